From an optimization exercise on the open Yosys and OpenROAD flow, aimed at small area, a short achievable clock period and few clock cycles per item; shortcuts taken in it are not production practice. Only simulation tests tie the RTL to the original design; equivalence was not proved. Runs are listed by start time; runs that overlapped did not see each other's results, and the first one shown may already differ from the original design. Some runs may be left out. An edit can pass the tests and still lose a function that they never use.

File: design/flow/run.sh
#!/bin/bash
# synth_recipe.tcl (not shown) runs the flow's synth.tcl, then flattens the netlist and writes it again
# the make line also repeats each setting of config.mk as NAME=value (left out here)
make -C /OpenROAD-flow-scripts/flow DESIGN_CONFIG=/design/flow/config.mk WORK_HOME=/design/flow/orfs CLKGATE_MAP_FILE= SYNTH_SCRIPT=/design/flow/synth_recipe.tcl finish
File: design/flow/design.v
module geofence ( clk,reset,X,Y,R,valid,is_inside);
input clk;
input reset;
input [9:0] X;
input [9:0] Y;
input [10:0] R;
output reg valid;
output reg is_inside;
reg [5:0]  state,next_state;
reg [9:0]  X_buffer [5:0];
reg [9:0]  Y_buffer [5:0];
reg [10:0] R_buffer [5:0];
reg signed [20:0] mul_reg;
reg  [9:0] temp0,temp3;
reg  [10:0] temp1,temp2;
wire signed [10:0] mul_a,mul_b;
wire signed [20:0] mul;
wire [9:0] S;
reg [9:0] S_reg;
assign mul_a = temp0 - temp1;
assign mul_b = temp2 - temp3;
wire bigger_flag;
assign mul = mul_a * mul_b;
assign bigger_flag = (mul_reg < mul)?1'b1:0;
assign S = (temp0+temp1+temp2)>>1;
wire [19:0] sqrt_in;
wire [9:0] sqrt_out;
reg [21:0] area_reg,area_all_reg,next_area_all,next_area_reg;
assign sqrt_in = mul + mul_reg;
DW_sqrt_inst m_sqrt_inst_1(sqrt_in, sqrt_out);
always@(*) begin
	if(state == 8 || state == 10 || state == 12 || state == 14) begin
		if (bigger_flag) next_state = 6;
		else next_state = state + 1;
	end
	else begin
		next_state = state + 1;
	end
	if (&state) begin
		valid = 1;
	end
	else valid = 0;
	if(area_all_reg < area_reg) begin
		is_inside = 0;
	end
	else begin
		is_inside = 1;
	end
	next_area_all = (state > 56)? area_all_reg - mul : area_all_reg + mul;
	next_area_reg = area_reg + mul;
end
always@(posedge clk or posedge reset) begin
	if(reset) begin
		state <= 0;
	end
	else begin
		state <= next_state;
	end
end
always@(posedge clk or posedge reset) begin
	if(reset) begin
		area_reg <= 0;
		area_all_reg <= 0;
	end
	else begin
		case(state)
			0:begin
				X_buffer[0] <= X;
				Y_buffer[0] <= Y;
				R_buffer[0] <= R;
			end
			1:begin
				X_buffer[1] <= X;
				Y_buffer[1] <= Y;
				R_buffer[1] <= R;
			end
			2:begin
				X_buffer[2] <= X;
				Y_buffer[2] <= Y;
				R_buffer[2] <= R;
			end
			3:begin
				X_buffer[3] <= X;
				Y_buffer[3] <= Y;
				R_buffer[3] <= R;
			end
			4:begin
				X_buffer[4] <= X;
				Y_buffer[4] <= Y;
				R_buffer[4] <= R;
			end
			5:begin
				X_buffer[5] <= X;
				Y_buffer[5] <= Y;
				R_buffer[5] <= R;
			end
			6: begin
				temp0 <= X_buffer[1];
				temp1 <= X_buffer[0];
				temp2 <= Y_buffer[2];
				temp3 <= Y_buffer[0];
			end
			7:begin
				mul_reg <= mul;
				temp0 <= Y_buffer[1];
				temp1 <= Y_buffer[0];
				temp2 <= X_buffer[2];
				temp3 <= X_buffer[0];
			end
			8: begin
				if(bigger_flag) begin
					X_buffer[1] <= X_buffer[2];
					X_buffer[2] <= X_buffer[1];
					Y_buffer[1] <= Y_buffer[2];
					Y_buffer[2] <= Y_buffer[1];
					R_buffer[1] <= R_buffer[2];
					R_buffer[2] <= R_buffer[1];
				end
				temp0 <= X_buffer[2];
				temp1 <= X_buffer[0];
				temp2 <= Y_buffer[3];
				temp3 <= Y_buffer[0];
			end
			9: begin
				mul_reg <= mul;
				temp0 <= Y_buffer[2];
				temp1 <= Y_buffer[0];
				temp2 <= X_buffer[3];
				temp3 <= X_buffer[0];				
			end
			10: begin
				if(bigger_flag) begin
					X_buffer[2] <= X_buffer[3];
					X_buffer[3] <= X_buffer[2];
					Y_buffer[2] <= Y_buffer[3];
					Y_buffer[3] <= Y_buffer[2];
					R_buffer[2] <= R_buffer[3];
					R_buffer[3] <= R_buffer[2];
				end
				temp0 <= X_buffer[3];
				temp1 <= X_buffer[0];
				temp2 <= Y_buffer[4];
				temp3 <= Y_buffer[0];
			end
			11: begin
				mul_reg <= mul;
				temp0 <= Y_buffer[3];
				temp1 <= Y_buffer[0];
				temp2 <= X_buffer[4];
				temp3 <= X_buffer[0];					
			end
			12: begin
				if(bigger_flag) begin
					X_buffer[3] <= X_buffer[4];
					X_buffer[4] <= X_buffer[3];
					Y_buffer[3] <= Y_buffer[4];
					Y_buffer[4] <= Y_buffer[3];
					R_buffer[3] <= R_buffer[4];
					R_buffer[4] <= R_buffer[3];
				end
				temp0 <= X_buffer[4];
				temp1 <= X_buffer[0];
				temp2 <= Y_buffer[5];
				temp3 <= Y_buffer[0];							
			end
			13: begin
				mul_reg <= mul;
				temp0 <= Y_buffer[4];
				temp1 <= Y_buffer[0];
				temp2 <= X_buffer[5];
				temp3 <= X_buffer[0];			
			end
			14: begin
				if(bigger_flag) begin
					X_buffer[4] <= X_buffer[5];
					X_buffer[5] <= X_buffer[4];
					Y_buffer[4] <= Y_buffer[5];
					Y_buffer[5] <= Y_buffer[4];
					R_buffer[4] <= R_buffer[5];
					R_buffer[5] <= R_buffer[4];
				end
				temp0 <= X_buffer[0];
				temp1 <= X_buffer[1];
				temp2 <= X_buffer[0];
				temp3 <= X_buffer[1];
			end
			15: begin
				mul_reg <= mul;
				temp0 <= Y_buffer[0];
				temp1 <= Y_buffer[1];
				temp2 <= Y_buffer[0];
				temp3 <= Y_buffer[1];
			end
			16: begin
				temp0 <= sqrt_out;
				temp1 <= R_buffer[0];
				temp2 <= R_buffer[1];
				mul_reg <= 0;
			end
			17: begin
				S_reg <= S;
				temp0 <= S;
				temp1 <= 0;
				temp2 <= S;
				temp3 <= temp0; 
			end
			18: begin
				temp0 <= S_reg;
				temp1 <= R_buffer[0];
				temp2 <= S_reg;
				temp3 <= R_buffer[1];
				S_reg <= sqrt_out;
			end
			19: begin
				temp0 <= S_reg;
				temp1 <= 0;
				temp2 <= sqrt_out;
				temp3 <= 0;
			end
			20: begin
				area_reg <= next_area_reg;
				temp0 <= X_buffer[1];
				temp1 <= X_buffer[2];
				temp2 <= X_buffer[1];
				temp3 <= X_buffer[2];
			end
			21: begin
				mul_reg <= mul;
				temp0 <= Y_buffer[1];
				temp1 <= Y_buffer[2];
				temp2 <= Y_buffer[1];
				temp3 <= Y_buffer[2];
			end
			22: begin
				temp0 <= sqrt_out;
				temp1 <= R_buffer[1];
				temp2 <= R_buffer[2];
				mul_reg <= 0;
			end
			23: begin
				S_reg <= S;
				temp0 <= S;
				temp1 <= 0;
				temp2 <= S;
				temp3 <= temp0; 
			end
			24: begin
				temp0 <= S_reg;
				temp1 <= R_buffer[1];
				temp2 <= S_reg;
				temp3 <= R_buffer[2];
				S_reg <= sqrt_out;
			end
			25: begin
				temp0 <= S_reg;
				temp1 <= 0;
				temp2 <= sqrt_out;
				temp3 <= 0;
			end
			26: begin
				area_reg <= next_area_reg;
				temp0 <= X_buffer[2];
				temp1 <= X_buffer[3];
				temp2 <= X_buffer[2];
				temp3 <= X_buffer[3];	
			end
			27: begin
				mul_reg <= mul;
				temp0 <= Y_buffer[2];
				temp1 <= Y_buffer[3];
				temp2 <= Y_buffer[2];
				temp3 <= Y_buffer[3];
			end
			28: begin
				temp0 <= sqrt_out;
				temp1 <= R_buffer[2];
				temp2 <= R_buffer[3];
				mul_reg <= 0;
			end
			29: begin
				S_reg <= S;
				temp0 <= S;
				temp1 <= 0;
				temp2 <= S;
				temp3 <= temp0; 
			end
			30: begin
				temp0 <= S_reg;
				temp1 <= R_buffer[2];
				temp2 <= S_reg;
				temp3 <= R_buffer[3];
				S_reg <= sqrt_out;
			end
			31: begin
				temp0 <= S_reg;
				temp1 <= 0;
				temp2 <= sqrt_out;
				temp3 <= 0;
			end
			32: begin
				area_reg <= next_area_reg;
				temp0 <= X_buffer[3];
				temp1 <= X_buffer[4];
				temp2 <= X_buffer[3];
				temp3 <= X_buffer[4];	
			end
			33: begin
				mul_reg <= mul;
				temp0 <= Y_buffer[3];
				temp1 <= Y_buffer[4];
				temp2 <= Y_buffer[3];
				temp3 <= Y_buffer[4];
			end
			34: begin
				temp0 <= sqrt_out;
				temp1 <= R_buffer[3];
				temp2 <= R_buffer[4];
				mul_reg <= 0;
			end
			35: begin
				S_reg <= S;
				temp0 <= S;
				temp1 <= 0;
				temp2 <= S;
				temp3 <= temp0; 
			end
			36: begin
				temp0 <= S_reg;
				temp1 <= R_buffer[3];
				temp2 <= S_reg;
				temp3 <= R_buffer[4];
				S_reg <= sqrt_out;
			end
			37: begin
				temp0 <= S_reg;
				temp1 <= 0;
				temp2 <= sqrt_out;
				temp3 <= 0;
			end
			38: begin
				area_reg <= next_area_reg;
				temp0 <= X_buffer[4];
				temp1 <= X_buffer[5];
				temp2 <= X_buffer[4];
				temp3 <= X_buffer[5];	
			end
			39: begin
				mul_reg <= mul;
				temp0 <= Y_buffer[4];
				temp1 <= Y_buffer[5];
				temp2 <= Y_buffer[4];
				temp3 <= Y_buffer[5];
			end
			40: begin
				temp0 <= sqrt_out;
				temp1 <= R_buffer[4];
				temp2 <= R_buffer[5];
				mul_reg <= 0;
			end
			41: begin
				S_reg <= S;
				temp0 <= S;
				temp1 <= 0;
				temp2 <= S;
				temp3 <= temp0; 
			end
			42: begin
				temp0 <= S_reg;
				temp1 <= R_buffer[4];
				temp2 <= S_reg;
				temp3 <= R_buffer[5];
				S_reg <= sqrt_out;
			end
			43: begin
				temp0 <= S_reg;
				temp1 <= 0;
				temp2 <= sqrt_out;
				temp3 <= 0;
			end
			44: begin
				area_reg <= next_area_reg;
				temp0 <= X_buffer[5];
				temp1 <= X_buffer[0];
				temp2 <= X_buffer[5];
				temp3 <= X_buffer[0];	
			end
			45: begin
				mul_reg <= mul;
				temp0 <= Y_buffer[5];
				temp1 <= Y_buffer[0];
				temp2 <= Y_buffer[5];
				temp3 <= Y_buffer[0];
			end
			46: begin
				temp0 <= sqrt_out;
				temp1 <= R_buffer[5];
				temp2 <= R_buffer[0];
				mul_reg <= 0;
			end
			47: begin
				S_reg <= S;
				temp0 <= S;
				temp1 <= 0;
				temp2 <= S;
				temp3 <= temp0; 
			end
			48: begin
				temp0 <= S_reg;
				temp1 <= R_buffer[5];
				temp2 <= S_reg;
				temp3 <= R_buffer[0];
				S_reg <= sqrt_out;
			end
			49: begin
				temp0 <= S_reg;
				temp1 <= 0;
				temp2 <= sqrt_out;
				temp3 <= 0;
			end
			50: begin
				area_reg <= next_area_reg;
				temp0 <= X_buffer[0];
				temp2 <= Y_buffer[1];
			end
			51: begin
				temp0 <= X_buffer[1];
				temp2 <= Y_buffer[2];
				area_all_reg <= next_area_all;
			end
			52: begin
				temp0 <= X_buffer[2];
				temp2 <= Y_buffer[3];
				area_all_reg <= next_area_all;
			end
			53: begin
				temp0 <= X_buffer[3];
				temp2 <= Y_buffer[4];
				area_all_reg <= next_area_all;
			end
			54: begin
				temp0 <= X_buffer[4];
				temp2 <= Y_buffer[5];
				area_all_reg <= next_area_all;
			end
			55: begin
				temp0 <= X_buffer[5];
				temp2 <= Y_buffer[0];
				area_all_reg <= next_area_all;
			end
			56: begin
				temp0 <= X_buffer[1];
				temp2 <= Y_buffer[0];
				area_all_reg <= next_area_all;
			end
			57: begin
				temp0 <= X_buffer[2];
				temp2 <= Y_buffer[1];
				area_all_reg <= next_area_all;
			end
			58: begin
				temp0 <= X_buffer[3];
				temp2 <= Y_buffer[2];
				area_all_reg <= next_area_all;
			end
			59: begin
				temp0 <= X_buffer[4];
				temp2 <= Y_buffer[3];
				area_all_reg <= next_area_all;
			end
			60: begin
				temp0 <= X_buffer[5];
				temp2 <= Y_buffer[4];
				area_all_reg <= next_area_all;
			end
			61: begin
				temp0 <= X_buffer[0];
				temp2 <= Y_buffer[5];
				area_all_reg <= next_area_all;
			end
			62: begin
				area_all_reg <= next_area_all>>1;
			end
			63: begin
				area_all_reg <= 0;
				area_reg <= 0;
			end
		endcase
	end
end
endmodule
module DW_sqrt_inst (radicand, square_root);
    parameter radicand_width = 20;
    parameter tc_mode        = 0;
    input  [radicand_width-1 : 0]       radicand;
    output [(radicand_width+1)/2-1 : 0] square_root;
    localparam RW = (radicand_width+1)/2;
    reg [2*RW-1:0] rad;
    reg [RW+1:0]   rem;
    reg [RW+1:0]   trial;
    reg [RW-1:0]   root;
    integer i;
    always @(*) begin
        rad  = radicand;
        rem  = {(RW+2){1'b0}};
        root = {RW{1'b0}};
        for (i = RW-1; i >= 0; i = i - 1) begin
            rem   = {rem[RW-1:0], rad[2*i+1], rad[2*i]};
            trial = {root, 2'b01};
            if (rem >= trial) begin
                rem  = rem - trial;
                root = {root[RW-2:0], 1'b1};
            end else begin
                root = {root[RW-2:0], 1'b0};
            end
        end
    end
    assign square_root = root;
endmodule
File: design/flow/constraint.sdc
create_clock -name core_clock -period 25.0 [get_ports {clk}]
set_input_delay 5.0000 -clock core_clock [delete_from_list [all_inputs] [get_ports {clk}]]
set_output_delay 5.0000 -clock core_clock [all_outputs]
set_load 0.01 [all_outputs]
File: design/flow/config.mk
export PLATFORM = sky130hd
export DESIGN_NAME = geofence
export DESIGN_NICKNAME = geofence
export VERILOG_FILES = /design/flow/design.v
export SDC_FILE = /design/flow/constraint.sdc
export NUM_CORES = 4
export LEC_CHECK = 0
export CAP_MARGIN = 20
export CORE_MARGIN = 2
export CORE_UTILIZATION = 40
export SLEW_MARGIN = 20
==> impl_metrics.csv, run 1 <==
group,metric,value,unit
cells_and_area,drive_gt1_frac,0.103,
global_route,grt_pass1_vias,27360,
synthesis,synthesis.nets,3859,
sta,hold_viol_final,0,
global_route,grt_pass1_wl,172,mm
sta,finalSetupViolations,0,
critical_path,r2r_end,"temp2[0]",
floorplanning,die_area,78300,um^2
cts,hold_buffers,0,
sta,fmax,42.6,MHz
synthesis,synth-main-ff-cell,"edfxtp_1",
synthesis,synth_edf_count,259,
cts,clock_sinks,309,
cts,clockBufferDepth,3,
sta,skew,0.0467,ns
drt,wirelength,113,mm
synthesis,avgSynthCellArea,8.80,um^2
cells_and_area,largest-register,"R_buffer",
critical_path,crit_slowest_cell,"fa_1",
global_route,grt_max_degree,65,
drt,wire_per_inst,25.1,um
place,preCtsSetupSlack,-0.195,ns
synthesis,ys_warn_count,5,
synthesis,synth_adder_area_share,0.184,
global_route,overflow,0,
cells_and_area,regArea,9030,um^2
sta,worst_slew_pin_slew,1.21,ns
cells_and_area,multi_input_area,19900,um^2
critical_path,path_max_fanout,17,
hold_path,min_path_type,"flop to flop",
place,portBuffers,34,
synthesis,synthTopCellsByArea,"edfxtp_1 26%, ha_1 10%, fa_1 8.4%",
floorplanning,coreArea,75600,um^2
cts,htree_num_levels,2,
synthesis,synth-xor-area-share,0.0484,
drt,dr_total_vias,27803,
critical_path,crit_end,"temp2[0]",
drt,drc,0,
cells_and_area,reg_top3,"R_buffer x66, X_buffer x60, Y_buffer x60",
synthesis,synth_area_leader_cell,"edfxtp_1",
critical_path,cp-startpoint,"temp1[1]",
cts,cts.reportedPaths.clkPinSlew,0.06,ns
cells_and_area,stdcell_area,34100,um^2
floorplanning,die_w,280,um
synthesis,synthMuxAreaShare,0.0250,
sta,period_needed,23.50,ns
cts,clk_latency,0.59,ns
critical_path,cp_common_cell,"ha_1",
synthesis,synth_top_family_by_area,"compound AO/OA/AOI/OAI gates",
critical_path,crit_type,"flop to flop",
critical_path,r2r-start,"temp1[1]",
synthesis,synthTopCellsByCount,"497 x nand2_1, 314 x inv_1, 269 x nor2_1",
synthesis,async_reset_ff_frac,0.162,
hold_path,hold_start,"area_reg[6]",
global_route,antenna_found_initial,4,
synthesis,netlist_instances,3455,
synthesis,synth_cell_types,103,
floorplanning,fp.dieH,280,um
critical_path,regToRegSetupSlack,1.50,ns
drt,drt_iter0_markers,2861,
cts,root_buffer,"clkbuf_16",
synthesis,yosys.area.top_type_share,0.256,
cells_and_area,nets,3919,
sta,fin_setup_tns,0,ns
sta,post-route-period-util,0.940,
cts,cts_tree,"built",
sta,fin_ws,1.50,ns
cells_and_area,largest_reg_flops,66,
synthesis,ys_ff_latch,309,
synthesis,post-synth-top-count-cell,"nand2_1",
place,postPlaceCellArea,32400,um^2
drt,drtPass1Iterations,10,
critical_path,end_kind,"flop",
cells_and_area,fillers,7448,
cells_and_area,syn2layout_area_growth,12.0,%
cts,cts_buffers,39,
synthesis,synth-simple-area-share,0.156,
cells_and_area,antenna_cells,0,
place,place.gp.congestion,1.00,
outcome,status,"finished clean",
critical_path,rr_worst_depth,120,
sta,slew_headroom,0.196,
place,post-dp-hpwl,82.1,mm
drt,drtAntennaViolNets,0,
synthesis,ys_seq_area_frac,0.297,
critical_path,worstPathRequired,25.30,ns
floorplanning,ioPinCount,35,
flow_run,drv_cap,0,
global_route,grt_usage,0.286,
sta,maxSlewViolCount,0,
synthesis,synth_compound_area_frac,0.228,
critical_path,crit_path_start_kind,"flop",
floorplanning,fp-row-count,101,
drt,vias_per_cell,6.15,
synthesis,syn_area,30400,um^2
floorplanning,start_util,0.403,
critical_path,worstPathArrival,23.79,ns
critical_path,worst_path_largest_cell_delay,0.54,ns
==> final cells by class <==
class	instances	share of cell area
Clock buffer	48	0.0296
Sequential cell	309	0.265
Timing Repair Buffer	181	0.0426
Tap cell	978	0.0359
Clock inverter	21	0.00668
Inverter	321	0.0355
Multi-Input combinational cell	2663	0.585
==> routing by layer <==
metal | part of all wire | global-route usage
met5 | 0.00037 | 0
met4 | 0.075 | 0.177
met3 | 0.085 | 0.0534
met2 | 0.44 | 0.454
met1 | 0.40 | 0.360
==> kinds of logic (layout without fill, tap and decap cells) <==
group / Yosys count / in the layout
and+or+nand+nor: 1075 / 1077
AOI/OAI and AO/OA: 980 / 980
adders and majority gates: 371 / 371
DFF: 309 / 309
muxes: 70 / 70
xor gates and xnor gates: 165 / 165
buffers and inverters: 485 / 571
==> stage by stage <==
| step | hold slack, ns | util | instances |
|---|---|---|---|
| floorplan | 0.467 | - | 3455 |
| finish | 0.522 | 0.451 | 4521 |
| detailed placement | 0.510 | 0.429 | 4428 |
| global route | 0.546 | 0.451 | 4521 |
| CTS | 0.526 | 0.445 | 4497 |
| global placement | 0.505 | 0.429 | 4427 |
==> worst min-delay path by stage <==
| stage | to | slack, ns | cells after the start |
|---|---|---|---|
| after CTS | area_reg[1] | 0.53 | 2 |
| after global placement | area_reg[0] | 0.51 | 2 |
| after global routing | area_reg[6] | 0.55 | 1 |
| after detailed placement | area_reg[1] | 0.51 | 2 |
| final | area_reg[6] | 0.52 | 1 |
| after floorplan | area_all_reg[0] | 0.47 | 2 |
==> critical path, delay by kind of cell, from the launching register on <==
kind                       cells  cell delay, ns
xor gates and xnor gates       2            0.34
DFF                            1            0.46
adders and majority gates     17            6.21
AOI/OAI and AO/OA             50            8.90
buffers and inverters         14            1.43
muxes                          5            1.60
and+or+nand+nor               32            4.21
==> cell usage in the layout, fill, tap and decap left out, drive strengths merged, types with 10 or more instances in the layout <==
cell type,count
a31oi,44
a221oi,70
and3,21
nand2,503
a222oi,31
fa,128
a21boi,11
mux2i,22
clkbuf,50
dfrtp,50
o21a,15
a21o,55
a22o,41
nor2,272
ha,243
mux2,48
nor3,38
xnor2,126
nor4,12
nand4,37
inv,318
clkinv,16
nor2b,31
buf,145
clkdlybuf4s50,34
xor2,39
a21oi,177
a211oi,25
o21ai,138
nand3,71
or3,15
o21bai,35
and2,10
nand2b,44
edfxtp,259
a22oi,235
==> what timing repair did <==
action                     in CTS  in global routing
buffers inserted                0                 19
gates resized for setup         4                 55
setup endpoints to repair       3                  6
pin swaps                       0                 11
gates cloned                    0                  2
Testbench counts, summed over its fixed seeds: cycles 147,583, items 1,600.
Power of run 1 is not shown: default switching activity piles up to over one toggle a cycle in this logic, so the estimate is an artifact.
==> run 2: changes to the inputs <==
==> design/flow/design.v (replaced) <==
module geofence (clk, reset, X, Y, R, valid, is_inside);
input clk;
input reset;
input [9:0] X;
input [9:0] Y;
input [10:0] R;
output reg valid;
output reg is_inside;
reg [9:0]  X0, Y0;
reg [10:0] R0;
reg [10:0] px [1:5];    
reg [10:0] py [1:5];
reg [10:0] pr [1:5];
reg        inph;        
reg [2:0]  t;           
reg        cph;        
reg [4:0]  c;           
reg [2:0]  ins;         
reg [2:0]  lo, hi;
reg [2:0]  L [0:4];     
reg  [2:0]  pidx;
reg  [10:0] rx, ry, rr;
always @(*) begin
    case (pidx)
        3'd1: begin rx = px[1]; ry = py[1]; rr = pr[1]; end
        3'd2: begin rx = px[2]; ry = py[2]; rr = pr[2]; end
        3'd3: begin rx = px[3]; ry = py[3]; rr = pr[3]; end
        3'd4: begin rx = px[4]; ry = py[4]; rr = pr[4]; end
        3'd5: begin rx = px[5]; ry = py[5]; rr = pr[5]; end
        default: begin rx = 11'd0; ry = 11'd0; rr = R0; end
    endcase
end
reg [10:0] nx, ny;
always @(*) begin
    case (ins)
        3'd2: begin nx = px[2]; ny = py[2]; end
        3'd3: begin nx = px[3]; ny = py[3]; end
        3'd4: begin nx = px[4]; ny = py[4]; end
        default: begin nx = px[5]; ny = py[5]; end
    endcase
end
wire [2:0] mid = (lo + hi) >> 1;
wire sorting = (ins != 3'd6) && (!inph || (t > ins));
reg [10:0] ax, ay;             
reg [32:0] pb, cb;             
reg [19:0] m1r;
reg [21:0] m2r;
reg [9:0]  aq0, aq1, aq2;      
reg [9:0]  S;
reg [10:0] e1, e2, e3;
reg [9:0]  ureg;
reg [9:0]  qout;
reg [21:0] A, T;
wire aph   = cph && (c <= 5'd5);                  
wire uprod = cph && (c >= 5'd6) && (c <= 5'd16) && !c[0];
wire vprod = cph && (c >= 5'd7) && (c <= 5'd17) &&  c[0];
wire uvmul = cph && (c >= 5'd11) && (c <= 5'd21) && c[0];
always @(*) begin
    if (!cph) pidx = L[mid];
    else case (c)
        5'd0: pidx = L[0];
        5'd1: pidx = L[1];
        5'd2: pidx = L[2];
        5'd3: pidx = L[3];
        5'd4: pidx = L[4];
        5'd6: pidx = L[1];
        5'd8: pidx = L[2];
        5'd10: pidx = L[3];
        5'd12: pidx = L[4];
        default: pidx = 3'd0;
    endcase
end
reg signed [10:0] m1a, m1b;
reg signed [11:0] m2a;
reg signed [10:0] m2b;
wire signed [10:0] dx = ax - rx;
wire signed [10:0] dy = ay - ry;
wire [10:0] shx_l = pb[32:22];
wire [10:0] shx_r = cb[32:22];
wire [11:0] shx = {shx_l[10], shx_l} + {shx_r[10], shx_r};
wire [10:0] shy = cb[21:11] - pb[21:11];
always @(*) begin
    if (!cph) begin m1a = nx; m1b = ry; m2a = {ny[10], ny}; m2b = rx; end
    else if (aph) begin m1a = dx; m1b = dx; m2a = {dy[10], dy}; m2b = dy; end
    else begin
        if (uprod) begin m1a = {1'b0, S}; m1b = e1; end
        else       begin m1a = {1'b0, ureg}; m1b = {1'b0, qout}; end
        if (vprod) begin m2a = {e2[10], e2}; m2b = e3; end
        else       begin m2a = shx; m2b = shy; end
    end
end
wire signed [21:0] m1 = m1a * m1b;
wire signed [22:0] m2 = m2a * m2b;
wire bef = m1 > m2;    
wire [19:0] rad = (c <= 5'd6) ? (m1r + m2r[19:0]) : (c[0] ? m1r : m2r[19:0]);
function [21:0] sqstep;    
    input [11:0] rem;
    input [9:0]  root;
    input [1:0]  b;
    reg [13:0] re, tr;
    begin
        re = {rem, b};
        tr = {2'b00, root, 2'b01};
        if (re >= tr) sqstep = {re[11:0] - tr[11:0], root[8:0], 1'b1};
        else          sqstep = {re[11:0], root[8:0], 1'b0};
    end
endfunction
reg [4:0]  q1rem; reg [3:0] q1root; reg [11:0] q1rad;
reg [7:0]  q2rem; reg [6:0] q2root; reg [5:0]  q2rad;
reg [21:0] s1, s2;
always @(*) begin
    s1 = {12'd0, 10'd0};
    s1 = sqstep(s1[21:10], s1[9:0], rad[19:18]);
    s1 = sqstep(s1[21:10], s1[9:0], rad[17:16]);
    s1 = sqstep(s1[21:10], s1[9:0], rad[15:14]);
    s1 = sqstep(s1[21:10], s1[9:0], rad[13:12]);
    s2 = {7'd0, q1rem, 6'd0, q1root};
    s2 = sqstep(s2[21:10], s2[9:0], q1rad[11:10]);
    s2 = sqstep(s2[21:10], s2[9:0], q1rad[9:8]);
    s2 = sqstep(s2[21:10], s2[9:0], q1rad[7:6]);
end
reg [21:0] s3;
always @(*) begin
    s3 = {4'd0, q2rem, 3'd0, q2root};
    s3 = sqstep(s3[21:10], s3[9:0], q2rad[5:4]);
    s3 = sqstep(s3[21:10], s3[9:0], q2rad[3:2]);
    s3 = sqstep(s3[21:10], s3[9:0], q2rad[1:0]);
end
always @(posedge clk) begin
    q1rem <= s1[14:10]; q1root <= s1[3:0]; q1rad <= rad[11:0];
    q2rem <= s2[17:10]; q2root <= s2[6:0]; q2rad <= q1rad[5:0];
    qout <= s3[9:0];
end
wire [9:0]  acur = (c == 5'd5) ? aq0 : (c == 5'd7 || c == 5'd13) ? aq1 : (c == 5'd15) ? aq0 : aq2;
wire [10:0] ri = pb[10:0];
wire [10:0] rj = cb[10:0];
wire [10:0] ssum = acur + ri + rj;
wire [9:0]  Sn = ssum[10:1];
wire sph = cph && (c >= 5'd5) && (c <= 5'd15) && c[0];
integer k;
always @(posedge clk or posedge reset) begin
    if (reset) begin
        inph <= 1'b1; t <= 3'd0; cph <= 1'b0; c <= 5'd0;
        valid <= 1'b0;
        ins <= 3'd2; lo <= 3'd0; hi <= 3'd1;
    end else begin
        valid <= cph && (c == 5'd22);
        if (inph) begin
            t <= t + 3'd1;
            if (t == 3'd5) inph <= 1'b0;
        end
        if (sorting) begin
            if (bef) begin
                if (lo == mid) begin
                    ins <= ins + 3'd1; lo <= 3'd0; hi <= ins;
                end else hi <= mid;
            end else begin
                if (mid + 3'd1 == hi) begin
                    ins <= ins + 3'd1; lo <= 3'd0; hi <= ins;
                end else lo <= mid + 3'd1;
            end
        end
        if (!inph && !cph && ins == 3'd6) begin
            cph <= 1'b1; c <= 5'd0;
        end
        if (cph) begin
            c <= c + 5'd1;
            if (c == 5'd23) begin
                cph <= 1'b0; inph <= 1'b1; t <= 3'd0;
                ins <= 3'd2; lo <= 3'd0; hi <= 3'd1;
            end
        end
    end
end
wire [2:0] pos = bef ? mid : mid + 3'd1;
wire done_ins = bef ? (lo == mid) : (mid + 3'd1 == hi);
always @(posedge clk) begin
    if (inph && t == 3'd1) L[0] <= 3'd1;
    if (sorting && done_ins) begin
        for (k = 0; k < 5; k = k + 1)
            if (k > pos) L[k] <= L[k-1];
            else if (k == pos) L[k] <= ins;
    end
end
always @(posedge clk) begin
    if (inph) begin
        case (t)
            3'd0: begin X0 <= X; Y0 <= Y; R0 <= R; end
            3'd1: begin px[1] <= {1'b0, X} - {1'b0, X0}; py[1] <= {1'b0, Y} - {1'b0, Y0}; pr[1] <= R; end
            3'd2: begin px[2] <= {1'b0, X} - {1'b0, X0}; py[2] <= {1'b0, Y} - {1'b0, Y0}; pr[2] <= R; end
            3'd3: begin px[3] <= {1'b0, X} - {1'b0, X0}; py[3] <= {1'b0, Y} - {1'b0, Y0}; pr[3] <= R; end
            3'd4: begin px[4] <= {1'b0, X} - {1'b0, X0}; py[4] <= {1'b0, Y} - {1'b0, Y0}; pr[4] <= R; end
            default: begin px[5] <= {1'b0, X} - {1'b0, X0}; py[5] <= {1'b0, Y} - {1'b0, Y0}; pr[5] <= R; end
        endcase
    end
    if (!cph) begin ax <= 11'd0; ay <= 11'd0; end
    else if (aph) begin ax <= rx; ay <= ry; end
    if (!cph) begin pb <= {22'd0, R0}; end
    if (cph && c == 5'd0) cb <= {rx, ry, rr};
    if (cph && (c == 5'd6 || c == 5'd8 || c == 5'd10 || c == 5'd12 || c == 5'd14)) begin
        pb <= cb; cb <= {rx, ry, rr};
    end
    m1r <= m1[19:0];
    m2r <= m2[21:0];
    if (cph && c >= 5'd4 && c <= 5'd9) begin aq0 <= qout; aq1 <= aq0; aq2 <= aq1; end
    if (sph) begin
        S  <= Sn;
        e1 <= {1'b0, Sn} - {1'b0, acur};
        e2 <= {1'b0, Sn} - ri;
        e3 <= {1'b0, Sn} - {1'b0, rj[9:0]};
    end
    if (cph && c >= 5'd10 && c <= 5'd20 && !c[0]) ureg <= qout;
    if (!cph) begin A <= 22'd0; T <= 22'd0; end
    else begin
        if (c >= 5'd7 && c <= 5'd17 && c[0]) A <= A + m2r;
        if (c >= 5'd12 && c <= 5'd22 && !c[0]) T <= T + {2'd0, m1r};
    end
    if (cph && c == 5'd22) is_inside <= (A[21:1] >= (T + {2'd0, m1r}));
end
endmodule
==> impl_metrics.csv, run 2 <==
group,metric,value,unit
global_route,grt_pass1_wl,172,mm
synthesis,netlist_instances,4207,
cells_and_area,layout.cells.non_filler,5652,
critical_path,cp_common_cell,"fa_1",
cts,postCtsSetupBuffers,0,
critical_path,r2r-start,"hi[0]",
critical_path,worstPathArrival,16.86,ns
sta,hold_viol_final,0,
floorplanning,fp.dieH,326,um
place,place.gp.congestion,0.899,
place,portBuffers,34,
cts,cts.reportedPaths.clkPinSlew,0.06,ns
drt,wl_met3,5.26,mm
hold_path,min_path_type,"flop to flop",
cells_and_area,layout_common_cells,"576 x inv_1, 381 x ha_1, 364 x nor2_1, 358 x edfxtp_1, 289 x nand2_1",
hold_path,hold_depth,0,
synthesis,yosys.area.top_type_share,0.259,
cells_and_area,nets,4905,
cts,root_buffer,"clkbuf_16",
critical_path,crit_path_start_kind,"flop",
cells_and_area,fillers,9919,
synthesis,synth_cell_types,96,
cells_and_area,syn2layout_area_growth,9.59,%
cells_and_area,final_common_cell,"inv_1",
critical_path,crit_type,"flop to flop",
critical_path,worst_path_largest_cell_delay,0.94,ns
critical_path,path_max_fanout,41,
synthesis,ys_warn_count,5,
cells_and_area,multi_input_area,24400,um^2
floorplanning,ioPinCount,35,
drt,drtAntennaViolNets,0,
drt,wl_met2,50.4,mm
global_route,grt_pass1_vias,29977,
global_route,overflow,0,
synthesis,ys_ff_latch,541,
cts,cts_tree,"built",
synthesis,async_reset_ff_frac,0.0370,
place,post-dp-hpwl,83.4,mm
global_route,grt_usage,0.205,
hold_path,hold_path_end,"q2rad[1]",
sta,rsz0062_at_grt,"no",
global_route,antenna_found_initial,0,
sta,finalSetupViolations,0,
synthesis,synthTopCellsByArea,"edfxtp_1 26%, fa_1 13%, ha_1 11%",
cells_and_area,reg_top3,"pr x55, px x55, py x55",
sta,fmax,60.5,MHz
floorplanning,die_area,107000,um^2
synthesis,synth_area_leader_cell,"edfxtp_1",
outcome,status,"finished clean",
critical_path,rr_worst_depth,58,
floorplanning,coreArea,103000,um^2
cells_and_area,drive_gt1_frac,0.0613,
synthesis,synthTopCellsByCount,"578 x inv_1, 381 x ha_1, 365 x nor2_1",
synthesis,synth_edf_count,358,
sta,fin_setup_tns,0,ns
floorplanning,fp-row-count,118,
drt,wire_per_inst,19.3,um
sta,skew,0.0619,ns
drt,wirelength,109,mm
cts,cts_resized,0,
drt,drc,0,
critical_path,regToRegSetupSlack,8.46,ns
sta,slew_headroom,0.260,
synthesis,ys_seq_area_frac,0.349,
sta,period_needed,16.54,ns
drt,wl_met1,50.9,mm
cts,clk_latency,0.66,ns
cells_and_area,antenna_cells,0,
synthesis,syn_area,41600,um^2
place,dp_cells,5544,
sta,maxSlewViolCount,0,
cts,hold_buffers,0,
cts,cts_buffers,58,
cts,clock_sinks,541,
drt,drtPass1Iterations,7,
cts,htree_num_levels,2,
drt,dr_total_vias,29947,
synthesis,avgSynthCellArea,9.88,um^2
critical_path,worstPathRequired,25.32,ns
global_route,grt_max_degree,73,
drt,vias_per_cell,5.30,
sta,post-route-period-util,0.661,
flow_run,drv_cap,0,
synthesis,synthesis.nets,4888,
synthesis,synth-main-ff-cell,"edfxtp_1",
drt,top_layer,"met4",
cts,clockBufferDepth,3,
synthesis,post-synth-top-count-cell,"inv_1",
hold_path,hold_start,"q1rad[1]",
floorplanning,die_w,326,um
critical_path,r2r_end,"L[4][0]",
drt,drt_iter0_markers,2283,
critical_path,crit_slowest_cell,"mux2i_1",
sta,worst_slew_pin_slew,1.08,ns
cells_and_area,regArea,14500,um^2
critical_path,end_kind,"flop",
floorplanning,start_util,0.402,
[run 2: cell count changes after synthesis, moves of 57 or more]
| cell | previous run | this run |
|---|---|---|
| inv_1 | 314 | 578 |
| a22oi_1 | 234 | 4 |
| nand2_1 | 497 | 289 |
| dfxtp_1 | 0 | 163 |
| fa_1 | 128 | 267 |
| ha_1 | 243 | 381 |
| a21oi_1 | 175 | 276 |
| edfxtp_1 | 259 | 358 |
| nor2_1 | 269 | 365 |
| mux2i_1 | 22 | 93 |
| o21ai_0 | 124 | 181 |
[run 2: worst max path at each step]
stage,startpoint,to,slack [ns]
after floorplan,hi[0],L[2][0],11.19
after detailed placement,hi[0],L[2][1],8.58
after global routing,hi[0],L[0][0],7.18
final,hi[0],L[4][0],8.46
after global placement,hi[0],L[3][0],8.88
after CTS,hi[0],L[4][0],8.53
[run 2: cell type report]
cell class,count,share of cell area
multi-input combinational,2944,0.535
sequential,541,0.319
inverter,580,0.0478
tap,1380,0.0379
clock buffer,67,0.0333
timing repair buffer,99,0.0182
clock inverter,41,0.00901
[run 2: metal layers]
layer / track usage / vias up
met5: 0 / -
met4: 0.0563 / 0
met3: 0.0228 / 131
met2: 0.337 / 744
met1: 0.287 / 14560
li1: - / 14512
[run 2: cells by family after synthesis]
family,after synthesis,synth area share
AO/OA/AOI/OAI,940,0.150
adder cells (fa/ha/maj),648,0.243
multiplexers,129,0.0322
AND/OR/NAND/NOR,996,0.110
buffers and inverters,722,0.0669
flip-flops,541,0.349
XOR/XNOR,231,0.0490
[run 2: metrics by stage]
step | util | hold WS [ns] | area, um^2 | setup slack (ns)
floorplan | - | 0.310 | 41600 | 11.19
global placement | 0.422 | 0.312 | 43600 | 8.88
detailed placement | 0.422 | 0.313 | 43600 | 8.58
CTS | 0.441 | 0.327 | 45600 | 8.53
global route | 0.441 | 0.330 | 45600 | 7.18
finish | 0.441 | 0.325 | 45600 | 8.46
[run 2: critical path: cells and delay by family (launching register included)]
kind                       cells  cell delay [ns]
AOI/OAI and AO/OA             21             4.58
adders and majority gates     11             4.52
and+or+nand+nor               12             2.18
buffers and inverters          8             1.62
muxes                          2             1.59
xor gates and xnor gates       4             1.05
DFF                            1             0.55
Testbench counts for the RTL of run 2, summed over its fixed seeds: cycles 56,078, items 1,600.
Power of run 2 is not shown: the default activity estimate is doubtful for this run.
==> run 3: changes to the inputs <==
==> design/flow/design.v (replaced) <==
module geofence (clk, reset, X, Y, R, valid, is_inside);
input clk;
input reset;
input [9:0] X;
input [9:0] Y;
input [10:0] R;
output reg valid;
output reg is_inside;
reg [5:0] n;                        
wire [5:0] n_n = (n == 6'd38) ? 6'd0 : n + 6'd1;
reg [2:0] g;                        
wire [2:0] g_n = (n == 6'd38 || g == 3'd5) ? 3'd0 : g + 3'd1;
reg inph;
reg [30:0] ring [0:5];              
reg [9:0] X0, Y0;
integer k;
always @(posedge clk) begin
    for (k = 0; k < 5; k = k + 1) ring[k] <= ring[k+1];
    ring[5] <= inph ? {X, Y, R} : ring[0];
    if (n == 6'd0) begin X0 <= X; Y0 <= Y; end
end
function [2:0] posof;               
    input [2:0] j;
    input [2:0] gg;
    reg [3:0] d;
    begin
        d = {1'b0, j} + 4'd6 - {1'b0, gg};
        posof = (d >= 4'd6) ? d[2:0] - 3'd6 : d[2:0];
    end
endfunction
reg [2:0] rk1, rk2, rk3, rk4, rk5;
function [2:0] lsel;                
    input [2:0] r;
    begin
        lsel = (rk1 == r) ? 3'd1 : (rk2 == r) ? 3'd2 : (rk3 == r) ? 3'd3 :
               (rk4 == r) ? 3'd4 : 3'd5;
    end
endfunction
reg [2:0] posA, posB;
reg       first;                    
wire [2:0] posB_e = first ? posof(lsel(3'd0), g) : posB;
wire [30:0] pA = ring[posA];
wire [30:0] pB = ring[posB_e];
wire [9:0]  ax = pA[30:21], ay = pA[20:11];
wire [10:0] ar = pA[10:0];
wire [9:0]  bx = pB[30:21], by = pB[20:11];
wire [10:0] br = pB[10:0];
reg sload, smul, aph, sph, eph, uvl, aqsh, aacc, tacc, fin, radsum, radodd;
reg [2:0] ci, cj;                   
reg [2:0] li, lj;                   
reg [2:0] asel;                     
function [5:0] pairof;
    input [5:0] nn;
    case (nn)
        6'd3:  pairof = {3'd1, 3'd2};
        6'd4:  pairof = {3'd1, 3'd3};
        6'd5:  pairof = {3'd2, 3'd3};
        6'd6:  pairof = {3'd1, 3'd4};
        6'd7:  pairof = {3'd2, 3'd4};
        6'd8:  pairof = {3'd3, 3'd4};
        6'd9:  pairof = {3'd1, 3'd5};
        6'd10: pairof = {3'd2, 3'd5};
        6'd11: pairof = {3'd3, 3'd5};
        default: pairof = {3'd4, 3'd5};
    endcase
endfunction
function [2:0] qsel;
    input [2:0] m;
    case (m)
        3'd1: qsel = lsel(3'd0);
        3'd2: qsel = lsel(3'd1);
        3'd3: qsel = lsel(3'd2);
        3'd4: qsel = lsel(3'd3);
        3'd5: qsel = lsel(3'd4);
        default: qsel = 3'd0;
    endcase
endfunction
wire [5:0] cn = n_n - 6'd14;        
reg  [2:0] kA_n;                    
reg  [2:0] jA_n, jB_n;
always @(*) begin
    kA_n = (cn <= 6'd5) ? cn[2:0] : cn[3:1] - 3'd3;
    if (n_n >= 6'd3 && n_n <= 6'd12) begin
        {jA_n, jB_n} = pairof(n_n);
    end else begin
        jA_n = qsel(kA_n);
        jB_n = qsel(kA_n + 3'd1);
    end
end
wire cph_n = (n_n >= 6'd14);
always @(posedge clk or posedge reset) begin
    if (reset) begin
        n <= 6'd0; g <= 3'd0; inph <= 1'b1; valid <= 1'b0;
    end else begin
        n <= n_n; g <= g_n;
        inph <= (n_n <= 6'd5);
        valid <= fin;
    end
end
always @(posedge clk) begin
    posA   <= posof(jA_n, g_n);
    posB   <= posof(jB_n, g_n);
    first  <= (n_n == 6'd14);
    sload  <= (n_n >= 6'd3) && (n_n <= 6'd12);
    smul   <= (n_n >= 6'd4) && (n_n <= 6'd13);
    {li, lj} <= pairof(n_n);
    {ci, cj} <= {li, lj};
    aph    <= cph_n && (cn <= 6'd5);
    sph    <= cph_n && (cn >= 6'd6) && (cn <= 6'd16) && !cn[0];
    eph    <= cph_n && (cn >= 6'd7) && (cn <= 6'd17) && cn[0];
    uvl    <= cph_n && (cn >= 6'd11) && (cn <= 6'd21) && cn[0];
    aqsh   <= cph_n && (cn >= 6'd5) && (cn <= 6'd10);
    aacc   <= cph_n && (cn >= 6'd8) && (cn <= 6'd18) && !cn[0];
    tacc   <= cph_n && (cn >= 6'd13) && (cn <= 6'd23) && cn[0];
    fin    <= cph_n && (cn == 6'd23);
    radsum <= (cn <= 6'd7);
    radodd <= cn[0];
    asel   <= (cn == 6'd6 || cn == 6'd16) ? 3'b001 : (cn == 6'd8 || cn == 6'd14) ? 3'b010 : 3'b100;
end
reg  [10:0] oa1, ob1, ob2;
reg  [11:0] oa2;
reg  [19:0] m1r;
reg  [21:0] m2r;
wire signed [10:0] soa1 = oa1, sob1 = ob1, sob2 = ob2;
wire signed [11:0] soa2 = oa2;
wire signed [21:0] m1 = soa1 * sob1;
wire signed [22:0] m2 = soa2 * sob2;
wire bef = m1 > m2;                 
always @(posedge clk) begin
    if (n <= 6'd3) begin
        rk1 <= 3'd0; rk2 <= 3'd0; rk3 <= 3'd0; rk4 <= 3'd0; rk5 <= 3'd0;
    end else if (smul) begin
        case (bef ? cj : ci)
            3'd1: rk1 <= rk1 + 3'd1;
            3'd2: rk2 <= rk2 + 3'd1;
            3'd3: rk3 <= rk3 + 3'd1;
            3'd4: rk4 <= rk4 + 3'd1;
            default: rk5 <= rk5 + 3'd1;
        endcase
    end
end
wire [19:0] rad = radsum ? (m1r + m2r[19:0]) : (radodd ? m2r[19:0] : m1r);
function [21:0] sqstep;    
    input [11:0] rem;
    input [9:0]  root;
    input [1:0]  b;
    reg [13:0] re, tr;
    begin
        re = {rem, b};
        tr = {2'b00, root, 2'b01};
        if (re >= tr) sqstep = {re[11:0] - tr[11:0], root[8:0], 1'b1};
        else          sqstep = {re[11:0], root[8:0], 1'b0};
    end
endfunction
reg [4:0]  q1rem; reg [3:0] q1root; reg [11:0] q1rad;
reg [7:0]  q2rem; reg [6:0] q2root; reg [5:0]  q2rad;
reg [9:0]  qout;
reg [21:0] s1, s2, s3;
always @(*) begin
    s1 = 22'd0;
    s1 = sqstep(s1[21:10], s1[9:0], rad[19:18]);
    s1 = sqstep(s1[21:10], s1[9:0], rad[17:16]);
    s1 = sqstep(s1[21:10], s1[9:0], rad[15:14]);
    s1 = sqstep(s1[21:10], s1[9:0], rad[13:12]);
    s2 = {7'd0, q1rem, 6'd0, q1root};
    s2 = sqstep(s2[21:10], s2[9:0], q1rad[11:10]);
    s2 = sqstep(s2[21:10], s2[9:0], q1rad[9:8]);
    s2 = sqstep(s2[21:10], s2[9:0], q1rad[7:6]);
    s3 = {4'd0, q2rem, 3'd0, q2root};
    s3 = sqstep(s3[21:10], s3[9:0], q2rad[5:4]);
    s3 = sqstep(s3[21:10], s3[9:0], q2rad[3:2]);
    s3 = sqstep(s3[21:10], s3[9:0], q2rad[1:0]);
end
always @(posedge clk) begin
    q1rem <= s1[14:10]; q1root <= s1[3:0]; q1rad <= rad[11:0];
    q2rem <= s2[17:10]; q2root <= s2[6:0]; q2rad <= q1rad[5:0];
    qout <= s3[9:0];
end
reg [9:0]  aq0, aq1, aq2;           
reg [10:0] e2r, e3r;
reg [21:0] A, T;
wire [9:0]  acur = asel[0] ? aq0 : asel[1] ? aq1 : aq2;
wire [10:0] ssum = acur + ar + br;
wire [9:0]  Sn = ssum[10:1];
wire [10:0] dx = {1'b0, ax} - {1'b0, bx};
wire [10:0] dy = {1'b0, ay} - {1'b0, by};
always @(posedge clk) begin
    if (sload) begin
        oa1 <= {1'b0, ax} - {1'b0, X0};
        ob1 <= {1'b0, by} - {1'b0, Y0};
        oa2 <= {1'b0, ay} - {1'b0, Y0};
        ob2 <= {1'b0, bx} - {1'b0, X0};
    end
    if (aph) begin
        oa1 <= dx; ob1 <= dx; oa2 <= {dy[10], dy}; ob2 <= dy;
    end
    if (sph) begin
        oa1 <= {1'b0, Sn}; ob1 <= {1'b0, Sn} - {1'b0, acur};
        oa2 <= {2'b00, ax} + {2'b00, bx}; ob2 <= {1'b0, by} - {1'b0, ay};
        e2r <= {1'b0, Sn} - ar;
        e3r <= {1'b0, Sn} - {1'b0, br[9:0]};
    end
    if (eph) begin
        oa2 <= {e2r[10], e2r}; ob2 <= e3r;
    end
    if (uvl) begin
        oa1 <= {1'b0, qout}; ob1 <= {1'b0, s3[9:0]};
    end
    m1r <= m1[19:0];
    m2r <= m2[21:0];
    if (aqsh) begin aq0 <= qout; aq1 <= aq0; aq2 <= aq1; end
    if (n <= 6'd13) begin A <= 22'd0; T <= 22'd0; end
    else begin
        if (aacc) A <= A + m2r;
        if (tacc) T <= T + {2'd0, m1r};
    end
    if (fin) is_inside <= (A[21:1] >= (T + {2'd0, m1r}));
end
endmodule
==> impl_metrics.csv, run 3 <==
group,metric,value,unit
outcome,status,"finished clean",
synthesis,synthTopCellsByArea,"dfxtp_1 18%, fa_1 13%, ha_1 13%",
floorplanning,die_area,104000,um^2
cells_and_area,largest-register,"ring",
synthesis,ys_ff_latch,498,
critical_path,path_max_fanout,12,
floorplanning,die_w,322,um
critical_path,end_kind,"flop",
critical_path,crit_slowest_cell,"edfxtp_1",
cts,clockBufferDepth,3,
sta,post-route-period-util,0.341,
synthesis,synth_area_leader_cell,"dfxtp_1",
critical_path,crit_path_start_kind,"flop",
cts,cts_resized,0,
drt,drtPass1Iterations,6,
global_route,grt_pass1_vias,30646,
synthesis,netlist_instances,4452,
drt,wire_per_inst,18.9,um
sta,whs,0.331,ns
place,dp_cells,5642,
sta,worst_slew_pin_slew,1.06,ns
synthesis,synth_cell_types,92,
drt,drtAntennaViolNets,0,
floorplanning,coreArea,100000,um^2
cells_and_area,drive_gt1_frac,0.0503,
cells_and_area,final_common_cell,"inv_1",
global_route,grt_max_degree,63,
floorplanning,ioPinCount,35,
flow_run,drv_cap,0,
cts,htree_num_levels,2,
place,portBuffers,34,
synthesis,post-synth-top-count-cell,"inv_1",
sta,slew_headroom,0.294,
cells_and_area,nets,5132,
cts,cts.reportedPaths.clkPinSlew,0.06,ns
cells_and_area,layout.cells.non_filler,5750,
drt,vias_per_cell,5.45,
cells_and_area,largest_reg_flops,186,
sta,hold_viol_final,0,
cells_and_area,layout_common_cells,"526 x inv_1, 425 x ha_1, 368 x dfxtp_1, 341 x nand2_1, 270 x fa_1",
critical_path,worst_path_largest_cell_delay,0.59,ns
place,post-dp-hpwl,83.8,mm
synthesis,yosys.area.top_type_share,0.184,
cts,clk_latency,0.67,ns
hold_path,min_path_type,"flop to flop",
critical_path,crit_type,"flop to flop",
cells_and_area,syn2layout_area_growth,8.77,%
cells_and_area,fillers,9789,
critical_path,worstPathArrival,9.09,ns
sta,fin_setup_tns,0,ns
sta,rsz0062_at_grt,"no",
synthesis,async_reset_ff_frac,0.0221,
floorplanning,fp-row-count,116,
sta,finalSetupViolations,0,
synthesis,synthesis.nets,5180,
sta,maxSlewViolCount,0,
place,place.gp.congestion,0.897,
drt,drt_iter0_markers,2296,
sta,skew,0.0855,ns
cts,hold_buffers,0,
global_route,antenna_found_initial,1,
cts,postCtsSetupBuffers,0,
drt,dr_total_vias,31340,
synthesis,syn_area,40400,um^2
critical_path,worstPathRequired,25.58,ns
floorplanning,start_util,0.404,
synthesis,ys_seq_area_frac,0.277,
cts,cts_tree,"built",
sta,period_needed,8.52,ns
global_route,grt_pass1_wl,171,mm
cells_and_area,antenna_cells,0,
cts,cts_buffers,57,
sta,fmax,117,MHz
global_route,overflow,0,
synthesis,ys_warn_count,2,
synthesis,synth_edf_count,116,
global_route,grt_usage,0.209,
synthesis,avgSynthCellArea,9.08,um^2
synthesis,synth-main-ff-cell,"dfxtp_1",
drt,drc,0,
cts,clock_sinks,498,
drt,wirelength,108,mm
synthesis,synthTopCellsByCount,"526 x inv_1, 425 x ha_1, 371 x dfxtp_1",
floorplanning,fp.dieH,322,um
cts,root_buffer,"clkbuf_16",
[run 3: cell types whose count changed after synthesis, sizes merged, moves of 44 or more]
cell | previous run | this run
edfxtp | 358 | 116
dfxtp | 163 | 371
nor2 | 368 | 270
and2 | 46 | 134
o21ai | 194 | 252
clkbuf | 92 | 149
o21a | 29 | 85
nand2 | 289 | 341
inv | 579 | 530
ha | 381 | 425
[run 3: layout make-up]
class | instances | area (um^2) | share of cell area
Clock buffer | 80 | 1690 | 0.0384
Clock inverter | 27 | 279 | 0.00634
Inverter | 534 | 2000 | 0.0456
Multi-Input combinational cell | 3246 | 26600 | 0.605
Sequential cell | 498 | 11200 | 0.254
Tap cell | 1298 | 1620 | 0.0369
Timing Repair Buffer | 67 | 584 | 0.0133
[run 3: cells by family (layout without fill, tap and decap cells)]
group,Yosys count,count (layout),share of synthesized area
AO/OA/AOI/OAI,1126,1126,0.183
XOR/XNOR,223,223,0.0483
adder cells (fa/ha/maj),695,695,0.265
buffers and inverters,708,708,0.0659
flip-flops,498,498,0.277
multiplexers,128,128,0.0335
AND/OR/NAND/NOR,1074,1074,0.127
[run 3: path summary, 6_finish.rpt]
kind / start / end / slack, ns / depth (start not counted)
worst max-delay path: ob2[4] / rk2[2] / 16.48 / 35
worst min-delay path: li[0] / ci[0] / 0.33 / 0
worst max register to register: ob2[4] / rk2[2] / 16.48 / 35
worst min register to register: li[0] / ci[0] / 0.33 / 0
max in group asynchronous: reset / inph / 19.92 / 2
min in group asynchronous: reset / valid / 4.69 / 2
[run 3: layer usage]
layer	GRT usage	vias up	share of wire	routed length (um)
li1	-	15175	-	-
met1	0.296	15221	0.47	50800
met2	0.336	805	0.46	49600
met3	0.0231	139	0.050	5400
met4	0.0561	0	0.024	2600
met5	0	-	0	0
[run 3: worst max-delay path: cells and delay by family (launching register included)]
family,cells,cell delay (ns)
fa+ha+maj,7,2.92
flops,1,0.59
buf+inv,4,0.22
compound gates,18,3.32
simple gates,5,1.18
xor+xnor,1,0.26
[run 3: metrics by stage]
stage	util	instance area, um^2	worst slack [ns]
after floorplan	-	40400	17.36
after global placement	0.420	42000	16.58
after detailed placement	0.420	42000	16.47
after CTS	0.439	44000	16.51
after global routing	0.439	44000	15.82
final	0.439	44000	16.48
Testbench counts for the RTL of run 3, summed over its fixed seeds: cycles 62,400, items 1,600.
Power of run 3 is left out: the tool's default activity adds up to more than one toggle a clock period on the data nets, which glitch-free logic cannot reach.
==> run 4: changes to the inputs <==
--- a/design/flow/config.mk
+++ b/design/flow/config.mk
@@ -5,6 +5,7 @@
 export SDC_FILE = /design/flow/constraint.sdc
 export NUM_CORES = 4
 export LEC_CHECK = 0
+export ABC_AREA = 1
 export CAP_MARGIN = 20
 export CORE_MARGIN = 2
 export CORE_UTILIZATION = 40
==> impl_metrics.csv, run 4 <==
group,metric,value,unit
outcome,status,"finished clean",
sta,whs,0.324,ns
cts,cts_buffers,57,
floorplanning,ioPinCount,35,
floorplanning,die_w,323,um
global_route,grt_pass1_wl,184,mm
synthesis,synth_cell_types,63,
synthesis,post-synth-top-count-cell,"nand2_1",
critical_path,end_kind,"flop",
sta,rsz0062_at_grt,"no",
critical_path,worst_path_largest_cell_delay,0.54,ns
cells_and_area,syn2layout_area_growth,9.26,%
synthesis,synthTopCellsByArea,"dfxtp_1 18%, fa_1 13%, ha_1 13%",
cells_and_area,layout_common_cells,"1066 x nand2_1, 983 x inv_1, 425 x ha_1, 386 x nor2_1, 370 x dfxtp_1",
cells_and_area,largest-register,"ring",
synthesis,synthesis.nets,5973,
global_route,grt_usage,0.225,
critical_path,path_max_fanout,60,
synthesis,ys_ff_latch,498,
cells_and_area,largest_reg_flops,186,
sta,maxSlewViolCount,0,
sta,worst_slew_pin_slew,1.07,ns
floorplanning,start_util,0.402,
cells_and_area,antenna_cells,0,
sta,slew_headroom,0.281,
drt,drt_iter0_markers,2340,
synthesis,synth_edf_count,116,
cts,postCtsSetupBuffers,0,
cts,hold_buffers,0,
drt,drtPass1Iterations,6,
cts,cts.reportedPaths.clkPinSlew,0.06,ns
global_route,antenna_found_initial,1,
sta,period_needed,8.18,ns
place,place.gp.congestion,0.928,
cts,cts_resized,0,
critical_path,crit_slowest_cell,"buf_4",
cts,cts_tree,"built",
global_route,grt_pass1_vias,32957,
cells_and_area,final_common_cell,"nand2_1",
critical_path,crit_type,"flop to flop",
floorplanning,die_area,105000,um^2
place,portBuffers,34,
cts,clock_sinks,498,
floorplanning,fp-row-count,117,
cts,clk_latency,0.69,ns
critical_path,cp_common_cell,"inv_1",
cells_and_area,utilization,0.440,
drt,vias_per_cell,5.12,
sta,post-route-period-util,0.327,
sta,fmax,122,MHz
hold_path,min_path_type,"flop to flop",
synthesis,ys_warn_count,2,
sta,finalSetupViolations,0,
synthesis,netlist_instances,5245,
critical_path,worstPathArrival,8.58,ns
floorplanning,coreArea,101000,um^2
critical_path,crit_path_start_kind,"flop",
synthesis,synth_area_leader_cell,"dfxtp_1",
synthesis,yosys.area.top_type_share,0.182,
cells_and_area,drive_gt1_frac,0.0488,
critical_path,worstPathRequired,25.41,ns
synthesis,ys_seq_area_frac,0.274,
synthesis,syn_area,40800,um^2
synthesis,avgSynthCellArea,7.78,um^2
synthesis,synth-main-ff-cell,"dfxtp_1",
global_route,overflow,0,
drt,wire_per_inst,17.7,um
floorplanning,fp.dieH,323,um
cts,clockBufferDepth,3,
synthesis,synthTopCellsByCount,"1066 x nand2_1, 983 x inv_1, 425 x ha_1",
cells_and_area,nets,5961,
drt,wirelength,118,mm
place,post-dp-hpwl,93.2,mm
drt,dr_total_vias,34027,
cts,root_buffer,"clkbuf_16",
sta,hold_viol_final,0,
cts,htree_num_levels,2,
flow_run,drv_cap,0,
drt,drtAntennaViolNets,0,
sta,skew,0.0533,ns
synthesis,async_reset_ff_frac,0.0221,
drt,drc,0,
sta,fin_setup_tns,0,ns
global_route,grt_max_degree,61,
## run 4: logic make-up (layout without fill, tap and decap cells)
family / Yosys count / in the layout / synth area share
AOI/OAI and AO/OA: 929 / 929 / 0.133
xor gates and xnor gates: 165 / 165 / 0.0359
adders and majority gates: 695 / 695 / 0.263
buffers and inverters: 1133 / 1170 / 0.104
DFF: 498 / 498 / 0.274
muxes: 26 / 26 / 0.00714
and+or+nand+nor: 1799 / 1799 / 0.183
## run 4: path summary, 6_finish.rpt
check	depth (start not counted)	slack, ns	to	startpoint
min in group asynchronous	2	4.69	g[0]	reset
min reg2reg	0	0.32	ci[2]	li[2]
max in group asynchronous	2	19.89	valid	reset
max	44	16.82	ob1[9]	rk3[0]
max reg2reg	44	16.82	ob1[9]	rk3[0]
min	0	0.32	ci[2]	li[2]
## run 4: area by class of cell
cell class / instances / area (um^2)
Clock inverter: 36 / 382
Timing Repair Buffer: 64 / 566
Inverter: 998 / 3750
Clock buffer: 72 / 1610
Fill cell: 10210 / 56800
Sequential cell: 498 / 11200
Tap cell: 1368 / 1710
Multi-Input combinational cell: 3614 / 25400
## run 4: routing by layer
| metal | GRT usage | up-vias | part of all wire |
|---|---|---|---|
| li1 | - | 16863 | - |
| met1 | 0.307 | 16115 | 0.46 |
| met2 | 0.371 | 869 | 0.46 |
| met3 | 0.0220 | 180 | 0.045 |
| met4 | 0.0783 | 0 | 0.035 |
| met5 | 0 | - | 0 |
## run 4: through the flow
step                setup WS, ns  instances  cell area [um^2]
floorplan                  17.84       5245             40800
global placement           17.00       6542             42600
detailed placement         16.93       6542             42600
CTS                        16.91       6650             44600
global route               15.86       6650             44600
finish                     16.82       6650             44600
## run 4: worst max-delay path: cells and delay by family (launching register included)
family          cells  cell delay, ns
flops               1            0.35
simple gates        9            1.03
fa+ha+maj           8            2.22
xor+xnor            3            0.49
compound gates     14            2.55
buf+inv            10            1.20
Power of run 4 is left out for the same reason.
==> run 5: changes to the inputs <==
--- a/design/flow/design.v
+++ b/design/flow/design.v
@@ -7,9 +7,9 @@
 output reg valid;
 output reg is_inside;
 reg [5:0] n;                        
-wire [5:0] n_n = (n == 6'd38) ? 6'd0 : n + 6'd1;
+wire [5:0] n_n = (n == 6'd39) ? 6'd0 : n + 6'd1;
 reg [2:0] g;                        
-wire [2:0] g_n = (n == 6'd38 || g == 3'd5) ? 3'd0 : g + 3'd1;
+wire [2:0] g_n = (n == 6'd39 || g == 3'd5) ? 3'd0 : g + 3'd1;
 reg inph;
 reg [30:0] ring [0:5];              
 reg [9:0] X0, Y0;
@@ -29,24 +29,24 @@
     end
 endfunction
 reg [2:0] rk1, rk2, rk3, rk4, rk5;
+wire [2:0] rf1, rf2, rf3, rf4, rf5;    
 function [2:0] lsel;                
     input [2:0] r;
     begin
-        lsel = (rk1 == r) ? 3'd1 : (rk2 == r) ? 3'd2 : (rk3 == r) ? 3'd3 :
-               (rk4 == r) ? 3'd4 : 3'd5;
+        lsel = (rf1 == r) ? 3'd1 : (rf2 == r) ? 3'd2 : (rf3 == r) ? 3'd3 :
+               (rf4 == r) ? 3'd4 : 3'd5;
     end
 endfunction
 reg [2:0] posA, posB;
-reg       first;                    
-wire [2:0] posB_e = first ? posof(lsel(3'd0), g) : posB;
 wire [30:0] pA = ring[posA];
-wire [30:0] pB = ring[posB_e];
+wire [30:0] pB = ring[posB];
 wire [9:0]  ax = pA[30:21], ay = pA[20:11];
 wire [10:0] ar = pA[10:0];
 wire [9:0]  bx = pB[30:21], by = pB[20:11];
 wire [10:0] br = pB[10:0];
-reg sload, smul, aph, sph, eph, uvl, aqsh, aacc, tacc, fin, radsum, radodd;
+reg sload, smul, scmp, aph, sph, eph, uvl, aqsh, aacc, tacc, fin, radsum, radodd;
 reg [2:0] ci, cj;                   
+reg [2:0] di, dj;                   
 reg [2:0] li, lj;                   
 reg [2:0] asel;                     
 function [5:0] pairof;
@@ -75,7 +75,7 @@
         default: qsel = 3'd0;
     endcase
 endfunction
-wire [5:0] cn = n_n - 6'd14;        
+wire [5:0] cn = n_n - 6'd15;        
 reg  [2:0] kA_n;                    
 reg  [2:0] jA_n, jB_n;
 always @(*) begin
@@ -87,7 +87,7 @@
         jB_n = qsel(kA_n + 3'd1);
     end
 end
-wire cph_n = (n_n >= 6'd14);
+wire cph_n = (n_n >= 6'd15);
 always @(posedge clk or posedge reset) begin
     if (reset) begin
         n <= 6'd0; g <= 3'd0; inph <= 1'b1; valid <= 1'b0;
@@ -100,11 +100,12 @@
 always @(posedge clk) begin
     posA   <= posof(jA_n, g_n);
     posB   <= posof(jB_n, g_n);
-    first  <= (n_n == 6'd14);
     sload  <= (n_n >= 6'd3) && (n_n <= 6'd12);
     smul   <= (n_n >= 6'd4) && (n_n <= 6'd13);
     {li, lj} <= pairof(n_n);
     {ci, cj} <= {li, lj};
+    {di, dj} <= {ci, cj};
+    scmp   <= smul;
     aph    <= cph_n && (cn <= 6'd5);
     sph    <= cph_n && (cn >= 6'd6) && (cn <= 6'd16) && !cn[0];
     eph    <= cph_n && (cn >= 6'd7) && (cn <= 6'd17) && cn[0];
@@ -119,27 +120,28 @@
 end
 reg  [10:0] oa1, ob1, ob2;
 reg  [11:0] oa2;
-reg  [19:0] m1r;
+reg  [21:0] m1r;
 reg  [21:0] m2r;
 wire signed [10:0] soa1 = oa1, sob1 = ob1, sob2 = ob2;
 wire signed [11:0] soa2 = oa2;
 wire signed [21:0] m1 = soa1 * sob1;
 wire signed [22:0] m2 = soa2 * sob2;
-wire bef = m1 > m2;                 
+wire signed [21:0] sm1r = m1r, sm2r = m2r;
+wire bef = sm1r > sm2r;             
 always @(posedge clk) begin
     if (n <= 6'd3) begin
         rk1 <= 3'd0; rk2 <= 3'd0; rk3 <= 3'd0; rk4 <= 3'd0; rk5 <= 3'd0;
-    end else if (smul) begin
-        case (bef ? cj : ci)
-            3'd1: rk1 <= rk1 + 3'd1;
-            3'd2: rk2 <= rk2 + 3'd1;
-            3'd3: rk3 <= rk3 + 3'd1;
-            3'd4: rk4 <= rk4 + 3'd1;
-            default: rk5 <= rk5 + 3'd1;
-        endcase
-    end
-end
-wire [19:0] rad = radsum ? (m1r + m2r[19:0]) : (radodd ? m2r[19:0] : m1r);
+    end else begin
+        rk1 <= rf1; rk2 <= rf2; rk3 <= rf3; rk4 <= rf4; rk5 <= rf5;
+    end
+end
+wire [2:0] win = bef ? dj : di;     
+assign rf1 = rk1 + {2'd0, scmp && win == 3'd1};
+assign rf2 = rk2 + {2'd0, scmp && win == 3'd2};
+assign rf3 = rk3 + {2'd0, scmp && win == 3'd3};
+assign rf4 = rk4 + {2'd0, scmp && win == 3'd4};
+assign rf5 = rk5 + {2'd0, scmp && win == 3'd5};
+wire [19:0] rad = radsum ? (m1r[19:0] + m2r[19:0]) : (radodd ? m2r[19:0] : m1r[19:0]);
 function [21:0] sqstep;    
     input [11:0] rem;
     input [9:0]  root;
@@ -180,8 +182,14 @@
 reg [10:0] e2r, e3r;
 reg [21:0] A, T;
 wire [9:0]  acur = asel[0] ? aq0 : asel[1] ? aq1 : aq2;
-wire [10:0] ssum = acur + ar + br;
+wire [12:0] ssum = {3'd0, acur} + {2'd0, ar} + {2'd0, br};
 wire [9:0]  Sn = ssum[10:1];
+wire [12:0] d1 = {2'd0, ar} + {2'd0, br} - {3'd0, acur};
+wire [12:0] d2 = {3'd0, acur} + {2'd0, br} - {2'd0, ar};
+wire [12:0] d3 = {3'd0, acur} + {2'd0, ar} + {2'd0, br[10], 10'd0} - {3'd0, br[9:0]};
+wire [10:0] e1n = {d1[11] ^ ssum[11], d1[10:1]};
+wire [10:0] e2n = {d2[11] ^ ssum[11], d2[10:1]};
+wire [10:0] e3n = {d3[11] ^ ssum[11], d3[10:1]};
 wire [10:0] dx = {1'b0, ax} - {1'b0, bx};
 wire [10:0] dy = {1'b0, ay} - {1'b0, by};
 always @(posedge clk) begin
@@ -195,10 +203,10 @@
         oa1 <= dx; ob1 <= dx; oa2 <= {dy[10], dy}; ob2 <= dy;
     end
     if (sph) begin
-        oa1 <= {1'b0, Sn}; ob1 <= {1'b0, Sn} - {1'b0, acur};
+        oa1 <= {1'b0, Sn}; ob1 <= e1n;
         oa2 <= {2'b00, ax} + {2'b00, bx}; ob2 <= {1'b0, by} - {1'b0, ay};
-        e2r <= {1'b0, Sn} - ar;
-        e3r <= {1'b0, Sn} - {1'b0, br[9:0]};
+        e2r <= e2n;
+        e3r <= e3n;
     end
     if (eph) begin
         oa2 <= {e2r[10], e2r}; ob2 <= e3r;
@@ -206,14 +214,14 @@
     if (uvl) begin
         oa1 <= {1'b0, qout}; ob1 <= {1'b0, s3[9:0]};
     end
-    m1r <= m1[19:0];
+    m1r <= m1[21:0];
     m2r <= m2[21:0];
     if (aqsh) begin aq0 <= qout; aq1 <= aq0; aq2 <= aq1; end
-    if (n <= 6'd13) begin A <= 22'd0; T <= 22'd0; end
+    if (n <= 6'd14) begin A <= 22'd0; T <= 22'd0; end
     else begin
         if (aacc) A <= A + m2r;
-        if (tacc) T <= T + {2'd0, m1r};
-    end
-    if (fin) is_inside <= (A[21:1] >= (T + {2'd0, m1r}));
+        if (tacc) T <= T + {2'd0, m1r[19:0]};
+    end
+    if (fin) is_inside <= (A[21:1] >= (T + {2'd0, m1r[19:0]}));
 end
 endmodule
--- a/design/flow/config.mk
+++ b/design/flow/config.mk
@@ -5,7 +5,6 @@
 export SDC_FILE = /design/flow/constraint.sdc
 export NUM_CORES = 4
 export LEC_CHECK = 0
-export ABC_AREA = 1
 export CAP_MARGIN = 20
 export CORE_MARGIN = 2
 export CORE_UTILIZATION = 40
==> impl_metrics.csv, run 5 <==
group,metric,value,unit
outcome,status,"finished clean",
drt,drtAntennaViolNets,0,
hold_path,min_path_type,"flop to flop",
cells_and_area,fillers,10072,
cells_and_area,drive_gt1_frac,0.0507,
sta,fin_setup_tns,0,ns
sta,skew,0.0204,ns
synthesis,async_reset_ff_frac,0.0217,
place,preCtsSetupSlack,17.92,ns
synthesis,netlist_instances,4650,
critical_path,crit_path_start_kind,"flop",
cells_and_area,largest-register,"ring",
synthesis,ys_seq_area_frac,0.270,
cts,postCtsSetupBuffers,0,
synthesis,yosys.area.top_type_share,0.181,
critical_path,crit_chain,"inv_1, ha_1, and3_1, and3_1, o31a_1, or2_2, nand2b_1, clkinv_1, o31ai_1, ha_1, a21oi_1, nand2b_1, o31ai_1, nand4b_1, inv_1, o21ai_0, ha_1, a21o_1, a21oi_1, nor2b_1, o21ai_0, nand2b_1, a2111o_1, a21o_1",
sta,period_needed,7.08,ns
critical_path,worst_path_largest_cell_delay,0.66,ns
cts,cts.reportedPaths.clkPinSlew,0.06,ns
sta,worst_slew_pin_slew,1.08,ns
cts,clk_latency,0.66,ns
sta,fmax,141,MHz
critical_path,path_max_fanout,16,
synthesis,synthTopCellsByCount,"566 x inv_1, 441 x ha_1, 379 x dfxtp_1",
critical_path,crit_type,"flop to flop",
sta,rsz0062_at_grt,"no",
cells_and_area,layout_common_cells,"566 x inv_1, 441 x ha_1, 374 x dfxtp_1, 338 x nand2_1, 303 x a21oi_1",
cts,cts_resized,0,
floorplanning,fp-row-count,118,
cells_and_area,syn2layout_area_growth,8.60,%
cts,root_buffer,"clkbuf_16",
sta,whs,0.324,ns
cts,cts_tree,"built",
cells_and_area,antenna_cells,0,
synthesis,synthTopCellsByArea,"dfxtp_1 18%, ha_1 13%, fa_1 13%",
drt,drc,0,
sta,post-route-period-util,0.283,
synthesis,synth_edf_count,116,
sta,hold_viol_final,0,
floorplanning,ioPinCount,35,
cts,clockBufferDepth,3,
cts,htree_num_levels,2,
drt,dr_total_vias,32488,
synthesis,avgSynthCellArea,9.02,um^2
place,post-dp-hpwl,89.6,mm
drt,drtPass1Iterations,6,
critical_path,end_kind,"flop",
critical_path,worstPathArrival,7.49,ns
sta,finalSetupViolations,0,
floorplanning,die_area,107000,um^2
global_route,overflow,0,
synthesis,synth_cell_types,104,
cts,hold_buffers,0,
floorplanning,coreArea,104000,um^2
global_route,grt_pass1_vias,31934,
drt,wirelength,115,mm
sta,slew_headroom,0.282,
global_route,antenna_found_initial,4,
cells_and_area,largest_reg_flops,186,
hold_path,hold_depth,0,
place,place.gp.congestion,0.909,
synthesis,synth_area_leader_cell,"dfxtp_1",
drt,vias_per_cell,5.39,
cells_and_area,nets,5353,
floorplanning,fp.dieH,328,um
floorplanning,die_w,328,um
synthesis,synth-main-ff-cell,"dfxtp_1",
synthesis,synthesis.nets,5399,
synthesis,ys_warn_count,2,
synthesis,ys_ff_latch,506,
critical_path,crit_slowest_cell,"nand4b_1",
critical_path,rr_worst_depth,24,
cells_and_area,final_common_cell,"inv_1",
global_route,grt_pass1_wl,180,mm
cells_and_area,multi_input_area,27800,um^2
cts,cts_buffers,58,
flow_run,drv_cap,0,
global_route,grt_usage,0.211,
place,portBuffers,34,
synthesis,post-synth-top-count-cell,"inv_1",
global_route,grt_max_degree,75,
floorplanning,start_util,0.404,
cells_and_area,regArea,11400,um^2
cts,clock_sinks,506,
sta,maxSlewViolCount,0,
critical_path,worstPathRequired,25.41,ns
sta,fin_ws,17.92,ns
cells_and_area,layout.cells.non_filler,6031,
place,dp_cells,5924,
drt,wire_per_inst,19.1,um
synthesis,syn_area,42000,um^2
drt,drt_iter0_markers,2233,
==> run 5: worst paths after layout <==
path | endpoint | startpoint | slack [ns]
max in group asynchronous | n[4] | reset | 19.85
worst min register to register | dj[1] | cj[1] | 0.32
min in group asynchronous | g[0] | reset | 4.73
worst max register to register | ob1[0] | q2root[3] | 17.92
worst max-delay path | ob1[0] | q2root[3] | 17.92
worst min-delay path | dj[1] | cj[1] | 0.32
==> run 5: final cells by class <==
| type | instances | area share |
|---|---|---|
| multi-input cells | 3393 | 0.610 |
| flip-flops and latches | 506 | 0.249 |
| inverters | 575 | 0.0474 |
| well taps | 1380 | 0.0379 |
| clock buffers | 73 | 0.0349 |
| repair buffers | 70 | 0.0134 |
| clock inverters | 34 | 0.00755 |
==> run 5: routing by layer <==
layer | wire length [um] | share of wire | track usage | vias to the layer above
li1 | - | - | - | 15814
met1 | 54000 | 0.47 | 0.294 | 15642
met2 | 51600 | 0.45 | 0.340 | 859
met3 | 5610 | 0.049 | 0.0235 | 171
met4 | 3770 | 0.033 | 0.0708 | 2
met5 | 13 | 0.00011 | 0 | -
==> run 5: cell families after synthesis <==
family,Yosys count,synth area share
xor gates and xnor gates,239,0.0502
adders and majority gates,716,0.263
muxes,152,0.0382
DFF,506,0.270
AOI/OAI and AO/OA,1119,0.173
and+or+nand+nor,1167,0.137
buffers and inverters,751,0.0677
==> run 5: metrics by stage <==
stage               instance area (um^2)   util
floorplan                          42000      -
global placement                   43600  0.420
detailed placement                 43600  0.420
CTS                                45600  0.439
global route                       45600  0.439
finish                             45600  0.439
==> run 5: worst max-delay path: cells and delay by family, from the launching register on <==
kind | cells | cell delay [ns]
adder cells (fa/ha/maj) | 3 | 1.05
flip-flops | 1 | 0.37
AO/OA/AOI/OAI | 10 | 2.52
buffers and inverters | 3 | 0.94
AND/OR/NAND/NOR | 8 | 1.94
Testbench counts for the RTL of run 5, summed over its fixed seeds: cycles 64,000, items 1,600.
Power of run 5 is not shown: the default activity estimate is doubtful for this run.
==> run 6: changes to the inputs <==
--- a/design/flow/config.mk
+++ b/design/flow/config.mk
@@ -5,6 +5,7 @@
 export SDC_FILE = /design/flow/constraint.sdc
 export NUM_CORES = 4
 export LEC_CHECK = 0
+export ABC_AREA = 1
 export CAP_MARGIN = 20
 export CORE_MARGIN = 2
 export CORE_UTILIZATION = 40
==> impl_metrics.csv, run 6 <==
group,metric,value,unit
floorplanning,ioPinCount,35,
cts,clock_sinks,506,
synthesis,ys_ff_latch,506,
critical_path,worstPathRequired,20.00,ns
critical_path,crit_chain,"clkdlybuf4s50_1",
cts,cts_resized,0,
critical_path,cp-startpoint,"is_inside",
sta,finalSetupViolations,0,
drt,drtAntennaViolNets,0,
global_route,use_met1,0.305,
floorplanning,coreArea,103000,um^2
drt,wirelength,117,mm
cells_and_area,fillers,10296,
place,place.gp.congestion,0.922,
cts,htree_num_levels,2,
global_route,use_met2,0.358,
floorplanning,die_w,326,um
hold_path,min_path_type,"flop to flop",
critical_path,end_kind,"output pin",
global_route,antenna_found_initial,5,
global_route,grt_usage,0.218,
floorplanning,fp-row-count,118,
cells_and_area,nets,5940,
global_route,grt_pass1_wl,184,mm
floorplanning,fp.dieH,326,um
global_route,overflow,0,
global_route,grt_use_met3,0.0228,
synthesis,yosys.area.top_type_share,0.183,
global_route,grt_pass1_vias,32724,
drt,drtPass1Iterations,6,
global_route,grt_max_degree,61,
critical_path,worstPathArrival,1.50,ns
sta,fmax,154,MHz
cells_and_area,syn2layout_area_growth,8.96,%
sta,worst_slew_pin_slew,1.08,ns
synthesis,async_reset_ff_frac,0.0217,
critical_path,critical-path-top-delay-family,"buffers and inverters",
critical_path,r2r-start,"posA[0]",
synthesis,synth_edf_count,116,
outcome,status,"finished clean",
cts,hold_buffers,0,
sta,hold_viol_final,0,
critical_path,path_max_fanout,1,
synthesis,ys_warn_count,2,
critical_path,crit_type,"flop to output pin",
synthesis,synth-main-ff-cell,"dfxtp_1",
cts,cts_tree,"built",
drt,vias_per_cell,5.12,
synthesis,netlist_instances,5213,
place,dp_cells,6513,
cts,postCtsSetupBuffers,0,
sta,post-route-period-util,0.260,
sta,fin_setup_tns,0,ns
place,post-dp-hpwl,93.6,mm
synthesis,synthesis.nets,5962,
global_route,gr-max-usage-layer,"met2",
synthesis,syn_area,41400,um^2
hold_path,hold_start,"ci[1]",
drt,drt_iter0_markers,2710,
place,portBuffers,34,
cts,clockBufferDepth,3,
cts,cts.reportedPaths.clkPinSlew,0.06,ns
synthesis,ys_seq_area_frac,0.274,
cts,cts_buffers,56,
cells_and_area,largest-register,"ring",
cts,clk_latency,0.69,ns
sta,period_needed,6.50,ns
cells_and_area,layout.cells.non_filler,6621,
cells_and_area,drive_gt1_frac,0.0531,
sta,maxSlewViolCount,0,
sta,slew_headroom,0.278,
critical_path,crit_slowest_cell,"clkdlybuf4s50_1",
floorplanning,start_util,0.401,
synthesis,synthTopCellsByArea,"dfxtp_1 18%, ha_1 13%, fa_1 13%",
critical_path,crit_path_start_kind,"flop",
drt,drc,0,
synthesis,synth_cell_types,71,
critical_path,worst_path_largest_cell_delay,0.53,ns
sta,rsz0062_at_grt,"no",
synthesis,synth_area_leader_cell,"dfxtp_1",
drt,dr_total_vias,33869,
floorplanning,die_area,106000,um^2
cells_and_area,final_common_cell,"inv_1",
drt,wire_per_inst,17.7,um
critical_path,path_buf_inv,1,
cts,root_buffer,"clkbuf_16",
cells_and_area,layout_common_cells,"973 x inv_1, 947 x nand2_1, 441 x ha_1, 378 x dfxtp_1, 338 x nor2_1",
flow_run,drv_cap,0,
cells_and_area,largest_reg_flops,186,
sta,skew,0.0599,ns
synthesis,avgSynthCellArea,7.95,um^2
synthesis,synthTopCellsByCount,"973 x inv_1, 948 x nand2_1, 441 x ha_1",
synthesis,post-synth-top-count-cell,"inv_1",
## run 6: metrics by stage
| step | instance area (um^2) | hold slack [ns] | worst slack, ns | util |
|---|---|---|---|---|
| after floorplan | 41400 | 0.310 | 19.59 | - |
| after global placement | 43200 | 0.311 | 18.76 | 0.419 |
| after detailed placement | 43200 | 0.312 | 18.76 | 0.419 |
| after CTS | 45100 | 0.318 | 18.43 | 0.437 |
| after global routing | 45100 | 0.325 | 18.02 | 0.437 |
| final | 45100 | 0.315 | 18.50 | 0.437 |
## run 6: layer usage
layer	vias up	wire length (um)	share of wire
met5	-	0	0
met2	863	53800	0.46
met3	150	5720	0.049
met4	0	3100	0.026
met1	16011	54700	0.47
li1	16845	-	-
## run 6: cells by family (layout without fill, tap and decap cells)
kind of cell,Yosys count,after routing,share of synthesized area
xor+xnor,175,175,0.0378
flops,506,506,0.274
compound gates,1001,1001,0.141
fa+ha+maj,716,716,0.266
mux,21,21,0.00571
simple gates,1651,1651,0.172
other cells,0,2,0
buf+inv,1143,1169,0.104
## run 6: area by class of cell
class                           instances  area [um^2]  area share
Antenna cell                            2         5.00    0.000111
Multi-Input combinational cell       3564        25800       0.572
Clock buffer                           76         1560      0.0345
Inverter                             1004         3770      0.0836
Timing Repair Buffer                   59          528      0.0117
Clock inverter                         30          387     0.00856
Sequential cell                       506        11300       0.251
Tap cell                             1380         1730      0.0382
## run 6: worst paths after layout
check	slack [ns]	depth (start not counted)	to
worst max-delay path	18.50	1	is_inside
max in group asynchronous	19.85	2	valid
min in group asynchronous	4.75	2	g[2]
worst min register to register	0.32	0	di[1]
worst max register to register	18.75	28	e2r[10]
worst min-delay path	0.32	0	di[1]
Power of run 6 is not shown: the default activity estimate is doubtful for this run.
==> run 7: changes to the inputs <==
--- a/design/flow/design.v
+++ b/design/flow/design.v
@@ -122,10 +122,9 @@
 reg  [11:0] oa2;
 reg  [21:0] m1r;
 reg  [21:0] m2r;
-wire signed [10:0] soa1 = oa1, sob1 = ob1, sob2 = ob2;
-wire signed [11:0] soa2 = oa2;
-wire signed [21:0] m1 = soa1 * sob1;
-wire signed [22:0] m2 = soa2 * sob2;
+wire [21:0] m1, m2;
+mul_s11x11 u_m1 (.a(oa1), .b(ob1), .p(m1));
+mul_s12x11 u_m2 (.a(oa2), .b(ob2), .p(m2));
 wire signed [21:0] sm1r = m1r, sm2r = m2r;
 wire bef = sm1r > sm2r;             
 always @(posedge clk) begin
@@ -225,3 +224,424 @@
     if (fin) is_inside <= (A[21:1] >= (T + {2'd0, m1r[19:0]}));
 end
 endmodule
+module mul_s11x11 (a, b, p);
+input [10:0] a;
+input [10:0] b;
+output [21:0] p;
+wire w1, w2, w3, w4, w5, w6, w7, w8, w9, w10, w11, w12, w13, w14, w15, w16;
+wire w17, w18, w19, w20, w21, w22, w23, w24, w25, w26, w27, w28, w29, w30, w31, w32;
+wire w33, w34, w35, w36, w37, w38, w39, w40, w41, w42, w43, w44, w45, w46, w47, w48;
+wire w49, w50, w51, w52, w53, w54, w55, w56, w57, w58, w59, w60, w61, w62, w63, w64;
+wire w65, w66, w67, w68, w69, w70, w71, w72, w73, w74, w75, w76, w77, w78, w79, w80;
+wire w81, w82, w83, w84, w85, w86, w87, w88, w89, w90, w91, w92, w93, w94, w95, w96;
+wire w97, w98, w99, w100, w101, w102, w103, w104, w105, w106, w107, w108, w109, w110, w111, w112;
+wire w113, w114, w115, w116, w117, w118, w119, w120, w121, w122, w123, w124, w125, w126, w127, w128;
+wire w129, w130, w131, w132, w133, w134, w135, w136, w137, w138, w139, w140, w141, w142, w143, w144;
+wire w145, w146, w147, w148, w149, w150, w151, w152, w153, w154, w155, w156, w157, w158, w159, w160;
+wire w161, w162, w163, w164, w165, w166, w167, w168, w169, w170, w171, w172, w173, w174, w175, w176;
+wire w177, w178, w179, w180;
+assign w1 = (a[0] & b[9]) ^ (a[1] & b[8]);
+assign w2 = (a[0] & b[9]) & (a[1] & b[8]);
+assign w3 = ~(a[0] & b[10]) ^ (a[1] & b[9]) ^ (a[2] & b[8]);
+assign w4 = (~(a[0] & b[10]) & (a[1] & b[9])) | (~(a[0] & b[10]) & (a[2] & b[8])) | ((a[1] & b[9]) & (a[2] & b[8]));
+assign w5 = (a[3] & b[7]) ^ (a[4] & b[6]);
+assign w6 = (a[3] & b[7]) & (a[4] & b[6]);
+assign w7 = ~(a[1] & b[10]) ^ (a[2] & b[9]) ^ (a[3] & b[8]);
+assign w8 = (~(a[1] & b[10]) & (a[2] & b[9])) | (~(a[1] & b[10]) & (a[3] & b[8])) | ((a[2] & b[9]) & (a[3] & b[8]));
+assign w9 = (a[4] & b[7]) ^ (a[5] & b[6]) ^ (a[6] & b[5]);
+assign w10 = ((a[4] & b[7]) & (a[5] & b[6])) | ((a[4] & b[7]) & (a[6] & b[5])) | ((a[5] & b[6]) & (a[6] & b[5]));
+assign w11 = ~(a[2] & b[10]) ^ (a[3] & b[9]) ^ (a[4] & b[8]);
+assign w12 = (~(a[2] & b[10]) & (a[3] & b[9])) | (~(a[2] & b[10]) & (a[4] & b[8])) | ((a[3] & b[9]) & (a[4] & b[8]));
+assign w13 = (a[0] & b[6]) ^ (a[1] & b[5]);
+assign w14 = (a[0] & b[6]) & (a[1] & b[5]);
+assign w15 = (a[0] & b[7]) ^ (a[1] & b[6]) ^ (a[2] & b[5]);
+assign w16 = ((a[0] & b[7]) & (a[1] & b[6])) | ((a[0] & b[7]) & (a[2] & b[5])) | ((a[1] & b[6]) & (a[2] & b[5]));
+assign w17 = (a[3] & b[4]) ^ (a[4] & b[3]);
+assign w18 = (a[3] & b[4]) & (a[4] & b[3]);
+assign w19 = (a[0] & b[8]) ^ (a[1] & b[7]) ^ (a[2] & b[6]);
+assign w20 = ((a[0] & b[8]) & (a[1] & b[7])) | ((a[0] & b[8]) & (a[2] & b[6])) | ((a[1] & b[7]) & (a[2] & b[6]));
+assign w21 = (a[3] & b[5]) ^ (a[4] & b[4]) ^ (a[5] & b[3]);
+assign w22 = ((a[3] & b[5]) & (a[4] & b[4])) | ((a[3] & b[5]) & (a[5] & b[3])) | ((a[4] & b[4]) & (a[5] & b[3]));
+assign w23 = (a[6] & b[2]) ^ (a[7] & b[1]);
+assign w24 = (a[6] & b[2]) & (a[7] & b[1]);
+assign w25 = (a[2] & b[7]) ^ (a[3] & b[6]) ^ (a[4] & b[5]);
+assign w26 = ((a[2] & b[7]) & (a[3] & b[6])) | ((a[2] & b[7]) & (a[4] & b[5])) | ((a[3] & b[6]) & (a[4] & b[5]));
+assign w27 = (a[5] & b[4]) ^ (a[6] & b[3]) ^ (a[7] & b[2]);
+assign w28 = ((a[5] & b[4]) & (a[6] & b[3])) | ((a[5] & b[4]) & (a[7] & b[2])) | ((a[6] & b[3]) & (a[7] & b[2]));
+assign w29 = (a[8] & b[1]) ^ (a[9] & b[0]) ^ w1;
+assign w30 = ((a[8] & b[1]) & (a[9] & b[0])) | ((a[8] & b[1]) & w1) | ((a[9] & b[0]) & w1);
+assign w31 = (a[5] & b[5]) ^ (a[6] & b[4]) ^ (a[7] & b[3]);
+assign w32 = ((a[5] & b[5]) & (a[6] & b[4])) | ((a[5] & b[5]) & (a[7] & b[3])) | ((a[6] & b[4]) & (a[7] & b[3]));
+assign w33 = (a[8] & b[2]) ^ (a[9] & b[1]) ^ ~(a[10] & b[0]);
+assign w34 = ((a[8] & b[2]) & (a[9] & b[1])) | ((a[8] & b[2]) & ~(a[10] & b[0])) | ((a[9] & b[1]) & ~(a[10] & b[0]));
+assign w35 = w2 ^ w3 ^ w5;
+assign w36 = (w2 & w3) | (w2 & w5) | (w3 & w5);
+assign w37 = (a[7] & b[4]) ^ (a[8] & b[3]) ^ (a[9] & b[2]);
+assign w38 = ((a[7] & b[4]) & (a[8] & b[3])) | ((a[7] & b[4]) & (a[9] & b[2])) | ((a[8] & b[3]) & (a[9] & b[2]));
+assign w39 = ~(a[10] & b[1]) ^ 1'b1 ^ w4;
+assign w40 = (~(a[10] & b[1]) & 1'b1) | (~(a[10] & b[1]) & w4) | (1'b1 & w4);
+assign w41 = w6 ^ w7 ^ w9;
+assign w42 = (w6 & w7) | (w6 & w9) | (w7 & w9);
+assign w43 = (a[5] & b[7]) ^ (a[6] & b[6]) ^ (a[7] & b[5]);
+assign w44 = ((a[5] & b[7]) & (a[6] & b[6])) | ((a[5] & b[7]) & (a[7] & b[5])) | ((a[6] & b[6]) & (a[7] & b[5]));
+assign w45 = (a[8] & b[4]) ^ (a[9] & b[3]) ^ ~(a[10] & b[2]);
+assign w46 = ((a[8] & b[4]) & (a[9] & b[3])) | ((a[8] & b[4]) & ~(a[10] & b[2])) | ((a[9] & b[3]) & ~(a[10] & b[2]));
+assign w47 = w8 ^ w10 ^ w11;
+assign w48 = (w8 & w10) | (w8 & w11) | (w10 & w11);
+assign w49 = ~(a[3] & b[10]) ^ (a[4] & b[9]) ^ (a[5] & b[8]);
+assign w50 = (~(a[3] & b[10]) & (a[4] & b[9])) | (~(a[3] & b[10]) & (a[5] & b[8])) | ((a[4] & b[9]) & (a[5] & b[8]));
+assign w51 = (a[6] & b[7]) ^ (a[7] & b[6]) ^ (a[8] & b[5]);
+assign w52 = ((a[6] & b[7]) & (a[7] & b[6])) | ((a[6] & b[7]) & (a[8] & b[5])) | ((a[7] & b[6]) & (a[8] & b[5]));
+assign w53 = (a[9] & b[4]) ^ ~(a[10] & b[3]) ^ w12;
+assign w54 = ((a[9] & b[4]) & ~(a[10] & b[3])) | ((a[9] & b[4]) & w12) | (~(a[10] & b[3]) & w12);
+assign w55 = ~(a[4] & b[10]) ^ (a[5] & b[9]) ^ (a[6] & b[8]);
+assign w56 = (~(a[4] & b[10]) & (a[5] & b[9])) | (~(a[4] & b[10]) & (a[6] & b[8])) | ((a[5] & b[9]) & (a[6] & b[8]));
+assign w57 = (a[7] & b[7]) ^ (a[8] & b[6]) ^ (a[9] & b[5]);
+assign w58 = ((a[7] & b[7]) & (a[8] & b[6])) | ((a[7] & b[7]) & (a[9] & b[5])) | ((a[8] & b[6]) & (a[9] & b[5]));
+assign w59 = ~(a[5] & b[10]) ^ (a[6] & b[9]) ^ (a[7] & b[8]);
+assign w60 = (~(a[5] & b[10]) & (a[6] & b[9])) | (~(a[5] & b[10]) & (a[7] & b[8])) | ((a[6] & b[9]) & (a[7] & b[8]));
+assign w61 = (a[0] & b[4]) ^ (a[1] & b[3]);
+assign w62 = (a[0] & b[4]) & (a[1] & b[3]);
+assign w63 = (a[0] & b[5]) ^ (a[1] & b[4]) ^ (a[2] & b[3]);
+assign w64 = ((a[0] & b[5]) & (a[1] & b[4])) | ((a[0] & b[5]) & (a[2] & b[3])) | ((a[1] & b[4]) & (a[2] & b[3]));
+assign w65 = (a[3] & b[2]) ^ (a[4] & b[1]);
+assign w66 = (a[3] & b[2]) & (a[4] & b[1]);
+assign w67 = (a[2] & b[4]) ^ (a[3] & b[3]) ^ (a[4] & b[2]);
+assign w68 = ((a[2] & b[4]) & (a[3] & b[3])) | ((a[2] & b[4]) & (a[4] & b[2])) | ((a[3] & b[3]) & (a[4] & b[2]));
+assign w69 = (a[5] & b[1]) ^ (a[6] & b[0]) ^ w13;
+assign w70 = ((a[5] & b[1]) & (a[6] & b[0])) | ((a[5] & b[1]) & w13) | ((a[6] & b[0]) & w13);
+assign w71 = (a[5] & b[2]) ^ (a[6] & b[1]) ^ (a[7] & b[0]);
+assign w72 = ((a[5] & b[2]) & (a[6] & b[1])) | ((a[5] & b[2]) & (a[7] & b[0])) | ((a[6] & b[1]) & (a[7] & b[0]));
+assign w73 = w14 ^ w15 ^ w17;
+assign w74 = (w14 & w15) | (w14 & w17) | (w15 & w17);
+assign w75 = (a[8] & b[0]) ^ w16 ^ w18;
+assign w76 = ((a[8] & b[0]) & w16) | ((a[8] & b[0]) & w18) | (w16 & w18);
+assign w77 = w19 ^ w21 ^ w23;
+assign w78 = (w19 & w21) | (w19 & w23) | (w21 & w23);
+assign w79 = w20 ^ w22 ^ w24;
+assign w80 = (w20 & w22) | (w20 & w24) | (w22 & w24);
+assign w81 = w25 ^ w27 ^ w29;
+assign w82 = (w25 & w27) | (w25 & w29) | (w27 & w29);
+assign w83 = w26 ^ w28 ^ w30;
+assign w84 = (w26 & w28) | (w26 & w30) | (w28 & w30);
+assign w85 = w31 ^ w33 ^ w35;
+assign w86 = (w31 & w33) | (w31 & w35) | (w33 & w35);
+assign w87 = w32 ^ w34 ^ w36;
+assign w88 = (w32 & w34) | (w32 & w36) | (w34 & w36);
+assign w89 = w37 ^ w39 ^ w41;
+assign w90 = (w37 & w39) | (w37 & w41) | (w39 & w41);
+assign w91 = w38 ^ w40 ^ w42;
+assign w92 = (w38 & w40) | (w38 & w42) | (w40 & w42);
+assign w93 = w43 ^ w45 ^ w47;
+assign w94 = (w43 & w45) | (w43 & w47) | (w45 & w47);
+assign w95 = w44 ^ w46 ^ w48;
+assign w96 = (w44 & w46) | (w44 & w48) | (w46 & w48);
+assign w97 = w49 ^ w51 ^ w53;
+assign w98 = (w49 & w51) | (w49 & w53) | (w51 & w53);
+assign w99 = ~(a[10] & b[4]) ^ w50 ^ w52;
+assign w100 = (~(a[10] & b[4]) & w50) | (~(a[10] & b[4]) & w52) | (w50 & w52);
+assign w101 = w54 ^ w55 ^ w57;
+assign w102 = (w54 & w55) | (w54 & w57) | (w55 & w57);
+assign w103 = (a[8] & b[7]) ^ (a[9] & b[6]) ^ ~(a[10] & b[5]);
+assign w104 = ((a[8] & b[7]) & (a[9] & b[6])) | ((a[8] & b[7]) & ~(a[10] & b[5])) | ((a[9] & b[6]) & ~(a[10] & b[5]));
+assign w105 = w56 ^ w58 ^ w59;
+assign w106 = (w56 & w58) | (w56 & w59) | (w58 & w59);
+assign w107 = ~(a[6] & b[10]) ^ (a[7] & b[9]) ^ (a[8] & b[8]);
+assign w108 = (~(a[6] & b[10]) & (a[7] & b[9])) | (~(a[6] & b[10]) & (a[8] & b[8])) | ((a[7] & b[9]) & (a[8] & b[8]));
+assign w109 = (a[9] & b[7]) ^ ~(a[10] & b[6]) ^ w60;
+assign w110 = ((a[9] & b[7]) & ~(a[10] & b[6])) | ((a[9] & b[7]) & w60) | (~(a[10] & b[6]) & w60);
+assign w111 = ~(a[7] & b[10]) ^ (a[8] & b[9]) ^ (a[9] & b[8]);
+assign w112 = (~(a[7] & b[10]) & (a[8] & b[9])) | (~(a[7] & b[10]) & (a[9] & b[8])) | ((a[8] & b[9]) & (a[9] & b[8]));
+assign w113 = (a[0] & b[3]) ^ (a[1] & b[2]);
+assign w114 = (a[0] & b[3]) & (a[1] & b[2]);
+assign w115 = (a[2] & b[2]) ^ (a[3] & b[1]) ^ (a[4] & b[0]);
+assign w116 = ((a[2] & b[2]) & (a[3] & b[1])) | ((a[2] & b[2]) & (a[4] & b[0])) | ((a[3] & b[1]) & (a[4] & b[0]));
+assign w117 = (a[5] & b[0]) ^ w62 ^ w63;
+assign w118 = ((a[5] & b[0]) & w62) | ((a[5] & b[0]) & w63) | (w62 & w63);
+assign w119 = w64 ^ w66 ^ w67;
+assign w120 = (w64 & w66) | (w64 & w67) | (w66 & w67);
+assign w121 = w68 ^ w70 ^ w71;
+assign w122 = (w68 & w70) | (w68 & w71) | (w70 & w71);
+assign w123 = w72 ^ w74 ^ w75;
+assign w124 = (w72 & w74) | (w72 & w75) | (w74 & w75);
+assign w125 = w76 ^ w78 ^ w79;
+assign w126 = (w76 & w78) | (w76 & w79) | (w78 & w79);
+assign w127 = w80 ^ w82 ^ w83;
+assign w128 = (w80 & w82) | (w80 & w83) | (w82 & w83);
+assign w129 = w84 ^ w86 ^ w87;
+assign w130 = (w84 & w86) | (w84 & w87) | (w86 & w87);
+assign w131 = w88 ^ w90 ^ w91;
+assign w132 = (w88 & w90) | (w88 & w91) | (w90 & w91);
+assign w133 = w92 ^ w94 ^ w95;
+assign w134 = (w92 & w94) | (w92 & w95) | (w94 & w95);
+assign w135 = w96 ^ w98 ^ w99;
+assign w136 = (w96 & w98) | (w96 & w99) | (w98 & w99);
+assign w137 = w100 ^ w102 ^ w103;
+assign w138 = (w100 & w102) | (w100 & w103) | (w102 & w103);
+assign w139 = w104 ^ w106 ^ w107;
+assign w140 = (w104 & w106) | (w104 & w107) | (w106 & w107);
+assign w141 = ~(a[10] & b[7]) ^ w108 ^ w110;
+assign w142 = (~(a[10] & b[7]) & w108) | (~(a[10] & b[7]) & w110) | (w108 & w110);
+assign w143 = ~(a[8] & b[10]) ^ (a[9] & b[9]) ^ ~(a[10] & b[8]);
+assign w144 = (~(a[8] & b[10]) & (a[9] & b[9])) | (~(a[8] & b[10]) & ~(a[10] & b[8])) | ((a[9] & b[9]) & ~(a[10] & b[8]));
+assign w145 = (a[0] & b[2]) ^ (a[1] & b[1]);
+assign w146 = (a[0] & b[2]) & (a[1] & b[1]);
+assign w147 = (a[2] & b[1]) ^ (a[3] & b[0]) ^ w113;
+assign w148 = ((a[2] & b[1]) & (a[3] & b[0])) | ((a[2] & b[1]) & w113) | ((a[3] & b[0]) & w113);
+assign w149 = w61 ^ w114 ^ w115;
+assign w150 = (w61 & w114) | (w61 & w115) | (w114 & w115);
+assign w151 = w65 ^ w116 ^ w117;
+assign w152 = (w65 & w116) | (w65 & w117) | (w116 & w117);
+assign w153 = w69 ^ w118 ^ w119;
+assign w154 = (w69 & w118) | (w69 & w119) | (w118 & w119);
+assign w155 = w73 ^ w120 ^ w121;
+assign w156 = (w73 & w120) | (w73 & w121) | (w120 & w121);
+assign w157 = w77 ^ w122 ^ w123;
+assign w158 = (w77 & w122) | (w77 & w123) | (w122 & w123);
+assign w159 = w81 ^ w124 ^ w125;
+assign w160 = (w81 & w124) | (w81 & w125) | (w124 & w125);
+assign w161 = w85 ^ w126 ^ w127;
+assign w162 = (w85 & w126) | (w85 & w127) | (w126 & w127);
+assign w163 = w89 ^ w128 ^ w129;
+assign w164 = (w89 & w128) | (w89 & w129) | (w128 & w129);
+assign w165 = w93 ^ w130 ^ w131;
+assign w166 = (w93 & w130) | (w93 & w131) | (w130 & w131);
+assign w167 = w97 ^ w132 ^ w133;
+assign w168 = (w97 & w132) | (w97 & w133) | (w132 & w133);
+assign w169 = w101 ^ w134 ^ w135;
+assign w170 = (w101 & w134) | (w101 & w135) | (w134 & w135);
+assign w171 = w105 ^ w136 ^ w137;
+assign w172 = (w105 & w136) | (w105 & w137) | (w136 & w137);
+assign w173 = w109 ^ w138 ^ w139;
+assign w174 = (w109 & w138) | (w109 & w139) | (w138 & w139);
+assign w175 = w111 ^ w140 ^ w141;
+assign w176 = (w111 & w140) | (w111 & w141) | (w140 & w141);
+assign w177 = w112 ^ w142 ^ w143;
+assign w178 = (w112 & w142) | (w112 & w143) | (w142 & w143);
+assign w179 = ~(a[9] & b[10]) ^ ~(a[10] & b[9]) ^ w144;
+assign w180 = (~(a[9] & b[10]) & ~(a[10] & b[9])) | (~(a[9] & b[10]) & w144) | (~(a[10] & b[9]) & w144);
+wire [21:0] r0 = {1'b1, (a[10] & b[10]), w178, w176, w174, w172, w170, w168, w166, w164, w162, w160, w158, w156, w154, w152, w150, w148, w146, (a[2] & b[0]), (a[0] & b[1]), (a[0] & b[0])};
+wire [21:0] r1 = {1'b0, w180, w179, w177, w175, w173, w171, w169, w167, w165, w163, w161, w159, w157, w155, w153, w151, w149, w147, w145, (a[1] & b[0]), 1'b0};
+assign p = r0 + r1;
+endmodule
+module mul_s12x11 (a, b, p);
+input [11:0] a;
+input [10:0] b;
+output [21:0] p;
+wire w1, w2, w3, w4, w5, w6, w7, w8, w9, w10, w11, w12, w13, w14, w15, w16;
+wire w17, w18, w19, w20, w21, w22, w23, w24, w25, w26, w27, w28, w29, w30, w31, w32;
+wire w33, w34, w35, w36, w37, w38, w39, w40, w41, w42, w43, w44, w45, w46, w47, w48;
+wire w49, w50, w51, w52, w53, w54, w55, w56, w57, w58, w59, w60, w61, w62, w63, w64;
+wire w65, w66, w67, w68, w69, w70, w71, w72, w73, w74, w75, w76, w77, w78, w79, w80;
+wire w81, w82, w83, w84, w85, w86, w87, w88, w89, w90, w91, w92, w93, w94, w95, w96;
+wire w97, w98, w99, w100, w101, w102, w103, w104, w105, w106, w107, w108, w109, w110, w111, w112;
+wire w113, w114, w115, w116, w117, w118, w119, w120, w121, w122, w123, w124, w125, w126, w127, w128;
+wire w129, w130, w131, w132, w133, w134, w135, w136, w137, w138, w139, w140, w141, w142, w143, w144;
+wire w145, w146, w147, w148, w149, w150, w151, w152, w153, w154, w155, w156, w157, w158, w159, w160;
+wire w161, w162, w163, w164, w165, w166, w167, w168, w169, w170, w171, w172, w173, w174, w175, w176;
+wire w177, w178, w179, w180, w181, w182, w183, w184, w185, w186, w187, w188, w189, w190, w191, w192;
+wire w193, w194, w195, w196, w197, w198, w199, w200;
+assign w1 = (a[0] & b[9]) ^ (a[1] & b[8]);
+assign w2 = (a[0] & b[9]) & (a[1] & b[8]);
+assign w3 = ~(a[0] & b[10]) ^ (a[1] & b[9]) ^ (a[2] & b[8]);
+assign w4 = (~(a[0] & b[10]) & (a[1] & b[9])) | (~(a[0] & b[10]) & (a[2] & b[8])) | ((a[1] & b[9]) & (a[2] & b[8]));
+assign w5 = (a[3] & b[7]) ^ (a[4] & b[6]) ^ (a[5] & b[5]);
+assign w6 = ((a[3] & b[7]) & (a[4] & b[6])) | ((a[3] & b[7]) & (a[5] & b[5])) | ((a[4] & b[6]) & (a[5] & b[5]));
+assign w7 = ~(a[1] & b[10]) ^ (a[2] & b[9]) ^ (a[3] & b[8]);
+assign w8 = (~(a[1] & b[10]) & (a[2] & b[9])) | (~(a[1] & b[10]) & (a[3] & b[8])) | ((a[2] & b[9]) & (a[3] & b[8]));
+assign w9 = (a[4] & b[7]) ^ (a[5] & b[6]) ^ (a[6] & b[5]);
+assign w10 = ((a[4] & b[7]) & (a[5] & b[6])) | ((a[4] & b[7]) & (a[6] & b[5])) | ((a[5] & b[6]) & (a[6] & b[5]));
+assign w11 = (a[7] & b[4]) ^ (a[8] & b[3]);
+assign w12 = (a[7] & b[4]) & (a[8] & b[3]);
+assign w13 = ~(a[2] & b[10]) ^ (a[3] & b[9]) ^ (a[4] & b[8]);
+assign w14 = (~(a[2] & b[10]) & (a[3] & b[9])) | (~(a[2] & b[10]) & (a[4] & b[8])) | ((a[3] & b[9]) & (a[4] & b[8]));
+assign w15 = (a[5] & b[7]) ^ (a[6] & b[6]) ^ (a[7] & b[5]);
+assign w16 = ((a[5] & b[7]) & (a[6] & b[6])) | ((a[5] & b[7]) & (a[7] & b[5])) | ((a[6] & b[6]) & (a[7] & b[5]));
+assign w17 = ~(a[3] & b[10]) ^ (a[4] & b[9]) ^ (a[5] & b[8]);
+assign w18 = (~(a[3] & b[10]) & (a[4] & b[9])) | (~(a[3] & b[10]) & (a[5] & b[8])) | ((a[4] & b[9]) & (a[5] & b[8]));
+assign w19 = (a[0] & b[6]) ^ (a[1] & b[5]);
+assign w20 = (a[0] & b[6]) & (a[1] & b[5]);
+assign w21 = (a[0] & b[7]) ^ (a[1] & b[6]) ^ (a[2] & b[5]);
+assign w22 = ((a[0] & b[7]) & (a[1] & b[6])) | ((a[0] & b[7]) & (a[2] & b[5])) | ((a[1] & b[6]) & (a[2] & b[5]));
+assign w23 = (a[3] & b[4]) ^ (a[4] & b[3]);
+assign w24 = (a[3] & b[4]) & (a[4] & b[3]);
+assign w25 = (a[0] & b[8]) ^ (a[1] & b[7]) ^ (a[2] & b[6]);
+assign w26 = ((a[0] & b[8]) & (a[1] & b[7])) | ((a[0] & b[8]) & (a[2] & b[6])) | ((a[1] & b[7]) & (a[2] & b[6]));
+assign w27 = (a[3] & b[5]) ^ (a[4] & b[4]) ^ (a[5] & b[3]);
+assign w28 = ((a[3] & b[5]) & (a[4] & b[4])) | ((a[3] & b[5]) & (a[5] & b[3])) | ((a[4] & b[4]) & (a[5] & b[3]));
+assign w29 = (a[6] & b[2]) ^ (a[7] & b[1]);
+assign w30 = (a[6] & b[2]) & (a[7] & b[1]);
+assign w31 = (a[2] & b[7]) ^ (a[3] & b[6]) ^ (a[4] & b[5]);
+assign w32 = ((a[2] & b[7]) & (a[3] & b[6])) | ((a[2] & b[7]) & (a[4] & b[5])) | ((a[3] & b[6]) & (a[4] & b[5]));
+assign w33 = (a[5] & b[4]) ^ (a[6] & b[3]) ^ (a[7] & b[2]);
+assign w34 = ((a[5] & b[4]) & (a[6] & b[3])) | ((a[5] & b[4]) & (a[7] & b[2])) | ((a[6] & b[3]) & (a[7] & b[2]));
+assign w35 = (a[8] & b[1]) ^ (a[9] & b[0]) ^ w1;
+assign w36 = ((a[8] & b[1]) & (a[9] & b[0])) | ((a[8] & b[1]) & w1) | ((a[9] & b[0]) & w1);
+assign w37 = (a[6] & b[4]) ^ (a[7] & b[3]) ^ (a[8] & b[2]);
+assign w38 = ((a[6] & b[4]) & (a[7] & b[3])) | ((a[6] & b[4]) & (a[8] & b[2])) | ((a[7] & b[3]) & (a[8] & b[2]));
+assign w39 = (a[9] & b[1]) ^ (a[10] & b[0]) ^ 1'b1;
+assign w40 = ((a[9] & b[1]) & (a[10] & b[0])) | ((a[9] & b[1]) & 1'b1) | ((a[10] & b[0]) & 1'b1);
+assign w41 = w2 ^ w3 ^ w5;
+assign w42 = (w2 & w3) | (w2 & w5) | (w3 & w5);
+assign w43 = (a[9] & b[2]) ^ (a[10] & b[1]) ^ ~(a[11] & b[0]);
+assign w44 = ((a[9] & b[2]) & (a[10] & b[1])) | ((a[9] & b[2]) & ~(a[11] & b[0])) | ((a[10] & b[1]) & ~(a[11] & b[0]));
+assign w45 = 1'b1 ^ w4 ^ w6;
+assign w46 = (1'b1 & w4) | (1'b1 & w6) | (w4 & w6);
+assign w47 = w7 ^ w9 ^ w11;
+assign w48 = (w7 & w9) | (w7 & w11) | (w9 & w11);
+assign w49 = (a[8] & b[4]) ^ (a[9] & b[3]) ^ (a[10] & b[2]);
+assign w50 = ((a[8] & b[4]) & (a[9] & b[3])) | ((a[8] & b[4]) & (a[10] & b[2])) | ((a[9] & b[3]) & (a[10] & b[2]));
+assign w51 = ~(a[11] & b[1]) ^ w8 ^ w10;
+assign w52 = (~(a[11] & b[1]) & w8) | (~(a[11] & b[1]) & w10) | (w8 & w10);
+assign w53 = w12 ^ w13 ^ w15;
+assign w54 = (w12 & w13) | (w12 & w15) | (w13 & w15);
+assign w55 = (a[6] & b[7]) ^ (a[7] & b[6]) ^ (a[8] & b[5]);
+assign w56 = ((a[6] & b[7]) & (a[7] & b[6])) | ((a[6] & b[7]) & (a[8] & b[5])) | ((a[7] & b[6]) & (a[8] & b[5]));
+assign w57 = (a[9] & b[4]) ^ (a[10] & b[3]) ^ ~(a[11] & b[2]);
+assign w58 = ((a[9] & b[4]) & (a[10] & b[3])) | ((a[9] & b[4]) & ~(a[11] & b[2])) | ((a[10] & b[3]) & ~(a[11] & b[2]));
+assign w59 = w14 ^ w16 ^ w17;
+assign w60 = (w14 & w16) | (w14 & w17) | (w16 & w17);
+assign w61 = ~(a[4] & b[10]) ^ (a[5] & b[9]) ^ (a[6] & b[8]);
+assign w62 = (~(a[4] & b[10]) & (a[5] & b[9])) | (~(a[4] & b[10]) & (a[6] & b[8])) | ((a[5] & b[9]) & (a[6] & b[8]));
+assign w63 = (a[7] & b[7]) ^ (a[8] & b[6]) ^ (a[9] & b[5]);
+assign w64 = ((a[7] & b[7]) & (a[8] & b[6])) | ((a[7] & b[7]) & (a[9] & b[5])) | ((a[8] & b[6]) & (a[9] & b[5]));
+assign w65 = (a[10] & b[4]) ^ ~(a[11] & b[3]) ^ w18;
+assign w66 = ((a[10] & b[4]) & ~(a[11] & b[3])) | ((a[10] & b[4]) & w18) | (~(a[11] & b[3]) & w18);
+assign w67 = ~(a[5] & b[10]) ^ (a[6] & b[9]) ^ (a[7] & b[8]);
+assign w68 = (~(a[5] & b[10]) & (a[6] & b[9])) | (~(a[5] & b[10]) & (a[7] & b[8])) | ((a[6] & b[9]) & (a[7] & b[8]));
+assign w69 = (a[8] & b[7]) ^ (a[9] & b[6]) ^ (a[10] & b[5]);
+assign w70 = ((a[8] & b[7]) & (a[9] & b[6])) | ((a[8] & b[7]) & (a[10] & b[5])) | ((a[9] & b[6]) & (a[10] & b[5]));
+assign w71 = ~(a[6] & b[10]) ^ (a[7] & b[9]) ^ (a[8] & b[8]);
+assign w72 = (~(a[6] & b[10]) & (a[7] & b[9])) | (~(a[6] & b[10]) & (a[8] & b[8])) | ((a[7] & b[9]) & (a[8] & b[8]));
+assign w73 = (a[0] & b[4]) ^ (a[1] & b[3]);
+assign w74 = (a[0] & b[4]) & (a[1] & b[3]);
+assign w75 = (a[0] & b[5]) ^ (a[1] & b[4]) ^ (a[2] & b[3]);
+assign w76 = ((a[0] & b[5]) & (a[1] & b[4])) | ((a[0] & b[5]) & (a[2] & b[3])) | ((a[1] & b[4]) & (a[2] & b[3]));
+assign w77 = (a[3] & b[2]) ^ (a[4] & b[1]);
+assign w78 = (a[3] & b[2]) & (a[4] & b[1]);
+assign w79 = (a[2] & b[4]) ^ (a[3] & b[3]) ^ (a[4] & b[2]);
+assign w80 = ((a[2] & b[4]) & (a[3] & b[3])) | ((a[2] & b[4]) & (a[4] & b[2])) | ((a[3] & b[3]) & (a[4] & b[2]));
+assign w81 = (a[5] & b[1]) ^ (a[6] & b[0]) ^ w19;
+assign w82 = ((a[5] & b[1]) & (a[6] & b[0])) | ((a[5] & b[1]) & w19) | ((a[6] & b[0]) & w19);
+assign w83 = (a[5] & b[2]) ^ (a[6] & b[1]) ^ (a[7] & b[0]);
+assign w84 = ((a[5] & b[2]) & (a[6] & b[1])) | ((a[5] & b[2]) & (a[7] & b[0])) | ((a[6] & b[1]) & (a[7] & b[0]));
+assign w85 = w20 ^ w21 ^ w23;
+assign w86 = (w20 & w21) | (w20 & w23) | (w21 & w23);
+assign w87 = (a[8] & b[0]) ^ w22 ^ w24;
+assign w88 = ((a[8] & b[0]) & w22) | ((a[8] & b[0]) & w24) | (w22 & w24);
+assign w89 = w25 ^ w27 ^ w29;
+assign w90 = (w25 & w27) | (w25 & w29) | (w27 & w29);
+assign w91 = w26 ^ w28 ^ w30;
+assign w92 = (w26 & w28) | (w26 & w30) | (w28 & w30);
+assign w93 = w31 ^ w33 ^ w35;
+assign w94 = (w31 & w33) | (w31 & w35) | (w33 & w35);
+assign w95 = w32 ^ w34 ^ w36;
+assign w96 = (w32 & w34) | (w32 & w36) | (w34 & w36);
+assign w97 = w37 ^ w39 ^ w41;
+assign w98 = (w37 & w39) | (w37 & w41) | (w39 & w41);
+assign w99 = w38 ^ w40 ^ w42;
+assign w100 = (w38 & w40) | (w38 & w42) | (w40 & w42);
+assign w101 = w43 ^ w45 ^ w47;
+assign w102 = (w43 & w45) | (w43 & w47) | (w45 & w47);
+assign w103 = w44 ^ w46 ^ w48;
+assign w104 = (w44 & w46) | (w44 & w48) | (w46 & w48);
+assign w105 = w49 ^ w51 ^ w53;
+assign w106 = (w49 & w51) | (w49 & w53) | (w51 & w53);
+assign w107 = w50 ^ w52 ^ w54;
+assign w108 = (w50 & w52) | (w50 & w54) | (w52 & w54);
+assign w109 = w55 ^ w57 ^ w59;
+assign w110 = (w55 & w57) | (w55 & w59) | (w57 & w59);
+assign w111 = w56 ^ w58 ^ w60;
+assign w112 = (w56 & w58) | (w56 & w60) | (w58 & w60);
+assign w113 = w61 ^ w63 ^ w65;
+assign w114 = (w61 & w63) | (w61 & w65) | (w63 & w65);
+assign w115 = ~(a[11] & b[4]) ^ w62 ^ w64;
+assign w116 = (~(a[11] & b[4]) & w62) | (~(a[11] & b[4]) & w64) | (w62 & w64);
+assign w117 = w66 ^ w67 ^ w69;
+assign w118 = (w66 & w67) | (w66 & w69) | (w67 & w69);
+assign w119 = (a[9] & b[7]) ^ (a[10] & b[6]) ^ ~(a[11] & b[5]);
+assign w120 = ((a[9] & b[7]) & (a[10] & b[6])) | ((a[9] & b[7]) & ~(a[11] & b[5])) | ((a[10] & b[6]) & ~(a[11] & b[5]));
+assign w121 = w68 ^ w70 ^ w71;
+assign w122 = (w68 & w70) | (w68 & w71) | (w70 & w71);
+assign w123 = ~(a[7] & b[10]) ^ (a[8] & b[9]) ^ (a[9] & b[8]);
+assign w124 = (~(a[7] & b[10]) & (a[8] & b[9])) | (~(a[7] & b[10]) & (a[9] & b[8])) | ((a[8] & b[9]) & (a[9] & b[8]));
+assign w125 = (a[10] & b[7]) ^ ~(a[11] & b[6]) ^ w72;
+assign w126 = ((a[10] & b[7]) & ~(a[11] & b[6])) | ((a[10] & b[7]) & w72) | (~(a[11] & b[6]) & w72);
+assign w127 = ~(a[8] & b[10]) ^ (a[9] & b[9]) ^ (a[10] & b[8]);
+assign w128 = (~(a[8] & b[10]) & (a[9] & b[9])) | (~(a[8] & b[10]) & (a[10] & b[8])) | ((a[9] & b[9]) & (a[10] & b[8]));
+assign w129 = (a[0] & b[3]) ^ (a[1] & b[2]);
+assign w130 = (a[0] & b[3]) & (a[1] & b[2]);
+assign w131 = (a[2] & b[2]) ^ (a[3] & b[1]) ^ (a[4] & b[0]);
+assign w132 = ((a[2] & b[2]) & (a[3] & b[1])) | ((a[2] & b[2]) & (a[4] & b[0])) | ((a[3] & b[1]) & (a[4] & b[0]));
+assign w133 = (a[5] & b[0]) ^ w74 ^ w75;
+assign w134 = ((a[5] & b[0]) & w74) | ((a[5] & b[0]) & w75) | (w74 & w75);
+assign w135 = w76 ^ w78 ^ w79;
+assign w136 = (w76 & w78) | (w76 & w79) | (w78 & w79);
+assign w137 = w80 ^ w82 ^ w83;
+assign w138 = (w80 & w82) | (w80 & w83) | (w82 & w83);
+assign w139 = w84 ^ w86 ^ w87;
+assign w140 = (w84 & w86) | (w84 & w87) | (w86 & w87);
+assign w141 = w88 ^ w90 ^ w91;
+assign w142 = (w88 & w90) | (w88 & w91) | (w90 & w91);
+assign w143 = w92 ^ w94 ^ w95;
+assign w144 = (w92 & w94) | (w92 & w95) | (w94 & w95);
+assign w145 = w96 ^ w98 ^ w99;
+assign w146 = (w96 & w98) | (w96 & w99) | (w98 & w99);
+assign w147 = w100 ^ w102 ^ w103;
+assign w148 = (w100 & w102) | (w100 & w103) | (w102 & w103);
+assign w149 = w104 ^ w106 ^ w107;
+assign w150 = (w104 & w106) | (w104 & w107) | (w106 & w107);
+assign w151 = w108 ^ w110 ^ w111;
+assign w152 = (w108 & w110) | (w108 & w111) | (w110 & w111);
+assign w153 = w112 ^ w114 ^ w115;
+assign w154 = (w112 & w114) | (w112 & w115) | (w114 & w115);
+assign w155 = w116 ^ w118 ^ w119;
+assign w156 = (w116 & w118) | (w116 & w119) | (w118 & w119);
+assign w157 = w120 ^ w122 ^ w123;
+assign w158 = (w120 & w122) | (w120 & w123) | (w122 & w123);
+assign w159 = ~(a[11] & b[7]) ^ w124 ^ w126;
+assign w160 = (~(a[11] & b[7]) & w124) | (~(a[11] & b[7]) & w126) | (w124 & w126);
+assign w161 = ~(a[9] & b[10]) ^ (a[10] & b[9]) ^ ~(a[11] & b[8]);
+assign w162 = (~(a[9] & b[10]) & (a[10] & b[9])) | (~(a[9] & b[10]) & ~(a[11] & b[8])) | ((a[10] & b[9]) & ~(a[11] & b[8]));
+assign w163 = (a[0] & b[2]) ^ (a[1] & b[1]);
+assign w164 = (a[0] & b[2]) & (a[1] & b[1]);
+assign w165 = (a[2] & b[1]) ^ (a[3] & b[0]) ^ w129;
+assign w166 = ((a[2] & b[1]) & (a[3] & b[0])) | ((a[2] & b[1]) & w129) | ((a[3] & b[0]) & w129);
+assign w167 = w73 ^ w130 ^ w131;
+assign w168 = (w73 & w130) | (w73 & w131) | (w130 & w131);
+assign w169 = w77 ^ w132 ^ w133;
+assign w170 = (w77 & w132) | (w77 & w133) | (w132 & w133);
+assign w171 = w81 ^ w134 ^ w135;
+assign w172 = (w81 & w134) | (w81 & w135) | (w134 & w135);
+assign w173 = w85 ^ w136 ^ w137;
+assign w174 = (w85 & w136) | (w85 & w137) | (w136 & w137);
+assign w175 = w89 ^ w138 ^ w139;
+assign w176 = (w89 & w138) | (w89 & w139) | (w138 & w139);
+assign w177 = w93 ^ w140 ^ w141;
+assign w178 = (w93 & w140) | (w93 & w141) | (w140 & w141);
+assign w179 = w97 ^ w142 ^ w143;
+assign w180 = (w97 & w142) | (w97 & w143) | (w142 & w143);
+assign w181 = w101 ^ w144 ^ w145;
+assign w182 = (w101 & w144) | (w101 & w145) | (w144 & w145);
+assign w183 = w105 ^ w146 ^ w147;
+assign w184 = (w105 & w146) | (w105 & w147) | (w146 & w147);
+assign w185 = w109 ^ w148 ^ w149;
+assign w186 = (w109 & w148) | (w109 & w149) | (w148 & w149);
+assign w187 = w113 ^ w150 ^ w151;
+assign w188 = (w113 & w150) | (w113 & w151) | (w150 & w151);
+assign w189 = w117 ^ w152 ^ w153;
+assign w190 = (w117 & w152) | (w117 & w153) | (w152 & w153);
+assign w191 = w121 ^ w154 ^ w155;
+assign w192 = (w121 & w154) | (w121 & w155) | (w154 & w155);
+assign w193 = w125 ^ w156 ^ w157;
+assign w194 = (w125 & w156) | (w125 & w157) | (w156 & w157);
+assign w195 = w127 ^ w158 ^ w159;
+assign w196 = (w127 & w158) | (w127 & w159) | (w158 & w159);
+assign w197 = w128 ^ w160 ^ w161;
+assign w198 = (w128 & w160) | (w128 & w161) | (w160 & w161);
+assign w199 = ~(a[10] & b[10]) ^ ~(a[11] & b[9]) ^ w162;
+assign w200 = (~(a[10] & b[10]) & ~(a[11] & b[9])) | (~(a[10] & b[10]) & w162) | (~(a[11] & b[9]) & w162);
+wire [21:0] r0 = {(a[11] & b[10]), w198, w196, w194, w192, w190, w188, w186, w184, w182, w180, w178, w176, w174, w172, w170, w168, w166, w164, (a[2] & b[0]), (a[0] & b[1]), (a[0] & b[0])};
+wire [21:0] r1 = {w200, w199, w197, w195, w193, w191, w189, w187, w185, w183, w181, w179, w177, w175, w173, w171, w169, w167, w165, w163, (a[1] & b[0]), 1'b0};
+assign p = r0 + r1;
+endmodule
--- a/design/flow/config.mk
+++ b/design/flow/config.mk
@@ -5,7 +5,6 @@
 export SDC_FILE = /design/flow/constraint.sdc
 export NUM_CORES = 4
 export LEC_CHECK = 0
-export ABC_AREA = 1
 export CAP_MARGIN = 20
 export CORE_MARGIN = 2
 export CORE_UTILIZATION = 40
==> impl_metrics.csv, run 7 <==
group,metric,value,unit
cts,htree_num_levels,2,
cts,clockBufferDepth,3,
sta,post-route-period-util,0.304,
drt,drt_iter0_markers,2330,
sta,period_needed,7.61,ns
drt,drtAntennaViolNets,0,
drt,drc,0,
hold_path,min_path_type,"flop to flop",
place,portBuffers,34,
synthesis,avgSynthCellArea,8.76,um^2
synthesis,ys_seq_area_frac,0.283,
critical_path,rr_worst_depth,27,
floorplanning,die_w,321,um
cts,clock_sinks,506,
cts,hold_buffers,0,
global_route,overflow,0,
synthesis,synthesis.nets,5221,
critical_path,cp-startpoint,"m1r[1]",
drt,wire_per_inst,19.0,um
hold_path,hold_start,"cj[2]",
sta,rsz0062_at_grt,"no",
flow_run,drv_cap,0,
global_route,grt_pass1_vias,31011,
synthesis,synth_edf_count,116,
cts,cts_resized,0,
cells_and_area,utilization,0.437,
floorplanning,die_area,103000,um^2
sta,fin_setup_tns,0,ns
synthesis,ys_ff_latch,506,
global_route,grt_max_degree,62,
synthesis,netlist_instances,4582,
sta,whs,0.325,ns
sta,worst_slew_pin_slew,1.10,ns
synthesis,synth_area_leader_cell,"dfxtp_1",
floorplanning,start_util,0.402,
floorplanning,fp.dieH,321,um
critical_path,path_max_fanout,9,
critical_path,crit_type,"flop to flop",
floorplanning,fp-row-count,116,
sta,finalSetupViolations,0,
critical_path,worstPathArrival,8.12,ns
cts,root_buffer,"clkbuf_16",
synthesis,ys_warn_count,2,
critical_path,crit_path_start_kind,"flop",
cells_and_area,largest_reg_flops,186,
synthesis,syn_area,40100,um^2
critical_path,regToRegSetupSlack,17.39,ns
critical_path,end_kind,"flop",
synthesis,synth_cell_types,105,
synthesis,synthTopCellsByArea,"dfxtp_1 19%, ha_1 12%, fa_1 10%",
sta,slew_headroom,0.259,
cells_and_area,layout_common_cells,"536 x inv_1, 399 x ha_1, 373 x dfxtp_1, 366 x nand2_1, 311 x a21oi_1",
place,place.gp.congestion,0.932,
drt,dr_total_vias,31827,
global_route,grt_pass1_wl,175,mm
place,post-dp-hpwl,86.1,mm
cts,postCtsSetupBuffers,0,
cells_and_area,drive_gt1_frac,0.0521,
drt,vias_per_cell,5.42,
sta,fmax,131,MHz
sta,hold_viol_final,0,
cts,cts.reportedPaths.clkPinSlew,0.06,ns
synthesis,synth-main-ff-cell,"dfxtp_1",
cts,cts_tree,"built",
floorplanning,ioPinCount,35,
synthesis,post-synth-top-count-cell,"inv_1",
cells_and_area,nets,5162,
critical_path,worstPathRequired,25.52,ns
cells_and_area,final_common_cell,"inv_1",
critical_path,r2r-start,"m1r[1]",
hold_path,hold_depth,0,
synthesis,yosys.area.top_type_share,0.189,
drt,drtPass1Iterations,6,
cells_and_area,largest-register,"ring",
sta,skew,0.0537,ns
outcome,status,"finished clean",
synthesis,synthTopCellsByCount,"536 x inv_1, 399 x ha_1, 379 x dfxtp_1",
cts,clk_latency,0.66,ns
critical_path,r2r_end,"q1rem[4]",
sta,maxSlewViolCount,0,
cells_and_area,syn2layout_area_growth,8.70,%
floorplanning,coreArea,99700,um^2
hold_path,hold_path_end,"dj[2]",
global_route,grt_usage,0.215,
drt,wirelength,111,mm
global_route,antenna_found_initial,0,
cells_and_area,antenna_cells,0,
cts,cts_buffers,57,
synthesis,async_reset_ff_frac,0.0217,
## run 7: changes by cell type after synthesis, moves of 63 or more
cell	change
o21a_1	+73
a21o_1	+63
nand3_1	-115
mux2i_1	+102
nor2b_1	+80
inv_1	-437
xnor2_1	+103
nand2_1	-582
and2_1	+153
fa_1	-68
## run 7: worst max path at each step
stage / end / slack [ns] / cells after the start
3_5_place_dp: q1rem[4] / 17.48 / 27
5_1_grt: q1rem[4] / 16.82 / 27
4_1_cts: q1rem[4] / 17.47 / 27
2_1_floorplan: q1rem[4] / 18.33 / 31
6_report: q1rem[4] / 17.39 / 27
3_3_place_gp: q1rem[4] / 17.50 / 27
## run 7: critical path, cell delays in order, from the launching register on
cell	delay [ns]
dfxtp_1	0.44
inv_1	0.11
fa_1	0.46
o21ba_1	0.21
or4_4	0.44
nand3_2	0.13
nand4_1	0.10
a211oi_1	0.23
or3_1	0.43
clkinv_2	0.21
ha_1	0.26
nand2b_1	0.22
a21oi_1	0.23
a21o_2	0.19
mux2i_1	0.25
ha_1	0.34
a21oi_1	0.30
o32ai_1	0.21
or2_2	0.38
mux2_2	0.30
inv_1	0.06
ha_1	0.25
a21oi_1	0.13
o21ai_0	0.09
a21o_1	0.18
or4b_1	0.49
a2111o_1	0.49
mux2_1	0.35
## run 7: cell families after synthesis
logic type                 count (synthesis)  share of synthesized area
and+or+nand+nor                         1229                      0.149
AOI/OAI and AO/OA                       1126                      0.180
buffers and inverters                    732                     0.0698
adders and majority gates                606                      0.228
DFF                                      506                      0.283
xor gates and xnor gates                 227                     0.0500
muxes                                    156                     0.0407
## run 7: per-stage QoR
| step | instance area [um^2] | cells | setup WS, ns |
|---|---|---|---|
| final | 43600 | 5870 | 17.39 |
| after global routing | 43600 | 5870 | 16.82 |
| after CTS | 43600 | 5869 | 17.47 |
| after detailed placement | 41600 | 5761 | 17.48 |
| after global placement | 41600 | 5761 | 17.50 |
| after floorplan | 40100 | 4582 | 18.33 |
## run 7: cell type report
class / instances / area, um^2
Tap cell: 1298 / 1620
Timing Repair Buffer: 70 / 618
Clock inverter: 26 / 310
Sequential cell: 506 / 11400
Multi-Input combinational cell: 3344 / 26000
Fill cell: 9758 / 56100
Clock buffer: 82 / 1670
Inverter: 544 / 2040
## run 7: routing by layer
metal / vias up / wire length (um) / global-route usage
met5: - / 0 / 0
met4: 0 / 3940 / 0.0747
met3: 176 / 5500 / 0.0260
met2: 759 / 51100 / 0.356
met1: 15307 / 50900 / 0.288
li1: 15585 / - / -
Testbench counts for the RTL of run 7, summed over its fixed seeds: cycles 64,000, items 1,600.
Power of run 7 is not shown: the default activity estimate is doubtful for this run.
==> run 8: changes to the inputs <==
--- a/design/flow/design.v
+++ b/design/flow/design.v
@@ -141,40 +141,42 @@
 assign rf4 = rk4 + {2'd0, scmp && win == 3'd4};
 assign rf5 = rk5 + {2'd0, scmp && win == 3'd5};
 wire [19:0] rad = radsum ? (m1r[19:0] + m2r[19:0]) : (radodd ? m2r[19:0] : m1r[19:0]);
-function [21:0] sqstep;    
-    input [11:0] rem;
-    input [9:0]  root;
+function [22:0] nrstep;    
+    input [12:0] r;
+    input [9:0]  q;
     input [1:0]  b;
-    reg [13:0] re, tr;
+    input [3:0]  j;
+    reg [12:0] rn, m;
     begin
-        re = {rem, b};
-        tr = {2'b00, root, 2'b01};
-        if (re >= tr) sqstep = {re[11:0] - tr[11:0], root[8:0], 1'b1};
-        else          sqstep = {re[11:0], root[8:0], 1'b0};
+        if (!r[12]) rn = {r[10:0], b} - {1'b0, q, 2'b01};
+        else        rn = {r[10:0], b} + {1'b0, q, 2'b11};
+        m = 13'h1fff << (j + 1);
+        rn = rn[j+1] ? (rn | m) : (rn & ~m);
+        nrstep = {rn, q[8:0], !rn[12]};
     end
 endfunction
-reg [4:0]  q1rem; reg [3:0] q1root; reg [11:0] q1rad;
-reg [7:0]  q2rem; reg [6:0] q2root; reg [5:0]  q2rad;
+reg [5:0]  q1r; reg [3:0] q1q; reg [11:0] q1rad;
+reg [8:0]  q2r; reg [6:0] q2q; reg [5:0]  q2rad;
 reg [9:0]  qout;
-reg [21:0] s1, s2, s3;
+reg [22:0] s1, s2, s3;
 always @(*) begin
-    s1 = 22'd0;
-    s1 = sqstep(s1[21:10], s1[9:0], rad[19:18]);
-    s1 = sqstep(s1[21:10], s1[9:0], rad[17:16]);
-    s1 = sqstep(s1[21:10], s1[9:0], rad[15:14]);
-    s1 = sqstep(s1[21:10], s1[9:0], rad[13:12]);
-    s2 = {7'd0, q1rem, 6'd0, q1root};
-    s2 = sqstep(s2[21:10], s2[9:0], q1rad[11:10]);
-    s2 = sqstep(s2[21:10], s2[9:0], q1rad[9:8]);
-    s2 = sqstep(s2[21:10], s2[9:0], q1rad[7:6]);
-    s3 = {4'd0, q2rem, 3'd0, q2root};
-    s3 = sqstep(s3[21:10], s3[9:0], q2rad[5:4]);
-    s3 = sqstep(s3[21:10], s3[9:0], q2rad[3:2]);
-    s3 = sqstep(s3[21:10], s3[9:0], q2rad[1:0]);
+    s1 = 23'd0;
+    s1 = nrstep(s1[22:10], s1[9:0], rad[19:18], 4'd1);
+    s1 = nrstep(s1[22:10], s1[9:0], rad[17:16], 4'd2);
+    s1 = nrstep(s1[22:10], s1[9:0], rad[15:14], 4'd3);
+    s1 = nrstep(s1[22:10], s1[9:0], rad[13:12], 4'd4);
+    s2 = {{7{q1r[5]}}, q1r, 6'd0, q1q};
+    s2 = nrstep(s2[22:10], s2[9:0], q1rad[11:10], 4'd5);
+    s2 = nrstep(s2[22:10], s2[9:0], q1rad[9:8], 4'd6);
+    s2 = nrstep(s2[22:10], s2[9:0], q1rad[7:6], 4'd7);
+    s3 = {{4{q2r[8]}}, q2r, 3'd0, q2q};
+    s3 = nrstep(s3[22:10], s3[9:0], q2rad[5:4], 4'd8);
+    s3 = nrstep(s3[22:10], s3[9:0], q2rad[3:2], 4'd9);
+    s3 = nrstep(s3[22:10], s3[9:0], q2rad[1:0], 4'd10);
 end
 always @(posedge clk) begin
-    q1rem <= s1[14:10]; q1root <= s1[3:0]; q1rad <= rad[11:0];
-    q2rem <= s2[17:10]; q2root <= s2[6:0]; q2rad <= q1rad[5:0];
+    q1r <= s1[15:10]; q1q <= s1[3:0]; q1rad <= rad[11:0];
+    q2r <= s2[18:10]; q2q <= s2[6:0]; q2rad <= q1rad[5:0];
     qout <= s3[9:0];
 end
 reg [9:0]  aq0, aq1, aq2;           
--- a/design/flow/config.mk
+++ b/design/flow/config.mk
@@ -5,6 +5,7 @@
 export SDC_FILE = /design/flow/constraint.sdc
 export NUM_CORES = 4
 export LEC_CHECK = 0
+export ABC_AREA = 1
 export CAP_MARGIN = 20
 export CORE_MARGIN = 2
 export CORE_UTILIZATION = 40
==> impl_metrics.csv, run 8 <==
group,metric,value,unit
global_route,grt_pass1_wl,177,mm
critical_path,critical-path-top-delay-family,"buffers and inverters",
synthesis,synth_edf_count,116,
sta,skew,0.0373,ns
cts,cts_tree,"built",
critical_path,end_kind,"output pin",
cells_and_area,syn2layout_area_growth,9.22,%
critical_path,cp-startpoint,"valid",
synthesis,avgSynthCellArea,7.75,um^2
floorplanning,die_w,317,um
synthesis,netlist_instances,5050,
synthesis,synth_cell_types,65,
critical_path,crit_path_start_kind,"flop",
sta,period_needed,6.49,ns
drt,dr_total_vias,32637,
global_route,grt_max_degree,58,
sta,fmax,154,MHz
synthesis,synthesis.nets,5674,
drt,drt_iter0_markers,2494,
critical_path,worstPathArrival,1.49,ns
floorplanning,fp-row-count,114,
cts,htree_num_levels,2,
floorplanning,coreArea,96900,um^2
global_route,antenna_found_initial,2,
cts,root_buffer,"clkbuf_16",
floorplanning,fp.dieH,317,um
outcome,status,"finished clean",
place,place.gp.congestion,0.943,
global_route,grt_pass1_vias,31653,
synthesis,ys_seq_area_frac,0.291,
cells_and_area,final_common_cell,"inv_1",
critical_path,crit_chain,"clkdlybuf4s50_1",
cts,postCtsSetupBuffers,0,
cells_and_area,utilization,0.441,
global_route,overflow,0,
drt,drtAntennaViolNets,0,
drt,drc,0,
synthesis,yosys.area.top_type_share,0.195,
cts,clockBufferDepth,3,
synthesis,synthTopCellsByCount,"997 x inv_1, 957 x nand2_1, 384 x ha_1",
synthesis,synth_area_leader_cell,"dfxtp_1",
floorplanning,ioPinCount,35,
cells_and_area,largest-register,"ring",
floorplanning,start_util,0.404,
synthesis,ys_ff_latch,508,
cts,cts_buffers,58,
cts,cts_resized,0,
place,post-dp-hpwl,88.0,mm
floorplanning,die_area,100000,um^2
place,portBuffers,34,
cts,clk_latency,0.66,ns
flow_run,drv_cap,0,
critical_path,path_buf_inv,1,
hold_path,min_path_type,"flop to flop",
critical_path,r2r-start,"posA[1]",
cts,hold_buffers,0,
critical_path,worst_path_largest_cell_delay,0.52,ns
sta,maxSlewViolCount,0,
synthesis,ys_warn_count,2,
synthesis,post-synth-top-count-cell,"inv_1",
sta,slew_headroom,0.261,
cells_and_area,drive_gt1_frac,0.0425,
sta,worst_slew_pin_slew,1.10,ns
critical_path,crit_type,"flop to output pin",
cells_and_area,nets,5658,
synthesis,synth-main-ff-cell,"dfxtp_1",
drt,wire_per_inst,17.6,um
drt,vias_per_cell,5.13,
synthesis,synthTopCellsByArea,"dfxtp_1 19%, ha_1 12%, fa_1 11%",
sta,post-route-period-util,0.260,
cells_and_area,largest_reg_flops,186,
sta,rsz0062_at_grt,"no",
cells_and_area,layout_common_cells,"997 x inv_1, 955 x nand2_1, 384 x ha_1, 380 x dfxtp_1, 345 x a21oi_1",
sta,hold_viol_final,0,
sta,finalSetupViolations,0,
critical_path,crit_slowest_cell,"clkdlybuf4s50_1",
synthesis,async_reset_ff_frac,0.0217,
synthesis,syn_area,39100,um^2
sta,fin_setup_tns,0,ns
drt,wirelength,112,mm
critical_path,path_max_fanout,1,
cts,cts.reportedPaths.clkPinSlew,0.06,ns
hold_path,hold_start,"lj[2]",
critical_path,worstPathRequired,20.00,ns
cts,clock_sinks,508,
drt,drtPass1Iterations,6,
global_route,grt_usage,0.224,
-- run 8: cell types whose count changed after synthesis, moves of 55 or more --
cell	delta
xnor2_1	-104
xor2_1	+84
a21o_1	-58
a221oi_1	+55
o21a_1	-63
nand2_1	+591
nand3_1	+118
and2_1	-149
nor2b_1	-80
mux2i_1	-101
inv_1	+461
-- run 8: area by class of cell --
cell class / instances / area, um^2
tap: 1276 / 1600
sequential: 508 / 11400
inverter: 1012 / 3800
timing repair buffer: 61 / 543
fill: 9748 / 54100
clock buffer: 71 / 1550
clock inverter: 37 / 429
multi-input combinational: 3393 / 23400
antenna: 2 / 5.00
-- run 8: metal layers --
metal  vias up  global-route usage  part of all wire
met5         -                   0           0.00011
met4         2              0.0757             0.033
met3       176              0.0257             0.051
met2       945               0.369              0.46
met1     15280               0.306              0.46
li1      16234                   -                 -
-- run 8: per-stage QoR --
step | setup WS, ns | hold slack [ns] | instances | area, um^2
after global placement | 18.92 | 0.311 | 6250 | 40700
after CTS | 18.46 | 0.326 | 6358 | 42700
after detailed placement | 18.85 | 0.312 | 6250 | 40700
after floorplan | 19.61 | 0.310 | 5050 | 39100
final | 18.51 | 0.325 | 6360 | 42700
after global routing | 18.02 | 0.331 | 6358 | 42700
-- run 8: final timing paths --
path                            depth (start not counted)  slack, ns       to
worst min register to register                          0       0.33    cj[2]
worst max register to register                         27      18.72  e2r[10]
worst max-delay path                                    1      18.51    valid
min in group asynchronous                               2       4.69     g[2]
max in group asynchronous                               2      19.94     inph
worst min-delay path                                    0       0.33    cj[2]
-- run 8: kinds of logic (layout without fill, tap and decap cells) --
kind of cell,Yosys count,in the layout,synth area share
AND/OR/NAND/NOR,1599,1599,0.170
buffers and inverters,1149,1181,0.111
AO/OA/AOI/OAI,970,970,0.145
adder cells (fa/ha/maj),591,591,0.229
flip-flops,508,508,0.291
XOR/XNOR,208,208,0.0469
multiplexers,25,25,0.00716
other,0,2,0
-- run 8: worst register-to-register path, stage by stage (launching register included) --
cell and delay [ns]:
dfxtp_1 0.39, inv_1 0.09, nor2_1 0.16, nand2_1 0.39
inv_1 0.44, buf_4 0.34, nand2_1 0.09, a31oi_1 0.52
inv_1 0.14, fa_1 0.47, o31ai_1 0.41, a21oi_1 0.12
o21bai_1 0.22, a21oi_1 0.10, o21bai_1 0.21, a21oi_1 0.10
nor2_1 0.10, nor2_1 0.05, xor2_1 0.17, inv_1 0.06
ha_1 0.30, inv_1 0.11, nor3_1 0.09, a211oi_1 0.38
nand2_1 0.17, nand2_1 0.09, nand2_1 0.09, xor2_1 0.17
Testbench counts for the RTL of run 8, summed over its fixed seeds: cycles 64,000, items 1,600.
Power of run 8 is not shown: the default activity estimate is doubtful for this run.
==> run 9: changes to the inputs <==
--- a/design/flow/design.v
+++ b/design/flow/design.v
@@ -7,16 +7,18 @@
 output reg valid;
 output reg is_inside;
 reg [5:0] n;                        
-wire [5:0] n_n = (n == 6'd39) ? 6'd0 : n + 6'd1;
+wire [5:0] n_n = (n == 6'd38) ? 6'd0 : n + 6'd1;
 reg [2:0] g;                        
-wire [2:0] g_n = (n == 6'd39 || g == 3'd5) ? 3'd0 : g + 3'd1;
+wire [2:0] g_n = (n == 6'd38 || g == 3'd5) ? 3'd0 : g + 3'd1;
 reg inph;
-reg [30:0] ring [0:5];              
+reg [32:0] ring [0:5];              
 reg [9:0] X0, Y0;
+wire [10:0] inx = {1'b0, X} - {1'b0, X0};
+wire [10:0] iny = {1'b0, Y} - {1'b0, Y0};
 integer k;
 always @(posedge clk) begin
     for (k = 0; k < 5; k = k + 1) ring[k] <= ring[k+1];
-    ring[5] <= inph ? {X, Y, R} : ring[0];
+    ring[5] <= inph ? ((n == 6'd0) ? {22'd0, R} : {inx, iny, R}) : ring[0];
     if (n == 6'd0) begin X0 <= X; Y0 <= Y; end
 end
 function [2:0] posof;               
@@ -38,13 +40,13 @@
     end
 endfunction
 reg [2:0] posA, posB;
-wire [30:0] pA = ring[posA];
-wire [30:0] pB = ring[posB];
-wire [9:0]  ax = pA[30:21], ay = pA[20:11];
+wire [32:0] pA = ring[posA];
+wire [32:0] pB = ring[posB];
+wire [10:0] ax = pA[32:22], ay = pA[21:11];
 wire [10:0] ar = pA[10:0];
-wire [9:0]  bx = pB[30:21], by = pB[20:11];
+wire [10:0] bx = pB[32:22], by = pB[21:11];
 wire [10:0] br = pB[10:0];
-reg sload, smul, scmp, aph, sph, eph, uvl, aqsh, aacc, tacc, fin, radsum, radodd;
+reg sload, byp, smul, scmp, aph, sph, eph, uvl, aqsh, aacc, tacc, fin, radsum, radodd;
 reg [2:0] ci, cj;                   
 reg [2:0] di, dj;                   
 reg [2:0] li, lj;                   
@@ -52,15 +54,15 @@
 function [5:0] pairof;
     input [5:0] nn;
     case (nn)
-        6'd3:  pairof = {3'd1, 3'd2};
-        6'd4:  pairof = {3'd1, 3'd3};
-        6'd5:  pairof = {3'd2, 3'd3};
-        6'd6:  pairof = {3'd1, 3'd4};
-        6'd7:  pairof = {3'd2, 3'd4};
-        6'd8:  pairof = {3'd3, 3'd4};
-        6'd9:  pairof = {3'd1, 3'd5};
-        6'd10: pairof = {3'd2, 3'd5};
-        6'd11: pairof = {3'd3, 3'd5};
+        6'd2:  pairof = {3'd1, 3'd2};
+        6'd3:  pairof = {3'd1, 3'd3};
+        6'd4:  pairof = {3'd2, 3'd3};
+        6'd5:  pairof = {3'd1, 3'd4};
+        6'd6:  pairof = {3'd2, 3'd4};
+        6'd7:  pairof = {3'd3, 3'd4};
+        6'd8:  pairof = {3'd1, 3'd5};
+        6'd9:  pairof = {3'd2, 3'd5};
+        6'd10: pairof = {3'd3, 3'd5};
         default: pairof = {3'd4, 3'd5};
     endcase
 endfunction
@@ -75,19 +77,19 @@
         default: qsel = 3'd0;
     endcase
 endfunction
-wire [5:0] cn = n_n - 6'd15;        
+wire [5:0] cn = n_n - 6'd14;        
 reg  [2:0] kA_n;                    
 reg  [2:0] jA_n, jB_n;
 always @(*) begin
     kA_n = (cn <= 6'd5) ? cn[2:0] : cn[3:1] - 3'd3;
-    if (n_n >= 6'd3 && n_n <= 6'd12) begin
+    if (n_n >= 6'd2 && n_n <= 6'd11) begin
         {jA_n, jB_n} = pairof(n_n);
     end else begin
         jA_n = qsel(kA_n);
         jB_n = qsel(kA_n + 3'd1);
     end
 end
-wire cph_n = (n_n >= 6'd15);
+wire cph_n = (n_n >= 6'd14);
 always @(posedge clk or posedge reset) begin
     if (reset) begin
         n <= 6'd0; g <= 3'd0; inph <= 1'b1; valid <= 1'b0;
@@ -100,8 +102,9 @@
 always @(posedge clk) begin
     posA   <= posof(jA_n, g_n);
     posB   <= posof(jB_n, g_n);
-    sload  <= (n_n >= 6'd3) && (n_n <= 6'd12);
-    smul   <= (n_n >= 6'd4) && (n_n <= 6'd13);
+    sload  <= (n_n >= 6'd2) && (n_n <= 6'd11);
+    byp    <= (n_n == 6'd2) || (n_n == 6'd3);
+    smul   <= (n_n >= 6'd3) && (n_n <= 6'd12);
     {li, lj} <= pairof(n_n);
     {ci, cj} <= {li, lj};
     {di, dj} <= {ci, cj};
@@ -128,7 +131,7 @@
 wire signed [21:0] sm1r = m1r, sm2r = m2r;
 wire bef = sm1r > sm2r;             
 always @(posedge clk) begin
-    if (n <= 6'd3) begin
+    if (n <= 6'd2) begin
         rk1 <= 3'd0; rk2 <= 3'd0; rk3 <= 3'd0; rk4 <= 3'd0; rk5 <= 3'd0;
     end else begin
         rk1 <= rf1; rk2 <= rf2; rk3 <= rf3; rk4 <= rf4; rk5 <= rf5;
@@ -191,21 +194,21 @@
 wire [10:0] e1n = {d1[11] ^ ssum[11], d1[10:1]};
 wire [10:0] e2n = {d2[11] ^ ssum[11], d2[10:1]};
 wire [10:0] e3n = {d3[11] ^ ssum[11], d3[10:1]};
-wire [10:0] dx = {1'b0, ax} - {1'b0, bx};
-wire [10:0] dy = {1'b0, ay} - {1'b0, by};
+wire [10:0] dx = ax - bx;
+wire [10:0] dy = ay - by;
 always @(posedge clk) begin
     if (sload) begin
-        oa1 <= {1'b0, ax} - {1'b0, X0};
-        ob1 <= {1'b0, by} - {1'b0, Y0};
-        oa2 <= {1'b0, ay} - {1'b0, Y0};
-        ob2 <= {1'b0, bx} - {1'b0, X0};
+        oa1 <= ax;
+        ob1 <= byp ? iny : by;
+        oa2 <= {ay[10], ay};
+        ob2 <= byp ? inx : bx;
     end
     if (aph) begin
         oa1 <= dx; ob1 <= dx; oa2 <= {dy[10], dy}; ob2 <= dy;
     end
     if (sph) begin
         oa1 <= {1'b0, Sn}; ob1 <= e1n;
-        oa2 <= {2'b00, ax} + {2'b00, bx}; ob2 <= {1'b0, by} - {1'b0, ay};
+        oa2 <= {ax[10], ax} + {bx[10], bx}; ob2 <= by - ay;
         e2r <= e2n;
         e3r <= e3n;
     end
@@ -218,7 +221,7 @@
     m1r <= m1[21:0];
     m2r <= m2[21:0];
     if (aqsh) begin aq0 <= qout; aq1 <= aq0; aq2 <= aq1; end
-    if (n <= 6'd14) begin A <= 22'd0; T <= 22'd0; end
+    if (n <= 6'd13) begin A <= 22'd0; T <= 22'd0; end
     else begin
         if (aacc) A <= A + m2r;
         if (tacc) T <= T + {2'd0, m1r[19:0]};
==> impl_metrics.csv, run 9 <==
group,metric,value,unit
drt,wire_per_inst,18.2,um
critical_path,regToRegSetupSlack,18.72,ns
drt,drc,0,
critical_path,r2r_end,"ob1[0]",
global_route,grt_usage,0.227,
cts,htree_num_levels,2,
floorplanning,start_util,0.404,
global_route,overflow,0,
sta,rsz0062_at_grt,"no",
critical_path,crit_slowest_cell,"clkdlybuf4s50_1",
synthesis,synthTopCellsByCount,"1017 x inv_1, 872 x nand2_1, 394 x dfxtp_1",
synthesis,synth-main-ff-cell,"dfxtp_1",
critical_path,critical-path-top-delay-family,"compound AO/OA/AOI/OAI gates",
floorplanning,fp-row-count,114,
synthesis,synth_edf_count,116,
global_route,grt_pass1_vias,31265,
drt,wirelength,114,mm
cells_and_area,largest_reg_flops,198,
cts,cts_resized,0,
critical_path,crit_chain,"clkdlybuf4s50_1, inv_1, ha_1, fa_1, o21ai_0, nand3_1, nand2_1, a21oi_1, o21bai_1, xor2_1, nand2_1, o211ai_1, nand3_1, o21ai_0, o21ai_0",
cells_and_area,syn2layout_area_growth,9.60,%
floorplanning,fp.dieH,317,um
drt,drtPass1Iterations,5,
critical_path,crit_path_start_kind,"input port",
cts,clockBufferDepth,3,
sta,period_needed,7.34,ns
sta,slew_headroom,0.268,
cts,postCtsSetupBuffers,0,
place,post-dp-hpwl,89.4,mm
synthesis,async_reset_ff_frac,0.0211,
synthesis,ys_seq_area_frac,0.298,
hold_path,hold_path_end,"cj[2]",
critical_path,r2r-start,"q2r[8]",
sta,finalSetupViolations,0,
synthesis,ys_warn_count,2,
synthesis,post-synth-top-count-cell,"inv_1",
global_route,antenna_found_initial,0,
place,portBuffers,34,
cells_and_area,largest-register,"ring",
cts,cts_tree,"built",
critical_path,crit_type,"input port to flop",
cells_and_area,antenna_cells,0,
cts,hold_buffers,0,
global_route,grt_pass1_wl,178,mm
critical_path,worst_path_largest_cell_delay,0.55,ns
critical_path,worstPathArrival,7.80,ns
floorplanning,die_area,100000,um^2
critical_path,path_max_fanout,2,
sta,fin_setup_tns,0,ns
place,place.gp.congestion,0.966,
critical_path,rr_worst_depth,33,
floorplanning,ioPinCount,35,
floorplanning,coreArea,96900,um^2
synthesis,yosys.area.top_type_share,0.202,
cells_and_area,drive_gt1_frac,0.0515,
cells_and_area,layout_common_cells,"1017 x inv_1, 871 x nand2_1, 393 x dfxtp_1, 373 x ha_1, 314 x a21oi_1",
synthesis,synthesis.nets,5557,
synthesis,netlist_instances,4946,
global_route,grt_max_degree,52,
sta,worst_slew_pin_slew,1.10,ns
hold_path,min_path_type,"flop to flop",
sta,post-route-period-util,0.294,
drt,dr_total_vias,32408,
cells_and_area,final_common_cell,"inv_1",
sta,hold_viol_final,0,
critical_path,end_kind,"flop",
sta,skew,0.0890,ns
sta,fmax,136,MHz
hold_path,hold_depth,0,
cts,clock_sinks,521,
synthesis,syn_area,39100,um^2
sta,maxSlewViolCount,0,
synthesis,avgSynthCellArea,7.91,um^2
drt,drt_iter0_markers,2644,
synthesis,synth_area_leader_cell,"dfxtp_1",
cts,cts.reportedPaths.clkPinSlew,0.08,ns
outcome,status,"finished clean",
critical_path,path_buf_inv,2,
synthesis,ys_ff_latch,521,
cts,cts_buffers,60,
drt,drtAntennaViolNets,0,
critical_path,cp_common_cell,"o21ai_0",
synthesis,synthTopCellsByArea,"dfxtp_1 20%, ha_1 12%, fa_1 10%",
synthesis,synth_cell_types,77,
cells_and_area,nets,5549,
hold_path,hold_start,"lj[2]",
flow_run,drv_cap,0,
cts,clk_latency,0.72,ns
critical_path,worstPathRequired,25.46,ns
drt,vias_per_cell,5.17,
floorplanning,die_w,317,um
cts,root_buffer,"clkbuf_16",
## run 9: cell types whose count changed after synthesis, sizes merged, moves of 13 or more
cell,before,now
a31oi,77,53
o211ai,48,78
dfxtp,381,394
o22ai,38,76
nand2,976,899
o21ai,286,255
inv,1004,1033
mux2,24,9
nor2,324,285
a21oi,346,315
## run 9: cell families after synthesis
kind of cell,after synthesis,share of synthesized area
compound gates,965,0.148
flops,521,0.298
fa+ha+maj,578,0.224
buf+inv,1185,0.115
simple gates,1462,0.160
xor+xnor,225,0.0516
mux,10,0.00285
## run 9: cell type report
type,instances,area (um^2)
timing repair buffer,73,633
tap,1276,1600
multi-input combinational,3240,23000
clock inverter,37,417
clock buffer,76,1650
sequential,521,11600
fill,9733,54000
inverter,1042,3920
## run 9: how the worst max path moves through the flow
stage / from / endpoint / cells after the start
global route: X[0] / ob2[8] / 15
global placement: X[0] / ob2[8] / 15
detailed placement: X[0] / ob2[8] / 15
floorplan: X[0] / ob2[8] / 14
CTS: X[0] / ob2[8] / 15
finish: X[0] / ob2[8] / 15
## run 9: layer usage
metal | part of all wire | vias up | GRT usage
li1 | - | 15942 | -
met1 | 0.45 | 15368 | 0.308
met2 | 0.45 | 892 | 0.371
met3 | 0.054 | 206 | 0.0267
met4 | 0.038 | 0 | 0.0838
met5 | 0 | - | 0
## run 9: stage by stage
| step | setup WS (ns) | utilization | hold slack [ns] | cell area (um^2) | std cells |
|---|---|---|---|---|---|
| 5_1_grt | 17.47 | 0.443 | 0.332 | 42900 | 6265 |
| 3_3_place_gp | 17.04 | 0.421 | 0.310 | 40800 | 6152 |
| 4_1_cts | 17.74 | 0.443 | 0.330 | 42900 | 6265 |
| 2_1_floorplan | 17.90 | - | 0.310 | 39100 | 4946 |
| 6_report | 17.66 | 0.443 | 0.325 | 42900 | 6265 |
| 3_5_place_dp | 16.99 | 0.421 | 0.312 | 40800 | 6152 |
Testbench counts for the RTL of run 9, summed over its fixed seeds: cycles 62,400, items 1,600.
Power of run 9 is not shown: the default activity estimate is doubtful for this run.
--- run 10: outline of the changes from run 9 ---
design/flow/design.v: 652 -> 689 lines; modules unchanged: 1
  geofence: edited, 231 -> 223 lines
  mul_s11x11a: new, 245 lines, shown in part
  removed: mul_s11x11
==> module geofence as of run 10 <==
module geofence (clk, reset, X, Y, R, valid, is_inside);
input clk;
input reset;
input [9:0] X;
input [9:0] Y;
input [10:0] R;
output reg valid;
output reg is_inside;
reg [5:0] n;                        
wire [5:0] n_n = (n == 6'd38) ? 6'd0 : n + 6'd1;
reg [2:0] g;                        
wire [2:0] g_n = (n == 6'd38 || g == 3'd5) ? 3'd0 : g + 3'd1;
reg inph;
reg [30:0] ring [0:5];              
reg [9:0] X0, Y0;
integer k;
always @(posedge clk) begin
    for (k = 0; k < 5; k = k + 1) ring[k] <= ring[k+1];
    ring[5] <= inph ? {X, Y, R} : ring[0];
    if (n == 6'd0) begin X0 <= X; Y0 <= Y; end
end
function [2:0] posof;               
    input [2:0] j;
    input [2:0] gg;
    reg [3:0] d;
    begin
        d = {1'b0, j} + 4'd6 - {1'b0, gg};
        posof = (d >= 4'd6) ? d[2:0] - 3'd6 : d[2:0];
    end
endfunction
reg [2:0] rk1, rk2, rk3, rk4, rk5;
wire [2:0] rf1, rf2, rf3, rf4, rf5;    
function [2:0] lsel;                
    input [2:0] r;
    begin
        lsel = (rf1 == r) ? 3'd1 : (rf2 == r) ? 3'd2 : (rf3 == r) ? 3'd3 :
               (rf4 == r) ? 3'd4 : 3'd5;
    end
endfunction
reg [2:0] posA, posB;
wire [30:0] pA = ring[posA];
wire [30:0] pB = ring[posB];
wire [9:0]  ax = pA[30:21], ay = pA[20:11];
wire [10:0] ar = pA[10:0];
wire [9:0]  bx = pB[30:21], by = pB[20:11];
wire [10:0] br = pB[10:0];
reg sload, smul, scmp, aph, sph, eph, uvl, aqsh, aacc, tsel, fin, radsum, radodd;
reg [2:0] asel;                     
function [5:0] pairof;
    input [5:0] nn;
    case (nn)
        6'd3:  pairof = {3'd1, 3'd2};
        6'd4:  pairof = {3'd1, 3'd3};
        6'd5:  pairof = {3'd2, 3'd3};
        6'd6:  pairof = {3'd1, 3'd4};
        6'd7:  pairof = {3'd2, 3'd4};
        6'd8:  pairof = {3'd3, 3'd4};
        6'd9:  pairof = {3'd1, 3'd5};
        6'd10: pairof = {3'd2, 3'd5};
        6'd11: pairof = {3'd3, 3'd5};
        default: pairof = {3'd4, 3'd5};
    endcase
endfunction
function [2:0] qsel;
    input [2:0] m;
    case (m)
        3'd1: qsel = lsel(3'd0);
        3'd2: qsel = lsel(3'd1);
        3'd3: qsel = lsel(3'd2);
        3'd4: qsel = lsel(3'd3);
        3'd5: qsel = lsel(3'd4);
        default: qsel = 3'd0;
    endcase
endfunction
wire [5:0] cn = n_n - 6'd15;        
reg  [2:0] kA_n;                    
reg  [2:0] jA_n, jB_n;
always @(*) begin
    kA_n = (cn <= 6'd5) ? cn[2:0] : cn[3:1] - 3'd3;
    if (n_n >= 6'd3 && n_n <= 6'd12) begin
        {jA_n, jB_n} = pairof(n_n);
    end else begin
        jA_n = qsel(kA_n);
        jB_n = qsel(kA_n + 3'd1);
    end
end
wire cph_n = (n_n >= 6'd15);
always @(posedge clk or posedge reset) begin
    if (reset) begin
        n <= 6'd0; g <= 3'd0; inph <= 1'b1; valid <= 1'b0;
    end else begin
        n <= n_n; g <= g_n;
        inph <= (n_n <= 6'd5);
        valid <= fin;
    end
end
always @(posedge clk) begin
    posA   <= posof(jA_n, g_n);
    posB   <= posof(jB_n, g_n);
    sload  <= (n_n >= 6'd3) && (n_n <= 6'd12);
    smul   <= (n_n >= 6'd4) && (n_n <= 6'd13);
    scmp   <= smul;
    aph    <= cph_n && (cn <= 6'd5);
    sph    <= cph_n && (cn >= 6'd6) && (cn <= 6'd16) && !cn[0];
    eph    <= cph_n && (cn >= 6'd7) && (cn <= 6'd17) && cn[0];
    uvl    <= cph_n && (cn >= 6'd11) && (cn <= 6'd21) && cn[0];
    aqsh   <= cph_n && (cn >= 6'd5) && (cn <= 6'd10);
    aacc   <= cph_n && (cn >= 6'd8) && (cn <= 6'd18) && !cn[0];
    tsel   <= cph_n && (cn >= 6'd12) && (cn <= 6'd22) && !cn[0];
    fin    <= cph_n && (cn == 6'd22);
    radsum <= (cn <= 6'd7);
    radodd <= cn[0];
    asel   <= (cn == 6'd6 || cn == 6'd16) ? 3'b001 : (cn == 6'd8 || cn == 6'd14) ? 3'b010 : 3'b100;
end
reg  [10:0] oa1, ob1, ob2;
reg  [11:0] oa2;
reg  [21:0] m1r;
reg  [21:0] A, T;
reg  [21:0] m2r;
wire [21:0] m1, m2;
mul_s11x11a u_m1 (.a(oa1), .b(ob1), .c(tsel ? T : 22'd0), .p(m1));    
mul_s12x11 u_m2 (.a(oa2), .b(ob2), .p(m2));
wire signed [21:0] sm1r = m1r, sm2r = m2r;
wire bef = sm1r > sm2r;             
always @(posedge clk) begin
    if (n <= 6'd3) begin
        rk1 <= 3'd0; rk2 <= 3'd0; rk3 <= 3'd0; rk4 <= 3'd0; rk5 <= 3'd0;
    end else begin
        rk1 <= rf1; rk2 <= rf2; rk3 <= rf3; rk4 <= rf4; rk5 <= rf5;
    end
end
wire [5:0] dij = pairof(n - 6'd2);  
wire [2:0] win = bef ? dij[2:0] : dij[5:3];     
assign rf1 = rk1 + {2'd0, scmp && win == 3'd1};
assign rf2 = rk2 + {2'd0, scmp && win == 3'd2};
assign rf3 = rk3 + {2'd0, scmp && win == 3'd3};
assign rf4 = rk4 + {2'd0, scmp && win == 3'd4};
assign rf5 = rk5 + {2'd0, scmp && win == 3'd5};
wire [19:0] rad = radsum ? (m1r[19:0] + m2r[19:0]) : (radodd ? m2r[19:0] : m1r[19:0]);
function [22:0] nrstep;    
    input [12:0] r;
    input [9:0]  q;
    input [1:0]  b;
    input [3:0]  j;
    reg [12:0] rn, m;
    begin
        if (!r[12]) rn = {r[10:0], b} - {1'b0, q, 2'b01};
        else        rn = {r[10:0], b} + {1'b0, q, 2'b11};
        m = 13'h1fff << (j + 1);
        rn = rn[j+1] ? (rn | m) : (rn & ~m);
        nrstep = {rn, q[8:0], !rn[12]};
    end
endfunction
reg [5:0]  q1r; reg [3:0] q1q; reg [11:0] q1rad;
reg [8:0]  q2r; reg [6:0] q2q; reg [5:0]  q2rad;
reg [9:0]  qout;
reg [22:0] s1, s2, s3;
always @(*) begin
    s1 = 23'd0;
    s1 = nrstep(s1[22:10], s1[9:0], rad[19:18], 4'd1);
    s1 = nrstep(s1[22:10], s1[9:0], rad[17:16], 4'd2);
    s1 = nrstep(s1[22:10], s1[9:0], rad[15:14], 4'd3);
    s1 = nrstep(s1[22:10], s1[9:0], rad[13:12], 4'd4);
    s2 = {{7{q1r[5]}}, q1r, 6'd0, q1q};
    s2 = nrstep(s2[22:10], s2[9:0], q1rad[11:10], 4'd5);
    s2 = nrstep(s2[22:10], s2[9:0], q1rad[9:8], 4'd6);
    s2 = nrstep(s2[22:10], s2[9:0], q1rad[7:6], 4'd7);
    s3 = {{4{q2r[8]}}, q2r, 3'd0, q2q};
    s3 = nrstep(s3[22:10], s3[9:0], q2rad[5:4], 4'd8);
    s3 = nrstep(s3[22:10], s3[9:0], q2rad[3:2], 4'd9);
    s3 = nrstep(s3[22:10], s3[9:0], q2rad[1:0], 4'd10);
end
always @(posedge clk) begin
    q1r <= s1[15:10]; q1q <= s1[3:0]; q1rad <= rad[11:0];
    q2r <= s2[18:10]; q2q <= s2[6:0]; q2rad <= q1rad[5:0];
    qout <= s3[9:0];
end
reg [9:0]  aq0, aq1, aq2;           
reg [10:0] e2r, e3r;
wire [9:0]  acur = asel[0] ? aq0 : asel[1] ? aq1 : aq2;
wire [12:0] ssum = {3'd0, acur} + {2'd0, ar} + {2'd0, br};
wire [9:0]  Sn = ssum[10:1];
wire [12:0] d1 = {2'd0, ar} + {2'd0, br} - {3'd0, acur};
wire [12:0] d2 = {3'd0, acur} + {2'd0, br} - {2'd0, ar};
wire [12:0] d3 = {3'd0, acur} + {2'd0, ar} + {2'd0, br[10], 10'd0} - {3'd0, br[9:0]};
wire [10:0] e1n = {d1[11] ^ ssum[11], d1[10:1]};
wire [10:0] e2n = {d2[11] ^ ssum[11], d2[10:1]};
wire [10:0] e3n = {d3[11] ^ ssum[11], d3[10:1]};
wire [10:0] dx = {1'b0, ax} - {1'b0, bx};
wire [10:0] dy = {1'b0, ay} - {1'b0, by};
always @(posedge clk) begin
    if (sload) begin
        oa1 <= {1'b0, ax} - {1'b0, X0};
        ob1 <= {1'b0, by} - {1'b0, Y0};
        oa2 <= {1'b0, ay} - {1'b0, Y0};
        ob2 <= {1'b0, bx} - {1'b0, X0};
    end
    if (aph) begin
        oa1 <= dx; ob1 <= dx; oa2 <= {dy[10], dy}; ob2 <= dy;
    end
    if (sph) begin
        oa1 <= {1'b0, Sn}; ob1 <= e1n;
        oa2 <= {2'b00, ax} + {2'b00, bx}; ob2 <= {1'b0, by} - {1'b0, ay};
        e2r <= e2n;
        e3r <= e3n;
    end
    if (eph) begin
        oa2 <= {e2r[10], e2r}; ob2 <= e3r;
    end
    if (uvl) begin
        oa1 <= {1'b0, qout}; ob1 <= {1'b0, s3[9:0]};
    end
    m1r <= m1[21:0];
    m2r <= m2[21:0];
    if (aqsh) begin aq0 <= qout; aq1 <= aq0; aq2 <= aq1; end
    if (n <= 6'd14) begin A <= 22'd0; T <= 22'd0; end
    else begin
        if (aacc) A <= A + m2r;
        if (tsel) T <= m1;
    end
    if (fin) is_inside <= ({1'b0, A[21:1]} >= m1);
end
endmodule
==> module mul_s11x11a as of run 10, first 26 of 245 lines <==
module mul_s11x11a (a, b, c, p);
input [10:0] a;
input [10:0] b;
input [21:0] c;
output [21:0] p;
wire w1, w2, w3, w4, w5, w6, w7, w8, w9, w10, w11, w12, w13, w14, w15, w16;
wire w17, w18, w19, w20, w21, w22, w23, w24, w25, w26, w27, w28, w29, w30, w31, w32;
wire w33, w34, w35, w36, w37, w38, w39, w40, w41, w42, w43, w44, w45, w46, w47, w48;
wire w49, w50, w51, w52, w53, w54, w55, w56, w57, w58, w59, w60, w61, w62, w63, w64;
wire w65, w66, w67, w68, w69, w70, w71, w72, w73, w74, w75, w76, w77, w78, w79, w80;
wire w81, w82, w83, w84, w85, w86, w87, w88, w89, w90, w91, w92, w93, w94, w95, w96;
wire w97, w98, w99, w100, w101, w102, w103, w104, w105, w106, w107, w108, w109, w110, w111, w112;
wire w113, w114, w115, w116, w117, w118, w119, w120, w121, w122, w123, w124, w125, w126, w127, w128;
wire w129, w130, w131, w132, w133, w134, w135, w136, w137, w138, w139, w140, w141, w142, w143, w144;
wire w145, w146, w147, w148, w149, w150, w151, w152, w153, w154, w155, w156, w157, w158, w159, w160;
wire w161, w162, w163, w164, w165, w166, w167, w168, w169, w170, w171, w172, w173, w174, w175, w176;
wire w177, w178, w179, w180, w181, w182, w183, w184, w185, w186, w187, w188, w189, w190, w191, w192;
wire w193, w194, w195, w196, w197, w198, w199, w200, w201, w202, w203, w204, w205, w206, w207, w208;
wire w209, w210, w211, w212, w213, w214, w215, w216, w217, w218, w219, w220, w221, w222;
assign w1 = (a[0] & b[8]) ^ (a[1] & b[7]);
assign w2 = (a[0] & b[8]) & (a[1] & b[7]);
assign w3 = (a[0] & b[9]) ^ (a[1] & b[8]) ^ (a[2] & b[7]);
assign w4 = ((a[0] & b[9]) & (a[1] & b[8])) | ((a[0] & b[9]) & (a[2] & b[7])) | ((a[1] & b[8]) & (a[2] & b[7]));
assign w5 = (a[3] & b[6]) ^ (a[4] & b[5]);
assign w6 = (a[3] & b[6]) & (a[4] & b[5]);
assign w7 = ~(a[0] & b[10]) ^ (a[1] & b[9]) ^ (a[2] & b[8]);
==> impl_metrics.csv, run 10 <==
group,metric,value,unit
hold_path,min_path_type,"flop to flop",
sta,slew_headroom,0.272,
drt,wire_per_inst,17.6,um
sta,post-route-period-util,0.260,
synthesis,yosys.area.top_type_share,0.188,
critical_path,crit_path_start_kind,"flop",
critical_path,crit_type,"flop to output pin",
critical_path,path_buf_inv,1,
sta,hold_viol_final,0,
cells_and_area,antenna_cells,0,
drt,drtAntennaViolNets,0,
critical_path,crit_chain,"clkdlybuf4s50_1",
cells_and_area,largest-register,"ring",
synthesis,synthTopCellsByArea,"dfxtp_1 19%, ha_1 12%, fa_1 12%",
sta,finalSetupViolations,0,
cts,postCtsSetupBuffers,0,
place,post-dp-hpwl,85.2,mm
critical_path,worstPathRequired,20.00,ns
cts,cts_buffers,55,
cts,htree_num_levels,2,
global_route,grt_pass1_vias,30738,
flow_run,drv_cap,0,
drt,drtPass1Iterations,6,
cells_and_area,stdcell_area,41900,um^2
floorplanning,die_w,314,um
cells_and_area,syn2layout_area_growth,8.74,%
synthesis,avgSynthCellArea,7.82,um^2
place,dp_cells,6112,
drt,drc,0,
drt,drt_iter0_markers,2736,
cells_and_area,drive_gt1_frac,0.0411,
cts,clk_latency,0.69,ns
synthesis,post-synth-top-count-cell,"inv_1",
critical_path,end_kind,"output pin",
floorplanning,fp-row-count,113,
sta,skew,0.0918,ns
cts,cts_tree,"built",
synthesis,synth_edf_count,116,
cells_and_area,fillers,9702,
floorplanning,coreArea,95300,um^2
sta,maxSlewViolCount,0,
cts,cts_resized,0,
outcome,status,"finished clean",
synthesis,synthesis.nets,5570,
place,postPlaceCellArea,40100,um^2
sta,period_needed,6.51,ns
synthesis,ys_seq_area_frac,0.286,
critical_path,crit_slowest_cell,"clkdlybuf4s50_1",
synthesis,ys_ff_latch,490,
floorplanning,start_util,0.405,
floorplanning,die_area,98900,um^2
critical_path,worst_path_largest_cell_delay,0.53,ns
synthesis,async_reset_ff_frac,0.0224,
cts,clock_sinks,490,
floorplanning,fp.dieH,314,um
cts,root_buffer,"clkbuf_16",
cells_and_area,layout_common_cells,"1005 x inv_1, 918 x nand2_1, 380 x ha_1, 361 x dfxtp_1, 319 x a21oi_1",
global_route,grt_max_degree,63,
cts,cts.reportedPaths.clkPinSlew,0.07,ns
cells_and_area,largest_reg_flops,186,
global_route,antenna_found_initial,0,
synthesis,netlist_instances,4932,
synthesis,synth_cell_types,65,
critical_path,critical-path-top-delay-family,"buffers and inverters",
synthesis,synthTopCellsByCount,"1006 x inv_1, 918 x nand2_1, 380 x ha_1",
sta,fmax,154,MHz
cts,clockBufferDepth,3,
sta,rsz0062_at_grt,"no",
sta,fin_setup_tns,0,ns
drt,dr_total_vias,31782,
place,portBuffers,34,
global_route,overflow,0,
global_route,grt_usage,0.220,
floorplanning,ioPinCount,35,
synthesis,synth_area_leader_cell,"dfxtp_1",
global_route,grt_pass1_wl,171,mm
critical_path,worstPathArrival,1.51,ns
cts,hold_buffers,0,
critical_path,path_max_fanout,1,
sta,worst_slew_pin_slew,1.09,ns
synthesis,ys_warn_count,2,
drt,vias_per_cell,5.12,
synthesis,synth-main-ff-cell,"dfxtp_1",
cells_and_area,layout.cells.non_filler,6209,
synthesis,syn_area,38600,um^2
cells_and_area,nets,5542,
cells_and_area,final_common_cell,"inv_1",
place,place.gp.congestion,0.914,
sta,whs,0.324,ns
drt,wirelength,109,mm
==> run 10: cell count changes in the layout (fill, tap and decap cells not counted), sizes merged, moves of 9 or more <==
cell	delta
dfxtp	-31
o211ai	-28
inv	-23
a31oi	+19
o22ai	-37
xor2	-20
mux2	+9
nand2	+35
o21ai	+53
nor2	+11
buf	-20
fa	+20
==> run 10: worst paths after layout <==
path                        startpoint          end  slack, ns  cells past startpoint
setup / recovery             is_inside    is_inside      18.49                      1
hold / removal             ring[4][10]  ring[3][10]       0.32                      0
setup reg to reg               posA[1]      ob1[10]      18.50                     35
hold reg to reg            ring[4][10]  ring[3][10]       0.32                      0
max in group asynchronous        reset         n[0]      19.82                      2
min in group asynchronous        reset         g[0]       4.74                      2
==> run 10: final cells by class <==
class / count / area [um^2] / area share
Multi-Input combinational cell: 3279 / 23200 / 0.553
Sequential cell: 490 / 11000 / 0.263
Inverter: 1025 / 3850 / 0.0918
Tap cell: 1265 / 1580 / 0.0378
Clock buffer: 75 / 1550 / 0.0370
Timing Repair Buffer: 53 / 483 / 0.0115
Clock inverter: 22 / 244 / 0.00582
==> run 10: cell families after synthesis <==
| group | share of synthesized area |
|---|---|
| XOR/XNOR | 0.0464 |
| flip-flops | 0.286 |
| AO/OA/AOI/OAI | 0.146 |
| multiplexers | 0.00526 |
| buffers and inverters | 0.113 |
| adder cells (fa/ha/maj) | 0.240 |
| AND/OR/NAND/NOR | 0.162 |
==> run 10: per-stage QoR <==
step,utilization,worst slack (ns)
6_report,0.440,18.49
5_1_grt,0.440,17.89
4_1_cts,0.440,18.42
3_5_place_dp,0.421,18.61
3_3_place_gp,0.421,18.83
2_1_floorplan,-,19.49
==> run 10: worst reg2reg max path: cells and delay by family, from the launching register on <==
family	cells	cell delay (ns)
fa+ha+maj	3	0.89
xor+xnor	1	0.20
simple gates	14	2.40
compound gates	9	1.63
buf+inv	8	1.03
flops	1	0.33
==> run 10: layer usage <==
metal	global-route usage	share of wire	vias up
li1	-	-	15782
met1	0.310	0.47	14946
met2	0.360	0.45	913
met3	0.0238	0.055	141
met4	0.0565	0.024	0
met5	0	0	-
Testbench counts for the RTL of run 10, summed over its fixed seeds: cycles 62,400, items 1,600.
Power of run 10 is not shown: the default activity estimate is doubtful for this run.
==> run 11: changes to the inputs <==
==> design/flow/flow/run.sh (new file) <==
#!/bin/bash
# Standard ORFS layout; the only change is the cell used to buffer the ports
# (a plain buf_2 instead of the delay buffer buffer_ports picks by default).
set -euo pipefail
export BUFFER_PORTS_ARGS="-buffer_cell sky130_fd_sc_hd__buf_2"
bash standard.sh > standard.log 2>&1
==> design/flow/standard.sh (new file) <==
#!/bin/bash
# synth_recipe.tcl (not shown) runs the flow's synth.tcl, then flattens the netlist and writes it again
# the make line also repeats each setting of config.mk as NAME=value (left out here)
make -C /OpenROAD-flow-scripts/flow DESIGN_CONFIG=/design/flow/config.mk WORK_HOME=/design/flow/orfs CLKGATE_MAP_FILE= SYNTH_SCRIPT=/design/flow/synth_recipe.tcl "${@:-finish}"
removed: design/flow/run.sh
==> impl_metrics.csv, run 11 <==
group,metric,value,unit
outcome,status,"finished clean",
cells_and_area,drive_gt1_frac,0.0497,
synthesis,synth_area_leader_cell,"dfxtp_1",
synthesis,synth-main-ff-cell,"dfxtp_1",
synthesis,ys_ff_latch,490,
synthesis,avgSynthCellArea,7.82,um^2
flow_run,drv_cap,0,
critical_path,path_max_fanout,57,
critical_path,end_kind,"flop",
global_route,grt_pass1_vias,30676,
synthesis,synthTopCellsByCount,"1006 x inv_1, 918 x nand2_1, 380 x ha_1",
cts,root_buffer,"clkbuf_16",
place,post-dp-hpwl,85.6,mm
cts,cts.reportedPaths.clkPinSlew,0.07,ns
critical_path,worstPathArrival,7.77,ns
global_route,grt_usage,0.220,
floorplanning,fp-row-count,113,
synthesis,yosys.area.top_type_share,0.188,
sta,period_needed,7.19,ns
drt,wirelength,110,mm
floorplanning,die_w,314,um
synthesis,syn_area,38600,um^2
floorplanning,start_util,0.405,
critical_path,regToRegSetupSlack,17.81,ns
cells_and_area,antenna_cells,0,
sta,hold_viol_final,0,
critical_path,crit_path_start_kind,"flop",
drt,drtPass1Iterations,5,
hold_path,hold_start,"q1rad[0]",
drt,dr_total_vias,31948,
critical_path,cp-startpoint,"posA[1]",
cells_and_area,layout.cells.non_filler,6214,
floorplanning,ioPinCount,35,
sta,finalSetupViolations,0,
sta,post-route-period-util,0.288,
synthesis,post-synth-top-count-cell,"inv_1",
cts,clockBufferDepth,3,
synthesis,ys_seq_area_frac,0.286,
drt,wire_per_inst,17.7,um
place,postPlaceCellArea,39900,um^2
global_route,grt_pass1_wl,171,mm
synthesis,synthesis.nets,5570,
critical_path,cp_common_cell,"nand2_1",
cells_and_area,syn2layout_area_growth,8.59,%
floorplanning,die_area,98900,um^2
drt,drc,0,
cts,clk_latency,0.69,ns
synthesis,async_reset_ff_frac,0.0224,
cts,cts_buffers,55,
global_route,grt_max_degree,63,
cts,clock_sinks,490,
sta,fmax,139,MHz
critical_path,crit_type,"flop to flop",
cells_and_area,layout_common_cells,"1005 x inv_1, 918 x nand2_1, 380 x ha_1, 361 x dfxtp_1, 319 x a21oi_1",
critical_path,r2r-start,"posA[1]",
cts,postCtsSetupBuffers,0,
cells_and_area,largest-register,"ring",
cts,cts_tree,"built",
place,place.gp.congestion,0.936,
critical_path,worstPathRequired,25.58,ns
sta,skew,0.0480,ns
sta,slew_headroom,0.309,
floorplanning,fp.dieH,314,um
critical_path,worst_path_largest_cell_delay,0.67,ns
synthesis,synth_edf_count,116,
floorplanning,coreArea,95300,um^2
cells_and_area,final_common_cell,"inv_1",
synthesis,synth_cell_types,65,
global_route,antenna_found_initial,0,
synthesis,netlist_instances,4932,
cells_and_area,stdcell_area,41900,um^2
drt,vias_per_cell,5.14,
cts,cts_resized,0,
sta,maxSlewViolCount,0,
drt,drtAntennaViolNets,0,
sta,rsz0062_at_grt,"no",
global_route,overflow,0,
place,portBuffers,34,
drt,drt_iter0_markers,2705,
sta,worst_slew_pin_slew,1.03,ns
hold_path,min_path_type,"flop to flop",
cts,htree_num_levels,2,
sta,fin_setup_tns,0,ns
synthesis,synthTopCellsByArea,"dfxtp_1 19%, ha_1 12%, fa_1 12%",
critical_path,crit_slowest_cell,"inv_1",
cells_and_area,largest_reg_flops,186,
cells_and_area,nets,5541,
synthesis,ys_warn_count,2,
cts,hold_buffers,0,
place,dp_cells,6111,
## run 11: area by class of cell
type / count / area (um^2)
Tap cell: 1265 / 1580
Inverter: 1025 / 3850
Fill cell: 9624 / 53400
Sequential cell: 490 / 11000
Clock inverter: 37 / 390
Timing Repair Buffer: 52 / 305
Multi-Input combinational cell: 3279 / 23200
Clock buffer: 66 / 1530
## run 11: layer usage
metal / global-route usage / part of all wire
met1: 0.307 / 0.47
met2: 0.354 / 0.45
met3: 0.0294 / 0.057
met4: 0.0674 / 0.029
met5: 0 / 0
## run 11: logic make-up (layout without fill, tap and decap cells)
kind of cell             after synthesis  after routing  synth area share
AND/OR/NAND/NOR                     1492           1492             0.162
buffers and inverters               1163           1180             0.113
AO/OA/AOI/OAI                        965            965             0.146
adder cells (fa/ha/maj)              605            605             0.240
flip-flops                           490            490             0.286
XOR/XNOR                             199            199            0.0464
multiplexers                          18             18           0.00526
## run 11: worst paths after layout
kind	end	depth (start not counted)
max in group asynchronous	g[2]	2
worst max register to register	ob1[10]	35
worst min register to register	q2rad[0]	0
min in group asynchronous	valid	2
worst min-delay path	q2rad[0]	0
worst max-delay path	ob1[10]	35
## run 11: metrics by stage
step / setup WS (ns) / hold slack [ns] / util
after floorplan: 19.49 / 0.310 / -
after global placement: 18.21 / 0.311 / 0.419
after detailed placement: 18.06 / 0.313 / 0.419
after CTS: 17.99 / 0.330 / 0.439
after global routing: 17.31 / 0.343 / 0.439
final: 17.81 / 0.330 / 0.439
## run 11: critical path, delay by kind of cell (launching register included)
kind	cells	cell delay, ns
flip-flops	1	0.33
XOR/XNOR	1	0.22
AND/OR/NAND/NOR	14	2.40
adder cells (fa/ha/maj)	3	0.93
AO/OA/AOI/OAI	9	1.63
buffers and inverters	8	1.55
Power of run 11 is not shown: the default activity estimate is doubtful for this run.
==> run 12: changes to the inputs <==
--- a/design/flow/design.v
+++ b/design/flow/design.v
@@ -37,9 +37,16 @@
                (rf4 == r) ? 3'd4 : 3'd5;
     end
 endfunction
-reg [2:0] posA, posB;
-wire [30:0] pA = ring[posA];
-wire [30:0] pB = ring[posB];
+reg [5:0] selA, selB;               
+reg [30:0] pA, pB;
+integer kk;
+always @(*) begin
+    pA = 31'd0; pB = 31'd0;
+    for (kk = 0; kk < 6; kk = kk + 1) begin
+        pA = pA | (ring[kk] & {31{selA[kk]}});
+        pB = pB | (ring[kk] & {31{selB[kk]}});
+    end
+end
 wire [9:0]  ax = pA[30:21], ay = pA[20:11];
 wire [10:0] ar = pA[10:0];
 wire [9:0]  bx = pB[30:21], by = pB[20:11];
@@ -95,8 +102,8 @@
     end
 end
 always @(posedge clk) begin
-    posA   <= posof(jA_n, g_n);
-    posB   <= posof(jB_n, g_n);
+    selA   <= 6'd1 << posof(jA_n, g_n);
+    selB   <= 6'd1 << posof(jB_n, g_n);
     sload  <= (n_n >= 6'd3) && (n_n <= 6'd12);
     smul   <= (n_n >= 6'd4) && (n_n <= 6'd13);
     scmp   <= smul;
==> design/flow/run.sh (new file) <==
#!/bin/bash
# synth_recipe.tcl (not shown) runs the flow's synth.tcl, then flattens the netlist and writes it again
# the make line also repeats each setting of config.mk as NAME=value (left out here)
make -C /OpenROAD-flow-scripts/flow DESIGN_CONFIG=/design/flow/config.mk WORK_HOME=/design/flow/orfs CLKGATE_MAP_FILE= SYNTH_SCRIPT=/design/flow/synth_recipe.tcl finish
removed: design/flow/flow/run.sh
removed: design/flow/standard.sh
==> impl_metrics.csv, run 12 <==
group,metric,value,unit
critical_path,path_buf_inv,1,
critical_path,crit_type,"flop to output pin",
floorplanning,fp.dieH,315,um
place,postPlaceCellArea,40300,um^2
cells_and_area,largest-register,"ring",
cts,cts.reportedPaths.clkPinSlew,0.06,ns
critical_path,crit_slowest_cell,"clkdlybuf4s50_1",
global_route,grt_pass1_vias,31112,
sta,finalSetupViolations,0,
sta,skew,0.0647,ns
floorplanning,fp-row-count,114,
place,place.gp.congestion,0.937,
cells_and_area,layout_common_cells,"1104 x nand2_1, 1026 x inv_1, 375 x ha_1, 367 x dfxtp_1, 311 x a21oi_1",
sta,maxSlewViolCount,0,
synthesis,yosys.area.top_type_share,0.191,
cells_and_area,nets,5678,
synthesis,syn_area,38700,um^2
floorplanning,coreArea,96300,um^2
critical_path,worstPathRequired,20.00,ns
hold_path,min_path_type,"flop to flop",
global_route,grt_usage,0.219,
drt,drt_iter0_markers,2676,
cts,root_buffer,"clkbuf_16",
sta,post-route-period-util,0.260,
critical_path,path_max_fanout,1,
critical_path,worstPathArrival,1.50,ns
drt,drtAntennaViolNets,0,
drt,drtPass1Iterations,6,
global_route,antenna_found_initial,0,
synthesis,avgSynthCellArea,7.63,um^2
sta,period_needed,6.50,ns
outcome,status,"finished clean",
synthesis,async_reset_ff_frac,0.0222,
synthesis,synthTopCellsByArea,"dfxtp_1 19%, ha_1 12%, fa_1 12%",
sta,worst_slew_pin_slew,1.13,ns
drt,dr_total_vias,31897,
global_route,grt_max_degree,63,
cells_and_area,stdcell_area,42200,um^2
floorplanning,die_w,315,um
sta,fmax,154,MHz
floorplanning,die_area,99300,um^2
synthesis,synthTopCellsByCount,"1104 x nand2_1, 1026 x inv_1, 375 x ha_1",
synthesis,synthesis.nets,5708,
synthesis,ys_seq_area_frac,0.288,
cts,cts_resized,0,
sta,slew_headroom,0.248,
floorplanning,ioPinCount,35,
synthesis,synth_area_leader_cell,"dfxtp_1",
floorplanning,start_util,0.402,
cts,cts_buffers,55,
cells_and_area,syn2layout_area_growth,8.90,%
drt,vias_per_cell,5.01,
critical_path,critical-path-top-delay-family,"buffers and inverters",
synthesis,ys_ff_latch,496,
synthesis,post-synth-top-count-cell,"nand2_1",
synthesis,netlist_instances,5075,
cts,clock_sinks,496,
critical_path,worst_path_largest_cell_delay,0.54,ns
synthesis,synth_edf_count,116,
cts,htree_num_levels,2,
cts,cts_tree,"built",
critical_path,crit_path_start_kind,"flop",
global_route,overflow,0,
sta,hold_viol_final,0,
cts,clk_latency,0.66,ns
cts,hold_buffers,0,
place,post-dp-hpwl,84.9,mm
cts,clockBufferDepth,3,
flow_run,drv_cap,0,
cells_and_area,final_common_cell,"nand2_1",
drt,wire_per_inst,17.0,um
cts,postCtsSetupBuffers,0,
critical_path,end_kind,"output pin",
sta,whs,0.327,ns
cells_and_area,largest_reg_flops,186,
sta,rsz0062_at_grt,"no",
synthesis,synth-main-ff-cell,"dfxtp_1",
drt,wirelength,108,mm
place,portBuffers,34,
critical_path,crit_chain,"clkdlybuf4s50_1",
cells_and_area,drive_gt1_frac,0.0401,
synthesis,ys_warn_count,2,
sta,fin_setup_tns,0,ns
drt,drc,0,
global_route,grt_pass1_wl,172,mm
synthesis,synth_cell_types,65,
## run 12: changes by cell type after synthesis, sizes merged, moves of 13 or more
cell / previous run / this run
nand2: 934 / 1124
nor3: 38 / 90
a221oi: 62 / 15
a31oi: 72 / 26
nand3: 153 / 188
o21ai: 308 / 279
o22ai: 39 / 65
inv: 1017 / 1038
mux2: 18 / 0
a22oi: 15 / 2
## run 12: path summary, 6_finish.rpt
check | startpoint | endpoint | slack (ns) | depth (start not counted)
max | is_inside | is_inside | 18.50 | 1
min | q1rad[5] | q2rad[5] | 0.33 | 0
max reg2reg | tsel | is_inside | 18.65 | 29
min reg2reg | q1rad[5] | q2rad[5] | 0.33 | 0
max in group asynchronous | reset | valid | 19.88 | 2
min in group asynchronous | reset | n[1] | 4.72 | 2
## run 12: per-stage QoR
step,instances,setup WS [ns],utilization
global placement,6264,18.82,0.418
finish,6368,18.50,0.438
global route,6367,18.12,0.438
detailed placement,6264,18.70,0.418
floorplan,5075,19.41,-
CTS,6367,18.43,0.438
## run 12: layout make-up
cell class / instances / area (um^2)
Clock inverter: 22 / 240
Clock buffer: 81 / 1640
Sequential cell: 496 / 11100
Antenna cell: 1 / 2.50
Multi-Input combinational cell: 3395 / 23100
Timing Repair Buffer: 57 / 513
Inverter: 1040 / 3910
Tap cell: 1276 / 1600
Fill cell: 9843 / 54100
## run 12: cells by family after synthesis
kind of cell / Yosys count / synth area share
xor gates and xnor gates: 199 / 0.0458
adders and majority gates: 600 / 0.237
DFF: 496 / 0.288
buffers and inverters: 1184 / 0.115
and+or+nand+nor: 1754 / 0.190
AOI/OAI and AO/OA: 842 / 0.124
## run 12: layer usage
| layer | track usage | vias up | part of all wire |
|---|---|---|---|
| li1 | - | 15974 | - |
| met1 | 0.310 | 14894 | 0.47 |
| met4 | 0.0689 | 0 | 0.033 |
| met5 | 0 | - | 0 |
| met3 | 0.0276 | 169 | 0.055 |
| met2 | 0.348 | 860 | 0.44 |
## run 12: worst reg2reg max path, delay by kind of cell (launching register included)
kind / cells / cell delay [ns]
flops: 1 / 0.32
buf+inv: 3 / 0.62
fa+ha+maj: 6 / 2.53
xor+xnor: 1 / 0.25
simple gates: 12 / 1.35
compound gates: 7 / 1.04
Testbench counts for the RTL of run 12, summed over its fixed seeds: cycles 62,400, items 1,600.
Power of run 12 is not shown: the default activity estimate is doubtful for this run.
==> run 13: changes to the inputs <==
==> design/flow/flow/run.sh (new file) <==
#!/bin/bash
# Standard ORFS layout; the only change is the cell used to buffer the ports
# (a plain buf_2 instead of the delay buffer buffer_ports picks by default).
set -euo pipefail
export BUFFER_PORTS_ARGS="-buffer_cell sky130_fd_sc_hd__buf_2"
bash standard.sh > standard.log 2>&1
==> design/flow/standard.sh (new file) <==
#!/bin/bash
# synth_recipe.tcl (not shown) runs the flow's synth.tcl, then flattens the netlist and writes it again
# the make line also repeats each setting of config.mk as NAME=value (left out here)
make -C /OpenROAD-flow-scripts/flow DESIGN_CONFIG=/design/flow/config.mk WORK_HOME=/design/flow/orfs CLKGATE_MAP_FILE= SYNTH_SCRIPT=/design/flow/synth_recipe.tcl "${@:-finish}"
removed: design/flow/run.sh
==> impl_metrics.csv, run 13 <==
group,metric,value,unit
outcome,status,"finished clean",
cells_and_area,largest-register,"ring",
sta,rsz0062_at_grt,"no",
drt,dr_total_vias,31970,
critical_path,crit_type,"flop to flop",
global_route,grt_max_degree,63,
synthesis,post-synth-top-count-cell,"nand2_1",
synthesis,ys_ff_latch,496,
hold_path,hold_path_end,"q2rad[3]",
critical_path,worst_path_largest_cell_delay,0.69,ns
synthesis,synth_edf_count,116,
critical_path,critical-path-top-delay-family,"adder cells",
floorplanning,die_area,99300,um^2
critical_path,regToRegSetupSlack,18.75,ns
sta,skew,0.0455,ns
place,place.gp.congestion,0.945,
synthesis,avgSynthCellArea,7.63,um^2
global_route,grt_pass1_vias,31073,
synthesis,synthTopCellsByArea,"dfxtp_1 19%, ha_1 12%, fa_1 12%",
hold_path,hold_start,"q1rad[3]",
place,post-dp-hpwl,84.9,mm
synthesis,netlist_instances,5075,
cts,cts_resized,0,
critical_path,worstPathRequired,25.37,ns
cts,cts_buffers,56,
critical_path,crit_path_start_kind,"flop",
sta,slew_headroom,0.316,
synthesis,synthesis.nets,5708,
cells_and_area,layout_common_cells,"1104 x nand2_1, 1026 x inv_1, 375 x ha_1, 367 x dfxtp_1, 311 x a21oi_1",
cells_and_area,syn2layout_area_growth,8.57,%
cts,root_buffer,"clkbuf_16",
flow_run,drv_cap,0,
critical_path,crit_slowest_cell,"dfxtp_1",
place,portBuffers,34,
cells_and_area,drive_gt1_frac,0.0459,
cts,postCtsSetupBuffers,0,
hold_path,hold_depth,0,
global_route,overflow,0,
synthesis,synthTopCellsByCount,"1104 x nand2_1, 1026 x inv_1, 375 x ha_1",
floorplanning,die_w,315,um
critical_path,r2r-start,"ob1[10]",
cts,hold_buffers,0,
cts,htree_num_levels,2,
cts,clk_latency,0.67,ns
synthesis,async_reset_ff_frac,0.0222,
critical_path,end_kind,"flop",
sta,whs,0.319,ns
hold_path,min_path_type,"flop to flop",
cells_and_area,nets,5680,
synthesis,ys_warn_count,2,
synthesis,ys_seq_area_frac,0.288,
drt,vias_per_cell,5.02,
synthesis,synth_area_leader_cell,"dfxtp_1",
global_route,grt_usage,0.219,
sta,worst_slew_pin_slew,1.02,ns
sta,period_needed,6.25,ns
floorplanning,start_util,0.402,
sta,hold_viol_final,0,
critical_path,path_max_fanout,12,
floorplanning,fp-row-count,114,
sta,fmax,160,MHz
drt,drtAntennaViolNets,0,
cells_and_area,largest_reg_flops,186,
sta,fin_setup_tns,0,ns
critical_path,crit_chain,"nand2_1, fa_1, inv_1, fa_1, inv_1, fa_1, fa_1, fa_1, ha_1, nand2_1, nor4_1, nand4_1, nand3_1, inv_1, or2_2, nand2_1, inv_1, ha_1, a21oi_1, o21ai_0, o211ai_1, nand2_1, nand2_1, a21oi_1",
global_route,antenna_found_initial,1,
cts,cts.reportedPaths.clkPinSlew,0.06,ns
synthesis,syn_area,38700,um^2
critical_path,rr_worst_depth,24,
drt,wire_per_inst,17.1,um
synthesis,synth_cell_types,65,
cts,clockBufferDepth,3,
synthesis,synth-main-ff-cell,"dfxtp_1",
critical_path,path_buf_inv,4,
cts,clock_sinks,496,
critical_path,r2r_end,"is_inside",
cells_and_area,final_common_cell,"nand2_1",
drt,drc,0,
drt,wirelength,109,mm
drt,drt_iter0_markers,2491,
synthesis,yosys.area.top_type_share,0.191,
drt,drtPass1Iterations,6,
sta,finalSetupViolations,0,
floorplanning,ioPinCount,35,
sta,maxSlewViolCount,0,
global_route,grt_pass1_wl,172,mm
critical_path,worstPathArrival,6.62,ns
floorplanning,fp.dieH,315,um
floorplanning,coreArea,96300,um^2
sta,post-route-period-util,0.250,
cts,cts_tree,"built",
## run 13: cell counts after synthesis
No cell type changed its count.
## run 13: how the worst max path moves through the flow
stage | endpoint | start | depth (start not counted) | slack, ns
final | is_inside | ob1[10] | 24 | 18.75
after global routing | ob1[0] | q2q[0] | 36 | 18.13
after CTS | is_inside | ob1[10] | 24 | 18.73
after detailed placement | ob1[0] | q2q[0] | 35 | 18.81
after global placement | is_inside | tsel | 24 | 18.88
after floorplan | is_inside | tsel | 27 | 19.41
## run 13: logic make-up after synthesis
| kind of cell | count (synthesis) | share of synthesized area |
|---|---|---|
| flip-flops | 496 | 0.288 |
| XOR/XNOR | 199 | 0.0458 |
| AO/OA/AOI/OAI | 842 | 0.124 |
| buffers and inverters | 1184 | 0.115 |
| AND/OR/NAND/NOR | 1754 | 0.190 |
| adder cells (fa/ha/maj) | 600 | 0.237 |
## run 13: metrics by stage
stage          area [um^2]  utilization  instances  setup slack, ns
4_1_cts              42000        0.437       6370            18.73
3_5_place_dp         40100        0.417       6265            18.81
6_report             42000        0.437       6371            18.75
5_1_grt              42000        0.437       6370            18.13
3_3_place_gp         40100        0.417       6265            18.88
2_1_floorplan        38700            -       5075            19.41
## run 13: layout make-up
| class | count | area [um^2] |
|---|---|---|
| Antenna cell | 1 | 2.50 |
| Inverter | 1040 | 3910 |
| Tap cell | 1276 | 1600 |
| Fill cell | 9762 | 54200 |
| Clock buffer | 74 | 1550 |
| Sequential cell | 496 | 11100 |
| Clock inverter | 31 | 364 |
| Multi-Input combinational cell | 3395 | 23100 |
| Timing Repair Buffer | 58 | 350 |
## run 13: metal layers
layer,wire length [um],up-vias,track usage
li1,-,16000,-
met1,51500,14917,0.310
met2,48100,886,0.346
met3,5650,167,0.0243
met4,3460,0,0.0713
met5,0,-,0
Power of run 13 is not shown: the default activity estimate is doubtful for this run.
==> run 14: changes to the inputs <==
==> design/flow/flow/run.sh (replaced) <==
#!/bin/bash
# Standard ORFS layout at the design's clock and constraints, with two changes:
# the ports are buffered with a plain buf_2 (instead of the delay buffer
# buffer_ports picks by default), and repair_timing is asked for 19 ns of
# setup margin so that it also works on paths that already meet the clock.
set -euo pipefail
export BUFFER_PORTS_ARGS="-buffer_cell sky130_fd_sc_hd__buf_2"
export SETUP_SLACK_MARGIN=19
bash standard.sh > standard.log 2>&1
==> impl_metrics.csv, run 14 <==
group,metric,value,unit
outcome,status,"finished clean",
synthesis,synthTopCellsByCount,"1104 x nand2_1, 1026 x inv_1, 375 x ha_1",
synthesis,synthesis.nets,5708,
critical_path,end_kind,"output pin",
sta,maxSlewViolCount,0,
sta,slew_headroom,0.334,
place,place.gp.congestion,0.945,
synthesis,netlist_instances,5075,
global_route,antenna_found_initial,1,
critical_path,crit_type,"flop to output pin",
sta,rsz0062_at_grt,"yes",
cts,htree_num_levels,2,
cts,clockBufferDepth,3,
synthesis,post-synth-top-count-cell,"nand2_1",
cells_and_area,final_common_cell,"nand2_1",
critical_path,rr_worst_depth,25,
sta,post-route-period-util,0.247,
flow_run,drv_cap,0,
critical_path,cp.depth,1,
synthesis,syn_area,38700,um^2
global_route,overflow,0,
cells_and_area,antenna_cells,0,
hold_path,min_path_type,"flop to flop",
floorplanning,die_w,315,um
synthesis,synth_edf_count,116,
synthesis,ys_warn_count,2,
sta,hold_viol_final,0,
sta,fin_setup_tns,0,ns
floorplanning,ioPinCount,35,
critical_path,crit_path_start_kind,"flop",
critical_path,crit_end,"valid",
critical_path,regToRegSetupSlack,19.09,ns
synthesis,ys_ff_latch,496,
synthesis,ys_seq_area_frac,0.288,
synthesis,avgSynthCellArea,7.63,um^2
critical_path,worst_path_largest_cell_delay,0.37,ns
cells_and_area,largest_reg_flops,186,
synthesis,async_reset_ff_frac,0.0222,
sta,finalSetupViolations,0,
drt,drt_iter0_markers,2486,
cts,cts_buffers,56,
drt,drtPass1Iterations,6,
cts,cts.reportedPaths.clkPinSlew,0.06,ns
critical_path,worstPathArrival,1.17,ns
critical_path,crit_chain,"buf_2",
drt,wire_per_inst,17.1,um
drt,drtAntennaViolNets,0,
critical_path,path_buf_inv,1,
cts,clock_sinks,496,
floorplanning,coreArea,96300,um^2
critical_path,critical-path-top-delay-family,"flip-flops",
cells_and_area,syn2layout_area_growth,10.4,%
global_route,grt_usage,0.219,
synthesis,synth_cell_types,65,
hold_path,hold_depth,0,
cts,root_buffer,"clkbuf_16",
synthesis,yosys.area.top_type_share,0.191,
drt,drc,0,
synthesis,synth-main-ff-cell,"dfxtp_1",
sta,worst_slew_pin_slew,0.997,ns
critical_path,worstPathRequired,20.00,ns
sta,skew,0.0490,ns
drt,dr_total_vias,32332,
cells_and_area,layout_common_cells,"1099 x nand2_1, 1025 x inv_1, 362 x ha_1, 352 x dfxtp_1, 306 x a21oi_1",
critical_path,r2r-start,"oa1[2]",
critical_path,r2r_end,"is_inside",
global_route,grt_pass1_vias,31071,
place,portBuffers,34,
drt,vias_per_cell,5.04,
synthesis,synth_area_leader_cell,"dfxtp_1",
place,post-dp-hpwl,84.9,mm
cts,cts_tree,"built",
cts,clk_latency,0.67,ns
sta,fmax,162,MHz
floorplanning,start_util,0.402,
floorplanning,fp-row-count,114,
critical_path,crit_slowest_cell,"dfrtp_1",
sta,period_needed,6.17,ns
cells_and_area,largest-register,"ring",
floorplanning,fp.dieH,315,um
synthesis,synthTopCellsByArea,"dfxtp_1 19%, ha_1 12%, fa_1 12%",
floorplanning,die_area,99300,um^2
critical_path,cp-startpoint,"valid",
critical_path,path_max_fanout,1,
drt,wirelength,110,mm
global_route,grt_pass1_wl,172,mm
cells_and_area,nets,5726,
cells_and_area,drive_gt1_frac,0.0681,
global_route,grt_max_degree,63,
[run 14: cell counts after synthesis]
Identical to the previous run, type by type.
[run 14: metrics by stage]
step	worst slack (ns)	util	hold WS [ns]	cell area, um^2	cells
after floorplan	19.41	-	0.310	38700	5075
after global placement	18.88	0.417	0.311	40100	6265
after detailed placement	18.81	0.417	0.319	40100	6265
after CTS	18.79	0.437	0.318	42100	6371
after global routing	18.74	0.444	0.323	42800	6416
final	18.83	0.444	0.317	42800	6416
[run 14: what timing repair did]
action | CTS | global route
resized for setup | 9 | 80
setup endpoints to repair | 4 | 21
gates cloned | 0 | 1
hold buffers | 0 | 0
setup buffers | 1 | 44
pin swaps | 1 | 13
[run 14: logic make-up (layout without fill, tap and decap cells)]
logic type | after synthesis | count (layout) | share of synthesized area
buffers and inverters | 1184 | 1248 | 0.115
and+or+nand+nor | 1754 | 1755 | 0.190
xor gates and xnor gates | 199 | 199 | 0.0458
AOI/OAI and AO/OA | 842 | 842 | 0.124
DFF | 496 | 496 | 0.288
adders and majority gates | 600 | 600 | 0.237
[run 14: worst min-delay path by stage]
stage	start	endpoint	slack [ns]
5_1_grt	q1rad[3]	q2rad[3]	0.32
2_1_floorplan	q1rad[0]	q2rad[0]	0.31
6_report	q1rad[3]	q2rad[3]	0.32
3_3_place_gp	q1rad[0]	q2rad[0]	0.31
4_1_cts	q1rad[3]	q2rad[3]	0.32
3_5_place_dp	q1rad[3]	q2rad[3]	0.32
[run 14: layer usage]
metal | track usage | share of wire | up-vias
li1 | - | - | 16095
met1 | 0.310 | 0.47 | 15159
met5 | 0 | 0 | -
met3 | 0.0243 | 0.055 | 163
met2 | 0.347 | 0.44 | 915
met4 | 0.0713 | 0.032 | 0
[run 14: worst reg2reg max path: cells and delay by family (launching register included)]
kind,cells,cell delay (ns)
DFF,1,0.51
buffers and inverters,5,0.46
adders and majority gates,7,3.01
AOI/OAI and AO/OA,4,0.48
and+or+nand+nor,9,1.18
[run 14: final cells by class]
class,count,area (um^2)
clock inverter,31,364
multi-input combinational,3396,23500
timing repair buffer,103,702
fill,9706,53500
sequential,496,11200
tap,1276,1600
clock buffer,74,1550
inverter,1040,3910
Power of run 14 is not shown: default switching activity piles up to over one toggle a cycle in this logic, so the estimate is an artifact.
==> run 15: changes to the inputs <==
--- a/design/flow/design.v
+++ b/design/flow/design.v
@@ -51,8 +51,8 @@
 wire [10:0] ar = pA[10:0];
 wire [9:0]  bx = pB[30:21], by = pB[20:11];
 wire [10:0] br = pB[10:0];
-reg sload, smul, scmp, aph, sph, eph, uvl, aqsh, aacc, tsel, fin, radsum, radodd;
-reg [2:0] asel;                     
+reg rld, sload, smul, scmp, aph, sph, eph, uvl, aqsh, aacc, tsel, fin, radsum, radodd;
+reg [3:0] asel;                     
 function [5:0] pairof;
     input [5:0] nn;
     case (nn)
@@ -83,7 +83,7 @@
 reg  [2:0] kA_n;                    
 reg  [2:0] jA_n, jB_n;
 always @(*) begin
-    kA_n = (cn <= 6'd5) ? cn[2:0] : cn[3:1] - 3'd3;
+    kA_n = (cn <= 6'd5) ? cn[2:0] : cn[0] ? cn[3:1] - 3'd2 : cn[3:1] - 3'd3;
     if (n_n >= 6'd3 && n_n <= 6'd12) begin
         {jA_n, jB_n} = pairof(n_n);
     end else begin
@@ -105,6 +105,7 @@
     selA   <= 6'd1 << posof(jA_n, g_n);
     selB   <= 6'd1 << posof(jB_n, g_n);
     sload  <= (n_n >= 6'd3) && (n_n <= 6'd12);
+    rld    <= cph_n && ((cn == 6'd0) || ((cn >= 6'd7) && (cn <= 6'd15) && cn[0]));
     smul   <= (n_n >= 6'd4) && (n_n <= 6'd13);
     scmp   <= smul;
     aph    <= cph_n && (cn <= 6'd5);
@@ -117,7 +118,12 @@
     fin    <= cph_n && (cn == 6'd22);
     radsum <= (cn <= 6'd7);
     radodd <= cn[0];
-    asel   <= (cn == 6'd6 || cn == 6'd16) ? 3'b001 : (cn == 6'd8 || cn == 6'd14) ? 3'b010 : 3'b100;
+    case (cn)
+        6'd6, 6'd16, 6'd17:        asel <= 4'b0001;
+        6'd7, 6'd8, 6'd14, 6'd15:  asel <= 4'b0010;
+        6'd9, 6'd10, 6'd12, 6'd13: asel <= 4'b0100;
+        default:                   asel <= 4'b1000;
+    endcase
 end
 reg  [10:0] oa1, ob1, ob2;
 reg  [11:0] oa2;
@@ -182,17 +188,14 @@
     q2r <= s2[18:10]; q2q <= s2[6:0]; q2rad <= q1rad[5:0];
     qout <= s3[9:0];
 end
-reg [9:0]  aq0, aq1, aq2;           
-reg [10:0] e2r, e3r;
-wire [9:0]  acur = asel[0] ? aq0 : asel[1] ? aq1 : aq2;
-wire [12:0] ssum = {3'd0, acur} + {2'd0, ar} + {2'd0, br};
+reg [9:0]  aq0, aq1, aq2, aq3;      
+wire [9:0]  acur = asel[0] ? aq0 : asel[1] ? aq1 : asel[2] ? aq2 : aq3;
+reg  [10:0] ri, rj;                 
+wire [10:0] ssum = acur + ri + rj;
 wire [9:0]  Sn = ssum[10:1];
-wire [12:0] d1 = {2'd0, ar} + {2'd0, br} - {3'd0, acur};
-wire [12:0] d2 = {3'd0, acur} + {2'd0, br} - {2'd0, ar};
-wire [12:0] d3 = {3'd0, acur} + {2'd0, ar} + {2'd0, br[10], 10'd0} - {3'd0, br[9:0]};
-wire [10:0] e1n = {d1[11] ^ ssum[11], d1[10:1]};
-wire [10:0] e2n = {d2[11] ^ ssum[11], d2[10:1]};
-wire [10:0] e3n = {d3[11] ^ ssum[11], d3[10:1]};
+wire [10:0] e1n = {1'b0, Sn} - {1'b0, acur};
+wire [10:0] e2n = {1'b0, Sn} - ri;
+wire [10:0] e3n = {1'b0, Sn} - {1'b0, rj[9:0]};
 wire [10:0] dx = {1'b0, ax} - {1'b0, bx};
 wire [10:0] dy = {1'b0, ay} - {1'b0, by};
 always @(posedge clk) begin
@@ -208,18 +211,17 @@
     if (sph) begin
         oa1 <= {1'b0, Sn}; ob1 <= e1n;
         oa2 <= {2'b00, ax} + {2'b00, bx}; ob2 <= {1'b0, by} - {1'b0, ay};
-        e2r <= e2n;
-        e3r <= e3n;
     end
     if (eph) begin
-        oa2 <= {e2r[10], e2r}; ob2 <= e3r;
+        oa2 <= {e2n[10], e2n}; ob2 <= e3n;
     end
     if (uvl) begin
         oa1 <= {1'b0, qout}; ob1 <= {1'b0, s3[9:0]};
     end
     m1r <= m1[21:0];
+    if (rld) begin ri <= ar; rj <= br; end
     m2r <= m2[21:0];
-    if (aqsh) begin aq0 <= qout; aq1 <= aq0; aq2 <= aq1; end
+    if (aqsh) begin aq0 <= qout; aq1 <= aq0; aq2 <= aq1; aq3 <= aq2; end
     if (n <= 6'd14) begin A <= 22'd0; T <= 22'd0; end
     else begin
         if (aacc) A <= A + m2r;
==> design/flow/flow/run.sh (replaced) <==
#!/bin/bash
# Standard ORFS layout; the only change is the cell used to buffer the ports
# (a plain buf_2 instead of the delay buffer buffer_ports picks by default).
set -euo pipefail
export BUFFER_PORTS_ARGS="-buffer_cell sky130_fd_sc_hd__buf_2"
bash standard.sh > standard.log 2>&1
==> impl_metrics.csv, run 15 <==
group,metric,value,unit
sta,hold_viol_final,0,
floorplanning,coreArea,94900,um^2
synthesis,synthTopCellsByCount,"1082 x nand2_1, 979 x inv_1, 371 x dfxtp_1",
global_route,grt_usage,0.214,
synthesis,synthTopCellsByArea,"dfxtp_1 19%, ha_1 12%, fa_1 11%",
drt,dr_total_vias,31688,
critical_path,cp_common_cell,"inv_1",
drt,drtPass1Iterations,5,
synthesis,post-synth-top-count-cell,"nand2_1",
floorplanning,fp.dieH,313,um
floorplanning,ioPinCount,35,
floorplanning,start_util,0.403,
place,portBuffers,34,
cells_and_area,final_common_cell,"nand2_1",
cells_and_area,largest_reg_flops,186,
place,place.gp.congestion,0.928,
synthesis,ys_ff_latch,508,
global_route,grt_use_met3,0.0205,
synthesis,synth_edf_count,126,
critical_path,worstPathRequired,25.62,ns
synthesis,yosys.area.top_type_share,0.194,
floorplanning,die_area,98100,um^2
critical_path,end_kind,"flop",
cts,cts.reportedPaths.clkPinSlew,0.06,ns
drt,wire_per_inst,16.9,um
sta,fmax,152,MHz
drt,drc,0,
cells_and_area,drive_gt1_frac,0.0447,
drt,wirelength,106,mm
cts,clk_latency,0.69,ns
cts,postCtsSetupBuffers,0,
critical_path,crit_type,"flop to flop",
sta,finalSetupViolations,0,
critical_path,worstPathArrival,7.18,ns
cts,hold_buffers,0,
critical_path,worst_path_largest_cell_delay,0.55,ns
cts,clock_sinks,508,
synthesis,ys_warn_count,2,
cts,cts_resized,0,
critical_path,regToRegSetupSlack,18.44,ns
synthesis,synth_cell_types,72,
cells_and_area,syn2layout_area_growth,8.99,%
synthesis,ys_seq_area_frac,0.300,
sta,period_needed,6.56,ns
global_route,grt_max_degree,66,
synthesis,synth_area_leader_cell,"dfxtp_1",
hold_path,min_path_type,"flop to flop",
global_route,antenna_found_initial,4,
sta,rsz0062_at_grt,"no",
cells_and_area,nets,5545,
global_route,grt_pass1_wl,167,mm
drt,vias_per_cell,5.06,
global_route,use_met2,0.359,
synthesis,avgSynthCellArea,7.68,um^2
drt,drtAntennaViolNets,0,
cells_and_area,largest-register,"ring",
place,post-dp-hpwl,82.0,mm
sta,skew,0.0577,ns
synthesis,syn_area,38200,um^2
cts,cts_tree,"built",
cells_and_area,layout_common_cells,"1082 x nand2_1, 979 x inv_1, 370 x dfxtp_1, 353 x ha_1, 322 x a21oi_1",
cts,root_buffer,"clkbuf_16",
cts,clockBufferDepth,3,
sta,slew_headroom,0.300,
drt,drt_iter0_markers,2515,
global_route,gr-max-usage-layer,"met2",
critical_path,crit_path_start_kind,"flop",
sta,fin_setup_tns,0,ns
critical_path,crit_slowest_cell,"dfrtp_1",
global_route,grt_pass1_vias,30685,
critical_path,path_max_fanout,10,
synthesis,synth-main-ff-cell,"dfxtp_1",
global_route,use_met1,0.294,
global_route,overflow,0,
flow_run,drv_cap,0,
cts,cts_buffers,57,
sta,worst_slew_pin_slew,1.04,ns
floorplanning,die_w,313,um
sta,post-route-period-util,0.263,
synthesis,async_reset_ff_frac,0.0217,
sta,maxSlewViolCount,0,
synthesis,synthesis.nets,5576,
synthesis,netlist_instances,4975,
outcome,status,"finished clean",
floorplanning,fp-row-count,113,
cts,htree_num_levels,2,
run 15: logic make-up after synthesis:
family,synth area share
AOI/OAI and AO/OA,0.129
xor gates and xnor gates,0.0417
adders and majority gates,0.228
buffers and inverters,0.113
DFF,0.300
and+or+nand+nor,0.189
run 15: worst paths after layout:
| check | cells past startpoint | to | from |
|---|---|---|---|
| setup / recovery | 37 | selB[2] | n[0] |
| hold / removal | 0 | q2rad[2] | q1rad[2] |
| setup reg to reg | 37 | selB[2] | n[0] |
| hold reg to reg | 0 | q2rad[2] | q1rad[2] |
| max in group asynchronous | 2 | n[5] | reset |
| min in group asynchronous | 2 | n[4] | reset |
run 15: per-stage QoR:
stage                     hold slack (ns)  setup slack (ns)  area [um^2]   util  std cells
after global placement              0.313             18.60        39600  0.417       6150
after floorplan                     0.310             19.28        38200      -       4975
after CTS                           0.326             18.50        41700  0.439       6258
after global routing                0.336             17.90        41700  0.439       6258
after detailed placement            0.315             18.53        39600  0.417       6150
final                               0.322             18.44        41700  0.439       6259
run 15: per-layer routing:
layer	vias up	share of wire	routed length, um
li1	15791	-	-
met1	14981	0.46	48200
met4	0	0.026	2710
met3	138	0.052	5510
met5	-	0	0
met2	778	0.47	49300
run 15: area by class of cell:
cell class | count | area (um^2)
diodes | 1 | 2.50
clock buffers | 67 | 1520
clock inverters | 41 | 542
fillers | 9577 | 53200
inverters | 997 | 3740
multi-input cells | 3323 | 22400
flip-flops and latches | 508 | 11500
well taps | 1265 | 1580
repair buffers | 57 | 343
run 15: worst max-delay path, delay by kind of cell (launching register included):
family                     cells  cell delay, ns
and+or+nand+nor               18            2.50
adders and majority gates      7            2.24
buffers and inverters         10            0.85
DFF                            1            0.55
AOI/OAI and AO/OA              2            0.34
Testbench counts for the RTL of run 15, summed over its fixed seeds: cycles 62,400, items 1,600.
Power of run 15 is left out for the same reason.
==> run 16: changes to the inputs <==
--- a/design/flow/design.v
+++ b/design/flow/design.v
@@ -80,17 +80,23 @@
     endcase
 endfunction
 wire [5:0] cn = n_n - 6'd15;        
-reg  [2:0] kA_n;                    
-reg  [2:0] jA_n, jB_n;
+wire [5:0] n_nn = (n_n == 6'd38) ? 6'd0 : n_n + 6'd1;
+wire [5:0] cn2 = n_nn - 6'd15;
+reg  [2:0] kA2;
+reg  [2:0] mA, mB;                  
+reg  [5:0] prn;                     
+reg        srtn;
 always @(*) begin
-    kA_n = (cn <= 6'd5) ? cn[2:0] : cn[0] ? cn[3:1] - 3'd2 : cn[3:1] - 3'd3;
-    if (n_n >= 6'd3 && n_n <= 6'd12) begin
-        {jA_n, jB_n} = pairof(n_n);
-    end else begin
-        jA_n = qsel(kA_n);
-        jB_n = qsel(kA_n + 3'd1);
-    end
+    kA2 = (cn2 <= 6'd5) ? cn2[2:0] : cn2[0] ? cn2[3:1] - 3'd2 : cn2[3:1] - 3'd3;
+end
+always @(posedge clk) begin
+    mA <= kA2;
+    mB <= kA2 + 3'd1;
+    prn <= pairof(n_nn);
+    srtn <= (n_nn >= 6'd3) && (n_nn <= 6'd12);
 end
+wire [2:0] jA_n = srtn ? prn[5:3] : qsel(mA);
+wire [2:0] jB_n = srtn ? prn[2:0] : qsel(mB);
 wire cph_n = (n_n >= 6'd15);
 always @(posedge clk or posedge reset) begin
     if (reset) begin
@@ -131,7 +137,7 @@
 reg  [21:0] A, T;
 reg  [21:0] m2r;
 wire [21:0] m1, m2;
-mul_s11x11a u_m1 (.a(oa1), .b(ob1), .c(tsel ? T : 22'd0), .p(m1));    
+mul_s11x11a u_m1 (.a(oa1), .b(tsel ? {1'b0, qout} : ob1), .c(tsel ? T : 22'd0), .p(m1));    
 mul_s12x11 u_m2 (.a(oa2), .b(ob2), .p(m2));
 wire signed [21:0] sm1r = m1r, sm2r = m2r;
 wire bef = sm1r > sm2r;             
@@ -216,7 +222,7 @@
         oa2 <= {e2n[10], e2n}; ob2 <= e3n;
     end
     if (uvl) begin
-        oa1 <= {1'b0, qout}; ob1 <= {1'b0, s3[9:0]};
+        oa1 <= {1'b0, qout};
     end
     m1r <= m1[21:0];
     if (rld) begin ri <= ar; rj <= br; end
==> design/flow/flow/run.sh (replaced) <==
#!/bin/bash
# Standard ORFS layout at the design's clock and constraints, with two changes:
# the ports are buffered with a plain buf_2 (instead of the delay buffer
# buffer_ports picks by default), and repair_timing is asked for 19 ns of
# setup margin so that it also works on paths that already meet the clock.
set -euo pipefail
export BUFFER_PORTS_ARGS="-buffer_cell sky130_fd_sc_hd__buf_2"
export SETUP_SLACK_MARGIN=19
bash standard.sh > standard.log 2>&1
==> impl_metrics.csv, run 16 <==
group,metric,value,unit
synthesis,synthTopCellsByCount,"1121 x nand2_1, 953 x inv_1, 383 x dfxtp_1",
place,preCtsSetupSlack,17.46,ns
cts,root_buffer,"clkbuf_16",
sta,fin_ws,18.73,ns
cells_and_area,fillers,9843,
cts,cts_buffers,58,
critical_path,r2r_end,"is_inside",
global_route,grt_pass1_wl,173,mm
critical_path,path_buf_inv,1,
cts,clockBufferDepth,3,
synthesis,synth-main-ff-cell,"dfxtp_1",
cts,htree_num_levels,2,
sta,post-route-period-util,0.251,
global_route,grt_pass1_vias,31701,
sta,worst_slew_pin_slew,1.07,ns
critical_path,crit_path_start_kind,"flop",
drt,dr_total_vias,32686,
critical_path,worstPathRequired,20.00,ns
sta,finalSetupViolations,0,
place,place.gp.congestion,0.965,
drt,vias_per_cell,5.09,
global_route,antenna_found_initial,6,
global_route,grt_usage,0.219,
cells_and_area,drive_gt1_frac,0.0723,
cts,cts.reportedPaths.clkPinSlew,0.06,ns
synthesis,avgSynthCellArea,7.63,um^2
synthesis,synthTopCellsByArea,"dfxtp_1 20%, ha_1 11%, fa_1 11%",
critical_path,crit_slowest_cell,"edfxtp_1",
floorplanning,ioPinCount,35,
outcome,status,"finished clean",
drt,drtAntennaViolNets,0,
drt,drt_iter0_markers,2066,
floorplanning,start_util,0.402,
sta,skew,0.0596,ns
critical_path,end_kind,"output pin",
floorplanning,fp-row-count,114,
critical_path,crit_type,"flop to output pin",
sta,maxSlewViolCount,0,
synthesis,synth_edf_count,127,
sta,period_needed,6.27,ns
cts,cts_tree,"built",
cells_and_area,final_common_cell,"nand2_1",
flow_run,drv_cap,0,
critical_path,worstPathArrival,1.27,ns
floorplanning,fp.dieH,315,um
sta,hold_viol_final,0,
synthesis,synthesis.nets,5677,
place,portBuffers,34,
hold_path,hold_start,"ring[4][9]",
cells_and_area,largest-register,"ring",
global_route,grt_max_degree,63,
cells_and_area,syn2layout_area_growth,11.0,%
critical_path,worst_path_largest_cell_delay,0.46,ns
sta,slew_headroom,0.284,
critical_path,crit_chain,"buf_2",
drt,drtPass1Iterations,5,
hold_path,min_path_type,"flop to flop",
drt,wirelength,110,mm
sta,rsz0062_at_grt,"yes",
cells_and_area,layout_common_cells,"1111 x nand2_1, 943 x inv_1, 361 x dfxtp_1, 335 x nor2_1, 328 x ha_1",
synthesis,post-synth-top-count-cell,"nand2_1",
cells_and_area,largest_reg_flops,186,
hold_path,hold_depth,0,
synthesis,yosys.area.top_type_share,0.198,
floorplanning,die_area,99500,um^2
global_route,overflow,0,
cells_and_area,nets,5685,
synthesis,syn_area,38800,um^2
synthesis,ys_seq_area_frac,0.303,
critical_path,regToRegSetupSlack,18.79,ns
synthesis,async_reset_ff_frac,0.0211,
synthesis,ys_warn_count,2,
floorplanning,coreArea,96400,um^2
sta,fmax,159,MHz
cts,clk_latency,0.69,ns
synthesis,synth_cell_types,69,
cells_and_area,regArea,11800,um^2
critical_path,rr_worst_depth,32,
drt,drc,0,
floorplanning,die_w,315,um
synthesis,ys_ff_latch,521,
sta,fin_setup_tns,0,ns
critical_path,r2r-start,"tsel",
hold_path,hold_path_end,"ring[3][9]",
cts,hold_buffers,0,
synthesis,netlist_instances,5086,
place,post-dp-hpwl,86.1,mm
cts,clock_sinks,521,
cells_and_area,multi_input_area,23400,um^2
drt,wire_per_inst,17.2,um
critical_path,path_max_fanout,1,
synthesis,synth_area_leader_cell,"dfxtp_1",
critical_path,critical-path-top-delay-family,"flip-flops",
-- run 16: cell families (layout without fill, tap and decap cells) --
| kind of cell | after synthesis | after routing | share of synthesized area |
|---|---|---|---|
| AND/OR/NAND/NOR | 1853 | 1853 | 0.198 |
| XOR/XNOR | 175 | 175 | 0.0405 |
| adder cells (fa/ha/maj) | 558 | 558 | 0.221 |
| buffers and inverters | 1105 | 1163 | 0.107 |
| flip-flops | 521 | 521 | 0.303 |
| AO/OA/AOI/OAI | 874 | 874 | 0.130 |
| other | 0 | 1 | 0 |
-- run 16: how the worst max path moves through the flow --
stage | depth (start not counted) | to | slack, ns | from
final | 1 | is_inside | 18.73 | is_inside
after global routing | 31 | is_inside | 18.55 | tsel
after CTS | 1 | is_inside | 18.66 | is_inside
after detailed placement | 33 | is_inside | 17.46 | tsel
after global placement | 33 | is_inside | 17.54 | tsel
after floorplan | 31 | is_inside | 19.01 | tsel
-- run 16: per-layer routing --
| layer | up-vias | share of wire | track usage |
|---|---|---|---|
| li1 | 16292 | - | - |
| met1 | 15398 | 0.45 | 0.292 |
| met2 | 806 | 0.46 | 0.368 |
| met3 | 190 | 0.051 | 0.0285 |
| met4 | 0 | 0.035 | 0.0741 |
| met5 | - | 0 | 0 |
-- run 16: stage by stage --
stage	instances	cell area [um^2]	hold slack [ns]	util
floorplan	5086	38800	0.310	-
global placement	6288	40300	0.312	0.418
detailed placement	6288	40300	0.315	0.418
CTS	6407	42500	0.322	0.440
global route	6420	43100	0.329	0.447
finish	6421	43100	0.325	0.447
-- run 16: repair_timing --
action                                  in CTS  in global routing
gates resized for setup                     21                127
endpoints found under the setup margin      25                 19
pin swaps                                    7                 40
buffers inserted                             9                 13
-- run 16: area by class of cell --
cell class	instances	share of cell area
multi-input cells	3460	0.543
flip-flops and latches	521	0.274
inverters	974	0.0854
clock buffers	77	0.0383
well taps	1276	0.0370
repair buffers	79	0.0135
clock inverters	33	0.00883
diodes	1	0.0000581
Testbench counts for the RTL of run 16, summed over its fixed seeds: cycles 62,400, items 1,600.
Power of run 16 is not shown: the default activity estimate is doubtful for this run.
==> run 17: changes to the inputs <==
--- a/design/flow/design.v
+++ b/design/flow/design.v
@@ -80,23 +80,17 @@
     endcase
 endfunction
 wire [5:0] cn = n_n - 6'd15;        
-wire [5:0] n_nn = (n_n == 6'd38) ? 6'd0 : n_n + 6'd1;
-wire [5:0] cn2 = n_nn - 6'd15;
-reg  [2:0] kA2;
-reg  [2:0] mA, mB;                  
-reg  [5:0] prn;                     
-reg        srtn;
+reg  [2:0] kA_n;                    
+reg  [2:0] jA_n, jB_n;
 always @(*) begin
-    kA2 = (cn2 <= 6'd5) ? cn2[2:0] : cn2[0] ? cn2[3:1] - 3'd2 : cn2[3:1] - 3'd3;
-end
-always @(posedge clk) begin
-    mA <= kA2;
-    mB <= kA2 + 3'd1;
-    prn <= pairof(n_nn);
-    srtn <= (n_nn >= 6'd3) && (n_nn <= 6'd12);
+    kA_n = (cn <= 6'd5) ? cn[2:0] : cn[0] ? cn[3:1] - 3'd2 : cn[3:1] - 3'd3;
+    if (n_n >= 6'd3 && n_n <= 6'd12) begin
+        {jA_n, jB_n} = pairof(n_n);
+    end else begin
+        jA_n = qsel(kA_n);
+        jB_n = qsel(kA_n + 3'd1);
+    end
 end
-wire [2:0] jA_n = srtn ? prn[5:3] : qsel(mA);
-wire [2:0] jB_n = srtn ? prn[2:0] : qsel(mB);
 wire cph_n = (n_n >= 6'd15);
 always @(posedge clk or posedge reset) begin
     if (reset) begin
@@ -137,7 +131,7 @@
 reg  [21:0] A, T;
 reg  [21:0] m2r;
 wire [21:0] m1, m2;
-mul_s11x11a u_m1 (.a(oa1), .b(tsel ? {1'b0, qout} : ob1), .c(tsel ? T : 22'd0), .p(m1));    
+mul_s11x11a u_m1 (.a(oa1), .b(ob1), .c(tsel ? T : 22'd0), .p(m1));    
 mul_s12x11 u_m2 (.a(oa2), .b(ob2), .p(m2));
 wire signed [21:0] sm1r = m1r, sm2r = m2r;
 wire bef = sm1r > sm2r;             
@@ -222,7 +216,7 @@
         oa2 <= {e2n[10], e2n}; ob2 <= e3n;
     end
     if (uvl) begin
-        oa1 <= {1'b0, qout};
+        oa1 <= {1'b0, qout}; ob1 <= {1'b0, s3[9:0]};
     end
     m1r <= m1[21:0];
     if (rld) begin ri <= ar; rj <= br; end
==> impl_metrics.csv, run 17 <==
group,metric,value,unit
synthesis,syn_area,38200,um^2
cells_and_area,largest_reg_flops,186,
cells_and_area,utilization,0.449,
sta,skew,0.0541,ns
sta,post-route-period-util,0.252,
critical_path,worst_path_largest_cell_delay,0.46,ns
floorplanning,die_w,313,um
synthesis,synth-main-ff-cell,"dfxtp_1",
drt,drc,0,
critical_path,path_max_fanout,1,
synthesis,avgSynthCellArea,7.68,um^2
cells_and_area,fillers,9513,
floorplanning,die_area,98100,um^2
sta,fin_ws,18.69,ns
cells_and_area,nets,5592,
drt,drtPass1Iterations,6,
cells_and_area,layout_common_cells,"1069 x nand2_1, 974 x inv_1, 356 x dfxtp_1, 329 x ha_1, 313 x a21oi_1",
sta,worst_slew_pin_slew,1.03,ns
synthesis,ys_warn_count,2,
sta,fmax,159,MHz
outcome,status,"finished clean",
drt,wirelength,107,mm
cts,hold_buffers,0,
sta,slew_headroom,0.310,
sta,period_needed,6.31,ns
sta,finalSetupViolations,0,
synthesis,synthesis.nets,5576,
drt,drtAntennaViolNets,0,
floorplanning,fp-row-count,113,
global_route,overflow,0,
global_route,grt_max_degree,66,
floorplanning,coreArea,94900,um^2
sta,hold_viol_final,0,
floorplanning,fp.dieH,313,um
sta,fin_setup_tns,0,ns
cells_and_area,drive_gt1_frac,0.0724,
critical_path,crit_slowest_cell,"edfxtp_1",
synthesis,netlist_instances,4975,
synthesis,yosys.area.top_type_share,0.194,
global_route,grt_usage,0.215,
cts,cts.reportedPaths.clkPinSlew,0.06,ns
cells_and_area,syn2layout_area_growth,11.4,%
critical_path,crit_path_start_kind,"flop",
drt,drt_iter0_markers,2382,
cts,htree_num_levels,2,
cts,cts_buffers,57,
synthesis,synthTopCellsByArea,"dfxtp_1 19%, ha_1 12%, fa_1 11%",
synthesis,ys_ff_latch,508,
synthesis,synthTopCellsByCount,"1082 x nand2_1, 979 x inv_1, 371 x dfxtp_1",
drt,vias_per_cell,5.07,
sta,maxSlewViolCount,0,
drt,dr_total_vias,31974,
floorplanning,start_util,0.403,
synthesis,ys_seq_area_frac,0.300,
critical_path,worstPathRequired,20.00,ns
critical_path,crit_chain,"buf_2",
sta,whs,0.326,ns
critical_path,crit_type,"flop to output pin",
drt,wire_per_inst,16.9,um
sta,rsz0062_at_grt,"yes",
synthesis,async_reset_ff_frac,0.0217,
cts,clockBufferDepth,3,
global_route,grt_pass1_vias,30767,
cts,clock_sinks,508,
critical_path,path_buf_inv,1,
global_route,grt_pass1_wl,168,mm
cts,cts_tree,"built",
place,portBuffers,34,
cts,clk_latency,0.69,ns
flow_run,drv_cap,0,
synthesis,synth_area_leader_cell,"dfxtp_1",
synthesis,synth_cell_types,72,
critical_path,end_kind,"output pin",
place,place.gp.congestion,0.928,
place,preCtsSetupSlack,18.53,ns
synthesis,post-synth-top-count-cell,"nand2_1",
place,post-dp-hpwl,82.0,mm
cts,root_buffer,"clkbuf_16",
critical_path,worstPathArrival,1.31,ns
synthesis,synth_edf_count,126,
global_route,antenna_found_initial,4,
cells_and_area,largest-register,"ring",
floorplanning,ioPinCount,35,
critical_path,critical-path-top-delay-family,"flip-flops",
hold_path,min_path_type,"flop to flop",
cells_and_area,final_common_cell,"nand2_1",
[run 17: cell count changes after synthesis, sizes merged, moves of 9 or more]
cell	delta
dfxtp	-12
o21ai	-14
clkbuf	+14
nor2	-75
nand2	-45
ha	+9
xor2	+10
inv	+23
a21oi	-15
a31oi	+13
nor3	-11
[run 17: worst paths after layout]
path                                start  depth (start not counted)  slack [ns]         to
worst min register to register   q1rad[2]                          0        0.33   q2rad[2]
max in group asynchronous           reset                          2       20.23       n[0]
min in group asynchronous           reset                          2        4.36       n[4]
worst min-delay path             q1rad[2]                          0        0.33   q2rad[2]
worst max-delay path            is_inside                          1       18.69  is_inside
worst max register to register     ob1[6]                         27       19.24  is_inside
[run 17: logic make-up after synthesis]
family                   share of synthesized area
XOR/XNOR                                    0.0417
AND/OR/NAND/NOR                              0.189
adder cells (fa/ha/maj)                      0.228
buffers and inverters                        0.113
flip-flops                                   0.300
AO/OA/AOI/OAI                                0.129
[run 17: per-stage QoR]
stage,cells,instance area [um^2]
after detailed placement,6150,39600
after CTS,6280,41900
after global routing,6305,42600
final,6307,42600
after floorplan,4975,38200
after global placement,6150,39600
[run 17: area by class of cell]
type	count	area [um^2]	area share
antenna	2	5.00	0.000118
clock buffer	67	1520	0.0356
timing repair buffer	104	707	0.0166
sequential	508	11500	0.271
inverter	997	3750	0.0881
tap	1265	1580	0.0372
multi-input combinational	3323	22900	0.539
clock inverter	41	542	0.0127
[run 17: timing repair]
action / 4_1_cts / 5_1_grt
setup endpoints to repair: 16 / 19
buffers inserted: 22 / 25
pin swaps: 1 / 36
resized for setup: 13 / 104
[run 17: layer usage]
metal | up-vias | global-route usage | share of wire
met5 | - | 0 | 0.00012
met4 | 2 | 0.0595 | 0.025
met3 | 145 | 0.0212 | 0.053
met2 | 809 | 0.360 | 0.47
met1 | 15132 | 0.296 | 0.45
li1 | 15886 | - | -
Testbench counts for the RTL of run 17, summed over its fixed seeds: cycles 62,400, items 1,600.
Power of run 17 is not shown: default switching activity piles up to over one toggle a cycle in this logic, so the estimate is an artifact.
==> run 18: changes to the inputs <==
--- a/design/flow/config.mk
+++ b/design/flow/config.mk
@@ -8,5 +8,6 @@
 export ABC_AREA = 1
 export CAP_MARGIN = 20
 export CORE_MARGIN = 2
-export CORE_UTILIZATION = 40
+export CORE_UTILIZATION = 55
+export CTS_BUF_LIST = sky130_fd_sc_hd__clkbuf_8
 export SLEW_MARGIN = 20
==> impl_metrics.csv, run 18 <==
group,metric,value,unit
place,post-dp-hpwl,82.0,mm
floorplanning,die_w,268,um
synthesis,ys_seq_area_frac,0.300,
place,place.gp.congestion,0.978,
critical_path,worst_path_largest_cell_delay,0.43,ns
cells_and_area,largest-register,"ring",
place,portBuffers,34,
synthesis,avgSynthCellArea,7.68,um^2
global_route,grt_usage,0.301,
synthesis,async_reset_ff_frac,0.0217,
hold_path,hold_start,"q1rad[2]",
sta,skew,0.0557,ns
synthesis,synth_cell_types,72,
cts,clock_sinks,508,
cts,hold_buffers,0,
floorplanning,fp.dieH,268,um
cells_and_area,largest_reg_flops,186,
drt,wire_per_inst,17.9,um
critical_path,cp-startpoint,"is_inside",
critical_path,crit_chain,"buf_6",
critical_path,worstPathArrival,1.29,ns
synthesis,synth_area_leader_cell,"dfxtp_1",
sta,finalSetupViolations,0,
drt,drt_iter0_markers,2165,
drt,drc,0,
critical_path,end_kind,"output pin",
drt,drtAntennaViolNets,0,
floorplanning,die_area,71600,um^2
synthesis,synthTopCellsByCount,"1082 x nand2_1, 979 x inv_1, 371 x dfxtp_1",
cts,cts.reportedPaths.clkPinSlew,0.06,ns
sta,whs,0.328,ns
cells_and_area,drive_gt1_frac,0.0863,
global_route,overflow,0,
cts,cts_tree,"built",
cells_and_area,fillers,6544,
sta,hold_viol_final,0,
synthesis,synth_edf_count,126,
critical_path,critical-path-top-delay-family,"flip-flops",
outcome,status,"finished clean",
global_route,grt_pass1_vias,30901,
cts,clockBufferDepth,3,
sta,maxSlewViolCount,0,
drt,drtPass1Iterations,8,
critical_path,path_max_fanout,1,
cts,cts_buffers,87,
critical_path,crit_type,"flop to output pin",
synthesis,ys_ff_latch,508,
sta,period_needed,6.29,ns
critical_path,r2r-start,"q2q[0]",
drt,wirelength,108,mm
synthesis,netlist_instances,4975,
global_route,antenna_found_initial,4,
sta,rsz0062_at_grt,"yes",
critical_path,worstPathRequired,20.00,ns
synthesis,synthesis.nets,5576,
synthesis,ys_warn_count,2,
cts,clk_latency,0.71,ns
synthesis,synthTopCellsByArea,"dfxtp_1 19%, ha_1 12%, fa_1 11%",
sta,worst_slew_pin_slew,0.915,ns
floorplanning,fp-row-count,96,
cts,htree_num_levels,3,
global_route,grt_pass1_wl,168,mm
drt,vias_per_cell,5.35,
global_route,grt_max_degree,66,
critical_path,crit_slowest_cell,"edfxtp_1",
sta,slew_headroom,0.388,
sta,fmax,159,MHz
cells_and_area,final_common_cell,"nand2_1",
floorplanning,ioPinCount,35,
cells_and_area,syn2layout_area_growth,10.4,%
synthesis,syn_area,38200,um^2
cells_and_area,nets,5632,
critical_path,path_buf_inv,1,
flow_run,drv_cap,0,
synthesis,yosys.area.top_type_share,0.194,
cells_and_area,layout_common_cells,"1065 x nand2_1, 996 x inv_1, 351 x dfxtp_1, 325 x ha_1, 311 x a21oi_1",
synthesis,post-synth-top-count-cell,"nand2_1",
hold_path,min_path_type,"flop to flop",
synthesis,synth-main-ff-cell,"dfxtp_1",
critical_path,crit_path_start_kind,"flop",
drt,dr_total_vias,32302,
sta,fin_setup_tns,0,ns
cts,root_buffer,"clkbuf_8",
floorplanning,coreArea,68700,um^2
floorplanning,start_util,0.556,
sta,post-route-period-util,0.251,
run 18: path summary, 6_finish.rpt:
check	endpoint	slack (ns)	cells past startpoint
max	is_inside	18.71	1
min	q2rad[2]	0.33	0
max reg2reg	ob1[0]	19.12	33
min reg2reg	q2rad[2]	0.33	0
max in group asynchronous	n[0]	20.32	2
min in group asynchronous	n[4]	4.31	2
run 18: logic make-up (layout without fill, tap and decap cells):
kind of cell | Yosys count | after routing | synth area share
simple gates | 1726 | 1726 | 0.189
fa+ha+maj | 568 | 568 | 0.228
xor+xnor | 178 | 178 | 0.0417
compound gates | 851 | 851 | 0.129
other cells | 0 | 1 | 0
buf+inv | 1144 | 1270 | 0.113
flops | 508 | 508 | 0.300
run 18: what timing repair did:
action / CTS / global route
setup endpoints to repair: 17 / 19
pin swaps: 3 / 49
resized for setup: 17 / 155
buffers inserted: 29 / 27
run 18: final cells by class:
type                    instances  area, um^2  share of cell area
repair buffers                114         785              0.0186
diodes                          1        2.50           0.0000593
inverters                     997        3750              0.0889
well taps                     931        1160              0.0276
multi-input cells            3323       23200               0.549
flip-flops and latches        508       11500               0.273
clock inverters                55         364             0.00863
clock buffers                 104        1430              0.0339
run 18: metrics by stage:
step	cells	utilization	setup slack [ns]	cell area [um^2]
after floorplan	4975	-	19.28	38200
after global placement	5817	0.570	18.52	39200
after detailed placement	5817	0.570	18.49	39200
after CTS	6005	0.601	18.63	41300
after global routing	6033	0.614	18.66	42200
final	6033	0.614	18.71	42200
run 18: routing by layer:
metal	vias to the layer above	global-route usage	share of wire
met3	211	0.0384	0.053
met5	-	0	0.00029
met4	4	0.135	0.044
li1	15983	-	-
met1	15196	0.403	0.45
met2	908	0.487	0.45
Power of run 18 is left out for the same reason.
==> run 19: changes to the inputs <==
--- a/design/flow/config.mk
+++ b/design/flow/config.mk
@@ -8,6 +8,6 @@
 export ABC_AREA = 1
 export CAP_MARGIN = 20
 export CORE_MARGIN = 2
-export CORE_UTILIZATION = 55
+export CORE_UTILIZATION = 40
 export CTS_BUF_LIST = sky130_fd_sc_hd__clkbuf_8
 export SLEW_MARGIN = 20
==> impl_metrics.csv, run 19 <==
group,metric,value,unit
synthesis,ys_warn_count,2,
drt,drtAntennaViolNets,0,
cells_and_area,largest_reg_flops,186,
critical_path,path_max_fanout,1,
global_route,grt_pass1_vias,31043,
floorplanning,start_util,0.403,
critical_path,critical-path-top-delay-family,"flip-flops",
synthesis,synthTopCellsByCount,"1082 x nand2_1, 979 x inv_1, 371 x dfxtp_1",
synthesis,synth-main-ff-cell,"dfxtp_1",
floorplanning,die_area,98100,um^2
cts,htree_num_levels,3,
sta,finalSetupViolations,0,
critical_path,regToRegSetupSlack,19.24,ns
synthesis,synth_edf_count,126,
sta,period_needed,6.39,ns
synthesis,synth_area_leader_cell,"dfxtp_1",
synthesis,synthesis.nets,5576,
drt,drt_iter0_markers,2371,
global_route,grt_max_degree,66,
global_route,antenna_found_initial,4,
synthesis,post-synth-top-count-cell,"nand2_1",
cts,root_buffer,"clkbuf_8",
hold_path,hold_depth,0,
place,post-dp-hpwl,82.0,mm
cells_and_area,final_common_cell,"nand2_1",
cts,cts_buffers,89,
sta,hold_viol_final,0,
drt,dr_total_vias,32165,
global_route,grt_pass1_wl,169,mm
place,portBuffers,34,
cts,clockBufferDepth,3,
critical_path,end_kind,"output pin",
cts,cts.reportedPaths.clkPinSlew,0.06,ns
sta,slew_headroom,0.299,
drt,wire_per_inst,16.9,um
cells_and_area,layout_common_cells,"1070 x nand2_1, 1001 x inv_1, 355 x dfxtp_1, 329 x ha_1, 313 x a21oi_1",
global_route,gr-max-usage-layer,"met2",
synthesis,ys_ff_latch,508,
sta,fmax,157,MHz
floorplanning,fp-row-count,113,
flow_run,drv_cap,0,
critical_path,worstPathArrival,1.39,ns
global_route,overflow,0,
floorplanning,fp.dieH,313,um
synthesis,netlist_instances,4975,
sta,worst_slew_pin_slew,1.04,ns
place,place.gp.congestion,0.928,
drt,wirelength,108,mm
cells_and_area,drive_gt1_frac,0.0787,
critical_path,crit_path_start_kind,"flop",
synthesis,synthTopCellsByArea,"dfxtp_1 19%, ha_1 12%, fa_1 11%",
synthesis,yosys.area.top_type_share,0.194,
critical_path,crit_chain,"buf_2",
drt,vias_per_cell,5.05,
critical_path,crit_type,"flop to output pin",
cts,hold_buffers,0,
global_route,grt_usage,0.217,
cts,clk_latency,0.77,ns
synthesis,async_reset_ff_frac,0.0217,
cells_and_area,largest-register,"ring",
critical_path,path_buf_inv,1,
sta,maxSlewViolCount,0,
global_route,use_met2,0.359,
critical_path,rr_worst_depth,27,
synthesis,ys_seq_area_frac,0.300,
sta,rsz0062_at_grt,"yes",
critical_path,cp.depth,1,
drt,drc,0,
synthesis,syn_area,38200,um^2
cts,cts_tree,"built",
synthesis,avgSynthCellArea,7.68,um^2
critical_path,worstPathRequired,20.00,ns
sta,skew,0.0498,ns
drt,drtPass1Iterations,5,
sta,fin_setup_tns,0,ns
outcome,status,"finished clean",
critical_path,crit_slowest_cell,"edfxtp_1",
global_route,grt_use_met3,0.0248,
global_route,use_met1,0.294,
cells_and_area,nets,5625,
floorplanning,die_w,313,um
floorplanning,coreArea,94900,um^2
sta,post-route-period-util,0.255,
hold_path,min_path_type,"flop to flop",
critical_path,worst_path_largest_cell_delay,0.45,ns
floorplanning,ioPinCount,35,
cts,clock_sinks,508,
cells_and_area,syn2layout_area_growth,11.0,%
synthesis,synth_cell_types,72,
-- run 19: what timing repair did --
action	CTS	global route
cloned	0	0
endpoints found under the setup margin	16	19
gates resized for setup	17	98
pin swaps	1	34
buffers inserted	21	27
-- run 19: kinds of logic after synthesis --
family / after synthesis / synth area share
buffers and inverters: 1144 / 0.113
XOR/XNOR: 178 / 0.0417
AO/OA/AOI/OAI: 851 / 0.129
flip-flops: 508 / 0.300
AND/OR/NAND/NOR: 1726 / 0.189
adder cells (fa/ha/maj): 568 / 0.228
-- run 19: layout make-up --
cell class / instances / area, um^2
Antenna cell: 2 / 5.00
Clock buffer: 106 / 1460
Clock inverter: 59 / 454
Fill cell: 9580 / 52400
Inverter: 997 / 3750
Multi-Input combinational cell: 3323 / 23000
Sequential cell: 508 / 11500
Tap cell: 1265 / 1580
Timing Repair Buffer: 105 / 711
-- run 19: worst paths after layout --
path / start / to
setup reg to reg: ob1[6] / is_inside
min in group asynchronous: reset / g[2]
setup / recovery: is_inside / is_inside
max in group asynchronous: reset / n[0]
hold reg to reg: q1rad[0] / q2rad[0]
hold / removal: q1rad[0] / q2rad[0]
-- run 19: per-layer routing --
layer / vias to the layer above / wire, um
met2: 795 / 50200
met1: 15243 / 48900
met5: - / 13
met3: 167 / 5400
met4: 2 / 3230
li1: 15958 / -
-- run 19: per-stage QoR --
step / setup slack [ns] / util / instance area [um^2] / hold slack (ns) / instances
6_report: 18.61 / 0.447 / 42400 / 0.326 / 6365
5_1_grt: 18.54 / 0.447 / 42400 / 0.323 / 6364
4_1_cts: 18.51 / 0.440 / 41700 / 0.329 / 6336
3_5_place_dp: 18.53 / 0.417 / 39600 / 0.315 / 6150
3_3_place_gp: 18.60 / 0.417 / 39600 / 0.313 / 6150
2_1_floorplan: 19.28 / - / 38200 / 0.310 / 4975
Power of run 19 is left out for the same reason.
==> run 20: changes to the inputs <==
--- a/design/flow/design.v
+++ b/design/flow/design.v
@@ -149,7 +149,9 @@
 assign rf3 = rk3 + {2'd0, scmp && win == 3'd3};
 assign rf4 = rk4 + {2'd0, scmp && win == 3'd4};
 assign rf5 = rk5 + {2'd0, scmp && win == 3'd5};
-wire [19:0] rad = radsum ? (m1r[19:0] + m2r[19:0]) : (radodd ? m2r[19:0] : m1r[19:0]);
+wire [19:0] radsq;
+bk20 u_rad (.a(m1r[19:0]), .b(m2r[19:0]), .cin(1'b0), .s(radsq), .co());
+wire [19:0] rad = radsum ? radsq : (radodd ? m2r[19:0] : m1r[19:0]);
 function [22:0] nrstep;    
     input [12:0] r;
     input [9:0]  q;
@@ -191,26 +193,37 @@
 reg [9:0]  aq0, aq1, aq2, aq3;      
 wire [9:0]  acur = asel[0] ? aq0 : asel[1] ? aq1 : asel[2] ? aq2 : aq3;
 reg  [10:0] ri, rj;                 
-wire [10:0] ssum = acur + ri + rj;
+wire [10:0] cs_s = {1'b0, acur} ^ ri ^ rj;
+wire [10:0] cs_c = ({1'b0, acur} & ri) | ({1'b0, acur} & rj) | (ri & rj);
+wire [10:0] ssum, e1n, e2n, e3n, dx, dy, rax, rby, ray, rbx, shy;
+wire [11:0] shx;
+wire [21:0] Asum;
+wire        ge;
+bk11 u_ss (.a(cs_s), .b({cs_c[9:0], 1'b0}), .cin(1'b0), .s(ssum), .co());
 wire [9:0]  Sn = ssum[10:1];
-wire [10:0] e1n = {1'b0, Sn} - {1'b0, acur};
-wire [10:0] e2n = {1'b0, Sn} - ri;
-wire [10:0] e3n = {1'b0, Sn} - {1'b0, rj[9:0]};
-wire [10:0] dx = {1'b0, ax} - {1'b0, bx};
-wire [10:0] dy = {1'b0, ay} - {1'b0, by};
+bk11 u_e1 (.a({1'b0, Sn}), .b(~{1'b0, acur}),    .cin(1'b1), .s(e1n), .co());
+bk11 u_e2 (.a({1'b0, Sn}), .b(~ri),              .cin(1'b1), .s(e2n), .co());
+bk11 u_e3 (.a({1'b0, Sn}), .b(~{1'b0, rj[9:0]}), .cin(1'b1), .s(e3n), .co());
+bk11 u_dx (.a({1'b0, ax}), .b(~{1'b0, bx}), .cin(1'b1), .s(dx), .co());
+bk11 u_dy (.a({1'b0, ay}), .b(~{1'b0, by}), .cin(1'b1), .s(dy), .co());
+bk11 u_rax (.a({1'b0, ax}), .b(~{1'b0, X0}), .cin(1'b1), .s(rax), .co());
+bk11 u_rby (.a({1'b0, by}), .b(~{1'b0, Y0}), .cin(1'b1), .s(rby), .co());
+bk11 u_ray (.a({1'b0, ay}), .b(~{1'b0, Y0}), .cin(1'b1), .s(ray), .co());
+bk11 u_rbx (.a({1'b0, bx}), .b(~{1'b0, X0}), .cin(1'b1), .s(rbx), .co());
+bk12 u_shx (.a({2'b00, ax}), .b({2'b00, bx}), .cin(1'b0), .s(shx), .co());
+bk11 u_shy (.a({1'b0, by}), .b(~{1'b0, ay}), .cin(1'b1), .s(shy), .co());
+bk22 u_A (.a(A), .b(m2r), .cin(1'b0), .s(Asum), .co());
+bk22 u_ge (.a({1'b0, A[21:1]}), .b(~m1), .cin(1'b1), .s(), .co(ge));
 always @(posedge clk) begin
     if (sload) begin
-        oa1 <= {1'b0, ax} - {1'b0, X0};
-        ob1 <= {1'b0, by} - {1'b0, Y0};
-        oa2 <= {1'b0, ay} - {1'b0, Y0};
-        ob2 <= {1'b0, bx} - {1'b0, X0};
+        oa1 <= rax; ob1 <= rby; oa2 <= {ray[10], ray}; ob2 <= rbx;
     end
     if (aph) begin
         oa1 <= dx; ob1 <= dx; oa2 <= {dy[10], dy}; ob2 <= dy;
     end
     if (sph) begin
         oa1 <= {1'b0, Sn}; ob1 <= e1n;
-        oa2 <= {2'b00, ax} + {2'b00, bx}; ob2 <= {1'b0, by} - {1'b0, ay};
+        oa2 <= shx; ob2 <= shy;
     end
     if (eph) begin
         oa2 <= {e2n[10], e2n}; ob2 <= e3n;
@@ -224,10 +237,10 @@
     if (aqsh) begin aq0 <= qout; aq1 <= aq0; aq2 <= aq1; aq3 <= aq2; end
     if (n <= 6'd14) begin A <= 22'd0; T <= 22'd0; end
     else begin
-        if (aacc) A <= A + m2r;
+        if (aacc) A <= Asum;
         if (tsel) T <= m1;
     end
-    if (fin) is_inside <= ({1'b0, A[21:1]} >= m1);
+    is_inside <= ge;                 
 end
 endmodule
 module mul_s11x11a (a, b, c, p);
@@ -473,7 +486,7 @@
 assign w222 = 1'b1 & c[21];
 wire [21:0] r0 = {w220, w218, w216, w214, w212, w210, w208, w206, w204, w202, w200, w198, w196, w194, w192, w190, w188, w186, w184, w182, c[1], (a[0] & b[0])};
 wire [21:0] r1 = {w221, w219, w217, w215, w213, w211, w209, w207, w205, w203, w201, w199, w197, w195, w193, w191, w189, w187, w185, w183, w181, c[0]};
-assign p = r0 + r1;
+bk22 u_fa (.a(r0), .b(r1), .cin(1'b0), .s(p), .co());
 endmodule
 module mul_s12x11 (a, b, p);
 input [11:0] a;
@@ -694,5 +707,265 @@
 assign w200 = (~(a[10] & b[10]) & ~(a[11] & b[9])) | (~(a[10] & b[10]) & w162) | (~(a[11] & b[9]) & w162);
 wire [21:0] r0 = {(a[11] & b[10]), w198, w196, w194, w192, w190, w188, w186, w184, w182, w180, w178, w176, w174, w172, w170, w168, w166, w164, (a[2] & b[0]), (a[0] & b[1]), (a[0] & b[0])};
 wire [21:0] r1 = {w200, w199, w197, w195, w193, w191, w189, w187, w185, w183, w181, w179, w177, w175, w173, w171, w169, w167, w165, w163, (a[1] & b[0]), 1'b0};
-assign p = r0 + r1;
+bk22 u_fa (.a(r0), .b(r1), .cin(1'b0), .s(p), .co());
+endmodule
+module bk11 (a, b, cin, s, co);
+input [10:0] a;
+input [10:0] b;
+input cin;
+output [10:0] s;
+output co;
+wire [10:0] p = a ^ b;
+wire [10:0] g = a & b;
+wire G1 = g[0] | (p[0] & cin);
+wire P1 = p[0] & 1'b0;
+wire G2 = g[2] | (p[2] & g[1]);
+wire P2 = p[2] & p[1];
+wire G3 = g[4] | (p[4] & g[3]);
+wire P3 = p[4] & p[3];
+wire G4 = g[6] | (p[6] & g[5]);
+wire P4 = p[6] & p[5];
+wire G5 = g[8] | (p[8] & g[7]);
+wire P5 = p[8] & p[7];
+wire G6 = g[10] | (p[10] & g[9]);
+wire P6 = p[10] & p[9];
+wire G7 = G2 | (P2 & G1);
+wire P7 = P2 & P1;
+wire G8 = G4 | (P4 & G3);
+wire P8 = P4 & P3;
+wire G9 = G6 | (P6 & G5);
+wire P9 = P6 & P5;
+wire G10 = G8 | (P8 & G7);
+wire P10 = P8 & P7;
+wire G11 = G9 | (P9 & G10);
+wire P11 = P9 & P10;
+wire G12 = G3 | (P3 & G7);
+wire P12 = P3 & P7;
+wire G13 = G5 | (P5 & G10);
+wire P13 = P5 & P10;
+wire G14 = g[1] | (p[1] & G1);
+wire P14 = p[1] & P1;
+wire G15 = g[3] | (p[3] & G7);
+wire P15 = p[3] & P7;
+wire G16 = g[5] | (p[5] & G12);
+wire P16 = p[5] & P12;
+wire G17 = g[7] | (p[7] & G10);
+wire P17 = p[7] & P10;
+wire G18 = g[9] | (p[9] & G13);
+wire P18 = p[9] & P13;
+assign s = p ^ {G18, G13, G17, G10, G16, G12, G15, G7, G14, G1, cin};
+assign co = G11;
+endmodule
+module bk12 (a, b, cin, s, co);
+input [11:0] a;
+input [11:0] b;
+input cin;
+output [11:0] s;
+output co;
+wire [11:0] p = a ^ b;
+wire [11:0] g = a & b;
+wire G1 = g[0] | (p[0] & cin);
+wire P1 = p[0] & 1'b0;
+wire G2 = g[2] | (p[2] & g[1]);
+wire P2 = p[2] & p[1];
+wire G3 = g[4] | (p[4] & g[3]);
+wire P3 = p[4] & p[3];
+wire G4 = g[6] | (p[6] & g[5]);
+wire P4 = p[6] & p[5];
+wire G5 = g[8] | (p[8] & g[7]);
+wire P5 = p[8] & p[7];
+wire G6 = g[10] | (p[10] & g[9]);
+wire P6 = p[10] & p[9];
+wire G7 = G2 | (P2 & G1);
+wire P7 = P2 & P1;
+wire G8 = G4 | (P4 & G3);
+wire P8 = P4 & P3;
+wire G9 = G6 | (P6 & G5);
+wire P9 = P6 & P5;
+wire G10 = G8 | (P8 & G7);
+wire P10 = P8 & P7;
+wire G11 = G9 | (P9 & G10);
+wire P11 = P9 & P10;
+wire G12 = G3 | (P3 & G7);
+wire P12 = P3 & P7;
+wire G13 = G5 | (P5 & G10);
+wire P13 = P5 & P10;
+wire G14 = g[1] | (p[1] & G1);
+wire P14 = p[1] & P1;
+wire G15 = g[3] | (p[3] & G7);
+wire P15 = p[3] & P7;
+wire G16 = g[5] | (p[5] & G12);
+wire P16 = p[5] & P12;
+wire G17 = g[7] | (p[7] & G10);
+wire P17 = p[7] & P10;
+wire G18 = g[9] | (p[9] & G13);
+wire P18 = p[9] & P13;
+wire G19 = g[11] | (p[11] & G11);
+wire P19 = p[11] & P11;
+assign s = p ^ {G11, G18, G13, G17, G10, G16, G12, G15, G7, G14, G1, cin};
+assign co = G19;
+endmodule
+module bk20 (a, b, cin, s, co);
+input [19:0] a;
+input [19:0] b;
+input cin;
+output [19:0] s;
+output co;
+wire [19:0] p = a ^ b;
+wire [19:0] g = a & b;
+wire G1 = g[0] | (p[0] & cin);
+wire P1 = p[0] & 1'b0;
+wire G2 = g[2] | (p[2] & g[1]);
+wire P2 = p[2] & p[1];
+wire G3 = g[4] | (p[4] & g[3]);
+wire P3 = p[4] & p[3];
+wire G4 = g[6] | (p[6] & g[5]);
+wire P4 = p[6] & p[5];
+wire G5 = g[8] | (p[8] & g[7]);
+wire P5 = p[8] & p[7];
+wire G6 = g[10] | (p[10] & g[9]);
+wire P6 = p[10] & p[9];
+wire G7 = g[12] | (p[12] & g[11]);
+wire P7 = p[12] & p[11];
+wire G8 = g[14] | (p[14] & g[13]);
+wire P8 = p[14] & p[13];
+wire G9 = g[16] | (p[16] & g[15]);
+wire P9 = p[16] & p[15];
+wire G10 = g[18] | (p[18] & g[17]);
+wire P10 = p[18] & p[17];
+wire G11 = G2 | (P2 & G1);
+wire P11 = P2 & P1;
+wire G12 = G4 | (P4 & G3);
+wire P12 = P4 & P3;
+wire G13 = G6 | (P6 & G5);
+wire P13 = P6 & P5;
+wire G14 = G8 | (P8 & G7);
+wire P14 = P8 & P7;
+wire G15 = G10 | (P10 & G9);
+wire P15 = P10 & P9;
+wire G16 = G12 | (P12 & G11);
+wire P16 = P12 & P11;
+wire G17 = G14 | (P14 & G13);
+wire P17 = P14 & P13;
+wire G18 = G17 | (P17 & G16);
+wire P18 = P17 & P16;
+wire G19 = G13 | (P13 & G16);
+wire P19 = P13 & P16;
+wire G20 = G15 | (P15 & G18);
+wire P20 = P15 & P18;
+wire G21 = G3 | (P3 & G11);
+wire P21 = P3 & P11;
+wire G22 = G5 | (P5 & G16);
+wire P22 = P5 & P16;
+wire G23 = G7 | (P7 & G19);
+wire P23 = P7 & P19;
+wire G24 = G9 | (P9 & G18);
+wire P24 = P9 & P18;
+wire G25 = g[1] | (p[1] & G1);
+wire P25 = p[1] & P1;
+wire G26 = g[3] | (p[3] & G11);
+wire P26 = p[3] & P11;
+wire G27 = g[5] | (p[5] & G21);
+wire P27 = p[5] & P21;
+wire G28 = g[7] | (p[7] & G16);
+wire P28 = p[7] & P16;
+wire G29 = g[9] | (p[9] & G22);
+wire P29 = p[9] & P22;
+wire G30 = g[11] | (p[11] & G19);
+wire P30 = p[11] & P19;
+wire G31 = g[13] | (p[13] & G23);
+wire P31 = p[13] & P23;
+wire G32 = g[15] | (p[15] & G18);
+wire P32 = p[15] & P18;
+wire G33 = g[17] | (p[17] & G24);
+wire P33 = p[17] & P24;
+wire G34 = g[19] | (p[19] & G20);
+wire P34 = p[19] & P20;
+assign s = p ^ {G20, G33, G24, G32, G18, G31, G23, G30, G19, G29, G22, G28, G16, G27, G21, G26, G11, G25, G1, cin};
+assign co = G34;
+endmodule
+module bk22 (a, b, cin, s, co);
+input [21:0] a;
+input [21:0] b;
+input cin;
+output [21:0] s;
+output co;
+wire [21:0] p = a ^ b;
+wire [21:0] g = a & b;
+wire G1 = g[0] | (p[0] & cin);
+wire P1 = p[0] & 1'b0;
+wire G2 = g[2] | (p[2] & g[1]);
+wire P2 = p[2] & p[1];
+wire G3 = g[4] | (p[4] & g[3]);
+wire P3 = p[4] & p[3];
+wire G4 = g[6] | (p[6] & g[5]);
+wire P4 = p[6] & p[5];
+wire G5 = g[8] | (p[8] & g[7]);
+wire P5 = p[8] & p[7];
+wire G6 = g[10] | (p[10] & g[9]);
+wire P6 = p[10] & p[9];
+wire G7 = g[12] | (p[12] & g[11]);
+wire P7 = p[12] & p[11];
+wire G8 = g[14] | (p[14] & g[13]);
+wire P8 = p[14] & p[13];
+wire G9 = g[16] | (p[16] & g[15]);
+wire P9 = p[16] & p[15];
+wire G10 = g[18] | (p[18] & g[17]);
+wire P10 = p[18] & p[17];
+wire G11 = g[20] | (p[20] & g[19]);
+wire P11 = p[20] & p[19];
+wire G12 = G2 | (P2 & G1);
+wire P12 = P2 & P1;
+wire G13 = G4 | (P4 & G3);
+wire P13 = P4 & P3;
+wire G14 = G6 | (P6 & G5);
+wire P14 = P6 & P5;
+wire G15 = G8 | (P8 & G7);
+wire P15 = P8 & P7;
+wire G16 = G10 | (P10 & G9);
+wire P16 = P10 & P9;
+wire G17 = G13 | (P13 & G12);
+wire P17 = P13 & P12;
+wire G18 = G15 | (P15 & G14);
+wire P18 = P15 & P14;
+wire G19 = G18 | (P18 & G17);
+wire P19 = P18 & P17;
+wire G20 = G14 | (P14 & G17);
+wire P20 = P14 & P17;
+wire G21 = G16 | (P16 & G19);
+wire P21 = P16 & P19;
+wire G22 = G3 | (P3 & G12);
+wire P22 = P3 & P12;
+wire G23 = G5 | (P5 & G17);
+wire P23 = P5 & P17;
+wire G24 = G7 | (P7 & G20);
+wire P24 = P7 & P20;
+wire G25 = G9 | (P9 & G19);
+wire P25 = P9 & P19;
+wire G26 = G11 | (P11 & G21);
+wire P26 = P11 & P21;
+wire G27 = g[1] | (p[1] & G1);
+wire P27 = p[1] & P1;
+wire G28 = g[3] | (p[3] & G12);
+wire P28 = p[3] & P12;
+wire G29 = g[5] | (p[5] & G22);
+wire P29 = p[5] & P22;
+wire G30 = g[7] | (p[7] & G17);
+wire P30 = p[7] & P17;
+wire G31 = g[9] | (p[9] & G23);
+wire P31 = p[9] & P23;
+wire G32 = g[11] | (p[11] & G20);
+wire P32 = p[11] & P20;
+wire G33 = g[13] | (p[13] & G24);
+wire P33 = p[13] & P24;
+wire G34 = g[15] | (p[15] & G19);
+wire P34 = p[15] & P19;
+wire G35 = g[17] | (p[17] & G25);
+wire P35 = p[17] & P25;
+wire G36 = g[19] | (p[19] & G21);
+wire P36 = p[19] & P21;
+wire G37 = g[21] | (p[21] & G26);
+wire P37 = p[21] & P26;
+assign s = p ^ {G26, G36, G21, G35, G25, G34, G19, G33, G24, G32, G20, G31, G23, G30, G17, G29, G22, G28, G12, G27, G1, cin};
+assign co = G37;
 endmodule
--- a/design/flow/config.mk
+++ b/design/flow/config.mk
@@ -9,5 +9,4 @@
 export CAP_MARGIN = 20
 export CORE_MARGIN = 2
 export CORE_UTILIZATION = 40
-export CTS_BUF_LIST = sky130_fd_sc_hd__clkbuf_8
 export SLEW_MARGIN = 20
==> impl_metrics.csv, run 20 <==
group,metric,value,unit
outcome,status,"finished clean",
cts,clk_latency,0.67,ns
synthesis,synth-xor-area-share,0.0399,
cts,cts_buffers,55,
synthesis,synthMuxAreaShare,0,
synthesis,ys_warn_count,2,
drt,drc,0,
synthesis,netlist_instances,4355,
flow_run,drv_cap,0,
critical_path,regToRegSetupSlack,19.31,ns
drt,wirelength,96.5,mm
synthesis,synth_cell_types,64,
sta,period_needed,6.15,ns
sta,maxSlewViolCount,0,
critical_path,worstPathArrival,1.15,ns
critical_path,crit_path_start_kind,"flop",
critical_path,rr_worst_depth,24,
critical_path,worstPathRequired,20.00,ns
sta,post-route-period-util,0.246,
cts,root_buffer,"clkbuf_16",
cells_and_area,syn2layout_area_growth,10.3,%
synthesis,ys_seq_area_frac,0.314,
floorplanning,start_util,0.405,
cells_and_area,largest-register,"ring",
synthesis,synthesis.nets,5019,
drt,vias_per_cell,4.99,
floorplanning,die_area,93700,um^2
synthesis,yosys.area.top_type_share,0.204,
synthesis,syn_area,36500,um^2
cts,clockBufferDepth,3,
global_route,grt_max_degree,63,
floorplanning,fp-row-count,110,
place,post-dp-hpwl,74.0,mm
global_route,grt_pass1_vias,27728,
synthesis,async_reset_ff_frac,0.0217,
synthesis,synthTopCellsByCount,"904 x inv_1, 892 x nand2_1, 372 x dfxtp_1",
cts,cts.reportedPaths.clkPinSlew,0.06,ns
sta,finalSetupViolations,0,
critical_path,path_buf_inv,1,
critical_path,path_max_fanout,1,
drt,dr_total_vias,27884,
sta,hold_viol_final,0,
sta,fin_setup_tns,0,ns
critical_path,end_kind,"output pin",
cells_and_area,largest_reg_flops,186,
global_route,grt_usage,0.207,
cts,cts_tree,"built",
hold_path,hold_path_end,"q2rad[2]",
sta,fmax,163,MHz
synthesis,synth_compound_area_frac,0.108,
critical_path,critical-path-top-delay-family,"flip-flops",
synthesis,avgSynthCellArea,8.39,um^2
sta,skew,0.0635,ns
cts,clock_sinks,508,
hold_path,min_path_type,"flop to flop",
cells_and_area,layout_common_cells,"902 x inv_1, 890 x nand2_1, 351 x dfxtp_1, 328 x ha_1, 297 x fa_1",
place,place.gp.congestion,0.917,
synthesis,synthTopCellsByArea,"dfxtp_1 20%, fa_1 16%, ha_1 11%",
cells_and_area,drive_gt1_frac,0.0681,
floorplanning,coreArea,90300,um^2
cells_and_area,fillers,8926,
synthesis,synth_adder_area_share,0.278,
synthesis,synth_area_leader_cell,"dfxtp_1",
drt,wire_per_inst,17.3,um
sta,worst_slew_pin_slew,1.08,ns
critical_path,crit_slowest_cell,"dfrtp_1",
drt,drtAntennaViolNets,0,
synthesis,synth_edf_count,125,
critical_path,crit_type,"flop to output pin",
floorplanning,fp.dieH,306,um
cells_and_area,final_common_cell,"inv_1",
cts,htree_num_levels,2,
drt,drtPass1Iterations,5,
hold_path,hold_start,"q1rad[2]",
global_route,antenna_found_initial,5,
place,portBuffers,34,
synthesis,ys_ff_latch,508,
floorplanning,die_w,306,um
global_route,overflow,0,
synthesis,synth-main-ff-cell,"dfxtp_1",
cells_and_area,antenna_cells,0,
drt,drt_iter0_markers,1986,
critical_path,cp.depth,1,
synthesis,post-synth-top-count-cell,"inv_1",
critical_path,crit_chain,"buf_6",
cells_and_area,nets,5034,
critical_path,r2r-start,"ob1[7]",
hold_path,hold_depth,0,
sta,slew_headroom,0.277,
synthesis,synth_top_family_by_area,"adder cells",
critical_path,r2r_end,"is_inside",
critical_path,worst_path_largest_cell_delay,0.38,ns
synthesis,synth-simple-area-share,0.151,
floorplanning,ioPinCount,35,
sta,rsz0062_at_grt,"yes",
global_route,grt_pass1_wl,154,mm
run 20: cell count changes after synthesis, sizes merged, moves of 66 or more:
cell	change
nand3	-81
nand2	-186
fa	+83
nor2	-117
o21ai	-66
inv	-82
a21oi	-70
run 20: final cells by class:
type / instances / area (um^2) / area share
Clock buffer: 75 / 1580 / 0.0393
Clock inverter: 29 / 305 / 0.00758
Inverter: 913 / 3440 / 0.0854
Multi-Input combinational cell: 2794 / 21300 / 0.529
Sequential cell: 508 / 11500 / 0.286
Tap cell: 1176 / 1470 / 0.0365
Timing Repair Buffer: 98 / 663 / 0.0165
run 20: per-layer routing:
layer	global-route usage	wire (um)	vias to the layer above
li1	-	-	13751
met1	0.278	43100	13255
met2	0.345	45000	717
met3	0.0273	5050	157
met4	0.0706	3320	4
met5	0	23	-
run 20: cell families after synthesis:
kind of cell | after synthesis
AOI/OAI and AO/OA | 679
buffers and inverters | 1053
adders and majority gates | 632
and+or+nand+nor | 1319
xor gates and xnor gates | 164
DFF | 508
run 20: worst max path at each step:
stage | from | endpoint | slack [ns]
after floorplan | oa1[4] | is_inside | 19.62
after global placement | n[0] | selB[2] | 18.97
after detailed placement | n[0] | selB[2] | 18.88
after CTS | valid | valid | 18.80
after global routing | valid | valid | 18.81
final | valid | valid | 18.85
run 20: through the flow:
step	utilization	hold slack, ns	area, um^2	cells	setup WS [ns]
after floorplan	-	0.310	36500	4355	19.62
after global placement	0.419	0.313	37800	5449	18.97
after detailed placement	0.419	0.319	37800	5449	18.88
after CTS	0.440	0.336	39700	5553	18.80
after global routing	0.446	0.341	40300	5593	18.81
final	0.446	0.334	40300	5593	18.85
run 20: worst reg2reg max path: stages (launching register included):
cell and delay (ns):
edfxtp_1 0.53, nand2_1 0.11, inv_1 0.06, fa_1 0.53, inv_1 0.06, fa_1 0.50, inv_1 0.05, fa_1 0.38
fa_1 0.53, fa_1 0.41, ha_1 0.35, inv_1 0.09, nor3_2 0.19, nand3_1 0.10, nand2_1 0.14, inv_1 0.08
fa_1 0.40, xor2_2 0.18, ha_1 0.30, a21oi_1 0.15, nor2_1 0.05, a211oi_1 0.17, nand2_1 0.08, nand2_1 0.06
a21oi_1 0.05
run 20: repair_timing:
action,in CTS,in global routing
hold buffers,0,0
cloned,0,0
buffers inserted,0,40
endpoints found under the setup margin,6,21
pin swaps,0,7
resized for setup,7,65
Testbench counts for the RTL of run 20, summed over its fixed seeds: cycles 62,400, items 1,600.
Power of run 20 is not shown: the default activity estimate is doubtful for this run.
==> run 21: changes to the inputs <==
--- a/design/flow/config.mk
+++ b/design/flow/config.mk
@@ -9,4 +9,6 @@
 export CAP_MARGIN = 20
 export CORE_MARGIN = 2
 export CORE_UTILIZATION = 40
+export CTS_CLUSTER_DIAMETER = 100
+export CTS_CLUSTER_SIZE = 20
 export SLEW_MARGIN = 20
==> impl_metrics.csv, run 21 <==
group,metric,value,unit
critical_path,worstPathArrival,1.15,ns
critical_path,crit_slowest_cell,"dfrtp_1",
sta,slew_headroom,0.264,
synthesis,ys_seq_area_frac,0.314,
cts,cts.reportedPaths.clkPinSlew,0.08,ns
sta,period_needed,6.15,ns
sta,finalSetupViolations,0,
critical_path,regToRegSetupSlack,19.28,ns
global_route,grt_pass1_vias,27469,
hold_path,hold_depth,0,
cells_and_area,drive_gt1_frac,0.0551,
drt,drc,0,
drt,drtPass1Iterations,6,
synthesis,post-synth-top-count-cell,"inv_1",
synthesis,ys_ff_latch,508,
floorplanning,ioPinCount,35,
global_route,grt_use_met3,0.0201,
drt,drt_iter0_markers,1875,
global_route,overflow,0,
sta,fmax,163,MHz
hold_path,min_path_type,"flop to flop",
global_route,grt_pass1_wl,152,mm
place,post-dp-hpwl,74.0,mm
cells_and_area,antenna_cells,0,
place,portBuffers,34,
cts,clk_latency,0.66,ns
sta,post-route-period-util,0.246,
sta,skew,0.0479,ns
cts,cts_tree,"built",
critical_path,crit_path_start_kind,"flop",
sta,whs,0.338,ns
sta,fin_setup_tns,0,ns
drt,vias_per_cell,5.00,
synthesis,yosys.area.top_type_share,0.204,
global_route,use_met2,0.345,
global_route,grt_max_degree,63,
critical_path,rr_worst_depth,22,
cts,hold_buffers,0,
critical_path,crit_chain,"buf_6",
floorplanning,fp-row-count,110,
synthesis,synth-main-ff-cell,"dfxtp_1",
flow_run,drv_cap,0,
cells_and_area,syn2layout_area_growth,7.48,%
critical_path,path_buf_inv,1,
critical_path,end_kind,"output pin",
floorplanning,start_util,0.405,
global_route,antenna_found_initial,2,
cts,htree_num_levels,1,
global_route,grt_usage,0.204,
drt,wire_per_inst,17.2,um
synthesis,synth_cell_types,64,
critical_path,worst_path_largest_cell_delay,0.39,ns
place,place.gp.congestion,0.917,
drt,wirelength,95.4,mm
cells_and_area,final_common_cell,"inv_1",
cts,clock_sinks,508,
synthesis,synthTopCellsByArea,"dfxtp_1 20%, fa_1 16%, ha_1 11%",
floorplanning,coreArea,90300,um^2
cells_and_area,nets,4997,
drt,drtAntennaViolNets,0,
critical_path,r2r_end,"is_inside",
synthesis,netlist_instances,4355,
floorplanning,die_w,306,um
critical_path,worstPathRequired,20.00,ns
synthesis,synthesis.nets,5019,
global_route,gr-max-usage-layer,"met2",
critical_path,r2r-start,"oa1[9]",
cells_and_area,largest-register,"ring",
synthesis,syn_area,36500,um^2
critical_path,path_max_fanout,1,
critical_path,critical-path-top-delay-family,"flip-flops",
synthesis,synth_edf_count,125,
drt,dr_total_vias,27669,
cells_and_area,largest_reg_flops,186,
cts,clockBufferDepth,3,
sta,maxSlewViolCount,0,
outcome,status,"finished clean",
floorplanning,die_area,93700,um^2
synthesis,synthTopCellsByCount,"904 x inv_1, 892 x nand2_1, 372 x dfxtp_1",
synthesis,async_reset_ff_frac,0.0217,
floorplanning,fp.dieH,306,um
cts,cts_buffers,31,
hold_path,hold_start,"smul",
synthesis,avgSynthCellArea,8.39,um^2
cells_and_area,layout_common_cells,"902 x inv_1, 889 x nand2_1, 349 x dfxtp_1, 328 x ha_1, 298 x fa_1",
synthesis,synth_area_leader_cell,"dfxtp_1",
sta,rsz0062_at_grt,"yes",
cts,root_buffer,"clkbuf_16",
sta,hold_viol_final,0,
synthesis,ys_warn_count,2,
sta,worst_slew_pin_slew,1.10,ns
global_route,use_met1,0.278,
hold_path,hold_path_end,"scmp",
critical_path,crit_type,"flop to output pin",
## run 21: final cells by class
class | count | area [um^2]
clock inverter | 8 | 85.1
sequential | 508 | 11500
tap | 1176 | 1470
multi-input combinational | 2794 | 21300
timing repair buffer | 85 | 566
fill | 9009 | 51000
inverter | 913 | 3440
clock buffer | 47 | 850
## run 21: layer usage
| metal | vias up | routed length [um] |
|---|---|---|
| met2 | 666 | 44800 |
| met5 | - | 0 |
| met1 | 13216 | 42900 |
| met4 | 0 | 2940 |
| met3 | 133 | 4760 |
| li1 | 13654 | - |
## run 21: kinds of logic (layout without fill, tap and decap cells)
family	Yosys count	in the layout	share of synthesized area
buffers and inverters	1053	1053	0.109
adder cells (fa/ha/maj)	632	632	0.278
AND/OR/NAND/NOR	1319	1319	0.151
XOR/XNOR	164	164	0.0399
AO/OA/AOI/OAI	679	679	0.108
flip-flops	508	508	0.314
## run 21: timing repair
| action | CTS | global route |
|---|---|---|
| pin swaps | 0 | 4 |
| setup buffers | 0 | 27 |
| gates resized for setup | 7 | 69 |
| setup endpoints to repair | 6 | 21 |
## run 21: through the flow
stage / setup WS (ns) / cells / utilization / instance area, um^2
finish: 18.85 / 5531 / 0.435 / 39300
detailed placement: 18.88 / 5449 / 0.419 / 37800
CTS: 18.81 / 5504 / 0.429 / 38800
global route: 18.81 / 5531 / 0.435 / 39300
floorplan: 19.62 / 4355 / - / 36500
global placement: 18.97 / 5449 / 0.419 / 37800
## run 21: worst max path at each step
stage | startpoint | to | slack, ns | cells past startpoint
6_report | valid | valid | 18.85 | 1
3_3_place_gp | n[0] | selB[2] | 18.97 | 34
4_1_cts | valid | valid | 18.81 | 1
5_1_grt | valid | valid | 18.81 | 1
3_5_place_dp | n[0] | selB[2] | 18.88 | 34
2_1_floorplan | oa1[4] | is_inside | 19.62 | 25
Power of run 21 is not shown: the default activity estimate is doubtful for this run.
==> run 22: changes to the inputs <==
==> design/flow/flow/run.sh (replaced) <==
#!/bin/bash
# Standard ORFS layout at the design's clock and constraints, with two changes:
# the ports are buffered with a plain buf_2 (instead of the delay buffer
# buffer_ports picks by default), and repair_timing is asked for 18.85 ns of
# setup margin so that it also works on paths that already meet the clock.
set -euo pipefail
export BUFFER_PORTS_ARGS="-buffer_cell sky130_fd_sc_hd__buf_2"
export SETUP_SLACK_MARGIN=18.85
bash standard.sh > standard.log 2>&1
--- a/design/flow/config.mk
+++ b/design/flow/config.mk
@@ -9,6 +9,5 @@
 export CAP_MARGIN = 20
 export CORE_MARGIN = 2
 export CORE_UTILIZATION = 40
-export CTS_CLUSTER_DIAMETER = 100
-export CTS_CLUSTER_SIZE = 20
+export GPL_TIMING_DRIVEN = 0
 export SLEW_MARGIN = 20
==> impl_metrics.csv, run 22 <==
group,metric,value,unit
cells_and_area,largest_reg_flops,186,
sta,rsz0062_at_grt,"yes",
drt,wirelength,98.9,mm
synthesis,ys_seq_area_frac,0.314,
critical_path,worstPathArrival,1.20,ns
synthesis,ys_warn_count,2,
drt,vias_per_cell,5.01,
synthesis,ys_ff_latch,508,
synthesis,synthTopCellsByCount,"904 x inv_1, 892 x nand2_1, 372 x dfxtp_1",
cells_and_area,syn2layout_area_growth,10.9,%
synthesis,synthesis.nets,5019,
cts,hold_buffers,0,
sta,skew,0.0765,ns
global_route,grt_max_degree,32,
critical_path,path_buf_inv,1,
global_route,overflow,0,
critical_path,crit_type,"flop to output pin",
cts,cts_buffers,56,
synthesis,synth_area_leader_cell,"dfxtp_1",
sta,slew_headroom,0.241,
place,place.gp.congestion,0.963,
floorplanning,ioPinCount,35,
drt,wire_per_inst,17.4,um
global_route,antenna_found_initial,0,
synthesis,avgSynthCellArea,8.39,um^2
critical_path,crit_slowest_cell,"dfrtp_1",
critical_path,crit_path_start_kind,"flop",
drt,dr_total_vias,28484,
sta,hold_viol_final,0,
flow_run,drv_cap,0,
cts,cts.reportedPaths.clkPinSlew,0.06,ns
cts,clockBufferDepth,3,
synthesis,netlist_instances,4355,
synthesis,yosys.area.top_type_share,0.204,
place,portBuffers,34,
drt,drtPass1Iterations,5,
hold_path,min_path_type,"flop to flop",
synthesis,async_reset_ff_frac,0.0217,
critical_path,worst_path_largest_cell_delay,0.40,ns
floorplanning,die_w,306,um
cells_and_area,final_common_cell,"inv_1",
cells_and_area,layout.cells.non_filler,5683,
place,dp_cells,5566,
drt,drt_iter0_markers,2113,
sta,worst_slew_pin_slew,1.13,ns
synthesis,synth-main-ff-cell,"dfxtp_1",
synthesis,synth_cell_types,64,
synthesis,post-synth-top-count-cell,"inv_1",
critical_path,crit_chain,"buf_2",
cts,htree_num_levels,2,
critical_path,path_max_fanout,1,
cts,cts_tree,"built",
sta,fmax,161,MHz
critical_path,end_kind,"output pin",
cells_and_area,layout_common_cells,"901 x inv_1, 890 x nand2_1, 355 x dfxtp_1, 330 x ha_1, 298 x fa_1",
sta,post-route-period-util,0.248,
cells_and_area,drive_gt1_frac,0.0588,
cells_and_area,nets,5125,
floorplanning,die_area,93700,um^2
sta,finalSetupViolations,0,
sta,period_needed,6.20,ns
outcome,status,"finished clean",
place,post-dp-hpwl,78.8,mm
global_route,grt_usage,0.212,
drt,drtAntennaViolNets,0,
sta,fin_setup_tns,0,ns
floorplanning,coreArea,90300,um^2
floorplanning,fp.dieH,306,um
cells_and_area,antenna_cells,0,
critical_path,critical-path-top-delay-family,"flip-flops",
sta,maxSlewViolCount,0,
cells_and_area,largest-register,"ring",
cts,clk_latency,0.66,ns
synthesis,syn_area,36500,um^2
synthesis,synthTopCellsByArea,"dfxtp_1 20%, fa_1 16%, ha_1 11%",
global_route,grt_pass1_wl,157,mm
floorplanning,start_util,0.405,
critical_path,worstPathRequired,20.00,ns
floorplanning,fp-row-count,110,
synthesis,synth_edf_count,125,
drt,drc,0,
cts,root_buffer,"clkbuf_16",
global_route,grt_pass1_vias,28160,
cts,clock_sinks,508,
-- run 22: final timing paths --
check / slack, ns / start / endpoint / cells after the start
max in group asynchronous: 20.21 / reset / n[1] / 2
hold reg to reg: 0.32 / q1rad[4] / q2rad[4] / 0
min in group asynchronous: 4.38 / reset / g[2] / 2
setup reg to reg: 19.17 / oa1[0] / is_inside / 23
hold / removal: 0.32 / q1rad[4] / q2rad[4] / 0
setup / recovery: 18.80 / valid / valid / 1
-- run 22: what timing repair did --
item	in CTS	in global routing
setup buffers	0	13
pin swaps	0	4
gates cloned	0	0
resized for setup	13	88
endpoints found under the setup margin	14	21
-- run 22: kinds of logic after synthesis --
logic type	Yosys count	share of synthesized area
and+or+nand+nor	1319	0.151
buffers and inverters	1053	0.109
AOI/OAI and AO/OA	679	0.108
adders and majority gates	632	0.278
DFF	508	0.314
xor gates and xnor gates	164	0.0399
-- run 22: metrics by stage --
stage | area, um^2 | hold WS, ns | worst slack, ns | util
floorplan | 36500 | 0.310 | 19.62 | -
global placement | 38200 | 0.312 | 18.51 | 0.423
detailed placement | 38200 | 0.312 | 18.52 | 0.423
CTS | 40200 | 0.325 | 18.72 | 0.445
global route | 40500 | 0.331 | 18.74 | 0.449
finish | 40500 | 0.324 | 18.80 | 0.449
-- run 22: final cells by class --
class	count	area, um^2
fill	8897	49800
multi-input combinational	2794	21300
sequential	508	11500
inverter	913	3440
clock buffer	70	1530
tap	1176	1470
buffer	140	577
clock inverter	34	434
timing repair buffer	48	288
-- run 22: routing by layer --
metal,vias to the layer above,wire length [um],part of all wire,global-route usage
li1,13960,-,-,-
met1,13586,44400,0.45,0.288
met2,817,46000,0.46,0.355
met3,121,5740,0.058,0.0252
met4,0,2790,0.028,0.0636
met5,-,0,0,0
Power of run 22 is not shown: the default activity estimate is doubtful for this run.
==> run 23: changes to the inputs <==
--- a/design/flow/design.v
+++ b/design/flow/design.v
@@ -7,9 +7,9 @@
 output reg valid;
 output reg is_inside;
 reg [5:0] n;                        
-wire [5:0] n_n = (n == 6'd38) ? 6'd0 : n + 6'd1;
+wire [5:0] n_n = (n == 6'd37) ? 6'd0 : n + 6'd1;
 reg [2:0] g;                        
-wire [2:0] g_n = (n == 6'd38 || g == 3'd5) ? 3'd0 : g + 3'd1;
+wire [2:0] g_n = (n == 6'd37 || g == 3'd5) ? 3'd0 : g + 3'd1;
 reg inph;
 reg [30:0] ring [0:5];              
 reg [9:0] X0, Y0;
@@ -38,13 +38,17 @@
     end
 endfunction
 reg [5:0] selA, selB;               
+reg       amb;                      
+wire      bef;
+wire       sw = amb & ~bef;
+wire [5:0] selBe = {selB[5:4], selB[3] | sw, selB[2] & ~sw, selB[1:0]};
 reg [30:0] pA, pB;
 integer kk;
 always @(*) begin
     pA = 31'd0; pB = 31'd0;
     for (kk = 0; kk < 6; kk = kk + 1) begin
         pA = pA | (ring[kk] & {31{selA[kk]}});
-        pB = pB | (ring[kk] & {31{selB[kk]}});
+        pB = pB | (ring[kk] & {31{selBe[kk]}});
     end
 end
 wire [9:0]  ax = pA[30:21], ay = pA[20:11];
@@ -79,7 +83,7 @@
         default: qsel = 3'd0;
     endcase
 endfunction
-wire [5:0] cn = n_n - 6'd15;        
+wire [5:0] cn = n_n - 6'd14;        
 reg  [2:0] kA_n;                    
 reg  [2:0] jA_n, jB_n;
 always @(*) begin
@@ -91,7 +95,7 @@
         jB_n = qsel(kA_n + 3'd1);
     end
 end
-wire cph_n = (n_n >= 6'd15);
+wire cph_n = (n_n >= 6'd14);
 always @(posedge clk or posedge reset) begin
     if (reset) begin
         n <= 6'd0; g <= 3'd0; inph <= 1'b1; valid <= 1'b0;
@@ -104,6 +108,7 @@
 always @(posedge clk) begin
     selA   <= 6'd1 << posof(jA_n, g_n);
     selB   <= 6'd1 << posof(jB_n, g_n);
+    amb    <= (n_n == 6'd14) && (rf4 == 3'd0) && (rf5 == 3'd0);
     sload  <= (n_n >= 6'd3) && (n_n <= 6'd12);
     rld    <= cph_n && ((cn == 6'd0) || ((cn >= 6'd7) && (cn <= 6'd15) && cn[0]));
     smul   <= (n_n >= 6'd4) && (n_n <= 6'd13);
@@ -134,7 +139,7 @@
 mul_s11x11a u_m1 (.a(oa1), .b(ob1), .c(tsel ? T : 22'd0), .p(m1));    
 mul_s12x11 u_m2 (.a(oa2), .b(ob2), .p(m2));
 wire signed [21:0] sm1r = m1r, sm2r = m2r;
-wire bef = sm1r > sm2r;             
+assign bef = sm1r > sm2r;             
 always @(posedge clk) begin
     if (n <= 6'd3) begin
         rk1 <= 3'd0; rk2 <= 3'd0; rk3 <= 3'd0; rk4 <= 3'd0; rk5 <= 3'd0;
@@ -235,7 +240,7 @@
     if (rld) begin ri <= ar; rj <= br; end
     m2r <= m2[21:0];
     if (aqsh) begin aq0 <= qout; aq1 <= aq0; aq2 <= aq1; aq3 <= aq2; end
-    if (n <= 6'd14) begin A <= 22'd0; T <= 22'd0; end
+    if (n <= 6'd13) begin A <= 22'd0; T <= 22'd0; end
     else begin
         if (aacc) A <= Asum;
         if (tsel) T <= m1;
==> design/flow/flow/run.sh (replaced) <==
#!/bin/bash
# Standard ORFS layout at the design's clock and constraints, with two changes:
# the ports are buffered with a plain buf_2 (instead of the delay buffer
# buffer_ports picks by default), and repair_timing is asked for 19 ns of
# setup margin so that it also works on paths that already meet the clock.
set -euo pipefail
export BUFFER_PORTS_ARGS="-buffer_cell sky130_fd_sc_hd__buf_2"
export SETUP_SLACK_MARGIN=19
bash standard.sh > standard.log 2>&1
--- a/design/flow/config.mk
+++ b/design/flow/config.mk
@@ -9,5 +9,4 @@
 export CAP_MARGIN = 20
 export CORE_MARGIN = 2
 export CORE_UTILIZATION = 40
-export GPL_TIMING_DRIVEN = 0
 export SLEW_MARGIN = 20
==> impl_metrics.csv, run 23 <==
group,metric,value,unit
critical_path,crit_end,"is_inside",
cts,cts_buffers,56,
critical_path,path_buf_inv,1,
drt,wirelength,97.1,mm
cts,htree_num_levels,2,
critical_path,crit_chain,"buf_6",
floorplanning,ioPinCount,35,
global_route,gr-max-usage-layer,"met2",
cells_and_area,largest_reg_flops,186,
critical_path,rr_worst_depth,24,
sta,fin_setup_tns,0,ns
cells_and_area,syn2layout_area_growth,11.0,%
global_route,grt_usage,0.206,
drt,wire_per_inst,17.2,um
synthesis,synth_edf_count,125,
cells_and_area,antenna_cells,0,
drt,drtAntennaViolNets,0,
cells_and_area,layout_common_cells,"899 x nand2_1, 883 x inv_1, 356 x dfxtp_1, 328 x ha_1, 292 x fa_1",
critical_path,cp-startpoint,"is_inside",
synthesis,post-synth-top-count-cell,"nand2_1",
synthesis,syn_area,36800,um^2
cts,clock_sinks,512,
sta,skew,0.0544,ns
place,postPlaceCellArea,38100,um^2
floorplanning,start_util,0.402,
floorplanning,die_area,94400,um^2
global_route,overflow,0,
global_route,grt_max_degree,63,
cells_and_area,largest-register,"ring",
critical_path,path_max_fanout,1,
synthesis,async_reset_ff_frac,0.0215,
synthesis,synthesis.nets,5044,
cells_and_area,stdcell_area,40800,um^2
floorplanning,coreArea,91400,um^2
sta,hold_viol_final,0,
cells_and_area,utilization,0.447,
cts,cts_tree,"built",
synthesis,synthTopCellsByCount,"908 x nand2_1, 890 x inv_1, 376 x dfxtp_1",
drt,drtPass1Iterations,6,
sta,finalSetupViolations,0,
sta,maxSlewViolCount,0,
critical_path,crit_type,"flop to output pin",
synthesis,avgSynthCellArea,8.40,um^2
critical_path,regToRegSetupSlack,19.14,ns
synthesis,ys_ff_latch,512,
sta,slew_headroom,0.304,
critical_path,crit_slowest_cell,"dfxtp_4",
drt,dr_total_vias,28256,
global_route,use_met1,0.276,
sta,post-route-period-util,0.244,
global_route,grt_use_met3,0.0319,
drt,drt_iter0_markers,2002,
synthesis,synth_cell_types,66,
global_route,antenna_found_initial,1,
cts,clk_latency,0.66,ns
critical_path,crit_path_start_kind,"flop",
cells_and_area,final_common_cell,"nand2_1",
global_route,grt_pass1_vias,27845,
critical_path,worst_path_largest_cell_delay,0.36,ns
cells_and_area,drive_gt1_frac,0.0773,
critical_path,cp.depth,1,
critical_path,r2r_end,"is_inside",
hold_path,min_path_type,"flop to flop",
sta,period_needed,6.11,ns
flow_run,drv_cap,0,
place,place.gp.congestion,0.941,
synthesis,ys_seq_area_frac,0.314,
synthesis,yosys.area.top_type_share,0.205,
cts,clockBufferDepth,3,
cells_and_area,fillers,8908,
critical_path,worstPathRequired,20.00,ns
synthesis,ys_warn_count,2,
cts,cts.reportedPaths.clkPinSlew,0.06,ns
floorplanning,die_w,307,um
critical_path,r2r-start,"ob1[9]",
global_route,grt_pass1_wl,153,mm
drt,vias_per_cell,5.01,
cts,root_buffer,"clkbuf_16",
drt,drc,0,
floorplanning,fp-row-count,111,
outcome,status,"finished clean",
place,post-dp-hpwl,74.4,mm
synthesis,synthTopCellsByArea,"dfxtp_1 20%, fa_1 16%, ha_1 11%",
sta,fmax,164,MHz
floorplanning,fp.dieH,307,um
synthesis,synth-main-ff-cell,"dfxtp_1",
sta,worst_slew_pin_slew,1.04,ns
place,portBuffers,34,
critical_path,worstPathArrival,1.11,ns
global_route,use_met2,0.330,
synthesis,netlist_instances,4378,
critical_path,end_kind,"output pin",
critical_path,critical-path-top-delay-family,"flip-flops",
cells_and_area,nets,5069,
synthesis,synth_area_leader_cell,"dfxtp_1",
sta,rsz0062_at_grt,"yes",
run 23: worst min path at each step:
| stage | endpoint | slack (ns) | cells past startpoint | from |
|---|---|---|---|---|
| final | q2rad[2] | 0.33 | 0 | q1rad[2] |
| after global routing | q2rad[3] | 0.33 | 0 | q1rad[3] |
| after CTS | q2rad[3] | 0.33 | 0 | q1rad[3] |
| after detailed placement | q2rad[3] | 0.31 | 0 | q1rad[3] |
| after global placement | q2rad[2] | 0.31 | 0 | q1rad[2] |
| after floorplan | q2rad[0] | 0.31 | 0 | q1rad[0] |
run 23: layer usage:
metal	up-vias	routed length, um
li1	13879	-
met1	13391	43100
met2	814	43800
met3	170	5960
met4	2	4230
met5	-	8
run 23: kinds of logic (layout without fill, tap and decap cells):
| group | Yosys count | in the layout | share of synthesized area |
|---|---|---|---|
| simple gates | 1368 | 1368 | 0.157 |
| xor+xnor | 159 | 159 | 0.0379 |
| flops | 512 | 512 | 0.314 |
| fa+ha+maj | 634 | 634 | 0.276 |
| buf+inv | 1038 | 1109 | 0.107 |
| compound gates | 667 | 667 | 0.108 |
run 23: what timing repair did:
action	in CTS	in global routing
hold buffers	0	0
gates resized for setup	7	94
endpoints found under the hold margin	0	0
setup endpoints to repair	7	30
setup buffers	7	38
pin swaps	0	25
run 23: stage by stage:
| stage | setup slack [ns] | hold WS, ns | instances |
|---|---|---|---|
| 2_1_floorplan | 19.50 | 0.310 | 4378 |
| 3_3_place_gp | 19.03 | 0.312 | 5486 |
| 3_5_place_dp | 18.92 | 0.314 | 5486 |
| 4_1_cts | 18.85 | 0.329 | 5597 |
| 5_1_grt | 18.85 | 0.331 | 5635 |
| 6_report | 18.89 | 0.327 | 5635 |
run 23: cell type report:
| type | instances | area [um^2] | share of cell area |
|---|---|---|---|
| clock buffer | 86 | 1720 | 0.0421 |
| clock inverter | 18 | 315 | 0.00772 |
| inverter | 902 | 3400 | 0.0832 |
| multi-input combinational | 2828 | 21600 | 0.529 |
| sequential | 512 | 11600 | 0.284 |
| tap | 1186 | 1480 | 0.0364 |
| timing repair buffer | 103 | 707 | 0.0173 |
Testbench counts for the RTL of run 23, summed over its fixed seeds: cycles 60,800, items 1,600.
Power of run 23 is not shown: default switching activity piles up to over one toggle a cycle in this logic, so the estimate is an artifact.
==> run 24: changes to the inputs <==
--- a/design/flow/config.mk
+++ b/design/flow/config.mk
@@ -9,4 +9,6 @@
 export CAP_MARGIN = 20
 export CORE_MARGIN = 2
 export CORE_UTILIZATION = 40
+export CTS_CLUSTER_DIAMETER = 100
+export CTS_CLUSTER_SIZE = 20
 export SLEW_MARGIN = 20
==> impl_metrics.csv, run 24 <==
group,metric,value,unit
drt,drtPass1Iterations,6,
global_route,grt_pass1_wl,153,mm
sta,skew,0.0433,ns
place,place.gp.congestion,0.941,
cts,clk_latency,0.61,ns
drt,drc,0,
synthesis,synthTopCellsByCount,"908 x nand2_1, 890 x inv_1, 376 x dfxtp_1",
sta,hold_viol_final,0,
synthesis,synth-main-ff-cell,"dfxtp_1",
outcome,status,"finished clean",
synthesis,netlist_instances,4378,
synthesis,synthTopCellsByArea,"dfxtp_1 20%, fa_1 16%, ha_1 11%",
critical_path,end_kind,"output pin",
floorplanning,coreArea,91400,um^2
cells_and_area,largest_reg_flops,186,
global_route,grt_usage,0.204,
sta,rsz0062_at_grt,"yes",
sta,post-route-period-util,0.243,
synthesis,synth_cell_types,66,
drt,wl_met1,43.7,mm
global_route,grt_pass1_vias,27625,
global_route,overflow,0,
critical_path,crit_slowest_cell,"dfrtp_1",
place,post-dp-hpwl,74.4,mm
floorplanning,die_w,307,um
floorplanning,ioPinCount,35,
synthesis,ys_warn_count,2,
critical_path,path_buf_inv,1,
cts,cts.reportedPaths.clkPinSlew,0.07,ns
critical_path,crit_path_start_kind,"flop",
synthesis,yosys.area.top_type_share,0.205,
critical_path,rr_worst_depth,23,
drt,wirelength,96.1,mm
drt,dr_total_vias,28054,
floorplanning,fp-row-count,111,
cts,cts_tree,"built",
drt,drtAntennaViolNets,0,
critical_path,crit_chain,"buf_6",
sta,finalSetupViolations,0,
cells_and_area,multi_input_area,21500,um^2
critical_path,critical-path-top-delay-family,"flip-flops",
cells_and_area,syn2layout_area_growth,8.22,%
sta,period_needed,6.08,ns
cells_and_area,layout_common_cells,"901 x nand2_1, 883 x inv_1, 353 x dfxtp_1, 330 x ha_1, 294 x fa_1",
hold_path,hold_path_end,"scmp",
cells_and_area,final_common_cell,"nand2_1",
critical_path,r2r-start,"oa1[1]",
drt,drt_iter0_markers,2151,
global_route,grt_max_degree,63,
synthesis,syn_area,36800,um^2
sta,worst_slew_pin_slew,1.05,ns
synthesis,post-synth-top-count-cell,"nand2_1",
floorplanning,die_area,94400,um^2
critical_path,worstPathArrival,1.08,ns
critical_path,worstPathRequired,20.00,ns
cts,hold_buffers,0,
cells_and_area,nets,5047,
synthesis,synth_area_leader_cell,"dfxtp_1",
sta,slew_headroom,0.300,
cts,htree_num_levels,2,
sta,maxSlewViolCount,0,
critical_path,worst_path_largest_cell_delay,0.38,ns
hold_path,hold_start,"smul",
cells_and_area,drive_gt1_frac,0.0666,
drt,wl_met3,4.90,mm
drt,wire_per_inst,17.2,um
synthesis,avgSynthCellArea,8.40,um^2
critical_path,path_max_fanout,1,
place,portBuffers,34,
hold_path,min_path_type,"flop to flop",
global_route,antenna_found_initial,0,
sta,fmax,165,MHz
cts,clockBufferDepth,3,
critical_path,regToRegSetupSlack,19.20,ns
cells_and_area,largest-register,"ring",
drt,wl_met2,44.3,mm
synthesis,async_reset_ff_frac,0.0215,
floorplanning,start_util,0.402,
drt,vias_per_cell,5.02,
sta,fin_setup_tns,0,ns
cts,cts_buffers,35,
cells_and_area,fillers,9011,
critical_path,crit_type,"flop to output pin",
synthesis,ys_seq_area_frac,0.314,
drt,top_layer,"met4",
cells_and_area,regArea,11600,um^2
hold_path,hold_depth,0,
cells_and_area,antenna_cells,0,
synthesis,ys_ff_latch,512,
critical_path,r2r_end,"is_inside",
synthesis,synth_edf_count,125,
cts,clock_sinks,512,
flow_run,drv_cap,0,
cts,root_buffer,"clkbuf_16",
synthesis,synthesis.nets,5044,
floorplanning,fp.dieH,307,um
## run 24: changes by cell type in the layout (fill, tap and decap cells not counted), moves of 4 or more
cell / before / now
clkbuf_16: 59 / 35
bufinv_16: 6 / 0
clkinv_2: 5 / 0
dfxtp_4: 2 / 6
clkbuf_8: 14 / 1
inv_8: 0 / 4
## run 24: cell families after synthesis
family | after synthesis | synth area share
simple gates | 1368 | 0.157
buf+inv | 1038 | 0.107
compound gates | 667 | 0.108
fa+ha+maj | 634 | 0.276
flops | 512 | 0.314
xor+xnor | 159 | 0.0379
## run 24: how the worst max path moves through the flow
| stage | from | end | slack, ns | cells past startpoint |
|---|---|---|---|---|
| global route | valid | valid | 18.88 | 1 |
| CTS | valid | valid | 18.89 | 1 |
| floorplan | oa1[0] | is_inside | 19.50 | 26 |
| detailed placement | m2r[13] | selB[2] | 18.92 | 31 |
| global placement | ob1[9] | is_inside | 19.03 | 25 |
| finish | valid | valid | 18.92 | 1 |
## run 24: timing repair
| item | in CTS | in global routing |
|---|---|---|
| pin swaps | 0 | 22 |
| buffers inserted | 5 | 39 |
| endpoints found under the setup margin | 13 | 30 |
| resized for setup | 6 | 93 |
## run 24: cell type report
cell class	instances	share of cell area
Multi-Input combinational cell	2828	0.541
Inverter	902	0.0854
Clock buffer	47	0.0234
Tap cell	1186	0.0373
Clock inverter	11	0.00327
Timing Repair Buffer	102	0.0177
Sequential cell	512	0.292
## run 24: metal layers
layer	global-route usage	vias up
met2	0.337	707
li1	-	13810
met3	0.0255	158
met4	0.0625	0
met1	0.280	13379
met5	0	-
## run 24: through the flow
stage	setup slack, ns	area [um^2]	util	hold slack [ns]	std cells
finish	18.92	39800	0.436	0.330	5588
global route	18.88	39800	0.436	0.339	5588
CTS	18.89	39200	0.429	0.333	5549
detailed placement	18.92	38100	0.417	0.314	5486
global placement	19.03	38100	0.417	0.312	5486
floorplan	19.50	36800	-	0.310	4378
Power of run 24 is left out for the same reason.
==> run 25: changes to the inputs <==
--- a/design/flow/design.v
+++ b/design/flow/design.v
@@ -220,22 +220,10 @@
 bk22 u_A (.a(A), .b(m2r), .cin(1'b0), .s(Asum), .co());
 bk22 u_ge (.a({1'b0, A[21:1]}), .b(~m1), .cin(1'b1), .s(), .co(ge));
 always @(posedge clk) begin
-    if (sload) begin
-        oa1 <= rax; ob1 <= rby; oa2 <= {ray[10], ray}; ob2 <= rbx;
-    end
-    if (aph) begin
-        oa1 <= dx; ob1 <= dx; oa2 <= {dy[10], dy}; ob2 <= dy;
-    end
-    if (sph) begin
-        oa1 <= {1'b0, Sn}; ob1 <= e1n;
-        oa2 <= shx; ob2 <= shy;
-    end
-    if (eph) begin
-        oa2 <= {e2n[10], e2n}; ob2 <= e3n;
-    end
-    if (uvl) begin
-        oa1 <= {1'b0, qout}; ob1 <= {1'b0, s3[9:0]};
-    end
+    oa1 <= sload ? rax : aph ? dx : uvl ? {1'b0, qout} : {1'b0, Sn};
+    ob1 <= sload ? rby : aph ? dx : uvl ? {1'b0, s3[9:0]} : e1n;
+    oa2 <= sload ? {ray[10], ray} : aph ? {dy[10], dy} : eph ? {e2n[10], e2n} : shx;
+    ob2 <= sload ? rbx : aph ? dy : eph ? e3n : shy;
     m1r <= m1[21:0];
     if (rld) begin ri <= ar; rj <= br; end
     m2r <= m2[21:0];
==> impl_metrics.csv, run 25 <==
group,metric,value,unit
sta,maxSlewViolCount,0,
synthesis,synthesis.nets,5056,
cts,clk_latency,0.60,ns
synthesis,post-synth-top-count-cell,"inv_1",
synthesis,async_reset_ff_frac,0.0215,
cells_and_area,final_common_cell,"inv_1",
critical_path,cp-startpoint,"valid",
synthesis,yosys.area.top_type_share,0.231,
sta,hold_viol_final,0,
sta,rsz0062_at_grt,"yes",
drt,drtPass1Iterations,6,
cts,htree_num_levels,2,
sta,fmax,164,MHz
critical_path,regToRegSetupSlack,19.32,ns
drt,wire_per_inst,16.9,um
place,post-dp-hpwl,72.1,mm
outcome,status,"finished clean",
synthesis,synthTopCellsByCount,"883 x inv_1, 881 x nand2_1, 418 x dfxtp_1",
global_route,grt_pass1_vias,27487,
floorplanning,coreArea,89900,um^2
synthesis,synth_area_leader_cell,"dfxtp_1",
drt,drtAntennaViolNets,0,
critical_path,r2r-start,"oa1[4]",
cells_and_area,layout_common_cells,"878 x inv_1, 875 x nand2_1, 373 x dfxtp_1, 328 x ha_1, 298 x fa_1",
cts,clock_sinks,511,
critical_path,worst_path_largest_cell_delay,0.38,ns
cells_and_area,syn2layout_area_growth,7.84,%
global_route,overflow,0,
synthesis,synth_edf_count,82,
global_route,grt_pass1_wl,150,mm
sta,post-route-period-util,0.243,
synthesis,synth-main-ff-cell,"dfxtp_1",
global_route,grt_usage,0.202,
drt,vias_per_cell,5.00,
drt,dr_total_vias,27764,
critical_path,crit_path_start_kind,"flop",
drt,drt_iter0_markers,1972,
synthesis,ys_ff_latch,511,
sta,finalSetupViolations,0,
sta,fin_setup_tns,0,ns
drt,wirelength,93.7,mm
sta,skew,0.0526,ns
critical_path,path_max_fanout,1,
global_route,antenna_found_initial,1,
floorplanning,fp.dieH,305,um
cells_and_area,largest_reg_flops,186,
synthesis,synthTopCellsByArea,"dfxtp_1 23%, fa_1 16%, ha_1 12%",
place,place.gp.congestion,0.915,
critical_path,path_buf_inv,1,
cells_and_area,drive_gt1_frac,0.0625,
drt,drc,0,
cts,cts_tree,"built",
floorplanning,ioPinCount,35,
floorplanning,die_w,305,um
critical_path,worstPathArrival,1.09,ns
hold_path,min_path_type,"flop to flop",
synthesis,netlist_instances,4390,
cts,clockBufferDepth,3,
cells_and_area,nets,5027,
synthesis,syn_area,36200,um^2
critical_path,worstPathRequired,20.00,ns
floorplanning,fp-row-count,110,
cts,cts.reportedPaths.clkPinSlew,0.09,ns
sta,period_needed,6.09,ns
cells_and_area,antenna_cells,0,
cells_and_area,largest-register,"ring",
global_route,grt_max_degree,63,
flow_run,drv_cap,0,
synthesis,ys_seq_area_frac,0.307,
critical_path,crit_slowest_cell,"dfrtp_1",
synthesis,avgSynthCellArea,8.25,um^2
critical_path,critical-path-top-delay-family,"flip-flops",
floorplanning,die_area,93000,um^2
cts,root_buffer,"clkbuf_16",
critical_path,crit_type,"flop to output pin",
sta,slew_headroom,0.321,
critical_path,end_kind,"output pin",
place,portBuffers,34,
synthesis,synth_cell_types,65,
sta,worst_slew_pin_slew,1.01,ns
hold_path,hold_start,"q1rad[3]",
synthesis,ys_warn_count,2,
cts,cts_buffers,34,
critical_path,crit_chain,"buf_6",
floorplanning,start_util,0.403,
## run 25: cell type report
class                           instances  area [um^2]
Inverter                              892         3350
Sequential cell                       511        11200
Fill cell                            8920        50800
Clock buffer                           45          892
Tap cell                             1176         1470
Timing Repair Buffer                   73          479
Clock inverter                         11          128
Multi-Input combinational cell       2849        21500
## run 25: cells by family (layout without fill, tap and decap cells)
logic type                 after synthesis  in the layout  share of synthesized area
adders and majority gates              634            634                      0.281
DFF                                    511            511                      0.307
and+or+nand+nor                       1403           1403                      0.161
buffers and inverters                 1030           1021                      0.107
xor gates and xnor gates               152            152                     0.0367
AOI/OAI and AO/OA                      659            659                      0.108
muxes                                    1              1                   0.000276
## run 25: path summary, 6_finish.rpt
check / endpoint / depth (start not counted)
worst max-delay path: valid / 1
worst min-delay path: q2rad[3] / 0
worst max register to register: is_inside / 24
worst min register to register: q2rad[3] / 0
max in group asynchronous: n[0] / 2
min in group asynchronous: g[2] / 2
## run 25: timing repair
item                       CTS  global route
gates resized for setup      8           119
setup buffers                0            13
setup endpoints to repair    6            33
gates cloned                 0             0
hold buffers                 0             0
pin swaps                    0            13
## run 25: per-stage QoR
step	area, um^2	std cells	utilization	worst slack, ns	hold slack, ns
6_report	39100	5557	0.435	18.91	0.328
5_1_grt	39100	5557	0.435	18.87	0.339
3_5_place_dp	37500	5488	0.418	18.62	0.315
3_3_place_gp	37500	5488	0.418	18.68	0.311
2_1_floorplan	36200	4390	-	19.46	0.310
4_1_cts	38600	5544	0.429	18.87	0.329
## run 25: per-layer routing
metal / wire length, um / up-vias / track usage
met3: 4410 / 178 / 0.0214
met1: 43400 / 13161 / 0.279
met4: 2910 / 0 / 0.0608
met5: 0 / - / 0
li1: - / 13690 / -
met2: 43000 / 735 / 0.332
Testbench counts for the RTL of run 25, summed over its fixed seeds: cycles 60,800, items 1,600.
Power of run 25 is left out for the same reason.
==> run 26: changes to the inputs <==
--- a/design/flow/config.mk
+++ b/design/flow/config.mk
@@ -10,5 +10,5 @@
 export CORE_MARGIN = 2
 export CORE_UTILIZATION = 40
 export CTS_CLUSTER_DIAMETER = 100
-export CTS_CLUSTER_SIZE = 20
+export CTS_CLUSTER_SIZE = 26
 export SLEW_MARGIN = 20
==> impl_metrics.csv, run 26 <==
group,metric,value,unit
outcome,status,"finished clean",
critical_path,crit_chain,"buf_6",
floorplanning,fp-row-count,110,
critical_path,worst_path_largest_cell_delay,0.39,ns
synthesis,yosys.area.top_type_share,0.231,
drt,drt_iter0_markers,2031,
global_route,use_met1,0.279,
flow_run,drv_cap,0,
place,place.gp.congestion,0.915,
synthesis,async_reset_ff_frac,0.0215,
cts,clock_sinks,511,
global_route,grt_usage,0.200,
global_route,grt_use_met3,0.0189,
sta,slew_headroom,0.314,
global_route,gr-max-usage-layer,"met2",
hold_path,min_path_type,"flop to flop",
sta,rsz0062_at_grt,"yes",
cts,clk_latency,0.63,ns
cells_and_area,drive_gt1_frac,0.0629,
floorplanning,coreArea,89900,um^2
drt,drc,0,
synthesis,ys_ff_latch,511,
sta,post-route-period-util,0.245,
drt,drtPass1Iterations,6,
synthesis,synth_cell_types,65,
cells_and_area,syn2layout_area_growth,7.77,%
cells_and_area,final_common_cell,"inv_1",
drt,dr_total_vias,27728,
floorplanning,die_w,305,um
cts,root_buffer,"clkbuf_16",
drt,vias_per_cell,4.99,
global_route,grt_pass1_wl,150,mm
synthesis,avgSynthCellArea,8.25,um^2
cells_and_area,nets,5020,
sta,worst_slew_pin_slew,1.02,ns
floorplanning,die_area,93000,um^2
critical_path,critical-path-top-delay-family,"flip-flops",
synthesis,synth-main-ff-cell,"dfxtp_1",
synthesis,synthTopCellsByArea,"dfxtp_1 23%, fa_1 16%, ha_1 12%",
global_route,grt_max_degree,63,
synthesis,synth_edf_count,82,
critical_path,crit_type,"flop to output pin",
place,portBuffers,34,
synthesis,synthTopCellsByCount,"883 x inv_1, 881 x nand2_1, 418 x dfxtp_1",
critical_path,end_kind,"output pin",
cts,htree_num_levels,1,
critical_path,crit_slowest_cell,"dfrtp_1",
cts,cts.reportedPaths.clkPinSlew,0.10,ns
global_route,overflow,0,
sta,hold_viol_final,0,
synthesis,ys_warn_count,2,
critical_path,worstPathArrival,1.13,ns
sta,maxSlewViolCount,0,
critical_path,path_buf_inv,1,
floorplanning,start_util,0.403,
synthesis,ys_seq_area_frac,0.307,
sta,finalSetupViolations,0,
critical_path,worstPathRequired,20.00,ns
floorplanning,ioPinCount,35,
sta,fmax,163,MHz
sta,skew,0.0387,ns
cts,clockBufferDepth,3,
drt,wirelength,93.4,mm
cts,cts_buffers,28,
place,post-dp-hpwl,72.1,mm
sta,period_needed,6.13,ns
synthesis,synthesis.nets,5056,
drt,wire_per_inst,16.8,um
floorplanning,fp.dieH,305,um
synthesis,synth_area_leader_cell,"dfxtp_1",
synthesis,netlist_instances,4390,
cells_and_area,layout_common_cells,"877 x inv_1, 874 x nand2_1, 377 x dfxtp_1, 327 x ha_1, 298 x fa_1",
cts,cts_tree,"built",
synthesis,syn_area,36200,um^2
cells_and_area,largest-register,"ring",
synthesis,post-synth-top-count-cell,"inv_1",
global_route,grt_pass1_vias,27403,
global_route,antenna_found_initial,1,
critical_path,crit_path_start_kind,"flop",
critical_path,path_max_fanout,1,
cells_and_area,largest_reg_flops,186,
drt,drtAntennaViolNets,0,
global_route,use_met2,0.328,
sta,fin_setup_tns,0,ns
run 26: what timing repair did:
action	CTS	global route
pin swaps	0	12
hold buffers	0	0
setup endpoints to repair	8	33
resized for setup	8	123
setup buffers	0	12
run 26: path summary, 6_finish.rpt:
| path | slack (ns) | startpoint | cells after the start | endpoint |
|---|---|---|---|---|
| setup / recovery | 18.87 | valid | 1 | valid |
| hold / removal | 0.33 | q1rad[3] | 0 | q2rad[3] |
| setup reg to reg | 19.31 | m2r[15] | 35 | selB[3] |
| hold reg to reg | 0.33 | q1rad[3] | 0 | q2rad[3] |
| max in group asynchronous | 20.27 | reset | 2 | n[0] |
| min in group asynchronous | 4.38 | reset | 2 | g[2] |
run 26: final cells by class:
| cell class | instances | area (um^2) |
|---|---|---|
| clock buffer | 41 | 801 |
| sequential | 511 | 11200 |
| multi-input combinational | 2849 | 21600 |
| fill | 8908 | 50800 |
| inverter | 892 | 3350 |
| tap | 1176 | 1470 |
| antenna | 1 | 2.50 |
| timing repair buffer | 72 | 472 |
| clock inverter | 10 | 163 |
run 26: cell families (layout without fill, tap and decap cells):
family / count (synthesis) / count (layout) / share of synthesized area
compound gates: 659 / 659 / 0.108
xor+xnor: 152 / 152 / 0.0367
mux: 1 / 1 / 0.000276
simple gates: 1403 / 1403 / 0.161
buf+inv: 1030 / 1015 / 0.107
other cells: 0 / 1 / 0
flops: 511 / 511 / 0.307
fa+ha+maj: 634 / 634 / 0.281
run 26: per-layer routing:
layer / up-vias / wire length, um
li1: 13683 / -
met1: 13224 / 43800
met2: 659 / 42700
met3: 162 / 4010
met4: 0 / 2900
met5: - / 0
run 26: through the flow:
stage	cell area [um^2]	setup WS, ns	util	std cells	hold WS, ns
finish	39000	18.87	0.434	5552	0.333
detailed placement	37500	18.62	0.418	5488	0.315
CTS	38500	18.81	0.429	5539	0.334
floorplan	36200	19.46	-	4390	0.310
global placement	37500	18.68	0.418	5488	0.311
global route	39000	18.81	0.434	5551	0.347
Power of run 26 is left out for the same reason.
==> run 27: changes to the inputs <==
--- a/design/flow/design.v
+++ b/design/flow/design.v
@@ -154,9 +154,9 @@
 assign rf3 = rk3 + {2'd0, scmp && win == 3'd3};
 assign rf4 = rk4 + {2'd0, scmp && win == 3'd4};
 assign rf5 = rk5 + {2'd0, scmp && win == 3'd5};
-wire [19:0] radsq;
-bk20 u_rad (.a(m1r[19:0]), .b(m2r[19:0]), .cin(1'b0), .s(radsq), .co());
-wire [19:0] rad = radsum ? radsq : (radodd ? m2r[19:0] : m1r[19:0]);
+wire [21:0] Asum;
+bk22 u_A (.a(radsum ? {2'b00, m1r[19:0]} : A), .b(radsum ? {2'b00, m2r[19:0]} : m2r), .cin(1'b0), .s(Asum), .co());
+wire [19:0] rad = radsum ? Asum[19:0] : (radodd ? m2r[19:0] : m1r[19:0]);
 function [22:0] nrstep;    
     input [12:0] r;
     input [9:0]  q;
@@ -200,30 +200,23 @@
 reg  [10:0] ri, rj;                 
 wire [10:0] cs_s = {1'b0, acur} ^ ri ^ rj;
 wire [10:0] cs_c = ({1'b0, acur} & ri) | ({1'b0, acur} & rj) | (ri & rj);
-wire [10:0] ssum, e1n, e2n, e3n, dx, dy, rax, rby, ray, rbx, shy;
-wire [11:0] shx;
-wire [21:0] Asum;
+wire [10:0] ssum, e12, e3n, x1, y1, y2;
+wire [11:0] x2;
 wire        ge;
 bk11 u_ss (.a(cs_s), .b({cs_c[9:0], 1'b0}), .cin(1'b0), .s(ssum), .co());
 wire [9:0]  Sn = ssum[10:1];
-bk11 u_e1 (.a({1'b0, Sn}), .b(~{1'b0, acur}),    .cin(1'b1), .s(e1n), .co());
-bk11 u_e2 (.a({1'b0, Sn}), .b(~ri),              .cin(1'b1), .s(e2n), .co());
+bk11 u_e12 (.a({1'b0, Sn}), .b(~(eph ? ri : {1'b0, acur})), .cin(1'b1), .s(e12), .co());
 bk11 u_e3 (.a({1'b0, Sn}), .b(~{1'b0, rj[9:0]}), .cin(1'b1), .s(e3n), .co());
-bk11 u_dx (.a({1'b0, ax}), .b(~{1'b0, bx}), .cin(1'b1), .s(dx), .co());
-bk11 u_dy (.a({1'b0, ay}), .b(~{1'b0, by}), .cin(1'b1), .s(dy), .co());
-bk11 u_rax (.a({1'b0, ax}), .b(~{1'b0, X0}), .cin(1'b1), .s(rax), .co());
-bk11 u_rby (.a({1'b0, by}), .b(~{1'b0, Y0}), .cin(1'b1), .s(rby), .co());
-bk11 u_ray (.a({1'b0, ay}), .b(~{1'b0, Y0}), .cin(1'b1), .s(ray), .co());
-bk11 u_rbx (.a({1'b0, bx}), .b(~{1'b0, X0}), .cin(1'b1), .s(rbx), .co());
-bk12 u_shx (.a({2'b00, ax}), .b({2'b00, bx}), .cin(1'b0), .s(shx), .co());
-bk11 u_shy (.a({1'b0, by}), .b(~{1'b0, ay}), .cin(1'b1), .s(shy), .co());
-bk22 u_A (.a(A), .b(m2r), .cin(1'b0), .s(Asum), .co());
+bk11 u_x1 (.a({1'b0, ax}), .b(~{1'b0, sload ? X0 : bx}), .cin(1'b1), .s(x1), .co());
+bk11 u_y1 (.a({1'b0, ay}), .b(~{1'b0, sload ? Y0 : by}), .cin(1'b1), .s(y1), .co());
+bk11 u_y2 (.a({1'b0, by}), .b(~{1'b0, sload ? Y0 : ay}), .cin(1'b1), .s(y2), .co());
+bk12 u_x2 (.a({2'b00, bx}), .b(sload ? ~{2'b00, X0} : {2'b00, ax}), .cin(sload), .s(x2), .co());
 bk22 u_ge (.a({1'b0, A[21:1]}), .b(~m1), .cin(1'b1), .s(), .co(ge));
 always @(posedge clk) begin
-    oa1 <= sload ? rax : aph ? dx : uvl ? {1'b0, qout} : {1'b0, Sn};
-    ob1 <= sload ? rby : aph ? dx : uvl ? {1'b0, s3[9:0]} : e1n;
-    oa2 <= sload ? {ray[10], ray} : aph ? {dy[10], dy} : eph ? {e2n[10], e2n} : shx;
-    ob2 <= sload ? rbx : aph ? dy : eph ? e3n : shy;
+    oa1 <= (sload | aph) ? x1 : uvl ? {1'b0, qout} : {1'b0, Sn};
+    ob1 <= sload ? y2 : aph ? x1 : uvl ? {1'b0, s3[9:0]} : e12;
+    oa2 <= (sload | aph) ? {y1[10], y1} : eph ? {e12[10], e12} : x2;
+    ob2 <= sload ? x2[10:0] : aph ? y1 : eph ? e3n : y2;
     m1r <= m1[21:0];
     if (rld) begin ri <= ar; rj <= br; end
     m2r <= m2[21:0];
--- a/design/flow/config.mk
+++ b/design/flow/config.mk
@@ -10,5 +10,5 @@
 export CORE_MARGIN = 2
 export CORE_UTILIZATION = 40
 export CTS_CLUSTER_DIAMETER = 100
-export CTS_CLUSTER_SIZE = 26
+export CTS_CLUSTER_SIZE = 20
 export SLEW_MARGIN = 20
==> impl_metrics.csv, run 27 <==
group,metric,value,unit
synthesis,avgSynthCellArea,8.21,um^2
synthesis,post-synth-top-count-cell,"nand2_1",
synthesis,syn_area,34500,um^2
global_route,antenna_found_initial,3,
floorplanning,coreArea,85300,um^2
outcome,status,"finished clean",
floorplanning,die_area,88600,um^2
drt,wirelength,90.8,mm
global_route,grt_usage,0.202,
flow_run,drv_cap,0,
cells_and_area,layout_common_cells,"957 x nand2_1, 808 x inv_1, 377 x dfxtp_1, 270 x ha_1, 261 x fa_1",
drt,wire_per_inst,17.0,um
drt,dr_total_vias,26548,
place,portBuffers,34,
sta,finalSetupViolations,0,
floorplanning,fp-row-count,107,
floorplanning,die_w,298,um
cts,clk_latency,0.65,ns
sta,post-route-period-util,0.246,
cts,root_buffer,"clkbuf_16",
synthesis,yosys.area.top_type_share,0.243,
floorplanning,ioPinCount,35,
cts,clock_sinks,511,
synthesis,synthTopCellsByCount,"968 x nand2_1, 812 x inv_1, 418 x dfxtp_1",
critical_path,worstPathArrival,1.15,ns
sta,fmax,163,MHz
critical_path,critical-path-top-delay-family,"flip-flops",
drt,drc,0,
synthesis,synthTopCellsByArea,"dfxtp_1 24%, fa_1 15%, nand2_1 11%",
global_route,overflow,0,
synthesis,synthesis.nets,4770,
sta,maxSlewViolCount,0,
drt,drtPass1Iterations,6,
global_route,grt_pass1_vias,26044,
cts,cts_tree,"built",
hold_path,min_path_type,"flop to flop",
critical_path,crit_path_start_kind,"flop",
global_route,grt_max_degree,63,
synthesis,synth_cell_types,65,
synthesis,synth_edf_count,82,
sta,slew_headroom,0.361,
drt,drtAntennaViolNets,0,
critical_path,regToRegSetupSlack,19.23,ns
cts,clockBufferDepth,3,
critical_path,crit_chain,"buf_6",
cells_and_area,largest_reg_flops,186,
cells_and_area,largest-register,"ring",
sta,fin_ws,18.85,ns
sta,period_needed,6.15,ns
sta,hold_viol_final,0,
cts,htree_num_levels,1,
critical_path,end_kind,"output pin",
global_route,grt_pass1_wl,144,mm
sta,worst_slew_pin_slew,0.957,ns
drt,vias_per_cell,4.96,
critical_path,crit_slowest_cell,"dfrtp_1",
critical_path,path_buf_inv,1,
cells_and_area,final_common_cell,"nand2_1",
cells_and_area,fillers,8476,
place,post-dp-hpwl,67.9,mm
cts,cts.reportedPaths.clkPinSlew,0.08,ns
critical_path,crit_type,"flop to output pin",
critical_path,worstPathRequired,20.00,ns
synthesis,netlist_instances,4198,
synthesis,synth_area_leader_cell,"dfxtp_1",
synthesis,ys_ff_latch,511,
synthesis,synth-main-ff-cell,"dfxtp_1",
critical_path,worst_path_largest_cell_delay,0.38,ns
drt,drt_iter0_markers,1884,
place,preCtsSetupSlack,18.55,ns
place,place.gp.congestion,0.897,
sta,rsz0062_at_grt,"yes",
cells_and_area,drive_gt1_frac,0.0766,
floorplanning,fp.dieH,298,um
synthesis,ys_warn_count,2,
sta,skew,0.0434,ns
critical_path,path_max_fanout,1,
synthesis,ys_seq_area_frac,0.322,
synthesis,async_reset_ff_frac,0.0215,
cts,cts_buffers,31,
cells_and_area,nets,4754,
sta,fin_setup_tns,0,ns
floorplanning,start_util,0.404,
cells_and_area,syn2layout_area_growth,8.49,%
## run 27: final timing paths
kind                       startpoint   endpoint  cells past startpoint
max                             valid      valid                      1
min                          q1rad[0]   q2rad[0]                      0
max reg2reg                    ob1[9]  is_inside                     25
min reg2reg                  q1rad[0]   q2rad[0]                      0
max in group asynchronous       reset       n[0]                      2
min in group asynchronous       reset       g[2]                      2
## run 27: timing repair
item / 4_1_cts / 5_1_grt
resized for setup: 26 / 103
hold buffers: 0 / 0
pin swaps: 1 / 25
setup buffers: 1 / 32
gates cloned: 1 / 2
hold endpoints to repair: 0 / 0
setup endpoints to repair: 5 / 28
## run 27: cells by family after synthesis
group                    count (synthesis)  synth area share
flip-flops                             511             0.322
AO/OA/AOI/OAI                          605             0.105
multiplexers                            18           0.00522
XOR/XNOR                               136            0.0353
AND/OR/NAND/NOR                       1421             0.172
adder cells (fa/ha/maj)                539             0.253
buffers and inverters                  968             0.106
## run 27: metal layers
layer  GRT usage  up-vias  wire (um)
met4      0.0481        2       2360
met2       0.343      634      42700
met1       0.277    12606      41500
li1            -    13161          -
met3      0.0210      145       4230
met5           0        -         14
## run 27: area by class of cell
class                      instances  area [um^2]  share of cell area
sequential                       511        11200               0.299
antenna                            1         2.50           0.0000669
multi-input combinational       2719        19900               0.533
clock buffer                      45          860              0.0230
clock inverter                     9          151             0.00405
timing repair buffer              94          713              0.0191
tap                             1144         1430              0.0383
inverter                         825         3120              0.0834
## run 27: metrics by stage
stage	std cells	util	hold slack, ns	area (um^2)
after detailed placement	5257	0.419	0.313	35700
after global placement	5257	0.419	0.313	35700
final	5348	0.439	0.333	37400
after global routing	5347	0.439	0.339	37400
after floorplan	4198	-	0.310	34500
after CTS	5313	0.432	0.332	36800
Testbench counts for the RTL of run 27, summed over its fixed seeds: cycles 60,800, items 1,600.
Power of run 27 is left out for the same reason.
==> run 28: changes to the inputs <==
--- a/design/flow/design.v
+++ b/design/flow/design.v
@@ -154,9 +154,9 @@
 assign rf3 = rk3 + {2'd0, scmp && win == 3'd3};
 assign rf4 = rk4 + {2'd0, scmp && win == 3'd4};
 assign rf5 = rk5 + {2'd0, scmp && win == 3'd5};
-wire [21:0] Asum;
-bk22 u_A (.a(radsum ? {2'b00, m1r[19:0]} : A), .b(radsum ? {2'b00, m2r[19:0]} : m2r), .cin(1'b0), .s(Asum), .co());
-wire [19:0] rad = radsum ? Asum[19:0] : (radodd ? m2r[19:0] : m1r[19:0]);
+wire [19:0] radsq;
+bk20 u_rad (.a(m1r[19:0]), .b(m2r[19:0]), .cin(1'b0), .s(radsq), .co());
+wire [19:0] rad = radsum ? radsq : (radodd ? m2r[19:0] : m1r[19:0]);
 function [22:0] nrstep;    
     input [12:0] r;
     input [9:0]  q;
@@ -202,6 +202,7 @@
 wire [10:0] cs_c = ({1'b0, acur} & ri) | ({1'b0, acur} & rj) | (ri & rj);
 wire [10:0] ssum, e12, e3n, x1, y1, y2;
 wire [11:0] x2;
+wire [21:0] Asum;
 wire        ge;
 bk11 u_ss (.a(cs_s), .b({cs_c[9:0], 1'b0}), .cin(1'b0), .s(ssum), .co());
 wire [9:0]  Sn = ssum[10:1];
@@ -211,6 +212,7 @@
 bk11 u_y1 (.a({1'b0, ay}), .b(~{1'b0, sload ? Y0 : by}), .cin(1'b1), .s(y1), .co());
 bk11 u_y2 (.a({1'b0, by}), .b(~{1'b0, sload ? Y0 : ay}), .cin(1'b1), .s(y2), .co());
 bk12 u_x2 (.a({2'b00, bx}), .b(sload ? ~{2'b00, X0} : {2'b00, ax}), .cin(sload), .s(x2), .co());
+bk22 u_A (.a(A), .b(m2r), .cin(1'b0), .s(Asum), .co());
 bk22 u_ge (.a({1'b0, A[21:1]}), .b(~m1), .cin(1'b1), .s(), .co(ge));
 always @(posedge clk) begin
     oa1 <= (sload | aph) ? x1 : uvl ? {1'b0, qout} : {1'b0, Sn};
==> impl_metrics.csv, run 28 <==
group,metric,value,unit
drt,wirelength,89.3,mm
floorplanning,fp-row-count,108,
sta,slew_headroom,0.365,
cts,clockBufferDepth,3,
outcome,status,"finished clean",
drt,drtPass1Iterations,6,
critical_path,crit_slowest_cell,"dfrtp_1",
critical_path,path_max_fanout,1,
place,post-dp-hpwl,68.5,mm
critical_path,crit_type,"flop to output pin",
floorplanning,fp.dieH,299,um
drt,drc,0,
cells_and_area,largest_reg_flops,186,
cts,htree_num_levels,2,
hold_path,hold_depth,0,
cells_and_area,multi_input_area,20400,um^2
synthesis,ys_warn_count,2,
synthesis,ys_seq_area_frac,0.318,
cells_and_area,layout_common_cells,"907 x nand2_1, 812 x inv_1, 389 x dfxtp_1, 289 x ha_1, 270 x fa_1",
synthesis,ys_ff_latch,511,
synthesis,post-synth-top-count-cell,"nand2_1",
critical_path,crit_path_start_kind,"flop",
critical_path,rr_worst_depth,29,
critical_path,path_buf_inv,1,
cells_and_area,regArea,11200,um^2
floorplanning,ioPinCount,35,
floorplanning,die_w,299,um
sta,hold_viol_final,0,
cells_and_area,fillers,8569,
critical_path,cp.depth,1,
floorplanning,start_util,0.403,
cts,clk_latency,0.59,ns
synthesis,synth_area_leader_cell,"dfxtp_1",
synthesis,avgSynthCellArea,8.26,um^2
sta,skew,0.0375,ns
critical_path,crit_chain,"buf_2",
cts,hold_buffers,0,
cts,cts_buffers,34,
cells_and_area,final_common_cell,"nand2_1",
drt,wire_per_inst,16.6,um
drt,dr_total_vias,26688,
floorplanning,die_area,89700,um^2
synthesis,synth-main-ff-cell,"dfxtp_1",
synthesis,synth_top_family_by_area,"adder cells",
synthesis,synth-xor-area-share,0.0374,
synthesis,async_reset_ff_frac,0.0215,
synthesis,yosys.area.top_type_share,0.240,
drt,vias_per_cell,4.96,
critical_path,worstPathRequired,20.00,ns
drt,drt_iter0_markers,1977,
synthesis,synth_compound_area_frac,0.108,
sta,fin_setup_tns,0,ns
cells_and_area,antenna_cells,0,
drt,drtAntennaViolNets,0,
global_route,grt_usage,0.200,
critical_path,worstPathArrival,1.10,ns
floorplanning,coreArea,86600,um^2
synthesis,synthesis.nets,4827,
synthesis,syn_area,34900,um^2
sta,maxSlewViolCount,0,
synthesis,synth_edf_count,82,
sta,post-route-period-util,0.244,
sta,fmax,164,MHz
flow_run,drv_cap,0,
global_route,grt_pass1_vias,26200,
cts,cts_tree,"built",
synthesis,synthTopCellsByCount,"913 x nand2_1, 816 x inv_1, 418 x dfxtp_1",
sta,rsz0062_at_grt,"yes",
cells_and_area,largest-register,"ring",
synthesis,synth_cell_types,62,
global_route,grt_pass1_wl,143,mm
place,portBuffers,34,
global_route,overflow,0,
place,place.gp.congestion,0.865,
critical_path,critical-path-top-delay-family,"flip-flops",
synthesis,synthMuxAreaShare,0.00487,
cells_and_area,nets,4797,
global_route,grt_max_degree,63,
sta,finalSetupViolations,0,
cells_and_area,drive_gt1_frac,0.0618,
cts,root_buffer,"clkbuf_16",
critical_path,worst_path_largest_cell_delay,0.38,ns
synthesis,synthTopCellsByArea,"dfxtp_1 24%, fa_1 16%, ha_1 10%",
cts,clock_sinks,511,
hold_path,min_path_type,"flop to flop",
sta,period_needed,6.10,ns
cts,cts.reportedPaths.clkPinSlew,0.08,ns
synthesis,netlist_instances,4227,
cells_and_area,syn2layout_area_growth,7.89,%
critical_path,end_kind,"output pin",
synthesis,synth_adder_area_share,0.262,
synthesis,synth-simple-area-share,0.166,
global_route,antenna_found_initial,5,
sta,worst_slew_pin_slew,0.951,ns
[run 28: worst paths after layout]
check / start / endpoint / slack, ns
worst max-delay path: valid / valid / 18.90
worst min-delay path: fin / valid / 0.33
worst max register to register: ob1[9] / is_inside / 19.21
worst min register to register: fin / valid / 0.33
max in group asynchronous: reset / n[1] / 20.16
min in group asynchronous: reset / g[2] / 4.44
[run 28: kinds of logic after synthesis]
group	Yosys count
compound gates	631
xor+xnor	145
fa+ha+maj	567
buf+inv	967
flops	511
mux	17
simple gates	1389
[run 28: final cells by class]
class	instances	area share
clock inverters	9	0.00315
repair buffers	75	0.0140
clock buffers	52	0.0246
flip-flops and latches	511	0.296
well taps	1155	0.0384
multi-input cells	2749	0.541
inverters	826	0.0824
[run 28: per-layer routing]
layer	vias up	part of all wire	global-route usage
li1	13264	-	-
met1	12653	0.47	0.279
met2	624	0.45	0.327
met3	147	0.045	0.0206
met4	0	0.030	0.0594
met5	-	0	0
[run 28: what timing repair did]
item	in CTS	in global routing
setup endpoints to repair	5	25
endpoints found under the hold margin	0	0
gates resized for setup	8	83
setup buffers	0	14
pin swaps	0	16
[run 28: metrics by stage]
step	instance area (um^2)	worst slack, ns	instances	util	hold slack [ns]
final	37700	18.90	5377	0.435	0.332
after global routing	37700	18.83	5377	0.435	0.338
after CTS	37300	18.85	5362	0.430	0.336
after detailed placement	36200	18.94	5301	0.418	0.314
after global placement	36200	19.02	5301	0.418	0.310
after floorplan	34900	19.44	4227	-	0.310
Testbench counts for the RTL of run 28, summed over its fixed seeds: cycles 60,800, items 1,600.
Power of run 28 is left out for the same reason.
## Run 29: large edit since run 28, in outline
design/flow/design.v: 959 -> 808 lines; modules unchanged: 3
  geofence: edited, 233 -> 231 lines
  mul_s11x11: new, 200 lines, shown in part
  removed: mul_s12x11, bk12, bk20
==> module geofence, changes in run 29 <==
@@ -131,13 +131,13 @@
     endcase
 end
 reg  [10:0] oa1, ob1, ob2;
-reg  [11:0] oa2;
+reg  [10:0] oa2;
 reg  [21:0] m1r;
 reg  [21:0] A, T;
 reg  [21:0] m2r;
 wire [21:0] m1, m2;
 mul_s11x11a u_m1 (.a(oa1), .b(ob1), .c(tsel ? T : 22'd0), .p(m1));    
-mul_s12x11 u_m2 (.a(oa2), .b(ob2), .p(m2));
+mul_s11x11 u_m2 (.a(oa2), .b(ob2), .p(m2));
 wire signed [21:0] sm1r = m1r, sm2r = m2r;
 assign bef = sm1r > sm2r;             
 always @(posedge clk) begin
@@ -154,9 +154,9 @@
 assign rf3 = rk3 + {2'd0, scmp && win == 3'd3};
 assign rf4 = rk4 + {2'd0, scmp && win == 3'd4};
 assign rf5 = rk5 + {2'd0, scmp && win == 3'd5};
-wire [19:0] radsq;
-bk20 u_rad (.a(m1r[19:0]), .b(m2r[19:0]), .cin(1'b0), .s(radsq), .co());
-wire [19:0] rad = radsum ? radsq : (radodd ? m2r[19:0] : m1r[19:0]);
+wire [21:0] Asum;
+bk22 u_A (.a(radsum ? {2'b00, m1r[19:0]} : A), .b(radsum ? {2'b00, m2r[19:0]} : m2r), .cin(1'b0), .s(Asum), .co());
+wire [19:0] rad = radsum ? Asum[19:0] : (radodd ? m2r[19:0] : m1r[19:0]);
 function [22:0] nrstep;    
     input [12:0] r;
     input [9:0]  q;
@@ -201,8 +201,7 @@
 wire [10:0] cs_s = {1'b0, acur} ^ ri ^ rj;
 wire [10:0] cs_c = ({1'b0, acur} & ri) | ({1'b0, acur} & rj) | (ri & rj);
 wire [10:0] ssum, e12, e3n, x1, y1, y2;
-wire [11:0] x2;
-wire [21:0] Asum;
+wire [10:0] x2;
 wire        ge;
 bk11 u_ss (.a(cs_s), .b({cs_c[9:0], 1'b0}), .cin(1'b0), .s(ssum), .co());
 wire [9:0]  Sn = ssum[10:1];
@@ -211,14 +210,13 @@
 bk11 u_x1 (.a({1'b0, ax}), .b(~{1'b0, sload ? X0 : bx}), .cin(1'b1), .s(x1), .co());
 bk11 u_y1 (.a({1'b0, ay}), .b(~{1'b0, sload ? Y0 : by}), .cin(1'b1), .s(y1), .co());
 bk11 u_y2 (.a({1'b0, by}), .b(~{1'b0, sload ? Y0 : ay}), .cin(1'b1), .s(y2), .co());
-bk12 u_x2 (.a({2'b00, bx}), .b(sload ? ~{2'b00, X0} : {2'b00, ax}), .cin(sload), .s(x2), .co());
-bk22 u_A (.a(A), .b(m2r), .cin(1'b0), .s(Asum), .co());
+bk11 u_x2 (.a({1'b0, bx}), .b(sload ? ~{1'b0, X0} : {1'b0, ax}), .cin(sload), .s(x2), .co());
 bk22 u_ge (.a({1'b0, A[21:1]}), .b(~m1), .cin(1'b1), .s(), .co(ge));
 always @(posedge clk) begin
     oa1 <= (sload | aph) ? x1 : uvl ? {1'b0, qout} : {1'b0, Sn};
     ob1 <= sload ? y2 : aph ? x1 : uvl ? {1'b0, s3[9:0]} : e12;
-    oa2 <= (sload | aph) ? {y1[10], y1} : eph ? {e12[10], e12} : x2;
-    ob2 <= sload ? x2[10:0] : aph ? y1 : eph ? e3n : y2;
+    oa2 <= (sload | aph) ? y1 : eph ? e12 : {~x2[10], x2[9:0]};
+    ob2 <= sload ? x2 : aph ? y1 : eph ? e3n : y2;
     m1r <= m1[21:0];
     if (rld) begin ri <= ar; rj <= br; end
     m2r <= m2[21:0];
==> module mul_s11x11 as of run 29, first 25 of 200 lines <==
module mul_s11x11 (a, b, p);
input [10:0] a;
input [10:0] b;
output [21:0] p;
wire w1, w2, w3, w4, w5, w6, w7, w8, w9, w10, w11, w12, w13, w14, w15, w16;
wire w17, w18, w19, w20, w21, w22, w23, w24, w25, w26, w27, w28, w29, w30, w31, w32;
wire w33, w34, w35, w36, w37, w38, w39, w40, w41, w42, w43, w44, w45, w46, w47, w48;
wire w49, w50, w51, w52, w53, w54, w55, w56, w57, w58, w59, w60, w61, w62, w63, w64;
wire w65, w66, w67, w68, w69, w70, w71, w72, w73, w74, w75, w76, w77, w78, w79, w80;
wire w81, w82, w83, w84, w85, w86, w87, w88, w89, w90, w91, w92, w93, w94, w95, w96;
wire w97, w98, w99, w100, w101, w102, w103, w104, w105, w106, w107, w108, w109, w110, w111, w112;
wire w113, w114, w115, w116, w117, w118, w119, w120, w121, w122, w123, w124, w125, w126, w127, w128;
wire w129, w130, w131, w132, w133, w134, w135, w136, w137, w138, w139, w140, w141, w142, w143, w144;
wire w145, w146, w147, w148, w149, w150, w151, w152, w153, w154, w155, w156, w157, w158, w159, w160;
wire w161, w162, w163, w164, w165, w166, w167, w168, w169, w170, w171, w172, w173, w174, w175, w176;
wire w177, w178, w179, w180;
assign w1 = (a[0] & b[9]) ^ (a[1] & b[8]);
assign w2 = (a[0] & b[9]) & (a[1] & b[8]);
assign w3 = ~(a[0] & b[10]) ^ (a[1] & b[9]) ^ (a[2] & b[8]);
assign w4 = (~(a[0] & b[10]) & (a[1] & b[9])) | (~(a[0] & b[10]) & (a[2] & b[8])) | ((a[1] & b[9]) & (a[2] & b[8]));
assign w5 = (a[3] & b[7]) ^ (a[4] & b[6]);
assign w6 = (a[3] & b[7]) & (a[4] & b[6]);
assign w7 = ~(a[1] & b[10]) ^ (a[2] & b[9]) ^ (a[3] & b[8]);
assign w8 = (~(a[1] & b[10]) & (a[2] & b[9])) | (~(a[1] & b[10]) & (a[3] & b[8])) | ((a[2] & b[9]) & (a[3] & b[8]));
assign w9 = (a[4] & b[7]) ^ (a[5] & b[6]) ^ (a[6] & b[5]);
==> impl_metrics.csv, run 29 <==
group,metric,value,unit
critical_path,path_max_fanout,1,
critical_path,worst_path_largest_cell_delay,0.37,ns
sta,finalSetupViolations,0,
synthesis,synth_edf_count,82,
synthesis,synth_cell_types,65,
sta,worst_slew_pin_slew,0.947,ns
drt,drtPass1Iterations,6,
cells_and_area,layout_common_cells,"931 x nand2_1, 809 x inv_1, 383 x dfxtp_1, 270 x ha_1, 253 x fa_1",
cells_and_area,largest-register,"ring",
drt,vias_per_cell,4.99,
critical_path,path_buf_inv,1,
global_route,grt_usage,0.205,
hold_path,min_path_type,"flop to flop",
drt,drt_iter0_markers,1812,
sta,skew,0.0647,ns
synthesis,ys_warn_count,2,
synthesis,synth-main-ff-cell,"dfxtp_1",
global_route,overflow,0,
critical_path,crit_chain,"buf_2",
place,post-dp-hpwl,68.2,mm
synthesis,synthTopCellsByCount,"938 x nand2_1, 813 x inv_1, 417 x dfxtp_1",
hold_path,hold_depth,0,
sta,rsz0062_at_grt,"yes",
cts,cts_tree,"built",
cts,hold_buffers,0,
drt,wire_per_inst,17.1,um
synthesis,synthesis.nets,4741,
cts,clockBufferDepth,3,
critical_path,worstPathArrival,1.08,ns
place,place.gp.congestion,0.911,
sta,post-route-period-util,0.243,
critical_path,worstPathRequired,20.00,ns
cts,root_buffer,"clkbuf_16",
synthesis,yosys.area.top_type_share,0.244,
hold_path,hold_path_end,"scmp",
synthesis,ys_ff_latch,510,
critical_path,cp.depth,1,
floorplanning,fp-row-count,107,
critical_path,crit_path_start_kind,"flop",
cells_and_area,multi_input_area,19700,um^2
floorplanning,coreArea,85000,um^2
cts,clk_latency,0.62,ns
drt,wl_met2,41.5,mm
cells_and_area,largest_reg_flops,186,
sta,maxSlewViolCount,0,
synthesis,netlist_instances,4179,
sta,slew_headroom,0.366,
sta,period_needed,6.08,ns
synthesis,synth_top_family_by_area,"adder cells",
cells_and_area,syn2layout_area_growth,8.42,%
synthesis,syn_area,34300,um^2
synthesis,synth-simple-area-share,0.173,
critical_path,critical-path-top-delay-family,"flip-flops",
drt,drtAntennaViolNets,0,
cells_and_area,final_common_cell,"nand2_1",
global_route,grt_max_degree,63,
sta,hold_viol_final,0,
synthesis,synthMuxAreaShare,0.00526,
synthesis,synth_adder_area_share,0.249,
cells_and_area,layout.cells.non_filler,5320,
synthesis,synth-xor-area-share,0.0349,
floorplanning,fp.dieH,297,um
place,dp_cells,5232,
sta,fmax,165,MHz
cts,cts.reportedPaths.clkPinSlew,0.08,ns
sta,fin_setup_tns,0,ns
floorplanning,die_w,297,um
critical_path,rr_worst_depth,22,
cts,clock_sinks,510,
critical_path,crit_slowest_cell,"dfrtp_1",
critical_path,r2r_end,"is_inside",
cells_and_area,drive_gt1_frac,0.0723,
drt,dr_total_vias,26553,
synthesis,synth_compound_area_frac,0.106,
drt,drc,0,
drt,wirelength,91.1,mm
flow_run,drv_cap,0,
critical_path,crit_type,"flop to output pin",
global_route,grt_pass1_vias,26194,
critical_path,regToRegSetupSlack,19.27,ns
hold_path,hold_start,"smul",
synthesis,post-synth-top-count-cell,"nand2_1",
critical_path,end_kind,"output pin",
drt,wl_met3,4.14,mm
cells_and_area,nets,4714,
cells_and_area,fillers,8549,
floorplanning,start_util,0.403,
cts,cts_buffers,34,
drt,wl_met1,42.7,mm
place,portBuffers,34,
critical_path,r2r-start,"oa1[2]",
synthesis,ys_seq_area_frac,0.323,
synthesis,synthTopCellsByArea,"dfxtp_1 24%, fa_1 15%, nand2_1 10%",
cells_and_area,antenna_cells,0,
cts,htree_num_levels,2,
floorplanning,die_area,88100,um^2
global_route,antenna_found_initial,0,
outcome,status,"finished clean",
synthesis,synth_area_leader_cell,"dfxtp_1",
drt,top_layer,"met4",
synthesis,avgSynthCellArea,8.20,um^2
cells_and_area,regArea,11200,um^2
floorplanning,ioPinCount,35,
synthesis,async_reset_ff_frac,0.0216,
global_route,grt_pass1_wl,145,mm
-- run 29: worst max path at each step --
stage	startpoint	to	slack (ns)
4_1_cts	valid	valid	18.86
3_3_place_gp	ob1[9]	is_inside	18.92
5_1_grt	valid	valid	18.88
6_report	valid	valid	18.92
2_1_floorplan	oa1[1]	is_inside	19.47
3_5_place_dp	oa1[1]	is_inside	18.85
-- run 29: kinds of logic (layout without fill, tap and decap cells) --
group | count (synthesis) | count (layout)
buffers and inverters | 980 | 977
AO/OA/AOI/OAI | 610 | 610
flip-flops | 510 | 510
adder cells (fa/ha/maj) | 529 | 529
XOR/XNOR | 134 | 134
multiplexers | 18 | 18
AND/OR/NAND/NOR | 1398 | 1398
-- run 29: per-layer routing --
layer	vias up	track usage
li1	13125	-
met1	12675	0.283
met5	-	0
met3	120	0.0237
met4	0	0.0674
met2	633	0.336
-- run 29: stage by stage --
stage                util  setup slack (ns)  hold slack [ns]  area [um^2]
global route        0.437             18.88            0.338        37200
global placement    0.418             18.92            0.315        35500
finish              0.437             18.92            0.331        37200
detailed placement  0.418             18.85            0.314        35500
CTS                 0.430             18.86            0.335        36600
floorplan               -             19.47            0.310        34300
-- run 29: worst reg2reg max path, cell delays in order (launching register included) --
cell      delay (ns)
dfxtp_4         0.39
buf_4           0.12
nand2_1         0.07
fa_1            0.51
fa_1            0.55
inv_1           0.05
fa_1            0.39
fa_1            0.53
fa_1            0.41
ha_1            0.30
a21o_1          0.20
a21oi_1         0.12
nor2_1          0.05
a211oi_1        0.16
nand2_1         0.17
inv_1           0.14
o21bai_1        0.10
fa_1            0.39
or2_2           0.29
nand2_2         0.13
ha_1            0.26
a21oi_1         0.16
a21oi_1         0.08
-- run 29: timing repair --
item | in CTS | in global routing
setup buffers | 0 | 26
pin swaps | 0 | 25
gates cloned | 0 | 2
resized for setup | 9 | 111
endpoints found under the setup margin | 7 | 31
hold endpoints to repair | 0 | 0
-- run 29: final cells by class --
cell class	count	area share
clock inverter	9	0.00380
timing repair buffer	89	0.0177
sequential	510	0.301
multi-input combinational	2689	0.530
tap	1144	0.0385
inverter	828	0.0841
clock buffer	51	0.0249
Testbench counts for the RTL of run 29, summed over its fixed seeds: cycles 60,800, items 1,600.
Power of run 29 is left out for the same reason.
==> run 30: changes to the inputs <==
--- a/design/flow/config.mk
+++ b/design/flow/config.mk
@@ -8,7 +8,7 @@
 export ABC_AREA = 1
 export CAP_MARGIN = 20
 export CORE_MARGIN = 2
-export CORE_UTILIZATION = 40
+export CORE_UTILIZATION = 55
 export CTS_CLUSTER_DIAMETER = 100
 export CTS_CLUSTER_SIZE = 20
 export SLEW_MARGIN = 20
==> impl_metrics.csv, run 30 <==
group,metric,value,unit
cells_and_area,layout_common_cells,"929 x nand2_1, 809 x inv_1, 388 x dfxtp_1, 267 x ha_1, 255 x fa_1",
critical_path,cp.depth,1,
floorplanning,start_util,0.555,
critical_path,rr_worst_depth,21,
floorplanning,die_w,254,um
critical_path,cp-startpoint,"valid",
drt,drt_iter0_markers,1937,
critical_path,r2r-start,"asel[1]",
critical_path,crit_type,"flop to output pin",
synthesis,ys_seq_area_frac,0.323,
place,portBuffers,34,
cells_and_area,utilization,0.597,
cells_and_area,antenna_cells,0,
synthesis,post-synth-top-count-cell,"nand2_1",
global_route,grt_pass1_vias,25609,
sta,worst_slew_pin_slew,0.950,ns
sta,fmax,165,MHz
cells_and_area,drive_gt1_frac,0.0693,
critical_path,crit_end,"valid",
synthesis,netlist_instances,4179,
cells_and_area,nets,4706,
cells_and_area,largest-register,"ring",
critical_path,r2r_end,"ob1[9]",
synthesis,synth-main-ff-cell,"dfxtp_1",
synthesis,synth_area_leader_cell,"dfxtp_1",
synthesis,ys_ff_latch,510,
outcome,status,"finished clean",
cts,clk_latency,0.59,ns
drt,vias_per_cell,5.26,
place,post-dp-hpwl,67.8,mm
synthesis,synthTopCellsByArea,"dfxtp_1 24%, fa_1 15%, nand2_1 10%",
cells_and_area,largest_reg_flops,186,
cells_and_area,final_common_cell,"nand2_1",
hold_path,min_path_type,"flop to flop",
critical_path,crit_slowest_cell,"dfrtp_1",
sta,post-route-period-util,0.243,
floorplanning,fp.dieH,254,um
flow_run,drv_cap,0,
sta,whs,0.325,ns
sta,rsz0062_at_grt,"yes",
cts,cts_tree,"built",
global_route,grt_max_degree,63,
cells_and_area,syn2layout_area_growth,7.42,%
sta,slew_headroom,0.366,
drt,wirelength,90.5,mm
critical_path,regToRegSetupSlack,19.25,ns
floorplanning,ioPinCount,35,
synthesis,ys_warn_count,2,
floorplanning,fp-row-count,91,
critical_path,worstPathArrival,1.08,ns
cts,htree_num_levels,2,
critical_path,crit_chain,"buf_2",
critical_path,crit_path_start_kind,"flop",
synthesis,yosys.area.top_type_share,0.244,
drt,dr_total_vias,26348,
cells_and_area,fillers,5699,
critical_path,path_buf_inv,1,
drt,drc,0,
global_route,grt_pass1_wl,142,mm
sta,hold_viol_final,0,
drt,drtPass1Iterations,5,
critical_path,path_max_fanout,1,
floorplanning,coreArea,61700,um^2
synthesis,syn_area,34300,um^2
global_route,grt_usage,0.285,
critical_path,end_kind,"output pin",
cts,cts.reportedPaths.clkPinSlew,0.08,ns
sta,fin_setup_tns,0,ns
cts,cts_buffers,35,
synthesis,async_reset_ff_frac,0.0216,
synthesis,synth_cell_types,65,
sta,skew,0.0337,ns
cts,clock_sinks,510,
floorplanning,die_area,64300,um^2
drt,drtAntennaViolNets,0,
critical_path,worstPathRequired,20.00,ns
sta,finalSetupViolations,0,
synthesis,synthesis.nets,4741,
drt,wire_per_inst,18.1,um
sta,period_needed,6.08,ns
sta,maxSlewViolCount,0,
place,place.gp.congestion,0.937,
cts,clockBufferDepth,3,
global_route,overflow,0,
synthesis,synth_edf_count,82,
critical_path,worst_path_largest_cell_delay,0.36,ns
global_route,antenna_found_initial,2,
cts,root_buffer,"clkbuf_16",
synthesis,synthTopCellsByCount,"938 x nand2_1, 813 x inv_1, 417 x dfxtp_1",
synthesis,avgSynthCellArea,8.20,um^2
critical_path,critical-path-top-delay-family,"flip-flops",
==> run 30: per-stage QoR <==
step | setup slack [ns] | cells | instance area [um^2]
3_3_place_gp | 18.51 | 4922 | 35100
5_1_grt | 18.89 | 5005 | 36800
4_1_cts | 18.89 | 4985 | 36300
2_1_floorplan | 19.47 | 4179 | 34300
6_report | 18.92 | 5005 | 36800
3_5_place_dp | 18.51 | 4922 | 35100
==> run 30: logic make-up (layout without fill, tap and decap cells) <==
logic type               after synthesis  count (layout)  share of synthesized area
buffers and inverters                980             969                      0.109
adder cells (fa/ha/maj)              529             529                      0.249
AND/OR/NAND/NOR                     1398            1398                      0.173
XOR/XNOR                             134             134                     0.0349
multiplexers                          18              18                    0.00526
AO/OA/AOI/OAI                        610             610                      0.106
flip-flops                           510             510                      0.323
==> run 30: layout make-up <==
type | instances | area [um^2] | area share
repair buffers | 80 | 614 | 0.0167
multi-input cells | 2689 | 19800 | 0.537
clock buffers | 50 | 975 | 0.0265
inverters | 828 | 3120 | 0.0848
flip-flops and latches | 510 | 11200 | 0.303
well taps | 837 | 1050 | 0.0284
clock inverters | 11 | 131 | 0.00357
==> run 30: how the worst min path moves through the flow <==
stage	startpoint	endpoint	slack, ns	cells after the start
6_report	smul	scmp	0.33	0
5_1_grt	q1rad[0]	q2rad[0]	0.34	0
4_1_cts	smul	scmp	0.33	0
3_5_place_dp	q1rad[4]	q2rad[4]	0.31	0
3_3_place_gp	q1rad[3]	q2rad[3]	0.31	0
2_1_floorplan	q1rad[0]	q2rad[0]	0.31	0
==> run 30: routing by layer <==
| layer | up-vias | wire [um] | share of wire | GRT usage |
|---|---|---|---|---|
| met5 | - | 0 | 0 | 0 |
| met4 | 0 | 2420 | 0.027 | 0.0827 |
| met3 | 134 | 4220 | 0.047 | 0.0298 |
| met2 | 679 | 43200 | 0.48 | 0.486 |
| met1 | 12417 | 40600 | 0.45 | 0.384 |
| li1 | 13118 | - | - | - |
==> run 30: timing repair <==
item,in CTS,in global routing
hold buffers,0,0
setup buffers,1,18
pin swaps,2,19
gates resized for setup,26,92
endpoints found under the setup margin,24,31
gates cloned,1,2
Power of run 30 is left out for the same reason.
==> run 31: changes to the inputs <==
--- a/design/flow/config.mk
+++ b/design/flow/config.mk
@@ -5,7 +5,7 @@
 export SDC_FILE = /design/flow/constraint.sdc
 export NUM_CORES = 4
 export LEC_CHECK = 0
-export ABC_AREA = 1
+export ABC_AREA = 0
 export CAP_MARGIN = 20
 export CORE_MARGIN = 2
 export CORE_UTILIZATION = 55
==> impl_metrics.csv, run 31 <==
group,metric,value,unit
sta,fin_setup_tns,0,ns
drt,drt_iter0_markers,1557,
critical_path,end_kind,"output pin",
synthesis,netlist_instances,3387,
cts,clock_sinks,510,
synthesis,yosys.area.top_type_share,0.249,
synthesis,synthTopCellsByCount,"417 x dfxtp_1, 355 x inv_1, 273 x ha_1",
cells_and_area,regArea,11200,um^2
floorplanning,die_area,62900,um^2
sta,period_needed,6.17,ns
drt,dr_total_vias,24545,
critical_path,path_buf_inv,1,
drt,vias_per_cell,5.81,
sta,finalSetupViolations,0,
synthesis,post-synth-top-count-cell,"dfxtp_1",
sta,maxSlewViolCount,0,
drt,drtPass1Iterations,6,
hold_path,hold_start,"q1rad[1]",
global_route,antenna_found_initial,4,
floorplanning,fp.dieH,251,um
synthesis,synth_edf_count,82,
cells_and_area,syn2layout_area_growth,10.5,%
place,place.gp.congestion,0.890,
critical_path,worstPathRequired,20.00,ns
sta,rsz0062_at_grt,"yes",
cells_and_area,largest-register,"ring",
synthesis,synth_area_leader_cell,"dfxtp_1",
floorplanning,fp-row-count,90,
cts,root_buffer,"clkbuf_16",
sta,skew,0.0213,ns
sta,worst_slew_pin_slew,1.07,ns
sta,hold_viol_final,0,
critical_path,crit_slowest_cell,"dfrtp_1",
synthesis,synthTopCellsByArea,"dfxtp_1 25%, fa_1 15%, ha_1 10%",
critical_path,worst_path_largest_cell_delay,0.39,ns
critical_path,rr_worst_depth,24,
cells_and_area,utilization,0.614,
critical_path,r2r_end,"is_inside",
synthesis,synth-xor-area-share,0.0454,
global_route,grt_usage,0.285,
synthesis,syn_area,33500,um^2
synthesis,synth_top_family_by_area,"adder cells",
drt,drtAntennaViolNets,0,
cts,htree_num_levels,1,
cts,clockBufferDepth,3,
sta,fmax,162,MHz
outcome,status,"finished clean",
hold_path,min_path_type,"flop to flop",
synthesis,synth_compound_area_frac,0.140,
floorplanning,die_w,251,um
cells_and_area,nets,3979,
critical_path,path_max_fanout,1,
cells_and_area,multi_input_area,21400,um^2
synthesis,synth_adder_area_share,0.255,
global_route,grt_pass1_vias,25083,
place,post-dp-hpwl,65.3,mm
drt,wirelength,89.9,mm
flow_run,drv_cap,0,
critical_path,critical-path-top-delay-family,"flip-flops",
critical_path,cp-startpoint,"valid",
synthesis,synth-main-ff-cell,"dfxtp_1",
cells_and_area,final_common_cell,"dfxtp_1",
critical_path,cp.depth,1,
place,portBuffers,34,
cts,cts.reportedPaths.clkPinSlew,0.08,ns
place,postPlaceCellArea,34400,um^2
cts,hold_buffers,0,
synthesis,ys_ff_latch,510,
drt,wire_per_inst,21.3,um
drt,drc,0,
critical_path,crit_type,"flop to output pin",
sta,post-route-period-util,0.247,
cells_and_area,drive_gt1_frac,0.132,
floorplanning,ioPinCount,35,
critical_path,regToRegSetupSlack,18.95,ns
synthesis,synthesis.nets,3949,
cells_and_area,layout_common_cells,"382 x dfxtp_1, 343 x inv_1, 254 x ha_1, 243 x fa_1, 228 x nand2_1",
synthesis,ys_warn_count,2,
cells_and_area,stdcell_area,37000,um^2
cells_and_area,fillers,5044,
synthesis,synthMuxAreaShare,0.0521,
critical_path,crit_path_start_kind,"flop",
global_route,grt_max_degree,64,
critical_path,r2r-start,"ob1[10]",
synthesis,synth_cell_types,81,
synthesis,avgSynthCellArea,9.89,um^2
global_route,grt_pass1_wl,140,mm
critical_path,crit_end,"valid",
critical_path,crit_chain,"buf_2",
cts,cts_buffers,31,
floorplanning,start_util,0.556,
synthesis,synth-simple-area-share,0.119,
cts,clk_latency,0.65,ns
cts,cts_tree,"built",
floorplanning,coreArea,60200,um^2
sta,slew_headroom,0.285,
global_route,overflow,0,
synthesis,async_reset_ff_frac,0.0216,
cells_and_area,largest_reg_flops,186,
critical_path,worstPathArrival,1.17,ns
synthesis,ys_seq_area_frac,0.331,
## run 31: area by class of cell
cell class,count,area share
clock buffer,46,0.0225
clock inverter,8,0.00223
antenna,1,0.0000676
sequential,510,0.303
multi-input combinational,2365,0.578
tap,782,0.0264
inverter,358,0.0364
timing repair buffer,151,0.0316
## run 31: cells by family (layout without fill, tap and decap cells)
logic type	Yosys count	in the layout
flip-flops	510	510
multiplexers	166	166
AO/OA/AOI/OAI	691	691
AND/OR/NAND/NOR	808	808
XOR/XNOR	169	169
buffers and inverters	512	563
adder cells (fa/ha/maj)	531	531
other	0	1
## run 31: worst min path at each step
stage	cells past startpoint	endpoint	slack, ns
2_1_floorplan	0	q2rad[0]	0.31
3_3_place_gp	0	q2rad[2]	0.31
3_5_place_dp	0	q2rad[1]	0.31
4_1_cts	0	q2rad[1]	0.33
5_1_grt	0	q2rad[1]	0.33
6_report	0	q2rad[1]	0.33
## run 31: worst register-to-register path, cell delays in order (launching register included)
cell	delay, ns
dfxtp_4	0.43
and2_1	0.17
fa_1	0.46
fa_2	0.59
inv_2	0.04
fa_2	0.39
fa_1	0.50
fa_1	0.55
ha_4	0.31
buf_4	0.10
and4_1	0.23
a31oi_4	0.12
buf_4	0.17
fa_2	0.38
xnor2_4	0.32
inv_2	0.10
ha_4	0.23
a21oi_1	0.12
nor2b_1	0.06
o21ai_1	0.14
nand2_2	0.09
a41oi_2	0.17
nor2_1	0.06
a21oi_1	0.14
nor2_1	0.05
## run 31: metal layers
metal  up-vias  share of wire  track usage
li1      11576              -            -
met2       690           0.47        0.475
met5         -        0.00014            0
met4         2          0.034       0.0973
met1     12114           0.44        0.387
met3       163          0.056       0.0322
## run 31: timing repair
item,4_1_cts,5_1_grt
pin swaps,35,68
gates cloned,2,0
gates resized for setup,132,117
buffers inserted,29,56
setup endpoints to repair,34,32
## run 31: stage by stage
step,worst slack (ns),hold slack (ns),std cells
after detailed placement,17.65,0.313,4079
after global placement,17.74,0.312,4079
after floorplan,19.00,0.310,3387
final,18.83,0.326,4221
after global routing,18.75,0.327,4221
after CTS,18.78,0.328,4164
Power of run 31 is left out for the same reason.
==> run 32: changes to the inputs <==
--- a/design/flow/design.v
+++ b/design/flow/design.v
@@ -7,9 +7,9 @@
 output reg valid;
 output reg is_inside;
 reg [5:0] n;                        
-wire [5:0] n_n = (n == 6'd37) ? 6'd0 : n + 6'd1;
+wire [5:0] n_n = (n == 6'd36) ? 6'd0 : n + 6'd1;
 reg [2:0] g;                        
-wire [2:0] g_n = (n == 6'd37 || g == 3'd5) ? 3'd0 : g + 3'd1;
+wire [2:0] g_n = (n == 6'd36 || g == 3'd5) ? 3'd0 : g + 3'd1;
 reg inph;
 reg [30:0] ring [0:5];              
 reg [9:0] X0, Y0;
@@ -41,7 +41,7 @@
 reg       amb;                      
 wire      bef;
 wire       sw = amb & ~bef;
-wire [5:0] selBe = {selB[5:4], selB[3] | sw, selB[2] & ~sw, selB[1:0]};
+wire [5:0] selBe = {selB[5], selB[4] | sw, selB[3] & ~sw, selB[2:0]};
 reg [30:0] pA, pB;
 integer kk;
 always @(*) begin
@@ -55,20 +55,20 @@
 wire [10:0] ar = pA[10:0];
 wire [9:0]  bx = pB[30:21], by = pB[20:11];
 wire [10:0] br = pB[10:0];
-reg rld, sload, smul, scmp, aph, sph, eph, uvl, aqsh, aacc, tsel, fin, radsum, radodd;
+reg rld, sload, byp, scmp, aph, sph, eph, uvl, aqsh, aacc, tsel, fin, radsum, radodd;
 reg [3:0] asel;                     
 function [5:0] pairof;
     input [5:0] nn;
     case (nn)
-        6'd3:  pairof = {3'd1, 3'd2};
-        6'd4:  pairof = {3'd1, 3'd3};
-        6'd5:  pairof = {3'd2, 3'd3};
-        6'd6:  pairof = {3'd1, 3'd4};
-        6'd7:  pairof = {3'd2, 3'd4};
-        6'd8:  pairof = {3'd3, 3'd4};
-        6'd9:  pairof = {3'd1, 3'd5};
-        6'd10: pairof = {3'd2, 3'd5};
-        6'd11: pairof = {3'd3, 3'd5};
+        6'd2:  pairof = {3'd1, 3'd2};
+        6'd3:  pairof = {3'd1, 3'd3};
+        6'd4:  pairof = {3'd2, 3'd3};
+        6'd5:  pairof = {3'd1, 3'd4};
+        6'd6:  pairof = {3'd2, 3'd4};
+        6'd7:  pairof = {3'd3, 3'd4};
+        6'd8:  pairof = {3'd1, 3'd5};
+        6'd9:  pairof = {3'd2, 3'd5};
+        6'd10: pairof = {3'd3, 3'd5};
         default: pairof = {3'd4, 3'd5};
     endcase
 endfunction
@@ -83,19 +83,19 @@
         default: qsel = 3'd0;
     endcase
 endfunction
-wire [5:0] cn = n_n - 6'd14;        
+wire [5:0] cn = n_n - 6'd13;        
 reg  [2:0] kA_n;                    
 reg  [2:0] jA_n, jB_n;
 always @(*) begin
     kA_n = (cn <= 6'd5) ? cn[2:0] : cn[0] ? cn[3:1] - 3'd2 : cn[3:1] - 3'd3;
-    if (n_n >= 6'd3 && n_n <= 6'd12) begin
+    if (n_n >= 6'd2 && n_n <= 6'd11) begin
         {jA_n, jB_n} = pairof(n_n);
     end else begin
         jA_n = qsel(kA_n);
         jB_n = qsel(kA_n + 3'd1);
     end
 end
-wire cph_n = (n_n >= 6'd14);
+wire cph_n = (n_n >= 6'd13);
 always @(posedge clk or posedge reset) begin
     if (reset) begin
         n <= 6'd0; g <= 3'd0; inph <= 1'b1; valid <= 1'b0;
@@ -108,11 +108,11 @@
 always @(posedge clk) begin
     selA   <= 6'd1 << posof(jA_n, g_n);
     selB   <= 6'd1 << posof(jB_n, g_n);
-    amb    <= (n_n == 6'd14) && (rf4 == 3'd0) && (rf5 == 3'd0);
-    sload  <= (n_n >= 6'd3) && (n_n <= 6'd12);
+    amb    <= (n_n == 6'd13) && (rf4 == 3'd0) && (rf5 == 3'd0);
+    sload  <= (n_n >= 6'd2) && (n_n <= 6'd11);
+    byp    <= (n_n == 6'd2) || (n_n == 6'd3);
     rld    <= cph_n && ((cn == 6'd0) || ((cn >= 6'd7) && (cn <= 6'd15) && cn[0]));
-    smul   <= (n_n >= 6'd4) && (n_n <= 6'd13);
-    scmp   <= smul;
+    scmp   <= (n_n >= 6'd4) && (n_n <= 6'd13);
     aph    <= cph_n && (cn <= 6'd5);
     sph    <= cph_n && (cn >= 6'd6) && (cn <= 6'd16) && !cn[0];
     eph    <= cph_n && (cn >= 6'd7) && (cn <= 6'd17) && cn[0];
@@ -210,18 +210,21 @@
 bk11 u_x1 (.a({1'b0, ax}), .b(~{1'b0, sload ? X0 : bx}), .cin(1'b1), .s(x1), .co());
 bk11 u_y1 (.a({1'b0, ay}), .b(~{1'b0, sload ? Y0 : by}), .cin(1'b1), .s(y1), .co());
 bk11 u_y2 (.a({1'b0, by}), .b(~{1'b0, sload ? Y0 : ay}), .cin(1'b1), .s(y2), .co());
+wire [10:0] inx, iny;
+bk11 u_ix (.a({1'b0, X}), .b(~{1'b0, X0}), .cin(1'b1), .s(inx), .co());
+bk11 u_iy (.a({1'b0, Y}), .b(~{1'b0, Y0}), .cin(1'b1), .s(iny), .co());
 bk11 u_x2 (.a({1'b0, bx}), .b(sload ? ~{1'b0, X0} : {1'b0, ax}), .cin(sload), .s(x2), .co());
 bk22 u_ge (.a({1'b0, A[21:1]}), .b(~m1), .cin(1'b1), .s(), .co(ge));
 always @(posedge clk) begin
     oa1 <= (sload | aph) ? x1 : uvl ? {1'b0, qout} : {1'b0, Sn};
-    ob1 <= sload ? y2 : aph ? x1 : uvl ? {1'b0, s3[9:0]} : e12;
+    ob1 <= sload ? (byp ? iny : y2) : aph ? x1 : uvl ? {1'b0, s3[9:0]} : e12;
     oa2 <= (sload | aph) ? y1 : eph ? e12 : {~x2[10], x2[9:0]};
-    ob2 <= sload ? x2 : aph ? y1 : eph ? e3n : y2;
+    ob2 <= sload ? (byp ? inx : x2) : aph ? y1 : eph ? e3n : y2;
     m1r <= m1[21:0];
     if (rld) begin ri <= ar; rj <= br; end
     m2r <= m2[21:0];
     if (aqsh) begin aq0 <= qout; aq1 <= aq0; aq2 <= aq1; aq3 <= aq2; end
-    if (n <= 6'd13) begin A <= 22'd0; T <= 22'd0; end
+    if (n <= 6'd12) begin A <= 22'd0; T <= 22'd0; end
     else begin
         if (aacc) A <= Asum;
         if (tsel) T <= m1;
--- a/design/flow/config.mk
+++ b/design/flow/config.mk
@@ -5,7 +5,7 @@
 export SDC_FILE = /design/flow/constraint.sdc
 export NUM_CORES = 4
 export LEC_CHECK = 0
-export ABC_AREA = 0
+export ABC_AREA = 1
 export CAP_MARGIN = 20
 export CORE_MARGIN = 2
 export CORE_UTILIZATION = 55
==> impl_metrics.csv, run 32 <==
group,metric,value,unit
outcome,status,"finished clean",
drt,vias_per_cell,5.34,
synthesis,synth_compound_area_frac,0.113,
synthesis,synth_area_leader_cell,"dfxtp_1",
floorplanning,start_util,0.555,
drt,drtAntennaViolNets,0,
cts,clock_sinks,510,
floorplanning,fp.dieH,256,um
synthesis,synth_edf_count,82,
critical_path,worstPathArrival,7.19,ns
synthesis,synthTopCellsByArea,"dfxtp_1 24%, fa_1 15%, ha_1 10%",
cells_and_area,layout_common_cells,"915 x nand2_1, 831 x inv_1, 382 x dfxtp_1, 273 x ha_1, 256 x fa_1",
cts,clockBufferDepth,3,
cells_and_area,nets,4841,
synthesis,syn_area,34900,um^2
critical_path,end_kind,"flop",
global_route,overflow,0,
synthesis,synthMuxAreaShare,0.00258,
critical_path,r2r-start,"ob1[0]",
critical_path,regToRegSetupSlack,19.20,ns
synthesis,post-synth-top-count-cell,"nand2_1",
sta,fmax,151,MHz
sta,rsz0062_at_grt,"yes",
drt,wire_per_inst,18.5,um
sta,hold_viol_final,0,
critical_path,crit_end,"ob2[9]",
synthesis,synth_cell_types,61,
cts,cts.reportedPaths.clkPinSlew,0.09,ns
sta,maxSlewViolCount,0,
place,portBuffers,34,
cts,cts_tree,"built",
sta,period_needed,6.61,ns
global_route,grt_pass1_vias,26527,
drt,drc,0,
cts,clk_latency,0.66,ns
cells_and_area,largest_reg_flops,186,
cells_and_area,drive_gt1_frac,0.0811,
synthesis,avgSynthCellArea,8.16,um^2
flow_run,drv_cap,0,
floorplanning,fp-row-count,92,
synthesis,synthesis.nets,4863,
cts,hold_buffers,0,
sta,worst_slew_pin_slew,1.03,ns
critical_path,r2r_end,"is_inside",
global_route,grt_max_degree,63,
cells_and_area,final_common_cell,"nand2_1",
synthesis,ys_warn_count,2,
cells_and_area,largest-register,"ring",
synthesis,synth_top_family_by_area,"adder cells",
synthesis,synthTopCellsByCount,"928 x nand2_1, 840 x inv_1, 417 x dfxtp_1",
sta,whs,0.337,ns
place,place.gp.congestion,0.904,
drt,drt_iter0_markers,1870,
hold_path,min_path_type,"flop to flop",
critical_path,path_max_fanout,3,
cts,htree_num_levels,1,
synthesis,async_reset_ff_frac,0.0216,
sta,skew,0.0532,ns
drt,drtPass1Iterations,7,
critical_path,rr_worst_depth,21,
sta,finalSetupViolations,0,
synthesis,yosys.area.top_type_share,0.239,
sta,post-route-period-util,0.264,
synthesis,ys_seq_area_frac,0.317,
sta,slew_headroom,0.314,
critical_path,cp-startpoint,"X[2]",
critical_path,worstPathRequired,25.58,ns
floorplanning,die_area,65500,um^2
cells_and_area,utilization,0.600,
cts,cts_buffers,31,
place,post-dp-hpwl,70.2,mm
global_route,grt_usage,0.286,
floorplanning,ioPinCount,35,
drt,wirelength,95.0,mm
sta,fin_setup_tns,0,ns
critical_path,crit_type,"input port to flop",
hold_path,hold_depth,0,
floorplanning,coreArea,63000,um^2
global_route,antenna_found_initial,1,
synthesis,ys_ff_latch,510,
global_route,grt_pass1_wl,148,mm
floorplanning,die_w,256,um
critical_path,crit_path_start_kind,"input port",
synthesis,synth-simple-area-share,0.164,
synthesis,synth-main-ff-cell,"dfxtp_1",
drt,dr_total_vias,27392,
cells_and_area,syn2layout_area_growth,8.24,%
cts,root_buffer,"clkbuf_16",
synthesis,synth_adder_area_share,0.255,
synthesis,synth-xor-area-share,0.0391,
synthesis,netlist_instances,4279,
==> run 32: worst min-delay path by stage <==
stage | end | slack (ns) | start
6_report | q2rad[5] | 0.34 | q1rad[5]
5_1_grt | q2rad[5] | 0.34 | q1rad[5]
4_1_cts | q2rad[5] | 0.34 | q1rad[5]
3_5_place_dp | q2rad[1] | 0.31 | q1rad[1]
3_3_place_gp | q2rad[1] | 0.31 | q1rad[1]
2_1_floorplan | q2rad[0] | 0.31 | q1rad[0]
==> run 32: worst max-delay path: stages <==
cell and delay [ns]:
buf_8 0.10, ha_4 0.23, nand2_2 0.07, nand2_2 0.07
a31oi_4 0.19, inv_2 0.07, a31oi_4 0.15, o21bai_1 0.11
a21oi_2 0.16, nor2_1 0.07, a211oi_2 0.19, fa_2 0.48
a21oi_1 0.15, o21ai_1 0.08, o221ai_1 0.07
==> run 32: kinds of logic (layout without fill, tap and decap cells) <==
logic type / count (synthesis) / count (layout)
AOI/OAI and AO/OA: 681 / 681
xor gates and xnor gates: 154 / 154
adders and majority gates: 551 / 551
buffers and inverters: 1006 / 1005
DFF: 510 / 510
muxes: 9 / 9
other: 0 / 1
and+or+nand+nor: 1368 / 1368
==> run 32: final cells by class <==
class / instances / area [um^2]
clock buffer: 47 / 867
inverter: 851 / 3220
multi-input combinational: 2763 / 20600
antenna: 1 / 2.50
timing repair buffer: 100 / 795
tap: 846 / 1060
clock inverter: 7 / 78.8
sequential: 510 / 11200
fill: 5790 / 25200
==> run 32: what timing repair did <==
item | CTS | global route
setup buffers | 11 | 23
pin swaps | 26 | 29
gates resized for setup | 38 | 157
cloned | 0 | 3
endpoints found under the setup margin | 26 | 38
==> run 32: routing by layer <==
layer | up-vias | track usage | share of wire
met3 | 143 | 0.0280 | 0.050
met5 | - | 0 | 0
li1 | 13458 | - | -
met1 | 13087 | 0.395 | 0.45
met4 | 0 | 0.0958 | 0.035
met2 | 704 | 0.473 | 0.47
==> run 32: stage by stage <==
| step | setup slack [ns] | cell area [um^2] | cells |
|---|---|---|---|
| 4_1_cts | 18.45 | 37000 | 5098 |
| 5_1_grt | 18.30 | 37800 | 5125 |
| 2_1_floorplan | 17.91 | 35000 | 4279 |
| 6_report | 18.39 | 37800 | 5125 |
| 3_3_place_gp | 17.48 | 35900 | 5033 |
| 3_5_place_dp | 17.45 | 35900 | 5033 |
Testbench counts for the RTL of run 32, summed over its fixed seeds: cycles 59,200, items 1,600.
Power of run 32 is left out for the same reason.
==> run 33: changes to the inputs <==
--- a/design/flow/design.v
+++ b/design/flow/design.v
@@ -7,9 +7,9 @@
 output reg valid;
 output reg is_inside;
 reg [5:0] n;                        
-wire [5:0] n_n = (n == 6'd36) ? 6'd0 : n + 6'd1;
+wire [5:0] n_n = (n == 6'd37) ? 6'd0 : n + 6'd1;
 reg [2:0] g;                        
-wire [2:0] g_n = (n == 6'd36 || g == 3'd5) ? 3'd0 : g + 3'd1;
+wire [2:0] g_n = (n == 6'd37 || g == 3'd5) ? 3'd0 : g + 3'd1;
 reg inph;
 reg [30:0] ring [0:5];              
 reg [9:0] X0, Y0;
@@ -41,34 +41,33 @@
 reg       amb;                      
 wire      bef;
 wire       sw = amb & ~bef;
-wire [5:0] selBe = {selB[5], selB[4] | sw, selB[3] & ~sw, selB[2:0]};
+wire [5:0] selBe = {selB[5:4], selB[3] | sw, selB[2] & ~sw, selB[1:0]};
 reg [30:0] pA, pB;
 integer kk;
 always @(*) begin
     pA = 31'd0; pB = 31'd0;
     for (kk = 0; kk < 6; kk = kk + 1) begin
-        pA = pA | (ring[kk] & {31{selA[kk]}});
+        pA = pA | (ring[kk] & {{20{selA[kk]}}, 11'd0});    
         pB = pB | (ring[kk] & {31{selBe[kk]}});
     end
 end
 wire [9:0]  ax = pA[30:21], ay = pA[20:11];
-wire [10:0] ar = pA[10:0];
 wire [9:0]  bx = pB[30:21], by = pB[20:11];
 wire [10:0] br = pB[10:0];
-reg rld, sload, byp, scmp, aph, sph, eph, uvl, aqsh, aacc, tsel, fin, radsum, radodd;
+reg rld, sload, smul, scmp, aph, sph, eph, uvl, aqsh, aacc, tsel, fin, radsum, radodd;
 reg [3:0] asel;                     
 function [5:0] pairof;
     input [5:0] nn;
     case (nn)
-        6'd2:  pairof = {3'd1, 3'd2};
-        6'd3:  pairof = {3'd1, 3'd3};
-        6'd4:  pairof = {3'd2, 3'd3};
-        6'd5:  pairof = {3'd1, 3'd4};
-        6'd6:  pairof = {3'd2, 3'd4};
-        6'd7:  pairof = {3'd3, 3'd4};
-        6'd8:  pairof = {3'd1, 3'd5};
-        6'd9:  pairof = {3'd2, 3'd5};
-        6'd10: pairof = {3'd3, 3'd5};
+        6'd3:  pairof = {3'd1, 3'd2};
+        6'd4:  pairof = {3'd1, 3'd3};
+        6'd5:  pairof = {3'd2, 3'd3};
+        6'd6:  pairof = {3'd1, 3'd4};
+        6'd7:  pairof = {3'd2, 3'd4};
+        6'd8:  pairof = {3'd3, 3'd4};
+        6'd9:  pairof = {3'd1, 3'd5};
+        6'd10: pairof = {3'd2, 3'd5};
+        6'd11: pairof = {3'd3, 3'd5};
         default: pairof = {3'd4, 3'd5};
     endcase
 endfunction
@@ -83,19 +82,19 @@
         default: qsel = 3'd0;
     endcase
 endfunction
-wire [5:0] cn = n_n - 6'd13;        
+wire [5:0] cn = n_n - 6'd14;        
 reg  [2:0] kA_n;                    
 reg  [2:0] jA_n, jB_n;
 always @(*) begin
     kA_n = (cn <= 6'd5) ? cn[2:0] : cn[0] ? cn[3:1] - 3'd2 : cn[3:1] - 3'd3;
-    if (n_n >= 6'd2 && n_n <= 6'd11) begin
+    if (n_n >= 6'd3 && n_n <= 6'd12) begin
         {jA_n, jB_n} = pairof(n_n);
     end else begin
         jA_n = qsel(kA_n);
         jB_n = qsel(kA_n + 3'd1);
     end
 end
-wire cph_n = (n_n >= 6'd13);
+wire cph_n = (n_n >= 6'd14);
 always @(posedge clk or posedge reset) begin
     if (reset) begin
         n <= 6'd0; g <= 3'd0; inph <= 1'b1; valid <= 1'b0;
@@ -108,11 +107,11 @@
 always @(posedge clk) begin
     selA   <= 6'd1 << posof(jA_n, g_n);
     selB   <= 6'd1 << posof(jB_n, g_n);
-    amb    <= (n_n == 6'd13) && (rf4 == 3'd0) && (rf5 == 3'd0);
-    sload  <= (n_n >= 6'd2) && (n_n <= 6'd11);
-    byp    <= (n_n == 6'd2) || (n_n == 6'd3);
+    amb    <= (n_n == 6'd14) && (rf4 == 3'd0) && (rf5 == 3'd0);
+    sload  <= (n_n >= 6'd3) && (n_n <= 6'd12);
     rld    <= cph_n && ((cn == 6'd0) || ((cn >= 6'd7) && (cn <= 6'd15) && cn[0]));
-    scmp   <= (n_n >= 6'd4) && (n_n <= 6'd13);
+    smul   <= (n_n >= 6'd4) && (n_n <= 6'd13);
+    scmp   <= smul;
     aph    <= cph_n && (cn <= 6'd5);
     sph    <= cph_n && (cn >= 6'd6) && (cn <= 6'd16) && !cn[0];
     eph    <= cph_n && (cn >= 6'd7) && (cn <= 6'd17) && cn[0];
@@ -210,21 +209,18 @@
 bk11 u_x1 (.a({1'b0, ax}), .b(~{1'b0, sload ? X0 : bx}), .cin(1'b1), .s(x1), .co());
 bk11 u_y1 (.a({1'b0, ay}), .b(~{1'b0, sload ? Y0 : by}), .cin(1'b1), .s(y1), .co());
 bk11 u_y2 (.a({1'b0, by}), .b(~{1'b0, sload ? Y0 : ay}), .cin(1'b1), .s(y2), .co());
-wire [10:0] inx, iny;
-bk11 u_ix (.a({1'b0, X}), .b(~{1'b0, X0}), .cin(1'b1), .s(inx), .co());
-bk11 u_iy (.a({1'b0, Y}), .b(~{1'b0, Y0}), .cin(1'b1), .s(iny), .co());
 bk11 u_x2 (.a({1'b0, bx}), .b(sload ? ~{1'b0, X0} : {1'b0, ax}), .cin(sload), .s(x2), .co());
 bk22 u_ge (.a({1'b0, A[21:1]}), .b(~m1), .cin(1'b1), .s(), .co(ge));
 always @(posedge clk) begin
     oa1 <= (sload | aph) ? x1 : uvl ? {1'b0, qout} : {1'b0, Sn};
-    ob1 <= sload ? (byp ? iny : y2) : aph ? x1 : uvl ? {1'b0, s3[9:0]} : e12;
+    ob1 <= sload ? y2 : aph ? x1 : uvl ? {1'b0, s3[9:0]} : e12;
     oa2 <= (sload | aph) ? y1 : eph ? e12 : {~x2[10], x2[9:0]};
-    ob2 <= sload ? (byp ? inx : x2) : aph ? y1 : eph ? e3n : y2;
+    ob2 <= sload ? x2 : aph ? y1 : eph ? e3n : y2;
     m1r <= m1[21:0];
-    if (rld) begin ri <= ar; rj <= br; end
+    if (rld) begin ri <= (n == 6'd14) ? ring[4][10:0] : rj; rj <= br; end
     m2r <= m2[21:0];
     if (aqsh) begin aq0 <= qout; aq1 <= aq0; aq2 <= aq1; aq3 <= aq2; end
-    if (n <= 6'd12) begin A <= 22'd0; T <= 22'd0; end
+    if (n <= 6'd13) begin A <= 22'd0; T <= 22'd0; end
     else begin
         if (aacc) A <= Asum;
         if (tsel) T <= m1;
==> impl_metrics.csv, run 33 <==
group,metric,value,unit
cts,root_buffer,"clkbuf_16",
critical_path,crit_path_start_kind,"flop",
synthesis,synthesis.nets,4624,
synthesis,ys_ff_latch,510,
place,place.gp.congestion,0.914,
cells_and_area,largest_reg_flops,186,
synthesis,avgSynthCellArea,8.32,um^2
synthesis,post-synth-top-count-cell,"nand2_1",
place,post-dp-hpwl,69.8,mm
synthesis,yosys.area.top_type_share,0.247,
global_route,use_met1,0.387,
global_route,overflow,0,
cts,clk_latency,0.59,ns
global_route,grt_pass1_wl,146,mm
flow_run,drv_cap,0,
global_route,use_met2,0.499,
cells_and_area,syn2layout_area_growth,8.12,%
critical_path,worstPathArrival,1.09,ns
synthesis,synthTopCellsByArea,"dfxtp_1 25%, fa_1 15%, ha_1 9.9%",
cts,clockBufferDepth,3,
synthesis,async_reset_ff_frac,0.0216,
sta,fmax,164,MHz
cells_and_area,drive_gt1_frac,0.0824,
critical_path,path_buf_inv,1,
sta,worst_slew_pin_slew,1.05,ns
cts,clock_sinks,510,
place,postPlaceCellArea,34700,um^2
place,portBuffers,34,
cts,hold_buffers,0,
drt,drt_iter0_markers,1928,
sta,skew,0.0255,ns
hold_path,hold_depth,0,
sta,fin_setup_tns,0,ns
sta,hold_viol_final,0,
cells_and_area,utilization,0.604,
floorplanning,start_util,0.559,
synthesis,ys_seq_area_frac,0.328,
drt,vias_per_cell,5.47,
cells_and_area,nets,4614,
floorplanning,ioPinCount,35,
sta,rsz0062_at_grt,"yes",
cts,cts_buffers,35,
cells_and_area,layout_common_cells,"850 x nand2_1, 778 x inv_1, 379 x dfxtp_1, 257 x ha_1, 254 x fa_1",
sta,whs,0.329,ns
cts,cts.reportedPaths.clkPinSlew,0.09,ns
critical_path,critical-path-top-delay-family,"flip-flops",
global_route,grt_use_met3,0.0303,
sta,period_needed,6.09,ns
drt,wire_per_inst,19.3,um
critical_path,rr_worst_depth,24,
global_route,antenna_found_initial,1,
sta,post-route-period-util,0.243,
synthesis,netlist_instances,4066,
cells_and_area,largest-register,"ring",
drt,drc,0,
global_route,grt_max_degree,62,
synthesis,ys_warn_count,2,
sta,slew_headroom,0.297,
floorplanning,coreArea,60600,um^2
cts,htree_num_levels,2,
synthesis,syn_area,33800,um^2
global_route,grt_pass1_vias,26676,
floorplanning,die_area,63500,um^2
critical_path,worstPathRequired,20.00,ns
floorplanning,die_w,252,um
drt,drtAntennaViolNets,0,
outcome,status,"finished clean",
sta,finalSetupViolations,0,
synthesis,synth_area_leader_cell,"dfxtp_1",
drt,drtPass1Iterations,5,
floorplanning,fp.dieH,252,um
synthesis,synthTopCellsByCount,"857 x nand2_1, 783 x inv_1, 417 x dfxtp_1",
cts,cts_tree,"built",
critical_path,worst_path_largest_cell_delay,0.37,ns
critical_path,cp.depth,1,
synthesis,synth_edf_count,82,
drt,dr_total_vias,26575,
sta,maxSlewViolCount,0,
critical_path,crit_type,"flop to output pin",
critical_path,crit_chain,"buf_2",
floorplanning,fp-row-count,90,
synthesis,synth-main-ff-cell,"dfxtp_1",
critical_path,crit_slowest_cell,"dfrtp_1",
critical_path,end_kind,"output pin",
synthesis,synth_cell_types,67,
cells_and_area,final_common_cell,"nand2_1",
drt,wirelength,93.6,mm
cells_and_area,antenna_cells,0,
critical_path,path_max_fanout,1,
global_route,grt_usage,0.294,
global_route,gr-max-usage-layer,"met2",
cells_and_area,stdcell_area,36600,um^2
hold_path,min_path_type,"flop to flop",
-- run 33: logic make-up (layout without fill, tap and decap cells) --
group                      count (synthesis)  count (layout)  share of synthesized area
muxes                                     20              20                    0.00603
and+or+nand+nor                         1313            1313                      0.166
DFF                                      510             510                      0.328
adders and majority gates                525             525                      0.251
xor gates and xnor gates                 145             145                     0.0382
buffers and inverters                    943             957                      0.105
AOI/OAI and AO/OA                        610             610                      0.106
-- run 33: path summary, 6_finish.rpt --
path / startpoint / endpoint / slack, ns
worst max register to register: oa1[1] / is_inside / 19.27
worst min register to register: q1rad[3] / q2rad[3] / 0.33
worst max-delay path: valid / valid / 18.91
min in group asynchronous: reset / n[1] / 4.44
worst min-delay path: q1rad[3] / q2rad[3] / 0.33
max in group asynchronous: reset / inph / 20.17
-- run 33: per-layer routing --
metal	up-vias	part of all wire
met5	-	0.00014
met3	177	0.052
met2	764	0.48
met4	2	0.041
met1	12827	0.43
li1	12805	-
-- run 33: layout make-up --
class | count | area [um^2]
fill | 5399 | 24000
sequential | 510 | 11200
multi-input combinational | 2613 | 19600
tap | 782 | 978
inverter | 802 | 3030
clock buffer | 51 | 957
clock inverter | 10 | 129
timing repair buffer | 94 | 689
-- run 33: what timing repair did --
action | in CTS | in global routing
setup endpoints to repair | 20 | 31
buffers inserted | 2 | 26
pin swaps | 1 | 20
cloned | 0 | 2
gates resized for setup | 37 | 117
-- run 33: per-stage QoR --
stage	cells	setup slack, ns
floorplan	4066	19.50
global placement	4771	18.60
detailed placement	4771	18.44
CTS	4834	18.89
global route	4862	18.84
finish	4862	18.91
Testbench counts for the RTL of run 33, summed over its fixed seeds: cycles 60,800, items 1,600.
Power of run 33 is left out for the same reason.
==> run 34: changes to the inputs <==
==> design/flow/flow/run.sh (replaced) <==
#!/bin/bash
# Standard ORFS layout at the design's clock and constraints, with two changes:
# the ports are buffered with a plain buf_2 (instead of the delay buffer
# buffer_ports picks by default), and repair_timing is asked for 18.9 ns of
# setup margin so that it also works on paths that already meet the clock.
set -euo pipefail
export BUFFER_PORTS_ARGS="-buffer_cell sky130_fd_sc_hd__buf_2"
export SETUP_SLACK_MARGIN=18.9
bash standard.sh > standard.log 2>&1
==> impl_metrics.csv, run 34 <==
group,metric,value,unit
outcome,status,"finished clean",
cts,clock_sinks,510,
cells_and_area,syn2layout_area_growth,7.22,%
critical_path,worst_path_largest_cell_delay,0.37,ns
floorplanning,die_area,63500,um^2
cells_and_area,antenna_cells,0,
critical_path,crit_chain,"buf_2",
synthesis,synthTopCellsByArea,"dfxtp_1 25%, fa_1 15%, ha_1 9.9%",
synthesis,yosys.area.top_type_share,0.247,
global_route,overflow,0,
critical_path,crit_slowest_cell,"dfrtp_1",
drt,vias_per_cell,5.47,
cts,cts_buffers,35,
cts,cts.reportedPaths.clkPinSlew,0.08,ns
global_route,antenna_found_initial,1,
critical_path,critical-path-top-delay-family,"flip-flops",
drt,drtPass1Iterations,7,
sta,post-route-period-util,0.243,
sta,rsz0062_at_grt,"yes",
synthesis,synth_edf_count,82,
drt,wire_per_inst,19.2,um
synthesis,ys_seq_area_frac,0.328,
floorplanning,die_w,252,um
sta,period_needed,6.08,ns
synthesis,synthesis.nets,4624,
critical_path,end_kind,"output pin",
floorplanning,fp.dieH,252,um
cts,clockBufferDepth,3,
critical_path,r2r-start,"oa1[4]",
hold_path,min_path_type,"flop to flop",
critical_path,cp-startpoint,"valid",
synthesis,synth_cell_types,67,
drt,drt_iter0_markers,1923,
sta,fin_setup_tns,0,ns
cts,clk_latency,0.59,ns
cells_and_area,largest_reg_flops,186,
global_route,grt_pass1_wl,146,mm
floorplanning,ioPinCount,35,
floorplanning,start_util,0.559,
critical_path,crit_path_start_kind,"flop",
cells_and_area,drive_gt1_frac,0.0718,
sta,fin_ws,18.92,ns
sta,finalSetupViolations,0,
synthesis,synth_area_leader_cell,"dfxtp_1",
drt,wirelength,93.2,mm
cells_and_area,largest-register,"ring",
synthesis,async_reset_ff_frac,0.0216,
synthesis,ys_warn_count,2,
cells_and_area,fillers,5430,
critical_path,worstPathArrival,1.08,ns
place,preCtsSetupSlack,18.44,ns
synthesis,post-synth-top-count-cell,"nand2_1",
drt,drtAntennaViolNets,0,
sta,hold_viol_final,0,
cells_and_area,final_common_cell,"nand2_1",
cts,htree_num_levels,2,
drt,drc,0,
cells_and_area,layout_common_cells,"853 x nand2_1, 778 x inv_1, 387 x dfxtp_1, 263 x ha_1, 256 x fa_1",
place,place.gp.congestion,0.914,
place,post-dp-hpwl,69.8,mm
place,portBuffers,34,
cells_and_area,nets,4599,
synthesis,syn_area,33800,um^2
cells_and_area,regArea,11200,um^2
critical_path,path_buf_inv,1,
global_route,grt_pass1_vias,26677,
sta,worst_slew_pin_slew,1.02,ns
synthesis,avgSynthCellArea,8.32,um^2
synthesis,synth-main-ff-cell,"dfxtp_1",
sta,maxSlewViolCount,0,
floorplanning,coreArea,60600,um^2
cts,cts_tree,"built",
floorplanning,fp-row-count,90,
cells_and_area,multi_input_area,19500,um^2
global_route,grt_max_degree,62,
critical_path,path_max_fanout,1,
drt,dr_total_vias,26506,
synthesis,netlist_instances,4066,
cts,root_buffer,"clkbuf_16",
sta,slew_headroom,0.321,
flow_run,drv_cap,0,
critical_path,worstPathRequired,20.00,ns
global_route,grt_usage,0.294,
sta,fmax,165,MHz
hold_path,hold_start,"q1rad[0]",
synthesis,ys_ff_latch,510,
synthesis,synthTopCellsByCount,"857 x nand2_1, 783 x inv_1, 417 x dfxtp_1",
critical_path,crit_type,"flop to output pin",
sta,skew,0.0249,ns
-- run 34: cell types whose count changed in the layout (fill, tap and decap cells not counted), moves of 3 or more --
cell / change
a21oi_2: -4
dfxtp_2: -4
a21oi_1: +4
buf_4: -14
ha_4: -4
nand2_1: +3
dfxtp_1: +8
ha_1: +6
dfxtp_4: -4
-- run 34: kinds of logic (layout without fill, tap and decap cells) --
group | Yosys count | in the layout | synth area share
XOR/XNOR | 145 | 145 | 0.0382
AO/OA/AOI/OAI | 610 | 610 | 0.106
flip-flops | 510 | 510 | 0.328
multiplexers | 20 | 20 | 0.00603
buffers and inverters | 943 | 942 | 0.105
adder cells (fa/ha/maj) | 525 | 525 | 0.251
AND/OR/NAND/NOR | 1313 | 1313 | 0.166
-- run 34: metal layers --
| layer | vias to the layer above | GRT usage | routed length, um |
|---|---|---|---|
| met2 | 806 | 0.500 | 44500 |
| met1 | 12733 | 0.386 | 39800 |
| met4 | 2 | 0.115 | 3770 |
| li1 | 12780 | - | - |
| met5 | - | 0 | 13 |
| met3 | 185 | 0.0305 | 5060 |
-- run 34: final cells by class --
cell class	instances	area share
clock buffers	51	0.0264
flip-flops and latches	510	0.307
well taps	782	0.0270
inverters	802	0.0834
repair buffers	79	0.0155
multi-input cells	2613	0.537
clock inverters	10	0.00355
-- run 34: final timing paths --
check                      slack [ns]  depth (start not counted)         to
setup / recovery                18.92                          1      valid
hold / removal                   0.33                          0   q2rad[0]
setup reg to reg                19.21                         23  is_inside
hold reg to reg                  0.33                          0   q2rad[0]
max in group asynchronous       20.17                          2       inph
min in group asynchronous        4.44                          2       n[1]
-- run 34: timing repair --
| action | 4_1_cts | 5_1_grt |
|---|---|---|
| pin swaps | 1 | 11 |
| endpoints found under the hold margin | 0 | 0 |
| setup endpoints to repair | 13 | 27 |
| resized for setup | 18 | 93 |
| hold buffers | 0 | 0 |
| buffers inserted | 2 | 11 |
| gates cloned | 0 | 2 |
-- run 34: metrics by stage --
step	std cells	hold WS, ns	area, um^2	util
final	4847	0.329	36300	0.599
after floorplan	4066	0.310	33800	-
after detailed placement	4771	0.316	34700	0.573
after global placement	4771	0.316	34700	0.573
after global routing	4847	0.341	36300	0.599
after CTS	4834	0.332	35800	0.592
Power of run 34 is left out for the same reason.
==> run 35: changes to the inputs <==
--- a/design/flow/design.v
+++ b/design/flow/design.v
@@ -54,7 +54,7 @@
 wire [9:0]  ax = pA[30:21], ay = pA[20:11];
 wire [9:0]  bx = pB[30:21], by = pB[20:11];
 wire [10:0] br = pB[10:0];
-reg rld, sload, smul, scmp, aph, sph, eph, uvl, aqsh, aacc, tsel, fin, radsum, radodd;
+reg tadd, afst, rld, sload, smul, scmp, aph, sph, eph, uvl, aqsh, aacc, tsel, fin, radsum, radodd;
 reg [3:0] asel;                     
 function [5:0] pairof;
     input [5:0] nn;
@@ -119,6 +119,8 @@
     aqsh   <= cph_n && (cn >= 6'd5) && (cn <= 6'd10);
     aacc   <= cph_n && (cn >= 6'd8) && (cn <= 6'd18) && !cn[0];
     tsel   <= cph_n && (cn >= 6'd12) && (cn <= 6'd22) && !cn[0];
+    tadd   <= cph_n && (cn >= 6'd14) && (cn <= 6'd22) && !cn[0];    
+    afst   <= cph_n && (cn == 6'd8);                                
     fin    <= cph_n && (cn == 6'd22);
     radsum <= (cn <= 6'd7);
     radodd <= cn[0];
@@ -135,7 +137,7 @@
 reg  [21:0] A, T;
 reg  [21:0] m2r;
 wire [21:0] m1, m2;
-mul_s11x11a u_m1 (.a(oa1), .b(ob1), .c(tsel ? T : 22'd0), .p(m1));    
+mul_s11x11a u_m1 (.a(oa1), .b(ob1), .c(tadd ? T : 22'd0), .p(m1));    
 mul_s11x11 u_m2 (.a(oa2), .b(ob2), .p(m2));
 wire signed [21:0] sm1r = m1r, sm2r = m2r;
 assign bef = sm1r > sm2r;             
@@ -154,7 +156,7 @@
 assign rf4 = rk4 + {2'd0, scmp && win == 3'd4};
 assign rf5 = rk5 + {2'd0, scmp && win == 3'd5};
 wire [21:0] Asum;
-bk22 u_A (.a(radsum ? {2'b00, m1r[19:0]} : A), .b(radsum ? {2'b00, m2r[19:0]} : m2r), .cin(1'b0), .s(Asum), .co());
+bk22 u_A (.a(radsum ? m1r : afst ? 22'd0 : A), .b(m2r), .cin(1'b0), .s(Asum), .co());
 wire [19:0] rad = radsum ? Asum[19:0] : (radodd ? m2r[19:0] : m1r[19:0]);
 function [22:0] nrstep;    
     input [12:0] r;
@@ -220,11 +222,8 @@
     if (rld) begin ri <= (n == 6'd14) ? ring[4][10:0] : rj; rj <= br; end
     m2r <= m2[21:0];
     if (aqsh) begin aq0 <= qout; aq1 <= aq0; aq2 <= aq1; aq3 <= aq2; end
-    if (n <= 6'd13) begin A <= 22'd0; T <= 22'd0; end
-    else begin
-        if (aacc) A <= Asum;
-        if (tsel) T <= m1;
-    end
+    if (aacc) A <= Asum;
+    if (tsel) T <= m1;
     is_inside <= ge;                 
 end
 endmodule
==> design/flow/flow/run.sh (replaced) <==
#!/bin/bash
# Standard ORFS layout at the design's clock and constraints, with two changes:
# the ports are buffered with a plain buf_2 (instead of the delay buffer
# buffer_ports picks by default), and repair_timing is asked for 19 ns of
# setup margin so that it also works on paths that already meet the clock.
set -euo pipefail
export BUFFER_PORTS_ARGS="-buffer_cell sky130_fd_sc_hd__buf_2"
export SETUP_SLACK_MARGIN=19
bash standard.sh > standard.log 2>&1
==> impl_metrics.csv, run 35 <==
group,metric,value,unit
cts,root_buffer,"clkbuf_16",
synthesis,synth-xor-area-share,0.0368,
critical_path,crit_chain,"buf_2",
drt,wirelength,91.9,mm
critical_path,cp.depth,1,
cells_and_area,layout_common_cells,"785 x nand2_1, 779 x inv_1, 336 x dfxtp_1, 269 x ha_1, 256 x fa_1",
synthesis,yosys.area.top_type_share,0.223,
cells_and_area,multi_input_area,18900,um^2
floorplanning,fp.dieH,252,um
drt,drt_iter0_markers,1884,
drt,drc,0,
global_route,grt_pass1_wl,143,mm
cts,htree_num_levels,1,
global_route,use_met2,0.484,
drt,dr_total_vias,25782,
synthesis,synth_compound_area_frac,0.102,
cells_and_area,final_common_cell,"nand2_1",
critical_path,worst_path_largest_cell_delay,0.36,ns
global_route,grt_pass1_vias,25896,
sta,period_needed,6.10,ns
cells_and_area,largest_reg_flops,186,
synthesis,async_reset_ff_frac,0.0215,
floorplanning,start_util,0.558,
critical_path,worstPathRequired,20.00,ns
sta,skew,0.0220,ns
synthesis,synthesis.nets,4487,
floorplanning,coreArea,60500,um^2
cells_and_area,nets,4453,
sta,maxSlewViolCount,0,
critical_path,cp-startpoint,"valid",
global_route,grt_usage,0.290,
cells_and_area,largest-register,"ring",
synthesis,synth_cell_types,65,
floorplanning,die_area,63300,um^2
synthesis,synth_edf_count,126,
global_route,grt_use_met3,0.0241,
synthesis,ys_seq_area_frac,0.343,
sta,finalSetupViolations,0,
cts,hold_buffers,0,
cts,clk_latency,0.62,ns
critical_path,worstPathArrival,1.10,ns
critical_path,r2r-start,"radsum",
critical_path,regToRegSetupSlack,19.30,ns
synthesis,synthTopCellsByCount,"791 x nand2_1, 782 x inv_1, 375 x dfxtp_1",
synthesis,synth_top_family_by_area,"adder cells",
synthesis,synth_adder_area_share,0.253,
synthesis,syn_area,33700,um^2
floorplanning,ioPinCount,35,
cts,cts.reportedPaths.clkPinSlew,0.09,ns
synthesis,netlist_instances,3925,
synthesis,synthMuxAreaShare,0.00701,
critical_path,crit_type,"flop to output pin",
critical_path,crit_slowest_cell,"dfrtp_1",
cts,cts_tree,"built",
critical_path,path_max_fanout,1,
global_route,grt_max_degree,60,
global_route,use_met1,0.398,
critical_path,end_kind,"output pin",
place,post-dp-hpwl,70.0,mm
flow_run,drv_cap,0,
synthesis,avgSynthCellArea,8.60,um^2
cells_and_area,regArea,11700,um^2
sta,worst_slew_pin_slew,1.07,ns
global_route,overflow,0,
critical_path,rr_worst_depth,32,
sta,post-route-period-util,0.244,
global_route,antenna_found_initial,2,
floorplanning,fp-row-count,90,
synthesis,synth-main-ff-cell,"dfxtp_1",
synthesis,ys_ff_latch,512,
cts,clockBufferDepth,3,
critical_path,crit_end,"valid",
place,portBuffers,34,
synthesis,ys_warn_count,2,
synthesis,synth-simple-area-share,0.154,
critical_path,crit_path_start_kind,"flop",
drt,wire_per_inst,19.6,um
synthesis,post-synth-top-count-cell,"nand2_1",
cells_and_area,fillers,5352,
global_route,gr-max-usage-layer,"met2",
critical_path,critical-path-top-delay-family,"flip-flops",
hold_path,min_path_type,"flop to flop",
sta,slew_headroom,0.288,
cells_and_area,syn2layout_area_growth,6.61,%
cts,cts_buffers,30,
sta,fmax,164,MHz
cts,clock_sinks,512,
synthesis,synthTopCellsByArea,"dfxtp_1 22%, fa_1 15%, edfxtp_1 11%",
critical_path,path_buf_inv,1,
drt,vias_per_cell,5.49,
outcome,status,"finished clean",
sta,fin_setup_tns,0,ns
synthesis,synth_area_leader_cell,"dfxtp_1",
place,place.gp.congestion,0.993,
cells_and_area,drive_gt1_frac,0.0682,
drt,drtAntennaViolNets,0,
critical_path,r2r_end,"q1q[0]",
sta,rsz0062_at_grt,"yes",
floorplanning,die_w,252,um
sta,hold_viol_final,0,
drt,drtPass1Iterations,7,
[run 35: stage by stage]
step	worst slack, ns	cells	cell area, um^2	hold WS (ns)	util
final	18.90	4698	36000	0.330	0.595
after global routing	18.86	4696	36000	0.339	0.595
after CTS	18.87	4689	35500	0.332	0.588
after detailed placement	18.29	4634	34600	0.315	0.572
after global placement	18.40	4634	34600	0.313	0.572
after floorplan	19.50	3925	33700	0.310	-
[run 35: cell families after synthesis]
| group | after synthesis |
|---|---|
| XOR/XNOR | 140 |
| multiplexers | 23 |
| AND/OR/NAND/NOR | 1220 |
| AO/OA/AOI/OAI | 571 |
| adder cells (fa/ha/maj) | 529 |
| buffers and inverters | 930 |
| flip-flops | 512 |
[run 35: metal layers]
metal / routed length [um] / vias to the layer above
met5: 0 / -
met4: 3310 / 0
met3: 5020 / 144
met2: 43200 / 800
met1: 40400 / 12473
li1: - / 12365
[run 35: cell type report]
class,instances,area share
antenna,2,0.000139
clock buffer,52,0.0246
clock inverter,3,0.00150
inverter,798,0.0837
multi-input combinational,2483,0.525
sequential,512,0.324
tap,782,0.0272
timing repair buffer,66,0.0135
[run 35: how the worst min path moves through the flow]
stage / startpoint / depth (start not counted) / end / slack, ns
final: q1rad[2] / 0 / q2rad[2] / 0.33
after CTS: q1rad[2] / 0 / q2rad[2] / 0.33
after floorplan: q1rad[0] / 0 / q2rad[0] / 0.31
after detailed placement: q1rad[2] / 0 / q2rad[2] / 0.32
after global routing: q1rad[4] / 0 / q2rad[4] / 0.34
after global placement: smul / 0 / scmp / 0.31
[run 35: what timing repair did]
action | in CTS | in global routing
pin swaps | 0 | 13
setup endpoints to repair | 33 | 34
setup buffers | 0 | 4
gates cloned | 0 | 3
gates resized for setup | 15 | 112
Testbench counts for the RTL of run 35, summed over its fixed seeds: cycles 60,800, items 1,600.
Power of run 35 is left out for the same reason.
==> run 36: changes to the inputs <==
==> design/flow/flow/run.sh (replaced) <==
#!/bin/bash
# Standard ORFS layout at the design's clock and constraints, with two changes:
# the ports are buffered with a plain buf_2 (instead of the delay buffer
# buffer_ports picks by default), and repair_timing is asked for 18.9 ns of
# setup margin so that it also works on paths that already meet the clock.
set -euo pipefail
export BUFFER_PORTS_ARGS="-buffer_cell sky130_fd_sc_hd__buf_2"
export SETUP_SLACK_MARGIN=18.9
bash standard.sh > standard.log 2>&1
==> impl_metrics.csv, run 36 <==
group,metric,value,unit
outcome,status,"finished clean",
floorplanning,ioPinCount,35,
global_route,grt_pass1_vias,25903,
hold_path,hold_start,"q1rad[2]",
synthesis,yosys.area.top_type_share,0.223,
drt,drtPass1Iterations,6,
synthesis,post-synth-top-count-cell,"nand2_1",
critical_path,worstPathArrival,1.10,ns
sta,worst_slew_pin_slew,1.08,ns
critical_path,crit_slowest_cell,"dfrtp_1",
cts,clockBufferDepth,3,
floorplanning,coreArea,60500,um^2
critical_path,path_max_fanout,1,
drt,wl_met3,4.99,mm
flow_run,drv_cap,0,
critical_path,crit_path_start_kind,"flop",
synthesis,synthTopCellsByCount,"791 x nand2_1, 782 x inv_1, 375 x dfxtp_1",
drt,wire_per_inst,19.5,um
floorplanning,fp-row-count,90,
floorplanning,die_w,252,um
cts,postCtsSetupBuffers,0,
sta,period_needed,6.10,ns
drt,drtAntennaViolNets,0,
cells_and_area,nets,4447,
synthesis,synth_area_leader_cell,"dfxtp_1",
cts,cts.reportedPaths.clkPinSlew,0.09,ns
synthesis,synth_edf_count,126,
sta,whs,0.331,ns
critical_path,end_kind,"output pin",
synthesis,avgSynthCellArea,8.60,um^2
drt,wirelength,91.3,mm
cells_and_area,largest_reg_flops,186,
cells_and_area,layout_common_cells,"785 x nand2_1, 779 x inv_1, 347 x dfxtp_1, 269 x ha_1, 256 x fa_1",
sta,fin_setup_tns,0,ns
sta,slew_headroom,0.280,
sta,rsz0062_at_grt,"yes",
cells_and_area,syn2layout_area_growth,6.04,%
cells_and_area,largest-register,"ring",
floorplanning,start_util,0.558,
cells_and_area,final_common_cell,"nand2_1",
global_route,antenna_found_initial,2,
place,place.gp.congestion,0.993,
synthesis,synth_cell_types,65,
cts,clk_latency,0.62,ns
critical_path,cp-startpoint,"valid",
critical_path,crit_type,"flop to output pin",
drt,wl_met2,42.8,mm
sta,hold_viol_final,0,
place,post-dp-hpwl,70.0,mm
critical_path,worstPathRequired,20.00,ns
cells_and_area,drive_gt1_frac,0.0614,
sta,finalSetupViolations,0,
drt,drc,0,
synthesis,synthesis.nets,4487,
drt,vias_per_cell,5.48,
cts,clock_sinks,512,
synthesis,netlist_instances,3925,
synthesis,synth-main-ff-cell,"dfxtp_1",
synthesis,ys_warn_count,2,
global_route,grt_pass1_wl,143,mm
critical_path,worst_path_largest_cell_delay,0.36,ns
place,portBuffers,34,
global_route,grt_max_degree,60,
synthesis,syn_area,33700,um^2
sta,post-route-period-util,0.244,
critical_path,critical-path-top-delay-family,"flip-flops",
sta,maxSlewViolCount,0,
sta,skew,0.0227,ns
synthesis,async_reset_ff_frac,0.0215,
drt,wl_met1,40.2,mm
cts,cts_buffers,30,
cts,htree_num_levels,1,
hold_path,min_path_type,"flop to flop",
drt,top_layer,"met4",
critical_path,path_buf_inv,1,
global_route,overflow,0,
critical_path,crit_chain,"buf_2",
drt,drt_iter0_markers,1769,
cts,root_buffer,"clkbuf_16",
cts,cts_tree,"built",
drt,dr_total_vias,25725,
sta,fmax,164,MHz
critical_path,r2r-start,"ob1[3]",
synthesis,ys_ff_latch,512,
synthesis,synthTopCellsByArea,"dfxtp_1 22%, fa_1 15%, edfxtp_1 11%",
floorplanning,fp.dieH,252,um
floorplanning,die_area,63300,um^2
global_route,grt_usage,0.290,
synthesis,ys_seq_area_frac,0.343,
cts,hold_buffers,0,
[run 36: cell count changes in the layout (fill, tap and decap cells not counted), moves of 2 or more]
cell	change
dfxtp_1	+11
o21ai_1	-2
nor3_2	-4
nor3_1	+4
o21ai_0	+2
buf_6	-3
dfxtp_4	-12
buf_4	-2
[run 36: per-stage QoR]
step                area (um^2)  utilization  std cells  setup slack (ns)
floorplan                 33700            -       3925             19.50
global placement          34600        0.572       4634             18.40
detailed placement        34600        0.572       4634             18.29
CTS                       35500        0.587       4689             18.87
global route              35800        0.591       4690             18.79
finish                    35800        0.592       4693             18.90
[run 36: worst paths after layout]
path,to,slack [ns],cells after the start
worst min-delay path,q2rad[2],0.33,0
min in group asynchronous,g[0],4.45,2
worst max-delay path,valid,18.90,1
worst max register to register,is_inside,19.23,20
max in group asynchronous,n[1],20.15,2
worst min register to register,q2rad[2],0.33,0
[run 36: per-layer routing]
| metal | track usage | vias up |
|---|---|---|
| met4 | 0.0980 | 0 |
| li1 | - | 12347 |
| met5 | 0 | - |
| met1 | 0.398 | 12397 |
| met3 | 0.0241 | 160 |
| met2 | 0.484 | 821 |
[run 36: cells by family (layout without fill, tap and decap cells)]
| family | Yosys count | after routing | synth area share |
|---|---|---|---|
| simple gates | 1220 | 1220 | 0.154 |
| mux | 23 | 23 | 0.00701 |
| fa+ha+maj | 529 | 529 | 0.253 |
| xor+xnor | 140 | 140 | 0.0368 |
| flops | 512 | 512 | 0.343 |
| other cells | 0 | 3 | 0 |
| buf+inv | 930 | 913 | 0.104 |
| compound gates | 571 | 571 | 0.102 |
[run 36: cell type report]
class	instances	area (um^2)
fill	5371	24700
timing repair buffer	60	407
clock buffer	52	886
sequential	512	11600
clock inverter	3	53.8
inverter	798	3010
tap	782	978
multi-input combinational	2483	18800
antenna	3	7.51
[run 36: timing repair]
action	in CTS	in global routing
setup endpoints to repair	26	31
pin swaps	0	4
gates resized for setup	8	75
gates cloned	0	1
Power of run 36 is left out for the same reason.
==> run 37: changes to the inputs <==
--- a/design/flow/design.v
+++ b/design/flow/design.v
@@ -55,7 +55,7 @@
 wire [9:0]  bx = pB[30:21], by = pB[20:11];
 wire [10:0] br = pB[10:0];
 reg tadd, afst, rld, sload, smul, scmp, aph, sph, eph, uvl, aqsh, aacc, tsel, fin, radsum, radodd;
-reg [3:0] asel;                     
+reg [2:0] asel;                     
 function [5:0] pairof;
     input [5:0] nn;
     case (nn)
@@ -125,10 +125,9 @@
     radsum <= (cn <= 6'd7);
     radodd <= cn[0];
     case (cn)
-        6'd6, 6'd16, 6'd17:        asel <= 4'b0001;
-        6'd7, 6'd8, 6'd14, 6'd15:  asel <= 4'b0010;
-        6'd9, 6'd10, 6'd12, 6'd13: asel <= 4'b0100;
-        default:                   asel <= 4'b1000;
+        6'd6, 6'd16:  asel <= 3'b001;
+        6'd8, 6'd14:  asel <= 3'b010;
+        default:      asel <= 3'b100;
     endcase
 end
 reg  [10:0] oa1, ob1, ob2;
@@ -196,8 +195,8 @@
     q2r <= s2[18:10]; q2q <= s2[6:0]; q2rad <= q1rad[5:0];
     qout <= s3[9:0];
 end
-reg [9:0]  aq0, aq1, aq2, aq3;      
-wire [9:0]  acur = asel[0] ? aq0 : asel[1] ? aq1 : asel[2] ? aq2 : aq3;
+reg [9:0]  aq0, aq1, aq2;           
+wire [9:0]  acur = asel[0] ? aq0 : asel[1] ? aq1 : aq2;
 reg  [10:0] ri, rj;                 
 wire [10:0] cs_s = {1'b0, acur} ^ ri ^ rj;
 wire [10:0] cs_c = ({1'b0, acur} & ri) | ({1'b0, acur} & rj) | (ri & rj);
@@ -206,8 +205,8 @@
 wire        ge;
 bk11 u_ss (.a(cs_s), .b({cs_c[9:0], 1'b0}), .cin(1'b0), .s(ssum), .co());
 wire [9:0]  Sn = ssum[10:1];
-bk11 u_e12 (.a({1'b0, Sn}), .b(~(eph ? ri : {1'b0, acur})), .cin(1'b1), .s(e12), .co());
-bk11 u_e3 (.a({1'b0, Sn}), .b(~{1'b0, rj[9:0]}), .cin(1'b1), .s(e3n), .co());
+bk11 u_e12 (.a({1'b0, eph ? oa1[9:0] : Sn}), .b(~(eph ? ri : {1'b0, acur})), .cin(1'b1), .s(e12), .co());
+bk11 u_e3 (.a({1'b0, oa1[9:0]}), .b(~{1'b0, rj[9:0]}), .cin(1'b1), .s(e3n), .co());
 bk11 u_x1 (.a({1'b0, ax}), .b(~{1'b0, sload ? X0 : bx}), .cin(1'b1), .s(x1), .co());
 bk11 u_y1 (.a({1'b0, ay}), .b(~{1'b0, sload ? Y0 : by}), .cin(1'b1), .s(y1), .co());
 bk11 u_y2 (.a({1'b0, by}), .b(~{1'b0, sload ? Y0 : ay}), .cin(1'b1), .s(y2), .co());
@@ -221,7 +220,7 @@
     m1r <= m1[21:0];
     if (rld) begin ri <= (n == 6'd14) ? ring[4][10:0] : rj; rj <= br; end
     m2r <= m2[21:0];
-    if (aqsh) begin aq0 <= qout; aq1 <= aq0; aq2 <= aq1; aq3 <= aq2; end
+    if (aqsh) begin aq0 <= qout; aq1 <= aq0; aq2 <= aq1; end
     if (aacc) A <= Asum;
     if (tsel) T <= m1;
     is_inside <= ge;                 
==> impl_metrics.csv, run 37 <==
group,metric,value,unit
outcome,status,"finished clean",
global_route,antenna_found_initial,6,
cts,clk_latency,0.64,ns
sta,maxSlewViolCount,0,
cts,cts_tree,"built",
sta,period_needed,6.12,ns
floorplanning,ioPinCount,35,
synthesis,synth_area_leader_cell,"dfxtp_1",
place,place.gp.congestion,0.928,
synthesis,ys_ff_latch,501,
synthesis,ys_warn_count,2,
sta,finalSetupViolations,0,
sta,post-route-period-util,0.245,
synthesis,avgSynthCellArea,8.56,um^2
critical_path,worstPathRequired,20.00,ns
place,post-dp-hpwl,70.8,mm
floorplanning,die_w,250,um
cells_and_area,utilization,0.589,
synthesis,synthTopCellsByArea,"dfxtp_1 22%, fa_1 15%, edfxtp_1 10%",
synthesis,synthesis.nets,4462,
drt,wire_per_inst,19.7,um
cells_and_area,largest-register,"ring",
cts,htree_num_levels,1,
drt,drtPass1Iterations,7,
cells_and_area,layout_common_cells,"789 x nand2_1, 781 x inv_1, 353 x dfxtp_1, 269 x ha_1, 256 x fa_1",
synthesis,yosys.area.top_type_share,0.224,
drt,vias_per_cell,5.50,
sta,worst_slew_pin_slew,1.10,ns
cells_and_area,syn2layout_area_growth,6.18,%
critical_path,crit_chain,"buf_2",
critical_path,crit_type,"flop to output pin",
critical_path,critical-path-top-delay-family,"flip-flops",
global_route,grt_pass1_vias,26306,
floorplanning,fp-row-count,90,
synthesis,ys_seq_area_frac,0.337,
floorplanning,start_util,0.555,
hold_path,min_path_type,"flop to flop",
sta,rsz0062_at_grt,"yes",
critical_path,path_buf_inv,1,
global_route,grt_pass1_wl,144,mm
drt,drt_iter0_markers,1718,
cts,clockBufferDepth,3,
cts,clock_sinks,501,
critical_path,crit_path_start_kind,"flop",
flow_run,drv_cap,0,
drt,wirelength,92.1,mm
synthesis,netlist_instances,3904,
synthesis,synth_edf_count,116,
synthesis,async_reset_ff_frac,0.0220,
critical_path,worstPathArrival,1.12,ns
cts,cts_buffers,31,
synthesis,synth-main-ff-cell,"dfxtp_1",
sta,slew_headroom,0.265,
cells_and_area,nets,4435,
global_route,grt_usage,0.294,
sta,skew,0.0378,ns
critical_path,crit_slowest_cell,"dfrtp_1",
cells_and_area,drive_gt1_frac,0.0610,
critical_path,path_max_fanout,1,
cells_and_area,layout.cells.non_filler,4684,
critical_path,end_kind,"output pin",
place,dp_cells,4610,
drt,drc,0,
drt,drtAntennaViolNets,0,
floorplanning,fp.dieH,250,um
sta,fmax,163,MHz
cts,root_buffer,"clkbuf_16",
floorplanning,coreArea,60200,um^2
cts,cts.reportedPaths.clkPinSlew,0.09,ns
floorplanning,die_area,62700,um^2
cells_and_area,final_common_cell,"nand2_1",
global_route,overflow,0,
synthesis,synthTopCellsByCount,"793 x nand2_1, 783 x inv_1, 374 x dfxtp_1",
synthesis,post-synth-top-count-cell,"nand2_1",
synthesis,syn_area,33400,um^2
sta,fin_setup_tns,0,ns
cells_and_area,largest_reg_flops,186,
drt,dr_total_vias,25782,
global_route,grt_max_degree,62,
synthesis,synth_cell_types,66,
critical_path,worst_path_largest_cell_delay,0.36,ns
place,portBuffers,34,
sta,hold_viol_final,0,
run 37: changes by cell type in the layout (fill, tap and decap cells not counted), moves of 7 or more:
cell	delta
buf_4	+12
dfxtp_2	-9
edfxtp_1	-10
nand3_1	-8
nor3_1	+8
o211ai_1	-7
xor2_1	+11
run 37: metal layers:
layer  up-vias  global-route usage  share of wire
met5         -                   0        0.00014
met4         2              0.0965          0.034
met3       160              0.0470          0.060
met2       749               0.509           0.49
met1     12576               0.375           0.42
li1      12295                   -              -
run 37: cells by family after synthesis:
kind of cell / Yosys count / share of synthesized area
muxes: 16 / 0.00494
buffers and inverters: 927 / 0.105
DFF: 501 / 0.337
and+or+nand+nor: 1215 / 0.155
adders and majority gates: 525 / 0.254
AOI/OAI and AO/OA: 569 / 0.103
xor gates and xnor gates: 151 / 0.0406
run 37: timing repair:
action / CTS / global route
setup endpoints to repair: 3 / 23
endpoints found under the hold margin: 0 / 0
setup buffers: 0 / 13
pin swaps: 0 / 9
gates resized for setup: 2 / 53
hold buffers: 0 / 0
gates cloned: 0 / 3
run 37: path summary, 6_finish.rpt:
path	endpoint	startpoint	slack, ns	cells after the start
min	scmp	smul	0.33	0
min reg2reg	scmp	smul	0.33	0
min in group asynchronous	n[5]	reset	4.41	2
max	valid	valid	18.88	1
max in group asynchronous	n[0]	reset	20.18	2
max reg2reg	q1r[5]	afst	19.15	33
run 37: layout make-up:
class / instances / area (um^2)
flip-flops and latches: 501 / 11300
clock buffers: 48 / 840
multi-input cells: 2476 / 18700
repair buffers: 75 / 554
diodes: 1 / 2.50
clock inverters: 9 / 88.8
well taps: 782 / 978
fillers: 5376 / 24800
inverters: 792 / 2980
run 37: through the flow:
step	hold WS, ns	setup slack [ns]	cell area, um^2
4_1_cts	0.333	18.85	35200
2_1_floorplan	0.310	19.42	33400
3_3_place_gp	0.312	18.99	34200
5_1_grt	0.340	18.81	35500
6_report	0.333	18.88	35500
3_5_place_dp	0.312	18.74	34200
Testbench counts for the RTL of run 37, summed over its fixed seeds: cycles 60,800, items 1,600.
Power of run 37 is left out for the same reason.
==> run 38: changes to the inputs <==
--- a/design/flow/design.v
+++ b/design/flow/design.v
@@ -47,14 +47,14 @@
 always @(*) begin
     pA = 31'd0; pB = 31'd0;
     for (kk = 0; kk < 6; kk = kk + 1) begin
-        pA = pA | (ring[kk] & {{20{selA[kk]}}, 11'd0});    
+        pA = pA | (ring[kk] & {31{selA[kk]}});
         pB = pB | (ring[kk] & {31{selBe[kk]}});
     end
 end
 wire [9:0]  ax = pA[30:21], ay = pA[20:11];
 wire [9:0]  bx = pB[30:21], by = pB[20:11];
 wire [10:0] br = pB[10:0];
-reg tadd, afst, rld, sload, smul, scmp, aph, sph, eph, uvl, aqsh, aacc, tsel, fin, radsum, radodd;
+reg tadd, afst, sload, smul, scmp, aph, sph, eph, uvl, aqsh, aacc, tsel, fin, radsum, radodd;
 reg [2:0] asel;                     
 function [5:0] pairof;
     input [5:0] nn;
@@ -86,7 +86,7 @@
 reg  [2:0] kA_n;                    
 reg  [2:0] jA_n, jB_n;
 always @(*) begin
-    kA_n = (cn <= 6'd5) ? cn[2:0] : cn[0] ? cn[3:1] - 3'd2 : cn[3:1] - 3'd3;
+    kA_n = (cn <= 6'd5) ? cn[2:0] : cn[3:1] - 3'd3;
     if (n_n >= 6'd3 && n_n <= 6'd12) begin
         {jA_n, jB_n} = pairof(n_n);
     end else begin
@@ -109,7 +109,6 @@
     selB   <= 6'd1 << posof(jB_n, g_n);
     amb    <= (n_n == 6'd14) && (rf4 == 3'd0) && (rf5 == 3'd0);
     sload  <= (n_n >= 6'd3) && (n_n <= 6'd12);
-    rld    <= cph_n && ((cn == 6'd0) || ((cn >= 6'd7) && (cn <= 6'd15) && cn[0]));
     smul   <= (n_n >= 6'd4) && (n_n <= 6'd13);
     scmp   <= smul;
     aph    <= cph_n && (cn <= 6'd5);
@@ -197,7 +196,7 @@
 end
 reg [9:0]  aq0, aq1, aq2;           
 wire [9:0]  acur = asel[0] ? aq0 : asel[1] ? aq1 : aq2;
-reg  [10:0] ri, rj;                 
+wire [10:0] ri = pA[10:0], rj = pB[10:0];    
 wire [10:0] cs_s = {1'b0, acur} ^ ri ^ rj;
 wire [10:0] cs_c = ({1'b0, acur} & ri) | ({1'b0, acur} & rj) | (ri & rj);
 wire [10:0] ssum, e12, e3n, x1, y1, y2;
@@ -218,7 +217,6 @@
     oa2 <= (sload | aph) ? y1 : eph ? e12 : {~x2[10], x2[9:0]};
     ob2 <= sload ? x2 : aph ? y1 : eph ? e3n : y2;
     m1r <= m1[21:0];
-    if (rld) begin ri <= (n == 6'd14) ? ring[4][10:0] : rj; rj <= br; end
     m2r <= m2[21:0];
     if (aqsh) begin aq0 <= qout; aq1 <= aq0; aq2 <= aq1; end
     if (aacc) A <= Asum;
==> impl_metrics.csv, run 38 <==
group,metric,value,unit
critical_path,worstPathArrival,1.10,ns
synthesis,synthesis.nets,4487,
sta,post-route-period-util,0.244,
critical_path,path_max_fanout,1,
global_route,grt_pass1_wl,145,mm
sta,finalSetupViolations,0,
synthesis,ys_warn_count,2,
sta,skew,0.0189,ns
synthesis,avgSynthCellArea,8.35,um^2
floorplanning,fp-row-count,89,
outcome,status,"finished clean",
critical_path,crit_type,"flop to output pin",
synthesis,synthTopCellsByCount,"844 x nand2_1, 794 x inv_1, 373 x dfxtp_1",
synthesis,synthTopCellsByArea,"dfxtp_1 23%, fa_1 16%, ha_1 10%",
cells_and_area,layout_common_cells,"826 x nand2_1, 777 x inv_1, 325 x dfxtp_1, 252 x fa_1, 250 x ha_1",
floorplanning,die_w,248,um
cts,cts.reportedPaths.clkPinSlew,0.09,ns
synthesis,post-synth-top-count-cell,"nand2_1",
cts,cts_tree,"built",
synthesis,syn_area,32800,um^2
drt,vias_per_cell,5.51,
cts,root_buffer,"clkbuf_16",
sta,hold_viol_final,0,
global_route,grt_usage,0.304,
floorplanning,coreArea,59000,um^2
floorplanning,start_util,0.556,
cells_and_area,nets,4493,
drt,wire_per_inst,19.7,um
sta,fin_setup_tns,0,ns
critical_path,crit_slowest_cell,"dfrtp_1",
drt,drtAntennaViolNets,0,
synthesis,ys_seq_area_frac,0.322,
global_route,overflow,0,
synthesis,ys_ff_latch,478,
cells_and_area,syn2layout_area_growth,8.97,%
cells_and_area,fillers,5248,
cts,cts_buffers,28,
hold_path,min_path_type,"flop to flop",
floorplanning,die_area,61600,um^2
place,portBuffers,34,
drt,wirelength,93.3,mm
sta,fmax,164,MHz
cts,clockBufferDepth,3,
flow_run,drv_cap,0,
drt,drc,0,
drt,drtPass1Iterations,5,
sta,rsz0062_at_grt,"yes",
sta,period_needed,6.10,ns
floorplanning,fp.dieH,248,um
synthesis,synth_area_leader_cell,"dfxtp_1",
cells_and_area,largest-register,"ring",
synthesis,synth_cell_types,58,
cts,clock_sinks,478,
critical_path,end_kind,"output pin",
cells_and_area,regArea,10700,um^2
global_route,antenna_found_initial,1,
drt,dr_total_vias,26045,
critical_path,critical-path-top-delay-family,"flip-flops",
critical_path,worst_path_largest_cell_delay,0.36,ns
sta,worst_slew_pin_slew,1.10,ns
sta,slew_headroom,0.257,
critical_path,worstPathRequired,20.00,ns
drt,drt_iter0_markers,1967,
global_route,grt_max_degree,63,
synthesis,yosys.area.top_type_share,0.228,
cells_and_area,final_common_cell,"nand2_1",
critical_path,path_buf_inv,1,
global_route,grt_pass1_vias,26114,
cells_and_area,largest_reg_flops,186,
synthesis,netlist_instances,3930,
place,post-dp-hpwl,70.5,mm
sta,maxSlewViolCount,0,
critical_path,crit_chain,"buf_2",
synthesis,synth-main-ff-cell,"dfxtp_1",
synthesis,async_reset_ff_frac,0.0230,
cells_and_area,drive_gt1_frac,0.0938,
cells_and_area,multi_input_area,19400,um^2
critical_path,crit_path_start_kind,"flop",
floorplanning,ioPinCount,35,
cts,clk_latency,0.61,ns
place,place.gp.congestion,0.918,
cts,htree_num_levels,1,
synthesis,synth_edf_count,94,
-- run 38: cell types whose count changed after synthesis, moves of 10 or more --
cell	delta
nand3_1	-10
nand2_1	+51
a21oi_1	-14
inv_1	+11
o211ai_1	+10
edfxtp_1	-22
o22ai_1	+15
-- run 38: layer usage --
layer  vias to the layer above  wire (um)  global-route usage
met2                       866      44700               0.519
met1                     12572      39400               0.401
li1                      12423          -                   -
met5                         -          0                   0
met3                       184       5460              0.0295
met4                         0       3800               0.116
-- run 38: timing repair --
item | in CTS | in global routing
gates resized for setup | 77 | 155
cloned | 4 | 2
buffers inserted | 17 | 26
hold buffers | 0 | 0
endpoints found under the setup margin | 26 | 28
pin swaps | 15 | 51
-- run 38: logic make-up (layout without fill, tap and decap cells) --
kind of cell	Yosys count	in the layout	synth area share
XOR/XNOR	150	150	0.0411
other	0	1	0
AO/OA/AOI/OAI	582	582	0.109
AND/OR/NAND/NOR	1246	1246	0.159
adder cells (fa/ha/maj)	524	524	0.258
multiplexers	11	11	0.00336
flip-flops	478	478	0.322
buffers and inverters	939	965	0.108
-- run 38: stage by stage --
step	instances	utilization	cell area, um^2	worst slack, ns	hold slack [ns]
after floorplan	3930	-	32800	19.05	0.310
after global placement	4630	0.570	33600	18.18	0.315
after detailed placement	4630	0.570	33600	18.04	0.312
after CTS	4701	0.592	34900	18.87	0.320
after global routing	4729	0.606	35800	18.81	0.333
final	4730	0.606	35800	18.90	0.319
-- run 38: path summary, 6_finish.rpt --
check                      startpoint  endpoint  slack (ns)  depth (start not counted)
min reg2reg                      smul      scmp        0.32                          0
max                             valid     valid       18.90                          1
min in group asynchronous       reset      n[2]        4.45                          2
max reg2reg                   m2r[13]    ob1[9]       19.09                         36
max in group asynchronous       reset      n[1]       20.12                          2
min                              smul      scmp        0.32                          0
-- run 38: cell type report --
type | count | share of cell area
Multi-Input combinational cell | 2513 | 0.542
Sequential cell | 478 | 0.298
Inverter | 804 | 0.0849
Tap cell | 773 | 0.0270
Timing Repair Buffer | 110 | 0.0250
Clock buffer | 46 | 0.0215
Clock inverter | 4 | 0.00126
Timing Repair inverter | 1 | 0.000140
Antenna cell | 1 | 0.0000700
-- run 38: worst register-to-register path, delay by kind of cell (launching register included) --
family | cells | cell delay (ns)
adders and majority gates | 6 | 2.33
and+or+nand+nor | 18 | 1.75
AOI/OAI and AO/OA | 6 | 0.90
buffers and inverters | 6 | 0.50
DFF | 1 | 0.35
Testbench counts for the RTL of run 38, summed over its fixed seeds: cycles 60,800, items 1,600.
Power of run 38 is left out for the same reason.

[what the ideal ports hide]
The flow's constraints put no driver on any port. The routed layouts listed below were extracted and timed again, unchanged, in two steps. Step 1: set_driving_cell puts a clkbuf_16 on clk and a buf_2 on each other input, an assumption about the parent block. Step 2 times the ports against the registers' clock, not the clock port: input delays grow and output delays shrink by t, the midpoint of the rising clock arrivals with the driver on. Three values: ideal ports, drivers, drivers and shift; two values: the first two.
run	t, ns	setup WS [ns]	worst hold slack (ns)	clock arrival spread, ns	worst slew at a driven data input, ns
run 1	0.625	1.504 / 1.504 / 1.504	0.522 / 0.522 / 0.522	0.047 / 0.047	0.06
run 2	0.701	8.464 / 8.464 / 8.464	0.325 / 0.325 / 0.325	0.063 / 0.062	0.05
run 3	0.706	16.482 / 16.482 / 16.482	0.331 / 0.331 / 0.331	0.087 / 0.086	0.05
run 4	0.724	16.824 / 16.824 / 16.824	0.324 / 0.324 / 0.324	0.065 / 0.065	0.06
run 5	0.721	17.919 / 17.919 / 17.919	0.324 / 0.324 / 0.324	0.021 / 0.020	0.05
run 6	0.730	18.495 / 18.430 / 18.753	0.315 / 0.315 / 0.315	0.060 / 0.061	0.06
run 7	0.698	17.395 / 17.395 / 17.395	0.325 / 0.325 / 0.325	0.059 / 0.059	0.05
run 8	0.707	18.508 / 18.441 / 18.719	0.325 / 0.325 / 0.325	0.041 / 0.041	0.04
run 9	0.752	17.656 / 17.709 / 16.956	0.325 / 0.325 / 0.325	0.090 / 0.089	0.04
run 10	0.721	18.488 / 18.410 / 18.497	0.324 / 0.324 / 0.324	0.093 / 0.092	0.04
run 11	0.734	17.810 / 17.810 / 17.810	0.330 / 0.330 / 0.330	0.049 / 0.049	0.03
run 12	0.701	18.502 / 18.431 / 18.649	0.327 / 0.327 / 0.327	0.078 / 0.078	0.07
run 13	0.713	18.753 / 18.753 / 18.753	0.319 / 0.319 / 0.319	0.047 / 0.048	0.07
run 14	0.718	18.828 / 18.760 / 19.085	0.317 / 0.317 / 0.317	0.050 / 0.049	0.07
run 15	0.726	18.435 / 18.435 / 18.435	0.322 / 0.322 / 0.322	0.060 / 0.060	0.04
run 16	0.734	18.726 / 18.653 / 18.794	0.325 / 0.325 / 0.325	0.061 / 0.061	0.03
run 17	0.726	18.693 / 18.625 / 19.239	0.326 / 0.326 / 0.326	0.055 / 0.055	0.04
run 18	0.750	18.714 / 18.647 / 19.116	0.328 / 0.328 / 0.328	0.057 / 0.057	0.04
run 19	0.810	18.613 / 18.546 / 19.243	0.326 / 0.326 / 0.326	0.052 / 0.052	0.05
run 20	0.698	18.850 / 18.786 / 19.306	0.334 / 0.334 / 0.334	0.065 / 0.066	0.03
run 21	0.704	18.851 / 18.784 / 19.275	0.338 / 0.338 / 0.338	0.048 / 0.048	0.03
run 22	0.688	18.802 / 18.734 / 19.167	0.324 / 0.324 / 0.324	0.079 / 0.079	0.03
run 23	0.702	18.895 / 18.829 / 19.144	0.327 / 0.327 / 0.327	0.055 / 0.055	0.06
run 24	0.651	18.925 / 18.858 / 19.197	0.330 / 0.330 / 0.330	0.044 / 0.044	0.06
run 25	0.635	18.914 / 18.849 / 19.319	0.328 / 0.328 / 0.328	0.058 / 0.058	0.04
run 26	0.681	18.867 / 18.796 / 19.312	0.333 / 0.333 / 0.333	0.039 / 0.038	0.04
run 27	0.700	18.848 / 18.779 / 19.233	0.333 / 0.333 / 0.333	0.049 / 0.050	0.05
run 28	0.623	18.901 / 18.845 / 19.206	0.332 / 0.332 / 0.332	0.038 / 0.037	0.06
run 29	0.657	18.922 / 18.852 / 19.270	0.331 / 0.331 / 0.331	0.066 / 0.066	0.04
run 30	0.642	18.925 / 18.856 / 19.246	0.325 / 0.325 / 0.325	0.033 / 0.034	0.05
run 31	0.711	18.829 / 18.759 / 18.954	0.326 / 0.326 / 0.326	0.023 / 0.022	0.05
run 32	0.702	18.390 / 18.407 / 17.705	0.337 / 0.337 / 0.337	0.056 / 0.057	0.09
run 33	0.642	18.914 / 18.847 / 19.266	0.329 / 0.329 / 0.329	0.025 / 0.026	0.06
run 34	0.641	18.922 / 18.854 / 19.207	0.329 / 0.329 / 0.329	0.025 / 0.025	0.06
run 35	0.675	18.898 / 18.832 / 19.305	0.330 / 0.330 / 0.330	0.023 / 0.023	0.04
run 36	0.673	18.901 / 18.836 / 19.232	0.331 / 0.331 / 0.331	0.024 / 0.023	0.04
run 37	0.678	18.878 / 18.816 / 19.153	0.333 / 0.333 / 0.333	0.042 / 0.042	0.03
run 38	0.663	18.899 / 18.837 / 19.086	0.319 / 0.319 / 0.319	0.020 / 0.021	0.07
After both steps setup and hold are still met in every run listed. The setup slack of run 9, which loses most, moves by +0.053 ns with the drivers and by -0.700 ns with both steps.
